What follows belongs to an exercise in optimizing a design on an open flow for small area and a short achievable clock period; a production flow would make more cautious choices. RTL that was checked went through simulation tests only; none was proved equivalent to the original. Order is by start time. A run may have started before the one above it ended, and the first run may already hold edits. The series may have gaps, and a smaller design here may also do less where the tests do not look. The RTL of runs 5 to 9, 19 and 20 was laid out without a check of its function.

<file path="flow/run.sh">
#!/bin/bash
# synth_recipe.tcl (not shown) runs the flow's synth.tcl, then flattens the netlist and writes it again
# the make line also repeats each setting of config.mk as NAME=value (left out here)
make -C /OpenROAD-flow-scripts/flow DESIGN_CONFIG=/design/flow/config.mk WORK_HOME=/design/flow/orfs CLKGATE_MAP_FILE= SYNTH_SCRIPT=/design/flow/synth_recipe.tcl finish
</file>
<file path="flow/config.mk">
export PLATFORM = sky130hd
export DESIGN_NAME = matrix_multiplier
export DESIGN_NICKNAME = matrix_multiplier
export VERILOG_FILES = /design/flow/design.v
export SDC_FILE = /design/flow/constraint.sdc
export NUM_CORES = 4
export LEC_CHECK = 0
export CAP_MARGIN = 20
export CORE_MARGIN = 2
export CORE_UTILIZATION = 40
export SLEW_MARGIN = 20
</file>
<file path="flow/constraint.sdc">
create_clock -name core_clock -period 8.0 [get_ports {clk}]
set_input_delay 1.6000 -clock core_clock [delete_from_list [all_inputs] [get_ports {clk}]]
set_output_delay 1.6000 -clock core_clock [all_outputs]
set_load 0.01 [all_outputs]
</file>
<file path="flow/design.v">
`timescale 1ns / 1ps
module matrix_multiplier (
    input clk,
    input reset,
    input start,
    input [7:0] in,
    output reg [15:0] o, 
    output reg done
);
 localparam
        IDLE = 2'b00,
        LOAD = 2'b01,
        CALC = 2'b10,
        DONE = 2'b11;
    reg [1:0] state, next_state;
    reg [4:0] count;
    reg [7:0] a[8:0];
    reg [7:0] b[8:0];
    reg [15:0] c[8:0]; 
    integer i, j, k;
    always @(posedge clk or posedge reset) begin
        if (reset) 
            state <= IDLE;
        else 
            state <= next_state;
    end
    always @* begin
        case (state)
            IDLE: begin
                if (start == 0)
                    next_state = IDLE;
                else
                    next_state = LOAD;
            end
            LOAD: begin
                if (count < 18)
                    next_state = LOAD;
                else
                    next_state = CALC;
            end
            CALC: begin
                next_state = DONE;
            end
            DONE: begin
                if (count < 9)
                    next_state = DONE;
                else
                    next_state = IDLE;
            end
            default: next_state = IDLE;
        endcase
    end
    always @(posedge clk or posedge reset) begin
        if (reset) begin
            done <= 0;
            count <= 0;
            o <= 0;
            for (i = 0; i < 9; i = i + 1) begin
                a[i] <= 0;
                b[i] <= 0;
                c[i] <= 0;
            end
        end else begin
            case (state)
                IDLE: begin
                    done <= 0;
                    count <= 0;
                    o <= 0;
                end
                LOAD: begin
                    if (count < 9) begin
                        a[count] <= in;
                    end else if (count < 18) begin
                        b[count - 9] <= in;
                    end
                    count <= count + 1;
                end
                CALC: begin
                    for (i = 0; i < 3; i = i + 1) begin
                        for (j = 0; j < 3; j = j + 1) begin
                            c[i * 3 + j] = 0;
                            for (k = 0; k < 3; k = k + 1) begin
                                c[i * 3 + j] = c[i * 3 + j] + (a[i * 3 + k] * b[k * 3 + j]);
                            end
                        end
                    end
                    count <= 0;
                end
                DONE: begin
                    if (count < 9)
                        o <= c[count];
                    else
                        o <= 0;
                    count <= count + 1;
                    if (count >= 8) begin
                        done <= 1;
                    end
                end
                default: begin
                    done <= 0;
                end
            endcase
        end
    end
endmodule
</file>
==> impl_metrics.csv, run 1 <==
group,metric,value,unit
detailed_routing,first_pass_iters,6,
critical_path,rr_worst_depth,19,
cells_and_area,fill_cells,17642,
grt,antenna_found_initial,9,
timing,rsz0062_at_grt,"false",
cells_and_area,drive_gt1_share,7.16,%
detailed_routing,drt-total-wl,243,mm
detailed_routing,dr_wl_met2,93.3,mm
timing,fmax,139,MHz
critical_path,critPathMaxFanout,14,
timing,slew_viol_final,0,
hold_path,hold_depth,2,
detailed_routing,wl_per_cell,24.2,µm
detailed_routing,viasPerCell,5.16,
cells_and_area,final_area,78300,µm²
cts,htree_levels,2,
status,outcome,"no timing/DRC/antenna violations",
cts,cts_tree,"built",
flow_run,drv_cap,0,
cts,cts_buffer_depth,3,
cts,cts_setup_buffers,0,
yosys,yosysTopAreaCellShare,38.9,%
cells_and_area,fin_nets,9900,
floorplan,rows,157,
yosys,yosys.area.top_type,"fa_1",
placed_design,io_buffers,27,
floorplan,io_pins,28,
detailed_routing,drc_errors,0,
grt,grt_pass1_vias,54920,
floorplan,fp.dieH,432,µm
yosys,avgSynthCellArea,9.47,µm²
timing,max-slew-margin-rel,18.1,%
timing,fin_crit_sh,90.2,%
cells_and_area,regArea,7830,µm²
floorplan,core_area,182000,µm²
detailed_routing,drtIter0Drc,4789,
placed_design,gp_congestion,0.974,
cts,cts_hold_buf,0,
cts,root_buffer,"clkbuf_16",
floorplan,die_area,187000,µm²
detailed_routing,top_layer,"met5",
cts,path_clk_slew,0.06,ns
placed_design,place_area,76600,µm²
yosys,yosysWarnings,4,
grt,track_usage,26.7,%
critical_path,critPathKind,"register to register",
critical_path,critical_path_required,8.56,ns
yosys,ys_seq_elements,312,
yosys,yosysSeqAreaShare,10.7,%
grt,grt_pass1_wl,365,mm
timing,hold_viol,0,
cells_and_area,multi_input_comb_area,56600,µm²
timing,setup_violations,0,
timing,tightestPinTransition,1.23,ns
detailed_routing,wl_met1,110,mm
yosys,syn_inst,7738,
yosys,synth_edf_count,0,
timing,setup_slack,0.785,ns
timing,tns,0,ns
critical_path,endpoint_kind,"register",
hold_path,hold_path.class,"register to register",
yosys,async_flop_share,100,%
cts,numCtsBuffers,44,
detailed_routing,vias,51901,
critical_path,setup.worst_path.start_class,"register",
yosys,synth_area,73300,µm²
grt,grt.overflow.total,0,
floorplan,start_util,40.1,%
placed_design,pre_cts_ws,0.975,ns
floorplan,die_w,432,µm
yosys,syn_nets,10001,
cts,cts-resized-gates,0,
yosys,ys_top_cells_by_area,"fa_1, ha_1, dfrtp_1, inv_1, and2_1",
critical_path,cp.arrival,7.77,ns
detailed_routing,wl_met3,28.2,mm
cts,clkLatencyLatePin,0.66,ns
timing,min_period,7.22,ns
yosys,ys_types,66,
timing,fin_skew,0.0366,ns
placed_design,hpwl,189,mm
cells_and_area,syn_to_final_growth,6.86,%
cts,cts.sinks,312,
detailed_routing,final_antenna_net_count,0,
grt,grt_max_degree,119,
yosys,ys.flop_type,"dfrtp_1",
-- path summary, 6_finish.rpt --
| path | end | slack [ns] | from |
|---|---|---|---|
| min in group asynchronous | c[8][14] | 1.50 | reset |
| worst min register to register | o[11] | 0.48 | o[11] |
| max in group asynchronous | c[0][1] | 4.90 | reset |
| worst max register to register | c[3][15] | 0.78 | a[3][6] |
| worst max-delay path | c[3][15] | 0.78 | a[3][6] |
| worst min-delay path | o[11] | 0.48 | o[11] |
-- metrics by stage --
step                      hold WS [ns]  util (%)  std cells
final                            0.481      42.9      10061
after global routing             0.507      42.9      10057
after CTS                        0.484      42.9      10055
after detailed placement         0.471      42.0       9974
after global placement           0.465      42.0       9974
after floorplan                  0.450         -       7738
-- critical path: stages, from the launching register on --
cell	delay, ns
dfrtp_1	0.86
buf_4	0.42
nand2_1	0.14
fa_1	0.58
fa_1	0.46
fa_1	0.48
fa_1	0.55
inv_1	0.06
fa_1	0.52
fa_1	0.50
inv_1	0.06
fa_1	0.60
inv_1	0.08
ha_1	0.39
a2111oi_0	0.45
nor3_1	0.08
o21ai_0	0.14
a31oi_1	0.17
or3_1	0.40
a31oi_1	0.18
-- placed cells by master, fill, tap and decap left out, types with 8 or more instances in the layout --
cell,instances
inv_1,2016
fa_1,1422
and2_1,1156
ha_1,828
nand2_1,632
dfrtp_1,292
mux2_2,246
buf_4,170
xnor2_1,102
o21ai_0,93
nor2_1,76
a21oi_1,61
clkbuf_16,44
xor2_1,35
nor3_1,31
a21o_1,31
nand3_1,28
a211oi_1,25
a221oi_1,24
clkdlybuf4s50_1,24
o211ai_1,21
dfrtp_2,20
a31oi_1,18
o21a_1,17
nor2b_1,14
a22o_1,14
o31ai_1,12
o31a_1,12
a22oi_1,12
and3_1,11
a2111oi_0,11
o21bai_1,10
a32oi_1,10
buf_12,8
-- per-layer routing --
layer | track usage (%) | vias to the layer above
met5 | 0.182 | -
met4 | 9.53 | 14
met2 | 35.7 | 2411
met3 | 8.83 | 332
met1 | 39.7 | 26469
li1 | - | 22675
-- synthesized netlist by cell type (14+ instances only) --
master / instances
a211oi_1: 25
a21o_1: 31
a21oi_1: 61
a221oi_1: 24
a22o_1: 14
a31oi_1: 18
and2_1: 1156
buf_2: 15
clkbuf_1: 326
dfrtp_1: 312
fa_1: 1422
ha_1: 830
inv_1: 2017
mux2_2: 246
nand2_1: 632
nand3_1: 28
nor2_1: 76
nor2b_1: 15
nor3_1: 31
o211ai_1: 21
o21a_1: 17
o21ai_0: 93
xnor2_1: 106
xor2_1: 35
-- logic make-up after synthesis --
family                   synth area share [%]
multiplexers                             3.94
adder cells (fa/ha/maj)                  53.0
XOR/XNOR                                 1.69
AND/OR/NAND/NOR                          14.6
AO/OA/AOI/OAI                            3.86
flip-flops                               10.7
buffers and inverters                    12.2
-- cell type report --
type,instances,share of cell area [%]
Clock buffer,54,1.51
Multi-Input combinational cell,5053,72.3
Timing Repair Buffer,207,2.22
Antenna cell,4,0.0128
Inverter,2019,9.69
Tap cell,2385,3.81
Sequential cell,312,10.0
Clock inverter,27,0.499
-- sequential cells by signal, indices dropped and copies added (netlist names) --
name,cells
o,16
b,72
done,1
a,72
c,144
count,5
state,2
Power of run 1 is left out: the tool's default activity adds up to more than one toggle a clock period on the data nets, which glitch-free logic cannot reach.
==> run 2: changes to the inputs <==
==> flow/design.v (replaced) <==
module matrix_multiplier (
    input clk,
    input reset,
    input start,
    input [7:0] in,
    output reg [15:0] o,
    output reg done
);
    reg        busy;
    reg [4:0]  cnt;           
    reg [7:0] ra [0:8];       
    reg [7:0] r0 [0:2];       
    reg [7:0] r1 [0:2];
    reg [7:0] r2 [0:2];
    reg [7:0] ha0, ha1, ha2;  
    reg [15:0] p0, p1;
    wire load_a  = busy && cnt >= 5'd1  && cnt <= 5'd9;
    wire load_b0 = busy && cnt >= 5'd10 && cnt <= 5'd12;
    wire load_b1 = busy && cnt >= 5'd13 && cnt <= 5'd15;
    wire load_b2 = busy && cnt >= 5'd16 && cnt <= 5'd18;
    wire cap0 = busy && (cnt == 5'd18 || cnt == 5'd21 || cnt == 5'd24);
    wire cap1 = busy && (cnt == 5'd19 || cnt == 5'd22 || cnt == 5'd25);
    wire cap2 = busy && (cnt == 5'd20 || cnt == 5'd23 || cnt == 5'd26);
    wire valid = busy && cnt >= 5'd21 && cnt <= 5'd29;
    integer p;
    always @(posedge clk) begin
        ra[0] <= load_a ? in : ra[8];
        for (p = 1; p < 9; p = p + 1) ra[p] <= ra[p-1];
        r0[0] <= load_b0 ? in : r0[2];
        r1[0] <= load_b1 ? in : r1[2];
        r2[0] <= load_b2 ? in : r2[2];
        for (p = 1; p < 3; p = p + 1) begin
            r0[p] <= r0[p-1];
            r1[p] <= r1[p-1];
            r2[p] <= r2[p-1];
        end
        if (cap0) ha0 <= ra[7];
        if (cap1) ha1 <= ra[7];
        if (cap2) ha2 <= ra[7];
        p0 <= ha0 * r0[2];
        p1 <= p0 + ha1 * r1[0];
    end
    wire [15:0] sum = p1 + ha2 * r2[1];
    always @(posedge clk or posedge reset) begin
        if (reset) begin
            busy <= 1'b0;
            cnt  <= 5'd0;
            o    <= 16'd0;
            done <= 1'b0;
        end else begin
            o    <= valid ? sum : 16'd0;
            done <= busy && (cnt == 5'd29 || cnt == 5'd30);
            if (busy) begin
                cnt <= cnt + 5'd1;
                if (cnt == 5'd30) busy <= 1'b0;
            end else if (start) begin
                busy <= 1'b1;
                cnt  <= 5'd1;
            end
        end
    end
endmodule
==> run 2 against run 1 <==
Fmax grew 63%. Critical path depth fell by 5. Critical path type unchanged. Via count is 85% lower. Synthesized cell count down 84%. Register-to-register slack gained 2.8 ns. Final cell count decreased by 83%. Count of clock-buffer cells in the layout decreased by 25. Utilization increased by 2.9 points. Synthesized area is 82% lower. Die area down 82%. Wire length shrank 90%.
==> impl_metrics.csv, run 2 <==
group,metric,value,unit
timing,fin_crit_sh,55.4,%
cells_and_area,top_register,"ra",
yosys,yosys.area.top_type,"dfxtp_1",
timing,fmax,225,MHz
timing,tns,0,ns
yosys,netlist_top_cells_count,"inv_1, dfxtp_1, fa_1, and2_1, ha_1",
yosys,synth_fa_ha_area_share,31.7,%
yosys,ys_types,55,
cells_and_area,final_area,14500,µm²
critical_path,rr_worst_depth,14,
yosys,synth_xor_area_share,1.96,%
detailed_routing,wl_per_cell,13.9,µm
yosys,yosysSeqAreaShare,37.2,%
detailed_routing,viasPerCell,4.66,
cts,root_buffer,"clkbuf_16",
floorplan,die_w,184,µm
grt,grt_pass1_wl,38.9,mm
cts,cts-resized-gates,0,
hold_path,hold_depth,0,
timing,setup_slack,3.56,ns
cells_and_area,drive_gt1_share,6.77,%
placed_design,hpwl,18.6,mm
cells_and_area,fin_nets,1511,
grt,track_usage,14.3,%
yosys,synth_edf_count,24,
grt,antenna_found_initial,1,
yosys,syn_nets,1474,
cts,cts_hold_buf,0,
yosys,synthMuxAreaShare,3.01,%
floorplan,rows,65,
grt,grt.overflow.total,0,
floorplan,io_pins,28,
cts,path_clk_slew,0.06,ns
yosys,yosysTopAreaCellShare,27.2,%
timing,slew_viol_final,0,
yosys,async_flop_share,10.3,%
yosys,avgSynthCellArea,10.7,µm²
placed_design,io_buffers,27,
detailed_routing,drc_errors,0,
yosys,yosys.area_share.simple,11.9,%
yosys,synth.most_common_cell,"inv_1",
critical_path,critPathMaxFanout,9,
cells_and_area,largest_reg_flops,72,
yosys,ys_seq_elements,223,
yosys,yosysWarnings,5,
yosys,ys_top_cells_by_area,"dfxtp_1, fa_1, ha_1, inv_1, and2_1",
critical_path,critical_path_required,8.45,ns
detailed_routing,drt-total-wl,23.3,mm
cts,clkLatencyLatePin,0.53,ns
timing,hold_viol,0,
timing,max-slew-margin-rel,38.9,%
cts,numCtsBuffers,24,
placed_design,pre_cts_ws,3.57,ns
cells_and_area,diodes,0,
yosys,ys.flop_type,"dfxtp_1",
cts,cts_tree,"built",
placed_design,place_area,13700,µm²
floorplan,die_area,33800,µm²
hold_path,hold_path.class,"register to register",
floorplan,core_area,31700,µm²
grt,grt_pass1_vias,7963,
floorplan,start_util,40.8,%
critical_path,critPathKind,"register to register",
floorplan,fp.dieH,184,µm
yosys,syn_inst,1216,
detailed_routing,vias,7799,
timing,tightestPinTransition,0.914,ns
flow_run,drv_cap,0,
yosys,synth_top_family_by_area,"adder cells",
cts,htree_levels,1,
cells_and_area,mostFrequentLayoutCell,"inv_1",
yosys,synth_area,13000,µm²
cells_and_area,layout_common_cells,"inv_1, dfxtp_1, fa_1",
status,outcome,"no timing/DRC/antenna violations",
timing,rsz0062_at_grt,"false",
critical_path,cp.arrival,4.89,ns
cells_and_area,syn_to_final_growth,12.1,%
detailed_routing,final_antenna_net_count,0,
critical_path,setup.worst_path.start_class,"register",
placed_design,gp_congestion,0.834,
timing,min_period,4.44,ns
yosys,synth-compound-area-share,6.21,%
timing,setup_violations,0,
cts,cts_buffer_depth,3,
grt,grt_max_degree,24,
cts,cts_setup_buffers,0,
cells_and_area,finalCoreUtilization,45.8,%
cts,cts.sinks,223,
timing,fin_skew,0.0251,ns
detailed_routing,first_pass_iters,4,
detailed_routing,drtIter0Drc,263,
critical_path,endpoint_kind,"register",
-- run 2: changes by cell type in the layout (fill, tap and decap cells not counted), sizes merged, moves of 183 or more --
cell / change
and2: -1033
buf: -183
dfrtp: -289
fa: -1286
ha: -719
inv: -1764
mux2: -221
nand2: -535
-- run 2: cells by family (layout without fill, tap and decap cells) --
family / count (synthesis) / after routing
and+or+nand+nor: 296 / 296
buffers and inverters: 272 / 327
adders and majority gates: 247 / 247
DFF: 223 / 223
AOI/OAI and AO/OA: 114 / 114
muxes: 35 / 35
xor gates and xnor gates: 29 / 29
-- run 2: path summary, 6_finish.rpt --
kind | start | endpoint | slack, ns
worst min-delay path | ra[6][4] | ra[7][4] | 0.32
worst max register to register | r1[0][0] | p1[12] | 3.56
max in group asynchronous | reset | o[12] | 5.85
min in group asynchronous | reset | o[0] | 1.58
worst max-delay path | r1[0][0] | p1[12] | 3.56
worst min register to register | ra[6][4] | ra[7][4] | 0.32
-- run 2: per-stage QoR --
stage | hold WS (ns) | std cells
finish | 0.320 | 1673
global route | 0.329 | 1673
CTS | 0.324 | 1673
detailed placement | 0.312 | 1629
global placement | 0.310 | 1629
floorplan | 0.310 | 1216
-- run 2: worst max-delay path, cell delays in order (launching register included) --
cell and delay, ns:
dfxtp_1 0.51, nand2_1 0.12, fa_1 0.51, inv_1 0.05
fa_1 0.49, inv_1 0.05, fa_1 0.49, fa_1 0.49
inv_1 0.04, ha_1 0.31, o21a_2 0.16, a2111oi_2 0.39
o21bai_1 0.21, or4_1 0.43, nand3_1 0.09
-- run 2: cell type report --
cell class / instances / area (µm²)
Multi-Input combinational cell: 721 / 7100
Tap cell: 402 / 503
Inverter: 256 / 961
Clock inverter: 15 / 155
Timing Repair Buffer: 27 / 270
Fill cell: 2968 / 17200
Sequential cell: 223 / 4820
Clock buffer: 29 / 703
-- run 2: per-layer routing --
layer | global-route usage (%) | up-vias | part of all wire, %
li1 | - | 3868 | -
met1 | 19.0 | 3792 | 47
met2 | 24.7 | 106 | 48
met3 | 2.10 | 33 | 3.3
met4 | 3.20 | 0 | 1.7
met5 | 0 | - | 0
Power of run 2 is left out for the same reason.
==> run 3: changes to the inputs <==
--- a/flow/config.mk
+++ b/flow/config.mk
@@ -8,4 +8,5 @@
 export CAP_MARGIN = 20
 export CORE_MARGIN = 2
 export CORE_UTILIZATION = 40
+export SETUP_SLACK_MARGIN = 4.5
 export SLEW_MARGIN = 20
==> run 3 against run 2 <==
Non-clock buffer count rose by 54. Wire length rose by 7.3%. Final area rose by 8.0%. Final cell count rose by 3.3%. Utilization rose by 3.7 points. Clock skew rose by 0.0015 ns. Critical path depth rose by 2. Global-route usage rose by 0.98 points. Hold slack improved by 0.0011 ns. Count of clock-buffer cells in the layout rose by 1. Die area did not move. Fmax rose by 8.7%.
==> impl_metrics.csv, run 3 <==
group,metric,value,unit
timing,min_period,4.08,ns
cts,cts.sinks,223,
floorplan,core_area,31700,µm²
cells_and_area,largest_reg_flops,72,
critical_path,cp.arrival,4.51,ns
yosys,yosysWarnings,5,
timing,tightestPinTransition,0.886,ns
cells_and_area,drive_gt1_share,21.8,%
floorplan,fp.dieH,184,µm
critical_path,critical_path.top_delay_family,"adder cells",
critical_path,rr_worst_depth,16,
yosys,yosys.area.top_type,"dfxtp_1",
cts,path_clk_slew,0.06,ns
hold_path,min_from,"r1[1][7]",
critical_path,critical_path_required,8.43,ns
timing,max-slew-margin-rel,40.6,%
cells_and_area,mostFrequentLayoutCell,"inv_1",
timing,fmax,245,MHz
yosys,ys_types,55,
critical_path,path_common_cell,"fa_1",
critical_path,rrSetupSlack,3.92,ns
cells_and_area,syn_to_final_growth,21.1,%
detailed_routing,drc_errors,0,
timing,setup_violations,0,
floorplan,rows,65,
timing,fin_skew,0.0265,ns
cts,numCtsBuffers,24,
cts,clkLatencyLatePin,0.54,ns
yosys,avgSynthCellArea,10.7,µm²
flow_run,drv_cap,0,
critical_path,critPathMaxFanout,6,
timing,tns,0,ns
placed_design,io_buffers,27,
cts,cts_hold_buf,0,
critical_path,endpoint_kind,"register",
cells_and_area,fill_cells,2866,
critical_path,critPathKind,"register to register",
hold_path,min_to,"r1[2][7]",
yosys,async_flop_share,10.3,%
placed_design,hpwl,18.7,mm
status,outcome,"no timing/DRC/antenna violations",
floorplan,die_area,33800,µm²
yosys,synth.most_common_cell,"inv_1",
yosys,syn_nets,1474,
critical_path,setup.worst_path.start_class,"register",
floorplan,start_util,40.8,%
grt,track_usage,15.3,%
cts,cts_buffer_depth,3,
yosys,ys_top_cells_by_area,"dfxtp_1, fa_1, ha_1, inv_1, and2_1",
yosys,yosysSeqAreaShare,37.2,%
cells_and_area,layout_common_cells,"inv_1, dfxtp_1, fa_1",
yosys,netlist_top_cells_count,"inv_1, dfxtp_1, fa_1, and2_1, ha_1",
critical_path,crit_chain,"buf_6 -> and2_4 -> fa_1 -> inv_1 -> fa_1 -> inv_1 -> fa_1 -> inv_1 -> fa_1 -> inv_2 -> ha_4 -> a211oi_4 -> a21oi_2 -> o211ai_1 -> o211ai_1 -> o211a_1",
yosys,syn_inst,1216,
cells_and_area,top_register,"ra",
timing,rsz0062_at_grt,"true",
cts,cts_tree,"built",
critical_path,r2r-end,"p0[15]",
cts,htree_levels,1,
detailed_routing,drtIter0Drc,265,
hold_path,hold_depth,0,
critical_path,cp_slowest_cell,"edfxtp_1",
timing,fin_crit_sh,51.0,%
yosys,synth_area,13000,µm²
detailed_routing,final_antenna_net_count,0,
yosys,ys_seq_elements,223,
grt,grt_pass1_vias,8358,
detailed_routing,vias,8049,
detailed_routing,wl_per_cell,14.5,µm
cts,root_buffer,"clkbuf_16",
critical_path,rr_startpoint,"ha0[3]",
detailed_routing,drt-total-wl,25.0,mm
yosys,synth_edf_count,24,
cells_and_area,fin_nets,1565,
grt,grt_max_degree,24,
floorplan,die_w,184,µm
timing,slew_viol_final,0,
placed_design,gp_congestion,0.793,
floorplan,io_pins,28,
yosys,ys.flop_type,"dfxtp_1",
yosys,yosysTopAreaCellShare,27.2,%
grt,grt_pass1_wl,41.8,mm
critical_path,max_stage_delay,0.50,ns
grt,antenna_found_initial,0,
detailed_routing,viasPerCell,4.66,
hold_path,hold_path.class,"register to register",
cells_and_area,regArea,4840,µm²
timing,hold_viol,0,
grt,grt.overflow.total,0,
detailed_routing,first_pass_iters,4,
critical_path,critical_path_buf_inv_count,5,
cells_and_area,multi_input_comb_area,7800,µm²
==> run 3: per-stage QoR <==
stage / hold WS [ns] / worst slack [ns] / cells / utilization [%] / cell area, µm²
2_1_floorplan: 0.310 / 4.02 / 1216 / - / 13400
3_3_place_gp: 0.310 / 3.80 / 1629 / 44.2 / 14000
3_5_place_dp: 0.312 / 3.76 / 1629 / 44.2 / 14000
4_1_cts: 0.324 / 3.87 / 1705 / 48.2 / 15300
5_1_grt: 0.326 / 3.70 / 1727 / 49.4 / 15700
6_report: 0.321 / 3.92 / 1728 / 49.4 / 15700
==> run 3: cell families (layout without fill, tap and decap cells) <==
family,count (synthesis),count (layout),synth area share [%]
simple gates,296,296,11.9
mux,35,35,3.01
compound gates,114,114,6.21
xor+xnor,29,29,1.96
fa+ha+maj,247,247,31.7
other cells,0,1,0
buf+inv,272,381,7.96
flops,223,223,37.2
==> run 3: worst max path at each step <==
stage                         from     end  slack [ns]  depth (start not counted)
after detailed placement  r1[0][1]  p1[12]        3.76                         14
after CTS                   ha1[6]  p1[12]        3.87                         14
after global routing        ha0[3]  p0[15]        3.70                         15
after global placement      ha1[4]  p1[12]        3.80                         14
final                       ha0[3]  p0[15]        3.92                         16
after floorplan             ha1[6]  p1[15]        4.02                         15
==> run 3: metal layers <==
metal	part of all wire, %	vias to the layer above	track usage [%]
li1	-	3980	-
met1	47	3943	20.7
met2	48	84	26.4
met3	2.6	42	1.70
met4	2.2	0	3.42
met5	0	-	0
==> run 3: final cells by class <==
cell class	count	area share, %
inverter	256	6.13
antenna	1	0.0160
sequential	223	30.9
tap	402	3.21
timing repair buffer	81	4.72
multi-input combinational	721	49.7
clock inverter	14	0.957
clock buffer	30	4.37
==> run 3: timing repair <==
| item | in CTS | in global routing |
|---|---|---|
| endpoints found under the setup margin | 26 | 30 |
| buffers inserted | 32 | 22 |
| cloned | 0 | 0 |
| gates resized for setup | 58 | 59 |
| pin swaps | 70 | 56 |
Power of run 3 is left out for the same reason.
==> run 4: changes to the inputs <==
--- a/flow/config.mk
+++ b/flow/config.mk
@@ -5,8 +5,9 @@
 export SDC_FILE = /design/flow/constraint.sdc
 export NUM_CORES = 4
 export LEC_CHECK = 0
+export ABC_CLOCK_PERIOD_IN_PS = 3000
 export CAP_MARGIN = 20
 export CORE_MARGIN = 2
-export CORE_UTILIZATION = 40
+export CORE_UTILIZATION = 60
 export SETUP_SLACK_MARGIN = 4.5
 export SLEW_MARGIN = 20
==> run 4 against run 3 <==
Critical endpoint is now p1[12]. First-iteration DRC count shrank 5.7%. Final cell count shrank 7.3%. Non-clock buffer count grew 4. Sequential share of layout area grew 0.48 points. Synthesized cell count is the same. Largest cell class unchanged. Fmax shrank 0.24%. Count of clock-buffer cells in the layout grew 2. Final area shrank 1.5%. Hold slack lost 0.00099 ns. Synthesized area is the same.
==> impl_metrics.csv, run 4 <==
group,metric,value,unit
grt,track_usage,23.8,%
critical_path,critPathMaxFanout,7,
yosys,yosysTopAreaCellShare,27.2,%
timing,fin_skew,0.0200,ns
yosys,synth.most_common_cell,"inv_1",
yosys,yosysSeqAreaShare,37.2,%
yosys,avgSynthCellArea,10.7,µm²
floorplan,core_area,21100,µm²
yosys,yosysWarnings,5,
cells_and_area,largest_reg_flops,72,
timing,timing.hold.ws,0.320,ns
placed_design,placed_cells,1502,
cts,cts_buffer_depth,3,
cts,path_clk_slew,0.06,ns
placed_design,hpwl,18.7,mm
timing,rsz0062_at_grt,"true",
yosys,yosys.area.top_type,"dfxtp_1",
critical_path,endpoint_kind,"register",
critical_path,cp.arrival,4.55,ns
grt,busiest_layer,"met2",
yosys,synth_area,13000,µm²
cts,htree_levels,1,
grt,grt_pass1_vias,8712,
yosys,ys_top_cells_by_area,"dfxtp_1, fa_1, ha_1, inv_1, and2_1",
yosys,synth_edf_count,24,
yosys,async_flop_share,10.3,%
grt,grt.overflow.total,0,
floorplan,die_w,151,µm
cells_and_area,fin_cells,1602,
floorplan,fp.dieH,151,µm
floorplan,die_area,22800,µm²
grt,use_met3,2.77,%
flow_run,drv_cap,0,
timing,slew_viol_final,0,
critical_path,critPathKind,"register to register",
detailed_routing,wl_per_cell,15.9,µm
cells_and_area,syn_to_final_growth,19.3,%
floorplan,io_pins,28,
cts,cts.sinks,223,
critical_path,rr_startpoint,"ha1[3]",
placed_design,io_buffers,27,
timing,max-slew-margin-rel,38.0,%
cells_and_area,top_register,"ra",
detailed_routing,vias,8205,
timing,setup_slack,3.91,ns
timing,setup_violations,0,
timing,min_period,4.09,ns
placed_design,gp_congestion,0.817,
cells_and_area,drive_gt1_share,22.1,%
timing,fmax,244,MHz
floorplan,start_util,61.4,%
grt,grt_use_met2,41.2,%
detailed_routing,viasPerCell,5.12,
cts,numCtsBuffers,23,
cells_and_area,layout_common_cells,"inv_1, dfxtp_1, fa_1",
status,outcome,"no timing/DRC/antenna violations",
detailed_routing,drtIter0Drc,250,
cells_and_area,diodes,0,
yosys,ys.flop_type,"dfxtp_1",
yosys,syn_nets,1474,
cells_and_area,mostFrequentLayoutCell,"inv_1",
detailed_routing,drc_errors,0,
critical_path,critical_path_required,8.45,ns
hold_path,hold_path.class,"register to register",
timing,hold_viol,0,
cells_and_area,fin_nets,1568,
yosys,syn_inst,1216,
yosys,ys_types,55,
timing,fin_crit_sh,51.1,%
detailed_routing,first_pass_iters,4,
grt,antenna_found_initial,0,
detailed_routing,drt-total-wl,25.5,mm
grt,grt_max_degree,24,
critical_path,critPathLaunch,"ha1[3]",
detailed_routing,final_antenna_net_count,0,
hold_path,min_from,"r1[1][6]",
yosys,ys_seq_elements,223,
placed_design,pre_cts_ws,3.78,ns
timing,tightestPinTransition,0.929,ns
cts,cts_tree,"built",
floorplan,rows,53,
timing,tns,0,ns
cts,clkLatencyLatePin,0.53,ns
critical_path,setup.worst_path.start_class,"register",
grt,gr-usage-met1,32.3,%
cts,root_buffer,"clkbuf_16",
yosys,netlist_top_cells_count,"inv_1, dfxtp_1, fa_1, and2_1, ha_1",
grt,grt_pass1_wl,42.6,mm
[run 4: path summary, 6_finish.rpt]
kind / endpoint / slack [ns] / depth (start not counted)
max in group asynchronous: o[15] / 5.84 / 2
worst max-delay path: p1[12] / 3.91 / 14
worst max register to register: p1[12] / 3.91 / 14
min in group asynchronous: done / 1.57 / 2
worst min-delay path: r1[2][6] / 0.32 / 0
worst min register to register: r1[2][6] / 0.32 / 0
[run 4: cell type report]
class,instances,area [µm²]
repair buffers,85,773
flip-flops and latches,223,4840
inverters,256,961
clock inverters,10,82.6
well taps,275,344
fillers,1546,5640
clock buffers,32,639
multi-input cells,721,7810
[run 4: stage by stage]
stage | util [%] | area (µm²)
2_1_floorplan | - | 13400
3_3_place_gp | 65.7 | 13800
3_5_place_dp | 65.7 | 13800
4_1_cts | 71.5 | 15100
5_1_grt | 73.3 | 15500
6_report | 73.3 | 15500
[run 4: worst max-delay path, cell delays in order (launching register included)]
cell	delay, ns
edfxtp_1	0.50
buf_6	0.17
and2_4	0.13
fa_1	0.49
inv_2	0.05
fa_1	0.53
inv_1	0.05
fa_1	0.45
fa_1	0.53
ha_4	0.22
o21a_1	0.19
o21ai_2	0.12
o21bai_2	0.09
or4_1	0.41
nand3_1	0.09
[run 4: metal layers]
layer  share of wire [%]  wire (µm)  vias up
met4                 1.8        456        0
li1                    -          -     3994
met5                   0          0        -
met2                  49      12600       99
met1                  46      11800     4084
met3                 2.8        701       28
[run 4: what timing repair did]
action                                  CTS  global route
hold buffers                              0             0
pin swaps                                75            66
endpoints found under the setup margin   26            32
setup buffers                            40            18
gates resized for setup                  58            64
hold endpoints to repair                  0             0
[run 4: kinds of logic (layout without fill, tap and decap cells)]
group | Yosys count | count (layout) | share of synthesized area, %
and+or+nand+nor | 296 | 296 | 11.9
buffers and inverters | 272 | 383 | 7.96
adders and majority gates | 247 | 247 | 31.7
DFF | 223 | 223 | 37.2
AOI/OAI and AO/OA | 114 | 114 | 6.21
muxes | 35 | 35 | 3.01
xor gates and xnor gates | 29 | 29 | 1.96
Power of run 4 is left out for the same reason.
## Run 5: large edit since run 4, in outline
flow/design.v: 62 -> 536 lines; modules unchanged: 0
  matrix_multiplier: edited, 62 -> 536 lines, not shown
==> flow/config.mk (replaced) <==
export PLATFORM = sky130hd
export DESIGN_NAME = matrix_multiplier
export DESIGN_NICKNAME = matrix_multiplier
export VERILOG_FILES = /design/flow/design.v
export SDC_FILE = /design/flow/constraint.sdc
export NUM_CORES = 4
export LEC_CHECK = 0
export CAP_MARGIN = 20
export CORE_MARGIN = 2
export CORE_UTILIZATION = 40
export SETUP_SLACK_MARGIN = 5
export SLEW_MARGIN = 20
==> run 5 against run 4 <==
Sequential share of layout area is 8.9 points higher. Final area down 2.8%. Count of clock-buffer cells in the layout increased by 11. Clock skew decreased by 0.0043 ns. Utilization shrank 27 points. Synthesized cell count down 8.3%. First-iteration DRC count increased by 32%. Fmax increased by 39%.
==> impl_metrics.csv, run 5 <==
group,metric,value,unit
status,outcome,"no timing/DRC/antenna violations",
grt,antenna_found_initial,0,
timing,timing.hold.ws,0.321,ns
cells_and_area,fill_cells,3009,
cts,cts.sinks,284,
timing,min_period,2.95,ns
yosys,netlist_top_cells_count,"dfxtp_1, inv_1, fa_1, and2_1, nand2_1",
placed_design,hpwl,18.4,mm
yosys,syn_nets,1330,
yosys,synth_area,13100,µm²
cells_and_area,syn_to_final_growth,14.9,%
cts,htree_levels,1,
timing,fmax,339,MHz
detailed_routing,drtIter0Drc,330,
flow_run,drv_cap,0,
floorplan,core_area,32400,µm²
yosys,ys.flop_type,"dfxtp_1",
timing,fin_crit_sh,36.9,%
timing,max-slew-margin-rel,36.5,%
cts,cts_tree,"built",
detailed_routing,drt-total-wl,24.1,mm
cts,numCtsBuffers,29,
cells_and_area,mostFrequentLayoutCell,"dfxtp_1",
yosys,yosys.area.top_type,"dfxtp_1",
yosys,synth.most_common_cell,"dfxtp_1",
hold_path,hold_path.class,"register to register",
floorplan,die_area,34100,µm²
cells_and_area,largest_reg_flops,72,
floorplan,rows,66,
grt,grt.overflow.total,0,
timing,setup_violations,0,
hold_path,min_from,"r1[1][3]",
critical_path,critPathMaxFanout,7,
yosys,syn_inst,1115,
yosys,ys_top_cells_by_area,"dfxtp_1, fa_1, inv_1, edfxtp_1, and2_1",
detailed_routing,final_antenna_net_count,0,
critical_path,critical_path_required,8.42,ns
cells_and_area,fin_nets,1383,
yosys,synth_edf_count,24,
detailed_routing,wl_per_cell,14.8,µm
critical_path,critPathLaunch,"ha1[0]",
timing,tns,0,ns
cells_and_area,drive_gt1_share,11.4,%
critical_path,setup.worst_path.start_class,"register",
cells_and_area,layout_common_cells,"dfxtp_1, inv_1, fa_1",
timing,rsz0062_at_grt,"true",
grt,grt_pass1_wl,40.5,mm
detailed_routing,viasPerCell,4.45,
critical_path,rr_startpoint,"ha1[0]",
yosys,yosysSeqAreaShare,46.2,%
timing,fin_skew,0.0156,ns
critical_path,cp.arrival,3.37,ns
yosys,ys_seq_elements,284,
grt,grt_pass1_vias,7713,
cts,clkLatencyLatePin,0.55,ns
yosys,async_flop_share,8.10,%
floorplan,io_pins,28,
cells_and_area,diodes,0,
critical_path,endpoint_kind,"register",
placed_design,io_buffers,27,
yosys,yosysWarnings,5,
timing,slew_viol_final,0,
detailed_routing,drc_errors,0,
timing,hold_viol,0,
detailed_routing,first_pass_iters,5,
timing,tightestPinTransition,0.949,ns
grt,grt_max_degree,24,
floorplan,die_w,185,µm
cells_and_area,top_register,"ra",
floorplan,start_util,40.4,%
cts,cts_buffer_depth,3,
yosys,yosysTopAreaCellShare,36.3,%
cts,path_clk_slew,0.06,ns
yosys,ys_types,52,
floorplan,fp.dieH,185,µm
placed_design,gp_congestion,0.853,
grt,track_usage,15.3,%
yosys,avgSynthCellArea,11.7,µm²
cts,root_buffer,"clkbuf_16",
critical_path,critPathKind,"register to register",
detailed_routing,vias,7272,
==> run 5: area by class of cell <==
cell class / instances / area [µm²] / share of cell area (%)
Sequential cell: 284 / 6050 / 40.3
Clock inverter: 11 / 108 / 0.716
Inverter: 229 / 860 / 5.72
Multi-Input combinational cell: 584 / 6180 / 41.1
Timing Repair Buffer: 40 / 362 / 2.41
Clock buffer: 43 / 912 / 6.07
Tap cell: 442 / 553 / 3.68
==> run 5: routing by layer <==
metal	GRT usage [%]	vias up	wire length, µm
met3	2.13	42	874
met5	0	-	0
li1	-	3489	-
met4	5.56	0	875
met2	25.1	118	11100
met1	20.7	3623	11200
==> run 5: worst max-delay path, cell delays in order (launching register included) <==
cell and delay, ns:
edfxtp_1 0.49, and2_4 0.22, ha_4 0.16, fa_2 0.55
inv_1 0.05, fa_2 0.35, fa_1 0.50, inv_1 0.05
fa_1 0.43
==> run 5: cells by family after synthesis <==
| logic type | share of synthesized area, % |
|---|---|
| buffers and inverters | 7.20 |
| flip-flops | 46.2 |
| AO/OA/AOI/OAI | 3.65 |
| adder cells (fa/ha/maj) | 28.7 |
| multiplexers | 3.14 |
| AND/OR/NAND/NOR | 10.5 |
| XOR/XNOR | 0.603 |
==> run 5: worst paths after layout <==
path | to | slack [ns] | cells past startpoint
worst max-delay path | q1_c9 | 5.05 | 8
worst min-delay path | r1[2][3] | 0.32 | 0
worst max register to register | q1_c9 | 5.05 | 8
worst min register to register | r1[2][3] | 0.32 | 0
max in group asynchronous | o[7] | 5.90 | 2
min in group asynchronous | cnt[0] | 1.55 | 2
==> run 5: metrics by stage <==
| stage | worst slack [ns] | utilization (%) | cells | cell area [µm²] |
|---|---|---|---|---|
| after detailed placement | 4.85 | 42.7 | 1567 | 13800 |
| after global placement | 4.92 | 42.7 | 1567 | 13800 |
| after floorplan | 5.00 | - | 1115 | 13100 |
| after global routing | 4.99 | 46.4 | 1633 | 15000 |
| final | 5.05 | 46.4 | 1633 | 15000 |
| after CTS | 4.97 | 46.0 | 1627 | 14900 |
==> run 5: what timing repair did <==
| item | CTS | global route |
|---|---|---|
| buffers inserted | 6 | 6 |
| pin swaps | 3 | 18 |
| endpoints found under the setup margin | 24 | 21 |
| resized for setup | 22 | 20 |
| hold buffers | 0 | 0 |
Power of run 5 is left out for the same reason.
==> run 6: too many edits to list; what changed since run 5 <==
flow/design.v: 536 -> 657 lines; modules unchanged: 0
  matrix_multiplier: edited, 536 -> 657 lines, shown in part
==> module matrix_multiplier as of run 6, first 26 of 657 lines <==
module matrix_multiplier (
    input clk,
    input reset,
    input start,
    input [7:0] in,
    output reg [15:0] o,
    output reg done
);
    reg        busy;
    reg [4:0]  cnt;           
    reg [7:0] ra [0:8];       
    reg [7:0] r0 [0:2];       
    reg [7:0] r1 [0:2];
    reg [7:0] r2 [0:2];
    wire load_a  = busy && cnt >= 5'd1  && cnt <= 5'd9;
    wire load_b0 = busy && cnt >= 5'd10 && cnt <= 5'd12;
    wire load_b1 = busy && cnt >= 5'd13 && cnt <= 5'd15;
    wire load_b2 = busy && cnt >= 5'd16 && cnt <= 5'd18;
    wire valid   = busy && cnt >= 5'd21 && cnt <= 5'd29;
    integer p;
    always @(posedge clk) begin
        ra[0] <= load_a ? in : ra[8];
        for (p = 1; p < 9; p = p + 1) ra[p] <= ra[p-1];
        r0[0] <= load_b0 ? in : r0[2];
        r1[0] <= load_b1 ? in : r1[2];
        r2[0] <= load_b2 ? in : r2[2];
==> run 6 against run 5 <==
Still clean on timing, DRC and antenna. Flip-flop and latch count grew 84. Global-route usage decreased by 1.5 points. Via count up 8.0%. Sequential share of layout area rose by 4.9 points. Clock skew about the same. Synthesized area grew 15%. Final area rose by 14%. Highest routed layer unchanged.
==> impl_metrics.csv, run 6 <==
group,metric,value,unit
yosys,yosysTopAreaCellShare,42.9,%
flow_run,drv_cap,0,
cts,cts_setup_buffers,0,
grt,grt_pass1_vias,8299,
yosys,yosys.area.top_type,"dfxtp_1",
hold_path,hold_depth,0,
yosys,yosysSeqAreaShare,51.5,%
cts,cts_tree,"built",
timing,rsz0062_at_grt,"false",
detailed_routing,drt-total-wl,25.3,mm
yosys,synth_area,15000,µm²
timing,tns,0,ns
critical_path,critPathKind,"register to output pin",
timing,fmax,339,MHz
yosys,ys_types,50,
yosys,synth.most_common_cell,"dfxtp_1",
detailed_routing,viasPerCell,4.36,
cts,clkLatencyLatePin,0.53,ns
detailed_routing,first_pass_iters,4,
cts,htree_levels,2,
detailed_routing,drc_errors,0,
grt,antenna_found_initial,0,
floorplan,die_area,39000,µm²
floorplan,core_area,36800,µm²
yosys,ys_seq_elements,368,
timing,setup_violations,0,
cells_and_area,syn_to_final_growth,14.1,%
cts,cts_buffer_depth,3,
floorplan,rows,70,
hold_path,hold_path.class,"register to register",
timing,tightestPinTransition,0.915,ns
floorplan,die_w,198,µm
cts,numCtsBuffers,39,
cells_and_area,finalCoreUtilization,46.5,%
grt,track_usage,13.8,%
cts,root_buffer,"clkbuf_16",
cells_and_area,diodes,0,
timing,fin_crit_sh,36.9,%
detailed_routing,final_antenna_net_count,0,
grt,grt_pass1_wl,42.0,mm
yosys,syn_inst,1242,
critical_path,endpoint_kind,"output pin",
cells_and_area,top_register,"ra",
critical_path,cp_slowest_cell,"clkdlybuf4s50_1",
detailed_routing,vias,7852,
critical_path,crit_chain,"clkdlybuf4s50_1",
yosys,avgSynthCellArea,12.1,µm²
timing,slew_viol_final,0,
yosys,async_flop_share,6.25,%
placed_design,gp_congestion,0.820,
grt,grt.overflow.total,0,
floorplan,io_pins,28,
cts,path_clk_slew,0.06,ns
critical_path,cp.arrival,1.35,ns
yosys,netlist_top_cells_count,"dfxtp_1, inv_1, fa_1, and2_1, ha_1",
critical_path,critical_path.top_delay_family,"buffers and inverters",
critical_path,rr_worst_depth,5,
critical_path,critical_path_required,6.40,ns
yosys,ys_top_cells_by_area,"dfxtp_1, fa_1, inv_1, and2_1, edfxtp_1",
yosys,ys.flop_type,"dfxtp_1",
critical_path,critical_path_buf_inv_count,1,
cells_and_area,mostFrequentLayoutCell,"dfxtp_1",
cells_and_area,fill_cells,3333,
floorplan,fp.dieH,198,µm
floorplan,start_util,40.7,%
placed_design,io_buffers,27,
timing,hold_viol,0,
status,outcome,"no timing/DRC/antenna violations",
critical_path,crit_cells,1,
detailed_routing,drtIter0Drc,306,
placed_design,hpwl,19.7,mm
timing,min_period,2.95,ns
timing,max-slew-margin-rel,38.9,%
yosys,syn_nets,1463,
yosys,yosysWarnings,5,
cells_and_area,fin_nets,1523,
critical_path,critPathMaxFanout,1,
cts,cts.sinks,368,
cells_and_area,largest_reg_flops,72,
detailed_routing,wl_per_cell,14.0,µm
grt,grt_max_degree,24,
yosys,synth_edf_count,24,
critical_path,setup.worst_path.start_class,"register",
cells_and_area,drive_gt1_share,7.74,%
critical_path,max_stage_delay,0.52,ns
timing,fin_skew,0.0156,ns
cells_and_area,layout_common_cells,"dfxtp_1, inv_1, fa_1",
==> run 6: changes by cell type after synthesis, sizes merged, moves of 6 or more <==
cell / delta
dfxtp: +84
nand2: -47
inv: +44
and2: +37
nor2: +17
clkbuf: -9
ha: +8
a21oi: -6
==> run 6: logic make-up (layout without fill, tap and decap cells) <==
logic type / Yosys count / count (layout) / share of synthesized area [%]
xor+xnor: 12 / 12 / 0.702
simple gates: 275 / 275 / 9.92
compound gates: 60 / 60 / 2.61
flops: 368 / 368 / 51.5
mux: 34 / 34 / 2.55
buf+inv: 283 / 372 / 7.27
fa+ha+maj: 210 / 210 / 25.4
==> run 6: layout make-up <==
cell class | instances | area [µm²] | area share [%]
Timing Repair Buffer | 29 | 303 | 1.77
Inverter | 273 | 1020 | 5.99
Clock inverter | 14 | 138 | 0.805
Clock buffer | 56 | 1150 | 6.74
Multi-Input combinational cell | 591 | 6170 | 36.1
Tap cell | 468 | 586 | 3.43
Sequential cell | 368 | 7720 | 45.2
==> run 6: through the flow <==
stage	setup slack, ns	hold slack, ns	area (µm²)	instances
after floorplan	5.76	0.310	15000	1242
final	5.05	0.324	17100	1799
after CTS	5.01	0.324	17100	1799
after global routing	5.00	0.326	17100	1799
after global placement	5.26	0.309	15800	1729
after detailed placement	5.22	0.312	15800	1729
==> run 6: path summary, 6_finish.rpt <==
kind                       slack, ns        to    from
setup / recovery                5.05     o[13]   o[13]
setup reg to reg                5.51  ra[0][7]  cnt[0]
hold reg to reg                 0.32     q1_c3   q0_c3
min in group asynchronous       1.59      o[2]   reset
hold / removal                  0.32     q1_c3   q0_c3
max in group asynchronous       5.84     o[13]   reset
==> run 6: repair_timing <==
item                       4_1_cts  5_1_grt
pin swaps                        0        0
setup endpoints to repair        2        8
resized for setup                2        8
hold buffers                     0        0
==> run 6: layer usage <==
| metal | GRT usage (%) | up-vias | routed length [µm] |
|---|---|---|---|
| li1 | - | 3838 | - |
| met1 | 17.7 | 3834 | 11700 |
| met2 | 23.6 | 133 | 11900 |
| met3 | 2.46 | 47 | 971 |
| met4 | 4.54 | 0 | 641 |
| met5 | 0 | - | 0 |
Power of run 6 is not shown: the default activity estimate is doubtful for this run.
## Run 7: large edit since run 6, in outline
flow/design.v: 657 -> 540 lines; modules unchanged: 0
  matrix_multiplier: edited, 657 -> 536 lines, shown in part
  fadd: new, 4 lines
==> module matrix_multiplier as of run 7, first 17 of 536 lines <==
module matrix_multiplier (
    input clk,
    input reset,
    input start,
    input [7:0] in,
    output reg [15:0] o,
    output reg done
);
    reg        busy;
    reg [4:0]  cnt;           
    reg [7:0] ra [0:8];       
    reg [7:0] r0 [0:2];       
    reg [7:0] r1 [0:2];
    reg [7:0] r2 [0:2];
    wire load_a  = busy && cnt >= 5'd1  && cnt <= 5'd9;
    wire load_b0 = busy && cnt >= 5'd10 && cnt <= 5'd12;
    wire load_b1 = busy && cnt >= 5'd13 && cnt <= 5'd15;
==> module fadd as of run 7 <==
module fadd (input a, input b, input c, output s, output co);
    assign s  = a ^ b ^ c;
    assign co = (a & b) | (a & c) | (b & c);
endmodule
--- a/flow/config.mk
+++ b/flow/config.mk
@@ -10,3 +10,5 @@
 export CORE_UTILIZATION = 40
 export SETUP_SLACK_MARGIN = 5
 export SLEW_MARGIN = 20
+export SYNTH_HIERARCHICAL = 1
+export SYNTH_MINIMUM_KEEP_SIZE = 0
==> run 7 against run 6 <==
Final area down 17%. Count of clock-buffer cells in the layout shrank 13. Non-clock buffer count up 3. Critical path type is now register to register. First-iteration DRC count fell by 31%. Clock skew down 0.0015 ns.
==> impl_metrics.csv, run 7 <==
group,metric,value,unit
cells_and_area,diodes,0,
yosys,avgSynthCellArea,13.9,µm²
timing,setup_violations,0,
critical_path,critPathMaxFanout,8,
critical_path,endpoint_kind,"register",
floorplan,die_area,32500,µm²
critical_path,rr_startpoint,"ha1[2]",
timing,hold_viol,0,
cells_and_area,mostFrequentLayoutCell,"dfxtp_1",
cts,numCtsBuffers,29,
cells_and_area,fin_nets,1161,
cts,cts.sinks,284,
yosys,synth.most_common_cell,"dfxtp_1",
timing,tns,0,ns
critical_path,r2r-end,"q1_c9",
yosys,netlist_top_cells_count,"dfxtp_1, and2_1, fa_1, ha_1",
critical_path,critical_path_required,8.43,ns
yosys,yosysSeqAreaShare,48.6,%
floorplan,io_pins,28,
yosys,synth_edf_count,24,
floorplan,fp.dieH,180,µm
floorplan,start_util,40.6,%
cells_and_area,largest_reg_flops,72,
timing,fin_crit_sh,36.5,%
yosys,yosys.area.top_type,"dfxtp_1",
critical_path,rr_worst_depth,6,
timing,fin_skew,0.0141,ns
grt,antenna_found_initial,1,
grt,grt_pass1_vias,6931,
detailed_routing,vias,6377,
placed_design,gp_congestion,0.823,
yosys,syn_nets,1108,
timing,rsz0062_at_grt,"false",
cells_and_area,layout_common_cells,"dfxtp_1, and2_1, fa_1",
yosys,syn_inst,892,
timing,tightestPinTransition,0.911,ns
grt,grt.overflow.total,0,
cts,clkLatencyLatePin,0.56,ns
timing,max-slew-margin-rel,39.3,%
detailed_routing,viasPerCell,4.68,
detailed_routing,first_pass_iters,4,
hold_path,min_to,"r2[2][3]",
cells_and_area,top_register,"ra",
critical_path,setup.worst_path.start_class,"register",
cts,htree_levels,1,
hold_path,min_from,"r2[1][3]",
detailed_routing,drc_errors,0,
cts,cts_hold_buf,0,
critical_path,critPathKind,"register to register",
grt,grt_pass1_wl,37.9,mm
yosys,yosysTopAreaCellShare,38.2,%
yosys,yosysWarnings,11,
cts,cts_tree,"built",
floorplan,rows,64,
hold_path,hold_path.class,"register to register",
hold_path,hold_depth,0,
detailed_routing,final_antenna_net_count,0,
cells_and_area,syn_to_final_growth,14.4,%
yosys,ys_seq_elements,284,
detailed_routing,drtIter0Drc,211,
floorplan,die_w,180,µm
cts,cts_buffer_depth,3,
yosys,ys_types,50,
grt,track_usage,14.6,%
cts,root_buffer,"clkbuf_16",
status,outcome,"no timing/DRC/antenna violations",
timing,min_period,2.92,ns
flow_run,drv_cap,0,
timing,slew_viol_final,0,
yosys,ys.flop_type,"dfxtp_1",
placed_design,hpwl,17.4,mm
placed_design,io_buffers,27,
critical_path,rrSetupSlack,5.08,ns
cts,path_clk_slew,0.07,ns
detailed_routing,drt-total-wl,22.9,mm
floorplan,core_area,30600,µm²
cells_and_area,fill_cells,2735,
grt,grt_max_degree,24,
critical_path,cp.arrival,3.36,ns
yosys,synth_area,12400,µm²
detailed_routing,wl_per_cell,16.8,µm
timing,fmax,342,MHz
cells_and_area,drive_gt1_share,10.9,%
yosys,ys_top_cells_by_area,"dfxtp_1, fa_1, and2_1, edfxtp_1, dfrtp_1",
yosys,async_flop_share,8.10,%
## run 7: cell count changes in the layout (fill, tap and decap cells not counted), sizes merged, moves of 7 or more
cell	previous run	this run
dlygate4sd2	2	17
ha	53	45
clkdlybuf4s50	17	10
clkbuf	56	43
inv	276	13
dlymetal6s2s	8	0
nand2	52	17
dfxtp	321	237
nor2	35	24
and2	152	196
## run 7: Yosys stat by module (local to each module, per instance)
module | cells | times used | cell area (µm²)
matrix_multiplier | 733 | 1 | 9240
fadd | 1 | 159 | 20.0
## run 7: worst max-delay path by stage
stage          startpoint     end  slack [ns]  cells after the start
3_3_place_gp       ha1[0]   q1_c8        4.99                      6
5_1_grt            ha1[1]  q1_c10        5.00                      6
3_5_place_dp       ha2[0]   q2_c8        4.93                      6
4_1_cts            ha1[1]   q1_c8        4.96                      6
6_report           ha1[2]   q1_c9        5.08                      6
2_1_floorplan      ha1[0]   q1_c8        5.09                      6
## run 7: what timing repair did
action	4_1_cts	5_1_grt
pin swaps	2	5
gates resized for setup	22	9
buffers inserted	2	3
setup endpoints to repair	26	14
## run 7: routing by layer
layer	share of wire (%)	global-route usage, %	wire (µm)
met1	49	20.9	11300
met2	46	23.5	10500
met3	3.0	2.10	679
met4	1.8	3.90	411
met5	0	0	0
## run 7: logic make-up (layout without fill, tap and decap cells)
family	after synthesis	after routing	synth area share [%]
AOI/OAI and AO/OA	69	69	3.66
xor gates and xnor gates	5	5	0.352
adders and majority gates	205	205	30.3
buffers and inverters	21	96	0.815
DFF	284	284	48.6
muxes	33	33	3.22
and+or+nand+nor	275	275	13.0
## run 7: layout make-up
| class | count | area (µm²) | share of cell area [%] |
|---|---|---|---|
| repair buffers | 32 | 287 | 2.02 |
| well taps | 396 | 495 | 3.48 |
| clock inverters | 10 | 103 | 0.722 |
| multi-input cells | 587 | 6340 | 44.6 |
| flip-flops and latches | 284 | 6040 | 42.5 |
| inverters | 11 | 41.3 | 0.290 |
| clock buffers | 43 | 913 | 6.42 |
## run 7: through the flow
stage / cell area, µm² / util [%] / setup WS, ns / std cells / hold slack, ns
after detailed placement: 13200 / 43.0 / 4.93 / 1305 / 0.312
after CTS: 14200 / 46.3 / 4.96 / 1360 / 0.317
after floorplan: 12400 / - / 5.09 / 892 / 0.310
after global routing: 14200 / 46.5 / 5.00 / 1363 / 0.325
final: 14200 / 46.5 / 5.08 / 1363 / 0.316
after global placement: 13200 / 43.0 / 4.99 / 1305 / 0.310
## run 7: critical path, cell delays in order (launching register included)
cell and delay [ns]:
edfxtp_1 0.47, and2_1 0.20, ha_1 0.30, fa_2 0.38, fa_2 0.58, fa_1 0.43
fa_1 0.45
Power of run 7 is not shown: the default activity estimate is doubtful for this run.
## Run 8: large edit since run 7, in outline
flow/design.v: 540 -> 537 lines; modules unchanged: 1
  matrix_multiplier: edited, 536 -> 533 lines, not shown
==> run 8 against run 7 <==
Still clean on timing, DRC and antenna. Final area is 0.43% higher. Count of clock-buffer cells in the layout is 10 lower. Global-route usage is 0.26 points lower. Clock skew is 0.023 ns higher. Register-to-register slack better by 0.10 ns. Sequential share of layout area is 0.17 points higher. Die area is 0.22% higher. Critical path depth is 5 lower. Synthesized area is 0.22% higher. Critical path type is now register to output pin.
==> impl_metrics.csv, run 8 <==
group,metric,value,unit
grt,grt_pass1_wl,37.5,mm
yosys,yosysTopAreaCellShare,38.3,%
status,outcome,"no timing/DRC/antenna violations",
critical_path,critical_path_required,6.40,ns
yosys,synth-compound-area-share,2.60,%
critical_path,critical_path.top_delay_family,"flip-flops",
floorplan,rows,64,
timing,setup_violations,0,
yosys,ys_top_cells_by_area,"dfxtp_1, fa_1, and2_1, edfxtp_1, ha_1",
critical_path,setup.worst_path.start_class,"register",
timing,rsz0062_at_grt,"false",
critical_path,rr_startpoint,"ha1[3]",
cts,cts_buffer_depth,3,
cells_and_area,fin_cells,1355,
detailed_routing,vias,6311,
cells_and_area,fill_cells,2724,
cells_and_area,mostFrequentLayoutCell,"dfxtp_1",
yosys,syn_inst,884,
timing,fmax,352,MHz
yosys,yosysWarnings,11,
yosys,yosys.area_share.simple,12.5,%
detailed_routing,wl_per_cell,16.4,µm
cts,numCtsBuffers,30,
cts,clkLatencyLatePin,0.57,ns
grt,grt_pass1_vias,6902,
detailed_routing,viasPerCell,4.66,
grt,grt_max_degree,24,
critical_path,max_stage_delay,0.38,ns
cells_and_area,layout_common_cells,"dfxtp_1, and2_1, fa_1",
hold_path,min_from,"r1[0][5]",
floorplan,fp.dieH,180,µm
detailed_routing,drt-total-wl,22.2,mm
cells_and_area,syn_to_final_growth,14.7,%
timing,tightestPinTransition,0.930,ns
floorplan,core_area,30600,µm²
grt,antenna_found_initial,0,
grt,grt_use_met2,23.0,%
grt,gr-usage-met1,20.5,%
cells_and_area,diodes,0,
placed_design,gp_congestion,0.838,
critical_path,rr_worst_depth,5,
cells_and_area,drive_gt1_share,9.49,%
critical_path,critPathKind,"register to output pin",
timing,max-slew-margin-rel,38.0,%
cts,htree_levels,1,
floorplan,die_w,180,µm
hold_path,hold_depth,0,
hold_path,hold_path.class,"register to register",
timing,min_period,2.84,ns
cells_and_area,top_register,"ra",
placed_design,placed_cells,1299,
critical_path,cp.arrival,1.24,ns
yosys,synth.most_common_cell,"dfxtp_1",
yosys,synthMuxAreaShare,2.97,%
critical_path,cp_slowest_cell,"dfrtp_1",
detailed_routing,first_pass_iters,4,
critical_path,crit_chain,"dlygate4sd2_1",
detailed_routing,drc_errors,0,
hold_path,min_to,"r1[1][5]",
timing,fin_crit_sh,35.5,%
yosys,yosysSeqAreaShare,48.9,%
yosys,ys.flop_type,"dfxtp_1",
yosys,syn_nets,1110,
cells_and_area,finalCoreUtilization,46.7,%
critical_path,critPathMaxFanout,1,
floorplan,start_util,40.7,%
timing,hold_viol,0,
yosys,synth_fa_ha_area_share,31.2,%
cts,cts_tree,"built",
yosys,ys_types,48,
placed_design,io_buffers,27,
flow_run,drv_cap,0,
detailed_routing,drtIter0Drc,201,
timing,tns,0,ns
floorplan,io_pins,28,
cts,cts.sinks,286,
critical_path,endpoint_kind,"output pin",
critical_path,rrSetupSlack,5.18,ns
critical_path,crit_cells,1,
yosys,async_flop_share,8.04,%
cells_and_area,regArea,6090,µm²
placed_design,hpwl,17.1,mm
grt,busiest_layer,"met2",
yosys,synth_top_family_by_area,"adder cells",
cts,root_buffer,"clkbuf_16",
yosys,synth_edf_count,25,
timing,fin_skew,0.0366,ns
cts,path_clk_slew,0.06,ns
critical_path,r2r-end,"q1_c10",
yosys,netlist_top_cells_count,"dfxtp_1, and2_1, fa_1, ha_1, nor2_1",
cells_and_area,largest_reg_flops,72,
yosys,synth_xor_area_share,0.985,%
floorplan,die_area,32600,µm²
cells_and_area,multi_input_comb_area,6290,µm²
detailed_routing,final_antenna_net_count,0,
critical_path,critical_path_buf_inv_count,1,
grt,grt.overflow.total,0,
cells_and_area,fin_nets,1161,
grt,track_usage,14.4,%
timing,slew_viol_final,0,
grt,use_met3,2.30,%
yosys,avgSynthCellArea,14.1,µm²
yosys,ys_seq_elements,286,
yosys,synth_area,12500,µm²
yosys,yosys.area.top_type,"dfxtp_1",
## run 8: logic make-up after synthesis
kind of cell | after synthesis
adder cells (fa/ha/maj) | 215
flip-flops | 286
AO/OA/AOI/OAI | 48
XOR/XNOR | 14
AND/OR/NAND/NOR | 265
multiplexers | 33
buffers and inverters | 23
## run 8: worst max-delay path by stage
stage	start	endpoint	slack, ns
finish	done	done	5.16
global route	done	done	5.10
CTS	done	done	5.12
detailed placement	ha2[3]	q2_c7	5.20
global placement	ha2[3]	q2_c7	5.22
floorplan	cnt[1]	ha0[0]	5.31
## run 8: cell type report
| class | count | area share [%] |
|---|---|---|
| multi-input cells | 575 | 44.0 |
| well taps | 396 | 3.47 |
| clock buffers | 33 | 5.41 |
| inverters | 14 | 0.368 |
| clock inverters | 23 | 2.27 |
| flip-flops and latches | 286 | 42.7 |
| repair buffers | 28 | 1.80 |
## run 8: stage by stage
step	setup WS (ns)	hold WS, ns	instance area [µm²]
after floorplan	5.31	0.310	12500
after global placement	5.22	0.310	13200
after detailed placement	5.20	0.312	13200
after CTS	5.12	0.326	14300
after global routing	5.10	0.329	14300
final	5.16	0.321	14300
## run 8: repair_timing
item	4_1_cts	5_1_grt
buffers inserted	0	0
hold buffers	0	0
hold endpoints to repair	0	0
setup endpoints to repair	17	0
gates resized for setup	17	0
## run 8: Yosys stat by module (local to each module, per instance)
| module | area [µm²] | copies in the design | cells | flip-flops and latches |
|---|---|---|---|---|
| matrix_multiplier | 9290 | 1 | 726 | 286 |
| fadd | 20.0 | 158 | 1 | 0 |
## run 8: routing by layer
layer | part of all wire [%] | up-vias | wire [µm]
met1 | 49 | 3202 | 10800
met2 | 45 | 95 | 10000
met3 | 4.0 | 32 | 888
met4 | 2.0 | 0 | 441
met5 | 0 | - | 0
li1 | - | 2982 | -
Power of run 8 is not shown: the default activity estimate is doubtful for this run.
==> run 9: changes to the inputs <==
--- a/flow/config.mk
+++ b/flow/config.mk
@@ -8,6 +8,7 @@
 export CAP_MARGIN = 20
 export CORE_MARGIN = 2
 export CORE_UTILIZATION = 40
+export CTS_BUF_LIST = sky130_fd_sc_hd__clkbuf_4 sky130_fd_sc_hd__clkbuf_8
 export SETUP_SLACK_MARGIN = 5
 export SLEW_MARGIN = 20
 export SYNTH_HIERARCHICAL = 1
==> run 9 against run 8 <==
Die area stayed put. Sequential share of layout area is 0.21 points higher. Via count is 1.3% higher. Critical path depth stayed put. Setup slack better by 0.020 ns. Highest routed layer unchanged.
==> impl_metrics.csv, run 9 <==
group,metric,value,unit
floorplan,core_area,30600,µm²
timing,tns,0,ns
floorplan,rows,64,
cells_and_area,largest_reg_flops,72,
critical_path,cp_slowest_cell,"dfrtp_1",
cts,cts_hold_buf,0,
yosys,syn_inst,884,
cts,root_buffer,"clkbuf_8",
placed_design,gp_congestion,0.838,
hold_path,min_to,"r1[2][7]",
timing,fmax,355,MHz
grt,grt_pass1_vias,7123,
floorplan,die_w,180,µm
critical_path,r2r-end,"q2_c7",
timing,fin_skew,0.0208,ns
cts,cts_setup_buffers,0,
yosys,yosys.area.top_type,"dfxtp_1",
grt,gr-usage-met1,20.5,%
placed_design,pre_cts_ws,5.20,ns
cells_and_area,fin_nets,1178,
flow_run,drv_cap,0,
detailed_routing,wl_per_cell,16.2,µm
hold_path,min_from,"r1[1][7]",
timing,rsz0062_at_grt,"false",
floorplan,start_util,40.7,%
yosys,synth.most_common_cell,"dfxtp_1",
critical_path,rrSetupSlack,5.20,ns
grt,grt_max_degree,24,
placed_design,io_buffers,27,
detailed_routing,final_antenna_net_count,0,
detailed_routing,vias,6392,
cts,cts_buffer_depth,3,
cells_and_area,syn_to_final_growth,14.1,%
grt,track_usage,14.7,%
critical_path,cp.arrival,1.22,ns
floorplan,io_pins,28,
critical_path,critical_path.top_delay_family,"flip-flops",
cells_and_area,fill_cells,2750,
hold_path,hold_path.class,"register to register",
yosys,yosysTopAreaCellShare,38.3,%
timing,setup_violations,0,
critical_path,critPathMaxFanout,1,
detailed_routing,drtIter0Drc,207,
critical_path,max_stage_delay,0.38,ns
timing,setup_slack,5.18,ns
cts,numCtsBuffers,47,
critical_path,crit_chain,"dlygate4sd2_1",
detailed_routing,first_pass_iters,4,
timing,tightestPinTransition,0.949,ns
yosys,netlist_top_cells_count,"dfxtp_1, and2_1, fa_1, ha_1, nor2_1",
timing,max-slew-margin-rel,36.7,%
cells_and_area,top_register,"ra",
cts,cts.sinks,286,
yosys,ys.flop_type,"dfxtp_1",
floorplan,fp.dieH,180,µm
cts,htree_levels,2,
critical_path,critical_path_required,6.40,ns
timing,min_period,2.82,ns
cts,cts-resized-gates,17,
detailed_routing,drt-total-wl,22.4,mm
yosys,synth_edf_count,25,
yosys,syn_nets,1110,
cells_and_area,mostFrequentLayoutCell,"dfxtp_1",
yosys,async_flop_share,8.04,%
cts,cts_tree,"built",
yosys,ys_top_cells_by_area,"dfxtp_1, fa_1, and2_1, edfxtp_1, ha_1",
grt,grt_pass1_wl,37.9,mm
yosys,ys_seq_elements,286,
critical_path,critical_path_buf_inv_count,1,
placed_design,hpwl,17.1,mm
timing,fin_crit_sh,35.3,%
yosys,yosysWarnings,11,
detailed_routing,viasPerCell,4.62,
grt,grt.overflow.total,0,
status,outcome,"no timing/DRC/antenna violations",
cts,path_clk_slew,0.06,ns
cells_and_area,drive_gt1_share,12.2,%
yosys,avgSynthCellArea,14.1,µm²
yosys,ys_types,48,
grt,use_met3,2.91,%
cells_and_area,layout_common_cells,"dfxtp_1, and2_1, fa_1",
timing,slew_viol_final,0,
critical_path,endpoint_kind,"output pin",
floorplan,die_area,32600,µm²
hold_path,hold_depth,0,
critical_path,setup.worst_path.start_class,"register",
critical_path,rr_startpoint,"ha2[3]",
critical_path,critPathKind,"register to output pin",
yosys,synth_area,12500,µm²
detailed_routing,drc_errors,0,
cts,clkLatencyLatePin,0.56,ns
yosys,yosysSeqAreaShare,48.9,%
grt,antenna_found_initial,0,
timing,hold_viol,0,
grt,grt_use_met2,23.2,%
critical_path,rr_worst_depth,5,
grt,busiest_layer,"met2",
cells_and_area,diodes,0,
==> run 9: kinds of logic (layout without fill, tap and decap cells) <==
kind of cell | count (synthesis) | after routing | share of synthesized area, %
AND/OR/NAND/NOR | 265 | 265 | 12.5
buffers and inverters | 23 | 127 | 0.753
AO/OA/AOI/OAI | 48 | 48 | 2.60
XOR/XNOR | 14 | 14 | 0.985
adder cells (fa/ha/maj) | 215 | 215 | 31.2
multiplexers | 33 | 33 | 2.97
flip-flops | 286 | 286 | 48.9
==> run 9: worst max-delay path by stage <==
stage | end | from | cells past startpoint | slack (ns)
2_1_floorplan | ha0[0] | cnt[1] | 6 | 5.31
3_3_place_gp | q2_c7 | ha2[3] | 5 | 5.22
3_5_place_dp | q2_c7 | ha2[3] | 5 | 5.20
4_1_cts | done | done | 1 | 5.13
5_1_grt | done | done | 1 | 5.10
6_report | done | done | 1 | 5.18
==> run 9: Yosys stat by module (local to each module, per instance) <==
module             cells inside  flip-flops and latches  copies in the design
matrix_multiplier           726                     286                     1
fadd                          1                       0                   158
==> run 9: area by class of cell <==
type | instances | area [µm²] | share of cell area (%)
tap | 396 | 495 | 3.49
sequential | 286 | 6090 | 42.9
inverter | 14 | 52.6 | 0.370
multi-input combinational | 575 | 6290 | 44.3
clock buffer | 73 | 923 | 6.50
timing repair buffer | 28 | 256 | 1.81
clock inverter | 12 | 101 | 0.713
==> run 9: per-layer routing <==
layer | wire length [µm] | vias up
met5 | 0 | -
met4 | 378 | 0
met3 | 948 | 38
met2 | 10200 | 111
met1 | 10900 | 3224
li1 | - | 3019
==> run 9: per-stage QoR <==
stage / instances / instance area, µm² / util [%] / hold slack [ns]
finish: 1384 / 14200 / 46.4 / 0.321
CTS: 1384 / 14200 / 46.4 / 0.322
global route: 1384 / 14200 / 46.4 / 0.327
floorplan: 884 / 12500 / - / 0.310
global placement: 1298 / 13200 / 43.1 / 0.310
detailed placement: 1299 / 13200 / 43.2 / 0.312
Power of run 9 is not shown: the default activity estimate is doubtful for this run.
==> run 10: too many edits to list; what changed since run 9 <==
flow/design.v: 537 -> 538 lines; modules unchanged: 1
  matrix_multiplier: edited, 533 -> 534 lines, shown in part
==> module matrix_multiplier, changes in run 10, first 11 of 405 lines <==
@@ -17,13 +17,14 @@
     wire load_b1 = busy && cnt >= 5'd13 && cnt <= 5'd15;
     wire load_b2 = busy && cnt >= 5'd16 && cnt <= 5'd18;
     wire valid   = busy && cnt >= 5'd21 && cnt <= 5'd29;
+    wire [7:0] in_n = ~in;    
     integer p;
     always @(posedge clk) begin
-        ra[0] <= load_a ? in : ra[8];
+        ra[0] <= load_a ? in_n : ra[8];
         for (p = 1; p < 9; p = p + 1) ra[p] <= ra[p-1];
-        r0[0] <= load_b0 ? in : r0[2];
--- a/flow/config.mk
+++ b/flow/config.mk
@@ -8,7 +8,9 @@
 export CAP_MARGIN = 20
 export CORE_MARGIN = 2
 export CORE_UTILIZATION = 40
-export CTS_BUF_LIST = sky130_fd_sc_hd__clkbuf_4 sky130_fd_sc_hd__clkbuf_8
+export CTS_BUF_LIST = sky130_fd_sc_hd__clkbuf_8
+export CTS_CLUSTER_DIAMETER = 60
+export CTS_CLUSTER_SIZE = 20
 export SETUP_SLACK_MARGIN = 5
 export SLEW_MARGIN = 20
 export SYNTH_HIERARCHICAL = 1
==> run 10 against run 9 <==
Still clean on timing, DRC and antenna. Sequential share of layout area increased by 3.0 points. Non-clock buffer count decreased by 1. Synthesized area decreased by 2.1%. Hold slack got worse by 0.0051 ns. Register-to-register slack about the same.
==> impl_metrics.csv, run 10 <==
group,metric,value,unit
cts,cts_hold_buf,0,
detailed_routing,final_antenna_net_count,0,
yosys,syn_nets,1189,
critical_path,setup.worst_path.start_class,"register",
yosys,synth_area,12200,µm²
yosys,netlist_top_cells_count,"dfxtp_1, nor2_1, fa_1, ha_1, clkbuf_1",
floorplan,core_area,29800,µm²
yosys,avgSynthCellArea,12.7,µm²
detailed_routing,drc_errors,0,
detailed_routing,drt-total-wl,21.6,mm
cells_and_area,diodes,0,
cells_and_area,drive_gt1_share,6.13,%
floorplan,rows,63,
cts,cts_tree,"built",
critical_path,cp.arrival,1.22,ns
grt,grt_max_degree,24,
floorplan,fp.dieH,179,µm
critical_path,critPathLaunch,"done",
cts,root_buffer,"clkbuf_8",
critical_path,endpoint_kind,"output pin",
critical_path,critPathMaxFanout,1,
floorplan,io_pins,28,
yosys,yosys.area.top_type,"dfxtp_1",
floorplan,die_w,179,µm
hold_path,hold_path.class,"register to register",
critical_path,critical_path.top_delay_family,"flip-flops",
grt,track_usage,14.4,%
critical_path,critPathKind,"register to output pin",
detailed_routing,wl_per_cell,15.8,µm
yosys,ys.flop_type,"dfxtp_1",
critical_path,max_stage_delay,0.37,ns
timing,max-slew-margin-rel,41.9,%
yosys,synth.most_common_cell,"dfxtp_1",
cts,cts_buffer_depth,3,
yosys,yosysWarnings,11,
yosys,yosysSeqAreaShare,50.0,%
critical_path,critical_path_buf_inv_count,1,
critical_path,critical_path_required,6.40,ns
cts,cts.sinks,286,
timing,fmax,355,MHz
detailed_routing,first_pass_iters,4,
cts,clkLatencyLatePin,0.57,ns
yosys,synth_edf_count,25,
detailed_routing,drtIter0Drc,360,
cells_and_area,finalCoreUtilization,44.5,%
cells_and_area,largest_reg_flops,72,
critical_path,cp_slowest_cell,"dfrtp_1",
grt,antenna_found_initial,0,
cts,path_clk_slew,0.12,ns
placed_design,hpwl,16.5,mm
critical_path,crit_chain,"dlygate4sd2_1",
yosys,syn_inst,963,
cells_and_area,syn_to_final_growth,8.83,%
timing,tns,0,ns
timing,min_period,2.82,ns
timing,fin_crit_sh,35.3,%
cells_and_area,layout_common_cells,"dfxtp_1, nor2_1, fa_1",
cts,htree_levels,1,
timing,rsz0062_at_grt,"false",
yosys,async_flop_share,8.04,%
timing,setup_violations,0,
yosys,ys_types,50,
cells_and_area,mostFrequentLayoutCell,"dfxtp_1",
yosys,ys_seq_elements,286,
cells_and_area,fin_nets,1187,
timing,tightestPinTransition,0.870,ns
hold_path,min_from,"ra[7][7]",
status,outcome,"no timing/DRC/antenna violations",
floorplan,start_util,40.9,%
floorplan,die_area,31900,µm²
detailed_routing,viasPerCell,4.74,
yosys,ys_top_cells_by_area,"dfxtp_1, fa_1, nor2_1, edfxtp_1, ha_1",
placed_design,io_buffers,27,
timing,hold_viol,0,
critical_path,rr_startpoint,"r1[2][4]",
timing,slew_viol_final,0,
grt,grt.overflow.total,0,
grt,grt_pass1_wl,35.9,mm
cells_and_area,top_register,"ra",
grt,grt_pass1_vias,6997,
cts,numCtsBuffers,24,
placed_design,gp_congestion,0.802,
timing,fin_skew,0.0258,ns
flow_run,drv_cap,0,
detailed_routing,vias,6489,
yosys,yosysTopAreaCellShare,39.1,%
[run 10: logic make-up (layout without fill, tap and decap cells)]
logic type / Yosys count / count (layout) / share of synthesized area [%]
AO/OA/AOI/OAI: 83 / 83 / 4.60
AND/OR/NAND/NOR: 284 / 284 / 9.51
flip-flops: 286 / 286 / 50.0
buffers and inverters: 75 / 90 / 2.47
XOR/XNOR: 9 / 9 / 0.647
multiplexers: 11 / 11 / 0.903
adder cells (fa/ha/maj): 215 / 215 / 31.9
[run 10: worst paths after layout]
check / end / slack (ns) / depth (start not counted)
worst min-delay path: ra[8][7] / 0.32 / 0
worst min register to register: ra[8][7] / 0.32 / 0
min in group asynchronous: cnt[2] / 1.50 / 2
worst max-delay path: done / 5.18 / 1
max in group asynchronous: o[5] / 5.94 / 2
worst max register to register: q1_c8 / 5.19 / 5
[run 10: area by class of cell]
type                       count  area (µm²)
timing repair buffer          27         249
fill                        2705       16500
clock buffer                  25         344
clock inverter                18         203
tap                          390         488
multi-input combinational    602        5820
sequential                   286        6090
inverter                      20        75.1
[run 10: repair_timing]
item	4_1_cts	5_1_grt
endpoints found under the setup margin	17	0
resized for setup	17	0
setup buffers	0	0
[run 10: layer usage]
metal / part of all wire [%] / wire [µm] / vias to the layer above / GRT usage, %
met1: 48 / 10300 / 3228 / 19.8
met3: 4.0 / 859 / 47 / 2.17
met4: 2.7 / 579 / 0 / 4.64
li1: - / - / 3059 / -
met2: 46 / 9820 / 155 / 23.5
met5: 0 / 0 / - / 0
[run 10: Yosys stat by module (local to each module, per instance)]
module / copies in the design / cells
matrix_multiplier: 1 / 805
fadd: 158 / 1
[run 10: through the flow]
step                worst slack [ns]  hold slack, ns  area, µm²  cells
finish                          5.18           0.316      13300   1368
global route                    5.07           0.315      13300   1368
CTS                             5.13           0.315      13300   1368
detailed placement              5.20           0.312      12700   1325
global placement                5.23           0.310      12700   1325
floorplan                       5.06           0.310      12200    963
Power of run 10 is left out: the tool's default activity adds up to more than one toggle a clock period on the data nets, which glitch-free logic cannot reach.
==> run 11: changes to the inputs <==
--- a/flow/config.mk
+++ b/flow/config.mk
@@ -8,9 +8,9 @@
 export CAP_MARGIN = 20
 export CORE_MARGIN = 2
 export CORE_UTILIZATION = 40
-export CTS_BUF_LIST = sky130_fd_sc_hd__clkbuf_8
-export CTS_CLUSTER_DIAMETER = 60
-export CTS_CLUSTER_SIZE = 20
+export CTS_BUF_LIST = sky130_fd_sc_hd__clkbuf_16
+export CTS_CLUSTER_DIAMETER = 80
+export CTS_CLUSTER_SIZE = 30
 export SETUP_SLACK_MARGIN = 5
 export SLEW_MARGIN = 20
 export SYNTH_HIERARCHICAL = 1
==> run 11 against run 10 <==
Flip-flop and latch count stayed put. Fmax is 4.3% lower. Synthesized area stayed put. Non-clock buffer count stayed put. Wire length is 0.54% lower. Sequential share of layout area is 0.052 points higher. Die area stayed put. Final area is 0.11% lower. Count of clock-buffer cells in the layout is 10 lower. Via count is 1.2% lower.
==> impl_metrics.csv, run 11 <==
group,metric,value,unit
cells_and_area,layout_common_cells,"dfxtp_1, nor2_1, fa_1",
timing,tns,0,ns
cts,cts_setup_buffers,0,
placed_design,io_buffers,27,
cells_and_area,syn_to_final_growth,8.70,%
yosys,yosys.area.top_type,"dfxtp_1",
detailed_routing,final_antenna_net_count,0,
grt,grt.overflow.total,0,
critical_path,crit_chain,"clkdlybuf4s50_1",
yosys,ys_seq_elements,286,
cells_and_area,final_area,13300,µm²
yosys,ys_top_cells_by_area,"dfxtp_1, fa_1, nor2_1, edfxtp_1, ha_1",
timing,tightestPinTransition,0.873,ns
timing,setup_violations,0,
timing,fin_skew,0.0262,ns
floorplan,die_area,31900,µm²
critical_path,critical_path_buf_inv_count,1,
yosys,synth.most_common_cell,"dfxtp_1",
timing,fmax,339,MHz
critical_path,endpoint_kind,"output pin",
cts,path_clk_slew,0.10,ns
cells_and_area,fin_cells,1350,
grt,track_usage,14.3,%
timing,slew_viol_final,0,
detailed_routing,wl_per_cell,15.9,µm
yosys,ys.flop_type,"dfxtp_1",
cts,cts_buffer_depth,3,
critical_path,setup.worst_path.start_class,"register",
hold_path,hold_path.class,"register to register",
cts,numCtsBuffers,15,
grt,grt_pass1_vias,6896,
critical_path,critPathKind,"register to output pin",
flow_run,drv_cap,0,
yosys,yosysWarnings,11,
cells_and_area,regArea,6090,µm²
grt,antenna_found_initial,0,
floorplan,core_area,29800,µm²
placed_design,hpwl,16.5,mm
detailed_routing,drt-total-wl,21.5,mm
floorplan,io_pins,28,
yosys,synth_edf_count,25,
yosys,async_flop_share,8.04,%
timing,min_period,2.95,ns
cts,root_buffer,"clkbuf_16",
floorplan,start_util,40.9,%
timing,max-slew-margin-rel,41.7,%
cells_and_area,fill_cells,2698,
yosys,avgSynthCellArea,12.7,µm²
detailed_routing,vias,6412,
yosys,syn_nets,1189,
detailed_routing,drtIter0Drc,371,
cts,cts.sinks,286,
detailed_routing,viasPerCell,4.75,
yosys,ys_types,50,
placed_design,placed_cells,1325,
cells_and_area,top_register,"ra",
cts,clkLatencyLatePin,0.50,ns
critical_path,critical_path.top_delay_family,"buffers and inverters",
critical_path,cp.arrival,1.35,ns
cells_and_area,multi_input_comb_area,5820,µm²
cts,cts_tree,"built",
status,outcome,"no timing/DRC/antenna violations",
detailed_routing,first_pass_iters,4,
cells_and_area,drive_gt1_share,4.27,%
placed_design,place_area,12700,µm²
yosys,yosysTopAreaCellShare,39.1,%
grt,grt_max_degree,32,
critical_path,critPathMaxFanout,1,
floorplan,die_w,179,µm
timing,timing.hold.ws,0.315,ns
placed_design,gp_congestion,0.802,
cts,htree_levels,1,
floorplan,fp.dieH,179,µm
timing,fin_crit_sh,36.8,%
yosys,yosysSeqAreaShare,50.0,%
yosys,syn_inst,963,
critical_path,max_stage_delay,0.52,ns
timing,rsz0062_at_grt,"false",
cells_and_area,largest_reg_flops,72,
timing,hold_viol,0,
critical_path,critical_path_required,6.40,ns
grt,grt_pass1_wl,35.7,mm
critical_path,cp_slowest_cell,"clkdlybuf4s50_1",
yosys,synth_area,12200,µm²
cells_and_area,diodes,0,
cells_and_area,mostFrequentLayoutCell,"dfxtp_1",
detailed_routing,drc_errors,0,
floorplan,rows,63,
yosys,netlist_top_cells_count,"dfxtp_1, nor2_1, fa_1, ha_1, clkbuf_1",
cells_and_area,fin_nets,1178,
-- run 11: metal layers --
layer,vias up,GRT usage (%),share of wire [%]
met5,-,0,0
met4,0,4.00,2.2
met3,37,2.07,3.8
met2,140,23.7,46
met1,3204,19.7,48
li1,3031,-,-
-- run 11: cells by family (layout without fill, tap and decap cells) --
logic type      count (synthesis)  count (layout)  share of synthesized area, %
flops                         286             286                          50.0
simple gates                  284             284                          9.51
fa+ha+maj                     215             215                          31.9
compound gates                 83              83                          4.60
buf+inv                        75              72                          2.47
mux                            11              11                         0.903
xor+xnor                        9               9                         0.647
-- run 11: timing repair --
action                     in CTS  in global routing
hold buffers                    0                  0
gates resized for setup         1                 13
setup endpoints to repair       1                 13
gates cloned                    0                  0
-- run 11: cell type report --
| class | count | area share (%) |
|---|---|---|
| inverters | 20 | 0.566 |
| clock inverters | 10 | 0.784 |
| multi-input cells | 602 | 43.9 |
| flip-flops and latches | 286 | 46.0 |
| repair buffers | 27 | 2.28 |
| well taps | 390 | 3.68 |
| clock buffers | 15 | 2.83 |
-- run 11: modules after synthesis, one instance, submodules excluded --
module | flops+latches | cells inside | times used
fadd | 0 | 1 | 158
matrix_multiplier | 286 | 805 | 1
-- run 11: worst paths after layout --
kind / startpoint / slack (ns) / to / cells past startpoint
max in group asynchronous: reset / 5.87 / o[10] / 2
min: ra[5][5] / 0.32 / ra[6][5] / 0
max: done / 5.05 / done / 1
min in group asynchronous: reset / 1.57 / o[5] / 2
max reg2reg: r1[2][4] / 5.20 / q1_c8 / 5
min reg2reg: ra[5][5] / 0.32 / ra[6][5] / 0
-- run 11: metrics by stage --
stage               utilization [%]  setup slack, ns
global placement               42.8             5.23
finish                         44.5             5.05
floorplan                         -             5.06
CTS                            44.4             5.01
global route                   44.5             5.00
detailed placement             42.8             5.20
Power of run 11 is left out for the same reason.
==> run 12: changes to the inputs <==
--- a/flow/config.mk
+++ b/flow/config.mk
@@ -7,10 +7,10 @@
 export LEC_CHECK = 0
 export CAP_MARGIN = 20
 export CORE_MARGIN = 2
-export CORE_UTILIZATION = 40
-export CTS_BUF_LIST = sky130_fd_sc_hd__clkbuf_16
-export CTS_CLUSTER_DIAMETER = 80
-export CTS_CLUSTER_SIZE = 30
+export CORE_UTILIZATION = 60
+export CTS_BUF_LIST = sky130_fd_sc_hd__clkbuf_8
+export CTS_CLUSTER_DIAMETER = 60
+export CTS_CLUSTER_SIZE = 20
 export SETUP_SLACK_MARGIN = 5
 export SLEW_MARGIN = 20
 export SYNTH_HIERARCHICAL = 1
==> run 12 against run 11 <==
Still clean. Fmax rose by 2.7%. Global-route usage up 7.6 points. Utilization is 20 points higher. Non-clock buffer count unchanged. Die area is 33% lower. Via count rose by 2.0%. Sequential share of layout area up 0.82 points. Hold slack improved by 0.013 ns. Flip-flop and latch count unchanged. Critical path depth is 4 higher. Wire length grew 2.2%. Synthesized cell count stayed put. Critical endpoint is now q2_c11.
==> impl_metrics.csv, run 12 <==
group,metric,value,unit
yosys,synth_area,12200,µm²
placed_design,hpwl,17.1,mm
floorplan,io_pins,28,
cells_and_area,diodes,0,
grt,grt_pass1_vias,7347,
critical_path,max_stage_delay,0.64,ns
critical_path,critPathLaunch,"r2[0][4]",
timing,tightestPinTransition,0.877,ns
yosys,ys_top_cells_by_area,"dfxtp_1, fa_1, nor2_1, edfxtp_1, ha_1",
floorplan,rows,52,
cells_and_area,largest_reg_flops,72,
flow_run,drv_cap,0,
yosys,yosys.area.top_type,"dfxtp_1",
cts,cts_tree,"built",
grt,grt.overflow.total,0,
timing,slew_viol_final,0,
grt,antenna_found_initial,0,
timing,fin_crit_sh,35.9,%
hold_path,min_to,"ra[5][6]",
critical_path,endpoint_kind,"register",
cells_and_area,drive_gt1_share,5.25,%
cells_and_area,syn_to_final_growth,6.79,%
floorplan,core_area,20100,µm²
critical_path,rr_startpoint,"r2[0][4]",
critical_path,rr_worst_depth,5,
cts,cts_hold_buf,0,
critical_path,r2r-end,"q2_c11",
yosys,ys_seq_elements,286,
yosys,synth.most_common_cell,"dfxtp_1",
yosys,yosysWarnings,11,
floorplan,fp.dieH,147,µm
cts,numCtsBuffers,21,
cts,htree_levels,1,
yosys,yosysSeqAreaShare,50.0,%
timing,fin_skew,0.0306,ns
critical_path,critical_path_required,8.42,ns
cts,cts_setup_buffers,0,
cts,path_clk_slew,0.11,ns
grt,grt_pass1_wl,37.2,mm
critical_path,critPathMaxFanout,9,
floorplan,die_w,147,µm
hold_path,min_from,"ra[4][6]",
detailed_routing,drt-total-wl,21.9,mm
detailed_routing,drc_errors,0,
cells_and_area,layout_common_cells,"dfxtp_1, nor2_1, fa_1",
grt,track_usage,22.0,%
detailed_routing,final_antenna_net_count,0,
floorplan,die_area,21500,µm²
critical_path,path_common_cell,"fa_1",
yosys,ys_types,50,
detailed_routing,wl_per_cell,17.7,µm
cts,cts.sinks,286,
yosys,syn_inst,963,
placed_design,gp_congestion,0.908,
critical_path,critical_path.top_delay_family,"adder cells",
timing,setup_violations,0,
timing,fmax,348,MHz
timing,rsz0062_at_grt,"false",
cells_and_area,fin_nets,1184,
hold_path,hold_depth,0,
cells_and_area,mostFrequentLayoutCell,"dfxtp_1",
yosys,synth_edf_count,25,
critical_path,setup.worst_path.start_class,"register",
timing,min_period,2.87,ns
timing,hold_viol,0,
detailed_routing,viasPerCell,5.26,
yosys,ys.flop_type,"dfxtp_1",
timing,max-slew-margin-rel,41.3,%
yosys,netlist_top_cells_count,"dfxtp_1, nor2_1, fa_1, ha_1, clkbuf_1",
yosys,async_flop_share,8.04,%
floorplan,start_util,60.6,%
critical_path,cp.arrival,3.29,ns
grt,grt_max_degree,24,
critical_path,rrSetupSlack,5.13,ns
critical_path,cp_slowest_cell,"dfxtp_1",
timing,tns,0,ns
yosys,syn_nets,1189,
critical_path,crit_chain,"nor2_1 -> fa_1 -> fa_1 -> fa_1 -> fa_1",
detailed_routing,drtIter0Drc,323,
cells_and_area,top_register,"ra",
cts,root_buffer,"clkbuf_8",
hold_path,hold_path.class,"register to register",
status,outcome,"no timing/DRC/antenna violations",
cts,clkLatencyLatePin,0.56,ns
detailed_routing,vias,6539,
yosys,avgSynthCellArea,12.7,µm²
cts,cts_buffer_depth,3,
placed_design,io_buffers,27,
detailed_routing,first_pass_iters,4,
critical_path,critPathKind,"register to register",
critical_path,critical_path_buf_inv_count,0,
yosys,yosysTopAreaCellShare,39.1,%
run 12: cell counts after synthesis:
No cell type changed its count.
run 12: kinds of logic (layout without fill, tap and decap cells):
logic type | count (synthesis) | count (layout) | synth area share (%)
AOI/OAI and AO/OA | 83 | 83 | 4.60
xor gates and xnor gates | 9 | 9 | 0.647
adders and majority gates | 215 | 215 | 31.9
buffers and inverters | 75 | 84 | 2.47
DFF | 286 | 286 | 50.0
muxes | 11 | 11 | 0.903
and+or+nand+nor | 284 | 284 | 9.51
run 12: worst max path at each step:
stage,end,slack [ns],depth (start not counted)
2_1_floorplan,ha0[0],5.06,5
3_3_place_gp,q2_c6,5.23,5
3_5_place_dp,q2_c11,5.16,5
4_1_cts,q2_c11,5.14,5
5_1_grt,q2_c6,5.04,5
6_report,q2_c11,5.13,5
run 12: metrics by stage:
| stage | instances | util, % | hold WS [ns] | instance area (µm²) | worst slack (ns) |
|---|---|---|---|---|---|
| finish | 1242 | 64.8 | 0.328 | 13000 | 5.13 |
| global route | 1242 | 64.8 | 0.328 | 13000 | 5.04 |
| CTS | 1242 | 64.8 | 0.332 | 13000 | 5.14 |
| detailed placement | 1205 | 62.6 | 0.312 | 12600 | 5.16 |
| global placement | 1205 | 62.6 | 0.310 | 12600 | 5.23 |
| floorplan | 963 | - | 0.310 | 12200 | 5.06 |
run 12: Yosys stat by module (local to each module, per instance):
module / area (µm²) / flops+latches / times used / cells inside
fadd: 20.0 / 0 / 158 / 1
matrix_multiplier: 9030 / 286 / 1 / 805
run 12: layout make-up:
class                           instances  area (µm²)
Clock buffer                           22         303
Sequential cell                       286        6090
Fill cell                            1532        7080
Timing Repair Buffer                   27         249
Tap cell                              270         338
Inverter                               20        75.1
Clock inverter                         15         146
Multi-Input combinational cell        602        5820
run 12: what timing repair did:
item,in CTS,in global routing
setup endpoints to repair,17,0
gates resized for setup,17,0
hold endpoints to repair,0,0
run 12: routing by layer:
metal,global-route usage (%),part of all wire [%],up-vias
li1,-,-,3053
met5,0,0,-
met4,7.77,2.4,0
met2,37.5,50,133
met1,29.0,44,3312
met3,3.19,4.2,41
Power of run 12 is left out for the same reason.
==> run 13: changes to the inputs <==
==> flow/flow/run.sh (new file) <==
#!/bin/bash
set -euo pipefail
bash standard.sh SETUP_SLACK_MARGIN=${MARGIN:-5.5} finish > standard.log 2>&1
==> flow/standard.sh (new file) <==
#!/bin/bash
# synth_recipe.tcl (not shown) runs the flow's synth.tcl, then flattens the netlist and writes it again
# the make line also repeats each setting of config.mk as NAME=value (left out here)
make -C /OpenROAD-flow-scripts/flow DESIGN_CONFIG=/design/flow/config.mk WORK_HOME=/design/flow/orfs CLKGATE_MAP_FILE= SYNTH_SCRIPT=/design/flow/synth_recipe.tcl "${@:-finish}"
--- a/flow/config.mk
+++ b/flow/config.mk
@@ -7,11 +7,10 @@
 export LEC_CHECK = 0
 export CAP_MARGIN = 20
 export CORE_MARGIN = 2
-export CORE_UTILIZATION = 60
+export CORE_UTILIZATION = 40
 export CTS_BUF_LIST = sky130_fd_sc_hd__clkbuf_8
 export CTS_CLUSTER_DIAMETER = 60
 export CTS_CLUSTER_SIZE = 20
-export SETUP_SLACK_MARGIN = 5
 export SLEW_MARGIN = 20
 export SYNTH_HIERARCHICAL = 1
 export SYNTH_MINIMUM_KEEP_SIZE = 0
removed: flow/run.sh
==> run 13 against run 12 <==
Still clean on timing, DRC and antenna. Flip-flop and latch count stayed put. Setup slack better by 0.13 ns. Via count is 1.6% higher. Sequential share of layout area is 3.8 points lower. Critical path type unchanged. Global-route usage is 6.9 points lower.
==> impl_metrics.csv, run 13 <==
group,metric,value,unit
yosys,ys_top_cells_by_area,"dfxtp_1, fa_1, nor2_1, edfxtp_1, ha_1",
cells_and_area,fin_nets,1237,
floorplan,die_w,179,µm
yosys,yosys.area.top_type,"dfxtp_1",
cells_and_area,layout_common_cells,"dfxtp_1, nor2_1, fa_2",
critical_path,endpoint_kind,"register",
critical_path,max_stage_delay,0.57,ns
grt,grt_pass1_wl,37.6,mm
yosys,synth_area,12200,µm²
flow_run,drv_cap,0,
placed_design,gp_congestion,0.825,
timing,fmax,365,MHz
cts,cts_hold_buf,0,
timing,fin_crit_sh,34.2,%
cts,clkLatencyLatePin,0.55,ns
yosys,yosysSeqAreaShare,50.0,%
detailed_routing,drt-total-wl,22.7,mm
detailed_routing,viasPerCell,4.70,
cells_and_area,top_register,"ra",
yosys,yosys.area_share.simple,9.51,%
yosys,yosysWarnings,11,
grt,antenna_found_initial,0,
yosys,syn_nets,1189,
grt,track_usage,15.1,%
detailed_routing,top_layer,"met4",
yosys,async_flop_share,8.04,%
grt,grt_max_degree,24,
detailed_routing,vias,6644,
cells_and_area,diodes,0,
critical_path,cp.arrival,3.23,ns
detailed_routing,drc_errors,0,
timing,hold_viol,0,
critical_path,critPathMaxFanout,8,
detailed_routing,first_pass_iters,4,
timing,rsz0062_at_grt,"true",
yosys,syn_inst,963,
detailed_routing,final_antenna_net_count,0,
timing,max-slew-margin-rel,40.3,%
floorplan,io_pins,28,
floorplan,core_area,29800,µm²
grt,grt.overflow.total,0,
yosys,ys_types,50,
cts,root_buffer,"clkbuf_8",
timing,tightestPinTransition,0.894,ns
yosys,synth_top_family_by_area,"adder cells",
critical_path,critical_path_required,8.49,ns
yosys,synthMuxAreaShare,0.903,%
cells_and_area,mostFrequentLayoutCell,"dfxtp_1",
yosys,yosysTopAreaCellShare,39.1,%
detailed_routing,drtIter0Drc,265,
yosys,synth-compound-area-share,4.60,%
critical_path,critPathKind,"register to register",
yosys,ys.flop_type,"dfxtp_1",
floorplan,die_area,31900,µm²
detailed_routing,wl_met1,10.7,mm
hold_path,hold_path.class,"register to register",
floorplan,fp.dieH,179,µm
yosys,ys_seq_elements,286,
cts,htree_levels,1,
yosys,synth_edf_count,25,
floorplan,start_util,40.9,%
yosys,synth_fa_ha_area_share,31.9,%
cts,path_clk_slew,0.12,ns
detailed_routing,wl_per_cell,16.1,µm
grt,grt_pass1_vias,6995,
yosys,avgSynthCellArea,12.7,µm²
critical_path,setup.worst_path.start_class,"register",
critical_path,cp_slowest_cell,"edfxtp_1",
detailed_routing,wl_met3,753,µm
placed_design,hpwl,16.8,mm
cells_and_area,drive_gt1_share,31.5,%
timing,timing.hold.ws,0.320,ns
critical_path,crit_chain,"buf_4 -> nor2_4 -> fa_2 -> fa_2 -> fa_1 -> fa_2",
cts,cts_tree,"built",
floorplan,rows,63,
cells_and_area,syn_to_final_growth,17.1,%
cts,cts_buffer_depth,3,
timing,fin_skew,0.0187,ns
yosys,synth_xor_area_share,0.646,%
placed_design,io_buffers,27,
timing,slew_viol_final,0,
cts,numCtsBuffers,20,
cts,cts.sinks,286,
yosys,netlist_top_cells_count,"dfxtp_1, nor2_1, fa_1, ha_1, clkbuf_1",
status,outcome,"no timing/DRC/antenna violations",
detailed_routing,dr_wl_met2,10.7,mm
timing,min_period,2.74,ns
cells_and_area,largest_reg_flops,72,
timing,tns,0,ns
yosys,synth.most_common_cell,"dfxtp_1",
critical_path,path_common_cell,"fa_2",
timing,setup_violations,0,
cells_and_area,fill_cells,2652,
[run 13: stage by stage]
step	setup WS [ns]	util, %	cell area [µm²]	std cells
6_report	5.26	47.9	14300	1413
3_5_place_dp	5.15	43.7	13000	1326
3_3_place_gp	5.20	43.7	13000	1326
5_1_grt	5.18	47.9	14300	1413
2_1_floorplan	5.44	-	12700	963
4_1_cts	5.29	46.9	14000	1404
[run 13: critical path: cells and delay by family (launching register included)]
family,cells,cell delay (ns)
fa+ha+maj,4,1.89
buf+inv,1,0.19
flops,1,0.57
simple gates,1,0.04
[run 13: what timing repair did]
| action | 4_1_cts | 5_1_grt |
|---|---|---|
| cloned | 0 | 0 |
| resized for setup | 169 | 63 |
| pin swaps | 72 | 57 |
| setup endpoints to repair | 76 | 82 |
| setup buffers | 44 | 9 |
[run 13: worst paths after layout]
kind,start,end,slack (ns),cells past startpoint
setup / recovery,ha1[5],q1_c10,5.26,6
hold / removal,r0[0][6],r0[1][6],0.32,0
setup reg to reg,ha1[5],q1_c10,5.26,6
hold reg to reg,r0[0][6],r0[1][6],0.32,0
max in group asynchronous,reset,o[10],5.90,2
min in group asynchronous,reset,cnt[0],1.53,2
[run 13: final cells by class]
cell class                      instances  area [µm²]  area share (%)
Timing Repair Buffer                   81         707            4.95
Tap cell                              390         488            3.42
Multi-Input combinational cell        602        6440            45.1
Clock buffer                           21         289            2.02
Clock inverter                         13         134           0.938
Inverter                               20        75.1           0.526
Sequential cell                       286        6140            43.0
[run 13: logic make-up (layout without fill, tap and decap cells)]
family,Yosys count,after routing
buf+inv,75,135
simple gates,284,284
flops,286,286
compound gates,83,83
mux,11,11
fa+ha+maj,215,215
xor+xnor,9,9
[run 13: per-layer routing]
layer  vias up  track usage, %
met5         -               0
met1      3350            20.8
met3        38            2.41
met4         0            3.73
li1       3158               -
met2        98            25.1
[run 13: modules after synthesis, one instance, submodules excluded]
module             times used  flip-flops and latches  cell area, µm²
fadd                      158                       0            20.0
matrix_multiplier           1                     286            9030
Power of run 13 is left out for the same reason.
==> run 14: changes to the inputs <==
==> flow/flow/run.sh (replaced) <==
#!/bin/bash
set -euo pipefail
bash standard.sh SETUP_SLACK_MARGIN=${MARGIN:-6.0} finish > standard.log 2>&1
==> run 14 against run 13 <==
Synthesized area is the same. Sequential share of layout area shrank 2.4 points. Die area is the same. Register-to-register slack lost 0.02 ns. Wire length grew 5.4%.
==> impl_metrics.csv, run 14 <==
group,metric,value,unit
status,outcome,"no timing/DRC/antenna violations",
timing,rsz0062_at_grt,"true",
critical_path,critPathMaxFanout,6,
critical_path,critical_path_required,8.44,ns
timing,fmax,363,MHz
floorplan,rows,63,
placed_design,gp_congestion,0.878,
cts,clkLatencyLatePin,0.59,ns
grt,track_usage,15.7,%
timing,fin_crit_sh,34.5,%
timing,tightestPinTransition,0.541,ns
flow_run,drv_cap,0,
placed_design,hpwl,17.0,mm
hold_path,hold_depth,0,
critical_path,crit_chain,"buf_12 -> nor2_4 -> fa_2 -> fa_2 -> fa_2 -> fa_1",
detailed_routing,wl_per_cell,16.6,µm
floorplan,die_area,31900,µm²
grt,grt_pass1_wl,38.8,mm
hold_path,min_from,"r1[0][2]",
yosys,synth_area,12200,µm²
cts,path_clk_slew,0.12,ns
timing,min_period,2.76,ns
yosys,ys_seq_elements,286,
cts,root_buffer,"clkbuf_8",
cts,numCtsBuffers,23,
detailed_routing,first_pass_iters,4,
timing,max-slew-margin-rel,63.9,%
critical_path,rr_worst_depth,6,
yosys,syn_nets,1189,
cells_and_area,largest_reg_flops,72,
cells_and_area,regArea,6160,µm²
cts,cts.sinks,286,
cts,cts_tree,"built",
hold_path,hold_path.class,"register to register",
cells_and_area,diodes,0,
cells_and_area,multi_input_comb_area,6910,µm²
timing,fin_skew,0.0472,ns
cells_and_area,mostFrequentLayoutCell,"dfxtp_1",
yosys,yosys.area.top_type,"dfxtp_1",
cells_and_area,drive_gt1_share,38.8,%
floorplan,die_w,179,µm
detailed_routing,drt-total-wl,23.9,mm
yosys,syn_inst,963,
floorplan,start_util,40.9,%
critical_path,cp_slowest_cell,"fa_2",
cts,cts_hold_buf,0,
cts,cts_buffer_depth,3,
timing,tns,0,ns
yosys,netlist_top_cells_count,"dfxtp_1, nor2_1, fa_1, ha_1, clkbuf_1",
timing,setup_violations,0,
critical_path,critPathKind,"register to register",
detailed_routing,viasPerCell,4.69,
detailed_routing,drc_errors,0,
critical_path,cp.arrival,3.20,ns
yosys,avgSynthCellArea,12.7,µm²
critical_path,max_stage_delay,0.55,ns
critical_path,r2r-end,"q1_c6",
yosys,synth.most_common_cell,"dfxtp_1",
critical_path,path_common_cell,"fa_2",
cts,htree_levels,1,
yosys,synth_edf_count,25,
cells_and_area,fin_nets,1258,
critical_path,rrSetupSlack,5.24,ns
yosys,ys_top_cells_by_area,"dfxtp_1, fa_1, nor2_1, edfxtp_1, ha_1",
detailed_routing,drtIter0Drc,294,
placed_design,io_buffers,27,
yosys,yosysSeqAreaShare,50.0,%
cells_and_area,top_register,"ra",
yosys,ys.flop_type,"dfxtp_1",
detailed_routing,vias,6751,
grt,grt_pass1_vias,7250,
yosys,yosysTopAreaCellShare,39.1,%
cells_and_area,syn_to_final_growth,24.5,%
floorplan,io_pins,28,
grt,antenna_found_initial,0,
cells_and_area,fill_cells,2520,
yosys,ys_types,50,
hold_path,min_to,"r1[1][2]",
floorplan,core_area,29800,µm²
critical_path,endpoint_kind,"register",
yosys,async_flop_share,8.04,%
grt,grt_max_degree,24,
yosys,yosysWarnings,11,
critical_path,rr_startpoint,"ha1[2]",
grt,grt.overflow.total,0,
detailed_routing,final_antenna_net_count,0,
floorplan,fp.dieH,179,µm
cells_and_area,layout_common_cells,"dfxtp_1, nor2_1, fa_2",
timing,hold_viol,0,
timing,slew_viol_final,0,
critical_path,setup.worst_path.start_class,"register",
run 14: what timing repair did:
action                                 CTS  global route
buffers inserted                        56            16
pin swaps                               96            60
endpoints found under the hold margin    0             0
resized for setup                      212            66
setup endpoints to repair              162           123
run 14: metal layers:
layer | vias up | GRT usage (%) | wire length (µm)
li1 | 3222 | - | -
met1 | 3381 | 21.9 | 11400
met2 | 114 | 25.5 | 11200
met3 | 34 | 2.45 | 877
met4 | 0 | 4.10 | 529
met5 | - | 0 | 0
run 14: kinds of logic after synthesis:
logic type / Yosys count / share of synthesized area, %
buffers and inverters: 75 / 2.47
AOI/OAI and AO/OA: 83 / 4.60
adders and majority gates: 215 / 31.9
and+or+nand+nor: 284 / 9.51
DFF: 286 / 50.0
xor gates and xnor gates: 9 / 0.647
muxes: 11 / 0.903
run 14: area by class of cell:
| cell class | instances | share of cell area [%] |
|---|---|---|
| multi-input combinational | 602 | 45.5 |
| tap | 390 | 3.21 |
| clock inverter | 18 | 1.36 |
| clock buffer | 24 | 2.18 |
| timing repair buffer | 99 | 6.59 |
| sequential | 286 | 40.6 |
| inverter | 20 | 0.519 |
run 14: how the worst max path moves through the flow:
stage          startpoint      to  cells after the start
2_1_floorplan      ha0[3]   q0_c7                      6
3_3_place_gp     r1[2][3]  q1_c12                      5
3_5_place_dp     r1[2][3]   q1_c7                      5
4_1_cts              o[0]    o[0]                      1
5_1_grt          r0[1][3]   q0_c7                      5
6_report           ha1[2]   q1_c6                      6
run 14: worst max-delay path, delay by kind of cell (launching register included):
family        cells  cell delay (ns)
simple gates      1             0.08
buf+inv           1             0.19
fa+ha+maj         4             1.87
flops             1             0.48
run 14: modules after synthesis (local to each module, per instance):
| module | flops+latches | times used | area, µm² |
|---|---|---|---|
| matrix_multiplier | 286 | 1 | 9030 |
| fadd | 0 | 158 | 20.0 |
run 14: metrics by stage:
| stage | hold WS [ns] | std cells | instance area [µm²] | utilization, % | setup slack [ns] |
|---|---|---|---|---|---|
| 6_report | 0.318 | 1439 | 15200 | 50.9 | 5.24 |
| 5_1_grt | 0.334 | 1439 | 15200 | 50.9 | 5.18 |
| 4_1_cts | 0.319 | 1423 | 14800 | 49.5 | 5.28 |
| 3_5_place_dp | 0.312 | 1325 | 13300 | 44.5 | 5.12 |
| 3_3_place_gp | 0.310 | 1325 | 13300 | 44.5 | 5.15 |
| 2_1_floorplan | 0.310 | 963 | 13000 | - | 5.44 |
Power of run 14 is left out for the same reason.
==> run 15: changes to the inputs <==
==> flow/flow/run.sh (replaced) <==
#!/bin/bash
set -euo pipefail
bash standard.sh SETUP_SLACK_MARGIN=5.25 TNS_END_PERCENT=5 \
    "BUFFER_PORTS_ARGS=-buffer_cell sky130_fd_sc_hd__buf_2" finish > standard.log 2>&1
==> run 15 against run 14 <==
Hold slack worse by 0.015 ns. Register-to-register slack lost 0.03 ns. Fmax is 1.1% lower. Via count down 4.4%. Final area fell by 12%. Non-clock buffer count fell by 56. Synthesized area unchanged. Synthesized cell count did not move. Final cell count is 4.1% lower. Critical path type unchanged. Critical endpoint is now q0_c10. Largest cell class is now sequential cells.
==> impl_metrics.csv, run 15 <==
group,metric,value,unit
status,outcome,"no timing/DRC/antenna violations",
floorplan,rows,63,
cts,cts_hold_buf,0,
cells_and_area,syn_to_final_growth,9.21,%
cts,root_buffer,"clkbuf_8",
floorplan,io_pins,28,
critical_path,endpoint_kind,"register",
timing,min_period,2.79,ns
flow_run,drv_cap,0,
timing,fin_crit_sh,34.9,%
yosys,netlist_top_cells_count,"dfxtp_1, nor2_1, fa_1, ha_1, clkbuf_1",
cells_and_area,drive_gt1_share,14.5,%
yosys,avgSynthCellArea,12.7,µm²
yosys,syn_inst,963,
yosys,yosys.area.top_type,"dfxtp_1",
grt,grt_max_degree,24,
floorplan,start_util,40.9,%
cts,numCtsBuffers,22,
critical_path,critPathKind,"register to register",
yosys,yosysWarnings,11,
grt,grt_pass1_vias,7008,
critical_path,crit_chain,"buf_4 -> nor2_2 -> fa_1 -> fa_1 -> fa_1 -> fa_1",
cts,cts_buffer_depth,3,
detailed_routing,wl_per_cell,15.8,µm
critical_path,cp_slowest_cell,"fa_1",
grt,grt.overflow.total,0,
placed_design,pre_cts_ws,5.19,ns
timing,slew_viol_final,0,
yosys,yosysSeqAreaShare,50.0,%
timing,setup_violations,0,
critical_path,setup.worst_path.start_class,"register",
detailed_routing,drc_errors,0,
hold_path,hold_path.class,"register to register",
yosys,ys_seq_elements,286,
critical_path,path_common_cell,"fa_1",
timing,tightestPinTransition,0.869,ns
grt,antenna_found_initial,0,
placed_design,hpwl,16.5,mm
timing,setup_slack,5.21,ns
detailed_routing,drtIter0Drc,346,
cells_and_area,top_register,"ra",
timing,hold_viol,0,
cells_and_area,largest_reg_flops,72,
cts,cts_tree,"built",
yosys,ys_top_cells_by_area,"dfxtp_1, fa_1, nor2_1, edfxtp_1, ha_1",
timing,tns,0,ns
critical_path,max_stage_delay,0.58,ns
timing,fmax,358,MHz
cells_and_area,final_area,13300,µm²
yosys,yosysTopAreaCellShare,39.1,%
yosys,syn_nets,1189,
timing,rsz0062_at_grt,"true",
yosys,synth_edf_count,25,
cells_and_area,diodes,0,
detailed_routing,final_antenna_net_count,0,
detailed_routing,viasPerCell,4.68,
cts,clkLatencyLatePin,0.56,ns
grt,grt_pass1_wl,36.7,mm
floorplan,fp.dieH,179,µm
critical_path,critPathMaxFanout,4,
floorplan,core_area,29800,µm²
cts,cts.sinks,286,
yosys,ys_types,50,
timing,fin_skew,0.0292,ns
detailed_routing,vias,6452,
cells_and_area,mostFrequentLayoutCell,"dfxtp_1",
placed_design,io_buffers,27,
detailed_routing,drt-total-wl,21.8,mm
critical_path,cp.arrival,3.22,ns
yosys,synth_area,12200,µm²
floorplan,die_area,31900,µm²
cells_and_area,layout_common_cells,"dfxtp_1, nor2_1, fa_1",
yosys,synth.most_common_cell,"dfxtp_1",
detailed_routing,first_pass_iters,4,
critical_path,critical_path_required,8.43,ns
grt,track_usage,14.7,%
timing,max-slew-margin-rel,42.0,%
cells_and_area,fill_cells,2750,
cts,htree_levels,1,
cells_and_area,fin_nets,1201,
placed_design,gp_congestion,0.823,
cts,path_clk_slew,0.12,ns
timing,timing.hold.ws,0.303,ns
placed_design,place_area,12600,µm²
yosys,async_flop_share,8.04,%
yosys,ys.flop_type,"dfxtp_1",
floorplan,die_w,179,µm
run 15: stage by stage:
stage                     util, %  cells
after floorplan                 -    963
after global placement       42.3   1326
after detailed placement     42.3   1326
after CTS                    44.2   1369
after global routing         44.7   1380
final                        44.7   1380
run 15: worst max-delay path: cells and delay by family (launching register included):
kind	cells	cell delay (ns)
fa+ha+maj	4	1.85
simple gates	1	0.11
buf+inv	1	0.20
flops	1	0.51
run 15: path summary, 6_finish.rpt:
kind,cells after the start,slack [ns],from,end
setup / recovery,6,5.21,ha0[4],q0_c10
hold / removal,0,0.30,r1[1][7],r1[2][7]
setup reg to reg,6,5.21,ha0[4],q0_c10
hold reg to reg,0,0.30,r1[1][7],r1[2][7]
max in group asynchronous,2,6.25,reset,o[6]
min in group asynchronous,2,1.20,reset,o[1]
run 15: layer usage:
layer  part of all wire [%]  global-route usage, %  up-vias
met5                      0                      0        -
met4                    2.5                   4.71        0
met3                    4.2                   2.07       38
met2                     46                   23.6      121
met1                     47                   20.5     3213
li1                       -                      -     3080
run 15: cell type report:
| type | count | area (µm²) | share of cell area [%] |
|---|---|---|---|
| sequential | 286 | 6110 | 45.9 |
| multi-input combinational | 602 | 5890 | 44.2 |
| clock buffer | 23 | 317 | 2.38 |
| inverter | 20 | 75.1 | 0.564 |
| clock inverter | 16 | 188 | 1.41 |
| tap | 390 | 488 | 3.66 |
| timing repair buffer | 43 | 255 | 1.92 |
run 15: what timing repair did:
item	in CTS	in global routing
pin swaps	0	13
cloned	0	0
buffers inserted	4	11
resized for setup	11	34
endpoints found under the setup margin	14	44
endpoints found under the hold margin	0	0
run 15: cell families (layout without fill, tap and decap cells):
kind of cell	count (synthesis)	after routing	synth area share [%]
adders and majority gates	215	215	31.9
DFF	286	286	50.0
muxes	11	11	0.903
xor gates and xnor gates	9	9	0.647
and+or+nand+nor	284	284	9.51
AOI/OAI and AO/OA	83	83	4.60
buffers and inverters	75	102	2.47
run 15: modules after synthesis, one instance, submodules excluded:
module             copies in the design  area [µm²]  cells
fadd                                158        20.0      1
matrix_multiplier                     1        9030    805
Power of run 15 is left out for the same reason.
==> run 16: changes to the inputs <==
==> flow/flow/run.sh (replaced) <==
#!/bin/bash
# The standard layout flow with one change in how the layout is made (the
# clock period and the constraints stay the design's): the ports are buffered
# with buf_2 cells. The make output goes to standard.log; each ORFS step keeps
# its own log under orfs/logs.
set -euo pipefail
bash standard.sh SETUP_SLACK_MARGIN=5 \
    "BUFFER_PORTS_ARGS=-buffer_cell sky130_fd_sc_hd__buf_2" finish > standard.log 2>&1
==> run 16 against run 15 <==
First-iteration DRC count is 4.3% lower. Clock skew down 0.0029 ns. Die area unchanged. Final area fell by 1.5%. Critical path depth down 1. Hold slack better by 0.010 ns. Setup slack lost 0.034 ns. Count of clock-buffer cells in the layout rose by 2. Wire length shrank 1.0%. Critical endpoint is now q1_c5.
==> impl_metrics.csv, run 16 <==
group,metric,value,unit
timing,fmax,354,MHz
grt,track_usage,14.7,%
cts,cts.sinks,286,
timing,fin_skew,0.0263,ns
yosys,syn_inst,963,
yosys,yosysWarnings,11,
timing,rsz0062_at_grt,"false",
cts,cts_hold_buf,0,
floorplan,rows,63,
detailed_routing,final_antenna_net_count,0,
yosys,ys_seq_elements,286,
detailed_routing,viasPerCell,4.73,
timing,tns,0,ns
floorplan,io_pins,28,
timing,timing.hold.ws,0.314,ns
yosys,syn_nets,1189,
detailed_routing,dr_wl_met2,9.82,mm
yosys,synth_edf_count,25,
floorplan,core_area,29800,µm²
hold_path,hold_path.class,"register to register",
cells_and_area,drive_gt1_share,8.62,%
cts,cts_tree,"built",
cts,cts_buffer_depth,3,
hold_path,min_to,"ra[2][7]",
yosys,ys.flop_type,"dfxtp_1",
timing,setup_slack,5.18,ns
cts,numCtsBuffers,22,
status,outcome,"no timing/DRC/antenna violations",
placed_design,hpwl,16.4,mm
critical_path,max_stage_delay,0.60,ns
grt,grt_pass1_vias,7111,
placed_design,io_buffers,27,
detailed_routing,wl_met3,1.12,mm
critical_path,critical_path_required,8.42,ns
hold_path,hold_depth,0,
critical_path,critical_path.top_delay_family,"adder cells",
cells_and_area,mostFrequentLayoutCell,"dfxtp_1",
yosys,yosys.area.top_type,"dfxtp_1",
yosys,ys_types,50,
timing,slew_viol_final,0,
timing,setup_violations,0,
cts,cts-resized-gates,0,
critical_path,rrSetupSlack,5.18,ns
critical_path,rr_worst_depth,5,
detailed_routing,vias,6454,
critical_path,cp.arrival,3.24,ns
timing,tightestPinTransition,0.863,ns
critical_path,endpoint_kind,"register",
floorplan,die_area,31900,µm²
critical_path,critPathKind,"register to register",
cells_and_area,syn_to_final_growth,7.56,%
floorplan,die_w,179,µm
cells_and_area,finalCoreUtilization,44.0,%
critical_path,r2r-end,"q1_c5",
timing,fin_crit_sh,35.3,%
hold_path,min_from,"ra[1][7]",
cts,path_clk_slew,0.12,ns
detailed_routing,drt-total-wl,21.5,mm
cts,clkLatencyLatePin,0.55,ns
timing,min_period,2.82,ns
cells_and_area,largest_reg_flops,72,
cells_and_area,diodes,0,
yosys,synth.most_common_cell,"dfxtp_1",
critical_path,rr_startpoint,"r1[2][5]",
critical_path,critical_path_buf_inv_count,0,
yosys,synth_area,12200,µm²
timing,max-slew-margin-rel,42.4,%
grt,grt_pass1_wl,36.8,mm
placed_design,gp_congestion,0.831,
cts,root_buffer,"clkbuf_8",
critical_path,critPathMaxFanout,9,
grt,grt.overflow.total,0,
grt,grt_max_degree,24,
grt,antenna_found_initial,0,
flow_run,drv_cap,0,
floorplan,fp.dieH,179,µm
floorplan,start_util,40.9,%
detailed_routing,wl_per_cell,15.8,µm
detailed_routing,drc_errors,0,
yosys,avgSynthCellArea,12.7,µm²
cts,cts_setup_buffers,0,
cts,htree_levels,1,
detailed_routing,wl_met1,10.0,mm
cells_and_area,top_register,"ra",
cells_and_area,layout_common_cells,"dfxtp_1, nor2_1, fa_1",
yosys,netlist_top_cells_count,"dfxtp_1, nor2_1, fa_1, ha_1, clkbuf_1",
detailed_routing,first_pass_iters,4,
yosys,async_flop_share,8.04,%
timing,hold_viol,0,
detailed_routing,top_layer,"met4",
detailed_routing,drtIter0Drc,331,
placed_design,pre_cts_ws,5.20,ns
critical_path,path_common_cell,"fa_1",
critical_path,setup.worst_path.start_class,"register",
cells_and_area,fin_nets,1186,
critical_path,cp_slowest_cell,"dfxtp_1",
critical_path,crit_chain,"nor2_1 -> fa_1 -> fa_1 -> fa_1 -> fa_1",
yosys,yosysTopAreaCellShare,39.1,%
yosys,ys_top_cells_by_area,"dfxtp_1, fa_1, nor2_1, edfxtp_1, ha_1",
yosys,yosysSeqAreaShare,50.0,%
## run 16: changes by cell type in the layout (fill, tap and decap cells not counted), moves of 3 or more
cell	before	now
nor2_1	181	211
dfxtp_1	225	238
buf_4	16	1
clkinv_8	3	0
dfxtp_2	13	0
nor2_2	30	0
## run 16: per-module statistics from Yosys (local to each module, per instance)
module | area (µm²) | copies in the design | cells inside
matrix_multiplier | 9030 | 1 | 805
fadd | 20.0 | 158 | 1
## run 16: layout make-up
type                       count  area (µm²)
tap                          390         488
timing repair buffer          28         143
multi-input combinational    602        5810
inverter                      20        75.1
clock inverter                14         168
sequential                   286        6090
clock buffer                  25         344
fill                        2716       16700
## run 16: logic make-up (layout without fill, tap and decap cells)
group | Yosys count | in the layout | share of synthesized area [%]
mux | 11 | 11 | 0.903
xor+xnor | 9 | 9 | 0.647
fa+ha+maj | 215 | 215 | 31.9
simple gates | 284 | 284 | 9.51
flops | 286 | 286 | 50.0
buf+inv | 75 | 87 | 2.47
compound gates | 83 | 83 | 4.60
## run 16: how the worst max path moves through the flow
stage / from / endpoint / slack, ns / cells past startpoint
floorplan: cnt[1] / ha0[0] / 5.06 / 5
global placement: r2[0][4] / q2_c6 / 5.24 / 5
detailed placement: r1[2][5] / q1_c5 / 5.20 / 5
CTS: r1[2][5] / q1_c5 / 5.19 / 5
global route: r1[2][5] / q1_c6 / 5.08 / 5
finish: r1[2][5] / q1_c5 / 5.18 / 5
## run 16: per-layer routing
| layer | track usage, % | vias to the layer above |
|---|---|---|
| met2 | 23.9 | 127 |
| met1 | 20.2 | 3239 |
| met5 | 0 | - |
| li1 | - | 3049 |
| met4 | 4.88 | 0 |
| met3 | 2.24 | 39 |
## run 16: per-stage QoR
| stage | cells | instance area (µm²) |
|---|---|---|
| 2_1_floorplan | 963 | 12200 |
| 3_3_place_gp | 1326 | 12600 |
| 3_5_place_dp | 1326 | 12600 |
| 4_1_cts | 1365 | 13100 |
| 5_1_grt | 1365 | 13100 |
| 6_report | 1365 | 13100 |
## run 16: worst register-to-register path, cell delays in order, from the launching register on
cell and delay (ns):
dfxtp_1 0.60, nor2_1 0.13, fa_1 0.58, fa_1 0.43, fa_1 0.51, fa_1 0.43
Power of run 16 is left out for the same reason.
==> run 17: changes to the inputs <==
==> flow/flow/run.sh (replaced) <==
#!/bin/bash
set -euo pipefail
bash standard.sh SETUP_SLACK_MARGIN=5.25 TNS_END_PERCENT=5 MATCH_CELL_FOOTPRINT=0 \
    "BUFFER_PORTS_ARGS=-buffer_cell sky130_fd_sc_hd__buf_2" finish > standard.log 2>&1
==> run 17 against run 16 <==
Synthesized area did not move. Critical path depth increased by 1. Non-clock buffer count grew 15. Clock skew increased by 0.0029 ns. First-iteration DRC count up 4.5%. Setup slack improved by 0.034 ns. Sequential share of layout area decreased by 0.58 points. Hold slack worse by 0.010 ns. Count of clock-buffer cells in the layout is 2 lower. Synthesized cell count unchanged. Largest cell class unchanged.
==> impl_metrics.csv, run 17 <==
group,metric,value,unit
status,outcome,"no timing/DRC/antenna violations",
yosys,synth.most_common_cell,"dfxtp_1",
hold_path,hold_path.class,"register to register",
cts,cts_buffer_depth,3,
timing,setup_violations,0,
timing,rsz0062_at_grt,"true",
floorplan,io_pins,28,
cts,path_clk_slew,0.12,ns
cells_and_area,layout_common_cells,"dfxtp_1, nor2_1, fa_1",
cts,cts.sinks,286,
yosys,ys_seq_elements,286,
yosys,ys_types,50,
yosys,synth_edf_count,25,
cts,root_buffer,"clkbuf_8",
grt,gr-usage-met1,20.5,%
yosys,netlist_top_cells_count,"dfxtp_1, nor2_1, fa_1, ha_1, clkbuf_1",
cts,cts_hold_buf,0,
critical_path,critPathKind,"register to register",
grt,grt_use_met2,23.6,%
yosys,yosysWarnings,11,
critical_path,critical_path_required,8.43,ns
grt,busiest_layer,"met2",
grt,antenna_found_initial,0,
yosys,synth_area,12200,µm²
grt,grt_pass1_wl,36.7,mm
cts,numCtsBuffers,22,
grt,track_usage,14.7,%
critical_path,crit_end,"q0_c10",
yosys,async_flop_share,8.04,%
grt,grt.overflow.total,0,
floorplan,start_util,40.9,%
grt,grt_max_degree,24,
cells_and_area,syn_to_final_growth,9.21,%
critical_path,rrSetupSlack,5.21,ns
timing,tightestPinTransition,0.869,ns
critical_path,max_stage_delay,0.58,ns
yosys,yosysTopAreaCellShare,39.1,%
critical_path,crit_chain,"buf_4 -> nor2_2 -> fa_1 -> fa_1 -> fa_1 -> fa_1",
timing,max-slew-margin-rel,42.0,%
floorplan,rows,63,
detailed_routing,drc_errors,0,
critical_path,rr_startpoint,"ha0[4]",
critical_path,path_common_cell,"fa_1",
grt,grt_pass1_vias,7008,
yosys,avgSynthCellArea,12.7,µm²
floorplan,die_w,179,µm
detailed_routing,vias,6452,
critical_path,r2r-end,"q0_c10",
critical_path,critPathMaxFanout,4,
critical_path,endpoint_kind,"register",
detailed_routing,final_antenna_net_count,0,
detailed_routing,drt-total-wl,21.8,mm
detailed_routing,first_pass_iters,4,
cells_and_area,drive_gt1_share,14.5,%
cells_and_area,fin_nets,1201,
cells_and_area,largest_reg_flops,72,
yosys,ys_top_cells_by_area,"dfxtp_1, fa_1, nor2_1, edfxtp_1, ha_1",
critical_path,setup.worst_path.start_class,"register",
critical_path,rr_worst_depth,6,
detailed_routing,wl_per_cell,15.8,µm
detailed_routing,drtIter0Drc,346,
yosys,yosysSeqAreaShare,50.0,%
yosys,syn_nets,1189,
cells_and_area,top_register,"ra",
yosys,yosys.area.top_type,"dfxtp_1",
yosys,syn_inst,963,
cells_and_area,diodes,0,
placed_design,gp_congestion,0.823,
floorplan,core_area,29800,µm²
critical_path,cp.arrival,3.22,ns
cts,clkLatencyLatePin,0.56,ns
detailed_routing,viasPerCell,4.68,
critical_path,critPathLaunch,"ha0[4]",
timing,hold_viol,0,
timing,tns,0,ns
placed_design,io_buffers,27,
timing,min_period,2.79,ns
placed_design,hpwl,16.5,mm
cells_and_area,fill_cells,2750,
flow_run,drv_cap,0,
floorplan,fp.dieH,179,µm
cts,cts_tree,"built",
timing,fin_skew,0.0292,ns
floorplan,die_area,31900,µm²
cells_and_area,regArea,6110,µm²
timing,fin_crit_sh,34.9,%
timing,slew_viol_final,0,
yosys,ys.flop_type,"dfxtp_1",
critical_path,cp_slowest_cell,"fa_1",
timing,fmax,358,MHz
cts,htree_levels,1,
grt,use_met3,2.07,%
cells_and_area,multi_input_comb_area,5890,µm²
cells_and_area,mostFrequentLayoutCell,"dfxtp_1",
==> run 17: timing repair <==
action | in CTS | in global routing
endpoints found under the setup margin | 14 | 44
setup buffers | 4 | 11
gates resized for setup | 11 | 34
pin swaps | 0 | 13
==> run 17: how the worst min path moves through the flow <==
stage                   from       end  slack (ns)  cells after the start
finish              r1[1][7]  r1[2][7]        0.30                      0
global route        r1[1][7]  r1[2][7]        0.31                      0
floorplan              q0_s0     q1_c0        0.31                      0
CTS                 r1[1][7]  r1[2][7]        0.31                      0
detailed placement  r0[0][2]  r0[1][2]        0.31                      0
global placement    ra[4][2]  ra[5][2]        0.31                      0
==> run 17: critical path: cells and delay by family, from the launching register on <==
kind,cells,cell delay (ns)
buffers and inverters,1,0.20
adder cells (fa/ha/maj),4,1.85
flip-flops,1,0.51
AND/OR/NAND/NOR,1,0.11
==> run 17: per-layer routing <==
layer  routed length [µm]  vias to the layer above
li1                     -                     3080
met1                10300                     3213
met2                 9970                      121
met3                  914                       38
met4                  546                        0
met5                    0                        -
==> run 17: cell type report <==
| class | instances | share of cell area (%) |
|---|---|---|
| clock buffers | 23 | 2.38 |
| clock inverters | 16 | 1.41 |
| inverters | 20 | 0.564 |
| multi-input cells | 602 | 44.2 |
| flip-flops and latches | 286 | 45.9 |
| well taps | 390 | 3.66 |
| repair buffers | 43 | 1.92 |
==> run 17: metrics by stage <==
stage                     setup slack, ns  instance area (µm²)  utilization [%]  std cells  hold slack [ns]
after floorplan                      5.35                12200                -        963            0.310
after global placement               5.24                12600             42.3       1326            0.310
after detailed placement             5.19                12600             42.3       1326            0.312
after CTS                            5.24                13200             44.2       1369            0.313
after global routing                 5.15                13300             44.7       1380            0.307
final                                5.21                13300             44.7       1380            0.303
==> run 17: kinds of logic (layout without fill, tap and decap cells) <==
group / Yosys count / after routing / synth area share [%]
AND/OR/NAND/NOR: 284 / 284 / 9.51
buffers and inverters: 75 / 102 / 2.47
AO/OA/AOI/OAI: 83 / 83 / 4.60
flip-flops: 286 / 286 / 50.0
adder cells (fa/ha/maj): 215 / 215 / 31.9
XOR/XNOR: 9 / 9 / 0.647
multiplexers: 11 / 11 / 0.903
==> run 17: modules after synthesis, one instance, submodules excluded <==
module	cells	area [µm²]	flops+latches
fadd	1	20.0	0
matrix_multiplier	805	9030	286
Power of run 17 is left out for the same reason.
==> run 18: changes to the inputs <==
==> flow/flow/run.sh (replaced) <==
#!/bin/bash
set -euo pipefail
bash standard.sh SETUP_SLACK_MARGIN=5.4 TNS_END_PERCENT=5 MATCH_CELL_FOOTPRINT=0 \
    "BUFFER_PORTS_ARGS=-buffer_cell sky130_fd_sc_hd__buf_2" finish > standard.log 2>&1
==> run 18 against run 17 <==
Still clean on timing, DRC and antenna. Synthesized area unchanged. Wire length is 1.5% higher. Count of clock-buffer cells in the layout unchanged. Clock skew is 0.0013 ns higher. Flip-flop and latch count unchanged. Sequential share of layout area fell by 0.15 points. Utilization is 0.15 points higher. Global-route usage up 0.23 points. Die area did not move. Final cell count grew 0.29%. Critical endpoint is now q2_c5.
==> impl_metrics.csv, run 18 <==
group,metric,value,unit
grt,grt_pass1_wl,37.2,mm
yosys,ys_seq_elements,286,
yosys,ys_top_cells_by_area,"dfxtp_1, fa_1, nor2_1, edfxtp_1, ha_1",
yosys,synth_top_family_by_area,"adder cells",
yosys,synth_fa_ha_area_share,31.9,%
cts,root_buffer,"clkbuf_8",
cells_and_area,final_area,13400,µm²
cts,cts.sinks,286,
detailed_routing,drtIter0Drc,330,
cells_and_area,syn_to_final_growth,9.58,%
cts,cts_buffer_depth,3,
timing,fin_skew,0.0305,ns
critical_path,cp_slowest_cell,"fa_2",
yosys,ys.flop_type,"dfxtp_1",
placed_design,hpwl,16.5,mm
grt,track_usage,14.9,%
cells_and_area,diodes,0,
cts,clkLatencyLatePin,0.57,ns
yosys,synthMuxAreaShare,0.903,%
hold_path,min_from,"r1[1][7]",
floorplan,rows,63,
cells_and_area,largest_reg_flops,72,
critical_path,max_stage_delay,0.58,ns
grt,grt_max_degree,24,
critical_path,critical_path_required,8.45,ns
yosys,synth.most_common_cell,"dfxtp_1",
floorplan,die_w,179,µm
timing,tightestPinTransition,0.872,ns
detailed_routing,final_antenna_net_count,0,
yosys,synth_edf_count,25,
critical_path,rr_worst_depth,5,
critical_path,cp.arrival,3.21,ns
yosys,avgSynthCellArea,12.7,µm²
timing,rsz0062_at_grt,"true",
yosys,ys_types,50,
hold_path,hold_path.class,"register to register",
critical_path,crit_chain,"nor2_2 -> fa_1 -> fa_2 -> fa_2 -> fa_1",
critical_path,critPathMaxFanout,6,
grt,antenna_found_initial,0,
cells_and_area,drive_gt1_share,15.5,%
cts,cts_tree,"built",
floorplan,io_pins,28,
timing,setup_violations,0,
cells_and_area,layout_common_cells,"dfxtp_1, nor2_1, fa_1",
detailed_routing,vias,6474,
yosys,synth_xor_area_share,0.646,%
timing,fin_crit_sh,34.5,%
yosys,synth-compound-area-share,4.60,%
yosys,yosys.area.top_type,"dfxtp_1",
timing,slew_viol_final,0,
placed_design,place_area,12600,µm²
grt,grt.overflow.total,0,
cells_and_area,mostFrequentLayoutCell,"dfxtp_1",
timing,min_period,2.76,ns
critical_path,rr_startpoint,"ha2[2]",
cells_and_area,finalCoreUtilization,44.8,%
critical_path,critPathKind,"register to register",
detailed_routing,wl_per_cell,16.0,µm
cts,path_clk_slew,0.12,ns
yosys,yosysSeqAreaShare,50.0,%
grt,grt_pass1_vias,7073,
timing,max-slew-margin-rel,41.8,%
hold_path,min_to,"r1[2][7]",
yosys,yosysWarnings,11,
timing,fmax,362,MHz
floorplan,core_area,29800,µm²
yosys,netlist_top_cells_count,"dfxtp_1, nor2_1, fa_1, ha_1, clkbuf_1",
timing,tns,0,ns
flow_run,drv_cap,0,
cells_and_area,fin_nets,1205,
yosys,syn_inst,963,
yosys,syn_nets,1189,
critical_path,setup.worst_path.start_class,"register",
status,outcome,"no timing/DRC/antenna violations",
yosys,async_flop_share,8.04,%
yosys,synth_area,12200,µm²
yosys,yosys.area_share.simple,9.51,%
detailed_routing,viasPerCell,4.68,
floorplan,start_util,40.9,%
cells_and_area,fill_cells,2736,
critical_path,endpoint_kind,"register",
critical_path,rrSetupSlack,5.24,ns
detailed_routing,first_pass_iters,4,
cts,numCtsBuffers,22,
detailed_routing,drt-total-wl,22.1,mm
yosys,yosysTopAreaCellShare,39.1,%
placed_design,gp_congestion,0.823,
floorplan,die_area,31900,µm²
hold_path,hold_depth,0,
cts,htree_levels,1,
detailed_routing,drc_errors,0,
cells_and_area,top_register,"ra",
floorplan,fp.dieH,179,µm
critical_path,r2r-end,"q2_c5",
placed_design,io_buffers,27,
timing,hold_viol,0,
-- run 18: cell counts after synthesis --
No cell type changed its count.
-- run 18: repair_timing --
item | CTS | global route
resized for setup | 21 | 30
pin swaps | 1 | 9
hold buffers | 0 | 0
buffers inserted | 16 | 3
endpoints found under the setup margin | 71 | 77
-- run 18: worst max path at each step --
stage	start	to	cells after the start
final	ha2[2]	q2_c5	5
after global routing	ha2[1]	q2_c8	5
after CTS	o[15]	o[15]	1
after detailed placement	r2[0][4]	q2_c6	5
after global placement	r1[2][4]	q1_c6	5
after floorplan	ha0[0]	q0_c7	6
-- run 18: kinds of logic after synthesis --
group,after synthesis
AOI/OAI and AO/OA,83
buffers and inverters,75
DFF,286
adders and majority gates,215
and+or+nand+nor,284
xor gates and xnor gates,9
muxes,11
-- run 18: final cells by class --
| type | instances | area (µm²) | area share (%) |
|---|---|---|---|
| Inverter | 20 | 75.1 | 0.562 |
| Timing Repair Buffer | 47 | 285 | 2.14 |
| Clock buffer | 23 | 317 | 2.37 |
| Clock inverter | 16 | 188 | 1.40 |
| Sequential cell | 286 | 6110 | 45.7 |
| Multi-Input combinational cell | 602 | 5900 | 44.2 |
| Tap cell | 390 | 488 | 3.65 |
-- run 18: critical path, delay by kind of cell, from the launching register on --
kind	cells	cell delay, ns
fa+ha+maj	4	1.97
flops	1	0.57
simple gates	1	0.10
-- run 18: through the flow --
stage | std cells | hold slack (ns) | worst slack (ns)
2_1_floorplan | 963 | 0.310 | 5.35
3_3_place_gp | 1326 | 0.310 | 5.24
3_5_place_dp | 1326 | 0.312 | 5.19
4_1_cts | 1381 | 0.306 | 5.26
5_1_grt | 1384 | 0.307 | 5.18
6_report | 1384 | 0.303 | 5.24
-- run 18: per-layer routing --
metal	track usage (%)	vias up	routed length, µm
met5	0	-	0
met3	2.28	43	1020
met1	20.6	3220	10300
met4	4.57	0	569
li1	-	3090	-
met2	24.3	121	10200
-- run 18: modules after synthesis, one instance, submodules excluded --
module	cells inside	times used
fadd	1	158
matrix_multiplier	805	1
Power of run 18 is left out for the same reason.
--- run 19: outline of the changes from run 18 ---
flow/design.v: 538 -> 535 lines; modules unchanged: 1
  matrix_multiplier: edited, 534 -> 531 lines, shown in part
==> module matrix_multiplier, changes in run 19, first 18 of 430 lines <==
@@ -6,46 +6,46 @@
     output reg [15:0] o,
     output reg done
 );
-    reg        busy;
-    reg [4:0]  cnt;           
-    reg [7:0] ra [0:8];       
-    reg [7:0] r0 [0:2];       
+    reg [4:0] cnt;
+    wire busy = cnt != 5'd0;
+    wire [7:0] in_n = ~in;    
+    reg [7:0] r0 [0:2];
     reg [7:0] r1 [0:2];
     reg [7:0] r2 [0:2];
-    wire load_a  = busy && cnt >= 5'd1  && cnt <= 5'd9;
-    wire load_b0 = busy && cnt >= 5'd10 && cnt <= 5'd12;
-    wire load_b1 = busy && cnt >= 5'd13 && cnt <= 5'd15;
-    wire load_b2 = busy && cnt >= 5'd16 && cnt <= 5'd18;
==> flow/flow/run.sh (replaced) <==
#!/bin/bash
# The standard layout flow with one change in how the layout is made (the
# clock period and the constraints stay the design's): the ports are buffered
# with buf_2 cells. The make output goes to standard.log; each ORFS step keeps
# its own log under orfs/logs.
set -euo pipefail
bash standard.sh SETUP_SLACK_MARGIN=5 \
    "BUFFER_PORTS_ARGS=-buffer_cell sky130_fd_sc_hd__buf_2" finish > standard.log 2>&1
==> run 19 against run 18 <==
Still clean on timing, DRC and antenna. Die area is 1.8% lower. Wire length is 6.4% lower. Count of clock-buffer cells in the layout is 2 lower. Flip-flop and latch count is 26 lower. Fmax is 2.6% lower. Critical path depth is 4 higher. Synthesized cell count is 4.0% lower. Clock skew is 0.013 ns lower. Final area is 3.2% lower. Register-to-register slack worse by 0.07 ns. Critical path type unchanged. Highest routed layer unchanged.
==> impl_metrics.csv, run 19 <==
group,metric,value,unit
yosys,syn_nets,1150,
critical_path,critPathKind,"register to register",
critical_path,critPathMaxFanout,8,
grt,grt_use_met2,22.9,%
detailed_routing,vias,6228,
floorplan,core_area,29600,µm²
placed_design,hpwl,15.7,mm
grt,use_met3,2.02,%
timing,tightestPinTransition,0.915,ns
timing,max-slew-margin-rel,38.9,%
status,outcome,"no timing/DRC/antenna violations",
grt,busiest_layer,"met2",
yosys,yosysTopAreaCellShare,27.8,%
cts,cts_buffer_depth,3,
detailed_routing,viasPerCell,4.71,
placed_design,pre_cts_ws,4.84,ns
yosys,yosysSeqAreaShare,50.4,%
yosys,yosysWarnings,13,
floorplan,rows,63,
cells_and_area,syn_to_final_growth,8.02,%
critical_path,endpoint_kind,"register",
grt,grt_max_degree,25,
floorplan,fp.dieH,177,µm
floorplan,io_pins,28,
grt,grt_pass1_vias,6727,
cts,cts.sinks,260,
cts,clkLatencyLatePin,0.54,ns
cells_and_area,regArea,6040,µm²
detailed_routing,drtIter0Drc,377,
timing,fin_crit_sh,35.4,%
yosys,synth_area,12000,µm²
timing,hold_viol,0,
cells_and_area,drive_gt1_share,8.80,%
grt,gr-usage-met1,20.1,%
detailed_routing,first_pass_iters,6,
cells_and_area,mostFrequentLayoutCell,"nor2_1",
yosys,synth_edf_count,72,
critical_path,setup.worst_path.start_class,"register",
cts,root_buffer,"clkbuf_8",
yosys,ys_seq_elements,260,
cells_and_area,fin_nets,1144,
floorplan,die_area,31300,µm²
grt,track_usage,14.1,%
hold_path,hold_path.class,"register to register",
grt,grt_pass1_wl,35.2,mm
yosys,netlist_top_cells_count,"nor2_1, dfxtp_1, fa_1, edfxtp_1, clkbuf_1",
yosys,ys.flop_type,"dfxtp_1",
cells_and_area,multi_input_comb_area,5670,µm²
timing,rsz0062_at_grt,"false",
placed_design,io_buffers,27,
yosys,yosys.area.top_type,"dfxtp_1",
cts,htree_levels,1,
yosys,syn_inst,924,
detailed_routing,drc_errors,0,
cts,path_clk_slew,0.11,ns
yosys,avgSynthCellArea,13.0,µm²
yosys,ys_types,49,
cts,numCtsBuffers,21,
yosys,ys_top_cells_by_area,"dfxtp_1, fa_1, edfxtp_1, nor2_1, ha_1",
cells_and_area,layout_common_cells,"nor2_1, dfxtp_1, fa_1",
critical_path,critical_path_required,8.43,ns
floorplan,start_util,40.5,%
detailed_routing,drt-total-wl,20.7,mm
grt,grt.overflow.total,0,
detailed_routing,final_antenna_net_count,0,
critical_path,cp.arrival,3.26,ns
cts,cts_hold_buf,0,
placed_design,gp_congestion,0.838,
flow_run,drv_cap,0,
yosys,async_flop_share,8.46,%
cells_and_area,finalCoreUtilization,43.8,%
timing,fmax,353,MHz
yosys,synth.most_common_cell,"nor2_1",
cts,cts_tree,"built",
timing,setup_violations,0,
timing,min_period,2.83,ns
grt,antenna_found_initial,0,
timing,setup_slack,5.17,ns
timing,slew_viol_final,0,
timing,fin_skew,0.0177,ns
detailed_routing,wl_per_cell,15.6,µm
cells_and_area,fill_cells,2718,
timing,tns,0,ns
floorplan,die_w,177,µm
==> run 19: metrics by stage <==
stage / hold slack [ns] / instances / instance area (µm²)
floorplan: 0.310 / 924 / 12000
global placement: 0.310 / 1283 / 12400
detailed placement: 0.312 / 1283 / 12400
CTS: 0.336 / 1321 / 12900
global route: 0.345 / 1322 / 12900
finish: 0.334 / 1323 / 12900
==> run 19: final timing paths <==
| kind | start | to | slack, ns | depth (start not counted) |
|---|---|---|---|---|
| max | cnt[1] | q0_c8 | 5.17 | 9 |
| min | r1[1][6] | r1[2][6] | 0.33 | 0 |
| max reg2reg | cnt[1] | q0_c8 | 5.17 | 9 |
| min reg2reg | r1[1][6] | r1[2][6] | 0.33 | 0 |
| max in group asynchronous | reset | cnt[0] | 6.17 | 2 |
| min in group asynchronous | reset | done | 1.23 | 2 |
==> run 19: per-module statistics from Yosys, one instance, submodules excluded <==
module,cell area [µm²],flip-flops and latches,times used
matrix_multiplier,8810,260,1
fadd,20.0,0,158
==> run 19: layout make-up <==
type / count / share of cell area [%]
flip-flops and latches: 260 / 46.7
multi-input cells: 582 / 43.8
well taps: 390 / 3.77
clock buffers: 21 / 2.23
clock inverters: 16 / 1.48
repair buffers: 32 / 1.34
inverters: 21 / 0.609
diodes: 1 / 0.0193
==> run 19: cell families after synthesis <==
logic type,after synthesis,synth area share (%)
and+or+nand+nor,274,9.35
DFF,260,50.4
adders and majority gates,215,32.5
AOI/OAI and AO/OA,82,4.33
buffers and inverters,82,2.59
xor gates and xnor gates,9,0.658
muxes,2,0.167
==> run 19: repair_timing <==
item | 4_1_cts | 5_1_grt
gates resized for setup | 3 | 7
pin swaps | 1 | 2
setup buffers | 1 | 1
setup endpoints to repair | 3 | 4
==> run 19: metal layers <==
| metal | part of all wire (%) | wire length (µm) | up-vias |
|---|---|---|---|
| li1 | - | - | 2973 |
| met1 | 49 | 10000 | 3124 |
| met2 | 46 | 9440 | 104 |
| met3 | 3.9 | 811 | 27 |
| met4 | 1.9 | 392 | 0 |
| met5 | 0 | 0 | - |
==> run 19: worst max-delay path: stages (launching register included) <==
cell      delay, ns
dfrtp_2        0.43
inv_1          0.09
ha_2           0.25
nand3b_1       0.14
o21ai_2        0.11
a21boi_1       0.11
a311oi_2       0.42
fa_2           0.29
fa_1           0.44
fa_1           0.45
Power of run 19 is left out for the same reason.
==> run 20: changes to the inputs <==
==> flow/run.sh (new file) <==
#!/bin/bash
# synth_recipe.tcl (not shown) runs the flow's synth.tcl, then flattens the netlist and writes it again
# the make line also repeats each setting of config.mk as NAME=value (left out here)
make -C /OpenROAD-flow-scripts/flow DESIGN_CONFIG=/design/flow/config.mk WORK_HOME=/design/flow/orfs CLKGATE_MAP_FILE= SYNTH_SCRIPT=/design/flow/synth_recipe.tcl finish
--- a/flow/config.mk
+++ b/flow/config.mk
@@ -11,6 +11,7 @@
 export CTS_BUF_LIST = sky130_fd_sc_hd__clkbuf_8
 export CTS_CLUSTER_DIAMETER = 60
 export CTS_CLUSTER_SIZE = 20
+export SETUP_SLACK_MARGIN = 5
 export SLEW_MARGIN = 20
 export SYNTH_HIERARCHICAL = 1
 export SYNTH_MINIMUM_KEEP_SIZE = 0
removed: flow/flow/run.sh
removed: flow/standard.sh
==> run 20 against run 19 <==
Register-to-register slack barely moved. Sequential share of layout area fell by 0.60 points. Die area did not move. Final area rose by 1.3%. Utilization rose by 0.56 points. Fmax barely moved. Setup slack got worse by 0.0016 ns. Largest cell class unchanged. First-iteration DRC count fell by 32%. Synthesized cell count did not move. Final cell count barely moved. Still clean.
==> impl_metrics.csv, run 20 <==
group,metric,value,unit
hold_path,hold_path.class,"register to register",
floorplan,start_util,40.5,%
grt,grt_pass1_wl,34.9,mm
cells_and_area,syn_to_final_growth,9.40,%
detailed_routing,first_pass_iters,4,
yosys,netlist_top_cells_count,"nor2_1, dfxtp_1, fa_1, edfxtp_1, clkbuf_1",
detailed_routing,final_antenna_net_count,0,
floorplan,core_area,29600,µm²
critical_path,critical_path_required,8.44,ns
yosys,avgSynthCellArea,13.0,µm²
detailed_routing,top_layer,"met4",
yosys,yosys.area.top_type,"dfxtp_1",
hold_path,min_from,"r0[0][7]",
cts,htree_levels,1,
timing,rsz0062_at_grt,"false",
yosys,ys.flop_type,"dfxtp_1",
cts,path_clk_slew,0.10,ns
timing,min_period,2.83,ns
cts,cts_hold_buf,0,
floorplan,io_pins,28,
timing,fin_crit_sh,35.4,%
detailed_routing,drtIter0Drc,256,
yosys,syn_nets,1150,
floorplan,fp.dieH,177,µm
cells_and_area,fill_cells,2690,
timing,hold_viol,0,
critical_path,critPathKind,"register to register",
yosys,synth_edf_count,72,
critical_path,critPathMaxFanout,12,
timing,max-slew-margin-rel,41.4,%
cts,cts_buffer_depth,3,
timing,slew_viol_final,0,
critical_path,setup.worst_path.start_class,"register",
yosys,yosysWarnings,13,
critical_path,critPathLaunch,"cnt[1]",
floorplan,rows,63,
timing,setup_slack,5.17,ns
grt,antenna_found_initial,0,
placed_design,pre_cts_ws,4.79,ns
detailed_routing,wl_per_cell,15.7,µm
grt,grt.overflow.total,0,
flow_run,drv_cap,0,
yosys,yosysSeqAreaShare,50.4,%
cts,cts_tree,"built",
cells_and_area,mostFrequentLayoutCell,"nor2_1",
timing,fin_skew,0.0214,ns
critical_path,rr_startpoint,"cnt[1]",
detailed_routing,drt-total-wl,20.7,mm
timing,tns,0,ns
yosys,synth_area,12000,µm²
yosys,async_flop_share,8.46,%
placed_design,gp_congestion,0.834,
status,outcome,"no timing/DRC/antenna violations",
critical_path,cp.arrival,3.27,ns
placed_design,place_area,12600,µm²
floorplan,die_w,177,µm
cts,numCtsBuffers,22,
placed_design,hpwl,15.9,mm
placed_design,io_buffers,27,
timing,tightestPinTransition,0.876,ns
yosys,ys_types,49,
floorplan,die_area,31300,µm²
cts,cts.sinks,260,
cts,clkLatencyLatePin,0.55,ns
yosys,ys_top_cells_by_area,"dfxtp_1, fa_1, edfxtp_1, nor2_1, ha_1",
detailed_routing,vias,6250,
grt,grt_pass1_vias,6819,
detailed_routing,drc_errors,0,
detailed_routing,wl_met3,720,µm
cells_and_area,fin_nets,1144,
grt,track_usage,14.1,%
yosys,synth.most_common_cell,"nor2_1",
yosys,yosysTopAreaCellShare,27.8,%
timing,fmax,353,MHz
yosys,ys_seq_elements,260,
cells_and_area,final_area,13100,µm²
cells_and_area,drive_gt1_share,6.21,%
detailed_routing,viasPerCell,4.72,
cts,root_buffer,"clkbuf_8",
cells_and_area,layout_common_cells,"nor2_1, dfxtp_1, fa_1",
critical_path,endpoint_kind,"register",
yosys,syn_inst,924,
detailed_routing,wl_met1,10.0,mm
grt,grt_max_degree,25,
detailed_routing,dr_wl_met2,9.57,mm
timing,setup_violations,0,
cts,cts_setup_buffers,0,
cells_and_area,diodes,0,
run 20: cell counts after synthesis:
Identical to the previous run, type by type.
run 20: path summary, 6_finish.rpt:
path                            slack, ns       end  cells past startpoint
max in group asynchronous            6.27      o[9]                      3
worst min register to register       0.34  r0[1][7]                      0
worst min-delay path                 0.34  r0[1][7]                      0
worst max-delay path                 5.17     q0_c8                      9
min in group asynchronous            1.32      done                      2
worst max register to register       5.17     q0_c8                      9
run 20: what timing repair did:
item                                   4_1_cts  5_1_grt
pin swaps                                    0        1
endpoints found under the hold margin        0        0
setup endpoints to repair                   21        5
resized for setup                           20        5
run 20: metrics by stage:
step	hold slack [ns]	std cells	util, %
floorplan	0.310	924	-
CTS	0.338	1323	44.2
global route	0.342	1324	44.3
detailed placement	0.312	1283	42.5
finish	0.335	1324	44.3
global placement	0.310	1283	42.5
run 20: layout make-up:
| cell class | count | area, µm² | area share [%] |
|---|---|---|---|
| Sequential cell | 260 | 6040 | 46.1 |
| Multi-Input combinational cell | 582 | 5670 | 43.3 |
| Tap cell | 390 | 488 | 3.72 |
| Clock buffer | 23 | 317 | 2.42 |
| Timing Repair Buffer | 31 | 299 | 2.28 |
| Clock inverter | 17 | 210 | 1.60 |
| Inverter | 21 | 78.8 | 0.602 |
run 20: cell families after synthesis:
group / Yosys count / share of synthesized area, %
compound gates: 82 / 4.33
xor+xnor: 9 / 0.658
fa+ha+maj: 215 / 32.5
buf+inv: 82 / 2.59
flops: 260 / 50.4
mux: 2 / 0.167
simple gates: 274 / 9.35
run 20: routing by layer:
metal / vias to the layer above / global-route usage (%)
li1: 2975 / -
met1: 3140 / 19.4
met2: 101 / 23.4
met3: 34 / 2.10
met4: 0 / 3.93
met5: - / 0
run 20: Yosys stat by module, one instance, submodules excluded:
module,flip-flops and latches,area [µm²],cells inside,times used
matrix_multiplier,260,8810,766,1
fadd,0,20.0,1,158
run 20: critical path: stages, from the launching register on:
cell,delay (ns)
dfrtp_2,0.50
inv_1,0.11
ha_2,0.27
nand3b_1,0.16
o21ai_2,0.11
a21boi_1,0.10
a311oi_2,0.31
fa_1,0.26
fa_1,0.44
fa_1,0.46
Power of run 20 is left out for the same reason.
==> run 21: changes to the inputs <==
--- a/flow/design.v
+++ b/flow/design.v
@@ -44,7 +44,8 @@
     wire [7:0] b1 = r1[2];            
     wire [7:0] ha2 = a2[0];           
     wire [7:0] b2 = r2[0];            
-    wire a1e_next = cnt == 5'd21 || cnt == 5'd24;
+    reg a1e_next;
+    always @(posedge clk) a1e_next <= cnt == 5'd20 || cnt == 5'd23;
     wire ha1e = a1e_next ? a1[1][7] : a1[0][7];
     wire b1e = r1[1][0];
     wire s0_1 = ~(ha0[0] | b0[6]) ^ ~(ha0[1] | b0[5]);
==> run 21 against run 20 <==
Largest cell class unchanged. Clock skew rose by 0.0035 ns. Die area increased by 0.35%. Global-route usage increased by 0.26 points. Hold slack lost 0.0035 ns. Register-to-register slack improved by 0.03 ns. Setup slack better by 0.026 ns. Non-clock buffer count decreased by 1. Flip-flop and latch count up 1. Critical endpoint is now done.
==> impl_metrics.csv, run 21 <==
group,metric,value,unit
status,outcome,"no timing/DRC/antenna violations",
timing,hold_viol,0,
yosys,synth_area,12000,µm²
timing,setup_slack,5.19,ns
yosys,async_flop_share,8.43,%
yosys,synth.most_common_cell,"nor2_1",
timing,tightestPinTransition,0.836,ns
cts,cts_hold_buf,0,
cts,numCtsBuffers,22,
critical_path,critical_path_required,6.40,ns
placed_design,gp_congestion,0.831,
cts,cts-resized-gates,17,
critical_path,cp_slowest_cell,"dfrtp_1",
yosys,ys_top_cells_by_area,"dfxtp_1, fa_1, edfxtp_1, nor2_1, ha_1",
yosys,yosysWarnings,13,
placed_design,pre_cts_ws,5.14,ns
timing,min_period,2.81,ns
floorplan,die_w,177,µm
placed_design,placed_cells,1285,
cts,root_buffer,"clkbuf_8",
critical_path,critPathKind,"register to output pin",
detailed_routing,wl_per_cell,16.0,µm
critical_path,cp.arrival,1.21,ns
cts,cts_buffer_depth,3,
timing,fmax,356,MHz
yosys,syn_nets,1150,
hold_path,hold_path.class,"register to register",
detailed_routing,viasPerCell,4.84,
detailed_routing,drtIter0Drc,301,
detailed_routing,first_pass_iters,4,
detailed_routing,drt-total-wl,21.2,mm
timing,fin_crit_sh,35.1,%
yosys,yosys.area.top_type,"dfxtp_1",
floorplan,rows,63,
yosys,ys_seq_elements,261,
cells_and_area,syn_to_final_growth,8.93,%
timing,setup_violations,0,
cts,clkLatencyLatePin,0.57,ns
cts,cts.sinks,261,
cts,path_clk_slew,0.12,ns
cells_and_area,fin_nets,1145,
placed_design,io_buffers,27,
detailed_routing,vias,6415,
timing,tns,0,ns
detailed_routing,drc_errors,0,
critical_path,setup.worst_path.start_class,"register",
yosys,synth_edf_count,72,
yosys,avgSynthCellArea,13.0,µm²
floorplan,core_area,29600,µm²
cells_and_area,final_area,13100,µm²
critical_path,endpoint_kind,"output pin",
timing,rsz0062_at_grt,"false",
yosys,ys_types,53,
cts,cts_setup_buffers,0,
yosys,yosysTopAreaCellShare,27.8,%
grt,grt.overflow.total,0,
detailed_routing,final_antenna_net_count,0,
yosys,yosysSeqAreaShare,50.4,%
floorplan,start_util,40.5,%
cells_and_area,fin_cells,1325,
cells_and_area,drive_gt1_share,5.13,%
grt,track_usage,14.4,%
grt,antenna_found_initial,0,
grt,grt_pass1_vias,6966,
placed_design,hpwl,16.2,mm
critical_path,critPathMaxFanout,1,
timing,slew_viol_final,0,
placed_design,place_area,12600,µm²
floorplan,die_area,31400,µm²
grt,grt_pass1_wl,36.0,mm
yosys,ys.flop_type,"dfxtp_1",
yosys,netlist_top_cells_count,"nor2_1, dfxtp_1, fa_1, edfxtp_1, clkbuf_1",
cells_and_area,mostFrequentLayoutCell,"nor2_1",
yosys,syn_inst,924,
floorplan,fp.dieH,177,µm
cells_and_area,layout_common_cells,"nor2_1, dfxtp_1, fa_1",
floorplan,io_pins,28,
cts,cts_tree,"built",
cts,htree_levels,1,
critical_path,critical_path_buf_inv_count,1,
grt,grt_max_degree,25,
critical_path,critical_path.top_delay_family,"flip-flops",
flow_run,drv_cap,0,
critical_path,crit_chain,"dlygate4sd2_1",
cells_and_area,diodes,0,
timing,fin_skew,0.0249,ns
timing,max-slew-margin-rel,44.2,%
critical_path,max_stage_delay,0.37,ns
-- run 21: through the flow --
step / util (%) / hold slack, ns
global placement: 42.5 / 0.310
detailed placement: 42.5 / 0.312
CTS: 44.2 / 0.337
global route: 44.2 / 0.333
finish: 44.2 / 0.332
floorplan: - / 0.310
-- run 21: logic make-up after synthesis --
kind of cell / share of synthesized area (%)
and+or+nand+nor: 9.41
buffers and inverters: 2.47
muxes: 0.0833
xor gates and xnor gates: 0.656
adders and majority gates: 32.4
DFF: 50.4
AOI/OAI and AO/OA: 4.60
-- run 21: final timing paths --
check                               from        to  depth (start not counted)  slack, ns
worst min register to register  r1[0][4]  r1[1][4]                          0       0.33
max in group asynchronous          reset      o[7]                          2       5.97
worst max-delay path                done      done                          1       5.19
min in group asynchronous          reset      done                          2       1.49
worst max register to register  r1[2][5]     q1_c7                          5       5.20
worst min-delay path            r1[0][4]  r1[1][4]                          0       0.33
-- run 21: cell type report --
type                    instances  area (µm²)
clock buffers                  22         303
clock inverters                18         223
fillers                      2747       16500
inverters                      19        71.3
multi-input cells             585        5680
flip-flops and latches        261        6060
well taps                     390         488
repair buffers                 30         272
-- run 21: routing by layer --
| layer | track usage, % | wire, µm | up-vias |
|---|---|---|---|
| met5 | 0 | 0 | - |
| met4 | 4.34 | 471 | 0 |
| met3 | 2.25 | 691 | 41 |
| met2 | 23.5 | 9940 | 121 |
| met1 | 19.8 | 10100 | 3254 |
| li1 | - | - | 2999 |
-- run 21: worst reg2reg max path: cells and delay by family, from the launching register on --
kind | cells | cell delay [ns]
flops | 1 | 0.58
simple gates | 1 | 0.14
fa+ha+maj | 4 | 1.94
-- run 21: per-module statistics from Yosys, one instance, submodules excluded --
module | flops+latches | copies in the design | cells inside | area (µm²)
matrix_multiplier | 261 | 1 | 766 | 8850
fadd | 0 | 158 | 1 | 20.0
Power of run 21 is left out for the same reason.
==> run 22: changes to the inputs <==
==> flow/flow/run.sh (new file) <==
#!/bin/bash
# The standard layout flow with these changes in how the layout is made (the
# clock period and the constraints stay the design's): the ports are buffered
# with buf_2 cells, and clock tree synthesis adds no dummy loads. The make
# output goes to standard.log; each ORFS step keeps its own log under orfs/logs.
set -euo pipefail
bash standard.sh SETUP_SLACK_MARGIN=5 \
    "BUFFER_PORTS_ARGS=-buffer_cell sky130_fd_sc_hd__buf_2" \
    "CTS_ARGS=-sink_clustering_enable -repair_clock_nets -dont_use_dummy_load -buf_list sky130_fd_sc_hd__clkbuf_8 -sink_clustering_size 20 -sink_clustering_max_diameter 60" \
    finish > standard.log 2>&1
==> flow/standard.sh (new file) <==
#!/bin/bash
# synth_recipe.tcl (not shown) runs the flow's synth.tcl, then flattens the netlist and writes it again
# the make line also repeats each setting of config.mk as NAME=value (left out here)
make -C /OpenROAD-flow-scripts/flow DESIGN_CONFIG=/design/flow/config.mk WORK_HOME=/design/flow/orfs CLKGATE_MAP_FILE= SYNTH_SCRIPT=/design/flow/synth_recipe.tcl "${@:-finish}"
--- a/flow/config.mk
+++ b/flow/config.mk
@@ -11,7 +11,6 @@
 export CTS_BUF_LIST = sky130_fd_sc_hd__clkbuf_8
 export CTS_CLUSTER_DIAMETER = 60
 export CTS_CLUSTER_SIZE = 20
-export SETUP_SLACK_MARGIN = 5
 export SLEW_MARGIN = 20
 export SYNTH_HIERARCHICAL = 1
 export SYNTH_MINIMUM_KEEP_SIZE = 0
removed: flow/run.sh
==> run 22 against run 21 <==
Critical path depth grew 4. Register-to-register slack lost 0.04 ns. Via count shrank 1.7%. Setup slack lost 0.036 ns. Hold slack lost 0.0046 ns. Critical endpoint is now q1_c7. Highest routed layer unchanged.
==> impl_metrics.csv, run 22 <==
group,metric,value,unit
cells_and_area,diodes,0,
yosys,synth_fa_ha_area_share,32.4,%
status,outcome,"no timing/DRC/antenna violations",
cts,root_buffer,"clkbuf_8",
timing,fmax,352,MHz
yosys,ys_top_cells_by_area,"dfxtp_1, fa_1, edfxtp_1, nor2_1, ha_1",
critical_path,setup.worst_path.start_class,"register",
cts,cts-resized-gates,0,
timing,tns,0,ns
yosys,yosys.area.top_type,"dfxtp_1",
cts,numCtsBuffers,21,
floorplan,io_pins,28,
cells_and_area,finalCoreUtilization,43.0,%
timing,min_period,2.84,ns
yosys,ys.flop_type,"dfxtp_1",
yosys,yosysWarnings,13,
hold_path,min_from,"r0[0][0]",
yosys,syn_inst,924,
grt,grt_pass1_wl,36.2,mm
critical_path,critPathLaunch,"a1[0][2]",
timing,slew_viol_final,0,
critical_path,endpoint_kind,"register",
cells_and_area,mostFrequentLayoutCell,"nor2_1",
detailed_routing,wl_per_cell,16.7,µm
grt,grt_max_degree,25,
critical_path,rr_worst_depth,5,
floorplan,die_w,177,µm
cells_and_area,fill_cells,2798,
yosys,synth_area,12000,µm²
cts,clkLatencyLatePin,0.55,ns
cells_and_area,regArea,6060,µm²
yosys,ys_types,53,
critical_path,critical_path_required,8.37,ns
yosys,yosys.area_share.simple,9.41,%
yosys,synth_xor_area_share,0.656,%
timing,max-slew-margin-rel,43.5,%
hold_path,hold_depth,0,
critical_path,rr_startpoint,"a1[0][2]",
detailed_routing,viasPerCell,4.83,
detailed_routing,final_antenna_net_count,0,
yosys,async_flop_share,8.43,%
yosys,ys_seq_elements,261,
cts,cts.sinks,261,
cells_and_area,syn_to_final_growth,6.02,%
cts,cts_hold_buf,0,
yosys,synth_top_family_by_area,"adder cells",
detailed_routing,drc_errors,0,
hold_path,hold_path.class,"register to register",
detailed_routing,drtIter0Drc,329,
cells_and_area,drive_gt1_share,6.55,%
detailed_routing,dr_wl_met2,9.97,mm
yosys,synth_edf_count,72,
detailed_routing,first_pass_iters,4,
timing,fin_skew,0.0593,ns
placed_design,hpwl,16.7,mm
floorplan,rows,63,
grt,antenna_found_initial,0,
cts,cts_buffer_depth,3,
cts,path_clk_slew,0.11,ns
timing,setup_violations,0,
yosys,synth.most_common_cell,"nor2_1",
cts,htree_levels,1,
floorplan,fp.dieH,177,µm
placed_design,io_buffers,27,
cells_and_area,layout_common_cells,"nor2_1, dfxtp_1, fa_1",
detailed_routing,vias,6307,
cells_and_area,multi_input_comb_area,5680,µm²
grt,track_usage,14.6,%
yosys,avgSynthCellArea,13.0,µm²
detailed_routing,top_layer,"met4",
flow_run,drv_cap,0,
critical_path,critPathKind,"register to register",
floorplan,die_area,31400,µm²
detailed_routing,drt-total-wl,21.7,mm
detailed_routing,wl_met3,782,µm
timing,hold_viol,0,
floorplan,start_util,40.5,%
floorplan,core_area,29600,µm²
critical_path,critPathMaxFanout,8,
yosys,synthMuxAreaShare,0.0833,%
cts,cts_tree,"built",
yosys,yosysSeqAreaShare,50.4,%
placed_design,gp_congestion,0.845,
timing,tightestPinTransition,0.847,ns
grt,grt.overflow.total,0,
critical_path,cp.arrival,3.21,ns
grt,grt_pass1_vias,6857,
yosys,syn_nets,1150,
cells_and_area,fin_nets,1144,
yosys,synth-compound-area-share,4.60,%
yosys,netlist_top_cells_count,"nor2_1, dfxtp_1, fa_1, edfxtp_1, clkbuf_1",
timing,fin_crit_sh,35.6,%
yosys,yosysTopAreaCellShare,27.8,%
cts,cts_setup_buffers,0,
detailed_routing,wl_met1,10.4,mm
timing,rsz0062_at_grt,"false",
[run 22: path summary, 6_finish.rpt]
kind	slack [ns]	endpoint
min in group asynchronous	1.22	done
worst min register to register	0.33	r0[1][0]
worst max register to register	5.16	q1_c7
worst min-delay path	0.33	r0[1][0]
max in group asynchronous	6.20	o[12]
worst max-delay path	5.16	q1_c7
[run 22: layout make-up]
class,instances,area share (%)
clock buffer,21,2.27
inverter,19,0.560
multi-input combinational,585,44.6
sequential,261,47.5
tap,390,3.83
timing repair buffer,30,1.24
[run 22: Yosys stat by module (local to each module, per instance)]
module / flip-flops and latches / cells inside
fadd: 0 / 1
matrix_multiplier: 261 / 766
[run 22: metal layers]
layer  up-vias  track usage, %
met1      3196            20.6
met5         -               0
met4         0            4.00
met2       110            23.8
li1       2967               -
met3        34            2.14
[run 22: stage by stage]
| step | hold WS, ns | worst slack (ns) | instances | area (µm²) |
|---|---|---|---|---|
| 2_1_floorplan | 0.310 | 5.25 | 924 | 12000 |
| 3_3_place_gp | 0.310 | 5.24 | 1285 | 12500 |
| 3_5_place_dp | 0.312 | 5.21 | 1285 | 12500 |
| 4_1_cts | 0.328 | 5.15 | 1306 | 12700 |
| 5_1_grt | 0.328 | 5.07 | 1306 | 12700 |
| 6_report | 0.327 | 5.16 | 1306 | 12700 |
[run 22: kinds of logic after synthesis]
family / count (synthesis)
buffers and inverters: 78
DFF: 261
and+or+nand+nor: 277
muxes: 1
AOI/OAI and AO/OA: 83
xor gates and xnor gates: 9
adders and majority gates: 215
[run 22: worst max-delay path: stages (launching register included)]
cell      delay (ns)
edfxtp_1        0.57
nor2_1          0.20
fa_1            0.48
fa_1            0.46
fa_1            0.54
fa_1            0.41
Power of run 22 is left out for the same reason.
==> run 23: changes to the inputs <==
==> flow/flow/run.sh (replaced) <==
#!/bin/bash
# The standard layout flow with one change in how the layout is made (the
# clock period and the constraints stay the design's): the ports are buffered
# with buf_2 cells. The make output goes to standard.log; each ORFS step keeps
# its own log under orfs/logs.
set -euo pipefail
bash standard.sh SETUP_SLACK_MARGIN=5 \
    "BUFFER_PORTS_ARGS=-buffer_cell sky130_fd_sc_hd__buf_2" finish > standard.log 2>&1
==> run 23 against run 22 <==
Highest routed layer unchanged. Non-clock buffer count did not move. Die area stayed put. Register-to-register slack improved by 0.05 ns. Utilization rose by 0.81 points. Via count about the same. Setup slack gained 0.046 ns. Synthesized area did not move. Sequential share of layout area fell by 0.88 points. Wire length grew 0.28%. Final area is 1.9% higher.
==> impl_metrics.csv, run 23 <==
group,metric,value,unit
cts,clkLatencyLatePin,0.55,ns
yosys,netlist_top_cells_count,"nor2_1, dfxtp_1, fa_1, edfxtp_1, clkbuf_1",
critical_path,cp.arrival,3.22,ns
cts,cts_hold_buf,0,
critical_path,critPathKind,"register to register",
yosys,ys_types,53,
floorplan,fp.dieH,177,µm
yosys,async_flop_share,8.43,%
cells_and_area,syn_to_final_growth,8.01,%
critical_path,setup.worst_path.start_class,"register",
yosys,synth_edf_count,72,
timing,setup_violations,0,
critical_path,rrSetupSlack,5.20,ns
yosys,yosys.area.top_type,"dfxtp_1",
cts,cts_buffer_depth,3,
detailed_routing,viasPerCell,4.77,
timing,rsz0062_at_grt,"false",
detailed_routing,drc_errors,0,
cts,htree_levels,1,
critical_path,rr_startpoint,"a1[0][2]",
yosys,avgSynthCellArea,13.0,µm²
hold_path,min_from,"r1[1][5]",
hold_path,hold_depth,0,
placed_design,placed_cells,1285,
timing,tightestPinTransition,0.843,ns
grt,grt.overflow.total,0,
detailed_routing,drt-total-wl,21.8,mm
yosys,ys.flop_type,"dfxtp_1",
status,outcome,"no timing/DRC/antenna violations",
detailed_routing,vias,6309,
floorplan,die_w,177,µm
detailed_routing,drtIter0Drc,335,
floorplan,rows,63,
yosys,syn_nets,1150,
detailed_routing,wl_per_cell,16.5,µm
detailed_routing,first_pass_iters,4,
detailed_routing,final_antenna_net_count,0,
cts,numCtsBuffers,21,
placed_design,io_buffers,27,
timing,slew_viol_final,0,
cells_and_area,fin_cells,1323,
timing,min_period,2.80,ns
yosys,synth_area,12000,µm²
placed_design,gp_congestion,0.845,
floorplan,start_util,40.5,%
cts,path_clk_slew,0.11,ns
grt,antenna_found_initial,0,
cells_and_area,mostFrequentLayoutCell,"nor2_1",
placed_design,hpwl,16.7,mm
floorplan,core_area,29600,µm²
critical_path,rr_worst_depth,5,
critical_path,endpoint_kind,"register",
cts,cts_setup_buffers,0,
grt,track_usage,14.7,%
timing,tns,0,ns
yosys,synth.most_common_cell,"nor2_1",
cts,cts_tree,"built",
hold_path,min_to,"r1[2][5]",
hold_path,hold_path.class,"register to register",
cells_and_area,diodes,0,
cells_and_area,finalCoreUtilization,43.8,%
grt,grt_max_degree,25,
yosys,yosysSeqAreaShare,50.4,%
critical_path,r2r-end,"q1_c7",
cells_and_area,layout_common_cells,"nor2_1, dfxtp_1, fa_1",
timing,fin_skew,0.0205,ns
flow_run,drv_cap,0,
cts,cts.sinks,261,
critical_path,critPathMaxFanout,8,
critical_path,critical_path_required,8.42,ns
timing,hold_viol,0,
cts,root_buffer,"clkbuf_8",
yosys,yosysTopAreaCellShare,27.8,%
grt,grt_pass1_vias,6844,
cts,cts-resized-gates,0,
floorplan,die_area,31400,µm²
yosys,ys_seq_elements,261,
floorplan,io_pins,28,
timing,max-slew-margin-rel,43.7,%
cells_and_area,fin_nets,1144,
yosys,ys_top_cells_by_area,"dfxtp_1, fa_1, edfxtp_1, nor2_1, ha_1",
timing,fmax,357,MHz
yosys,yosysWarnings,13,
cells_and_area,fill_cells,2765,
grt,grt_pass1_wl,36.3,mm
yosys,syn_inst,924,
cells_and_area,drive_gt1_share,7.93,%
timing,fin_crit_sh,35.0,%
-- run 23: cell types whose count changed in the layout (fill, tap and decap cells not counted) --
cell / before / now
clkinv_8: 0 / 4
clkbuf_8: 21 / 22
clkinvlp_4: 0 / 2
inv_8: 0 / 2
clkinv_2: 0 / 1
bufinv_16: 0 / 3
inv_1: 19 / 22
inv_12: 0 / 1
-- run 23: logic make-up (layout without fill, tap and decap cells) --
family | count (synthesis) | count (layout) | share of synthesized area, %
compound gates | 83 | 83 | 4.60
simple gates | 277 | 277 | 9.41
xor+xnor | 9 | 9 | 0.656
fa+ha+maj | 215 | 215 | 32.4
mux | 1 | 1 | 0.0833
flops | 261 | 261 | 50.4
buf+inv | 78 | 87 | 2.47
-- run 23: stage by stage --
stage,instance area [µm²],hold WS [ns],setup slack (ns)
finish,13000,0.332,5.20
global route,13000,0.338,5.08
CTS,13000,0.336,5.18
detailed placement,12500,0.312,5.21
global placement,12500,0.310,5.24
floorplan,12000,0.310,5.25
-- run 23: how the worst max path moves through the flow --
stage | from | to | slack (ns) | cells after the start
finish | a1[0][2] | q1_c7 | 5.20 | 5
global route | q2_s7 | o[14] | 5.08 | 9
CTS | a1[0][2] | q1_c7 | 5.18 | 5
detailed placement | a1[0][2] | q1_c10 | 5.21 | 5
global placement | a1[0][2] | q1_c10 | 5.24 | 5
floorplan | cnt[1] | a0[0][0] | 5.25 | 6
-- run 23: critical path, stage by stage, from the launching register on --
cell	delay, ns
edfxtp_1	0.57
nor2_1	0.20
fa_1	0.48
fa_1	0.46
fa_1	0.54
fa_1	0.41
-- run 23: modules after synthesis (local to each module, per instance) --
module	flops+latches	area [µm²]
fadd	0	20.0
matrix_multiplier	261	8850
-- run 23: cell type report --
cell class | instances | area, µm² | share of cell area (%)
Clock inverter | 16 | 225 | 1.74
Timing Repair Buffer | 30 | 158 | 1.21
Tap cell | 390 | 488 | 3.76
Clock buffer | 22 | 303 | 2.33
Inverter | 19 | 71.3 | 0.550
Multi-Input combinational cell | 585 | 5680 | 43.7
Sequential cell | 261 | 6060 | 46.7
-- run 23: per-layer routing --
layer  wire length [µm]  vias up  track usage, %
met1              10300     3168            20.5
met2              10100      114            24.0
met4                520        0            4.10
met5                  0        -               0
li1                   -     2990               -
met3                873       37            2.12
Power of run 23 is left out for the same reason.
==> run 24: changes to the inputs <==
==> flow/flow/run.sh (replaced) <==
#!/bin/bash
# The standard layout flow with these changes in how the layout is made (the
# clock period and the constraints stay the design's): the ports are buffered
# with buf_1 cells, and clock tree synthesis adds no dummy loads. The make
# output goes to standard.log; each ORFS step keeps its own log under orfs/logs.
set -euo pipefail
bash standard.sh SETUP_SLACK_MARGIN=5 \
    "BUFFER_PORTS_ARGS=-buffer_cell sky130_fd_sc_hd__buf_1" \
    "CTS_ARGS=-sink_clustering_enable -repair_clock_nets -dont_use_dummy_load -buf_list sky130_fd_sc_hd__clkbuf_8 -sink_clustering_size 20 -sink_clustering_max_diameter 60" \
    finish > standard.log 2>&1
==> run 24 against run 23 <==
Utilization shrank 0.97 points. First-iteration DRC count decreased by 4.5%. Critical path depth unchanged. Critical path type unchanged. Wire length is 2.9% lower.
==> impl_metrics.csv, run 24 <==
group,metric,value,unit
cts,htree_levels,1,
detailed_routing,wl_per_cell,16.2,µm
floorplan,core_area,29600,µm²
critical_path,critPathKind,"register to register",
detailed_routing,final_antenna_net_count,0,
cells_and_area,syn_to_final_growth,5.62,%
critical_path,critical_path_required,8.38,ns
yosys,ys_top_cells_by_area,"dfxtp_1, fa_1, edfxtp_1, nor2_1, ha_1",
yosys,syn_nets,1150,
cells_and_area,multi_input_comb_area,5680,µm²
cells_and_area,fill_cells,2801,
grt,grt_use_met2,23.2,%
floorplan,fp.dieH,177,µm
grt,track_usage,14.5,%
cts,cts_tree,"built",
timing,tns,0,ns
yosys,yosysWarnings,13,
timing,fin_skew,0.0492,ns
hold_path,hold_depth,0,
floorplan,die_w,177,µm
yosys,async_flop_share,8.43,%
critical_path,cp.arrival,3.23,ns
cells_and_area,regArea,6060,µm²
hold_path,hold_path.class,"register to register",
yosys,synth_area,12000,µm²
detailed_routing,drc_errors,0,
grt,use_met3,2.66,%
yosys,netlist_top_cells_count,"nor2_1, dfxtp_1, fa_1, edfxtp_1, clkbuf_1",
detailed_routing,viasPerCell,4.78,
cells_and_area,drive_gt1_share,3.50,%
yosys,yosysSeqAreaShare,50.4,%
cts,numCtsBuffers,20,
yosys,yosysTopAreaCellShare,27.8,%
yosys,synth.most_common_cell,"nor2_1",
flow_run,drv_cap,0,
grt,antenna_found_initial,0,
cells_and_area,layout_common_cells,"nor2_1, dfxtp_1, fa_1",
timing,fin_crit_sh,35.6,%
yosys,ys_types,53,
detailed_routing,vias,6244,
status,outcome,"no timing/DRC/antenna violations",
placed_design,io_buffers,27,
timing,min_period,2.85,ns
cts,cts-resized-gates,0,
timing,rsz0062_at_grt,"false",
timing,slew_viol_final,0,
yosys,avgSynthCellArea,13.0,µm²
floorplan,start_util,40.5,%
detailed_routing,drtIter0Drc,320,
timing,fmax,351,MHz
cts,cts_buffer_depth,3,
cts,cts.sinks,261,
cts,path_clk_slew,0.11,ns
floorplan,die_area,31400,µm²
yosys,synth_edf_count,72,
cts,cts_hold_buf,0,
grt,grt_pass1_vias,6751,
hold_path,min_to,"r1[2][5]",
critical_path,rr_worst_depth,5,
yosys,ys_seq_elements,261,
critical_path,endpoint_kind,"register",
grt,busiest_layer,"met2",
critical_path,r2r-end,"q1_c7",
floorplan,rows,63,
detailed_routing,first_pass_iters,4,
floorplan,io_pins,28,
grt,grt_pass1_wl,35.8,mm
grt,grt_max_degree,25,
timing,max-slew-margin-rel,44.2,%
cts,cts_setup_buffers,0,
critical_path,critPathMaxFanout,8,
detailed_routing,drt-total-wl,21.2,mm
yosys,ys.flop_type,"dfxtp_1",
cells_and_area,diodes,0,
timing,hold_viol,0,
grt,gr-usage-met1,20.3,%
cells_and_area,fin_nets,1143,
cts,root_buffer,"clkbuf_8",
placed_design,gp_congestion,0.857,
timing,setup_violations,0,
cells_and_area,mostFrequentLayoutCell,"nor2_1",
critical_path,rr_startpoint,"a1[0][2]",
yosys,syn_inst,924,
yosys,yosys.area.top_type,"dfxtp_1",
hold_path,min_from,"r1[1][5]",
timing,tightestPinTransition,0.837,ns
placed_design,hpwl,16.4,mm
grt,grt.overflow.total,0,
cts,clkLatencyLatePin,0.55,ns
critical_path,rrSetupSlack,5.15,ns
critical_path,setup.worst_path.start_class,"register",
==> run 24: cell counts after synthesis <==
No cell type changed its count.
==> run 24: Yosys stat by module (local to each module, per instance) <==
| module | flip-flops and latches | cells | copies in the design |
|---|---|---|---|
| matrix_multiplier | 261 | 766 | 1 |
| fadd | 0 | 1 | 158 |
==> run 24: worst max-delay path: stages (launching register included) <==
cell      delay (ns)
edfxtp_1        0.58
nor2_1          0.22
fa_1            0.47
fa_1            0.46
fa_1            0.54
fa_1            0.41
==> run 24: cell families (layout without fill, tap and decap cells) <==
kind of cell             Yosys count  in the layout  synth area share (%)
AO/OA/AOI/OAI                     83             83                  4.60
multiplexers                       1              1                0.0833
flip-flops                       261            261                  50.4
adder cells (fa/ha/maj)          215            215                  32.4
buffers and inverters             78             69                  2.47
AND/OR/NAND/NOR                  277            277                  9.41
XOR/XNOR                           9              9                 0.656
==> run 24: how the worst max path moves through the flow <==
stage | startpoint | endpoint | slack [ns]
2_1_floorplan | cnt[1] | a0[0][0] | 5.25
3_3_place_gp | a1[0][2] | q1_c10 | 5.24
3_5_place_dp | a1[0][2] | q1_c7 | 5.21
4_1_cts | a1[0][2] | q1_c7 | 5.14
5_1_grt | a1[0][2] | q1_c7 | 5.07
6_report | a1[0][2] | q1_c7 | 5.15
==> run 24: stage by stage <==
step / setup WS (ns) / instances / cell area (µm²) / hold slack (ns) / utilization [%]
finish: 5.15 / 1305 / 12700 / 0.275 / 42.8
global route: 5.07 / 1305 / 12700 / 0.261 / 42.8
CTS: 5.14 / 1305 / 12700 / 0.273 / 42.8
detailed placement: 5.21 / 1285 / 12400 / 0.312 / 41.9
global placement: 5.24 / 1285 / 12400 / 0.310 / 41.9
floorplan: 5.25 / 924 / 12000 / 0.310 / -
==> run 24: per-layer routing <==
metal,up-vias,share of wire (%)
met5,-,0
met4,0,2.6
met3,37,4.4
met2,120,46
met1,3120,47
li1,2967,-
==> run 24: area by class of cell <==
type                    instances  area share [%]
multi-input cells             585            44.7
well taps                     390            3.84
repair buffers                 30           0.976
clock buffers                  20            2.17
inverters                      19           0.562
flip-flops and latches        261            47.7
Power of run 24 is left out for the same reason.
==> run 25: changes to the inputs <==
==> flow/flow/run.sh (replaced) <==
#!/bin/bash
# The standard layout flow with these changes in how the layout is made (the
# clock period and the constraints stay the design's): the ports are buffered
# with buf_2 cells, and clock tree synthesis adds no dummy loads. The make
# output goes to standard.log; each ORFS step keeps its own log under orfs/logs.
set -euo pipefail
bash standard.sh SETUP_SLACK_MARGIN=5 \
    "BUFFER_PORTS_ARGS=-buffer_cell sky130_fd_sc_hd__buf_2" \
    "CTS_ARGS=-sink_clustering_enable -repair_clock_nets -dont_use_dummy_load -buf_list sky130_fd_sc_hd__clkbuf_8 -sink_clustering_size 20 -sink_clustering_max_diameter 60" \
    finish > standard.log 2>&1
--- a/flow/config.mk
+++ b/flow/config.mk
@@ -7,7 +7,7 @@
 export LEC_CHECK = 0
 export CAP_MARGIN = 20
 export CORE_MARGIN = 2
-export CORE_UTILIZATION = 40
+export CORE_UTILIZATION = 50
 export CTS_BUF_LIST = sky130_fd_sc_hd__clkbuf_8
 export CTS_CLUSTER_DIAMETER = 60
 export CTS_CLUSTER_SIZE = 20
==> run 25 against run 24 <==
Largest cell class unchanged. Setup slack better by 0.0084 ns. Clock skew is 0.0091 ns higher. Still clean on timing, DRC and antenna. Fmax is 0.30% higher.
==> impl_metrics.csv, run 25 <==
group,metric,value,unit
status,outcome,"no timing/DRC/antenna violations",
yosys,synth.most_common_cell,"nor2_1",
yosys,synth_area,12000,µm²
cells_and_area,finalCoreUtilization,53.8,%
timing,tightestPinTransition,0.914,ns
grt,grt_pass1_vias,6679,
hold_path,min_from,"r2[1][6]",
yosys,synth_edf_count,72,
cells_and_area,fin_nets,1144,
timing,setup_violations,0,
critical_path,path_common_cell,"fa_1",
hold_path,hold_path.class,"register to register",
critical_path,crit_chain,"nor2_1 -> fa_1 -> fa_1 -> fa_1 -> fa_1",
floorplan,io_pins,28,
yosys,syn_inst,924,
yosys,ys_seq_elements,261,
detailed_routing,drt-total-wl,21.3,mm
critical_path,r2r-end,"q1_c7",
yosys,ys_types,53,
cts,cts_tree,"built",
critical_path,rr_startpoint,"a1[0][2]",
floorplan,die_area,25300,µm²
cells_and_area,regArea,6060,µm²
cts,cts_hold_buf,0,
cts,clkLatencyLatePin,0.55,ns
cells_and_area,mostFrequentLayoutCell,"nor2_1",
detailed_routing,final_antenna_net_count,0,
critical_path,rr_worst_depth,5,
cts,cts_setup_buffers,0,
placed_design,hpwl,16.4,mm
critical_path,critPathMaxFanout,8,
critical_path,rrSetupSlack,5.16,ns
detailed_routing,drtIter0Drc,284,
placed_design,gp_congestion,0.868,
yosys,yosysWarnings,13,
yosys,async_flop_share,8.43,%
floorplan,core_area,23500,µm²
detailed_routing,vias,6248,
timing,fin_crit_sh,35.5,%
floorplan,start_util,51.0,%
timing,tns,0,ns
critical_path,setup.worst_path.start_class,"register",
detailed_routing,viasPerCell,5.06,
cells_and_area,layout_common_cells,"nor2_1, dfxtp_1, fa_1",
yosys,netlist_top_cells_count,"nor2_1, dfxtp_1, fa_1, edfxtp_1, clkbuf_1",
cts,path_clk_slew,0.11,ns
timing,hold_viol,0,
cells_and_area,syn_to_final_growth,5.39,%
yosys,syn_nets,1150,
grt,grt_pass1_wl,35.2,mm
critical_path,critical_path_required,8.37,ns
cells_and_area,drive_gt1_share,6.55,%
critical_path,cp.arrival,3.21,ns
timing,fmax,352,MHz
yosys,ys_top_cells_by_area,"dfxtp_1, fa_1, edfxtp_1, nor2_1, ha_1",
timing,slew_viol_final,0,
cells_and_area,multi_input_comb_area,5690,µm²
cells_and_area,fill_cells,2027,
hold_path,min_to,"r2[2][6]",
cts,cts-resized-gates,0,
cells_and_area,diodes,0,
flow_run,drv_cap,0,
timing,fin_skew,0.0583,ns
detailed_routing,first_pass_iters,4,
detailed_routing,drc_errors,0,
critical_path,max_stage_delay,0.58,ns
hold_path,hold_depth,0,
floorplan,rows,56,
yosys,yosys.area.top_type,"dfxtp_1",
timing,max-slew-margin-rel,38.8,%
cts,root_buffer,"clkbuf_8",
cts,cts.sinks,261,
grt,antenna_found_initial,0,
placed_design,io_buffers,27,
critical_path,cp_slowest_cell,"edfxtp_1",
yosys,ys.flop_type,"dfxtp_1",
grt,grt.overflow.total,0,
yosys,yosysTopAreaCellShare,27.8,%
timing,rsz0062_at_grt,"false",
yosys,avgSynthCellArea,13.0,µm²
timing,min_period,2.84,ns
critical_path,endpoint_kind,"register",
grt,track_usage,17.4,%
critical_path,critPathKind,"register to register",
grt,grt_max_degree,25,
floorplan,fp.dieH,159,µm
floorplan,die_w,159,µm
yosys,yosysSeqAreaShare,50.4,%
detailed_routing,wl_per_cell,17.3,µm
cts,numCtsBuffers,22,
cts,htree_levels,1,
cts,cts_buffer_depth,3,
==> run 25: metal layers <==
metal / track usage (%) / routed length (µm) / vias up
met5: 0 / 0 / -
met4: 4.75 / 560 / 0
met3: 2.68 / 740 / 34
met2: 28.7 / 10000 / 103
met1: 24.3 / 10000 / 3144
li1: - / - / 2967
==> run 25: worst max-delay path by stage <==
stage	from	endpoint	cells past startpoint
global placement	a1[0][0]	q1_c6	5
detailed placement	a2[0][3]	q2_c11	5
CTS	a1[0][0]	q1_c6	5
floorplan	cnt[1]	a0[0][0]	6
finish	a1[0][2]	q1_c7	5
global route	a2[0][2]	q2_c7	5
==> run 25: kinds of logic (layout without fill, tap and decap cells) <==
| group | Yosys count | after routing | synth area share, % |
|---|---|---|---|
| muxes | 1 | 1 | 0.0833 |
| adders and majority gates | 215 | 215 | 32.4 |
| DFF | 261 | 261 | 50.4 |
| xor gates and xnor gates | 9 | 9 | 0.656 |
| and+or+nand+nor | 277 | 277 | 9.41 |
| AOI/OAI and AO/OA | 83 | 83 | 4.60 |
| buffers and inverters | 78 | 70 | 2.47 |
==> run 25: modules after synthesis (local to each module, per instance) <==
module	area, µm²	cells
matrix_multiplier	8850	766
fadd	20.0	1
==> run 25: area by class of cell <==
cell class	instances	area share (%)
timing repair buffer	29	1.19
multi-input combinational	585	44.9
clock buffer	22	2.39
tap	319	3.15
inverter	19	0.563
sequential	261	47.8
==> run 25: worst max-delay path, delay by kind of cell (launching register included) <==
family,cells,cell delay [ns]
fa+ha+maj,4,1.87
flops,1,0.58
simple gates,1,0.21
==> run 25: through the flow <==
stage / instance area [µm²] / std cells / setup WS [ns] / hold slack [ns]
2_1_floorplan: 12000 / 924 / 5.25 / 0.310
3_3_place_gp: 12400 / 1213 / 5.24 / 0.310
3_5_place_dp: 12400 / 1213 / 5.20 / 0.312
4_1_cts: 12700 / 1235 / 5.16 / 0.302
5_1_grt: 12700 / 1235 / 5.06 / 0.306
6_report: 12700 / 1235 / 5.16 / 0.305
Power of run 25 is left out for the same reason.
==> run 26: changes to the inputs <==
--- a/flow/design.v
+++ b/flow/design.v
@@ -300,7 +300,8 @@
     fadd u_s1_133 (s1_104, s1_105, ~(ha1[7] | b1[6]), s1_133, s1_134);
     wire s1_135, s1_136;
     fadd u_s1_135 (s1_106, s1_107, ~(ha1[7] | b1[7]), s1_135, s1_136);
-    reg q1_s0, q1_c0, q1_s1, q1_c1, q1_s2, q1_c2, q1_s3, q1_c3, q1_s4, q1_c4, q1_s5, q1_c5, q1_s6, q1_c6, q1_s7, q1_c7, q1_s8, q1_c8, q1_s9, q1_c9, q1_s10, q1_c10, q1_s11, q1_c11, q1_s12, q1_c12, q1_s13, q1_c13, q1_s14, q1_c14, q1_s15, q1_c15;
+    wire s1_137 = s1_136 ^ s1_108;
+    reg q1_s0, q1_c0, q1_s1, q1_c1, q1_s2, q1_c2, q1_s3, q1_c3, q1_s4, q1_c4, q1_s5, q1_c5, q1_s6, q1_c6, q1_s7, q1_c7, q1_s8, q1_c8, q1_s9, q1_c9, q1_s10, q1_c10, q1_s11, q1_c11, q1_s12, q1_c12, q1_s13, q1_c13, q1_s14, q1_c14, q1_s15;
     always @(posedge clk) begin
         q1_s0 <= q0_s0;
         q1_c0 <= ~(ha1[0] | b1[0]);
@@ -332,8 +333,7 @@
         q1_c13 <= s1_133;
         q1_s14 <= s1_134;
         q1_c14 <= s1_135;
-        q1_s15 <= s1_136;
-        q1_c15 <= s1_108;
+        q1_s15 <= s1_137;
     end
     wire s2_1 = q1_s4 ^ q1_c4;
     wire s2_2 = q1_s4 & q1_c4;
@@ -473,9 +473,9 @@
     fadd u_s2_135 (s2_104, s2_105, ~(ha2[7] | b2[6]), s2_135, s2_136);
     wire s2_137, s2_138;
     fadd u_s2_137 (s2_106, s2_107, ~(ha2[7] | b2[7]), s2_137, s2_138);
-    wire s2_139, s2_140;
-    fadd u_s2_139 (s2_108, q1_s15, q1_c15, s2_139, s2_140);
-    reg q2_s0, q2_c0, q2_s1, q2_c1, q2_s2, q2_c2, q2_s3, q2_c3, q2_s4, q2_c4, q2_s5, q2_c5, q2_s6, q2_c6, q2_s7, q2_c7, q2_s8, q2_c8, q2_s9, q2_c9, q2_s10, q2_c10, q2_s11, q2_c11, q2_s12, q2_c12, q2_s13, q2_c13, q2_s14, q2_c14, q2_s15, q2_c15, q2_x7;
+    wire s2_139 = s2_108 ^ q1_s15;
+    wire s2_140 = s2_138 ^ s2_139;
+    reg q2_s0, q2_c0, q2_s1, q2_c1, q2_s2, q2_c2, q2_s3, q2_c3, q2_s4, q2_c4, q2_s5, q2_c5, q2_s6, q2_c6, q2_s7, q2_c7, q2_s8, q2_c8, q2_s9, q2_c9, q2_s10, q2_c10, q2_s11, q2_c11, q2_s12, q2_c12, q2_s13, q2_c13, q2_s14, q2_c14, q2_s15, q2_x7;
     always @(posedge clk) begin
         q2_s0 <= s2_109;
         q2_c0 <= ~(ha2[0] | b2[0]);
@@ -507,12 +507,11 @@
         q2_c13 <= s2_135;
         q2_s14 <= s2_136;
         q2_c14 <= s2_137;
-        q2_s15 <= s2_138;
-        q2_c15 <= s2_139;
+        q2_s15 <= s2_140;
         q2_x7 <= ~(ha2[7] | b2[0]);
     end
     wire [15:0] sum_s = {q2_s15, q2_s14, q2_s13, q2_s12, q2_s11, q2_s10, q2_s9, q2_s8, q2_s7, q2_s6, q2_s5, q2_s4, q2_s3, q2_s2, q2_s1, q2_s0};
-    wire [15:0] sum_c = {q2_c15, q2_c14, q2_c13, q2_c12, q2_c11, q2_c10, q2_c9, q2_c8, q2_c7, q2_c6, q2_c5, q2_c4, q2_c3, q2_c2, q2_c1, q2_c0};
+    wire [15:0] sum_c = {1'b0, q2_c14, q2_c13, q2_c12, q2_c11, q2_c10, q2_c9, q2_c8, q2_c7, q2_c6, q2_c5, q2_c4, q2_c3, q2_c2, q2_c1, q2_c0};
     wire [15:0] sum = sum_s + sum_c + {8'd0, q2_x7, 7'd0};
     wire valid = cnt >= 5'd21 && cnt <= 5'd29;
     always @(posedge clk or posedge reset) begin
--- a/flow/flow/run.sh
+++ b/flow/flow/run.sh
@@ -6,5 +6,5 @@
 set -euo pipefail
 bash standard.sh SETUP_SLACK_MARGIN=5 \
     "BUFFER_PORTS_ARGS=-buffer_cell sky130_fd_sc_hd__buf_2" \
-    "CTS_ARGS=-sink_clustering_enable -repair_clock_nets -dont_use_dummy_load -buf_list sky130_fd_sc_hd__clkbuf_8 -sink_clustering_size 20 -sink_clustering_max_diameter 60" \
+    "CTS_ARGS=-sink_clustering_enable -repair_clock_nets -dont_use_dummy_load -buf_list sky130_fd_sc_hd__clkbuf_16 -sink_clustering_size 30 -sink_clustering_max_diameter 80" \
     finish > standard.log 2>&1
--- a/flow/config.mk
+++ b/flow/config.mk
@@ -7,7 +7,7 @@
 export LEC_CHECK = 0
 export CAP_MARGIN = 20
 export CORE_MARGIN = 2
-export CORE_UTILIZATION = 50
+export CORE_UTILIZATION = 40
 export CTS_BUF_LIST = sky130_fd_sc_hd__clkbuf_8
 export CTS_CLUSTER_DIAMETER = 60
 export CTS_CLUSTER_SIZE = 20
==> run 26 against run 25 <==
Critical path depth is the same. Setup slack gained 0.032 ns. Via count shrank 1.8%. Sequential share of layout area shrank 0.41 points. Utilization shrank 11 points. Flip-flop and latch count shrank 2. Register-to-register slack gained 0.03 ns. Highest routed layer unchanged.
==> impl_metrics.csv, run 26 <==
group,metric,value,unit
grt,track_usage,14.1,%
yosys,synth_fa_ha_area_share,32.5,%
floorplan,die_area,31200,µm²
detailed_routing,viasPerCell,4.75,
timing,hold_viol,0,
critical_path,critical_path_buf_inv_count,0,
floorplan,rows,63,
timing,fmax,356,MHz
cts,cts_tree,"built",
critical_path,critical_path.top_delay_family,"adder cells",
floorplan,die_w,177,µm
cells_and_area,layout_common_cells,"nor2_1, dfxtp_1, fa_1",
timing,max-slew-margin-rel,41.4,%
cts,cts-resized-gates,0,
detailed_routing,final_antenna_net_count,0,
yosys,synth_top_family_by_area,"adder cells",
flow_run,drv_cap,0,
grt,antenna_found_initial,0,
cts,cts_setup_buffers,0,
detailed_routing,wl_per_cell,16.3,µm
timing,setup_violations,0,
detailed_routing,top_layer,"met4",
timing,fin_skew,0.0575,ns
yosys,syn_nets,1141,
cells_and_area,finalCoreUtilization,43.0,%
critical_path,critical_path_required,8.33,ns
yosys,yosysTopAreaCellShare,27.7,%
yosys,yosys.area.top_type,"dfxtp_1",
critical_path,critPathMaxFanout,8,
detailed_routing,wl_met1,10.2,mm
timing,min_period,2.81,ns
placed_design,io_buffers,27,
floorplan,core_area,29500,µm²
timing,rsz0062_at_grt,"false",
detailed_routing,vias,6134,
detailed_routing,drt-total-wl,21.0,mm
floorplan,start_util,40.4,%
yosys,synth_edf_count,72,
grt,grt_max_degree,31,
yosys,yosys.area_share.simple,9.28,%
cells_and_area,fin_nets,1129,
grt,grt_pass1_vias,6512,
critical_path,cp_slowest_cell,"edfxtp_1",
grt,grt.overflow.total,0,
status,outcome,"no timing/DRC/antenna violations",
critical_path,cp.arrival,3.14,ns
yosys,yosysSeqAreaShare,50.5,%
critical_path,max_stage_delay,0.58,ns
cts,cts.sinks,259,
yosys,ys_seq_elements,259,
yosys,synthMuxAreaShare,0.168,%
floorplan,io_pins,28,
hold_path,hold_path.class,"register to register",
yosys,yosysWarnings,13,
critical_path,path_common_cell,"fa_1",
yosys,netlist_top_cells_count,"nor2_1, dfxtp_1, fa_1, edfxtp_1, ha_1",
yosys,avgSynthCellArea,13.0,µm²
critical_path,endpoint_kind,"register",
placed_design,gp_congestion,0.798,
detailed_routing,wl_met3,524,µm
grt,grt_pass1_wl,34.5,mm
yosys,synth.most_common_cell,"nor2_1",
critical_path,crit_chain,"nor2_1 -> fa_1 -> fa_1 -> fa_1 -> fa_1",
cts,clkLatencyLatePin,0.49,ns
yosys,ys.flop_type,"dfxtp_1",
yosys,synth_area,11900,µm²
detailed_routing,drtIter0Drc,336,
yosys,ys_top_cells_by_area,"dfxtp_1, fa_1, edfxtp_1, nor2_1, ha_1",
yosys,synth-compound-area-share,4.19,%
detailed_routing,dr_wl_met2,9.79,mm
critical_path,critPathKind,"register to register",
timing,fin_crit_sh,35.1,%
yosys,ys_types,43,
yosys,async_flop_share,8.49,%
timing,tns,0,ns
cells_and_area,syn_to_final_growth,6.59,%
critical_path,setup.worst_path.start_class,"register",
cells_and_area,mostFrequentLayoutCell,"nor2_1",
cells_and_area,drive_gt1_share,5.65,%
floorplan,fp.dieH,177,µm
cts,cts_hold_buf,0,
detailed_routing,first_pass_iters,4,
timing,tightestPinTransition,0.878,ns
yosys,synth_xor_area_share,0.883,%
cells_and_area,diodes,0,
cts,path_clk_slew,0.10,ns
cts,htree_levels,1,
cts,numCtsBuffers,14,
timing,slew_viol_final,0,
yosys,syn_inst,916,
timing,timing.hold.ws,0.329,ns
detailed_routing,drc_errors,0,
cts,root_buffer,"clkbuf_16",
cts,cts_buffer_depth,3,
placed_design,hpwl,16.2,mm
==> run 26: changes by cell type after synthesis, sizes merged, moves of 3 or more <==
cell    delta
or3        +4
clkbuf    -10
buf        +9
nand3      -4
xnor2      +3
nand2      +5
o21a       +3
nand2b     -3
a31oi      -3
==> run 26: path summary, 6_finish.rpt <==
check,start,to,slack (ns),cells after the start
max,a1[0][3],q1_c7,5.19,5
min,r1[0][7],r1[1][7],0.33,0
max reg2reg,a1[0][3],q1_c7,5.19,5
min reg2reg,r1[0][7],r1[1][7],0.33,0
max in group asynchronous,reset,o[5],6.12,2
min in group asynchronous,reset,done,1.29,2
==> run 26: worst reg2reg max path: stages (launching register included) <==
cell and delay (ns):
edfxtp_1 0.58, nor2_1 0.19, fa_1 0.46, fa_1 0.47, fa_1 0.54, fa_1 0.41
==> run 26: area by class of cell <==
cell class                 count  area (µm²)
fill                        2716       16800
sequential                   259        6020
multi-input combinational    581        5610
tap                          390         488
clock buffer                  14         350
timing repair buffer          30         158
inverter                      18        67.6
==> run 26: kinds of logic (layout without fill, tap and decap cells) <==
kind of cell / after synthesis / after routing
AOI/OAI and AO/OA: 77 / 77
xor gates and xnor gates: 12 / 12
adders and majority gates: 214 / 214
buffers and inverters: 76 / 62
DFF: 259 / 259
muxes: 2 / 2
and+or+nand+nor: 276 / 276
==> run 26: metrics by stage <==
step	std cells	setup slack [ns]	cell area, µm²
6_report	1292	5.19	12700
2_1_floorplan	916	5.29	11900
5_1_grt	1292	5.06	12700
4_1_cts	1292	5.17	12700
3_5_place_dp	1278	5.23	12300
3_3_place_gp	1278	5.26	12300
==> run 26: modules after synthesis (local to each module, per instance) <==
module	cells	area, µm²	times used	flops+latches
matrix_multiplier	759	8760	1	259
fadd	1	20.0	157	0
==> run 26: layer usage <==
layer / GRT usage, % / vias up
met5: 0 / -
met4: 4.37 / 0
met3: 1.74 / 29
met2: 23.2 / 97
met1: 19.5 / 3087
li1: - / 2921
Power of run 26 is left out for the same reason.
==> run 27: changes to the inputs <==
--- a/flow/flow/run.sh
+++ b/flow/flow/run.sh
@@ -6,5 +6,5 @@
 set -euo pipefail
 bash standard.sh SETUP_SLACK_MARGIN=5 \
     "BUFFER_PORTS_ARGS=-buffer_cell sky130_fd_sc_hd__buf_2" \
-    "CTS_ARGS=-sink_clustering_enable -repair_clock_nets -dont_use_dummy_load -buf_list sky130_fd_sc_hd__clkbuf_16 -sink_clustering_size 30 -sink_clustering_max_diameter 80" \
+    "CTS_ARGS=-sink_clustering_enable -repair_clock_nets -dont_use_dummy_load -buf_list sky130_fd_sc_hd__clkbuf_8 -sink_clustering_size 20 -sink_clustering_max_diameter 60" \
     finish > standard.log 2>&1
==> run 27 against run 26 <==
Synthesized cell count is the same. First-iteration DRC count rose by 5.7%. Register-to-register slack barely moved. Critical path depth is the same. Fmax is 0.30% lower. Largest cell class unchanged.
==> impl_metrics.csv, run 27 <==
group,metric,value,unit
detailed_routing,viasPerCell,4.80,
yosys,yosysSeqAreaShare,50.5,%
cts,numCtsBuffers,20,
critical_path,rr_worst_depth,5,
placed_design,hpwl,16.2,mm
timing,fin_crit_sh,35.2,%
yosys,netlist_top_cells_count,"nor2_1, dfxtp_1, fa_1, edfxtp_1, ha_1",
yosys,yosys.area.top_type,"dfxtp_1",
timing,hold_viol,0,
critical_path,endpoint_kind,"register",
cts,cts-resized-gates,0,
timing,setup_violations,0,
detailed_routing,wl_per_cell,16.3,µm
critical_path,crit_cells,5,
timing,max-slew-margin-rel,41.5,%
cells_and_area,fill_cells,2737,
cells_and_area,diodes,0,
cells_and_area,fin_nets,1135,
yosys,syn_inst,916,
yosys,ys.flop_type,"dfxtp_1",
cells_and_area,multi_input_comb_area,5610,µm²
yosys,yosysWarnings,13,
flow_run,drv_cap,0,
floorplan,core_area,29500,µm²
grt,grt_max_degree,25,
critical_path,critical_path_required,8.36,ns
grt,grt_pass1_vias,6523,
critical_path,cp.arrival,3.18,ns
cells_and_area,drive_gt1_share,6.28,%
cts,clkLatencyLatePin,0.54,ns
cts,cts_setup_buffers,0,
floorplan,fp.dieH,177,µm
cts,htree_levels,1,
critical_path,cp_slowest_cell,"edfxtp_1",
yosys,avgSynthCellArea,13.0,µm²
grt,grt_pass1_wl,34.7,mm
timing,fmax,355,MHz
floorplan,die_w,177,µm
timing,setup_slack,5.18,ns
placed_design,pre_cts_ws,5.23,ns
yosys,yosysTopAreaCellShare,27.7,%
timing,tns,0,ns
critical_path,critPathMaxFanout,8,
detailed_routing,first_pass_iters,4,
yosys,ys_types,43,
detailed_routing,drc_errors,0,
detailed_routing,drt-total-wl,21.2,mm
detailed_routing,drtIter0Drc,355,
cts,cts.sinks,259,
placed_design,gp_congestion,0.798,
cells_and_area,mostFrequentLayoutCell,"nor2_1",
timing,slew_viol_final,0,
critical_path,path_common_cell,"fa_1",
floorplan,start_util,40.4,%
yosys,async_flop_share,8.49,%
hold_path,hold_path.class,"register to register",
yosys,synth_edf_count,72,
placed_design,io_buffers,27,
status,outcome,"no timing/DRC/antenna violations",
critical_path,setup.worst_path.start_class,"register",
cells_and_area,regArea,6020,µm²
timing,rsz0062_at_grt,"false",
grt,grt.overflow.total,0,
yosys,synth.most_common_cell,"nor2_1",
floorplan,rows,63,
cts,cts_buffer_depth,3,
detailed_routing,vias,6230,
timing,min_period,2.82,ns
critical_path,critPathKind,"register to register",
critical_path,max_stage_delay,0.56,ns
timing,tightestPinTransition,0.877,ns
hold_path,hold_depth,0,
grt,antenna_found_initial,0,
floorplan,die_area,31200,µm²
grt,track_usage,14.1,%
yosys,syn_nets,1141,
cells_and_area,syn_to_final_growth,5.96,%
cts,path_clk_slew,0.11,ns
timing,fin_skew,0.0648,ns
cells_and_area,finalCoreUtilization,42.8,%
detailed_routing,final_antenna_net_count,0,
cts,cts_hold_buf,0,
critical_path,critical_path.top_delay_family,"adder cells",
cts,cts_tree,"built",
floorplan,io_pins,28,
cts,root_buffer,"clkbuf_8",
yosys,synth_area,11900,µm²
yosys,ys_seq_elements,259,
critical_path,critical_path_buf_inv_count,0,
yosys,ys_top_cells_by_area,"dfxtp_1, fa_1, edfxtp_1, nor2_1, ha_1",
cells_and_area,layout_common_cells,"nor2_1, dfxtp_1, fa_1",
critical_path,crit_chain,"nor2_1 -> fa_1 -> fa_1 -> fa_1 -> fa_1",
run 27: cell counts after synthesis:
Identical to the previous run, type by type.
run 27: final timing paths:
path / startpoint / end / slack [ns]
setup / recovery: a2[0][2] / q2_c7 / 5.18
hold reg to reg: r0[0][5] / r0[1][5] / 0.33
setup reg to reg: a2[0][2] / q2_c7 / 5.18
max in group asynchronous: reset / o[9] / 6.16
min in group asynchronous: reset / done / 1.23
hold / removal: r0[0][5] / r0[1][5] / 0.33
run 27: layer usage:
| layer | part of all wire (%) | track usage, % | up-vias |
|---|---|---|---|
| li1 | - | - | 2930 |
| met3 | 4.3 | 1.96 | 44 |
| met5 | 0 | 0 | - |
| met4 | 3.2 | 4.92 | 0 |
| met2 | 45 | 23.0 | 141 |
| met1 | 47 | 19.4 | 3115 |
run 27: kinds of logic (layout without fill, tap and decap cells):
kind of cell,count (synthesis),in the layout,synth area share [%]
flip-flops,259,259,50.5
multiplexers,2,2,0.168
adder cells (fa/ha/maj),214,214,32.5
buffers and inverters,76,68,2.44
AND/OR/NAND/NOR,276,276,9.28
AO/OA/AOI/OAI,77,77,4.19
XOR/XNOR,12,12,0.883
run 27: per-module statistics from Yosys (local to each module, per instance):
module / flip-flops and latches / copies in the design / cells / cell area, µm²
fadd: 0 / 157 / 1 / 20.0
matrix_multiplier: 259 / 1 / 759 / 8760
run 27: final cells by class:
type	instances	area share [%]
inverters	18	0.536
repair buffers	30	1.25
clock buffers	20	2.18
multi-input cells	581	44.5
well taps	390	3.87
flip-flops and latches	259	47.7
run 27: per-stage QoR:
step                area (µm²)  hold slack [ns]  cells
detailed placement       12300            0.312   1278
global route             12600            0.338   1298
finish                   12600            0.329   1298
CTS                      12600            0.333   1298
floorplan                11900            0.310    916
global placement         12300            0.311   1278
Power of run 27 is left out for the same reason.
==> run 28: changes to the inputs <==
--- a/flow/flow/run.sh
+++ b/flow/flow/run.sh
@@ -6,5 +6,5 @@
 set -euo pipefail
 bash standard.sh SETUP_SLACK_MARGIN=5 \
     "BUFFER_PORTS_ARGS=-buffer_cell sky130_fd_sc_hd__buf_2" \
-    "CTS_ARGS=-sink_clustering_enable -repair_clock_nets -dont_use_dummy_load -buf_list sky130_fd_sc_hd__clkbuf_8 -sink_clustering_size 20 -sink_clustering_max_diameter 60" \
+    "CTS_ARGS=-sink_clustering_enable -repair_clock_nets -dont_use_dummy_load -buf_list {sky130_fd_sc_hd__clkbuf_4 sky130_fd_sc_hd__clkbuf_8} -sink_clustering_size 12 -sink_clustering_max_diameter 50" \
     finish > standard.log 2>&1
==> run 28 against run 27 <==
Flip-flop and latch count unchanged. Clock skew down 0.0057 ns. Via count about the same. Critical path type unchanged. Largest cell class unchanged.
==> impl_metrics.csv, run 28 <==
group,metric,value,unit
yosys,netlist_top_cells_count,"nor2_1, dfxtp_1, fa_1, edfxtp_1, ha_1",
cts,cts.sinks,259,
timing,fin_skew,0.0592,ns
detailed_routing,drt-total-wl,21.2,mm
floorplan,fp.dieH,177,µm
yosys,syn_nets,1141,
placed_design,hpwl,16.2,mm
cells_and_area,regArea,6020,µm²
detailed_routing,final_antenna_net_count,0,
timing,min_period,2.81,ns
cts,cts-resized-gates,0,
cells_and_area,syn_to_final_growth,6.88,%
cts,cts_setup_buffers,0,
timing,fmax,356,MHz
flow_run,drv_cap,0,
yosys,yosys.area.top_type,"dfxtp_1",
timing,setup_violations,0,
timing,hold_viol,0,
detailed_routing,first_pass_iters,4,
status,outcome,"no timing/DRC/antenna violations",
grt,track_usage,14.2,%
cts,htree_levels,1,
critical_path,endpoint_kind,"register",
yosys,ys.flop_type,"dfxtp_1",
cts,cts_hold_buf,0,
timing,rsz0062_at_grt,"false",
critical_path,cp.arrival,3.20,ns
yosys,yosysSeqAreaShare,50.5,%
grt,grt.overflow.total,0,
yosys,synth_edf_count,72,
timing,max-slew-margin-rel,41.3,%
grt,grt_pass1_wl,34.8,mm
cts,cts_tree,"built",
cts,clkLatencyLatePin,0.56,ns
placed_design,io_buffers,27,
floorplan,die_area,31200,µm²
critical_path,critical_path_required,8.40,ns
timing,tightestPinTransition,0.880,ns
cells_and_area,fill_cells,2733,
detailed_routing,drc_errors,0,
timing,fin_crit_sh,35.1,%
yosys,avgSynthCellArea,13.0,µm²
detailed_routing,vias,6234,
cts,path_clk_slew,0.07,ns
grt,grt_pass1_vias,6576,
grt,grt_max_degree,25,
cells_and_area,diodes,0,
yosys,yosysTopAreaCellShare,27.7,%
floorplan,start_util,40.4,%
floorplan,io_pins,28,
cells_and_area,mostFrequentLayoutCell,"nor2_1",
yosys,async_flop_share,8.49,%
floorplan,die_w,177,µm
hold_path,hold_path.class,"register to register",
yosys,ys_types,43,
yosys,syn_inst,916,
critical_path,critPathMaxFanout,8,
placed_design,gp_congestion,0.798,
yosys,synth.most_common_cell,"nor2_1",
yosys,synth_area,11900,µm²
cells_and_area,multi_input_comb_area,5610,µm²
timing,slew_viol_final,0,
detailed_routing,drtIter0Drc,363,
grt,antenna_found_initial,0,
cts,numCtsBuffers,28,
cts,cts_buffer_depth,3,
timing,tns,0,ns
critical_path,critPathKind,"register to register",
yosys,ys_seq_elements,259,
detailed_routing,wl_per_cell,16.2,µm
floorplan,core_area,29500,µm²
cts,root_buffer,"clkbuf_8",
floorplan,rows,63,
yosys,yosysWarnings,13,
cells_and_area,fin_nets,1143,
yosys,ys_top_cells_by_area,"dfxtp_1, fa_1, edfxtp_1, nor2_1, ha_1",
cells_and_area,layout_common_cells,"nor2_1, dfxtp_1, fa_1",
detailed_routing,viasPerCell,4.77,
critical_path,setup.worst_path.start_class,"register",
cells_and_area,drive_gt1_share,7.10,%
run 28: cell counts after synthesis:
No cell type changed its count.
run 28: per-layer routing:
metal,vias up,track usage (%),routed length (µm)
li1,2950,-,-
met1,3128,19.7,10200
met2,115,23.0,9710
met3,41,2.05,672
met4,0,4.75,599
met5,-,0,0
run 28: layout make-up:
| class | count | area share (%) |
|---|---|---|
| clock buffers | 28 | 3.03 |
| inverters | 18 | 0.531 |
| multi-input cells | 581 | 44.1 |
| flip-flops and latches | 259 | 47.3 |
| well taps | 390 | 3.83 |
| repair buffers | 30 | 1.24 |
run 28: worst paths after layout:
check | startpoint | endpoint | slack, ns | cells past startpoint
max in group asynchronous | reset | o[15] | 6.18 | 2
min in group asynchronous | reset | done | 1.24 | 2
setup / recovery | a1[0][3] | q1_c7 | 5.19 | 5
setup reg to reg | a1[0][3] | q1_c7 | 5.19 | 5
hold / removal | r0[0][2] | r0[1][2] | 0.30 | 0
hold reg to reg | r0[0][2] | r0[1][2] | 0.30 | 0
run 28: modules after synthesis, one instance, submodules excluded:
module             times used  flops+latches
fadd                      157              0
matrix_multiplier           1            259
run 28: logic make-up (layout without fill, tap and decap cells):
| logic type | after synthesis | after routing | synth area share [%] |
|---|---|---|---|
| AO/OA/AOI/OAI | 77 | 77 | 4.19 |
| XOR/XNOR | 12 | 12 | 0.883 |
| adder cells (fa/ha/maj) | 214 | 214 | 32.5 |
| buffers and inverters | 76 | 76 | 2.44 |
| flip-flops | 259 | 259 | 50.5 |
| multiplexers | 2 | 2 | 0.168 |
| AND/OR/NAND/NOR | 276 | 276 | 9.28 |
run 28: through the flow:
stage	utilization [%]	setup WS, ns	hold slack (ns)	instances	cell area [µm²]
2_1_floorplan	-	5.29	0.310	916	11900
3_3_place_gp	41.9	5.26	0.311	1278	12300
3_5_place_dp	41.9	5.23	0.312	1278	12300
4_1_cts	43.2	5.18	0.304	1306	12700
5_1_grt	43.2	5.08	0.305	1306	12700
6_report	43.2	5.19	0.305	1306	12700
run 28: critical path, stage by stage (launching register included):
cell and delay (ns):
edfxtp_1 0.56, nor2_1 0.20, fa_1 0.46, fa_1 0.47, fa_1 0.54, fa_1 0.41
Power of run 28 is left out for the same reason.
==> run 29: changes to the inputs <==
--- a/flow/flow/run.sh
+++ b/flow/flow/run.sh
@@ -6,5 +6,5 @@
 set -euo pipefail
 bash standard.sh SETUP_SLACK_MARGIN=5 \
     "BUFFER_PORTS_ARGS=-buffer_cell sky130_fd_sc_hd__buf_2" \
-    "CTS_ARGS=-sink_clustering_enable -repair_clock_nets -dont_use_dummy_load -buf_list {sky130_fd_sc_hd__clkbuf_4 sky130_fd_sc_hd__clkbuf_8} -sink_clustering_size 12 -sink_clustering_max_diameter 50" \
+    "CTS_ARGS=-sink_clustering_enable -repair_clock_nets -dont_use_dummy_load -buf_list sky130_fd_sc_hd__clkbuf_8 -sink_clustering_size 20 -sink_clustering_max_diameter 60" \
     finish > standard.log 2>&1
--- a/flow/config.mk
+++ b/flow/config.mk
@@ -7,10 +7,11 @@
 export LEC_CHECK = 0
 export CAP_MARGIN = 20
 export CORE_MARGIN = 2
-export CORE_UTILIZATION = 40
+export CORE_UTILIZATION = 55
 export CTS_BUF_LIST = sky130_fd_sc_hd__clkbuf_8
 export CTS_CLUSTER_DIAMETER = 60
 export CTS_CLUSTER_SIZE = 20
+export PLACE_DENSITY = 0.85
 export SLEW_MARGIN = 20
 export SYNTH_HIERARCHICAL = 1
 export SYNTH_MINIMUM_KEEP_SIZE = 0
==> run 29 against run 28 <==
Critical path depth unchanged. Non-clock buffer count unchanged. Synthesized area unchanged. Critical path type unchanged. Largest cell class unchanged.
==> impl_metrics.csv, run 29 <==
group,metric,value,unit
status,outcome,"no timing/DRC/antenna violations",
critical_path,endpoint_kind,"register",
cts,clkLatencyLatePin,0.53,ns
yosys,synth_area,11900,µm²
yosys,yosysSeqAreaShare,50.5,%
cts,cts_setup_buffers,0,
critical_path,cp.arrival,3.24,ns
detailed_routing,drt-total-wl,21.2,mm
yosys,yosysWarnings,13,
detailed_routing,viasPerCell,5.52,
cells_and_area,syn_to_final_growth,4.52,%
floorplan,start_util,56.3,%
critical_path,path_common_cell,"fa_1",
critical_path,critical_path_required,8.41,ns
critical_path,crit_chain,"nor2_1 -> fa_1 -> fa_1 -> fa_1 -> fa_1",
hold_path,hold_path.class,"register to register",
cells_and_area,diodes,0,
yosys,async_flop_share,8.49,%
critical_path,cp_slowest_cell,"edfxtp_1",
grt,grt_pass1_wl,35.1,mm
yosys,syn_nets,1141,
critical_path,rrSetupSlack,5.17,ns
detailed_routing,first_pass_iters,4,
critical_path,critPathLaunch,"a1[0][3]",
timing,tightestPinTransition,0.857,ns
cts,cts_buffer_depth,3,
floorplan,fp.dieH,151,µm
yosys,synth_edf_count,72,
detailed_routing,wl_per_cell,18.0,µm
grt,grt.overflow.total,0,
cts,cts_hold_buf,0,
cts,cts-resized-gates,0,
cts,path_clk_slew,0.11,ns
timing,min_period,2.83,ns
cts,htree_levels,1,
yosys,synth.most_common_cell,"nor2_1",
timing,max-slew-margin-rel,42.8,%
critical_path,critPathKind,"register to register",
timing,setup_violations,0,
critical_path,setup.worst_path.start_class,"register",
flow_run,drv_cap,0,
yosys,avgSynthCellArea,13.0,µm²
yosys,syn_inst,916,
cts,cts.sinks,259,
grt,track_usage,20.0,%
floorplan,die_w,151,µm
timing,timing.hold.ws,0.311,ns
critical_path,crit_end,"q1_c7",
cells_and_area,layout_common_cells,"nor2_1, dfxtp_1, fa_1",
yosys,yosysTopAreaCellShare,27.7,%
detailed_routing,drc_errors,0,
placed_design,hpwl,16.4,mm
critical_path,rr_startpoint,"a1[0][3]",
floorplan,rows,53,
timing,fin_skew,0.0390,ns
cts,root_buffer,"clkbuf_8",
timing,hold_viol,0,
placed_design,gp_congestion,0.883,
yosys,yosys.area.top_type,"dfxtp_1",
yosys,netlist_top_cells_count,"nor2_1, dfxtp_1, fa_1, edfxtp_1, ha_1",
timing,fmax,353,MHz
grt,grt_pass1_vias,7023,
cts,numCtsBuffers,18,
grt,grt_max_degree,25,
detailed_routing,final_antenna_net_count,0,
detailed_routing,vias,6518,
placed_design,io_buffers,27,
cells_and_area,drive_gt1_share,6.07,%
cells_and_area,fin_nets,1133,
timing,fin_crit_sh,35.4,%
floorplan,die_area,22800,µm²
cts,cts_tree,"built",
yosys,ys_top_cells_by_area,"dfxtp_1, fa_1, edfxtp_1, nor2_1, ha_1",
yosys,ys.flop_type,"dfxtp_1",
timing,rsz0062_at_grt,"false",
critical_path,rr_worst_depth,5,
critical_path,max_stage_delay,0.57,ns
critical_path,r2r-end,"q1_c7",
critical_path,critPathMaxFanout,8,
timing,slew_viol_final,0,
floorplan,core_area,21200,µm²
yosys,ys_seq_elements,259,
grt,antenna_found_initial,0,
yosys,ys_types,43,
cells_and_area,mostFrequentLayoutCell,"nor2_1",
timing,tns,0,ns
detailed_routing,drtIter0Drc,410,
floorplan,io_pins,28,
run 29: cell count changes in the layout (fill, tap and decap cells not counted), sizes merged:
cell	change
clkbuf	-10
run 29: routing by layer:
| layer | track usage, % | wire [µm] | vias up |
|---|---|---|---|
| met5 | 0 | 0 | - |
| met4 | 6.92 | 701 | 0 |
| met1 | 25.1 | 8890 | 3277 |
| met3 | 3.07 | 1160 | 55 |
| met2 | 35.5 | 10500 | 264 |
| li1 | - | - | 2922 |
run 29: worst min-delay path by stage:
stage,endpoint,cells after the start,slack (ns),start
global route,r1[1][5],0,0.31,r1[0][5]
detailed placement,r1[1][6],0,0.31,r1[0][6]
floorplan,q1_s0,0,0.31,q0_s0
finish,r0[1][1],0,0.31,r0[0][1]
global placement,r0[1][4],0,0.31,r0[0][4]
CTS,r0[1][1],0,0.31,r0[0][1]
run 29: logic make-up (layout without fill, tap and decap cells):
logic type               count (synthesis)  in the layout  synth area share (%)
AND/OR/NAND/NOR                        276            276                  9.28
flip-flops                             259            259                  50.5
adder cells (fa/ha/maj)                214            214                  32.5
AO/OA/AOI/OAI                           77             77                  4.19
buffers and inverters                   76             66                  2.44
XOR/XNOR                                12             12                 0.883
multiplexers                             2              2                 0.168
run 29: final cells by class:
type | count | area [µm²]
clock buffer | 18 | 248
fill | 1604 | 8710
tap | 275 | 344
sequential | 259 | 6020
inverter | 18 | 67.6
multi-input combinational | 581 | 5610
timing repair buffer | 30 | 158
run 29: through the flow:
stage / utilization, % / setup slack [ns] / cells / area [µm²]
after floorplan: - / 5.29 / 916 / 11900
after global placement: 57.7 / 5.27 / 1163 / 12200
after detailed placement: 57.7 / 5.22 / 1163 / 12200
after CTS: 58.8 / 5.17 / 1181 / 12400
after global routing: 58.8 / 5.07 / 1181 / 12400
final: 58.8 / 5.17 / 1181 / 12400
run 29: critical path: cells and delay by family, from the launching register on:
| kind | cells | cell delay, ns |
|---|---|---|
| adder cells (fa/ha/maj) | 4 | 1.90 |
| flip-flops | 1 | 0.57 |
| AND/OR/NAND/NOR | 1 | 0.24 |
run 29: Yosys stat by module, one instance, submodules excluded:
module             times used  cell area [µm²]
fadd                      157             20.0
matrix_multiplier           1             8760
Power of run 29 is left out for the same reason.
==> run 30: changes to the inputs <==
--- a/flow/config.mk
+++ b/flow/config.mk
@@ -7,11 +7,11 @@
 export LEC_CHECK = 0
 export CAP_MARGIN = 20
 export CORE_MARGIN = 2
-export CORE_UTILIZATION = 55
+export CORE_UTILIZATION = 40
 export CTS_BUF_LIST = sky130_fd_sc_hd__clkbuf_8
 export CTS_CLUSTER_DIAMETER = 60
 export CTS_CLUSTER_SIZE = 20
-export PLACE_DENSITY = 0.85
+export PLACE_DENSITY = 0.8
 export SLEW_MARGIN = 20
 export SYNTH_HIERARCHICAL = 1
 export SYNTH_MINIMUM_KEEP_SIZE = 0
==> run 30 against run 29 <==
Fmax is 1.1% higher. Via count is 1.3% lower. Flip-flop and latch count stayed put.
==> impl_metrics.csv, run 30 <==
group,metric,value,unit
yosys,synth_edf_count,72,
critical_path,max_stage_delay,0.56,ns
yosys,synth.most_common_cell,"nor2_1",
floorplan,start_util,40.4,%
flow_run,drv_cap,0,
detailed_routing,wl_per_cell,16.1,µm
grt,busiest_layer,"met2",
detailed_routing,final_antenna_net_count,0,
cts,cts-resized-gates,0,
timing,fin_crit_sh,35.0,%
yosys,netlist_top_cells_count,"nor2_1, dfxtp_1, fa_1, edfxtp_1, ha_1",
yosys,yosysSeqAreaShare,50.5,%
placed_design,hpwl,16.1,mm
yosys,syn_inst,916,
placed_design,gp_congestion,0.869,
floorplan,die_w,177,µm
timing,min_period,2.80,ns
timing,tns,0,ns
placed_design,io_buffers,27,
detailed_routing,drtIter0Drc,422,
yosys,ys_top_cells_by_area,"dfxtp_1, fa_1, edfxtp_1, nor2_1, ha_1",
floorplan,die_area,31200,µm²
critical_path,cp_slowest_cell,"edfxtp_1",
cts,cts_setup_buffers,0,
yosys,synth_area,11900,µm²
grt,grt_pass1_wl,34.6,mm
cells_and_area,syn_to_final_growth,5.73,%
floorplan,fp.dieH,177,µm
cts,clkLatencyLatePin,0.54,ns
yosys,yosys.area.top_type,"dfxtp_1",
cts,path_clk_slew,0.11,ns
placed_design,pre_cts_ws,5.24,ns
cells_and_area,diodes,0,
grt,grt_pass1_vias,6966,
cells_and_area,fill_cells,2646,
grt,use_met3,2.41,%
yosys,ys.flop_type,"dfxtp_1",
cells_and_area,fin_nets,1133,
critical_path,cp.arrival,3.20,ns
timing,rsz0062_at_grt,"false",
timing,fmax,357,MHz
cells_and_area,drive_gt1_share,6.07,%
timing,hold_viol,0,
floorplan,core_area,29500,µm²
grt,track_usage,13.9,%
hold_path,hold_path.class,"register to register",
detailed_routing,viasPerCell,4.96,
cells_and_area,layout_common_cells,"nor2_1, dfxtp_1, fa_1",
critical_path,path_common_cell,"fa_1",
detailed_routing,first_pass_iters,4,
floorplan,rows,63,
detailed_routing,vias,6431,
cells_and_area,mostFrequentLayoutCell,"nor2_1",
timing,max-slew-margin-rel,41.6,%
cts,cts_hold_buf,0,
detailed_routing,drt-total-wl,20.8,mm
yosys,ys_types,43,
critical_path,crit_chain,"nor2_1 -> fa_1 -> fa_1 -> fa_1 -> fa_1",
grt,grt_use_met2,23.8,%
critical_path,setup.worst_path.start_class,"register",
yosys,yosysTopAreaCellShare,27.7,%
critical_path,critPathMaxFanout,8,
critical_path,critical_path_required,8.40,ns
yosys,ys_seq_elements,259,
grt,antenna_found_initial,0,
yosys,avgSynthCellArea,13.0,µm²
cts,cts_tree,"built",
grt,gr-usage-met1,18.0,%
yosys,async_flop_share,8.49,%
timing,tightestPinTransition,0.875,ns
cts,cts.sinks,259,
cts,root_buffer,"clkbuf_8",
cts,htree_levels,1,
detailed_routing,drc_errors,0,
timing,timing.hold.ws,0.289,ns
yosys,syn_nets,1141,
timing,setup_violations,0,
timing,fin_skew,0.0489,ns
floorplan,io_pins,28,
status,outcome,"no timing/DRC/antenna violations",
grt,grt.overflow.total,0,
timing,setup_slack,5.20,ns
critical_path,endpoint_kind,"register",
cts,numCtsBuffers,18,
yosys,yosysWarnings,13,
critical_path,critPathKind,"register to register",
cts,cts_buffer_depth,3,
grt,grt_max_degree,25,
timing,slew_viol_final,0,
==> run 30: cell type report <==
type                       count  area, µm²  share of cell area, %
clock buffer                  18        248                   1.97
multi-input combinational    581       5610                   44.6
timing repair buffer          30        158                   1.25
sequential                   259       6020                   47.8
inverter                      18       67.6                  0.537
tap                          390        488                   3.88
==> run 30: per-stage QoR <==
| step | utilization [%] | std cells | cell area, µm² |
|---|---|---|---|
| after floorplan | - | 916 | 11900 |
| final | 42.7 | 1296 | 12600 |
| after CTS | 42.7 | 1296 | 12600 |
| after global placement | 41.9 | 1278 | 12300 |
| after global routing | 42.7 | 1296 | 12600 |
| after detailed placement | 41.9 | 1278 | 12300 |
==> run 30: logic make-up (layout without fill, tap and decap cells) <==
group                      after synthesis  count (layout)  share of synthesized area, %
muxes                                    2               2                         0.168
AOI/OAI and AO/OA                       77              77                          4.19
buffers and inverters                   76              66                          2.44
and+or+nand+nor                        276             276                          9.28
xor gates and xnor gates                12              12                         0.883
DFF                                    259             259                          50.5
adders and majority gates              214             214                          32.5
==> run 30: modules after synthesis (local to each module, per instance) <==
| module | cells | times used | flip-flops and latches | cell area, µm² |
|---|---|---|---|---|
| matrix_multiplier | 759 | 1 | 259 | 8760 |
| fadd | 1 | 157 | 0 | 20.0 |
==> run 30: critical path, delay by kind of cell, from the launching register on <==
kind	cells	cell delay, ns
adder cells (fa/ha/maj)	4	1.86
flip-flops	1	0.56
AND/OR/NAND/NOR	1	0.24
==> run 30: final timing paths <==
check                      slack (ns)       end      from  depth (start not counted)
max                              5.20     q2_c7  a2[0][1]                          5
min                              0.29  r1[2][4]  r1[1][4]                          0
max reg2reg                      5.20     q2_c7  a2[0][1]                          5
min reg2reg                      0.29  r1[2][4]  r1[1][4]                          0
max in group asynchronous        6.20      o[4]     reset                          2
min in group asynchronous        1.22    cnt[0]     reset                          2
==> run 30: routing by layer <==
metal	part of all wire, %	vias to the layer above
li1	-	2921
met1	44	3265
met2	48	200
met3	5.4	45
met4	2.9	0
met5	0	-
Power of run 30 is left out for the same reason.
==> run 31: changes to the inputs <==
--- a/flow/config.mk
+++ b/flow/config.mk
@@ -11,7 +11,7 @@
 export CTS_BUF_LIST = sky130_fd_sc_hd__clkbuf_8
 export CTS_CLUSTER_DIAMETER = 60
 export CTS_CLUSTER_SIZE = 20
-export PLACE_DENSITY = 0.8
+export PLACE_DENSITY = 0.9
 export SLEW_MARGIN = 20
 export SYNTH_HIERARCHICAL = 1
 export SYNTH_MINIMUM_KEEP_SIZE = 0
==> run 31 against run 30 <==
Via count is 0.40% higher. Critical endpoint is now q1_c7. Setup slack got worse by 0.053 ns. Critical path depth unchanged. Still clean. Final area up 0.11%. Utilization about the same. Register-to-register slack got worse by 0.05 ns. Count of clock-buffer cells in the layout grew 1. Wire length is 3.8% higher. Hold slack lost 0.0028 ns.
==> impl_metrics.csv, run 31 <==
group,metric,value,unit
cells_and_area,fin_nets,1134,
yosys,netlist_top_cells_count,"nor2_1, dfxtp_1, fa_1, edfxtp_1, ha_1",
timing,fin_skew,0.0749,ns
grt,track_usage,14.5,%
cts,cts_tree,"built",
cts,cts_hold_buf,0,
grt,grt_max_degree,25,
critical_path,setup.worst_path.start_class,"register",
cts,root_buffer,"clkbuf_8",
placed_design,gp_congestion,0.902,
hold_path,hold_path.class,"register to register",
yosys,yosysTopAreaCellShare,27.7,%
critical_path,critPathKind,"register to register",
floorplan,start_util,40.4,%
yosys,ys_top_cells_by_area,"dfxtp_1, fa_1, edfxtp_1, nor2_1, ha_1",
timing,setup_violations,0,
detailed_routing,final_antenna_net_count,0,
yosys,yosys.area.top_type,"dfxtp_1",
timing,min_period,2.85,ns
timing,fin_crit_sh,35.7,%
yosys,syn_nets,1141,
floorplan,rows,63,
floorplan,core_area,29500,µm²
critical_path,crit_chain,"nor2_1 -> fa_1 -> fa_1 -> fa_1 -> fa_1",
floorplan,fp.dieH,177,µm
critical_path,rrSetupSlack,5.15,ns
timing,hold_viol,0,
critical_path,cp.arrival,3.25,ns
critical_path,max_stage_delay,0.55,ns
yosys,ys.flop_type,"dfxtp_1",
yosys,ys_seq_elements,259,
cells_and_area,syn_to_final_growth,5.84,%
critical_path,critPathMaxFanout,8,
cells_and_area,layout_common_cells,"nor2_1, dfxtp_1, fa_1",
detailed_routing,wl_per_cell,16.7,µm
timing,slew_viol_final,0,
timing,max-slew-margin-rel,43.0,%
cells_and_area,diodes,0,
detailed_routing,drt-total-wl,21.6,mm
critical_path,endpoint_kind,"register",
grt,grt.overflow.total,0,
yosys,async_flop_share,8.49,%
cells_and_area,drive_gt1_share,6.17,%
cts,clkLatencyLatePin,0.54,ns
critical_path,cp_slowest_cell,"edfxtp_1",
timing,rsz0062_at_grt,"false",
detailed_routing,viasPerCell,4.98,
placed_design,hpwl,16.7,mm
grt,grt_pass1_vias,7197,
cells_and_area,mostFrequentLayoutCell,"nor2_1",
cts,path_clk_slew,0.11,ns
cts,cts-resized-gates,0,
cts,htree_levels,1,
placed_design,io_buffers,27,
detailed_routing,first_pass_iters,5,
yosys,ys_types,43,
cts,cts_setup_buffers,0,
yosys,syn_inst,916,
cts,cts.sinks,259,
yosys,synth.most_common_cell,"nor2_1",
detailed_routing,vias,6457,
yosys,yosysSeqAreaShare,50.5,%
critical_path,critical_path_required,8.39,ns
yosys,synth_edf_count,72,
floorplan,io_pins,28,
floorplan,die_area,31200,µm²
grt,grt_pass1_wl,36.0,mm
status,outcome,"no timing/DRC/antenna violations",
floorplan,die_w,177,µm
yosys,yosysWarnings,13,
flow_run,drv_cap,0,
timing,tightestPinTransition,0.854,ns
cts,numCtsBuffers,19,
timing,fmax,350,MHz
yosys,avgSynthCellArea,13.0,µm²
detailed_routing,drtIter0Drc,467,
yosys,synth_area,11900,µm²
critical_path,path_common_cell,"fa_1",
cts,cts_buffer_depth,3,
detailed_routing,drc_errors,0,
grt,antenna_found_initial,0,
timing,tns,0,ns
run 31: changes by cell type in the layout (fill, tap and decap cells not counted):
cell	delta
clkbuf_8	+1
run 31: kinds of logic after synthesis:
family                   Yosys count  synth area share, %
AO/OA/AOI/OAI                     77                 4.19
XOR/XNOR                          12                0.883
adder cells (fa/ha/maj)          214                 32.5
buffers and inverters             76                 2.44
flip-flops                       259                 50.5
multiplexers                       2                0.168
AND/OR/NAND/NOR                  276                 9.28
run 31: final cells by class:
type | instances | area [µm²]
multi-input combinational | 581 | 5610
fill | 2571 | 16900
tap | 390 | 488
timing repair buffer | 30 | 158
clock buffer | 19 | 262
sequential | 259 | 6020
inverter | 18 | 67.6
run 31: modules after synthesis, one instance, submodules excluded:
module,cell area (µm²),cells inside,copies in the design,flip-flops and latches
matrix_multiplier,8760,759,1,259
fadd,20.0,1,157,0
run 31: path summary, 6_finish.rpt:
| kind | start | end | depth (start not counted) |
|---|---|---|---|
| setup / recovery | a1[0][2] | q1_c7 | 5 |
| hold / removal | q0_s0 | q1_s0 | 0 |
| setup reg to reg | a1[0][2] | q1_c7 | 5 |
| hold reg to reg | q0_s0 | q1_s0 | 0 |
| max in group asynchronous | reset | o[11] | 2 |
| min in group asynchronous | reset | cnt[4] | 2 |
run 31: per-layer routing:
layer | vias to the layer above | global-route usage, % | share of wire, %
met4 | 0 | 5.13 | 3.3
li1 | 2919 | - | -
met3 | 68 | 2.69 | 6.3
met5 | - | 0 | 0
met2 | 260 | 25.5 | 49
met1 | 3210 | 17.7 | 41
run 31: critical path, delay by kind of cell (launching register included):
kind / cells / cell delay, ns
DFF: 1 / 0.55
adders and majority gates: 4 / 1.91
and+or+nand+nor: 1 / 0.25
run 31: stage by stage:
step                utilization [%]  setup slack, ns  hold slack [ns]  area [µm²]  cells
finish                         42.7             5.15            0.287       12600   1297
global route                   42.7             5.06            0.280       12600   1297
CTS                            42.7             5.18            0.286       12600   1297
detailed placement             41.9             5.21            0.312       12300   1278
global placement               41.9             5.27            0.310       12300   1278
floorplan                         -             5.29            0.310       11900    916
Power of run 31 is left out for the same reason.
==> run 32: changes to the inputs <==
--- a/flow/config.mk
+++ b/flow/config.mk
@@ -7,11 +7,12 @@
 export LEC_CHECK = 0
 export CAP_MARGIN = 20
 export CORE_MARGIN = 2
-export CORE_UTILIZATION = 40
+export CORE_UTILIZATION = 45
 export CTS_BUF_LIST = sky130_fd_sc_hd__clkbuf_8
 export CTS_CLUSTER_DIAMETER = 60
 export CTS_CLUSTER_SIZE = 20
-export PLACE_DENSITY = 0.9
+export GPL_ROUTABILITY_DRIVEN = 0
+export PLACE_DENSITY = 0.8
 export SLEW_MARGIN = 20
 export SYNTH_HIERARCHICAL = 1
 export SYNTH_MINIMUM_KEEP_SIZE = 0
==> run 32 against run 31 <==
Largest cell class unchanged. Hold slack gained 0.015 ns. Setup slack better by 0.015 ns. Synthesized area is the same. Synthesized cell count did not move. Die area fell by 11%.
==> impl_metrics.csv, run 32 <==
group,metric,value,unit
status,outcome,"no timing/DRC/antenna violations",
yosys,syn_nets,1141,
hold_path,hold_path.class,"register to register",
timing,max-slew-margin-rel,41.0,%
cts,clkLatencyLatePin,0.53,ns
cts,numCtsBuffers,18,
cts,cts_hold_buf,0,
grt,grt.overflow.total,0,
timing,fin_skew,0.0590,ns
timing,rsz0062_at_grt,"false",
grt,grt_pass1_wl,34.5,mm
cts,cts-resized-gates,0,
timing,fmax,352,MHz
critical_path,critPathKind,"register to register",
floorplan,fp.dieH,167,µm
timing,tns,0,ns
yosys,yosys.area.top_type,"dfxtp_1",
yosys,yosysWarnings,13,
cells_and_area,final_area,12500,µm²
grt,grt_max_degree,25,
detailed_routing,wl_per_cell,16.5,µm
critical_path,cp_slowest_cell,"edfxtp_1",
cts,cts_setup_buffers,0,
timing,min_period,2.84,ns
floorplan,io_pins,28,
detailed_routing,viasPerCell,5.14,
critical_path,path_common_cell,"fa_1",
critical_path,cp.arrival,3.19,ns
cells_and_area,drive_gt1_share,6.07,%
yosys,synth_area,11900,µm²
detailed_routing,final_antenna_net_count,0,
yosys,synth.most_common_cell,"nor2_1",
placed_design,io_buffers,27,
cts,path_clk_slew,0.11,ns
timing,slew_viol_final,0,
cells_and_area,finalCoreUtilization,48.2,%
detailed_routing,drt-total-wl,20.5,mm
floorplan,start_util,45.8,%
detailed_routing,vias,6383,
critical_path,critPathMaxFanout,8,
cells_and_area,mostFrequentLayoutCell,"nor2_1",
timing,fin_crit_sh,35.5,%
floorplan,die_area,27800,µm²
cts,cts_buffer_depth,3,
yosys,ys_top_cells_by_area,"dfxtp_1, fa_1, edfxtp_1, nor2_1, ha_1",
timing,hold_viol,0,
yosys,synth_edf_count,72,
yosys,ys_types,43,
yosys,yosysTopAreaCellShare,27.7,%
cts,root_buffer,"clkbuf_8",
detailed_routing,drtIter0Drc,463,
grt,antenna_found_initial,0,
cells_and_area,diodes,0,
cells_and_area,fin_nets,1133,
yosys,netlist_top_cells_count,"nor2_1, dfxtp_1, fa_1, edfxtp_1, ha_1",
placed_design,hpwl,15.8,mm
grt,grt_pass1_vias,6836,
critical_path,setup.worst_path.start_class,"register",
grt,track_usage,15.3,%
floorplan,die_w,167,µm
timing,tightestPinTransition,0.884,ns
critical_path,max_stage_delay,0.59,ns
cells_and_area,fill_cells,2242,
critical_path,crit_chain,"nor2_1 -> fa_1 -> fa_1 -> fa_1 -> fa_1",
cts,cts_tree,"built",
timing,setup_violations,0,
yosys,avgSynthCellArea,13.0,µm²
detailed_routing,drc_errors,0,
detailed_routing,first_pass_iters,5,
floorplan,core_area,26000,µm²
cells_and_area,syn_to_final_growth,5.15,%
cts,cts.sinks,259,
critical_path,endpoint_kind,"register",
cells_and_area,layout_common_cells,"nor2_1, dfxtp_1, fa_1",
yosys,syn_inst,916,
floorplan,rows,59,
flow_run,drv_cap,0,
yosys,yosysSeqAreaShare,50.5,%
cts,htree_levels,1,
yosys,ys_seq_elements,259,
yosys,ys.flop_type,"dfxtp_1",
placed_design,place_area,12300,µm²
yosys,async_flop_share,8.49,%
critical_path,critical_path_required,8.35,ns
## run 32: cell types whose count changed in the layout (fill, tap and decap cells not counted), sizes merged
cell	before	now
clkbuf	19	18
## run 32: metal layers
layer / up-vias / part of all wire (%) / routed length [µm] / track usage [%]
met5: - / 0 / 0 / 0
met4: 0 / 2.4 / 499 / 4.31
met3: 39 / 5.6 / 1140 / 2.90
met2: 201 / 48 / 9890 / 26.4
met1: 3222 / 44 / 8940 / 19.7
li1: 2921 / - / - / -
## run 32: critical path, delay by kind of cell (launching register included)
family	cells	cell delay [ns]
and+or+nand+nor	1	0.24
adders and majority gates	4	1.83
DFF	1	0.59
## run 32: cells by family (layout without fill, tap and decap cells)
group	Yosys count	in the layout	share of synthesized area [%]
DFF	259	259	50.5
muxes	2	2	0.168
buffers and inverters	76	66	2.44
xor gates and xnor gates	12	12	0.883
adders and majority gates	214	214	32.5
AOI/OAI and AO/OA	77	77	4.19
and+or+nand+nor	276	276	9.28
## run 32: per-stage QoR
step / hold slack (ns) / setup WS (ns) / std cells
final: 0.301 / 5.16 / 1241
after global routing: 0.310 / 5.05 / 1241
after CTS: 0.305 / 5.16 / 1241
after detailed placement: 0.313 / 5.22 / 1223
after global placement: 0.310 / 5.28 / 1223
after floorplan: 0.310 / 5.29 / 916
## run 32: Yosys stat by module (local to each module, per instance)
module / cell area, µm² / copies in the design / cells inside
matrix_multiplier: 8760 / 1 / 759
fadd: 20.0 / 157 / 1
## run 32: area by class of cell
| class | count | area [µm²] | area share [%] |
|---|---|---|---|
| clock buffer | 18 | 248 | 1.98 |
| timing repair buffer | 30 | 158 | 1.26 |
| tap | 335 | 419 | 3.35 |
| multi-input combinational | 581 | 5610 | 44.8 |
| sequential | 259 | 6020 | 48.1 |
| inverter | 18 | 67.6 | 0.540 |
## run 32: path summary, 6_finish.rpt
kind | from | to | slack (ns) | cells after the start
max reg2reg | a1[0][5] | q1_c9 | 5.16 | 5
max | a1[0][5] | q1_c9 | 5.16 | 5
max in group asynchronous | reset | o[15] | 6.17 | 2
min reg2reg | r2[1][4] | r2[2][4] | 0.30 | 0
min | r2[1][4] | r2[2][4] | 0.30 | 0
min in group asynchronous | reset | done | 1.23 | 2
Power of run 32 is left out for the same reason.
==> run 33: changes to the inputs <==
--- a/flow/flow/run.sh
+++ b/flow/flow/run.sh
@@ -4,7 +4,7 @@
 # with buf_2 cells, and clock tree synthesis adds no dummy loads. The make
 # output goes to standard.log; each ORFS step keeps its own log under orfs/logs.
 set -euo pipefail
-bash standard.sh SETUP_SLACK_MARGIN=5 \
+bash standard.sh SETUP_SLACK_MARGIN=5.2 MATCH_CELL_FOOTPRINT=0 \
     "BUFFER_PORTS_ARGS=-buffer_cell sky130_fd_sc_hd__buf_2" \
     "CTS_ARGS=-sink_clustering_enable -repair_clock_nets -dont_use_dummy_load -buf_list sky130_fd_sc_hd__clkbuf_8 -sink_clustering_size 20 -sink_clustering_max_diameter 60" \
     finish > standard.log 2>&1
--- a/flow/config.mk
+++ b/flow/config.mk
@@ -7,11 +7,10 @@
 export LEC_CHECK = 0
 export CAP_MARGIN = 20
 export CORE_MARGIN = 2
-export CORE_UTILIZATION = 45
+export CORE_UTILIZATION = 40
 export CTS_BUF_LIST = sky130_fd_sc_hd__clkbuf_8
 export CTS_CLUSTER_DIAMETER = 60
 export CTS_CLUSTER_SIZE = 20
-export GPL_ROUTABILITY_DRIVEN = 0
 export PLACE_DENSITY = 0.8
 export SLEW_MARGIN = 20
 export SYNTH_HIERARCHICAL = 1
==> run 33 against run 32 <==
Sequential share of layout area fell by 1.0 points. Critical endpoint is now q0_c8. Non-clock buffer count up 23. Die area up 12%.
==> impl_metrics.csv, run 33 <==
group,metric,value,unit
cts,clkLatencyLatePin,0.53,ns
cts,htree_levels,1,
critical_path,critical_path.top_delay_family,"adder cells",
cells_and_area,drive_gt1_share,11.6,%
timing,max-slew-margin-rel,41.6,%
floorplan,start_util,40.4,%
detailed_routing,first_pass_iters,5,
yosys,ys_top_cells_by_area,"dfxtp_1, fa_1, edfxtp_1, nor2_1, ha_1",
cells_and_area,fin_nets,1156,
yosys,ys_seq_elements,259,
critical_path,cp_slowest_cell,"fa_1",
placed_design,hpwl,16.1,mm
detailed_routing,drt-total-wl,21.2,mm
grt,antenna_found_initial,0,
timing,fin_crit_sh,34.5,%
cells_and_area,mostFrequentLayoutCell,"nor2_1",
status,outcome,"no timing/DRC/antenna violations",
floorplan,die_w,177,µm
cts,cts.sinks,259,
floorplan,core_area,29500,µm²
grt,grt_max_degree,25,
yosys,yosysTopAreaCellShare,27.7,%
cts,root_buffer,"clkbuf_8",
detailed_routing,vias,6455,
critical_path,cp.arrival,3.13,ns
placed_design,io_buffers,27,
critical_path,critical_path_required,8.37,ns
yosys,yosys.area.top_type,"dfxtp_1",
detailed_routing,final_antenna_net_count,0,
detailed_routing,drtIter0Drc,433,
grt,grt_pass1_wl,34.6,mm
timing,setup_violations,0,
floorplan,die_area,31200,µm²
cts,numCtsBuffers,18,
critical_path,critPathKind,"register to register",
timing,tns,0,ns
timing,setup_slack,5.24,ns
critical_path,crit_chain,"nor2_2 -> fa_1 -> fa_2 -> fa_1 -> fa_1",
yosys,avgSynthCellArea,13.0,µm²
timing,slew_viol_final,0,
placed_design,place_area,12300,µm²
timing,tightestPinTransition,0.875,ns
cells_and_area,syn_to_final_growth,7.70,%
hold_path,hold_path.class,"register to register",
yosys,ys_types,43,
cells_and_area,regArea,6030,µm²
timing,fmax,362,MHz
yosys,yosysWarnings,13,
timing,rsz0062_at_grt,"true",
yosys,syn_nets,1141,
cells_and_area,final_area,12800,µm²
yosys,ys.flop_type,"dfxtp_1",
yosys,synth_area,11900,µm²
yosys,async_flop_share,8.49,%
floorplan,rows,63,
cts,cts_tree,"built",
timing,timing.hold.ws,0.282,ns
placed_design,pre_cts_ws,5.24,ns
cells_and_area,diodes,0,
cts,cts_buffer_depth,3,
critical_path,critical_path_buf_inv_count,0,
detailed_routing,drc_errors,0,
critical_path,path_common_cell,"fa_1",
critical_path,rr_worst_depth,5,
timing,min_period,2.76,ns
cells_and_area,fill_cells,2602,
yosys,synth.most_common_cell,"nor2_1",
detailed_routing,wl_per_cell,16.1,µm
floorplan,io_pins,28,
hold_path,hold_depth,0,
placed_design,gp_congestion,0.869,
yosys,syn_inst,916,
yosys,netlist_top_cells_count,"nor2_1, dfxtp_1, fa_1, edfxtp_1, ha_1",
timing,fin_skew,0.0469,ns
cts,cts_hold_buf,0,
critical_path,setup.worst_path.start_class,"register",
critical_path,critPathMaxFanout,7,
yosys,synth_edf_count,72,
critical_path,max_stage_delay,0.59,ns
timing,hold_viol,0,
detailed_routing,viasPerCell,4.89,
yosys,yosysSeqAreaShare,50.5,%
cells_and_area,layout_common_cells,"nor2_1, fa_1, dfxtp_1",
critical_path,endpoint_kind,"register",
floorplan,fp.dieH,177,µm
critical_path,crit_cells,5,
cells_and_area,multi_input_comb_area,5660,µm²
grt,grt_pass1_vias,6966,
grt,track_usage,13.9,%
cts,path_clk_slew,0.11,ns
grt,grt.overflow.total,0,
flow_run,drv_cap,0,
run 33: through the flow:
| stage | cells | util, % |
|---|---|---|
| 2_1_floorplan | 916 | - |
| 3_3_place_gp | 1278 | 41.9 |
| 3_5_place_dp | 1278 | 41.9 |
| 4_1_cts | 1296 | 42.7 |
| 5_1_grt | 1319 | 43.5 |
| 6_report | 1319 | 43.5 |
run 33: metal layers:
metal	part of all wire, %	vias to the layer above	global-route usage, %
li1	-	2971	-
met1	44	3229	18.0
met2	48	207	23.8
met3	5.4	48	2.41
met4	3.0	0	4.68
met5	0	-	0
run 33: final cells by class:
class                      instances  share of cell area (%)
clock buffer                      18                    1.93
inverter                          18                   0.527
multi-input combinational        581                    44.2
sequential                       259                    47.0
tap                              390                    3.81
timing repair buffer              53                    2.58
run 33: worst paths after layout:
path | startpoint | to | slack, ns
max in group asynchronous | reset | o[4] | 6.20
max reg2reg | a0[0][3] | q0_c8 | 5.24
max | a0[0][3] | q0_c8 | 5.24
min in group asynchronous | reset | cnt[0] | 1.23
min reg2reg | r1[1][4] | r1[2][4] | 0.28
min | r1[1][4] | r1[2][4] | 0.28
run 33: cells by family (layout without fill, tap and decap cells):
family | Yosys count | after routing | synth area share, %
AOI/OAI and AO/OA | 77 | 77 | 4.19
adders and majority gates | 214 | 214 | 32.5
muxes | 2 | 2 | 0.168
xor gates and xnor gates | 12 | 12 | 0.883
and+or+nand+nor | 276 | 276 | 9.28
buffers and inverters | 76 | 89 | 2.44
DFF | 259 | 259 | 50.5
run 33: Yosys stat by module (local to each module, per instance):
| module | cells | cell area [µm²] |
|---|---|---|
| fadd | 1 | 20.0 |
| matrix_multiplier | 759 | 8760 |
run 33: what timing repair did:
item	CTS	global route
buffers inserted	0	23
endpoints found under the hold margin	0	0
endpoints found under the setup margin	0	28
resized for setup	0	30
run 33: worst register-to-register path, stage by stage, from the launching register on:
cell,delay [ns]
edfxtp_1,0.54
nor2_2,0.08
fa_1,0.59
fa_2,0.46
fa_1,0.45
fa_1,0.49
Power of run 33 is left out for the same reason.
==> run 34: changes to the inputs <==
--- a/flow/flow/run.sh
+++ b/flow/flow/run.sh
@@ -4,7 +4,7 @@
 # with buf_2 cells, and clock tree synthesis adds no dummy loads. The make
 # output goes to standard.log; each ORFS step keeps its own log under orfs/logs.
 set -euo pipefail
-bash standard.sh SETUP_SLACK_MARGIN=5.2 MATCH_CELL_FOOTPRINT=0 \
+bash standard.sh SETUP_SLACK_MARGIN=5.3 MATCH_CELL_FOOTPRINT=0 \
     "BUFFER_PORTS_ARGS=-buffer_cell sky130_fd_sc_hd__buf_2" \
     "CTS_ARGS=-sink_clustering_enable -repair_clock_nets -dont_use_dummy_load -buf_list sky130_fd_sc_hd__clkbuf_8 -sink_clustering_size 20 -sink_clustering_max_diameter 60" \
     finish > standard.log 2>&1
==> run 34 against run 33 <==
Still clean on timing, DRC and antenna. Global-route usage is 0.14 points higher. Setup slack better by 0.034 ns. Wire length up 2.5%. Highest routed layer unchanged.
==> impl_metrics.csv, run 34 <==
group,metric,value,unit
floorplan,rows,63,
grt,track_usage,14.1,%
placed_design,io_buffers,27,
cells_and_area,fin_cells,1333,
cts,path_clk_slew,0.11,ns
timing,rsz0062_at_grt,"true",
cts,cts_buffer_depth,3,
critical_path,crit_end,"q1_c8",
timing,tns,0,ns
critical_path,endpoint_kind,"register",
cts,cts.sinks,259,
yosys,async_flop_share,8.49,%
grt,antenna_found_initial,0,
yosys,yosys.area.top_type,"dfxtp_1",
floorplan,fp.dieH,177,µm
yosys,ys_top_cells_by_area,"dfxtp_1, fa_1, edfxtp_1, nor2_1, ha_1",
critical_path,rr_startpoint,"a1[0][3]",
cts,cts_tree,"built",
detailed_routing,drtIter0Drc,472,
yosys,avgSynthCellArea,13.0,µm²
detailed_routing,drt-total-wl,21.8,mm
timing,fin_crit_sh,34.1,%
cts,cts_hold_buf,0,
timing,min_period,2.73,ns
critical_path,setup.worst_path.start_class,"register",
cells_and_area,layout_common_cells,"nor2_1, dfxtp_1, fa_1",
cts,clkLatencyLatePin,0.54,ns
critical_path,rr_worst_depth,5,
cells_and_area,mostFrequentLayoutCell,"nor2_1",
timing,hold_viol,0,
yosys,yosysWarnings,13,
floorplan,die_area,31200,µm²
yosys,synth_edf_count,72,
cts,htree_levels,1,
grt,grt_pass1_wl,34.7,mm
yosys,syn_inst,916,
placed_design,hpwl,16.0,mm
detailed_routing,viasPerCell,4.93,
yosys,ys.flop_type,"dfxtp_1",
placed_design,gp_congestion,0.880,
yosys,synth_area,11900,µm²
critical_path,critPathKind,"register to register",
critical_path,critPathMaxFanout,6,
timing,setup_violations,0,
yosys,ys_seq_elements,259,
status,outcome,"no timing/DRC/antenna violations",
cts,root_buffer,"clkbuf_8",
detailed_routing,drc_errors,0,
floorplan,start_util,40.4,%
cells_and_area,drive_gt1_share,17.3,%
timing,fin_skew,0.0334,ns
grt,grt_pass1_vias,6876,
detailed_routing,wl_per_cell,16.3,µm
hold_path,hold_path.class,"register to register",
yosys,ys_types,43,
flow_run,drv_cap,0,
detailed_routing,final_antenna_net_count,0,
detailed_routing,vias,6570,
critical_path,critPathLaunch,"a1[0][3]",
yosys,synth.most_common_cell,"nor2_1",
yosys,syn_nets,1141,
timing,slew_viol_final,0,
grt,grt_max_degree,25,
critical_path,rrSetupSlack,5.27,ns
cts,numCtsBuffers,18,
detailed_routing,first_pass_iters,5,
timing,fmax,367,MHz
grt,grt.overflow.total,0,
critical_path,critical_path_required,8.40,ns
placed_design,placed_cells,1278,
critical_path,r2r-end,"q1_c8",
floorplan,die_w,177,µm
cells_and_area,diodes,0,
critical_path,cp.arrival,3.12,ns
floorplan,io_pins,28,
cells_and_area,syn_to_final_growth,9.51,%
timing,max-slew-margin-rel,42.6,%
floorplan,core_area,29500,µm²
yosys,yosysTopAreaCellShare,27.7,%
cells_and_area,fin_nets,1170,
yosys,yosysSeqAreaShare,50.5,%
timing,tightestPinTransition,0.861,ns
yosys,netlist_top_cells_count,"nor2_1, dfxtp_1, fa_1, edfxtp_1, ha_1",
run 34: cell count changes in the layout (fill, tap and decap cells not counted), moves of 11 or more:
cell | previous run | this run
fa_2 | 2 | 18
fa_1 | 157 | 141
buf_4 | 26 | 37
nor2_2 | 18 | 35
nor2_1 | 189 | 172
run 34: how the worst min path moves through the flow:
stage	startpoint	end	slack [ns]	depth (start not counted)
3_3_place_gp	r1[0][5]	r1[1][5]	0.31	0
3_5_place_dp	r1[1][7]	r1[2][7]	0.31	0
6_report	r1[0][4]	r1[1][4]	0.32	0
5_1_grt	r1[0][4]	r1[1][4]	0.33	0
4_1_cts	r1[0][4]	r1[1][4]	0.32	0
2_1_floorplan	q0_s0	q1_s0	0.31	0
run 34: what timing repair did:
item                                    4_1_cts  5_1_grt
resized for setup                            19       56
setup buffers                                20       17
gates cloned                                  0        0
hold endpoints to repair                      0        0
pin swaps                                     6       40
endpoints found under the setup margin       28       40
run 34: metrics by stage:
stage | utilization [%] | instance area, µm² | setup slack [ns] | hold slack (ns)
final | 44.2 | 13000 | 5.27 | 0.319
after global routing | 44.2 | 13000 | 5.22 | 0.326
after CTS | 43.3 | 12800 | 5.27 | 0.318
after detailed placement | 41.9 | 12300 | 5.23 | 0.313
after global placement | 41.9 | 12300 | 5.29 | 0.310
after floorplan | - | 11900 | 5.30 | 0.310
run 34: Yosys stat by module (local to each module, per instance):
module	cells inside	cell area [µm²]
matrix_multiplier	759	8760
fadd	1	20.0
run 34: per-layer routing:
metal	routed length (µm)	track usage [%]	vias to the layer above	part of all wire, %
li1	-	-	2993	-
met5	0	0	-	0
met2	10700	24.5	201	49
met1	9410	18.0	3320	43
met4	784	4.99	0	3.6
met3	907	1.87	56	4.2
run 34: cell families (layout without fill, tap and decap cells):
group                      count (synthesis)  after routing  share of synthesized area [%]
DFF                                      259            259                           50.5
xor gates and xnor gates                  12             12                          0.883
AOI/OAI and AO/OA                         77             77                           4.19
and+or+nand+nor                          276            276                           9.28
buffers and inverters                     76            103                           2.44
muxes                                      2              2                          0.168
adders and majority gates                214            214                           32.5
run 34: area by class of cell:
type | instances | area [µm²]
fillers | 2595 | 16400
flip-flops and latches | 259 | 6040
multi-input cells | 581 | 5740
well taps | 390 | 488
repair buffers | 67 | 453
clock buffers | 18 | 248
inverters | 18 | 67.6
run 34: worst max-delay path: stages, from the launching register on:
cell      delay [ns]
edfxtp_1        0.54
nor2_1          0.22
fa_1            0.46
fa_1            0.43
fa_1            0.54
fa_1            0.41
Power of run 34 is left out for the same reason.
## Run 35: large edit since run 34, in outline
flow/design.v: 535 -> 510 lines; modules unchanged: 1
  matrix_multiplier: edited, 531 -> 506 lines, shown in part
==> module matrix_multiplier, changes in run 35, first 7 of 598 lines <==
@@ -48,36 +48,36 @@
     always @(posedge clk) a1e_next <= cnt == 5'd20 || cnt == 5'd23;
     wire ha1e = a1e_next ? a1[1][7] : a1[0][7];
     wire b1e = r1[1][0];
-    wire s0_1 = ~(ha0[0] | b0[6]) ^ ~(ha0[1] | b0[5]);
-    wire s0_2 = ~(ha0[0] | b0[6]) & ~(ha0[1] | b0[5]);
+    wire s0_1, s0_2;
--- a/flow/flow/run.sh
+++ b/flow/flow/run.sh
@@ -4,7 +4,7 @@
 # with buf_2 cells, and clock tree synthesis adds no dummy loads. The make
 # output goes to standard.log; each ORFS step keeps its own log under orfs/logs.
 set -euo pipefail
-bash standard.sh SETUP_SLACK_MARGIN=5.3 MATCH_CELL_FOOTPRINT=0 \
+bash standard.sh SETUP_SLACK_MARGIN=5 \
     "BUFFER_PORTS_ARGS=-buffer_cell sky130_fd_sc_hd__buf_2" \
     "CTS_ARGS=-sink_clustering_enable -repair_clock_nets -dont_use_dummy_load -buf_list sky130_fd_sc_hd__clkbuf_8 -sink_clustering_size 20 -sink_clustering_max_diameter 60" \
     finish > standard.log 2>&1
==> run 35 against run 34 <==
Critical endpoint is now q0_c6. Critical path type unchanged. Fmax down 3.8%. First-iteration DRC count down 6.6%. Wire length down 7.6%. Final cell count down 4.5%. Final area down 5.3%. Register-to-register slack worse by 0.11 ns. Flip-flop and latch count down 3. Synthesized cell count down 1.9%.
==> impl_metrics.csv, run 35 <==
group,metric,value,unit
yosys,ys.flop_type,"dfxtp_1",
timing,rsz0062_at_grt,"false",
timing,fin_crit_sh,35.4,%
yosys,yosysWarnings,13,
yosys,yosysSeqAreaShare,50.9,%
cts,root_buffer,"clkbuf_8",
yosys,synth_edf_count,72,
detailed_routing,first_pass_iters,4,
timing,hold_viol,0,
yosys,synth.most_common_cell,"nor2_1",
timing,fin_skew,0.0383,ns
yosys,netlist_top_cells_count,"nor2_1, dfxtp_1, fa_1, edfxtp_1, clkbuf_1",
cells_and_area,syn_to_final_growth,5.57,%
cts,cts_tree,"built",
timing,tightestPinTransition,0.909,ns
critical_path,crit_chain,"nor2_1 -> fa_1 -> fa_1 -> fa_1 -> fa_1",
cts,path_clk_slew,0.12,ns
hold_path,hold_path.class,"register to register",
yosys,async_flop_share,8.59,%
grt,grt_max_degree,25,
critical_path,critPathKind,"register to register",
critical_path,cp_slowest_cell,"fa_1",
floorplan,start_util,40.6,%
critical_path,path_common_cell,"fa_1",
grt,grt_pass1_vias,6705,
floorplan,core_area,28800,µm²
cells_and_area,drive_gt1_share,7.09,%
timing,setup_violations,0,
critical_path,max_stage_delay,0.56,ns
placed_design,gp_congestion,0.885,
detailed_routing,vias,6225,
cells_and_area,mostFrequentLayoutCell,"nor2_1",
detailed_routing,drc_errors,0,
detailed_routing,final_antenna_net_count,0,
yosys,syn_inst,899,
cts,cts_setup_buffers,0,
floorplan,die_w,175,µm
yosys,yosysTopAreaCellShare,27.7,%
cells_and_area,fill_cells,2514,
detailed_routing,wl_per_cell,15.8,µm
timing,max-slew-margin-rel,39.3,%
yosys,synth_area,11700,µm²
critical_path,critPathMaxFanout,8,
grt,grt.overflow.total,0,
critical_path,critical_path_required,8.40,ns
timing,fmax,353,MHz
timing,min_period,2.83,ns
flow_run,drv_cap,0,
cts,cts.sinks,256,
yosys,ys_top_cells_by_area,"dfxtp_1, fa_1, edfxtp_1, nor2_1, dfrtp_1",
placed_design,io_buffers,27,
detailed_routing,drtIter0Drc,441,
floorplan,rows,62,
yosys,ys_types,47,
yosys,ys_seq_elements,256,
cts,cts_buffer_depth,3,
cts,htree_levels,1,
detailed_routing,drt-total-wl,20.1,mm
cts,numCtsBuffers,17,
yosys,syn_nets,1111,
status,outcome,"no timing/DRC/antenna violations",
floorplan,fp.dieH,175,µm
cells_and_area,fin_nets,1103,
cts,cts_hold_buf,0,
cells_and_area,diodes,0,
cts,cts-resized-gates,0,
critical_path,setup.worst_path.start_class,"register",
detailed_routing,viasPerCell,4.89,
timing,tns,0,ns
floorplan,io_pins,28,
cells_and_area,layout_common_cells,"nor2_1, dfxtp_1, fa_1",
grt,grt_pass1_wl,33.7,mm
critical_path,endpoint_kind,"register",
grt,antenna_found_initial,0,
floorplan,die_area,30600,µm²
cts,clkLatencyLatePin,0.52,ns
timing,slew_viol_final,0,
critical_path,cp.arrival,3.23,ns
yosys,avgSynthCellArea,13.0,µm²
grt,track_usage,13.7,%
placed_design,hpwl,15.6,mm
yosys,yosys.area.top_type,"dfxtp_1",
-- run 35: cell types whose count changed in the layout (fill, tap and decap cells not counted), sizes merged, moves of 3 or more --
cell / delta
buf: -37
ha: -14
inv: +7
nand3: +5
a21o: -4
a21oi: +4
nand2: -4
o21ai: -4
dfxtp: -3
nor2b: +3
nor3b: +3
-- run 35: path summary, 6_finish.rpt --
kind / from / endpoint / slack (ns) / cells past startpoint
max: a0[0][0] / q0_c6 / 5.17 / 5
min: r2[1][0] / r2[2][0] / 0.32 / 0
max reg2reg: a0[0][0] / q0_c6 / 5.17 / 5
min reg2reg: r2[1][0] / r2[2][0] / 0.32 / 0
max in group asynchronous: reset / o[8] / 6.14 / 2
min in group asynchronous: reset / cnt[4] / 1.25 / 2
-- run 35: kinds of logic after synthesis --
kind of cell | share of synthesized area, %
DFF | 50.9
adders and majority gates | 31.8
AOI/OAI and AO/OA | 3.69
buffers and inverters | 2.78
xor gates and xnor gates | 1.05
and+or+nand+nor | 9.78
-- run 35: critical path: cells and delay by family, from the launching register on --
family / cells / cell delay [ns]
flops: 1 / 0.55
fa+ha+maj: 4 / 1.95
simple gates: 1 / 0.21
-- run 35: routing by layer --
| layer | GRT usage [%] | part of all wire (%) |
|---|---|---|
| met4 | 3.61 | 2.0 |
| met3 | 2.02 | 4.9 |
| met1 | 18.2 | 45 |
| met5 | 0 | 0 |
| met2 | 23.6 | 48 |
-- run 35: modules after synthesis, one instance, submodules excluded --
module / area [µm²] / flops+latches / cells / times used
fadd: 20.0 / 0 / 1 / 158
matrix_multiplier: 8530 / 256 / 741 / 1
-- run 35: metrics by stage --
stage / instances / worst slack, ns / instance area [µm²] / utilization [%] / hold WS (ns)
floorplan: 899 / 5.29 / 11700 / - / 0.310
global placement: 1256 / 5.27 / 12100 / 42.1 / 0.310
detailed placement: 1256 / 5.16 / 12100 / 42.1 / 0.312
CTS: 1273 / 5.17 / 12300 / 42.9 / 0.324
global route: 1273 / 5.07 / 12300 / 42.9 / 0.324
finish: 1273 / 5.17 / 12300 / 42.9 / 0.320
-- run 35: final cells by class --
| type | instances | area (µm²) | area share, % |
|---|---|---|---|
| Clock buffer | 17 | 234 | 1.90 |
| Inverter | 25 | 93.8 | 0.760 |
| Tap cell | 384 | 480 | 3.89 |
| Sequential cell | 256 | 5960 | 48.2 |
| Multi-Input combinational cell | 561 | 5430 | 43.9 |
| Timing Repair Buffer | 30 | 158 | 1.28 |
Power of run 35 is left out for the same reason.
==> run 36: changes to the inputs <==
==> flow/design.v (replaced) <==
module matrix_multiplier (
    input clk,
    input reset,
    input start,
    input [7:0] in,
    output reg [15:0] o,
    output reg done
);
    reg [4:0] cnt;
    wire busy = cnt != 5'd0;
    wire [7:0] in_n = ~in;    
    reg [7:0] r0 [0:2];
    reg [7:0] r1 [0:2];
    reg [7:0] r2 [0:2];
    wire load_b0 = cnt >= 5'd10 && cnt <= 5'd12;
    wire load_b1 = cnt >= 5'd13 && cnt <= 5'd15;
    wire load_b2 = cnt >= 5'd16 && cnt <= 5'd18;
    always @(posedge clk) begin
        r0[0] <= load_b0 ? in_n : r0[2];
        r1[0] <= load_b1 ? in_n : r1[2];
        r2[0] <= load_b2 ? in_n : r2[2];
        r0[1] <= r0[0]; r0[2] <= r0[1];
        r1[1] <= r1[0]; r1[2] <= r1[1];
        r2[1] <= r2[0]; r2[2] <= r2[1];
    end
    reg [7:0] a0 [0:2];
    always @(posedge clk)
        if (cnt == 5'd1 || cnt == 5'd4 || cnt == 5'd7 || cnt == 5'd20 || cnt == 5'd23) begin
            a0[0] <= a0[1]; a0[1] <= a0[2]; a0[2] <= in_n;
        end
    reg [7:0] a1 [0:2];
    always @(posedge clk)
        if (cnt == 5'd2 || cnt == 5'd5 || cnt == 5'd8 || cnt == 5'd21 || cnt == 5'd24) begin
            a1[0] <= a1[1]; a1[1] <= a1[2]; a1[2] <= in_n;
        end
    reg [7:0] a2 [0:2];
    always @(posedge clk)
        if (cnt == 5'd3 || cnt == 5'd6 || cnt == 5'd9 || cnt == 5'd22 || cnt == 5'd25) begin
            a2[0] <= a2[1]; a2[1] <= a2[2]; a2[2] <= in_n;
        end
    wire [7:0] ha0 = a0[0];           
    wire [7:0] b0 = r0[1];            
    wire [7:0] ha1 = a1[0];           
    wire [7:0] b1 = r1[2];            
    wire [7:0] ha2 = a2[0];           
    wire [7:0] b2 = r2[0];            
    wire s0_1, s0_2;
    fadd u_s0_1 (~(ha0[0] | b0[6]), ~(ha0[1] | b0[5]), ~(ha0[2] | b0[4]), s0_1, s0_2);
    wire s0_3, s0_4;
    fadd u_s0_3 (~(ha0[3] | b0[3]), ~(ha0[4] | b0[2]), ~(ha0[5] | b0[1]), s0_3, s0_4);
    wire s0_5, s0_6;
    fadd u_s0_5 (~(ha0[0] | b0[7]), ~(ha0[1] | b0[6]), ~(ha0[2] | b0[5]), s0_5, s0_6);
    wire s0_7, s0_8;
    fadd u_s0_7 (~(ha0[3] | b0[4]), ~(ha0[4] | b0[3]), ~(ha0[5] | b0[2]), s0_7, s0_8);
    wire s0_9 = ~(ha0[6] | b0[1]) ^ ~(ha0[7] | b0[0]);
    wire s0_10 = ~(ha0[6] | b0[1]) & ~(ha0[7] | b0[0]);
    wire s0_11, s0_12;
    fadd u_s0_11 (~(ha0[1] | b0[7]), ~(ha0[2] | b0[6]), ~(ha0[3] | b0[5]), s0_11, s0_12);
    wire s0_13, s0_14;
    fadd u_s0_13 (~(ha0[4] | b0[4]), ~(ha0[5] | b0[3]), ~(ha0[6] | b0[2]), s0_13, s0_14);
    wire s0_15, s0_16;
    fadd u_s0_15 (~(ha0[2] | b0[7]), ~(ha0[3] | b0[6]), ~(ha0[4] | b0[5]), s0_15, s0_16);
    wire s0_17, s0_18;
    fadd u_s0_17 (~(ha0[3] | b0[7]), ~(ha0[4] | b0[6]), ~(ha0[5] | b0[5]), s0_17, s0_18);
    wire s0_19, s0_20;
    fadd u_s0_19 (~(ha0[0] | b0[3]), ~(ha0[1] | b0[2]), ~(ha0[2] | b0[1]), s0_19, s0_20);
    wire s0_21, s0_22;
    fadd u_s0_21 (~(ha0[0] | b0[4]), ~(ha0[1] | b0[3]), ~(ha0[2] | b0[2]), s0_21, s0_22);
    wire s0_23 = ~(ha0[3] | b0[1]) ^ ~(ha0[4] | b0[0]);
    wire s0_24 = ~(ha0[3] | b0[1]) & ~(ha0[4] | b0[0]);
    wire s0_25, s0_26;
    fadd u_s0_25 (~(ha0[0] | b0[5]), ~(ha0[1] | b0[4]), ~(ha0[2] | b0[3]), s0_25, s0_26);
    wire s0_27, s0_28;
    fadd u_s0_27 (~(ha0[3] | b0[2]), ~(ha0[4] | b0[1]), ~(ha0[5] | b0[0]), s0_27, s0_28);
    wire s0_29, s0_30;
    fadd u_s0_29 (s0_9, s0_2, s0_4, s0_29, s0_30);
    wire s0_31, s0_32;
    fadd u_s0_31 (~(ha0[7] | b0[1]), s0_10, s0_6, s0_31, s0_32);
    wire s0_33, s0_34;
    fadd u_s0_33 (s0_8, s0_11, s0_13, s0_33, s0_34);
    wire s0_35, s0_36;
    fadd u_s0_35 (~(ha0[5] | b0[4]), ~(ha0[6] | b0[3]), ~(ha0[7] | b0[2]), s0_35, s0_36);
    wire s0_37, s0_38;
    fadd u_s0_37 (s0_12, s0_14, s0_15, s0_37, s0_38);
    wire s0_39, s0_40;
    fadd u_s0_39 (~(ha0[6] | b0[4]), ~(ha0[7] | b0[3]), s0_16, s0_39, s0_40);
    wire s0_41, s0_42;
    fadd u_s0_41 (~(ha0[0] | b0[2]), ~(ha0[1] | b0[1]), ~(ha0[2] | b0[0]), s0_41, s0_42);
    wire s0_43, s0_44;
    fadd u_s0_43 (s0_23, s0_20, s0_21, s0_43, s0_44);
    wire s0_45, s0_46;
    fadd u_s0_45 (s0_24, s0_22, s0_25, s0_45, s0_46);
    wire s0_47, s0_48;
    fadd u_s0_47 (~(ha0[6] | b0[0]), s0_26, s0_28, s0_47, s0_48);
    wire s0_49 = s0_1 ^ s0_3;
    wire s0_50 = s0_1 & s0_3;
    wire s0_51, s0_52;
    fadd u_s0_51 (s0_5, s0_7, s0_29, s0_51, s0_52);
    wire s0_53, s0_54;
    fadd u_s0_53 (s0_30, s0_31, s0_33, s0_53, s0_54);
    wire s0_55, s0_56;
    fadd u_s0_55 (s0_35, s0_32, s0_34, s0_55, s0_56);
    wire s0_57, s0_58;
    fadd u_s0_57 (s0_36, s0_17, s0_38, s0_57, s0_58);
    wire s0_59, s0_60;
    fadd u_s0_59 (~(ha0[4] | b0[7]), ~(ha0[5] | b0[6]), ~(ha0[6] | b0[5]), s0_59, s0_60);
    wire s0_61, s0_62;
    fadd u_s0_61 (~(ha0[7] | b0[4]), s0_18, s0_40, s0_61, s0_62);
    wire s0_63, s0_64;
    fadd u_s0_63 (~(ha0[5] | b0[7]), ~(ha0[6] | b0[6]), ~(ha0[7] | b0[5]), s0_63, s0_64);
    wire s0_65, s0_66;
    fadd u_s0_65 (~(ha0[3] | b0[0]), s0_42, s0_19, s0_65, s0_66);
    wire s0_67, s0_68;
    fadd u_s0_67 (s0_27, s0_44, s0_45, s0_67, s0_68);
    wire s0_69, s0_70;
    fadd u_s0_69 (s0_49, s0_46, s0_47, s0_69, s0_70);
    wire s0_71, s0_72;
    fadd u_s0_71 (s0_50, s0_48, s0_51, s0_71, s0_72);
    wire s0_73 = s0_52 ^ s0_53;
    wire s0_74 = s0_52 & s0_53;
    wire s0_75, s0_76;
    fadd u_s0_75 (s0_37, s0_54, s0_55, s0_75, s0_76);
    wire s0_77, s0_78;
    fadd u_s0_77 (s0_39, s0_56, s0_57, s0_77, s0_78);
    wire s0_79, s0_80;
    fadd u_s0_79 (s0_59, s0_58, s0_61, s0_79, s0_80);
    wire s0_81, s0_82;
    fadd u_s0_81 (s0_60, s0_63, s0_62, s0_81, s0_82);
    wire s0_83, s0_84;
    fadd u_s0_83 (~(ha0[6] | b0[7]), ~(ha0[7] | b0[6]), s0_64, s0_83, s0_84);
    reg q0_s0, q0_s1, q0_c1, q0_s2, q0_s3, q0_s4, q0_c4, q0_s5, q0_s6, q0_c6, q0_s7, q0_c7, q0_s8, q0_c8, q0_s9, q0_c9, q0_s10, q0_c10, q0_s11, q0_c11, q0_s12, q0_c12, q0_s13, q0_c13, q0_s14, q0_c14;
    always @(posedge clk) begin
        q0_s0 <= ~(ha0[0] | b0[0]);
        q0_s1 <= ~(ha0[0] | b0[1]);
        q0_c1 <= ~(ha0[1] | b0[0]);
        q0_s2 <= s0_41;
        q0_s3 <= s0_65;
        q0_s4 <= s0_66;
        q0_c4 <= s0_43;
        q0_s5 <= s0_67;
        q0_s6 <= s0_68;
        q0_c6 <= s0_69;
        q0_s7 <= s0_70;
        q0_c7 <= s0_71;
        q0_s8 <= s0_72;
        q0_c8 <= s0_73;
        q0_s9 <= s0_74;
        q0_c9 <= s0_75;
        q0_s10 <= s0_76;
        q0_c10 <= s0_77;
        q0_s11 <= s0_78;
        q0_c11 <= s0_79;
        q0_s12 <= s0_80;
        q0_c12 <= s0_81;
        q0_s13 <= s0_82;
        q0_c13 <= s0_83;
        q0_s14 <= s0_84;
        q0_c14 <= ~(ha0[7] | b0[7]);
    end
    wire s1_1, s1_2;
    fadd u_s1_1 (q0_s4, q0_c4, ~(ha1[0] | b1[4]), s1_1, s1_2);
    wire s1_3, s1_4;
    fadd u_s1_3 (~(ha1[1] | b1[3]), ~(ha1[2] | b1[2]), ~(ha1[3] | b1[1]), s1_3, s1_4);
    wire s1_5, s1_6;
    fadd u_s1_5 (q0_s5, ~(ha1[0] | b1[5]), ~(ha1[1] | b1[4]), s1_5, s1_6);
    wire s1_7, s1_8;
    fadd u_s1_7 (~(ha1[2] | b1[3]), ~(ha1[3] | b1[2]), ~(ha1[4] | b1[1]), s1_7, s1_8);
    wire s1_9, s1_10;
    fadd u_s1_9 (q0_s6, q0_c6, ~(ha1[0] | b1[6]), s1_9, s1_10);
    wire s1_11, s1_12;
    fadd u_s1_11 (~(ha1[1] | b1[5]), ~(ha1[2] | b1[4]), ~(ha1[3] | b1[3]), s1_11, s1_12);
    wire s1_13, s1_14;
    fadd u_s1_13 (~(ha1[4] | b1[2]), ~(ha1[5] | b1[1]), ~(ha1[6] | b1[0]), s1_13, s1_14);
    wire s1_15, s1_16;
    fadd u_s1_15 (q0_s7, q0_c7, ~(ha1[0] | b1[7]), s1_15, s1_16);
    wire s1_17, s1_18;
    fadd u_s1_17 (~(ha1[1] | b1[6]), ~(ha1[2] | b1[5]), ~(ha1[3] | b1[4]), s1_17, s1_18);
    wire s1_19, s1_20;
    fadd u_s1_19 (~(ha1[4] | b1[3]), ~(ha1[5] | b1[2]), ~(ha1[6] | b1[1]), s1_19, s1_20);
    wire s1_21, s1_22;
    fadd u_s1_21 (q0_s8, q0_c8, ~(ha1[1] | b1[7]), s1_21, s1_22);
    wire s1_23, s1_24;
    fadd u_s1_23 (~(ha1[2] | b1[6]), ~(ha1[3] | b1[5]), ~(ha1[4] | b1[4]), s1_23, s1_24);
    wire s1_25, s1_26;
    fadd u_s1_25 (~(ha1[5] | b1[3]), ~(ha1[6] | b1[2]), ~(ha1[7] | b1[1]), s1_25, s1_26);
    wire s1_27, s1_28;
    fadd u_s1_27 (q0_s9, q0_c9, ~(ha1[2] | b1[7]), s1_27, s1_28);
    wire s1_29, s1_30;
    fadd u_s1_29 (~(ha1[3] | b1[6]), ~(ha1[4] | b1[5]), ~(ha1[5] | b1[4]), s1_29, s1_30);
    wire s1_31 = ~(ha1[6] | b1[3]) ^ ~(ha1[7] | b1[2]);
    wire s1_32 = ~(ha1[6] | b1[3]) & ~(ha1[7] | b1[2]);
    wire s1_33, s1_34;
    fadd u_s1_33 (q0_s10, q0_c10, ~(ha1[3] | b1[7]), s1_33, s1_34);
    wire s1_35, s1_36;
    fadd u_s1_35 (~(ha1[4] | b1[6]), ~(ha1[5] | b1[5]), ~(ha1[6] | b1[4]), s1_35, s1_36);
    wire s1_37, s1_38;
    fadd u_s1_37 (q0_s11, q0_c11, ~(ha1[4] | b1[7]), s1_37, s1_38);
    wire s1_39, s1_40;
    fadd u_s1_39 (~(ha1[5] | b1[6]), ~(ha1[6] | b1[5]), ~(ha1[7] | b1[4]), s1_39, s1_40);
    wire s1_41, s1_42;
    fadd u_s1_41 (q0_s2, ~(ha1[0] | b1[2]), ~(ha1[1] | b1[1]), s1_41, s1_42);
    wire s1_43, s1_44;
    fadd u_s1_43 (q0_s3, ~(ha1[0] | b1[3]), ~(ha1[1] | b1[2]), s1_43, s1_44);
    wire s1_45 = ~(ha1[2] | b1[1]) ^ ~(ha1[3] | b1[0]);
    wire s1_46 = ~(ha1[2] | b1[1]) & ~(ha1[3] | b1[0]);
    wire s1_47, s1_48;
    fadd u_s1_47 (~(ha1[4] | b1[0]), s1_1, s1_3, s1_47, s1_48);
    wire s1_49, s1_50;
    fadd u_s1_49 (~(ha1[5] | b1[0]), s1_2, s1_4, s1_49, s1_50);
    wire s1_51, s1_52;
    fadd u_s1_51 (s1_6, s1_8, s1_9, s1_51, s1_52);
    wire s1_53, s1_54;
    fadd u_s1_53 (~(ha1[7] | b1[0]), s1_10, s1_12, s1_53, s1_54);
    wire s1_55, s1_56;
    fadd u_s1_55 (s1_14, s1_15, s1_17, s1_55, s1_56);
    wire s1_57, s1_58;
    fadd u_s1_57 (s1_16, s1_18, s1_20, s1_57, s1_58);
    wire s1_59, s1_60;
    fadd u_s1_59 (s1_21, s1_23, s1_25, s1_59, s1_60);
    wire s1_61, s1_62;
    fadd u_s1_61 (s1_31, s1_22, s1_24, s1_61, s1_62);
    wire s1_63, s1_64;
    fadd u_s1_63 (s1_26, s1_27, s1_29, s1_63, s1_64);
    wire s1_65, s1_66;
    fadd u_s1_65 (~(ha1[7] | b1[3]), s1_32, s1_28, s1_65, s1_66);
    wire s1_67, s1_68;
    fadd u_s1_67 (s1_30, s1_33, s1_35, s1_67, s1_68);
    wire s1_69, s1_70;
    fadd u_s1_69 (s1_34, s1_36, s1_37, s1_69, s1_70);
    wire s1_71, s1_72;
    fadd u_s1_71 (q0_s12, q0_c12, ~(ha1[5] | b1[7]), s1_71, s1_72);
    wire s1_73, s1_74;
    fadd u_s1_73 (~(ha1[6] | b1[6]), ~(ha1[7] | b1[5]), s1_38, s1_73, s1_74);
    wire s1_75, s1_76;
    fadd u_s1_75 (q0_s13, q0_c13, ~(ha1[6] | b1[7]), s1_75, s1_76);
    wire s1_77, s1_78;
    fadd u_s1_77 (q0_s1, q0_c1, ~(ha1[0] | b1[1]), s1_77, s1_78);
    wire s1_79, s1_80;
    fadd u_s1_79 (s1_45, s1_42, s1_43, s1_79, s1_80);
    wire s1_81, s1_82;
    fadd u_s1_81 (s1_46, s1_44, s1_47, s1_81, s1_82);
    wire s1_83, s1_84;
    fadd u_s1_83 (s1_5, s1_7, s1_48, s1_83, s1_84);
    wire s1_85, s1_86;
    fadd u_s1_85 (s1_11, s1_13, s1_50, s1_85, s1_86);
    wire s1_87, s1_88;
    fadd u_s1_87 (s1_19, s1_52, s1_53, s1_87, s1_88);
    wire s1_89, s1_90;
    fadd u_s1_89 (s1_54, s1_56, s1_57, s1_89, s1_90);
    wire s1_91, s1_92;
    fadd u_s1_91 (s1_58, s1_60, s1_61, s1_91, s1_92);
    wire s1_93, s1_94;
    fadd u_s1_93 (s1_62, s1_64, s1_65, s1_93, s1_94);
    wire s1_95, s1_96;
    fadd u_s1_95 (s1_39, s1_66, s1_68, s1_95, s1_96);
    wire s1_97, s1_98;
    fadd u_s1_97 (s1_40, s1_71, s1_70, s1_97, s1_98);
    wire s1_99, s1_100;
    fadd u_s1_99 (~(ha1[7] | b1[6]), s1_72, s1_75, s1_99, s1_100);
    wire s1_101, s1_102;
    fadd u_s1_101 (q0_s14, q0_c14, ~(ha1[7] | b1[7]), s1_101, s1_102);
    wire s1_103, s1_104;
    fadd u_s1_103 (~(ha1[2] | b1[0]), s1_78, s1_41, s1_103, s1_104);
    wire s1_105, s1_106;
    fadd u_s1_105 (s1_49, s1_82, s1_83, s1_105, s1_106);
    wire s1_107, s1_108;
    fadd u_s1_107 (s1_51, s1_84, s1_85, s1_107, s1_108);
    wire s1_109, s1_110;
    fadd u_s1_109 (s1_55, s1_86, s1_87, s1_109, s1_110);
    wire s1_111, s1_112;
    fadd u_s1_111 (s1_59, s1_88, s1_89, s1_111, s1_112);
    wire s1_113, s1_114;
    fadd u_s1_113 (s1_63, s1_90, s1_91, s1_113, s1_114);
    wire s1_115, s1_116;
    fadd u_s1_115 (s1_67, s1_92, s1_93, s1_115, s1_116);
    wire s1_117, s1_118;
    fadd u_s1_117 (s1_69, s1_94, s1_95, s1_117, s1_118);
    wire s1_119, s1_120;
    fadd u_s1_119 (s1_73, s1_96, s1_97, s1_119, s1_120);
    wire s1_121, s1_122;
    fadd u_s1_121 (s1_74, s1_99, s1_98, s1_121, s1_122);
    wire s1_123, s1_124;
    fadd u_s1_123 (s1_76, s1_101, s1_100, s1_123, s1_124);
    wire s1_125 = s1_124 ^ s1_102;
    reg q1_s0, q1_c0, q1_s1, q1_c1, q1_s2, q1_s3, q1_c3, q1_s4, q1_c4, q1_s5, q1_s6, q1_c6, q1_s7, q1_c7, q1_s8, q1_c8, q1_s9, q1_c9, q1_s10, q1_c10, q1_s11, q1_c11, q1_s12, q1_c12, q1_s13, q1_c13, q1_s14, q1_c14, q1_s15;
    always @(posedge clk) begin
        q1_s0 <= q0_s0;
        q1_c0 <= ~(ha1[0] | b1[0]);
        q1_s1 <= ~(ha1[1] | b1[0]);
        q1_c1 <= s1_77;
        q1_s2 <= s1_103;
        q1_s3 <= s1_104;
        q1_c3 <= s1_79;
        q1_s4 <= s1_80;
        q1_c4 <= s1_81;
        q1_s5 <= s1_105;
        q1_s6 <= s1_106;
        q1_c6 <= s1_107;
        q1_s7 <= s1_108;
        q1_c7 <= s1_109;
        q1_s8 <= s1_110;
        q1_c8 <= s1_111;
        q1_s9 <= s1_112;
        q1_c9 <= s1_113;
        q1_s10 <= s1_114;
        q1_c10 <= s1_115;
        q1_s11 <= s1_116;
        q1_c11 <= s1_117;
        q1_s12 <= s1_118;
        q1_c12 <= s1_119;
        q1_s13 <= s1_120;
        q1_c13 <= s1_121;
        q1_s14 <= s1_122;
        q1_c14 <= s1_123;
        q1_s15 <= s1_125;
    end
    wire s2_1, s2_2;
    fadd u_s2_1 (q1_s4, q1_c4, ~(ha2[0] | b2[4]), s2_1, s2_2);
    wire s2_3, s2_4;
    fadd u_s2_3 (~(ha2[1] | b2[3]), ~(ha2[2] | b2[2]), ~(ha2[3] | b2[1]), s2_3, s2_4);
    wire s2_5, s2_6;
    fadd u_s2_5 (q1_s5, ~(ha2[0] | b2[5]), ~(ha2[1] | b2[4]), s2_5, s2_6);
    wire s2_7, s2_8;
    fadd u_s2_7 (q1_s6, q1_c6, ~(ha2[0] | b2[6]), s2_7, s2_8);
    wire s2_9, s2_10;
    fadd u_s2_9 (~(ha2[1] | b2[5]), ~(ha2[2] | b2[4]), ~(ha2[3] | b2[3]), s2_9, s2_10);
    wire s2_11, s2_12;
    fadd u_s2_11 (q1_s7, q1_c7, ~(ha2[0] | b2[7]), s2_11, s2_12);
    wire s2_13, s2_14;
    fadd u_s2_13 (~(ha2[1] | b2[6]), ~(ha2[2] | b2[5]), ~(ha2[3] | b2[4]), s2_13, s2_14);
    wire s2_15, s2_16;
    fadd u_s2_15 (~(ha2[4] | b2[3]), ~(ha2[5] | b2[2]), ~(ha2[6] | b2[1]), s2_15, s2_16);
    wire s2_17, s2_18;
    fadd u_s2_17 (q1_s8, q1_c8, ~(ha2[1] | b2[7]), s2_17, s2_18);
    wire s2_19, s2_20;
    fadd u_s2_19 (~(ha2[2] | b2[6]), ~(ha2[3] | b2[5]), ~(ha2[4] | b2[4]), s2_19, s2_20);
    wire s2_21, s2_22;
    fadd u_s2_21 (~(ha2[5] | b2[3]), ~(ha2[6] | b2[2]), ~(ha2[7] | b2[1]), s2_21, s2_22);
    wire s2_23, s2_24;
    fadd u_s2_23 (q1_s9, q1_c9, ~(ha2[2] | b2[7]), s2_23, s2_24);
    wire s2_25, s2_26;
    fadd u_s2_25 (~(ha2[3] | b2[6]), ~(ha2[4] | b2[5]), ~(ha2[5] | b2[4]), s2_25, s2_26);
    wire s2_27 = ~(ha2[6] | b2[3]) ^ ~(ha2[7] | b2[2]);
    wire s2_28 = ~(ha2[6] | b2[3]) & ~(ha2[7] | b2[2]);
    wire s2_29, s2_30;
    fadd u_s2_29 (q1_s10, q1_c10, ~(ha2[3] | b2[7]), s2_29, s2_30);
    wire s2_31, s2_32;
    fadd u_s2_31 (~(ha2[4] | b2[6]), ~(ha2[5] | b2[5]), ~(ha2[6] | b2[4]), s2_31, s2_32);
    wire s2_33, s2_34;
    fadd u_s2_33 (q1_s11, q1_c11, ~(ha2[4] | b2[7]), s2_33, s2_34);
    wire s2_35, s2_36;
    fadd u_s2_35 (~(ha2[5] | b2[6]), ~(ha2[6] | b2[5]), ~(ha2[7] | b2[4]), s2_35, s2_36);
    wire s2_37, s2_38;
    fadd u_s2_37 (q1_s1, q1_c1, ~(ha2[0] | b2[1]), s2_37, s2_38);
    wire s2_39, s2_40;
    fadd u_s2_39 (q1_s2, ~(ha2[0] | b2[2]), ~(ha2[1] | b2[1]), s2_39, s2_40);
    wire s2_41, s2_42;
    fadd u_s2_41 (q1_s3, q1_c3, ~(ha2[0] | b2[3]), s2_41, s2_42);
    wire s2_43, s2_44;
    fadd u_s2_43 (~(ha2[1] | b2[2]), ~(ha2[2] | b2[1]), ~(ha2[3] | b2[0]), s2_43, s2_44);
    wire s2_45, s2_46;
    fadd u_s2_45 (~(ha2[4] | b2[0]), s2_1, s2_3, s2_45, s2_46);
    wire s2_47, s2_48;
    fadd u_s2_47 (~(ha2[2] | b2[3]), ~(ha2[3] | b2[2]), ~(ha2[4] | b2[1]), s2_47, s2_48);
    wire s2_49, s2_50;
    fadd u_s2_49 (~(ha2[5] | b2[0]), s2_2, s2_4, s2_49, s2_50);
    wire s2_51, s2_52;
    fadd u_s2_51 (~(ha2[4] | b2[2]), ~(ha2[5] | b2[1]), ~(ha2[6] | b2[0]), s2_51, s2_52);
    wire s2_53, s2_54;
    fadd u_s2_53 (s2_6, s2_7, s2_9, s2_53, s2_54);
    wire s2_55, s2_56;
    fadd u_s2_55 (~(ha2[7] | b2[0]), s2_8, s2_10, s2_55, s2_56);
    wire s2_57, s2_58;
    fadd u_s2_57 (s2_11, s2_13, s2_15, s2_57, s2_58);
    wire s2_59, s2_60;
    fadd u_s2_59 (s2_12, s2_14, s2_16, s2_59, s2_60);
    wire s2_61, s2_62;
    fadd u_s2_61 (s2_17, s2_19, s2_21, s2_61, s2_62);
    wire s2_63, s2_64;
    fadd u_s2_63 (s2_27, s2_18, s2_20, s2_63, s2_64);
    wire s2_65, s2_66;
    fadd u_s2_65 (s2_22, s2_23, s2_25, s2_65, s2_66);
    wire s2_67, s2_68;
    fadd u_s2_67 (~(ha2[7] | b2[3]), s2_28, s2_24, s2_67, s2_68);
    wire s2_69, s2_70;
    fadd u_s2_69 (s2_26, s2_29, s2_31, s2_69, s2_70);
    wire s2_71, s2_72;
    fadd u_s2_71 (q1_s12, q1_c12, ~(ha2[5] | b2[7]), s2_71, s2_72);
    wire s2_73, s2_74;
    fadd u_s2_73 (~(ha2[6] | b2[6]), ~(ha2[7] | b2[5]), s2_34, s2_73, s2_74);
    wire s2_75, s2_76;
    fadd u_s2_75 (q1_s13, q1_c13, ~(ha2[6] | b2[7]), s2_75, s2_76);
    wire s2_77, s2_78;
    fadd u_s2_77 (s2_40, s2_41, s2_43, s2_77, s2_78);
    wire s2_79, s2_80;
    fadd u_s2_79 (s2_42, s2_44, s2_45, s2_79, s2_80);
    wire s2_81, s2_82;
    fadd u_s2_81 (s2_47, s2_5, s2_46, s2_81, s2_82);
    wire s2_83, s2_84;
    fadd u_s2_83 (s2_48, s2_51, s2_50, s2_83, s2_84);
    wire s2_85, s2_86;
    fadd u_s2_85 (s2_52, s2_54, s2_55, s2_85, s2_86);
    wire s2_87, s2_88;
    fadd u_s2_87 (s2_56, s2_58, s2_59, s2_87, s2_88);
    wire s2_89, s2_90;
    fadd u_s2_89 (s2_60, s2_62, s2_63, s2_89, s2_90);
    wire s2_91, s2_92;
    fadd u_s2_91 (s2_64, s2_66, s2_67, s2_91, s2_92);
    wire s2_93, s2_94;
    fadd u_s2_93 (s2_30, s2_32, s2_33, s2_93, s2_94);
    wire s2_95, s2_96;
    fadd u_s2_95 (s2_35, s2_68, s2_70, s2_95, s2_96);
    wire s2_97, s2_98;
    fadd u_s2_97 (s2_36, s2_71, s2_73, s2_97, s2_98);
    wire s2_99, s2_100;
    fadd u_s2_99 (~(ha2[7] | b2[6]), s2_72, s2_75, s2_99, s2_100);
    wire s2_101, s2_102;
    fadd u_s2_101 (q1_s14, q1_c14, ~(ha2[7] | b2[7]), s2_101, s2_102);
    wire s2_103, s2_104;
    fadd u_s2_103 (q1_s0, q1_c0, ~(ha2[0] | b2[0]), s2_103, s2_104);
    wire s2_105 = ~(ha2[1] | b2[0]) ^ s2_37;
    wire s2_106 = ~(ha2[1] | b2[0]) & s2_37;
    wire s2_107, s2_108;
    fadd u_s2_107 (~(ha2[2] | b2[0]), s2_38, s2_39, s2_107, s2_108);
    wire s2_109, s2_110;
    fadd u_s2_109 (s2_49, s2_80, s2_81, s2_109, s2_110);
    wire s2_111, s2_112;
    fadd u_s2_111 (s2_53, s2_82, s2_83, s2_111, s2_112);
    wire s2_113, s2_114;
    fadd u_s2_113 (s2_57, s2_84, s2_85, s2_113, s2_114);
    wire s2_115, s2_116;
    fadd u_s2_115 (s2_61, s2_86, s2_87, s2_115, s2_116);
    wire s2_117, s2_118;
    fadd u_s2_117 (s2_65, s2_88, s2_89, s2_117, s2_118);
    wire s2_119, s2_120;
    fadd u_s2_119 (s2_69, s2_90, s2_91, s2_119, s2_120);
    wire s2_121, s2_122;
    fadd u_s2_121 (s2_93, s2_92, s2_95, s2_121, s2_122);
    wire s2_123, s2_124;
    fadd u_s2_123 (s2_94, s2_96, s2_97, s2_123, s2_124);
    wire s2_125, s2_126;
    fadd u_s2_125 (s2_74, s2_99, s2_98, s2_125, s2_126);
    wire s2_127, s2_128;
    fadd u_s2_127 (s2_76, s2_101, s2_100, s2_127, s2_128);
    wire s2_129 = q1_s15 ^ s2_102;
    wire s2_130 = s2_128 ^ s2_129;
    reg q2_s0, q2_s1, q2_c1, q2_s2, q2_c2, q2_s3, q2_c3, q2_s4, q2_c4, q2_s5, q2_s6, q2_c6, q2_s7, q2_c7, q2_s8, q2_c8, q2_s9, q2_c9, q2_s10, q2_c10, q2_s11, q2_c11, q2_s12, q2_c12, q2_s13, q2_c13, q2_s14, q2_c14, q2_s15;
    always @(posedge clk) begin
        q2_s0 <= s2_103;
        q2_s1 <= s2_104;
        q2_c1 <= s2_105;
        q2_s2 <= s2_106;
        q2_c2 <= s2_107;
        q2_s3 <= s2_108;
        q2_c3 <= s2_77;
        q2_s4 <= s2_78;
        q2_c4 <= s2_79;
        q2_s5 <= s2_109;
        q2_s6 <= s2_110;
        q2_c6 <= s2_111;
        q2_s7 <= s2_112;
        q2_c7 <= s2_113;
        q2_s8 <= s2_114;
        q2_c8 <= s2_115;
        q2_s9 <= s2_116;
        q2_c9 <= s2_117;
        q2_s10 <= s2_118;
        q2_c10 <= s2_119;
        q2_s11 <= s2_120;
        q2_c11 <= s2_121;
        q2_s12 <= s2_122;
        q2_c12 <= s2_123;
        q2_s13 <= s2_124;
        q2_c13 <= s2_125;
        q2_s14 <= s2_126;
        q2_c14 <= s2_127;
        q2_s15 <= s2_130;
    end
    wire [15:0] sum_s = {q2_s15, q2_s14, q2_s13, q2_s12, q2_s11, q2_s10, q2_s9, q2_s8, q2_s7, q2_s6, q2_s5, q2_s4, q2_s3, q2_s2, q2_s1, q2_s0};
    wire [15:0] sum_c = {1'b0, q2_c14, q2_c13, q2_c12, q2_c11, q2_c10, q2_c9, q2_c8, q2_c7, q2_c6, 1'b0, q2_c4, q2_c3, q2_c2, q2_c1, 1'b0};
    wire [15:0] sum = sum_s + sum_c;
    wire valid = cnt >= 5'd21 && cnt <= 5'd29;
    always @(posedge clk or posedge reset) begin
        if (reset) begin
            cnt  <= 5'd0;
            o    <= 16'd0;
            done <= 1'b0;
        end else begin
            o    <= valid ? sum : 16'd0;
            done <= cnt == 5'd29 || cnt == 5'd30;
            if (cnt == 5'd30)
                cnt <= 5'd0;
            else if (busy || start)
                cnt <= cnt + 5'd1;
        end
    end
endmodule
module fadd (input a, input b, input c, output s, output co);
    assign s  = a ^ b ^ c;
    assign co = (a & b) | (a & c) | (b & c);
endmodule
==> run 36 against run 35 <==
Still clean. Register-to-register slack gained 0.098 ns. Flip-flop and latch count decreased by 6. Count of clock-buffer cells in the layout is the same. Critical endpoint is now q1_c9. Highest routed layer unchanged.
==> impl_metrics.csv, run 36 <==
group,metric,value,unit
status,outcome,"no timing/DRC/antenna violations",
detailed_routing,drc_errors,0,
timing,tightestPinTransition,0.874,ns
yosys,ys.flop_type,"dfxtp_1",
placed_design,place_area,11900,µm²
placed_design,io_buffers,27,
yosys,syn_inst,883,
yosys,yosys.area.top_type,"fa_1",
cts,numCtsBuffers,17,
cells_and_area,final_area,12100,µm²
placed_design,hpwl,15.5,mm
timing,fin_crit_sh,34.2,%
yosys,synth_edf_count,72,
floorplan,die_w,174,µm
detailed_routing,drt-total-wl,20.2,mm
critical_path,critPathMaxFanout,8,
timing,hold_viol,0,
cells_and_area,fin_nets,1068,
yosys,syn_nets,1081,
timing,min_period,2.74,ns
yosys,synth_fa_ha_area_share,30.9,%
yosys,synth_xor_area_share,1.14,%
placed_design,placed_cells,1235,
yosys,yosysSeqAreaShare,50.7,%
cells_and_area,mostFrequentLayoutCell,"nor2_1",
grt,grt_pass1_wl,33.5,mm
yosys,yosysWarnings,13,
yosys,async_flop_share,8.80,%
yosys,synth-compound-area-share,4.40,%
cells_and_area,layout_common_cells,"nor2_1, fa_1, dfxtp_1",
floorplan,die_area,30100,µm²
yosys,ys_seq_elements,250,
detailed_routing,first_pass_iters,4,
critical_path,setup.worst_path.start_class,"register",
timing,setup_violations,0,
timing,slew_viol_final,0,
detailed_routing,viasPerCell,4.88,
yosys,synth.most_common_cell,"nor2_1",
floorplan,io_pins,28,
timing,fin_skew,0.0404,ns
cells_and_area,fin_cells,1252,
cts,cts_buffer_depth,3,
cts,cts_setup_buffers,0,
detailed_routing,wl_per_cell,16.1,µm
floorplan,fp.dieH,174,µm
grt,grt_max_degree,25,
cts,cts-resized-gates,0,
yosys,ys_types,48,
critical_path,endpoint_kind,"register",
timing,fmax,366,MHz
cts,clkLatencyLatePin,0.52,ns
cells_and_area,fill_cells,2532,
cts,path_clk_slew,0.11,ns
yosys,yosysTopAreaCellShare,28.0,%
detailed_routing,drtIter0Drc,395,
cts,cts_tree,"built",
detailed_routing,vias,6107,
yosys,synth_top_family_by_area,"adder cells",
cells_and_area,drive_gt1_share,8.41,%
grt,grt.overflow.total,0,
cts,root_buffer,"clkbuf_8",
yosys,avgSynthCellArea,13.0,µm²
hold_path,hold_path.class,"register to register",
critical_path,cp.arrival,3.13,ns
critical_path,critPathKind,"register to register",
critical_path,critical_path_required,8.39,ns
timing,max-slew-margin-rel,41.7,%
timing,rsz0062_at_grt,"false",
cts,cts_hold_buf,0,
floorplan,rows,62,
yosys,synthMuxAreaShare,0,%
placed_design,gp_congestion,0.890,
floorplan,start_util,40.4,%
cells_and_area,syn_to_final_growth,5.51,%
yosys,yosys.area_share.simple,9.84,%
cells_and_area,finalCoreUtilization,42.6,%
grt,track_usage,13.7,%
floorplan,core_area,28500,µm²
flow_run,drv_cap,0,
grt,grt_pass1_vias,6677,
cts,cts.sinks,250,
cts,htree_levels,1,
grt,antenna_found_initial,0,
cells_and_area,diodes,0,
timing,tns,0,ns
detailed_routing,final_antenna_net_count,0,
yosys,netlist_top_cells_count,"nor2_1, fa_1, dfxtp_1, edfxtp_1, clkbuf_1",
yosys,ys_top_cells_by_area,"fa_1, dfxtp_1, edfxtp_1, nor2_1, dfrtp_1",
yosys,synth_area,11500,µm²
==> run 36: cell count changes after synthesis, moves of 7 or more <==
cell,delta
o21ai_1,+20
o21ai_0,-18
ha_1,-15
nor2_2,+9
buf_1,-7
==> run 36: logic make-up after synthesis <==
kind of cell / count (synthesis)
xor gates and xnor gates: 15
buffers and inverters: 81
AOI/OAI and AO/OA: 72
adders and majority gates: 187
DFF: 250
and+or+nand+nor: 278
==> run 36: metal layers <==
metal | GRT usage, % | share of wire (%) | wire length [µm]
met4 | 3.92 | 2.1 | 418
met3 | 2.48 | 5.6 | 1130
met5 | 0 | 0 | 0
met1 | 18.2 | 44 | 8860
met2 | 23.4 | 48 | 9780
==> run 36: final timing paths <==
path	start	endpoint	slack, ns	cells past startpoint
hold reg to reg	q0_s0	q1_s0	0.33	0
hold / removal	q0_s0	q1_s0	0.33	0
setup reg to reg	a1[0][4]	q1_c9	5.26	5
setup / recovery	a1[0][4]	q1_c9	5.26	5
min in group asynchronous	reset	cnt[1]	1.24	2
max in group asynchronous	reset	o[11]	6.19	2
==> run 36: critical path, stage by stage (launching register included) <==
cell and delay (ns):
edfxtp_1 0.58, nor2_1 0.12, fa_1 0.48, fa_1 0.45, fa_1 0.58, fa_1 0.41
==> run 36: final cells by class <==
class	instances	area [µm²]	area share, %
clock buffer	17	234	1.93
multi-input combinational	552	5350	44.1
timing repair buffer	30	161	1.33
sequential	250	5840	48.1
inverter	19	71.3	0.588
tap	384	480	3.96
==> run 36: modules after synthesis, one instance, submodules excluded <==
module / cell area, µm² / times used / cells inside
matrix_multiplier: 8300 / 1 / 723
fadd: 20.0 / 160 / 1
==> run 36: metrics by stage <==
stage / hold slack, ns / setup WS [ns]
detailed placement: 0.312 / 5.30
CTS: 0.334 / 5.27
global route: 0.337 / 5.15
finish: 0.330 / 5.26
global placement: 0.310 / 5.35
floorplan: 0.310 / 5.42
Power of run 36 is left out for the same reason.
==> run 37: changes to the inputs <==
==> flow/design.v (replaced) <==
module matrix_multiplier (
    input clk,
    input reset,
    input start,
    input [7:0] in,
    output reg [15:0] o,
    output reg done
);
    reg [4:0] cnt;
    wire busy = cnt != 5'd0;
    wire [7:0] in_n = ~in;    
    reg [7:0] r0 [0:2];
    reg [7:0] r1 [0:2];
    reg [7:0] r2 [0:2];
    wire load_b0 = cnt >= 5'd10 && cnt <= 5'd12;
    wire load_b1 = cnt >= 5'd13 && cnt <= 5'd15;
    wire load_b2 = cnt >= 5'd16 && cnt <= 5'd18;
    always @(posedge clk) begin
        r0[0] <= load_b0 ? in_n : r0[2];
        r1[0] <= load_b1 ? in_n : r1[2];
        r2[0] <= load_b2 ? in_n : r2[2];
        r0[1] <= r0[0]; r0[2] <= r0[1];
        r1[1] <= r1[0]; r1[2] <= r1[1];
        r2[1] <= r2[0]; r2[2] <= r2[1];
    end
    reg [7:0] a0 [0:2];
    always @(posedge clk)
        if (cnt == 5'd1 || cnt == 5'd4 || cnt == 5'd7 || cnt == 5'd20 || cnt == 5'd23) begin
            a0[0] <= a0[1]; a0[1] <= a0[2]; a0[2] <= in_n;
        end
    reg [7:0] a1 [0:2];
    always @(posedge clk)
        if (cnt == 5'd2 || cnt == 5'd5 || cnt == 5'd8 || cnt == 5'd21 || cnt == 5'd24) begin
            a1[0] <= a1[1]; a1[1] <= a1[2]; a1[2] <= in_n;
        end
    reg [7:0] a2 [0:2];
    always @(posedge clk)
        if (cnt == 5'd3 || cnt == 5'd6 || cnt == 5'd9 || cnt == 5'd22 || cnt == 5'd25) begin
            a2[0] <= a2[1]; a2[1] <= a2[2]; a2[2] <= in_n;
        end
    wire [7:0] ha0 = a0[0];           
    wire [7:0] b0 = r0[1];            
    wire [7:0] ha1 = a1[0];           
    wire [7:0] b1 = r1[2];            
    wire [7:0] ha2 = a2[0];           
    wire [7:0] b2 = r2[0];            
    wire s0_1, s0_2;
    fadd u_s0_1 (~(ha0[0] | b0[5]), ~(ha0[1] | b0[4]), ~(ha0[2] | b0[3]), s0_1, s0_2);
    wire s0_3, s0_4;
    fadd u_s0_3 (~(ha0[0] | b0[6]), ~(ha0[1] | b0[5]), ~(ha0[2] | b0[4]), s0_3, s0_4);
    wire s0_5, s0_6;
    fadd u_s0_5 (~(ha0[0] | b0[7]), ~(ha0[1] | b0[6]), ~(ha0[2] | b0[5]), s0_5, s0_6);
    wire s0_7, s0_8;
    fadd u_s0_7 (~(ha0[3] | b0[4]), ~(ha0[4] | b0[3]), ~(ha0[5] | b0[2]), s0_7, s0_8);
    wire s0_9, s0_10;
    fadd u_s0_9 (~(ha0[1] | b0[7]), ~(ha0[2] | b0[6]), ~(ha0[3] | b0[5]), s0_9, s0_10);
    wire s0_11, s0_12;
    fadd u_s0_11 (~(ha0[4] | b0[4]), ~(ha0[5] | b0[3]), ~(ha0[6] | b0[2]), s0_11, s0_12);
    wire s0_13, s0_14;
    fadd u_s0_13 (~(ha0[2] | b0[7]), ~(ha0[3] | b0[6]), ~(ha0[4] | b0[5]), s0_13, s0_14);
    wire s0_15, s0_16;
    fadd u_s0_15 (~(ha0[5] | b0[4]), ~(ha0[6] | b0[3]), ~(ha0[7] | b0[2]), s0_15, s0_16);
    wire s0_17, s0_18;
    fadd u_s0_17 (~(ha0[3] | b0[7]), ~(ha0[4] | b0[6]), ~(ha0[5] | b0[5]), s0_17, s0_18);
    wire s0_19, s0_20;
    fadd u_s0_19 (~(ha0[0] | b0[3]), ~(ha0[1] | b0[2]), ~(ha0[2] | b0[1]), s0_19, s0_20);
    wire s0_21, s0_22;
    fadd u_s0_21 (~(ha0[0] | b0[4]), ~(ha0[1] | b0[3]), ~(ha0[2] | b0[2]), s0_21, s0_22);
    wire s0_23 = ~(ha0[3] | b0[1]) ^ ~(ha0[4] | b0[0]);
    wire s0_24 = ~(ha0[3] | b0[1]) & ~(ha0[4] | b0[0]);
    wire s0_25, s0_26;
    fadd u_s0_25 (~(ha0[3] | b0[2]), ~(ha0[4] | b0[1]), ~(ha0[5] | b0[0]), s0_25, s0_26);
    wire s0_27, s0_28;
    fadd u_s0_27 (~(ha0[3] | b0[3]), ~(ha0[4] | b0[2]), ~(ha0[5] | b0[1]), s0_27, s0_28);
    wire s0_29, s0_30;
    fadd u_s0_29 (~(ha0[6] | b0[1]), ~(ha0[7] | b0[0]), s0_4, s0_29, s0_30);
    wire s0_31 = s0_5 ^ s0_7;
    wire s0_32 = s0_5 & s0_7;
    wire s0_33, s0_34;
    fadd u_s0_33 (~(ha0[7] | b0[1]), s0_6, s0_8, s0_33, s0_34);
    wire s0_35 = s0_9 ^ s0_11;
    wire s0_36 = s0_9 & s0_11;
    wire s0_37, s0_38;
    fadd u_s0_37 (s0_10, s0_12, s0_13, s0_37, s0_38);
    wire s0_39, s0_40;
    fadd u_s0_39 (~(ha0[6] | b0[4]), ~(ha0[7] | b0[3]), s0_14, s0_39, s0_40);
    wire s0_41, s0_42;
    fadd u_s0_41 (~(ha0[0] | b0[2]), ~(ha0[1] | b0[1]), ~(ha0[2] | b0[0]), s0_41, s0_42);
    wire s0_43, s0_44;
    fadd u_s0_43 (s0_23, s0_20, s0_21, s0_43, s0_44);
    wire s0_45, s0_46;
    fadd u_s0_45 (s0_24, s0_22, s0_25, s0_45, s0_46);
    wire s0_47, s0_48;
    fadd u_s0_47 (~(ha0[6] | b0[0]), s0_26, s0_2, s0_47, s0_48);
    wire s0_49 = s0_27 ^ s0_3;
    wire s0_50 = s0_27 & s0_3;
    wire s0_51, s0_52;
    fadd u_s0_51 (s0_28, s0_31, s0_29, s0_51, s0_52);
    wire s0_53, s0_54;
    fadd u_s0_53 (s0_32, s0_35, s0_30, s0_53, s0_54);
    wire s0_55, s0_56;
    fadd u_s0_55 (s0_15, s0_36, s0_34, s0_55, s0_56);
    wire s0_57, s0_58;
    fadd u_s0_57 (s0_16, s0_17, s0_39, s0_57, s0_58);
    wire s0_59, s0_60;
    fadd u_s0_59 (~(ha0[4] | b0[7]), ~(ha0[5] | b0[6]), ~(ha0[6] | b0[5]), s0_59, s0_60);
    wire s0_61, s0_62;
    fadd u_s0_61 (~(ha0[7] | b0[4]), s0_18, s0_40, s0_61, s0_62);
    wire s0_63, s0_64;
    fadd u_s0_63 (~(ha0[5] | b0[7]), ~(ha0[6] | b0[6]), ~(ha0[7] | b0[5]), s0_63, s0_64);
    wire s0_65, s0_66;
    fadd u_s0_65 (~(ha0[3] | b0[0]), s0_42, s0_19, s0_65, s0_66);
    wire s0_67, s0_68;
    fadd u_s0_67 (s0_1, s0_44, s0_45, s0_67, s0_68);
    wire s0_69, s0_70;
    fadd u_s0_69 (s0_49, s0_46, s0_47, s0_69, s0_70);
    wire s0_71, s0_72;
    fadd u_s0_71 (s0_50, s0_48, s0_51, s0_71, s0_72);
    wire s0_73, s0_74;
    fadd u_s0_73 (s0_33, s0_52, s0_53, s0_73, s0_74);
    wire s0_75, s0_76;
    fadd u_s0_75 (s0_37, s0_54, s0_55, s0_75, s0_76);
    wire s0_77, s0_78;
    fadd u_s0_77 (s0_38, s0_56, s0_57, s0_77, s0_78);
    wire s0_79, s0_80;
    fadd u_s0_79 (s0_59, s0_61, s0_58, s0_79, s0_80);
    wire s0_81, s0_82;
    fadd u_s0_81 (s0_60, s0_63, s0_62, s0_81, s0_82);
    wire s0_83, s0_84;
    fadd u_s0_83 (~(ha0[6] | b0[7]), ~(ha0[7] | b0[6]), s0_64, s0_83, s0_84);
    reg q0_s0, q0_s1, q0_c1, q0_s2, q0_s3, q0_s4, q0_c4, q0_s5, q0_s6, q0_c6, q0_s7, q0_c7, q0_s8, q0_c8, q0_s9, q0_c9, q0_s10, q0_c10, q0_s11, q0_c11, q0_s12, q0_c12, q0_s13, q0_c13, q0_s14, q0_c14;
    always @(posedge clk) begin
        q0_s0 <= ~(ha0[0] | b0[0]);
        q0_s1 <= ~(ha0[0] | b0[1]);
        q0_c1 <= ~(ha0[1] | b0[0]);
        q0_s2 <= s0_41;
        q0_s3 <= s0_65;
        q0_s4 <= s0_66;
        q0_c4 <= s0_43;
        q0_s5 <= s0_67;
        q0_s6 <= s0_68;
        q0_c6 <= s0_69;
        q0_s7 <= s0_70;
        q0_c7 <= s0_71;
        q0_s8 <= s0_72;
        q0_c8 <= s0_73;
        q0_s9 <= s0_74;
        q0_c9 <= s0_75;
        q0_s10 <= s0_76;
        q0_c10 <= s0_77;
        q0_s11 <= s0_78;
        q0_c11 <= s0_79;
        q0_s12 <= s0_80;
        q0_c12 <= s0_81;
        q0_s13 <= s0_82;
        q0_c13 <= s0_83;
        q0_s14 <= s0_84;
        q0_c14 <= ~(ha0[7] | b0[7]);
    end
    wire s1_1, s1_2;
    fadd u_s1_1 (q0_s3, ~(ha1[0] | b1[3]), ~(ha1[1] | b1[2]), s1_1, s1_2);
    wire s1_3, s1_4;
    fadd u_s1_3 (q0_s4, q0_c4, ~(ha1[0] | b1[4]), s1_3, s1_4);
    wire s1_5, s1_6;
    fadd u_s1_5 (~(ha1[1] | b1[3]), ~(ha1[2] | b1[2]), ~(ha1[3] | b1[1]), s1_5, s1_6);
    wire s1_7, s1_8;
    fadd u_s1_7 (q0_s5, ~(ha1[0] | b1[5]), ~(ha1[1] | b1[4]), s1_7, s1_8);
    wire s1_9, s1_10;
    fadd u_s1_9 (~(ha1[2] | b1[3]), ~(ha1[3] | b1[2]), ~(ha1[4] | b1[1]), s1_9, s1_10);
    wire s1_11, s1_12;
    fadd u_s1_11 (q0_s6, q0_c6, ~(ha1[0] | b1[6]), s1_11, s1_12);
    wire s1_13, s1_14;
    fadd u_s1_13 (~(ha1[1] | b1[5]), ~(ha1[2] | b1[4]), ~(ha1[3] | b1[3]), s1_13, s1_14);
    wire s1_15, s1_16;
    fadd u_s1_15 (~(ha1[4] | b1[2]), ~(ha1[5] | b1[1]), ~(ha1[6] | b1[0]), s1_15, s1_16);
    wire s1_17, s1_18;
    fadd u_s1_17 (q0_s7, q0_c7, ~(ha1[0] | b1[7]), s1_17, s1_18);
    wire s1_19, s1_20;
    fadd u_s1_19 (~(ha1[1] | b1[6]), ~(ha1[2] | b1[5]), ~(ha1[3] | b1[4]), s1_19, s1_20);
    wire s1_21, s1_22;
    fadd u_s1_21 (~(ha1[4] | b1[3]), ~(ha1[5] | b1[2]), ~(ha1[6] | b1[1]), s1_21, s1_22);
    wire s1_23, s1_24;
    fadd u_s1_23 (q0_s8, q0_c8, ~(ha1[1] | b1[7]), s1_23, s1_24);
    wire s1_25, s1_26;
    fadd u_s1_25 (~(ha1[2] | b1[6]), ~(ha1[3] | b1[5]), ~(ha1[4] | b1[4]), s1_25, s1_26);
    wire s1_27, s1_28;
    fadd u_s1_27 (~(ha1[5] | b1[3]), ~(ha1[6] | b1[2]), ~(ha1[7] | b1[1]), s1_27, s1_28);
    wire s1_29, s1_30;
    fadd u_s1_29 (q0_s9, q0_c9, ~(ha1[2] | b1[7]), s1_29, s1_30);
    wire s1_31, s1_32;
    fadd u_s1_31 (~(ha1[3] | b1[6]), ~(ha1[4] | b1[5]), ~(ha1[5] | b1[4]), s1_31, s1_32);
    wire s1_33 = ~(ha1[6] | b1[3]) ^ ~(ha1[7] | b1[2]);
    wire s1_34 = ~(ha1[6] | b1[3]) & ~(ha1[7] | b1[2]);
    wire s1_35, s1_36;
    fadd u_s1_35 (q0_s10, q0_c10, ~(ha1[3] | b1[7]), s1_35, s1_36);
    wire s1_37, s1_38;
    fadd u_s1_37 (~(ha1[4] | b1[6]), ~(ha1[5] | b1[5]), ~(ha1[6] | b1[4]), s1_37, s1_38);
    wire s1_39, s1_40;
    fadd u_s1_39 (q0_s11, q0_c11, ~(ha1[4] | b1[7]), s1_39, s1_40);
    wire s1_41, s1_42;
    fadd u_s1_41 (~(ha1[5] | b1[6]), ~(ha1[6] | b1[5]), ~(ha1[7] | b1[4]), s1_41, s1_42);
    wire s1_43, s1_44;
    fadd u_s1_43 (q0_s1, q0_c1, ~(ha1[0] | b1[1]), s1_43, s1_44);
    wire s1_45, s1_46;
    fadd u_s1_45 (q0_s2, ~(ha1[0] | b1[2]), ~(ha1[1] | b1[1]), s1_45, s1_46);
    wire s1_47, s1_48;
    fadd u_s1_47 (~(ha1[2] | b1[1]), ~(ha1[3] | b1[0]), s1_1, s1_47, s1_48);
    wire s1_49, s1_50;
    fadd u_s1_49 (~(ha1[4] | b1[0]), s1_2, s1_3, s1_49, s1_50);
    wire s1_51, s1_52;
    fadd u_s1_51 (~(ha1[5] | b1[0]), s1_4, s1_6, s1_51, s1_52);
    wire s1_53, s1_54;
    fadd u_s1_53 (s1_8, s1_10, s1_11, s1_53, s1_54);
    wire s1_55, s1_56;
    fadd u_s1_55 (~(ha1[7] | b1[0]), s1_12, s1_14, s1_55, s1_56);
    wire s1_57, s1_58;
    fadd u_s1_57 (s1_16, s1_17, s1_19, s1_57, s1_58);
    wire s1_59, s1_60;
    fadd u_s1_59 (s1_18, s1_20, s1_22, s1_59, s1_60);
    wire s1_61, s1_62;
    fadd u_s1_61 (s1_23, s1_25, s1_27, s1_61, s1_62);
    wire s1_63, s1_64;
    fadd u_s1_63 (s1_33, s1_24, s1_26, s1_63, s1_64);
    wire s1_65, s1_66;
    fadd u_s1_65 (s1_28, s1_29, s1_31, s1_65, s1_66);
    wire s1_67, s1_68;
    fadd u_s1_67 (~(ha1[7] | b1[3]), s1_34, s1_30, s1_67, s1_68);
    wire s1_69, s1_70;
    fadd u_s1_69 (s1_32, s1_35, s1_37, s1_69, s1_70);
    wire s1_71, s1_72;
    fadd u_s1_71 (s1_36, s1_38, s1_39, s1_71, s1_72);
    wire s1_73, s1_74;
    fadd u_s1_73 (q0_s12, q0_c12, ~(ha1[5] | b1[7]), s1_73, s1_74);
    wire s1_75, s1_76;
    fadd u_s1_75 (~(ha1[6] | b1[6]), ~(ha1[7] | b1[5]), s1_40, s1_75, s1_76);
    wire s1_77, s1_78;
    fadd u_s1_77 (q0_s13, q0_c13, ~(ha1[6] | b1[7]), s1_77, s1_78);
    wire s1_79, s1_80;
    fadd u_s1_79 (~(ha1[2] | b1[0]), s1_44, s1_45, s1_79, s1_80);
    wire s1_81, s1_82;
    fadd u_s1_81 (s1_5, s1_48, s1_49, s1_81, s1_82);
    wire s1_83, s1_84;
    fadd u_s1_83 (s1_7, s1_9, s1_50, s1_83, s1_84);
    wire s1_85, s1_86;
    fadd u_s1_85 (s1_13, s1_15, s1_52, s1_85, s1_86);
    wire s1_87, s1_88;
    fadd u_s1_87 (s1_21, s1_54, s1_55, s1_87, s1_88);
    wire s1_89, s1_90;
    fadd u_s1_89 (s1_56, s1_58, s1_59, s1_89, s1_90);
    wire s1_91, s1_92;
    fadd u_s1_91 (s1_60, s1_63, s1_62, s1_91, s1_92);
    wire s1_93, s1_94;
    fadd u_s1_93 (s1_64, s1_67, s1_66, s1_93, s1_94);
    wire s1_95, s1_96;
    fadd u_s1_95 (s1_41, s1_68, s1_70, s1_95, s1_96);
    wire s1_97, s1_98;
    fadd u_s1_97 (s1_42, s1_73, s1_75, s1_97, s1_98);
    wire s1_99, s1_100;
    fadd u_s1_99 (~(ha1[7] | b1[6]), s1_74, s1_77, s1_99, s1_100);
    wire s1_101, s1_102;
    fadd u_s1_101 (q0_s14, q0_c14, ~(ha1[7] | b1[7]), s1_101, s1_102);
    wire s1_103, s1_104;
    fadd u_s1_103 (s1_46, s1_80, s1_47, s1_103, s1_104);
    wire s1_105, s1_106;
    fadd u_s1_105 (s1_51, s1_82, s1_83, s1_105, s1_106);
    wire s1_107, s1_108;
    fadd u_s1_107 (s1_53, s1_84, s1_85, s1_107, s1_108);
    wire s1_109, s1_110;
    fadd u_s1_109 (s1_57, s1_86, s1_87, s1_109, s1_110);
    wire s1_111, s1_112;
    fadd u_s1_111 (s1_61, s1_88, s1_89, s1_111, s1_112);
    wire s1_113, s1_114;
    fadd u_s1_113 (s1_65, s1_90, s1_91, s1_113, s1_114);
    wire s1_115, s1_116;
    fadd u_s1_115 (s1_69, s1_92, s1_93, s1_115, s1_116);
    wire s1_117, s1_118;
    fadd u_s1_117 (s1_71, s1_94, s1_95, s1_117, s1_118);
    wire s1_119, s1_120;
    fadd u_s1_119 (s1_72, s1_96, s1_97, s1_119, s1_120);
    wire s1_121, s1_122;
    fadd u_s1_121 (s1_76, s1_99, s1_98, s1_121, s1_122);
    wire s1_123, s1_124;
    fadd u_s1_123 (s1_78, s1_101, s1_100, s1_123, s1_124);
    wire s1_125 = s1_124 ^ s1_102;
    reg q1_s0, q1_c0, q1_s1, q1_c1, q1_s2, q1_s3, q1_s4, q1_c4, q1_s5, q1_s6, q1_c6, q1_s7, q1_c7, q1_s8, q1_c8, q1_s9, q1_c9, q1_s10, q1_c10, q1_s11, q1_c11, q1_s12, q1_c12, q1_s13, q1_c13, q1_s14, q1_c14, q1_s15;
    always @(posedge clk) begin
        q1_s0 <= q0_s0;
        q1_c0 <= ~(ha1[0] | b1[0]);
        q1_s1 <= ~(ha1[1] | b1[0]);
        q1_c1 <= s1_43;
        q1_s2 <= s1_79;
        q1_s3 <= s1_103;
        q1_s4 <= s1_104;
        q1_c4 <= s1_81;
        q1_s5 <= s1_105;
        q1_s6 <= s1_106;
        q1_c6 <= s1_107;
        q1_s7 <= s1_108;
        q1_c7 <= s1_109;
        q1_s8 <= s1_110;
        q1_c8 <= s1_111;
        q1_s9 <= s1_112;
        q1_c9 <= s1_113;
        q1_s10 <= s1_114;
        q1_c10 <= s1_115;
        q1_s11 <= s1_116;
        q1_c11 <= s1_117;
        q1_s12 <= s1_118;
        q1_c12 <= s1_119;
        q1_s13 <= s1_120;
        q1_c13 <= s1_121;
        q1_s14 <= s1_122;
        q1_c14 <= s1_123;
        q1_s15 <= s1_125;
    end
    wire s2_1, s2_2;
    fadd u_s2_1 (q1_s3, ~(ha2[0] | b2[3]), ~(ha2[1] | b2[2]), s2_1, s2_2);
    wire s2_3, s2_4;
    fadd u_s2_3 (q1_s4, q1_c4, ~(ha2[0] | b2[4]), s2_3, s2_4);
    wire s2_5, s2_6;
    fadd u_s2_5 (q1_s5, ~(ha2[0] | b2[5]), ~(ha2[1] | b2[4]), s2_5, s2_6);
    wire s2_7, s2_8;
    fadd u_s2_7 (q1_s6, q1_c6, ~(ha2[0] | b2[6]), s2_7, s2_8);
    wire s2_9, s2_10;
    fadd u_s2_9 (~(ha2[1] | b2[5]), ~(ha2[2] | b2[4]), ~(ha2[3] | b2[3]), s2_9, s2_10);
    wire s2_11, s2_12;
    fadd u_s2_11 (~(ha2[4] | b2[2]), ~(ha2[5] | b2[1]), ~(ha2[6] | b2[0]), s2_11, s2_12);
    wire s2_13, s2_14;
    fadd u_s2_13 (q1_s7, q1_c7, ~(ha2[0] | b2[7]), s2_13, s2_14);
    wire s2_15, s2_16;
    fadd u_s2_15 (~(ha2[1] | b2[6]), ~(ha2[2] | b2[5]), ~(ha2[3] | b2[4]), s2_15, s2_16);
    wire s2_17, s2_18;
    fadd u_s2_17 (~(ha2[4] | b2[3]), ~(ha2[5] | b2[2]), ~(ha2[6] | b2[1]), s2_17, s2_18);
    wire s2_19, s2_20;
    fadd u_s2_19 (q1_s8, q1_c8, ~(ha2[1] | b2[7]), s2_19, s2_20);
    wire s2_21, s2_22;
    fadd u_s2_21 (~(ha2[2] | b2[6]), ~(ha2[3] | b2[5]), ~(ha2[4] | b2[4]), s2_21, s2_22);
    wire s2_23, s2_24;
    fadd u_s2_23 (~(ha2[5] | b2[3]), ~(ha2[6] | b2[2]), ~(ha2[7] | b2[1]), s2_23, s2_24);
    wire s2_25, s2_26;
    fadd u_s2_25 (q1_s9, q1_c9, ~(ha2[2] | b2[7]), s2_25, s2_26);
    wire s2_27, s2_28;
    fadd u_s2_27 (~(ha2[3] | b2[6]), ~(ha2[4] | b2[5]), ~(ha2[5] | b2[4]), s2_27, s2_28);
    wire s2_29 = ~(ha2[6] | b2[3]) ^ ~(ha2[7] | b2[2]);
    wire s2_30 = ~(ha2[6] | b2[3]) & ~(ha2[7] | b2[2]);
    wire s2_31, s2_32;
    fadd u_s2_31 (q1_s10, q1_c10, ~(ha2[3] | b2[7]), s2_31, s2_32);
    wire s2_33, s2_34;
    fadd u_s2_33 (~(ha2[4] | b2[6]), ~(ha2[5] | b2[5]), ~(ha2[6] | b2[4]), s2_33, s2_34);
    wire s2_35, s2_36;
    fadd u_s2_35 (q1_s11, q1_c11, ~(ha2[4] | b2[7]), s2_35, s2_36);
    wire s2_37, s2_38;
    fadd u_s2_37 (q1_s1, q1_c1, ~(ha2[0] | b2[1]), s2_37, s2_38);
    wire s2_39, s2_40;
    fadd u_s2_39 (q1_s2, ~(ha2[0] | b2[2]), ~(ha2[1] | b2[1]), s2_39, s2_40);
    wire s2_41, s2_42;
    fadd u_s2_41 (~(ha2[2] | b2[1]), ~(ha2[3] | b2[0]), s2_1, s2_41, s2_42);
    wire s2_43, s2_44;
    fadd u_s2_43 (~(ha2[1] | b2[3]), ~(ha2[2] | b2[2]), ~(ha2[3] | b2[1]), s2_43, s2_44);
    wire s2_45, s2_46;
    fadd u_s2_45 (~(ha2[4] | b2[0]), s2_2, s2_3, s2_45, s2_46);
    wire s2_47, s2_48;
    fadd u_s2_47 (~(ha2[2] | b2[3]), ~(ha2[3] | b2[2]), ~(ha2[4] | b2[1]), s2_47, s2_48);
    wire s2_49, s2_50;
    fadd u_s2_49 (~(ha2[5] | b2[0]), s2_4, s2_5, s2_49, s2_50);
    wire s2_51, s2_52;
    fadd u_s2_51 (s2_6, s2_7, s2_9, s2_51, s2_52);
    wire s2_53, s2_54;
    fadd u_s2_53 (~(ha2[7] | b2[0]), s2_8, s2_10, s2_53, s2_54);
    wire s2_55, s2_56;
    fadd u_s2_55 (s2_12, s2_13, s2_15, s2_55, s2_56);
    wire s2_57, s2_58;
    fadd u_s2_57 (s2_14, s2_16, s2_18, s2_57, s2_58);
    wire s2_59, s2_60;
    fadd u_s2_59 (s2_19, s2_21, s2_23, s2_59, s2_60);
    wire s2_61, s2_62;
    fadd u_s2_61 (s2_29, s2_20, s2_22, s2_61, s2_62);
    wire s2_63, s2_64;
    fadd u_s2_63 (s2_24, s2_25, s2_27, s2_63, s2_64);
    wire s2_65, s2_66;
    fadd u_s2_65 (~(ha2[7] | b2[3]), s2_30, s2_26, s2_65, s2_66);
    wire s2_67, s2_68;
    fadd u_s2_67 (s2_28, s2_31, s2_33, s2_67, s2_68);
    wire s2_69, s2_70;
    fadd u_s2_69 (~(ha2[5] | b2[6]), ~(ha2[6] | b2[5]), ~(ha2[7] | b2[4]), s2_69, s2_70);
    wire s2_71, s2_72;
    fadd u_s2_71 (s2_32, s2_34, s2_35, s2_71, s2_72);
    wire s2_73, s2_74;
    fadd u_s2_73 (q1_s12, q1_c12, ~(ha2[5] | b2[7]), s2_73, s2_74);
    wire s2_75, s2_76;
    fadd u_s2_75 (~(ha2[6] | b2[6]), ~(ha2[7] | b2[5]), s2_36, s2_75, s2_76);
    wire s2_77, s2_78;
    fadd u_s2_77 (q1_s13, q1_c13, ~(ha2[6] | b2[7]), s2_77, s2_78);
    wire s2_79, s2_80;
    fadd u_s2_79 (q1_s14, q1_c14, ~(ha2[7] | b2[7]), s2_79, s2_80);
    wire s2_81, s2_82;
    fadd u_s2_81 (~(ha2[2] | b2[0]), s2_38, s2_39, s2_81, s2_82);
    wire s2_83, s2_84;
    fadd u_s2_83 (s2_43, s2_42, s2_45, s2_83, s2_84);
    wire s2_85, s2_86;
    fadd u_s2_85 (s2_44, s2_47, s2_46, s2_85, s2_86);
    wire s2_87, s2_88;
    fadd u_s2_87 (s2_48, s2_11, s2_50, s2_87, s2_88);
    wire s2_89, s2_90;
    fadd u_s2_89 (s2_17, s2_53, s2_52, s2_89, s2_90);
    wire s2_91, s2_92;
    fadd u_s2_91 (s2_54, s2_56, s2_57, s2_91, s2_92);
    wire s2_93, s2_94;
    fadd u_s2_93 (s2_58, s2_61, s2_60, s2_93, s2_94);
    wire s2_95, s2_96;
    fadd u_s2_95 (s2_62, s2_65, s2_64, s2_95, s2_96);
    wire s2_97, s2_98;
    fadd u_s2_97 (s2_69, s2_66, s2_68, s2_97, s2_98);
    wire s2_99, s2_100;
    fadd u_s2_99 (s2_70, s2_73, s2_75, s2_99, s2_100);
    wire s2_101, s2_102;
    fadd u_s2_101 (~(ha2[7] | b2[6]), s2_74, s2_77, s2_101, s2_102);
    wire s2_103, s2_104;
    fadd u_s2_103 (q1_s0, q1_c0, ~(ha2[0] | b2[0]), s2_103, s2_104);
    wire s2_105 = ~(ha2[1] | b2[0]) ^ s2_37;
    wire s2_106 = ~(ha2[1] | b2[0]) & s2_37;
    wire s2_107, s2_108;
    fadd u_s2_107 (s2_40, s2_82, s2_41, s2_107, s2_108);
    wire s2_109, s2_110;
    fadd u_s2_109 (s2_49, s2_84, s2_85, s2_109, s2_110);
    wire s2_111, s2_112;
    fadd u_s2_111 (s2_51, s2_86, s2_87, s2_111, s2_112);
    wire s2_113, s2_114;
    fadd u_s2_113 (s2_55, s2_88, s2_89, s2_113, s2_114);
    wire s2_115, s2_116;
    fadd u_s2_115 (s2_59, s2_90, s2_91, s2_115, s2_116);
    wire s2_117, s2_118;
    fadd u_s2_117 (s2_63, s2_92, s2_93, s2_117, s2_118);
    wire s2_119, s2_120;
    fadd u_s2_119 (s2_67, s2_94, s2_95, s2_119, s2_120);
    wire s2_121, s2_122;
    fadd u_s2_121 (s2_71, s2_96, s2_97, s2_121, s2_122);
    wire s2_123, s2_124;
    fadd u_s2_123 (s2_72, s2_98, s2_99, s2_123, s2_124);
    wire s2_125, s2_126;
    fadd u_s2_125 (s2_76, s2_101, s2_100, s2_125, s2_126);
    wire s2_127, s2_128;
    fadd u_s2_127 (s2_78, s2_79, s2_102, s2_127, s2_128);
    wire s2_129 = q1_s15 ^ s2_80;
    wire s2_130 = s2_128 ^ s2_129;
    reg q2_s0, q2_s1, q2_c1, q2_s2, q2_c2, q2_s3, q2_s4, q2_c4, q2_s5, q2_s6, q2_c6, q2_s7, q2_c7, q2_s8, q2_c8, q2_s9, q2_c9, q2_s10, q2_c10, q2_s11, q2_c11, q2_s12, q2_c12, q2_s13, q2_c13, q2_s14, q2_c14, q2_s15;
    always @(posedge clk) begin
        q2_s0 <= s2_103;
        q2_s1 <= s2_104;
        q2_c1 <= s2_105;
        q2_s2 <= s2_106;
        q2_c2 <= s2_81;
        q2_s3 <= s2_107;
        q2_s4 <= s2_108;
        q2_c4 <= s2_83;
        q2_s5 <= s2_109;
        q2_s6 <= s2_110;
        q2_c6 <= s2_111;
        q2_s7 <= s2_112;
        q2_c7 <= s2_113;
        q2_s8 <= s2_114;
        q2_c8 <= s2_115;
        q2_s9 <= s2_116;
        q2_c9 <= s2_117;
        q2_s10 <= s2_118;
        q2_c10 <= s2_119;
        q2_s11 <= s2_120;
        q2_c11 <= s2_121;
        q2_s12 <= s2_122;
        q2_c12 <= s2_123;
        q2_s13 <= s2_124;
        q2_c13 <= s2_125;
        q2_s14 <= s2_126;
        q2_c14 <= s2_127;
        q2_s15 <= s2_130;
    end
    wire [15:0] sum_s = {q2_s15, q2_s14, q2_s13, q2_s12, q2_s11, q2_s10, q2_s9, q2_s8, q2_s7, q2_s6, q2_s5, q2_s4, q2_s3, q2_s2, q2_s1, q2_s0};
    wire [15:0] sum_c = {1'b0, q2_c14, q2_c13, q2_c12, q2_c11, q2_c10, q2_c9, q2_c8, q2_c7, q2_c6, 1'b0, q2_c4, 1'b0, q2_c2, q2_c1, 1'b0};
    wire [15:0] sum = sum_s + sum_c;
    wire valid = cnt >= 5'd21 && cnt <= 5'd29;
    always @(posedge clk or posedge reset) begin
        if (reset) begin
            cnt  <= 5'd0;
            o    <= 16'd0;
            done <= 1'b0;
        end else begin
            o    <= valid ? sum : 16'd0;
            done <= cnt == 5'd29 || cnt == 5'd30;
            if (cnt == 5'd30)
                cnt <= 5'd0;
            else if (busy || start)
                cnt <= cnt + 5'd1;
        end
    end
endmodule
module fadd (input a, input b, input c, output s, output co);
    assign s  = a ^ b ^ c;
    assign co = (a & b) | (a & c) | (b & c);
endmodule
==> run 37 against run 36 <==
Still clean on timing, DRC and antenna. Final area shrank 1.1%. Register-to-register slack lost 0.05 ns. Non-clock buffer count grew 1. Setup slack lost 0.052 ns. Utilization grew 0.46 points. Die area shrank 1.2%. Count of clock-buffer cells in the layout is the same. Final cell count shrank 1.4%. Critical path depth is the same. First-iteration DRC count grew 44%. Largest cell class unchanged. Highest routed layer unchanged.
==> impl_metrics.csv, run 37 <==
group,metric,value,unit
detailed_routing,final_antenna_net_count,0,
floorplan,rows,61,
detailed_routing,drtIter0Drc,570,
yosys,ys_types,51,
detailed_routing,vias,5960,
yosys,synth-compound-area-share,4.18,%
cells_and_area,layout_common_cells,"nor2_1, fa_1, dfxtp_1",
critical_path,path_common_cell,"fa_1",
flow_run,drv_cap,0,
yosys,yosysWarnings,13,
detailed_routing,viasPerCell,4.83,
floorplan,die_area,29800,µm²
yosys,syn_nets,1065,
cts,cts-resized-gates,0,
hold_path,min_to,"r1[2][1]",
timing,slew_viol_final,0,
yosys,netlist_top_cells_count,"nor2_1, fa_1, dfxtp_1, edfxtp_1, clkbuf_1",
cells_and_area,fin_nets,1055,
timing,hold_viol,0,
critical_path,rr_worst_depth,5,
detailed_routing,first_pass_iters,5,
critical_path,r2r-end,"q2_c9",
hold_path,min_from,"r1[1][1]",
critical_path,endpoint_kind,"register",
grt,antenna_found_initial,0,
yosys,ys.flop_type,"dfxtp_1",
critical_path,critical_path_buf_inv_count,0,
yosys,yosys.area_share.simple,9.69,%
cts,clkLatencyLatePin,0.52,ns
yosys,synth.most_common_cell,"nor2_1",
timing,setup_violations,0,
yosys,avgSynthCellArea,13.1,µm²
cells_and_area,fill_cells,2513,
floorplan,io_pins,28,
critical_path,rr_startpoint,"a2[0][7]",
yosys,ys_top_cells_by_area,"fa_1, dfxtp_1, edfxtp_1, nor2_1, dfrtp_1",
cells_and_area,diodes,0,
yosys,synth_top_family_by_area,"adder cells",
placed_design,hpwl,15.3,mm
yosys,ys_seq_elements,248,
timing,rsz0062_at_grt,"false",
timing,tightestPinTransition,0.816,ns
timing,fmax,359,MHz
floorplan,fp.dieH,172,µm
grt,grt_pass1_wl,32.6,mm
critical_path,critPathMaxFanout,8,
timing,min_period,2.79,ns
grt,track_usage,14.0,%
cts,path_clk_slew,0.12,ns
yosys,synth_xor_area_share,1.00,%
grt,grt_pass1_vias,6504,
critical_path,rrSetupSlack,5.21,ns
cts,numCtsBuffers,17,
floorplan,core_area,27900,µm²
cells_and_area,drive_gt1_share,7.24,%
grt,grt_max_degree,25,
critical_path,cp.arrival,3.15,ns
critical_path,setup.worst_path.start_class,"register",
yosys,synth_area,11400,µm²
cts,cts_setup_buffers,0,
critical_path,crit_chain,"nor2_1 -> fa_1 -> fa_1 -> fa_1 -> fa_1",
critical_path,critPathLaunch,"a2[0][7]",
yosys,synthMuxAreaShare,0.176,%
timing,tns,0,ns
critical_path,critical_path_required,8.37,ns
status,outcome,"no timing/DRC/antenna violations",
cts,root_buffer,"clkbuf_8",
cts,cts_hold_buf,0,
placed_design,io_buffers,27,
detailed_routing,drc_errors,0,
critical_path,critPathKind,"register to register",
cts,cts_tree,"built",
yosys,yosysTopAreaCellShare,28.6,%
hold_path,hold_depth,0,
cts,cts.sinks,248,
critical_path,critical_path.top_delay_family,"adder cells",
yosys,async_flop_share,8.87,%
cells_and_area,syn_to_final_growth,5.70,%
critical_path,max_stage_delay,0.57,ns
detailed_routing,wl_per_cell,16.2,µm
timing,fin_skew,0.0453,ns
yosys,synth_edf_count,72,
cts,cts_buffer_depth,3,
yosys,synth_fa_ha_area_share,31.2,%
cells_and_area,finalCoreUtilization,43.1,%
floorplan,start_util,40.8,%
timing,fin_crit_sh,34.8,%
placed_design,gp_congestion,0.893,
yosys,yosysSeqAreaShare,51.0,%
hold_path,hold_path.class,"register to register",
timing,timing.hold.ws,0.335,ns
yosys,yosys.area.top_type,"fa_1",
yosys,syn_inst,868,
cts,htree_levels,1,
timing,max-slew-margin-rel,45.5,%
floorplan,die_w,172,µm
cells_and_area,mostFrequentLayoutCell,"nor2_1",
critical_path,cp_slowest_cell,"edfxtp_1",
grt,grt.overflow.total,0,
detailed_routing,drt-total-wl,20.0,mm
run 37: per-layer routing:
layer / GRT usage (%) / share of wire (%)
met2: 23.5 / 48
met5: 0 / 0
met1: 18.4 / 45
met3: 2.54 / 4.6
met4: 4.60 / 2.5
run 37: Yosys stat by module (local to each module, per instance):
module             flops+latches  area (µm²)  copies in the design  cells inside
matrix_multiplier            248        8130                     1           707
fadd                           0        20.0                   161             1
run 37: how the worst max path moves through the flow:
stage,endpoint,cells past startpoint
after floorplan,a2[0][0],6
final,q2_c9,5
after detailed placement,q2_c9,5
after global placement,q2_c8,5
after global routing,q2_c9,5
after CTS,q2_c9,5
run 37: worst register-to-register path: stages (launching register included):
cell	delay, ns
edfxtp_1	0.57
nor2_1	0.21
fa_1	0.47
fa_1	0.41
fa_1	0.54
fa_1	0.43
run 37: cells by family (layout without fill, tap and decap cells):
family | count (synthesis) | in the layout
AND/OR/NAND/NOR | 272 | 272
flip-flops | 248 | 248
adder cells (fa/ha/maj) | 186 | 186
buffers and inverters | 76 | 64
AO/OA/AOI/OAI | 71 | 71
XOR/XNOR | 13 | 13
multiplexers | 2 | 2
run 37: area by class of cell:
class                      instances  area (µm²)  area share [%]
tap                              378         473            3.94
sequential                       248        5800            48.3
timing repair buffer              31         165            1.38
clock buffer                      17         234            1.95
inverter                          16        60.1           0.500
multi-input combinational        544        5270            43.9
run 37: per-stage QoR:
stage	cells	cell area, µm²	setup slack [ns]
floorplan	868	11400	5.41
global placement	1217	11800	5.37
detailed placement	1217	11800	5.29
CTS	1234	12000	5.23
global route	1234	12000	5.11
finish	1234	12000	5.21
Power of run 37 is left out for the same reason.
==> run 38: changes to the inputs <==
==> flow/design.v: back to that of run 36 <==
--- a/flow/flow/run.sh
+++ b/flow/flow/run.sh
@@ -4,7 +4,7 @@
 # with buf_2 cells, and clock tree synthesis adds no dummy loads. The make
 # output goes to standard.log; each ORFS step keeps its own log under orfs/logs.
 set -euo pipefail
-bash standard.sh SETUP_SLACK_MARGIN=5 \
+bash standard.sh SETUP_SLACK_MARGIN=5.25 MATCH_CELL_FOOTPRINT=0 \
     "BUFFER_PORTS_ARGS=-buffer_cell sky130_fd_sc_hd__buf_2" \
     "CTS_ARGS=-sink_clustering_enable -repair_clock_nets -dont_use_dummy_load -buf_list sky130_fd_sc_hd__clkbuf_8 -sink_clustering_size 20 -sink_clustering_max_diameter 60" \
     finish > standard.log 2>&1
==> run 38 against run 37 <==
Flip-flop and latch count rose by 2. Wire length rose by 2.9%. Utilization increased by 0.44 points. Final area rose by 3.2%. Final cell count up 3.5%. Non-clock buffer count grew 24. Setup slack improved by 0.079 ns. First-iteration DRC count decreased by 14%. Critical path type unchanged. Critical endpoint is now q1_s5.
==> impl_metrics.csv, run 38 <==
group,metric,value,unit
status,outcome,"no timing/DRC/antenna violations",
timing,fmax,369,MHz
yosys,yosysWarnings,13,
placed_design,gp_congestion,0.890,
cts,cts_hold_buf,0,
detailed_routing,drt-total-wl,20.6,mm
critical_path,cp_slowest_cell,"edfxtp_1",
yosys,ys_seq_elements,250,
yosys,synth.most_common_cell,"nor2_1",
floorplan,die_w,174,µm
timing,slew_viol_final,0,
floorplan,io_pins,28,
yosys,async_flop_share,8.80,%
grt,grt_pass1_vias,6677,
critical_path,critical_path.top_delay_family,"adder cells",
critical_path,cp.arrival,3.08,ns
yosys,ys.flop_type,"dfxtp_1",
yosys,avgSynthCellArea,13.0,µm²
cts,cts.sinks,250,
critical_path,rr_worst_depth,5,
floorplan,fp.dieH,174,µm
grt,antenna_found_initial,0,
critical_path,rrSetupSlack,5.29,ns
timing,fin_skew,0.0380,ns
detailed_routing,wl_per_cell,16.1,µm
yosys,yosys.area.top_type,"fa_1",
critical_path,critical_path_required,8.37,ns
detailed_routing,dr_wl_met2,10.0,mm
cts,cts_buffer_depth,3,
detailed_routing,wl_met3,1.26,mm
hold_path,hold_path.class,"register to register",
grt,track_usage,13.7,%
cells_and_area,syn_to_final_growth,7.75,%
cells_and_area,mostFrequentLayoutCell,"nor2_1",
yosys,yosysSeqAreaShare,50.7,%
yosys,ys_types,48,
timing,tightestPinTransition,0.875,ns
cells_and_area,fin_nets,1093,
critical_path,critPathKind,"register to register",
grt,grt.overflow.total,0,
grt,grt_max_degree,25,
timing,fin_crit_sh,33.9,%
cts,path_clk_slew,0.11,ns
timing,tns,0,ns
cells_and_area,drive_gt1_share,14.8,%
cts,root_buffer,"clkbuf_8",
timing,rsz0062_at_grt,"true",
detailed_routing,drc_errors,0,
cells_and_area,diodes,0,
grt,grt_pass1_wl,33.5,mm
cells_and_area,layout_common_cells,"nor2_1, fa_1, dfxtp_1",
critical_path,critPathLaunch,"a1[0][2]",
detailed_routing,top_layer,"met4",
timing,min_period,2.71,ns
yosys,yosysTopAreaCellShare,28.0,%
detailed_routing,wl_met1,8.83,mm
critical_path,path_common_cell,"fa_1",
floorplan,core_area,28500,µm²
detailed_routing,vias,6258,
critical_path,rr_startpoint,"a1[0][2]",
placed_design,io_buffers,27,
cts,htree_levels,1,
detailed_routing,drtIter0Drc,491,
critical_path,critical_path_buf_inv_count,0,
timing,hold_viol,0,
yosys,syn_inst,883,
critical_path,critPathMaxFanout,8,
critical_path,max_stage_delay,0.60,ns
yosys,netlist_top_cells_count,"nor2_1, fa_1, dfxtp_1, edfxtp_1, clkbuf_1",
critical_path,setup.worst_path.start_class,"register",
critical_path,crit_cells,5,
floorplan,rows,62,
yosys,ys_top_cells_by_area,"fa_1, dfxtp_1, edfxtp_1, nor2_1, dfrtp_1",
critical_path,crit_chain,"nor2_2 -> fa_1 -> fa_2 -> fa_1 -> fa_1",
critical_path,crit_end,"q1_s5",
yosys,synth_edf_count,72,
critical_path,endpoint_kind,"register",
cts,numCtsBuffers,17,
yosys,syn_nets,1081,
detailed_routing,first_pass_iters,5,
yosys,synth_area,11500,µm²
hold_path,hold_depth,0,
flow_run,drv_cap,0,
floorplan,die_area,30100,µm²
floorplan,start_util,40.4,%
critical_path,r2r-end,"q1_s5",
cts,clkLatencyLatePin,0.52,ns
detailed_routing,viasPerCell,4.90,
detailed_routing,final_antenna_net_count,0,
cells_and_area,fill_cells,2487,
timing,max-slew-margin-rel,41.6,%
placed_design,hpwl,15.5,mm
cts,cts_tree,"built",
timing,setup_violations,0,
[run 38: cell count changes after synthesis, moves of 3 or more]
cell,previous run,this run
and2_1,3,0
buf_6,1,4
nand3_1,1,6
nand4_1,1,4
nor2_2,0,10
nor3_1,6,3
o21ai_0,31,12
o21ai_1,1,20
xor2_1,5,8
[run 38: per-stage QoR]
| stage | cells | instance area, µm² | hold slack (ns) | worst slack, ns | utilization (%) |
|---|---|---|---|---|---|
| 6_report | 1277 | 12400 | 0.329 | 5.29 | 43.5 |
| 2_1_floorplan | 883 | 11500 | 0.310 | 5.42 | - |
| 3_5_place_dp | 1235 | 11900 | 0.312 | 5.30 | 41.8 |
| 3_3_place_gp | 1234 | 11900 | 0.310 | 5.35 | 41.7 |
| 5_1_grt | 1277 | 12400 | 0.337 | 5.20 | 43.5 |
| 4_1_cts | 1252 | 12100 | 0.334 | 5.27 | 42.6 |
[run 38: worst reg2reg max path, cell delays in order (launching register included)]
cell	delay [ns]
edfxtp_1	0.60
nor2_2	0.10
fa_1	0.55
fa_2	0.45
fa_1	0.40
fa_1	0.47
[run 38: worst min-delay path by stage]
stage,start,end
4_1_cts,q0_s0,q1_s0
3_5_place_dp,r0[0][6],r0[1][6]
2_1_floorplan,q0_s0,q1_s0
3_3_place_gp,r1[0][1],r1[1][1]
5_1_grt,q0_s0,q1_s0
6_report,r0[0][2],r0[1][2]
[run 38: what timing repair did]
item                                    CTS  global route
buffers inserted                          0            25
endpoints found under the setup margin    0            14
gates resized for setup                   0            35
[run 38: cells by family (layout without fill, tap and decap cells)]
| group | count (synthesis) | after routing | share of synthesized area, % |
|---|---|---|---|
| adders and majority gates | 187 | 187 | 30.9 |
| AOI/OAI and AO/OA | 72 | 72 | 4.40 |
| DFF | 250 | 250 | 50.7 |
| buffers and inverters | 81 | 91 | 3.02 |
| xor gates and xnor gates | 15 | 15 | 1.14 |
| and+or+nand+nor | 278 | 278 | 9.84 |
[run 38: area by class of cell]
type	count	area [µm²]	area share, %
inverter	19	71.3	0.576
clock buffer	17	234	1.89
timing repair buffer	55	353	2.85
sequential	250	5850	47.2
multi-input combinational	552	5400	43.6
tap	384	480	3.88
[run 38: routing by layer]
| layer | track usage [%] | vias to the layer above |
|---|---|---|
| met4 | 3.92 | 0 |
| li1 | - | 2823 |
| met5 | 0 | - |
| met2 | 23.4 | 229 |
| met3 | 2.48 | 37 |
| met1 | 18.2 | 3169 |
[run 38: Yosys stat by module, one instance, submodules excluded]
| module | times used | flip-flops and latches | cells inside | cell area (µm²) |
|---|---|---|---|---|
| matrix_multiplier | 1 | 250 | 723 | 8300 |
| fadd | 160 | 0 | 1 | 20.0 |
Power of run 38 is left out for the same reason.
==> run 39: changes to the inputs <==
--- a/flow/flow/run.sh
+++ b/flow/flow/run.sh
@@ -4,7 +4,7 @@
 # with buf_2 cells, and clock tree synthesis adds no dummy loads. The make
 # output goes to standard.log; each ORFS step keeps its own log under orfs/logs.
 set -euo pipefail
-bash standard.sh SETUP_SLACK_MARGIN=5.25 MATCH_CELL_FOOTPRINT=0 \
+bash standard.sh SETUP_SLACK_MARGIN=5.35 MATCH_CELL_FOOTPRINT=0 \
     "BUFFER_PORTS_ARGS=-buffer_cell sky130_fd_sc_hd__buf_2" \
     "CTS_ARGS=-sink_clustering_enable -repair_clock_nets -dont_use_dummy_load -buf_list sky130_fd_sc_hd__clkbuf_8 -sink_clustering_size 20 -sink_clustering_max_diameter 60" \
     finish > standard.log 2>&1
==> run 39 against run 38 <==
Hold slack worse by 0.0030 ns. Clock skew up 0.0028 ns. Flip-flop and latch count unchanged. Final area up 2.9%. Via count up 2.3%. Critical path type unchanged. Critical endpoint unchanged.
==> impl_metrics.csv, run 39 <==
group,metric,value,unit
cells_and_area,fin_nets,1117,
yosys,ys_seq_elements,250,
floorplan,die_w,174,µm
critical_path,endpoint_kind,"register",
yosys,async_flop_share,8.80,%
critical_path,critical_path.top_delay_family,"adder cells",
detailed_routing,first_pass_iters,5,
detailed_routing,drtIter0Drc,446,
cts,clkLatencyLatePin,0.52,ns
yosys,syn_nets,1081,
critical_path,rrSetupSlack,5.34,ns
yosys,yosysWarnings,13,
critical_path,cp.arrival,3.03,ns
yosys,synth_edf_count,72,
grt,grt_max_degree,25,
cts,numCtsBuffers,17,
critical_path,critical_path_buf_inv_count,0,
placed_design,gp_congestion,0.890,
critical_path,critPathKind,"register to register",
critical_path,crit_chain,"nor2_1 -> fa_1 -> fa_2 -> fa_2 -> fa_1",
timing,tns,0,ns
yosys,yosysSeqAreaShare,50.7,%
yosys,ys.flop_type,"dfxtp_1",
yosys,synth_area,11500,µm²
floorplan,io_pins,28,
grt,grt_pass1_wl,34.3,mm
detailed_routing,final_antenna_net_count,0,
timing,fmax,376,MHz
cts,cts_tree,"built",
timing,fin_skew,0.0408,ns
yosys,avgSynthCellArea,13.0,µm²
cts,cts_hold_buf,0,
critical_path,critPathMaxFanout,7,
yosys,yosys.area.top_type,"fa_1",
timing,slew_viol_final,0,
hold_path,hold_path.class,"register to register",
cells_and_area,drive_gt1_share,23.4,%
cts,htree_levels,1,
cells_and_area,mostFrequentLayoutCell,"nor2_1",
timing,max-slew-margin-rel,41.7,%
cells_and_area,layout_common_cells,"nor2_1, dfxtp_1, fa_1",
cts,path_clk_slew,0.12,ns
yosys,synth.most_common_cell,"nor2_1",
yosys,syn_inst,883,
detailed_routing,wl_per_cell,16.6,µm
grt,track_usage,14.1,%
critical_path,critical_path_required,8.37,ns
floorplan,core_area,28500,µm²
floorplan,rows,62,
detailed_routing,vias,6402,
flow_run,drv_cap,0,
timing,fin_crit_sh,33.2,%
placed_design,io_buffers,27,
critical_path,setup.worst_path.start_class,"register",
detailed_routing,viasPerCell,4.92,
grt,grt.overflow.total,0,
yosys,ys_types,48,
timing,min_period,2.66,ns
timing,tightestPinTransition,0.874,ns
grt,antenna_found_initial,0,
yosys,yosysTopAreaCellShare,28.0,%
timing,setup_violations,0,
yosys,ys_top_cells_by_area,"fa_1, dfxtp_1, edfxtp_1, nor2_1, dfrtp_1",
detailed_routing,drc_errors,0,
grt,grt_pass1_vias,6842,
cts,root_buffer,"clkbuf_8",
detailed_routing,drt-total-wl,21.5,mm
timing,hold_viol,0,
floorplan,start_util,40.4,%
cells_and_area,syn_to_final_growth,10.9,%
critical_path,cp_slowest_cell,"edfxtp_1",
cts,cts.sinks,250,
cts,cts_buffer_depth,3,
yosys,netlist_top_cells_count,"nor2_1, fa_1, dfxtp_1, edfxtp_1, clkbuf_1",
placed_design,hpwl,15.5,mm
critical_path,max_stage_delay,0.57,ns
floorplan,fp.dieH,174,µm
timing,rsz0062_at_grt,"true",
cells_and_area,diodes,0,
status,outcome,"no timing/DRC/antenna violations",
floorplan,die_area,30100,µm²
==> run 39: kinds of logic after synthesis <==
kind of cell,after synthesis,synth area share [%]
AOI/OAI and AO/OA,72,4.40
xor gates and xnor gates,15,1.14
adders and majority gates,187,30.9
buffers and inverters,81,3.02
DFF,250,50.7
and+or+nand+nor,278,9.84
==> run 39: Yosys stat by module (local to each module, per instance) <==
| module | cells | times used | cell area (µm²) |
|---|---|---|---|
| fadd | 1 | 160 | 20.0 |
| matrix_multiplier | 723 | 1 | 8300 |
==> run 39: cell type report <==
class | instances | area (µm²)
flip-flops and latches | 250 | 5860
repair buffers | 79 | 554
clock buffers | 17 | 234
fillers | 2423 | 15700
multi-input cells | 552 | 5550
inverters | 19 | 71.3
well taps | 384 | 480
==> run 39: metal layers <==
layer / wire, µm / up-vias / global-route usage, %
met3: 1300 / 58 / 2.37
li1: - / 2871 / -
met5: 0 / - / 0
met1: 9180 / 3204 / 18.3
met4: 604 / 0 / 4.66
met2: 10500 / 269 / 24.2
==> run 39: through the flow <==
step	hold slack, ns	utilization (%)	cells	worst slack, ns	instance area, µm²
6_report	0.326	44.8	1301	5.34	12700
5_1_grt	0.336	44.8	1301	5.26	12700
4_1_cts	0.334	43.4	1278	5.32	12400
3_5_place_dp	0.312	41.8	1235	5.30	11900
3_3_place_gp	0.310	41.7	1234	5.35	11900
2_1_floorplan	0.310	-	883	5.42	11500
==> run 39: worst paths after layout <==
kind,start,endpoint,depth (start not counted)
hold reg to reg,r0[0][2],r0[1][2],0
max in group asynchronous,reset,o[11],2
setup reg to reg,a1[0][1],q1_s5,5
setup / recovery,a1[0][1],q1_s5,5
hold / removal,r0[0][2],r0[1][2],0
min in group asynchronous,reset,cnt[1],2
==> run 39: timing repair <==
item | 4_1_cts | 5_1_grt
endpoints found under the setup margin | 16 | 41
setup buffers | 26 | 23
resized for setup | 23 | 80
pin swaps | 5 | 32
gates cloned | 0 | 0
Power of run 39 is left out for the same reason.
==> run 40: changes to the inputs <==
==> flow/design.v: back to that of run 37 <==
--- a/flow/flow/run.sh
+++ b/flow/flow/run.sh
@@ -4,7 +4,7 @@
 # with buf_2 cells, and clock tree synthesis adds no dummy loads. The make
 # output goes to standard.log; each ORFS step keeps its own log under orfs/logs.
 set -euo pipefail
-bash standard.sh SETUP_SLACK_MARGIN=5.35 MATCH_CELL_FOOTPRINT=0 \
+bash standard.sh SETUP_SLACK_MARGIN=5 \
     "BUFFER_PORTS_ARGS=-buffer_cell sky130_fd_sc_hd__buf_2" \
     "CTS_ARGS=-sink_clustering_enable -repair_clock_nets -dont_use_dummy_load -buf_list sky130_fd_sc_hd__clkbuf_8 -sink_clustering_size 20 -sink_clustering_max_diameter 60" \
     finish > standard.log 2>&1
--- a/flow/config.mk
+++ b/flow/config.mk
@@ -11,7 +11,7 @@
 export CTS_BUF_LIST = sky130_fd_sc_hd__clkbuf_8
 export CTS_CLUSTER_DIAMETER = 60
 export CTS_CLUSTER_SIZE = 20
-export PLACE_DENSITY = 0.8
+export PLACE_DENSITY = 0.85
 export SLEW_MARGIN = 20
 export SYNTH_HIERARCHICAL = 1
 export SYNTH_MINIMUM_KEEP_SIZE = 0
==> run 40 against run 39 <==
Still clean on timing, DRC and antenna. Setup slack got worse by 0.069 ns. Global-route usage grew 0.42 points. Count of clock-buffer cells in the layout is 1 lower. Non-clock buffer count shrank 48. Critical path depth stayed put. Wire length is 6.4% lower. Fmax decreased by 2.5%. Clock skew is 0.0028 ns lower. Final area down 6.0%. Via count is 5.4% lower. Utilization fell by 1.8 points.
==> impl_metrics.csv, run 40 <==
group,metric,value,unit
critical_path,r2r-end,"q1_c8",
critical_path,cp.arrival,3.12,ns
grt,grt_max_degree,25,
cts,numCtsBuffers,16,
yosys,synth_top_family_by_area,"adder cells",
detailed_routing,drc_errors,0,
cts,clkLatencyLatePin,0.52,ns
critical_path,critPathMaxFanout,8,
cts,cts_hold_buf,0,
timing,tns,0,ns
cts,path_clk_slew,0.12,ns
yosys,ys_top_cells_by_area,"fa_1, dfxtp_1, edfxtp_1, nor2_1, dfrtp_1",
yosys,yosys.area_share.simple,9.69,%
yosys,synth-compound-area-share,4.18,%
detailed_routing,viasPerCell,4.91,
floorplan,start_util,40.8,%
yosys,syn_nets,1065,
detailed_routing,wl_per_cell,16.4,µm
yosys,ys.flop_type,"dfxtp_1",
timing,fin_skew,0.0380,ns
cells_and_area,diodes,0,
yosys,ys_seq_elements,248,
hold_path,hold_path.class,"register to register",
yosys,yosys.area.top_type,"fa_1",
floorplan,die_area,29800,µm²
grt,track_usage,14.5,%
cells_and_area,layout_common_cells,"nor2_1, fa_1, dfxtp_1",
floorplan,fp.dieH,172,µm
timing,tightestPinTransition,0.826,ns
yosys,synth_area,11400,µm²
grt,grt.overflow.total,0,
yosys,ys_types,51,
yosys,synth_fa_ha_area_share,31.2,%
yosys,yosysSeqAreaShare,51.0,%
detailed_routing,drt-total-wl,20.2,mm
yosys,synthMuxAreaShare,0.176,%
timing,slew_viol_final,0,
hold_path,min_from,"r1[1][5]",
grt,antenna_found_initial,0,
status,outcome,"no timing/DRC/antenna violations",
critical_path,critical_path_required,8.39,ns
placed_design,io_buffers,27,
timing,hold_viol,0,
detailed_routing,drtIter0Drc,575,
critical_path,endpoint_kind,"register",
yosys,avgSynthCellArea,13.1,µm²
timing,min_period,2.73,ns
yosys,synth.most_common_cell,"nor2_1",
floorplan,rows,61,
yosys,syn_inst,868,
cells_and_area,fin_nets,1054,
cells_and_area,mostFrequentLayoutCell,"nor2_1",
cts,cts_tree,"built",
timing,fmax,367,MHz
floorplan,io_pins,28,
yosys,yosysWarnings,13,
yosys,synth_edf_count,72,
cts,cts_setup_buffers,0,
yosys,async_flop_share,8.87,%
timing,max-slew-margin-rel,44.8,%
critical_path,setup.worst_path.start_class,"register",
placed_design,hpwl,15.5,mm
cells_and_area,drive_gt1_share,7.13,%
placed_design,gp_congestion,0.906,
critical_path,rr_worst_depth,5,
critical_path,critPathLaunch,"a1[0][0]",
flow_run,drv_cap,0,
timing,rsz0062_at_grt,"false",
critical_path,rr_startpoint,"a1[0][0]",
cells_and_area,syn_to_final_growth,5.55,%
yosys,yosysTopAreaCellShare,28.6,%
hold_path,hold_depth,0,
yosys,netlist_top_cells_count,"nor2_1, fa_1, dfxtp_1, edfxtp_1, clkbuf_1",
critical_path,crit_end,"q1_c8",
yosys,synth_xor_area_share,1.00,%
critical_path,rrSetupSlack,5.27,ns
grt,grt_pass1_vias,6734,
timing,setup_violations,0,
grt,grt_pass1_wl,34.0,mm
detailed_routing,vias,6057,
floorplan,core_area,27900,µm²
cts,root_buffer,"clkbuf_8",
cts,cts-resized-gates,0,
detailed_routing,first_pass_iters,5,
detailed_routing,final_antenna_net_count,0,
timing,fin_crit_sh,34.1,%
cts,cts.sinks,248,
cts,htree_levels,1,
critical_path,critPathKind,"register to register",
cts,cts_buffer_depth,3,
floorplan,die_w,172,µm
==> run 40: per-module statistics from Yosys, one instance, submodules excluded <==
module / cells / flops+latches / times used / cell area [µm²]
matrix_multiplier: 707 / 248 / 1 / 8130
fadd: 1 / 0 / 161 / 20.0
==> run 40: area by class of cell <==
class / count / area (µm²)
flip-flops and latches: 248 / 5800
repair buffers: 31 / 163
inverters: 16 / 60.1
clock buffers: 16 / 220
well taps: 378 / 473
multi-input cells: 544 / 5270
fillers: 2450 / 15900
==> run 40: routing by layer <==
metal	routed length [µm]	track usage, %	up-vias
met5	0	0	-
met4	522	5.12	0
met3	1080	2.66	41
met2	9780	24.6	199
met1	8780	18.8	3088
li1	-	-	2729
==> run 40: worst min-delay path by stage <==
stage and endpoint:
6_report r1[2][5], 4_1_cts r0[1][1], 3_3_place_gp r0[1][7], 5_1_grt r1[2][5]
3_5_place_dp r1[2][2], 2_1_floorplan q1_s0
==> run 40: kinds of logic after synthesis <==
logic type                 count (synthesis)
and+or+nand+nor                          272
xor gates and xnor gates                  13
muxes                                      2
DFF                                      248
buffers and inverters                     76
adders and majority gates                186
AOI/OAI and AO/OA                         71
==> run 40: metrics by stage <==
stage | utilization (%) | setup slack, ns | cells | cell area [µm²] | hold slack (ns)
6_report | 43.0 | 5.27 | 1233 | 12000 | 0.320
5_1_grt | 43.0 | 5.17 | 1233 | 12000 | 0.329
4_1_cts | 43.0 | 5.29 | 1233 | 12000 | 0.326
3_5_place_dp | 42.2 | 5.31 | 1217 | 11800 | 0.313
3_3_place_gp | 42.2 | 5.36 | 1216 | 11800 | 0.310
2_1_floorplan | - | 5.41 | 868 | 11400 | 0.310
==> run 40: critical path, cell delays in order, from the launching register on <==
cell and delay, ns:
edfxtp_1 0.55, nor2_1 0.18, fa_1 0.47, fa_1 0.43, fa_1 0.55, fa_1 0.42
Power of run 40 is left out for the same reason.
==> run 41: changes to the inputs <==
--- a/flow/config.mk
+++ b/flow/config.mk
@@ -11,7 +11,7 @@
 export CTS_BUF_LIST = sky130_fd_sc_hd__clkbuf_8
 export CTS_CLUSTER_DIAMETER = 60
 export CTS_CLUSTER_SIZE = 20
-export PLACE_DENSITY = 0.85
+export PLACE_DENSITY = 0.7
 export SLEW_MARGIN = 20
 export SYNTH_HIERARCHICAL = 1
 export SYNTH_MINIMUM_KEEP_SIZE = 0
==> run 41 against run 40 <==
Still clean on timing, DRC and antenna. Sequential share of layout area down 0.066 points. Synthesized area unchanged. Flip-flop and latch count unchanged. Die area unchanged. Critical path depth unchanged.
==> impl_metrics.csv, run 41 <==
group,metric,value,unit
yosys,yosysTopAreaCellShare,28.6,%
yosys,syn_inst,868,
placed_design,io_buffers,27,
grt,antenna_found_initial,0,
cells_and_area,fill_cells,2534,
critical_path,crit_chain,"nor2_1 -> fa_1 -> fa_1 -> fa_1 -> fa_1",
cells_and_area,finalCoreUtilization,43.1,%
cells_and_area,mostFrequentLayoutCell,"nor2_1",
yosys,synth_fa_ha_area_share,31.2,%
timing,hold_viol,0,
cts,cts.sinks,248,
yosys,synthMuxAreaShare,0.176,%
cts,cts_setup_buffers,0,
critical_path,rr_worst_depth,5,
critical_path,max_stage_delay,0.54,ns
detailed_routing,final_antenna_net_count,0,
critical_path,path_common_cell,"fa_1",
yosys,ys_top_cells_by_area,"fa_1, dfxtp_1, edfxtp_1, nor2_1, dfrtp_1",
timing,setup_violations,0,
timing,slew_viol_final,0,
cts,htree_levels,1,
timing,timing.hold.ws,0.302,ns
cts,cts_tree,"built",
critical_path,critical_path_required,8.40,ns
detailed_routing,drtIter0Drc,446,
grt,grt_pass1_vias,6192,
grt,grt.overflow.total,0,
placed_design,hpwl,15.0,mm
yosys,synth_area,11400,µm²
yosys,synth-compound-area-share,4.18,%
critical_path,critPathMaxFanout,8,
cells_and_area,fin_nets,1055,
timing,fin_crit_sh,34.0,%
flow_run,drv_cap,0,
cts,cts_hold_buf,0,
timing,tightestPinTransition,0.824,ns
floorplan,fp.dieH,172,µm
grt,grt_pass1_wl,32.4,mm
detailed_routing,wl_per_cell,15.9,µm
yosys,avgSynthCellArea,13.1,µm²
yosys,yosys.area_share.simple,9.69,%
grt,track_usage,14.0,%
detailed_routing,viasPerCell,4.78,
cts,cts_buffer_depth,3,
cells_and_area,syn_to_final_growth,5.70,%
hold_path,hold_path.class,"register to register",
yosys,synth_edf_count,72,
timing,tns,0,ns
floorplan,core_area,27900,µm²
placed_design,gp_congestion,0.882,
yosys,yosysSeqAreaShare,51.0,%
status,outcome,"no timing/DRC/antenna violations",
detailed_routing,drc_errors,0,
critical_path,cp_slowest_cell,"edfxtp_1",
floorplan,start_util,40.8,%
timing,min_period,2.72,ns
cts,clkLatencyLatePin,0.52,ns
yosys,syn_nets,1065,
yosys,ys.flop_type,"dfxtp_1",
floorplan,rows,61,
timing,fmax,368,MHz
detailed_routing,drt-total-wl,19.6,mm
critical_path,cp.arrival,3.11,ns
yosys,ys_seq_elements,248,
floorplan,io_pins,28,
floorplan,die_w,172,µm
critical_path,setup.worst_path.start_class,"register",
placed_design,place_area,11800,µm²
yosys,netlist_top_cells_count,"nor2_1, fa_1, dfxtp_1, edfxtp_1, clkbuf_1",
yosys,synth_xor_area_share,1.00,%
timing,rsz0062_at_grt,"false",
critical_path,endpoint_kind,"register",
detailed_routing,vias,5900,
detailed_routing,first_pass_iters,5,
yosys,async_flop_share,8.87,%
cells_and_area,drive_gt1_share,7.24,%
cells_and_area,final_area,12000,µm²
floorplan,die_area,29800,µm²
yosys,synth_top_family_by_area,"adder cells",
cts,numCtsBuffers,17,
yosys,yosys.area.top_type,"fa_1",
cts,root_buffer,"clkbuf_8",
timing,fin_skew,0.0334,ns
yosys,synth.most_common_cell,"nor2_1",
yosys,ys_types,51,
hold_path,hold_depth,0,
cells_and_area,layout_common_cells,"nor2_1, fa_1, dfxtp_1",
yosys,yosysWarnings,13,
timing,max-slew-margin-rel,45.0,%
cts,cts-resized-gates,0,
grt,grt_max_degree,25,
cts,path_clk_slew,0.12,ns
critical_path,critPathKind,"register to register",
cells_and_area,diodes,0,
-- run 41: area by class of cell --
| cell class | instances | area, µm² | share of cell area [%] |
|---|---|---|---|
| Sequential cell | 248 | 5800 | 48.3 |
| Inverter | 16 | 60.1 | 0.500 |
| Tap cell | 378 | 473 | 3.94 |
| Clock buffer | 17 | 234 | 1.95 |
| Multi-Input combinational cell | 544 | 5270 | 43.9 |
| Timing Repair Buffer | 31 | 165 | 1.38 |
-- run 41: critical path: cells and delay by family, from the launching register on --
family	cells	cell delay [ns]
fa+ha+maj	4	1.85
simple gates	1	0.19
flops	1	0.54
-- run 41: logic make-up after synthesis --
group,count (synthesis)
flops,248
mux,2
fa+ha+maj,186
simple gates,272
xor+xnor,13
compound gates,71
buf+inv,76
-- run 41: metrics by stage --
stage	cells	setup WS, ns
global placement	1217	5.34
CTS	1234	5.27
finish	1234	5.28
floorplan	868	5.41
detailed placement	1217	5.28
global route	1234	5.17
-- run 41: path summary, 6_finish.rpt --
kind,endpoint,slack (ns),startpoint
setup reg to reg,q2_c9,5.28,a2[0][1]
setup / recovery,q2_c9,5.28,a2[0][1]
hold / removal,r0[1][3],0.30,r0[0][3]
max in group asynchronous,o[14],6.26,reset
hold reg to reg,r0[1][3],0.30,r0[0][3]
min in group asynchronous,cnt[2],1.22,reset
-- run 41: Yosys stat by module (local to each module, per instance) --
module / cell area, µm² / times used / flip-flops and latches
matrix_multiplier: 8130 / 1 / 248
fadd: 20.0 / 161 / 0
-- run 41: per-layer routing --
metal / up-vias / share of wire, % / GRT usage, % / wire length, µm
met4: 0 / 2.6 / 4.20 / 512
met1: 2947 / 46 / 19.3 / 9120
met5: - / 0 / 0 / 0
met3: 38 / 5.5 / 2.82 / 1080
met2: 180 / 45 / 22.5 / 8940
li1: 2735 / - / - / -
Power of run 41 is left out for the same reason.
==> run 42: changes to the inputs <==
--- a/flow/config.mk
+++ b/flow/config.mk
@@ -11,7 +11,7 @@
 export CTS_BUF_LIST = sky130_fd_sc_hd__clkbuf_8
 export CTS_CLUSTER_DIAMETER = 60
 export CTS_CLUSTER_SIZE = 20
-export PLACE_DENSITY = 0.7
+export PLACE_DENSITY = 0.65
 export SLEW_MARGIN = 20
 export SYNTH_HIERARCHICAL = 1
 export SYNTH_MINIMUM_KEEP_SIZE = 0
==> run 42 against run 41 <==
Highest routed layer unchanged. Clock skew grew 0.010 ns. Fmax is 2.3% lower. Synthesized area unchanged.
==> impl_metrics.csv, run 42 <==
group,metric,value,unit
critical_path,crit_chain,"nor2_1 -> fa_1 -> fa_1 -> fa_1 -> fa_1",
timing,rsz0062_at_grt,"false",
cts,path_clk_slew,0.12,ns
cts,numCtsBuffers,18,
floorplan,start_util,40.8,%
floorplan,die_w,172,µm
timing,timing.hold.ws,0.317,ns
critical_path,path_common_cell,"fa_1",
cts,cts.sinks,248,
yosys,yosysWarnings,13,
grt,grt_use_met2,23.2,%
detailed_routing,drt-total-wl,20.1,mm
cts,root_buffer,"clkbuf_8",
status,outcome,"no timing/DRC/antenna violations",
cts,clkLatencyLatePin,0.52,ns
yosys,syn_nets,1065,
cells_and_area,drive_gt1_share,7.35,%
yosys,synth_edf_count,72,
grt,gr-usage-met1,20.1,%
yosys,syn_inst,868,
critical_path,cp.arrival,3.17,ns
yosys,ys.flop_type,"dfxtp_1",
timing,max-slew-margin-rel,44.7,%
yosys,ys_top_cells_by_area,"fa_1, dfxtp_1, edfxtp_1, nor2_1, dfrtp_1",
critical_path,critical_path.top_delay_family,"adder cells",
grt,grt_max_degree,25,
placed_design,io_buffers,27,
cts,htree_levels,1,
yosys,yosysSeqAreaShare,51.0,%
placed_design,hpwl,15.3,mm
critical_path,critical_path_buf_inv_count,0,
cells_and_area,diodes,0,
critical_path,critical_path_required,8.39,ns
critical_path,setup.worst_path.start_class,"register",
timing,fin_crit_sh,34.8,%
timing,tns,0,ns
detailed_routing,first_pass_iters,5,
yosys,yosys.area.top_type,"fa_1",
critical_path,critPathMaxFanout,8,
cells_and_area,fin_cells,1235,
yosys,avgSynthCellArea,13.1,µm²
critical_path,max_stage_delay,0.55,ns
detailed_routing,drc_errors,0,
floorplan,core_area,27900,µm²
grt,use_met3,2.13,%
timing,fin_skew,0.0437,ns
cts,cts_buffer_depth,3,
grt,grt.overflow.total,0,
timing,tightestPinTransition,0.829,ns
detailed_routing,final_antenna_net_count,0,
critical_path,endpoint_kind,"register",
floorplan,rows,61,
timing,hold_viol,0,
floorplan,io_pins,28,
detailed_routing,viasPerCell,4.78,
grt,antenna_found_initial,0,
yosys,yosysTopAreaCellShare,28.6,%
cells_and_area,mostFrequentLayoutCell,"nor2_1",
floorplan,die_area,29800,µm²
critical_path,cp_slowest_cell,"edfxtp_1",
yosys,synth.most_common_cell,"nor2_1",
grt,grt_pass1_wl,33.3,mm
cells_and_area,layout_common_cells,"nor2_1, fa_1, dfxtp_1",
cts,cts_hold_buf,0,
placed_design,placed_cells,1217,
yosys,ys_seq_elements,248,
cells_and_area,syn_to_final_growth,5.82,%
timing,min_period,2.78,ns
detailed_routing,vias,5899,
yosys,synth_area,11400,µm²
cts,cts-resized-gates,0,
cts,cts_setup_buffers,0,
cells_and_area,fin_nets,1056,
grt,grt_pass1_vias,6305,
timing,slew_viol_final,0,
placed_design,gp_congestion,0.865,
flow_run,drv_cap,0,
floorplan,fp.dieH,172,µm
grt,busiest_layer,"met2",
yosys,netlist_top_cells_count,"nor2_1, fa_1, dfxtp_1, edfxtp_1, clkbuf_1",
detailed_routing,wl_per_cell,16.3,µm
detailed_routing,drtIter0Drc,353,
timing,fmax,360,MHz
critical_path,critPathKind,"register to register",
hold_path,hold_path.class,"register to register",
grt,track_usage,14.3,%
cts,cts_tree,"built",
yosys,ys_types,51,
timing,setup_violations,0,
yosys,async_flop_share,8.87,%
## run 42: final timing paths
kind | cells after the start | slack (ns) | start | endpoint
worst min register to register | 0 | 0.32 | r1[1][3] | r1[2][3]
worst min-delay path | 0 | 0.32 | r1[1][3] | r1[2][3]
max in group asynchronous | 2 | 6.21 | reset | o[8]
worst max-delay path | 5 | 5.22 | a1[0][0] | q1_c7
worst max register to register | 5 | 5.22 | a1[0][0] | q1_c7
min in group asynchronous | 2 | 1.23 | reset | cnt[1]
## run 42: cells by family after synthesis
family	Yosys count	synth area share, %
and+or+nand+nor	272	9.69
buffers and inverters	76	2.71
adders and majority gates	186	31.2
AOI/OAI and AO/OA	71	4.18
DFF	248	51.0
muxes	2	0.176
xor gates and xnor gates	13	1.00
## run 42: stage by stage
stage / setup slack, ns / area [µm²] / util, %
finish: 5.22 / 12000 / 43.1
global route: 5.12 / 12000 / 43.1
CTS: 5.23 / 12000 / 43.1
detailed placement: 5.26 / 11800 / 42.2
global placement: 5.33 / 11800 / 42.2
floorplan: 5.41 / 11400 / -
## run 42: per-module statistics from Yosys, one instance, submodules excluded
module,area (µm²),cells,times used,flip-flops and latches
matrix_multiplier,8130,707,1,248
fadd,20.0,1,161,0
## run 42: routing by layer
layer,vias up,share of wire (%),wire [µm]
li1,2738,-,-
met1,2990,47,9510
met2,144,46,9320
met3,27,3.9,793
met4,0,2.3,470
met5,-,0,0
## run 42: cell type report
cell class                 count  area [µm²]
fill                        2549       15800
sequential                   248        5800
multi-input combinational    544        5270
tap                          378         473
clock buffer                  18         248
timing repair buffer          31         165
inverter                      16        60.1
Power of run 42 is left out for the same reason.
==> run 43: changes to the inputs <==
--- a/flow/config.mk
+++ b/flow/config.mk
@@ -7,11 +7,11 @@
 export LEC_CHECK = 0
 export CAP_MARGIN = 20
 export CORE_MARGIN = 2
-export CORE_UTILIZATION = 40
+export CORE_UTILIZATION = 50
 export CTS_BUF_LIST = sky130_fd_sc_hd__clkbuf_8
 export CTS_CLUSTER_DIAMETER = 60
 export CTS_CLUSTER_SIZE = 20
-export PLACE_DENSITY = 0.65
+export PLACE_DENSITY = 0.7
 export SLEW_MARGIN = 20
 export SYNTH_HIERARCHICAL = 1
 export SYNTH_MINIMUM_KEEP_SIZE = 0
==> run 43 against run 42 <==
Flip-flop and latch count stayed put. Utilization is 9.9 points higher. Via count up 1.2%. Non-clock buffer count unchanged. Register-to-register slack better by 0.05 ns. Critical path depth is the same. Fmax grew 1.7%. Synthesized cell count unchanged. Die area shrank 20%. Global-route usage up 3.0 points. Highest routed layer unchanged.
==> impl_metrics.csv, run 43 <==
group,metric,value,unit
yosys,netlist_top_cells_count,"nor2_1, fa_1, dfxtp_1, edfxtp_1, clkbuf_1",
yosys,ys_top_cells_by_area,"fa_1, dfxtp_1, edfxtp_1, nor2_1, dfrtp_1",
cells_and_area,mostFrequentLayoutCell,"nor2_1",
cts,cts_setup_buffers,0,
critical_path,critPathLaunch,"a2[0][4]",
timing,slew_viol_final,0,
critical_path,crit_chain,"nor2_1 -> fa_1 -> fa_1 -> fa_1 -> fa_1",
timing,fmax,366,MHz
timing,max-slew-margin-rel,44.8,%
yosys,yosys.area.top_type,"fa_1",
hold_path,hold_path.class,"register to register",
detailed_routing,vias,5971,
timing,setup_violations,0,
cts,cts_tree,"built",
cts,cts-resized-gates,0,
timing,rsz0062_at_grt,"false",
status,outcome,"no timing/DRC/antenna violations",
cells_and_area,drive_gt1_share,7.35,%
cells_and_area,diodes,0,
detailed_routing,first_pass_iters,5,
yosys,ys_types,51,
yosys,ys.flop_type,"dfxtp_1",
critical_path,critPathKind,"register to register",
cts,numCtsBuffers,18,
yosys,ys_seq_elements,248,
cells_and_area,regArea,5800,µm²
floorplan,die_area,23900,µm²
yosys,yosysWarnings,13,
hold_path,hold_depth,0,
timing,setup_slack,5.27,ns
critical_path,rrSetupSlack,5.27,ns
critical_path,endpoint_kind,"register",
yosys,synth_area,11400,µm²
floorplan,start_util,50.6,%
timing,min_period,2.73,ns
critical_path,r2r-end,"q2_c9",
placed_design,hpwl,14.7,mm
cells_and_area,multi_input_comb_area,5270,µm²
timing,fin_crit_sh,34.2,%
yosys,syn_nets,1065,
yosys,syn_inst,868,
cells_and_area,fill_cells,1895,
floorplan,die_w,155,µm
placed_design,pre_cts_ws,5.30,ns
critical_path,critical_path_required,8.38,ns
placed_design,io_buffers,27,
timing,fin_skew,0.0366,ns
critical_path,cp.arrival,3.11,ns
placed_design,gp_congestion,0.871,
hold_path,min_to,"r2[2][3]",
cts,cts_buffer_depth,3,
cts,cts_hold_buf,0,
detailed_routing,wl_per_cell,17.0,µm
yosys,async_flop_share,8.87,%
cells_and_area,layout_common_cells,"nor2_1, fa_1, dfxtp_1",
grt,grt.overflow.total,0,
critical_path,cp_slowest_cell,"edfxtp_1",
cts,clkLatencyLatePin,0.52,ns
cells_and_area,finalCoreUtilization,53.0,%
timing,hold_viol,0,
cts,htree_levels,1,
critical_path,critical_path_buf_inv_count,0,
grt,track_usage,17.3,%
yosys,avgSynthCellArea,13.1,µm²
floorplan,rows,55,
detailed_routing,final_antenna_net_count,0,
cells_and_area,syn_to_final_growth,4.79,%
critical_path,setup.worst_path.start_class,"register",
grt,grt_pass1_vias,6332,
critical_path,critical_path.top_delay_family,"adder cells",
critical_path,path_common_cell,"fa_1",
floorplan,core_area,22400,µm²
grt,grt_max_degree,25,
detailed_routing,drtIter0Drc,351,
detailed_routing,viasPerCell,5.23,
yosys,yosysSeqAreaShare,51.0,%
critical_path,rr_worst_depth,5,
timing,tns,0,ns
grt,antenna_found_initial,0,
floorplan,fp.dieH,155,µm
critical_path,critPathMaxFanout,8,
grt,grt_pass1_wl,32.8,mm
detailed_routing,drc_errors,0,
timing,tightestPinTransition,0.827,ns
hold_path,min_from,"r2[1][3]",
critical_path,rr_startpoint,"a2[0][4]",
cts,root_buffer,"clkbuf_8",
cells_and_area,fin_nets,1056,
cts,path_clk_slew,0.09,ns
detailed_routing,drt-total-wl,19.5,mm
cts,cts.sinks,248,
floorplan,io_pins,28,
yosys,synth.most_common_cell,"nor2_1",
critical_path,max_stage_delay,0.55,ns
yosys,synth_edf_count,72,
yosys,yosysTopAreaCellShare,28.6,%
flow_run,drv_cap,0,
==> run 43: cell counts in the layout (fill, tap and decap cells not counted) <==
No cell type changed its count.
==> run 43: layer usage <==
layer	vias up	wire (µm)	share of wire [%]	global-route usage [%]
met1	3052	8950	46	24.1
met5	-	0	0	0
li1	2734	-	-	-
met3	36	921	4.7	2.72
met4	0	376	1.9	4.45
met2	149	9200	47	28.8
==> run 43: logic make-up after synthesis <==
group	share of synthesized area (%)
AO/OA/AOI/OAI	4.18
XOR/XNOR	1.00
adder cells (fa/ha/maj)	31.2
buffers and inverters	2.71
flip-flops	51.0
multiplexers	0.176
AND/OR/NAND/NOR	9.69
==> run 43: final cells by class <==
class,count,area share (%)
Multi-Input combinational cell,544,44.3
Inverter,16,0.505
Tap cell,285,3.00
Timing Repair Buffer,31,1.39
Clock buffer,18,2.08
Sequential cell,248,48.7
==> run 43: stage by stage <==
| step | instances | cell area [µm²] | hold slack (ns) |
|---|---|---|---|
| 2_1_floorplan | 868 | 11400 | 0.310 |
| 3_3_place_gp | 1124 | 11700 | 0.310 |
| 3_5_place_dp | 1124 | 11700 | 0.312 |
| 4_1_cts | 1142 | 11900 | 0.339 |
| 5_1_grt | 1142 | 11900 | 0.344 |
| 6_report | 1142 | 11900 | 0.334 |
==> run 43: modules after synthesis, one instance, submodules excluded <==
| module | area, µm² | cells |
|---|---|---|
| matrix_multiplier | 8130 | 707 |
| fadd | 20.0 | 1 |
==> run 43: worst max path at each step <==
| stage | to | slack [ns] | depth (start not counted) |
|---|---|---|---|
| 2_1_floorplan | a2[0][0] | 5.41 | 6 |
| 3_3_place_gp | q1_c8 | 5.38 | 5 |
| 3_5_place_dp | q2_c9 | 5.30 | 5 |
| 4_1_cts | q2_c9 | 5.28 | 5 |
| 5_1_grt | q2_c9 | 5.18 | 5 |
| 6_report | q2_c9 | 5.27 | 5 |
Power of run 43 is left out for the same reason.
==> run 44: changes to the inputs <==
--- a/flow/config.mk
+++ b/flow/config.mk
@@ -7,11 +7,11 @@
 export LEC_CHECK = 0
 export CAP_MARGIN = 20
 export CORE_MARGIN = 2
-export CORE_UTILIZATION = 50
+export CORE_UTILIZATION = 40
 export CTS_BUF_LIST = sky130_fd_sc_hd__clkbuf_8
 export CTS_CLUSTER_DIAMETER = 60
 export CTS_CLUSTER_SIZE = 20
-export PLACE_DENSITY = 0.7
+export PLACE_DENSITY = 0.75
 export SLEW_MARGIN = 20
 export SYNTH_HIERARCHICAL = 1
 export SYNTH_MINIMUM_KEEP_SIZE = 0
==> run 44 against run 43 <==
Synthesized area did not move. Fmax about the same. Highest routed layer unchanged. Hold slack worse by 0.0025 ns. Flip-flop and latch count is the same. Critical path type unchanged. Critical path depth did not move. Final area up 0.75%.
==> impl_metrics.csv, run 44 <==
group,metric,value,unit
detailed_routing,first_pass_iters,4,
yosys,yosysTopAreaCellShare,28.6,%
placed_design,hpwl,15.1,mm
placed_design,pre_cts_ws,5.30,ns
floorplan,core_area,27900,µm²
critical_path,rr_worst_depth,5,
cts,cts_tree,"built",
critical_path,critical_path_required,8.41,ns
yosys,yosysSeqAreaShare,51.0,%
cts,cts_setup_buffers,0,
cells_and_area,diodes,0,
detailed_routing,final_antenna_net_count,0,
grt,grt_pass1_wl,32.8,mm
critical_path,critical_path.top_delay_family,"adder cells",
timing,tightestPinTransition,0.822,ns
grt,track_usage,14.1,%
detailed_routing,wl_per_cell,16.1,µm
cts,clkLatencyLatePin,0.52,ns
grt,antenna_found_initial,0,
cells_and_area,layout_common_cells,"nor2_1, fa_1, dfxtp_1",
yosys,synth_area,11400,µm²
critical_path,cp.arrival,3.14,ns
yosys,ys_top_cells_by_area,"fa_1, dfxtp_1, edfxtp_1, nor2_1, dfrtp_1",
grt,grt.overflow.total,0,
critical_path,cp_slowest_cell,"edfxtp_1",
critical_path,max_stage_delay,0.57,ns
yosys,synth.most_common_cell,"nor2_1",
yosys,ys.flop_type,"dfxtp_1",
hold_path,min_to,"r1[2][5]",
cts,cts_buffer_depth,3,
placed_design,io_buffers,27,
cts,htree_levels,1,
critical_path,setup.worst_path.start_class,"register",
critical_path,critical_path_buf_inv_count,0,
floorplan,start_util,40.8,%
timing,min_period,2.74,ns
cells_and_area,finalCoreUtilization,43.0,%
critical_path,r2r-end,"q1_c9",
detailed_routing,drtIter0Drc,467,
yosys,synth_edf_count,72,
cts,cts.sinks,248,
detailed_routing,viasPerCell,4.84,
grt,grt_pass1_vias,6421,
yosys,avgSynthCellArea,13.1,µm²
critical_path,critPathKind,"register to register",
floorplan,die_w,172,µm
hold_path,hold_depth,0,
yosys,syn_inst,868,
yosys,yosysWarnings,13,
yosys,syn_nets,1065,
detailed_routing,drt-total-wl,19.8,mm
timing,rsz0062_at_grt,"false",
critical_path,critPathMaxFanout,8,
cts,cts-resized-gates,0,
cells_and_area,fin_nets,1054,
detailed_routing,drc_errors,0,
yosys,async_flop_share,8.87,%
timing,setup_slack,5.26,ns
timing,tns,0,ns
cells_and_area,multi_input_comb_area,5270,µm²
timing,fmax,366,MHz
critical_path,critPathLaunch,"a1[0][6]",
floorplan,io_pins,28,
yosys,netlist_top_cells_count,"nor2_1, fa_1, dfxtp_1, edfxtp_1, clkbuf_1",
cells_and_area,regArea,5800,µm²
yosys,ys_types,51,
yosys,yosys.area.top_type,"fa_1",
status,outcome,"no timing/DRC/antenna violations",
critical_path,path_common_cell,"fa_1",
detailed_routing,vias,5971,
critical_path,rrSetupSlack,5.26,ns
cts,path_clk_slew,0.12,ns
critical_path,crit_chain,"nor2_1 -> fa_1 -> fa_1 -> fa_1 -> fa_1",
timing,fin_skew,0.0210,ns
floorplan,die_area,29800,µm²
timing,max-slew-margin-rel,45.1,%
placed_design,gp_congestion,0.873,
timing,slew_viol_final,0,
timing,setup_violations,0,
flow_run,drv_cap,0,
floorplan,fp.dieH,172,µm
floorplan,rows,61,
yosys,ys_seq_elements,248,
timing,fin_crit_sh,34.2,%
cts,root_buffer,"clkbuf_8",
hold_path,hold_path.class,"register to register",
cts,numCtsBuffers,16,
grt,grt_max_degree,25,
cells_and_area,syn_to_final_growth,5.58,%
cells_and_area,mostFrequentLayoutCell,"nor2_1",
cts,cts_hold_buf,0,
cells_and_area,fill_cells,2524,
timing,hold_viol,0,
critical_path,rr_startpoint,"a1[0][6]",
cells_and_area,drive_gt1_share,7.13,%
critical_path,endpoint_kind,"register",
hold_path,min_from,"r1[1][5]",
-- run 44: per-layer routing --
layer  GRT usage [%]  routed length [µm]
met3            2.01                 953
met2            24.0                9320
met1            18.8                9040
met5               0                   0
met4            4.06                 486
-- run 44: layout make-up --
cell class              count  share of cell area [%]
clock buffers              16                    1.84
inverters                  16                   0.501
multi-input cells         544                    44.0
flip-flops and latches    248                    48.3
well taps                 378                    3.95
repair buffers             31                    1.38
-- run 44: worst reg2reg max path, stage by stage, from the launching register on --
cell	delay [ns]
edfxtp_1	0.57
nor2_1	0.23
fa_1	0.49
fa_1	0.41
fa_1	0.53
fa_1	0.41
-- run 44: per-stage QoR --
step | instance area, µm² | cells | hold WS [ns]
2_1_floorplan | 11400 | 868 | 0.310
3_3_place_gp | 11800 | 1217 | 0.310
3_5_place_dp | 11800 | 1217 | 0.312
4_1_cts | 12000 | 1233 | 0.329
5_1_grt | 12000 | 1233 | 0.342
6_report | 12000 | 1233 | 0.331
-- run 44: per-module statistics from Yosys, one instance, submodules excluded --
module | cell area (µm²) | times used
fadd | 20.0 | 161
matrix_multiplier | 8130 | 1
-- run 44: worst max-delay path by stage --
stage,end,depth (start not counted)
after floorplan,a2[0][0],6
after global placement,q2_c9,5
after detailed placement,q1_c7,5
after CTS,q1_c7,5
after global routing,q2_c8,5
final,q1_c9,5
-- run 44: cell families after synthesis --
| group | count (synthesis) | synth area share [%] |
|---|---|---|
| simple gates | 272 | 9.69 |
| flops | 248 | 51.0 |
| fa+ha+maj | 186 | 31.2 |
| buf+inv | 76 | 2.71 |
| compound gates | 71 | 4.18 |
| xor+xnor | 13 | 1.00 |
| mux | 2 | 0.176 |
Power of run 44 is left out for the same reason.
==> run 45: changes to the inputs <==
--- a/flow/config.mk
+++ b/flow/config.mk
@@ -11,7 +11,8 @@
 export CTS_BUF_LIST = sky130_fd_sc_hd__clkbuf_8
 export CTS_CLUSTER_DIAMETER = 60
 export CTS_CLUSTER_SIZE = 20
-export PLACE_DENSITY = 0.75
+export GPL_ROUTABILITY_DRIVEN = 0
+export PLACE_DENSITY = 0.7
 export SLEW_MARGIN = 20
 export SYNTH_HIERARCHICAL = 1
 export SYNTH_MINIMUM_KEEP_SIZE = 0
==> run 45 against run 44 <==
Die area is the same. Count of clock-buffer cells in the layout unchanged. Non-clock buffer count stayed put. Still clean on timing, DRC and antenna. Fmax increased by 0.30%. Final area did not move. Clock skew is 0.017 ns higher. First-iteration DRC count down 24%.
==> impl_metrics.csv, run 45 <==
group,metric,value,unit
timing,fin_skew,0.0376,ns
floorplan,die_area,29800,µm²
detailed_routing,vias,5998,
placed_design,pre_cts_ws,5.31,ns
detailed_routing,drt-total-wl,19.5,mm
grt,track_usage,13.9,%
critical_path,endpoint_kind,"register",
yosys,ys_top_cells_by_area,"fa_1, dfxtp_1, edfxtp_1, nor2_1, dfrtp_1",
yosys,yosys.area.top_type,"fa_1",
yosys,synth_area,11400,µm²
timing,rsz0062_at_grt,"false",
yosys,yosysTopAreaCellShare,28.6,%
timing,timing.hold.ws,0.325,ns
cts,cts_setup_buffers,0,
detailed_routing,viasPerCell,4.86,
yosys,async_flop_share,8.87,%
cts,cts.sinks,248,
cells_and_area,fin_cells,1233,
floorplan,rows,61,
timing,min_period,2.73,ns
flow_run,drv_cap,0,
grt,busiest_layer,"met2",
critical_path,rrSetupSlack,5.27,ns
yosys,synth_edf_count,72,
cts,path_clk_slew,0.11,ns
grt,grt.overflow.total,0,
grt,grt_pass1_vias,6343,
detailed_routing,first_pass_iters,5,
critical_path,critPathMaxFanout,8,
grt,grt_max_degree,25,
timing,hold_viol,0,
cts,root_buffer,"clkbuf_8",
timing,tightestPinTransition,0.840,ns
timing,fmax,367,MHz
yosys,yosysSeqAreaShare,51.0,%
grt,grt_use_met2,23.2,%
cts,cts_hold_buf,0,
grt,use_met3,2.27,%
yosys,syn_inst,868,
timing,fin_crit_sh,34.1,%
critical_path,critPathKind,"register to register",
grt,gr-usage-met1,19.1,%
cells_and_area,mostFrequentLayoutCell,"nor2_1",
critical_path,cp.arrival,3.11,ns
timing,setup_slack,5.27,ns
cts,cts_tree,"built",
cells_and_area,drive_gt1_share,7.13,%
cells_and_area,layout_common_cells,"nor2_1, fa_1, dfxtp_1",
timing,setup_violations,0,
yosys,ys.flop_type,"dfxtp_1",
yosys,yosysWarnings,13,
hold_path,hold_path.class,"register to register",
grt,antenna_found_initial,0,
timing,max-slew-margin-rel,44.0,%
cells_and_area,syn_to_final_growth,5.58,%
cells_and_area,fill_cells,2522,
floorplan,start_util,40.8,%
placed_design,hpwl,14.9,mm
yosys,netlist_top_cells_count,"nor2_1, fa_1, dfxtp_1, edfxtp_1, clkbuf_1",
detailed_routing,wl_per_cell,15.8,µm
floorplan,core_area,27900,µm²
detailed_routing,drc_errors,0,
status,outcome,"no timing/DRC/antenna violations",
floorplan,io_pins,28,
timing,slew_viol_final,0,
placed_design,placed_cells,1217,
critical_path,critical_path_required,8.38,ns
timing,tns,0,ns
placed_design,io_buffers,27,
yosys,synth.most_common_cell,"nor2_1",
floorplan,fp.dieH,172,µm
yosys,ys_seq_elements,248,
critical_path,setup.worst_path.start_class,"register",
cells_and_area,diodes,0,
cts,cts-resized-gates,0,
cts,clkLatencyLatePin,0.52,ns
detailed_routing,drtIter0Drc,356,
cts,cts_buffer_depth,3,
cts,numCtsBuffers,16,
detailed_routing,final_antenna_net_count,0,
yosys,syn_nets,1065,
yosys,ys_types,51,
floorplan,die_w,172,µm
yosys,avgSynthCellArea,13.1,µm²
cts,htree_levels,1,
cells_and_area,fin_nets,1054,
grt,grt_pass1_wl,32.6,mm
## run 45: cell counts after synthesis
Identical to the previous run, type by type.
## run 45: stage by stage
| stage | util (%) | cell area (µm²) |
|---|---|---|
| floorplan | - | 11400 |
| global placement | 42.2 | 11800 |
| detailed placement | 42.2 | 11800 |
| CTS | 43.0 | 12000 |
| global route | 43.0 | 12000 |
| finish | 43.0 | 12000 |
## run 45: worst paths after layout
check,endpoint,cells past startpoint,startpoint
worst max-delay path,q1_c7,5,a1[0][2]
worst min-delay path,r0[1][0],0,r0[0][0]
worst max register to register,q1_c7,5,a1[0][2]
worst min register to register,r0[1][0],0,r0[0][0]
max in group asynchronous,o[14],2,reset
min in group asynchronous,done,2,reset
## run 45: cells by family after synthesis
logic type,synth area share [%]
buffers and inverters,2.71
AO/OA/AOI/OAI,4.18
AND/OR/NAND/NOR,9.69
XOR/XNOR,1.00
adder cells (fa/ha/maj),31.2
flip-flops,51.0
multiplexers,0.176
## run 45: final cells by class
type,instances,area (µm²),share of cell area (%)
multi-input cells,544,5270,44.0
clock buffers,16,220,1.84
repair buffers,31,165,1.38
flip-flops and latches,248,5800,48.3
inverters,16,60.1,0.501
well taps,378,473,3.95
## run 45: metal layers
metal	vias up	routed length, µm
li1	2731	-
met1	3072	9270
met2	163	9100
met3	32	792
met4	0	377
met5	-	0
## run 45: modules after synthesis, one instance, submodules excluded
module             flip-flops and latches  times used  cells inside  cell area (µm²)
matrix_multiplier                     248           1           707             8130
fadd                                    0         161             1             20.0
## run 45: worst max-delay path: stages (launching register included)
cell and delay [ns]:
edfxtp_1 0.60, nor2_1 0.13, fa_1 0.48, fa_1 0.43, fa_1 0.53, fa_1 0.40
Power of run 45 is left out for the same reason.
==> run 46: changes to the inputs <==
--- a/flow/config.mk
+++ b/flow/config.mk
@@ -12,7 +12,7 @@
 export CTS_CLUSTER_DIAMETER = 60
 export CTS_CLUSTER_SIZE = 20
 export GPL_ROUTABILITY_DRIVEN = 0
-export PLACE_DENSITY = 0.7
+export PLACE_DENSITY = 0.8
 export SLEW_MARGIN = 20
 export SYNTH_HIERARCHICAL = 1
 export SYNTH_MINIMUM_KEEP_SIZE = 0
==> run 46 against run 45 <==
Still clean. Flip-flop and latch count unchanged. Wire length up 0.86%. Clock skew down 0.0049 ns. Synthesized area unchanged. Non-clock buffer count unchanged. Largest cell class unchanged.
==> impl_metrics.csv, run 46 <==
group,metric,value,unit
floorplan,start_util,40.8,%
timing,tns,0,ns
timing,fin_skew,0.0327,ns
yosys,ys.flop_type,"dfxtp_1",
detailed_routing,drc_errors,0,
cells_and_area,drive_gt1_share,7.24,%
cts,clkLatencyLatePin,0.52,ns
grt,track_usage,14.1,%
grt,grt_pass1_wl,32.8,mm
detailed_routing,first_pass_iters,5,
critical_path,critPathKind,"register to register",
timing,hold_viol,0,
floorplan,core_area,27900,µm²
grt,grt_max_degree,25,
detailed_routing,final_antenna_net_count,0,
yosys,yosysTopAreaCellShare,28.6,%
cts,path_clk_slew,0.11,ns
critical_path,critPathMaxFanout,9,
placed_design,io_buffers,27,
yosys,yosysSeqAreaShare,51.0,%
grt,grt_pass1_vias,6415,
floorplan,die_w,172,µm
detailed_routing,wl_per_cell,16.0,µm
yosys,yosysWarnings,13,
cells_and_area,fin_nets,1055,
yosys,syn_inst,868,
cells_and_area,mostFrequentLayoutCell,"nor2_1",
cts,htree_levels,1,
floorplan,rows,61,
cts,cts-resized-gates,0,
cts,cts_hold_buf,0,
cts,numCtsBuffers,17,
yosys,ys_types,51,
floorplan,die_area,29800,µm²
critical_path,endpoint_kind,"register",
yosys,async_flop_share,8.87,%
flow_run,drv_cap,0,
critical_path,setup.worst_path.start_class,"register",
timing,fmax,365,MHz
cts,cts.sinks,248,
yosys,synth_edf_count,72,
timing,rsz0062_at_grt,"false",
yosys,avgSynthCellArea,13.1,µm²
timing,tightestPinTransition,0.813,ns
detailed_routing,viasPerCell,4.89,
yosys,ys_top_cells_by_area,"fa_1, dfxtp_1, edfxtp_1, nor2_1, dfrtp_1",
floorplan,fp.dieH,172,µm
detailed_routing,vias,6030,
cts,root_buffer,"clkbuf_8",
yosys,ys_seq_elements,248,
yosys,synth_area,11400,µm²
critical_path,cp.arrival,3.11,ns
placed_design,place_area,11800,µm²
cts,cts_buffer_depth,3,
cts,cts_tree,"built",
timing,min_period,2.74,ns
timing,slew_viol_final,0,
floorplan,io_pins,28,
cells_and_area,final_area,12000,µm²
timing,fin_crit_sh,34.2,%
timing,setup_violations,0,
yosys,synth.most_common_cell,"nor2_1",
status,outcome,"no timing/DRC/antenna violations",
detailed_routing,drtIter0Drc,513,
detailed_routing,drt-total-wl,19.7,mm
timing,max-slew-margin-rel,45.8,%
yosys,netlist_top_cells_count,"nor2_1, fa_1, dfxtp_1, edfxtp_1, clkbuf_1",
placed_design,hpwl,15.0,mm
yosys,syn_nets,1065,
critical_path,critical_path_required,8.38,ns
cells_and_area,diodes,0,
cells_and_area,layout_common_cells,"nor2_1, fa_1, dfxtp_1",
cells_and_area,syn_to_final_growth,5.70,%
hold_path,hold_path.class,"register to register",
grt,antenna_found_initial,0,
grt,grt.overflow.total,0,
cts,cts_setup_buffers,0,
yosys,yosys.area.top_type,"fa_1",
[run 46: worst max-delay path, cell delays in order (launching register included)]
cell     delay [ns]
dfxtp_1        0.59
nor2_1         0.14
fa_1           0.48
fa_1           0.46
fa_1           0.51
fa_1           0.40
[run 46: layout make-up]
cell class              instances  area [µm²]
well taps                     378         473
multi-input cells             544        5270
inverters                      16        60.1
fillers                      2488       15900
clock buffers                  17         234
repair buffers                 31         165
flip-flops and latches        248        5800
[run 46: final timing paths]
kind	endpoint	from	depth (start not counted)	slack, ns
worst max-delay path	q2_c10	r2[0][3]	5	5.26
worst min-delay path	r2[2][0]	r2[1][0]	0	0.33
worst max register to register	q2_c10	r2[0][3]	5	5.26
worst min register to register	r2[2][0]	r2[1][0]	0	0.33
max in group asynchronous	o[9]	reset	2	6.24
min in group asynchronous	cnt[4]	reset	2	1.21
[run 46: cells by family after synthesis]
logic type | after synthesis | synth area share (%)
compound gates | 71 | 4.18
xor+xnor | 13 | 1.00
fa+ha+maj | 186 | 31.2
buf+inv | 76 | 2.71
flops | 248 | 51.0
mux | 2 | 0.176
simple gates | 272 | 9.69
[run 46: through the flow]
stage / util (%) / std cells / hold WS, ns / worst slack [ns]
2_1_floorplan: - / 868 / 0.310 / 5.41
3_3_place_gp: 42.2 / 1216 / 0.310 / 5.37
3_5_place_dp: 42.2 / 1216 / 0.312 / 5.31
4_1_cts: 43.1 / 1233 / 0.315 / 5.30
5_1_grt: 43.1 / 1234 / 0.317 / 5.17
6_report: 43.1 / 1234 / 0.327 / 5.26
[run 46: modules after synthesis, one instance, submodules excluded]
module             cells  copies in the design
matrix_multiplier    707                     1
fadd                   1                   161
[run 46: layer usage]
layer  track usage [%]  share of wire (%)  up-vias
met5                 0                  0        -
met4              4.79                3.0        0
met3              3.50                6.9       55
met2              23.1                 47      240
met1              18.3                 43     2993
li1                  -                  -     2742
Power of run 46 is left out for the same reason.
==> run 47: changes to the inputs <==
==> flow/flow/run.sh (replaced) <==
#!/bin/bash
# The standard layout flow with these changes in how the layout is made (the
# clock period and the constraints stay the design's): the ports are buffered
# with buf_1 cells, and clock tree synthesis adds no dummy loads. The make
# output goes to standard.log; each ORFS step keeps its own log under orfs/logs.
set -euo pipefail
bash standard.sh SETUP_SLACK_MARGIN=5 \
    "BUFFER_PORTS_ARGS=-buffer_cell sky130_fd_sc_hd__buf_1" \
    "CTS_ARGS=-sink_clustering_enable -repair_clock_nets -dont_use_dummy_load -buf_list sky130_fd_sc_hd__clkbuf_8 -sink_clustering_size 20 -sink_clustering_max_diameter 60" \
    finish > standard.log 2>&1
--- a/flow/config.mk
+++ b/flow/config.mk
@@ -12,7 +12,7 @@
 export CTS_CLUSTER_DIAMETER = 60
 export CTS_CLUSTER_SIZE = 20
 export GPL_ROUTABILITY_DRIVEN = 0
-export PLACE_DENSITY = 0.8
+export PLACE_DENSITY = 0.7
 export SLEW_MARGIN = 20
 export SYNTH_HIERARCHICAL = 1
 export SYNTH_MINIMUM_KEEP_SIZE = 0
==> run 47 against run 46 <==
Hold slack got worse by 0.018 ns. Non-clock buffer count did not move. Utilization fell by 0.12 points. Final cell count did not move. Sequential share of layout area rose by 0.14 points. Wire length fell by 0.42%. Critical endpoint is now q2_c9.
==> impl_metrics.csv, run 47 <==
group,metric,value,unit
status,outcome,"no timing/DRC/antenna violations",
cells_and_area,diodes,0,
cells_and_area,syn_to_final_growth,5.40,%
timing,min_period,2.70,ns
yosys,synth_area,11400,µm²
yosys,syn_nets,1065,
timing,tightestPinTransition,0.838,ns
timing,fin_skew,0.0729,ns
critical_path,critical_path_buf_inv_count,0,
yosys,yosys.area.top_type,"fa_1",
timing,hold_viol,0,
grt,track_usage,14.0,%
critical_path,cp_slowest_cell,"edfxtp_1",
yosys,synth_edf_count,72,
floorplan,io_pins,28,
cells_and_area,fin_nets,1055,
timing,fmax,370,MHz
detailed_routing,viasPerCell,4.85,
hold_path,hold_depth,0,
cells_and_area,layout_common_cells,"nor2_1, fa_1, dfxtp_1",
critical_path,setup.worst_path.start_class,"register",
yosys,yosysTopAreaCellShare,28.6,%
grt,antenna_found_initial,0,
floorplan,start_util,40.8,%
grt,grt_use_met2,22.7,%
cts,path_clk_slew,0.12,ns
critical_path,rr_worst_depth,5,
yosys,yosysSeqAreaShare,51.0,%
yosys,avgSynthCellArea,13.1,µm²
cts,cts_hold_buf,0,
critical_path,crit_chain,"nor2_1 -> fa_1 -> fa_1 -> fa_1 -> fa_1",
floorplan,die_area,29800,µm²
critical_path,path_common_cell,"fa_1",
grt,busiest_layer,"met2",
yosys,async_flop_share,8.87,%
grt,grt.overflow.total,0,
cells_and_area,mostFrequentLayoutCell,"nor2_1",
detailed_routing,first_pass_iters,5,
grt,grt_pass1_vias,6336,
timing,tns,0,ns
yosys,ys_top_cells_by_area,"fa_1, dfxtp_1, edfxtp_1, nor2_1, dfrtp_1",
floorplan,core_area,27900,µm²
yosys,syn_inst,868,
cts,cts.sinks,248,
timing,rsz0062_at_grt,"false",
floorplan,die_w,172,µm
critical_path,endpoint_kind,"register",
hold_path,hold_path.class,"register to register",
cells_and_area,drive_gt1_share,4.09,%
floorplan,rows,61,
detailed_routing,final_antenna_net_count,0,
grt,grt_pass1_wl,32.7,mm
flow_run,drv_cap,0,
yosys,netlist_top_cells_count,"nor2_1, fa_1, dfxtp_1, edfxtp_1, clkbuf_1",
yosys,yosysWarnings,13,
timing,slew_viol_final,0,
cts,cts_buffer_depth,3,
detailed_routing,drt-total-wl,19.6,mm
critical_path,cp.arrival,3.11,ns
yosys,ys.flop_type,"dfxtp_1",
grt,gr-usage-met1,19.7,%
yosys,ys_seq_elements,248,
yosys,synth.most_common_cell,"nor2_1",
cts,clkLatencyLatePin,0.52,ns
timing,fin_crit_sh,33.8,%
cts,cts_setup_buffers,0,
cts,htree_levels,1,
placed_design,hpwl,15.0,mm
timing,setup_violations,0,
critical_path,critical_path_required,8.41,ns
floorplan,fp.dieH,172,µm
timing,timing.hold.ws,0.309,ns
critical_path,crit_cells,5,
grt,use_met3,2.11,%
cts,cts-resized-gates,0,
placed_design,io_buffers,27,
critical_path,critPathKind,"register to register",
critical_path,critPathMaxFanout,8,
critical_path,max_stage_delay,0.56,ns
cts,cts_tree,"built",
cts,root_buffer,"clkbuf_8",
yosys,ys_types,51,
detailed_routing,vias,5981,
grt,grt_max_degree,25,
critical_path,critical_path.top_delay_family,"adder cells",
detailed_routing,drtIter0Drc,474,
timing,max-slew-margin-rel,44.1,%
cts,numCtsBuffers,17,
detailed_routing,wl_per_cell,15.9,µm
detailed_routing,drc_errors,0,
-- run 47: final cells by class --
| cell class | instances | area, µm² |
|---|---|---|
| Sequential cell | 248 | 5800 |
| Clock buffer | 17 | 234 |
| Tap cell | 378 | 473 |
| Multi-Input combinational cell | 544 | 5270 |
| Timing Repair Buffer | 31 | 131 |
| Inverter | 16 | 60.1 |
| Fill cell | 2513 | 15900 |
-- run 47: modules after synthesis (local to each module, per instance) --
| module | flops+latches | copies in the design | cells inside | cell area [µm²] |
|---|---|---|---|---|
| fadd | 0 | 161 | 1 | 20.0 |
| matrix_multiplier | 248 | 1 | 707 | 8130 |
-- run 47: cell families after synthesis --
logic type / share of synthesized area [%]
adders and majority gates: 31.2
AOI/OAI and AO/OA: 4.18
DFF: 51.0
muxes: 0.176
buffers and inverters: 2.71
xor gates and xnor gates: 1.00
and+or+nand+nor: 9.69
-- run 47: through the flow --
stage | cells | setup slack, ns | util [%] | area [µm²]
detailed placement | 1217 | 5.30 | 42.1 | 11700
CTS | 1234 | 5.29 | 43.0 | 12000
floorplan | 868 | 5.41 | - | 11400
global placement | 1217 | 5.35 | 42.1 | 11700
finish | 1234 | 5.30 | 43.0 | 12000
global route | 1234 | 5.21 | 43.0 | 12000
-- run 47: per-layer routing --
metal / vias to the layer above / wire length [µm]
met2: 175 / 9060
li1: 2743 / -
met5: - / 0
met3: 32 / 857
met4: 0 / 354
met1: 3031 / 9350
-- run 47: final timing paths --
check | startpoint | to | slack, ns
setup / recovery | a2[0][2] | q2_c9 | 5.30
hold / removal | r1[1][4] | r1[2][4] | 0.31
setup reg to reg | a2[0][2] | q2_c9 | 5.30
hold reg to reg | r1[1][4] | r1[2][4] | 0.31
max in group asynchronous | reset | o[13] | 6.27
min in group asynchronous | reset | done | 1.19
-- run 47: worst reg2reg max path: cells and delay by family (launching register included) --
kind | cells | cell delay (ns)
adders and majority gates | 4 | 1.80
and+or+nand+nor | 1 | 0.23
DFF | 1 | 0.56
Power of run 47 is left out for the same reason.

[separate check: timing with driven ports]
In the flow no input, the clock included, has a driving cell. The finished layouts below were timed again as built, in two steps.
Step 1, drivers: a clkbuf_16 drives clk and a buf_2 each remaining input, both assumed.
Step 2 also shifts input and output timing later by t, the mid clock arrival at the registers, as if the neighbouring blocks saw the same clock.
Slacks: ideal / step 1 / step 2; pairs: ideal / step 1.
| run | t (ns) | setup slack, ns | worst hold slack (ns) | worst setup path after step 2 |
|---|---|---|---|---|
| run 1 | 0.718 | 0.785 / 0.785 / 0.785 | 0.481 / 0.481 / 0.481 | register to register |
| run 2 | 0.569 | 3.564 / 3.564 / 3.564 | 0.320 / 0.320 / 0.320 | register to register |
| run 3 | 0.571 | 3.918 / 3.918 / 3.918 | 0.321 / 0.321 / 0.321 | register to register |
| run 4 | 0.567 | 3.909 / 3.909 / 3.909 | 0.320 / 0.320 / 0.320 | register to register |
| run 5 | 0.587 | 5.051 / 5.051 / 5.051 | 0.321 / 0.321 / 0.321 | register to register |
| run 6 | 0.567 | 5.046 / 4.997 / 5.305 | 0.324 / 0.324 / 0.324 | input, reset recovery |
| run 7 | 0.599 | 5.077 / 5.077 / 5.077 | 0.316 / 0.316 / 0.316 | register to register |
| run 8 | 0.601 | 5.160 / 5.111 / 5.182 | 0.321 / 0.321 / 0.321 | register to register |
| run 9 | 0.591 | 5.180 / 5.136 / 5.199 | 0.321 / 0.321 / 0.321 | register to register |
| run 10 | 0.603 | 5.180 / 5.136 / 5.187 | 0.316 / 0.316 / 0.316 | register to register |
| run 11 | 0.532 | 5.052 / 5.005 / 5.200 | 0.315 / 0.315 / 0.315 | register to register |
| run 12 | 0.585 | 5.128 / 5.128 / 5.128 | 0.328 / 0.328 / 0.328 | register to register |
| run 13 | 0.581 | 5.260 / 5.260 / 5.260 | 0.320 / 0.320 / 0.320 | register to register |
| run 14 | 0.605 | 5.241 / 5.241 / 5.241 | 0.318 / 0.318 / 0.318 | register to register |
| run 15 | 0.585 | 5.210 / 5.210 / 5.210 | 0.303 / 0.303 / 0.303 | register to register |
| run 16 | 0.578 | 5.177 / 5.177 / 5.177 | 0.314 / 0.314 / 0.314 | register to register |
| run 17 | 0.585 | 5.210 / 5.210 / 5.210 | 0.303 / 0.303 / 0.303 | register to register |
| run 18 | 0.586 | 5.241 / 5.241 / 5.241 | 0.303 / 0.303 / 0.303 | register to register |
| run 19 | 0.573 | 5.167 / 5.167 / 5.167 | 0.334 / 0.334 / 0.334 | register to register |
| run 20 | 0.583 | 5.165 / 5.165 / 5.165 | 0.335 / 0.335 / 0.335 | register to register |
| run 21 | 0.598 | 5.191 / 5.147 / 5.153 | 0.332 / 0.332 / 0.332 | input to register |
| run 22 | 0.558 | 5.156 / 5.156 / 5.156 | 0.327 / 0.327 / 0.327 | register to register |
| run 23 | 0.581 | 5.201 / 5.201 / 5.201 | 0.332 / 0.332 / 0.332 | register to register |
| run 24 | 0.565 | 5.152 / 5.152 / 5.152 | 0.275 / 0.275 / 0.275 | register to register |
| run 25 | 0.557 | 5.160 / 5.160 / 5.160 | 0.305 / 0.305 / 0.305 | register to register |
| run 26 | 0.512 | 5.192 / 5.192 / 5.192 | 0.329 / 0.329 / 0.329 | register to register |
| run 27 | 0.554 | 5.184 / 5.184 / 5.184 | 0.329 / 0.329 / 0.329 | register to register |
| run 28 | 0.575 | 5.194 / 5.194 / 5.194 | 0.305 / 0.305 / 0.305 | register to register |
| run 29 | 0.547 | 5.168 / 5.168 / 5.168 | 0.311 / 0.311 / 0.311 | register to register |
| run 30 | 0.553 | 5.199 / 5.199 / 5.199 | 0.289 / 0.289 / 0.289 | register to register |
| run 31 | 0.548 | 5.146 / 5.146 / 5.146 | 0.287 / 0.287 / 0.287 | register to register |
| run 32 | 0.547 | 5.161 / 5.161 / 5.161 | 0.301 / 0.301 / 0.301 | register to register |
| run 33 | 0.554 | 5.239 / 5.239 / 5.239 | 0.282 / 0.282 / 0.282 | register to register |
| run 34 | 0.562 | 5.273 / 5.273 / 5.273 | 0.319 / 0.319 / 0.319 | register to register |
| run 35 | 0.543 | 5.166 / 5.166 / 5.166 | 0.320 / 0.320 / 0.320 | register to register |
| run 36 | 0.543 | 5.264 / 5.264 / 5.264 | 0.330 / 0.330 / 0.330 | register to register |
| run 37 | 0.545 | 5.212 / 5.212 / 5.212 | 0.335 / 0.335 / 0.335 | register to register |
| run 38 | 0.542 | 5.291 / 5.291 / 5.291 | 0.329 / 0.329 / 0.329 | register to register |
| run 39 | 0.546 | 5.343 / 5.331 / 5.343 | 0.326 / 0.326 / 0.326 | register to register |
| run 40 | 0.542 | 5.274 / 5.274 / 5.274 | 0.320 / 0.320 / 0.320 | register to register |
| run 41 | 0.547 | 5.282 / 5.282 / 5.282 | 0.302 / 0.302 / 0.302 | register to register |
| run 42 | 0.542 | 5.219 / 5.219 / 5.219 | 0.317 / 0.317 / 0.317 | register to register |
| run 43 | 0.552 | 5.267 / 5.267 / 5.267 | 0.334 / 0.334 / 0.334 | register to register |
| run 44 | 0.549 | 5.265 / 5.265 / 5.265 | 0.331 / 0.331 / 0.331 | register to register |
| run 45 | 0.545 | 5.273 / 5.273 / 5.273 | 0.325 / 0.325 / 0.325 | register to register |
| run 46 | 0.557 | 5.261 / 5.261 / 5.261 | 0.327 / 0.327 / 0.327 | register to register |
| run 47 | 0.527 | 5.295 / 5.295 / 5.295 | 0.309 / 0.309 / 0.309 | register to register |
After both steps setup and hold are still met in every run listed. For run 21, which loses most, drivers alone change the setup slack by -0.044 ns; drivers and shift together by -0.038 ns. The worst setup slack also covers recovery checks on asynchronous resets.
